From an optimization exercise on the open Yosys and OpenROAD flow, aimed at small area; shortcuts taken in it are not production practice. Where RTL was checked, it was by simulation tests only, not by an equivalence proof against the original. Runs are listed by start time; runs that overlapped did not see each other's results, and the first one shown may already differ from the original design. Not every run is shown, and edits may drop behaviour that the tests do not exercise. Only the layout flow was run in runs 2, 3, 7 to 9, 12 to 23, 27, 31, 33 to 35, 39 and 41 to 50; the RTL was not checked for function there.

===== config.mk =====
export PLATFORM = sky130hd
export DESIGN_NAME = mulNbit
export DESIGN_NICKNAME = mulNbit
export VERILOG_FILES = /design/flow/design.v
export SDC_FILE = /design/flow/constraint.sdc
export NUM_CORES = 4
export LEC_CHECK = 0
export CAP_MARGIN = 20
export CORE_MARGIN = 2
export CORE_UTILIZATION = 40
export SLEW_MARGIN = 20

===== constraint.sdc =====
create_clock -name core_clock -period 8.5 [get_ports {clk}]
set_input_delay 1.7000 -clock core_clock [delete_from_list [all_inputs] [get_ports {clk}]]
set_output_delay 1.7000 -clock core_clock [all_outputs]
set_load 0.01 [all_outputs]

===== design.v =====
module mulNbit(a, b, clk, cin, rst, sum, cout);
	parameter N = 32;
	input [N-1:0] a, b;
	input cin, clk, rst;
	output reg [N-1:0] sum;
	output reg cout;
	always @ (posedge clk)
	begin
		if(~rst)
			begin
				sum <= 0;
				cout <= 0;
			end
		else 
			begin
				{cout, sum} = a * b;
			end
	end
endmodule

===== run.sh =====
#!/bin/bash
# synth_recipe.tcl (not shown) runs the flow's synth.tcl, then flattens the netlist and writes it again
# the make line also repeats each setting of config.mk as NAME=value (left out here)
make -C /OpenROAD-flow-scripts/flow DESIGN_CONFIG=/design/flow/config.mk WORK_HOME=/design/flow/orfs CLKGATE_MAP_FILE= SYNTH_SCRIPT=/design/flow/synth_recipe.tcl finish

==> results of run 1 <==
==> layout by cell type (no fill, tap or decap), types with 5 or more instances in the layout <==
cell,Yosys,routed
nor2_1,20,20
o21ai_0,19,17
nand2b_1,9,9
nand3_1,6,6
dfxtp_1,33,33
fa_1,438,436
ha_1,124,123
clkdlybuf4s50_1,0,82
and3_1,5,5
a21o_1,14,14
inv_1,429,428
clkbuf_16,0,5
and2_1,317,316
buf_12,0,33
xnor2_1,57,57
dlymetal6s2s_1,0,15
xor2_1,15,15
a21oi_1,31,27
nand2_1,276,276
buf_4,0,186
nand4_1,6,6
==> cells by family (layout without fill, tap and decap cells) <==
| group | after synthesis | in the layout | synth area share |
|---|---|---|---|
| simple gates | 655 | 655 | 0.191 |
| flops | 33 | 33 | 0.0375 |
| buf+inv | 527 | 758 | 0.113 |
| xor+xnor | 73 | 73 | 0.0370 |
| mux | 3 | 3 | 0.00170 |
| fa+ha+maj | 562 | 562 | 0.585 |
| compound gates | 94 | 94 | 0.0352 |
==> per-stage QoR <==
step	cell area, um^2	setup slack [ns]	utilization	hold slack [ns]
global placement	20900	-0.236	0.484	2.44
CTS	21100	0.0216	0.488	2.25
global route	21300	0.00305	0.493	2.28
floorplan	17600	0.503	-	1.85
finish	21300	0.204	0.493	2.24
detailed placement	20900	-0.313	0.484	2.44
==> cell type report <==
cell class / instances / area, um^2
Multi-Input combinational cell: 1387 / 15000
Timing Repair Buffer: 321 / 3120
Fill cell: 4128 / 21900
Clock inverter: 1 / 30.0
Inverter: 429 / 1610
Clock buffer: 7 / 143
Tap cell: 585 / 732
Sequential cell: 33 / 661
==> routing by layer <==
layer / wire length (um) / global-route usage / part of all wire / vias to the layer above
li1: - / - / - / 6077
met1: 20300 / 0.281 / 0.41 / 6845
met2: 24900 / 0.389 / 0.51 / 305
met3: 2260 / 0.0243 / 0.046 / 78
met4: 1620 / 0.0769 / 0.033 / 0
met5: 0 / 0 / 0 / -
==> final timing paths <==
| path | start | end | slack (ns) | cells past startpoint |
|---|---|---|---|---|
| worst max-delay path | a[11] | cout | 0.20 | 26 |
| worst min-delay path | rst | sum[27] | 2.24 | 4 |
==> registers in the layout (all words and copies together) (netlist names) <==
signal	flops
cout	1
sum	32
==> what timing repair did <==
| item | CTS | global route |
|---|---|---|
| gates resized for setup | 1 | 32 |
| setup endpoints to repair | 2 | 10 |
| setup buffers | 0 | 9 |
| cloned | 0 | 0 |
| pin swaps | 0 | 12 |
==> results.py, run 1 <==
metrics = {
    "synthesis": {
        "synth_top_flop_cell": "dfxtp_1",
        "synth_edf_count": 0,
        "yosysSeqAreaShare": 0.0375,
        "async_flop_share": 0,
        "synth_top_area_cell": "fa_1",
        "synthCells": 1947,
        "ys_types": 48,
        "synth-warning-count": 1,
        "synthesis.nets": 2576,
        "ys_top_cells_by_count": "fa_1 (438), inv_1 (429), and2_1 (317)",
        "synth_area_leaders": "fa_1 (50%), and2_1 (11%), inv_1 (9.1%), ha_1 (8.8%), nand2_1 (5.9%)",
        "syn_avg_cell_area_um2": 9.06,
        "synth_area_um2": 17600,
        "yosysMostFrequentCell": "fa_1",
        "synth_top_area_frac": 0.497,
        "ys_seq_elements": 33,
    },
    "floorplan": {
        "rows": 76,
        "core-area_um2": 43300,
        "start_util": 0.408,
        "boundaryPins": 100,
        "die_h_um": 214,
        "die_area_um2": 45800,
        "die_w_um": 214,
    },
    "placed_design": {
        "gp_congestion": 0.894,
        "dp_hpwl_um": 42800,
        "port_buffers": 98,
        "dp_cells": 2746,
    },
    "drt": {
        "wl_per_cell_um": 17.8,
        "drt_iter0_drc": 708,
        "ant_nets": 0,
        "drc_errors": 0,
        "routed_via_density": 4.82,
        "route.vias.total": 13300,
        "routed_wl_um": 49100,
        "first_pass_iters": 5,
    },
    "timing": {
        "relSlewSlack": 0.704,
        "period_share": 0.976,
        "slew_violations": 0,
        "setup_violations": 0,
        "final.setup.tns_ns": 0,
        "tightest_slew_ns": 0.440,
        "rsz0062_at_grt": "false",
        "period_needed_ns": 8.30,
        "fmax_mhz": 121,
        "finalHoldViolCount": 0,
    },
    "clock_network": {
        "clockBufferDepth": 2,
        "cts_inserted_buffers": 5,
        "hold_buffers": 0,
        "clk_pin_slew_ns": 0.05,
        "root_buffer": "clkbuf_16",
        "htreeDepth": 2,
        "cts.sinks": 33,
        "cts_tree": "yes",
    },
    "setup_path": {
        "crit_path_end_kind": "register",
        "path_buf_inv": 9,
        "path_class": "input port to register",
        "crit_fanout": 12,
        "cpMostUsedCell": "fa_1",
        "start_kind": "input port",
        "crit_arrival_ns": 8.48,
        "critPathSlowestCell": "fa_1",
        "cp.required_ns": 8.68,
        "critPathMaxStageDelay_ns": 0.55,
        "cp_top_family": "adder cells",
    },
    "global_routing": {
        "grt_usage": 0.220,
        "grt_pass1_wl_um": 78500,
        "grt_start_max_net_pins": 42,
        "antenna_found_initial": 0,
        "grt_pass1_vias": 14700,
        "gr-total-overflow": 0,
    },
    "layout": {
        "nets": 2806,
        "diodes": 0,
        "drive_gt1_frac": 0.113,
        "syn2layout_area_growth_pct": 21.0,
        "layout.cells.non_filler": 2763,
    },
    "flow_run": {
        "drv.max_cap_violation_count": 0,
    },
    "worst_hold_path": {
        "hold_class": "input port to register",
    },
    "status": {
        "outcome": "finished clean",
    },
}
Power of run 1 is not shown: default switching activity piles up to over one toggle a cycle in this logic, so the estimate is an artifact.
## Run 2: large edit since run 1, in outline
design.v: 19 -> 811 lines; modules unchanged: 0
  mulNbit: edited, 19 -> 805 lines, shown in part
  fa: new, 6 lines
==> module mulNbit as of run 2, first 6 of 805 lines <==
module mulNbit(a, b, clk, cin, rst, sum, cout);
	parameter N = 32;
	input [N-1:0] a, b;
	input cin, clk, rst;
	output reg [N-1:0] sum;
	output reg cout;
==> module fa as of run 2 <==
module fa(x, y, z, s, c);
	input x, y, z;
	output s, c;
	assign s = x ^ y ^ z;
	assign c = (x & y) | (x & z) | (y & z);
endmodule
--- a/config.mk
+++ b/config.mk
@@ -11 +11,3 @@
 export SLEW_MARGIN = 20
+export SYNTH_HIERARCHICAL = 1
+export SYNTH_MINIMUM_KEEP_SIZE = 0
==> run 2 against run 1 <==
Still clean. Worst hold slack worse by 0.032 ns. Wire length fell by 14%. Global-route usage rose by 4.3 points. Flip-flop and latch count unchanged. Synthesized cell count down 35%. Non-clock buffer count decreased by 100. Sequential share of layout area increased by 1.4 points. Utilization decreased by 2.3 points. Highest routed layer unchanged.
==> results.py, run 2 <==
metrics = {
    "drt": {
        "drt_iter0_drc": 939,
        "routed_wl_um": 42200,
        "drc_errors": 0,
        "ant_nets": 0,
        "first_pass_iters": 5,
        "route.vias.total": 10200,
        "routed_via_density": 5.85,
        "wl_per_cell_um": 24.2,
    },
    "status": {
        "outcome": "finished clean",
    },
    "timing": {
        "setup_ws_ns": 0.292,
        "finalHoldViolCount": 0,
        "setup_violations": 0,
        "rsz0062_at_grt": "false",
        "relSlewSlack": 0.472,
        "fmax_mhz": 122,
        "period_needed_ns": 8.21,
        "slew_violations": 0,
        "period_share": 0.966,
        "tightest_slew_ns": 0.792,
        "final.setup.tns_ns": 0,
    },
    "clock_network": {
        "root_buffer": "clkbuf_16",
        "cts.sinks": 33,
        "cts_tree": "yes",
        "cts_inserted_buffers": 5,
        "ctsResizeCount": 0,
        "clk_pin_slew_ns": 0.06,
        "hold_buffers": 0,
        "clockBufferDepth": 2,
        "htreeDepth": 2,
        "postCtsSetupBuffers": 0,
    },
    "floorplan": {
        "die_w_um": 182,
        "core-area_um2": 31300,
        "die_h_um": 182,
        "die_area_um2": 33000,
        "rows": 65,
        "boundaryPins": 100,
        "start_util": 0.403,
    },
    "synthesis": {
        "syn_avg_cell_area_um2": 9.94,
        "synth_top_area_frac": 0.381,
        "synth_top_area_cell": "fa_1",
        "ys_top_cells_by_count": "xnor2_1 (256), fa_1 (240), a22oi_1 (213)",
        "ys_seq_elements": 33,
        "synth_area_leaders": "fa_1 (38%), xnor2_1 (18%), a22oi_1 (13%), dfxtp_1 (5.2%), ha_1 (4.6%)",
        "ys_types": 40,
        "yosysMostFrequentCell": "xnor2_1",
        "synth_area_um2": 12600,
        "synth_top_flop_cell": "dfxtp_1",
        "synthesis.nets": 1622,
        "synth-warning-count": 7,
        "yosysSeqAreaShare": 0.0524,
        "async_flop_share": 0,
        "synth_edf_count": 0,
        "synthCells": 1269,
    },
    "setup_path": {
        "crit_path_end_kind": "register",
        "crit_chain": "clkdlybuf4s50_1 -> inv_1 -> ha_1 -> mux2_4 -> buf_4 -> a22oi_1 -> xnor2_1 -> fa_1 -> fa_1 -> fa_1 -> fa_1 -> fa_1 -> fa_1 -> fa_1 -> xor2_1 -> xnor2_1 -> xnor2_1 -> xnor2_1 -> xnor2_1 -> xnor3_2 -> xnor2_1 -> and2_1",
        "cpMostUsedCell": "fa_1",
        "path_class": "input port to register",
        "start_kind": "input port",
        "crit_arrival_ns": 8.40,
        "critPathMaxStageDelay_ns": 0.68,
        "crit_fanout": 8,
        "cp.required_ns": 8.69,
        "critPathSlowestCell": "clkdlybuf4s50_1",
    },
    "placed_design": {
        "dp_hpwl_um": 33500,
        "dp_cells": 1738,
        "place_ws_ns": -0.0595,
        "gp_congestion": 0.953,
        "port_buffers": 98,
    },
    "layout": {
        "diodes": 0,
        "fin_util": 0.470,
        "largest_reg_flops": 32,
        "final_cell_mix": "xnor2_1 (256), fa_1 (240), a22oi_1 (212)",
        "layout.cells.non_filler": 1746,
        "mostFrequentLayoutCell": "xnor2_1",
        "nets": 1696,
        "drive_gt1_frac": 0.117,
        "syn2layout_area_growth_pct": 16.6,
    },
    "global_routing": {
        "gr-total-overflow": 0,
        "antenna_found_initial": 0,
        "grt_pass1_wl_um": 65500,
        "grt_start_max_net_pins": 38,
        "grt_usage": 0.263,
        "grt_pass1_vias": 10700,
    },
    "flow_run": {
        "drv.max_cap_violation_count": 0,
    },
    "worst_hold_path": {
        "hold_class": "input port to register",
    },
}
==> run 2: cell types whose count changed after synthesis, sizes merged, moves of 24 or more <==
cell	before	now
buf	5	44
inv	429	44
xor2	15	39
xnor2	57	256
and2	317	44
ha	124	46
fa	438	240
a22oi	0	220
nand2	276	39
o31ai	1	27
==> run 2: modules after synthesis (local to each module, per instance) <==
module,flip-flops and latches,cells inside
mulNbit,33,1040
fa,0,1
==> run 2: cells by family (layout without fill, tap and decap cells) <==
| kind of cell | Yosys count | after routing | share of synthesized area |
|---|---|---|---|
| AND/OR/NAND/NOR | 117 | 117 | 0.0462 |
| buffers and inverters | 198 | 273 | 0.0612 |
| XOR/XNOR | 296 | 296 | 0.207 |
| adder cells (fa/ha/maj) | 286 | 286 | 0.426 |
| AO/OA/AOI/OAI | 324 | 324 | 0.192 |
| multiplexers | 15 | 15 | 0.0148 |
| flip-flops | 33 | 33 | 0.0524 |
==> run 2: area by class of cell <==
class	count	area, um^2
fillers	2973	16600
multi-input cells	1038	11200
repair buffers	221	2020
flip-flops and latches	33	661
well taps	402	503
inverters	44	165
clock buffers	7	143
clock inverters	1	30.0
==> run 2: worst paths after layout <==
| path | from | endpoint | slack (ns) | cells after the start |
|---|---|---|---|---|
| max | b[17] | cout | 0.29 | 22 |
| min | b[3] | sum[3] | 2.21 | 6 |
==> run 2: worst max-delay path, delay by kind of cell <==
family | cells | cell delay (ns)
simple gates | 1 | 0.15
buf+inv | 3 | 0.99
mux | 1 | 0.28
xor+xnor | 8 | 1.61
compound gates | 1 | 0.21
fa+ha+maj | 8 | 3.45
==> run 2: routing by layer <==
layer	share of wire	up-vias	GRT usage
li1	-	4460	-
met1	0.43	5203	0.357
met2	0.47	461	0.430
met3	0.062	82	0.0323
met4	0.042	0	0.104
met5	0	-	0
==> run 2: stage by stage <==
step | cell area (um^2) | hold slack (ns)
CTS | 14700 | 2.22
global placement | 14500 | 2.43
global route | 14700 | 2.28
floorplan | 12600 | 1.83
finish | 14700 | 2.21
detailed placement | 14500 | 2.43
Power of run 2 is left out for the same reason.
--- run 3: outline of the changes from run 2 ---
design.v: 811 -> 1034 lines; modules unchanged: 0
  mulNbit: edited, 805 -> 1034 lines, shown in part
  removed: fa
==> module mulNbit, changes in run 3, first 19 of 696 lines <==
@@ -363,237 +363,466 @@
   assign c355 = pc50 & pp51;
-  fa u_fa0 (.x(pp83), .y(pp52), .z(c355), .s(s356), .c(c357));
-  fa u_fa1 (.x(pp53), .y(pc84), .z(pp85), .s(s358), .c(c359));
+  assign s356 = pp83 ^ pp52 ^ c355;
+  assign c357 = (pp83 & pp52) | (pp83 & c355) | (pp52 & c355);
+  assign s358 = pp53 ^ pc84 ^ pp85;
+  assign c359 = (pp53 & pc84) | (pp53 & pp85) | (pc84 & pp85);
   assign s360 = s358 ^ c357;
   assign c361 = s358 & c357;
-  fa u_fa2 (.x(pp115), .y(pp54), .z(pp86), .s(s362), .c(c363));
-  fa u_fa3 (.x(c359), .y(s362), .z(c361), .s(s364), .c(c365));
-  fa u_fa4 (.x(pp55), .y(pp87), .z(pc116), .s(s366), .c(c367));
-  fa u_fa5 (.x(pp117), .y(c363), .z(s366), .s(s368), .c(c369));
+  assign s362 = pp115 ^ pp54 ^ pp86;
+  assign c363 = (pp115 & pp54) | (pp115 & pp86) | (pp54 & pp86);
+  assign s364 = c359 ^ s362 ^ c361;
+  assign c365 = (c359 & s362) | (c359 & c361) | (s362 & c361);
+  assign s366 = pp55 ^ pp87 ^ pc116;
--- a/config.mk
+++ b/config.mk
@@ -11,3 +11 @@
 export SLEW_MARGIN = 20
-export SYNTH_HIERARCHICAL = 1
-export SYNTH_MINIMUM_KEEP_SIZE = 0
==> run 3 against run 2 <==
Design area increased by 4.6%. Critical path depth increased by 1. Global-route usage decreased by 1.5 points. Sequential share of layout area decreased by 0.20 points. Largest cell class unchanged. Area after synthesis increased by 5.2%.
==> results.py, run 3 <==
metrics = {
    "status": {
        "outcome": "finished clean",
    },
    "drt": {
        "ant_nets": 0,
        "met2_length_um": 19700,
        "first_pass_iters": 7,
        "wl_per_cell_um": 21.0,
        "routed_wl_um": 41300,
        "top_layer_used": "met4",
        "route.vias.total": 10600,
        "drc_errors": 0,
        "drt_iter0_drc": 991,
        "wl_met1_um": 17700,
        "routed_via_density": 5.40,
        "met3_length_um": 2760,
    },
    "layout": {
        "drive_gt1_frac": 0.103,
        "syn2layout_area_growth_pct": 15.9,
        "final_cell_mix": "xnor2_1 (254), fa_1 (240), a22oi_1 (227)",
        "stdcell_area_um2": 15400,
        "diodes": 0,
        "nets": 1872,
        "mostFrequentLayoutCell": "xnor2_1",
        "largest_reg_flops": 32,
        "n_fill_cell": 3125,
    },
    "floorplan": {
        "rows": 66,
        "die_w_um": 186,
        "boundaryPins": 100,
        "die_h_um": 186,
        "core-area_um2": 32600,
        "die_area_um2": 34700,
        "start_util": 0.407,
    },
    "global_routing": {
        "antenna_found_initial": 0,
        "grt_pass1_vias": 10800,
        "gr-total-overflow": 0,
        "grt_usage": 0.249,
        "grt_start_max_net_pins": 42,
        "grt_pass1_wl_um": 64400,
    },
    "worst_hold_path": {
        "whs_path_depth": 2,
        "holdPathEnd": "sum[0]",
        "worstHoldStart": "b[0]",
        "hold_class": "input port to register",
    },
    "synthesis": {
        "ys_seq_elements": 33,
        "synth-warning-count": 1,
        "synthCells": 1444,
        "yosysMostFrequentCell": "xnor2_1",
        "synth_area_leaders": "fa_1 (36%), xnor2_1 (17%), a22oi_1 (13%), inv_1 (6.2%), dfxtp_1 (5.0%)",
        "syn_avg_cell_area_um2": 9.20,
        "synthesis.nets": 1797,
        "synth_edf_count": 0,
        "ys_types": 46,
        "synth_top_flop_cell": "dfxtp_1",
        "synth_top_area_frac": 0.362,
        "async_flop_share": 0,
        "yosysSeqAreaShare": 0.0498,
        "synth_area_um2": 13300,
        "synth_top_area_cell": "fa_1",
        "ys_top_cells_by_count": "xnor2_1 (254), fa_1 (240), a22oi_1 (227)",
    },
    "placed_design": {
        "placed_area_um2": 15200,
        "dp_hpwl_um": 33300,
        "gp_congestion": 0.902,
        "place_ws_ns": -0.162,
        "port_buffers": 98,
    },
    "clock_network": {
        "root_buffer": "clkbuf_16",
        "htreeDepth": 2,
        "clk_pin_slew_ns": 0.06,
        "clockBufferDepth": 2,
        "postCtsSetupBuffers": 0,
        "cts_inserted_buffers": 5,
        "cts.sinks": 33,
        "cts_tree": "yes",
    },
    "timing": {
        "period_needed_ns": 8.08,
        "relSlewSlack": 0.468,
        "hold_slack_ns": 2.04,
        "fmax_mhz": 124,
        "finalHoldViolCount": 0,
        "setup_violations": 0,
        "tightest_slew_ns": 0.791,
        "setup_ws_ns": 0.418,
        "slew_violations": 0,
        "period_share": 0.951,
        "rsz0062_at_grt": "false",
    },
    "flow_run": {
        "drv.max_cap_violation_count": 0,
    },
    "setup_path": {
        "path_class": "input port to register",
        "start_kind": "input port",
        "crit_arrival_ns": 8.28,
        "cp.required_ns": 8.70,
        "crit_path_end_kind": "register",
        "crit_fanout": 8,
    },
}
## run 3: changes by cell type in the layout (fill, tap and decap cells not counted), moves of 6 or more
cell / delta
a22o_1: -11
a22oi_1: +15
inv_1: +176
and2_1: -11
nor3_1: +13
a221oi_1: -10
a21oi_1: +7
nand2_1: -12
nor2_1: -8
inv_2: +6
o21ai_0: +9
o31ai_1: -14
a221o_1: +10
## run 3: worst max path at each step
stage | startpoint | end | slack, ns | depth (start not counted)
after global routing | b[5] | sum[30] | 0.09 | 27
after global placement | b[11] | sum[30] | -0.13 | 26
after CTS | b[11] | sum[30] | 0.15 | 26
after floorplan | b[1] | sum[30] | 0.14 | 26
after detailed placement | b[11] | sum[30] | -0.16 | 26
final | b[5] | cout | 0.42 | 23
## run 3: what timing repair did
action / in CTS / in global routing
setup endpoints to repair: 0 / 4
hold buffers: 0 / 0
gates resized for setup: 0 / 3
## run 3: logic make-up after synthesis
family,Yosys count,share of synthesized area
XOR/XNOR,295,0.196
AND/OR/NAND/NOR,110,0.0440
adder cells (fa/ha/maj),286,0.405
flip-flops,33,0.0498
AO/OA/AOI/OAI,327,0.181
multiplexers,15,0.0137
buffers and inverters,378,0.110
## run 3: metrics by stage
step | util | cells | setup TNS (ns)
finish | 0.472 | 1962 | 0
global route | 0.472 | 1962 | 0
global placement | 0.467 | 1954 | -0.188
CTS | 0.472 | 1962 | 0
floorplan | - | 1444 | 0
detailed placement | 0.467 | 1954 | -0.266
## run 3: layout make-up
cell class / count / area (um^2) / area share
multi-input combinational: 1033 / 11200 / 0.725
timing repair buffer: 217 / 2000 / 0.130
inverter: 229 / 860 / 0.0558
sequential: 33 / 661 / 0.0429
tap: 442 / 553 / 0.0359
clock buffer: 7 / 153 / 0.00992
clock inverter: 1 / 5.00 / 0.000325
## run 3: per-layer routing
| metal | track usage | vias up |
|---|---|---|
| li1 | - | 4821 |
| met1 | 0.341 | 5296 |
| met2 | 0.414 | 433 |
| met3 | 0.0312 | 52 |
| met4 | 0.0724 | 0 |
| met5 | 0 | - |
## run 3: critical path: stages
cell and delay, ns:
clkdlybuf4s50_1 0.61, inv_2 0.06, ha_1 0.19, mux2_2 0.35
a22oi_1 0.19, xnor2_1 0.12, fa_1 0.58, inv_1 0.08
fa_1 0.45, fa_1 0.52, inv_1 0.05, fa_1 0.38
fa_1 0.46, fa_1 0.39, fa_1 0.40, xor2_1 0.17
xnor2_1 0.19, xnor2_1 0.16, xnor2_1 0.15, xnor2_1 0.15
xnor3_1 0.31, or4_1 0.42, and3_1 0.18
Power of run 3 is left out for the same reason.
==> run 4: too many edits to list; what changed since run 3 <==
design.v: 1034 -> 802 lines; modules unchanged: 0
  mulNbit: edited, 1034 -> 790 lines, not shown
  benc: new, 6 lines
  fa: new, 6 lines
==> module benc as of run 4 <==
module benc(b1, b0, bm, one, two);
	input b1, b0, bm;
	output one, two;
	assign one = b0 ^ bm;
	assign two = (b1 ^ b0) & ~(b0 ^ bm);
endmodule
==> module fa as of run 4 <==
module fa(x, y, z, s, c);
	input x, y, z;
	output s, c;
	assign s = x ^ y ^ z;
	assign c = (x & y) | (x & z) | (y & z);
endmodule
--- a/config.mk
+++ b/config.mk
@@ -7,5 +7,8 @@
 export LEC_CHECK = 0
-export CAP_MARGIN = 20
+export CAP_MARGIN = 0
 export CORE_MARGIN = 2
 export CORE_UTILIZATION = 40
-export SLEW_MARGIN = 20
+export GPL_TIMING_DRIVEN = 0
+export SLEW_MARGIN = 0
+export SYNTH_HIERARCHICAL = 1
+export SYNTH_MINIMUM_KEEP_SIZE = 0
==> run 4 against run 3 <==
Setup slack got worse by 0.24 ns. Critical path type unchanged. Global-route usage is 2.8 points higher. Die area down 6.9%. Wire length increased by 7.1%. Still clean on timing, DRC and antenna. Clock-buffer cell count shrank 1. Largest cell class unchanged. Design area decreased by 8.9%. Sequential share of layout area up 0.42 points.
==> results.py, run 4 <==
metrics = {
    "timing": {
        "rsz0062_at_grt": "false",
        "fmax_mhz": 120,
        "slew_violations": 0,
        "setup_violations": 0,
        "period_share": 0.979,
        "hold_slack_ns": 2.19,
        "tightest_slew_ns": 1.21,
        "relSlewSlack": 0.196,
        "period_needed_ns": 8.32,
        "finalHoldViolCount": 0,
    },
    "floorplan": {
        "core-area_um2": 30500,
        "boundaryPins": 100,
        "start_util": 0.405,
        "rows": 64,
        "die_area_um2": 32300,
        "die_h_um": 180,
        "die_w_um": 180,
    },
    "layout": {
        "nets": 1671,
        "largest_reg_flops": 32,
        "mostFrequentLayoutCell": "xnor2_1",
        "syn2layout_area_growth_pct": 13.6,
        "diodes": 0,
        "final_cell_mix": "xnor2_1 (292), a22oi_1 (240), fa_1 (239)",
        "drive_gt1_frac": 0.0771,
    },
    "placed_design": {
        "dp_hpwl_um": 35400,
        "gp_congestion": 0.945,
        "port_buffers": 85,
    },
    "synthesis": {
        "yosysSeqAreaShare": 0.0535,
        "synthCells": 1257,
        "synthesis.nets": 1580,
        "synth-warning-count": 7,
        "synth_area_um2": 12300,
        "synth_top_area_frac": 0.389,
        "ys_top_cells_by_count": "xnor2_1 (295), a22oi_1 (240), fa_1 (240)",
        "synth_edf_count": 0,
        "yosysMostFrequentCell": "xnor2_1",
        "synth_area_leaders": "fa_1 (39%), xnor2_1 (21%), a22oi_1 (15%), dfxtp_1 (5.4%), clkbuf_1 (2.9%)",
        "synth_top_area_cell": "fa_1",
        "synth_top_flop_cell": "dfxtp_1",
        "async_flop_share": 0,
        "syn_avg_cell_area_um2": 9.82,
        "ys_types": 34,
        "ys_seq_elements": 33,
    },
    "drt": {
        "ant_nets": 0,
        "routed_via_density": 5.90,
        "wl_per_cell_um": 25.3,
        "drt_iter0_drc": 816,
        "route.vias.total": 10300,
        "drc_errors": 0,
        "routed_wl_um": 44200,
        "first_pass_iters": 6,
    },
    "worst_hold_path": {
        "hold_class": "input port to register",
        "whs_path_depth": 5,
    },
    "setup_path": {
        "start_kind": "input port",
        "cp.required_ns": 8.69,
        "crit_arrival_ns": 8.52,
        "crit_fanout": 10,
        "crit_path_end_kind": "register",
        "path_class": "input port to register",
    },
    "global_routing": {
        "grt_usage": 0.277,
        "grt_pass1_wl_um": 67400,
        "antenna_found_initial": 0,
        "grt_start_max_net_pins": 11,
        "grt_pass1_vias": 10900,
        "gr-total-overflow": 0,
    },
    "flow_run": {
        "drv.max_cap_violation_count": 0,
    },
    "status": {
        "outcome": "finished clean",
    },
    "clock_network": {
        "clk_pin_slew_ns": 0.06,
        "cts.sinks": 33,
        "hold_buffers": 0,
        "cts_tree": "yes",
        "htreeDepth": 2,
        "cts_inserted_buffers": 5,
        "clockBufferDepth": 2,
        "root_buffer": "clkbuf_16",
    },
}
-- run 4: routing by layer --
metal	track usage	routed length, um	vias to the layer above
met5	0	0	-
met4	0.137	2390	0
met3	0.0577	3990	98
met2	0.441	20200	511
met1	0.360	17600	5268
li1	-	-	4414
-- run 4: cell families after synthesis --
family,Yosys count,synth area share
flops,33,0.0535
xor+xnor,326,0.232
fa+ha+maj,256,0.405
compound gates,334,0.191
buf+inv,189,0.0589
simple gates,119,0.0590
-- run 4: per-module statistics from Yosys, one instance, submodules excluded --
module | cells inside | cell area, um^2 | flops+latches
fa | 1 | 20.0 | 0
mulNbit | 968 | 7290 | 33
benc | 4 | 31.3 | 0
-- run 4: worst paths after layout --
kind | startpoint | endpoint
min | a[1] | sum[1]
max | a[2] | sum[31]
-- run 4: worst max-delay path: stages --
cell,delay (ns)
clkdlybuf4s50_1,0.62
clkbuf_1,0.93
a22oi_1,0.25
xnor2_1,0.21
fa_1,0.45
fa_1,0.48
fa_1,0.52
fa_1,0.46
fa_1,0.43
fa_1,0.46
fa_1,0.46
ha_1,0.33
a41oi_1,0.15
o21ai_0,0.17
and2_1,0.21
fa_1,0.37
xor2_1,0.17
and2_1,0.15
-- run 4: metrics by stage --
stage / utilization / setup slack (ns) / TNS [ns] / instance area (um^2) / std cells
after floorplan: - / 0.925 / 0 / 12300 / 1257
after global placement: 0.449 / -0.925 / -7.25 / 13700 / 1738
after detailed placement: 0.449 / -0.979 / -7.48 / 13700 / 1738
after CTS: 0.457 / 0.0000488 / 0 / 13900 / 1746
after global routing: 0.460 / 0.00103 / 0 / 14000 / 1745
final: 0.460 / 0.177 / 0 / 14000 / 1745
-- run 4: repair_timing --
item                                    in CTS  in global routing
pin swaps                                    2                  4
resized for setup                           31                 83
endpoints found under the setup margin      12                  9
setup buffers                                2                  1
-- run 4: layout make-up --
type                    count  area (um^2)
repair buffers             88          881
well taps                 396          495
flip-flops and latches     33          661
multi-input cells        1035        11000
inverters                  40          150
clock inverters             2         10.0
plain buffers             145          659
fillers                  2952        16500
clock buffers               6          129
Power of run 4 is left out for the same reason.
==> run 5, diff against run 4 <==
--- a/config.mk
+++ b/config.mk
@@ -7,7 +7,6 @@
 export LEC_CHECK = 0
-export CAP_MARGIN = 0
+export CAP_MARGIN = 20
 export CORE_MARGIN = 2
 export CORE_UTILIZATION = 40
-export GPL_TIMING_DRIVEN = 0
-export SLEW_MARGIN = 0
+export SLEW_MARGIN = 20
 export SYNTH_HIERARCHICAL = 1
==> run 5 against run 4 <==
Non-clock buffer count decreased by 48. Cell count decreased by 2.7%. Setup slack improved by 0.12 ns. Critical path type unchanged. Critical endpoint unchanged. Largest cell class unchanged.
==> results.py, run 5 <==
metrics = {
    "floorplan": {
        "die_w_um": 180,
        "start_util": 0.405,
        "die_area_um2": 32300,
        "rows": 64,
        "core-area_um2": 30500,
        "boundaryPins": 100,
        "die_h_um": 180,
    },
    "placed_design": {
        "port_buffers": 98,
        "gp_congestion": 0.900,
        "place_ws_ns": -0.206,
        "dp_hpwl_um": 28400,
        "placed_area_um2": 14100,
    },
    "drt": {
        "ant_nets": 0,
        "routed_via_density": 5.77,
        "routed_wl_um": 37500,
        "route.vias.total": 9805,
        "drc_errors": 0,
        "first_pass_iters": 6,
        "drt_iter0_drc": 812,
        "wl_per_cell_um": 22.1,
    },
    "layout": {
        "final_cell_mix": "xnor2_1 (295), a22oi_1 (240), fa_1 (240)",
        "syn2layout_area_growth_pct": 15.8,
        "mostFrequentLayoutCell": "xnor2_1",
        "largest_reg_flops": 32,
        "stdcell_area_um2": 14300,
        "drive_gt1_frac": 0.0922,
        "nets": 1623,
    },
    "global_routing": {
        "grt_pass1_wl_um": 59300,
        "grt_usage": 0.236,
        "gr-total-overflow": 0,
        "antenna_found_initial": 0,
        "grt_pass1_vias": 10200,
        "grt_start_max_net_pins": 45,
    },
    "worst_hold_path": {
        "hold_class": "input port to register",
        "whs_path_depth": 2,
    },
    "synthesis": {
        "async_flop_share": 0,
        "ys_types": 34,
        "synthCells": 1257,
        "synthAdderAreaFrac": 0.405,
        "synth_top_flop_cell": "dfxtp_1",
        "synth_edf_count": 0,
        "synth_top_area_cell": "fa_1",
        "yosysMostFrequentCell": "xnor2_1",
        "synth_compound_area_frac": 0.191,
        "synth_mux_area_frac": 0,
        "syn_avg_cell_area_um2": 9.82,
        "ys_top_cells_by_count": "xnor2_1 (295), a22oi_1 (240), fa_1 (240)",
        "synth_area_leaders": "fa_1 (39%), xnor2_1 (21%), a22oi_1 (15%), dfxtp_1 (5.4%), clkbuf_1 (2.9%)",
        "yosysSeqAreaShare": 0.0535,
        "synth_xor_area_frac": 0.232,
        "synth_top_family_by_area": "adder cells",
        "ys_seq_elements": 33,
        "synth_area_um2": 12300,
        "synth-simple-area-share": 0.0590,
        "synth_top_area_frac": 0.389,
        "synth-warning-count": 7,
        "synthesis.nets": 1580,
    },
    "timing": {
        "relSlewSlack": 0.350,
        "setup_violations": 0,
        "hold_slack_ns": 1.93,
        "slew_violations": 0,
        "rsz0062_at_grt": "false",
        "finalHoldViolCount": 0,
        "setup_ws_ns": 0.297,
        "period_share": 0.965,
        "tightest_slew_ns": 0.974,
        "final.setup.tns_ns": 0,
        "fmax_mhz": 122,
        "period_needed_ns": 8.20,
    },
    "clock_network": {
        "clk_pin_slew_ns": 0.06,
        "cts.sinks": 33,
        "hold_buffers": 0,
        "postCtsSetupBuffers": 0,
        "clockBufferDepth": 2,
        "ctsResizeCount": 0,
        "root_buffer": "clkbuf_16",
        "cts_tree": "yes",
        "htreeDepth": 2,
        "cts_inserted_buffers": 5,
    },
    "setup_path": {
        "cp.required_ns": 8.69,
        "crit_path_end_kind": "register",
        "start_kind": "input port",
        "path_class": "input port to register",
        "crit_fanout": 16,
        "crit_arrival_ns": 8.39,
    },
    "status": {
        "outcome": "finished clean",
    },
    "flow_run": {
        "drv.max_cap_violation_count": 0,
    },
}
==> run 5: cell counts after synthesis <==
No cell type changed its count.
==> run 5: worst max-delay path, cell delays in order <==
cell and delay (ns):
clkdlybuf4s50_1 0.44, o21ai_2 0.78, a22oi_1 0.18, xnor2_1 0.24, fa_1 0.50, fa_1 0.46
fa_1 0.46, fa_1 0.43, fa_1 0.43, fa_1 0.46, ha_1 0.31, nand2_1 0.09
nor2_1 0.05, a311oi_1 0.42, buf_4 0.20, or2_2 0.16, o21ai_0 0.14, and2_1 0.20
fa_1 0.38, xor2_1 0.17, and2_1 0.16
==> run 5: final timing paths <==
path	from	to	slack [ns]
worst max-delay path	b[6]	sum[31]	0.30
worst min-delay path	rst	sum[12]	1.93
==> run 5: layout make-up <==
| cell class | instances | area [um^2] |
|---|---|---|
| tap | 396 | 495 |
| multi-input combinational | 1035 | 11000 |
| timing repair buffer | 185 | 1830 |
| antenna | 1 | 2.50 |
| inverter | 40 | 150 |
| sequential | 33 | 661 |
| clock inverter | 1 | 5.00 |
| clock buffer | 7 | 153 |
| fill | 2881 | 16200 |
==> run 5: layer usage <==
layer	vias to the layer above	part of all wire	global-route usage
met5	-	0	0
met4	0	0.039	0.0878
met3	72	0.061	0.0276
met2	407	0.49	0.393
met1	5013	0.41	0.315
li1	4313	-	-
==> run 5: through the flow <==
step / cells / utilization
detailed placement: 1689 / 0.463
global placement: 1689 / 0.463
CTS: 1697 / 0.468
global route: 1697 / 0.468
finish: 1698 / 0.469
floorplan: 1257 / -
==> run 5: logic make-up (layout without fill, tap and decap cells) <==
logic type      after synthesis  after routing
compound gates              334            334
xor+xnor                    326            326
fa+ha+maj                   256            256
buf+inv                     189            233
flops                        33             33
other cells                   0              1
simple gates                119            119
==> run 5: per-module statistics from Yosys, one instance, submodules excluded <==
module / cells inside / flip-flops and latches / times used / cell area, um^2
benc: 4 / 0 / 15 / 31.3
fa: 1 / 0 / 229 / 20.0
mulNbit: 968 / 33 / 1 / 7290
Power of run 5 is left out for the same reason.
==> run 6, diff against run 5 <==
==> flow/run.sh (new file) <==
#!/bin/bash
# Standard layout (standard.sh), with the port buffers made of the
# smallest buffer cell instead of the resizer's default choice.
set -euo pipefail
bash standard.sh BUFFER_PORTS_ARGS="-buffer_cell sky130_fd_sc_hd__buf_1" finish > standard.log 2>&1
==> standard.sh (new file) <==
#!/bin/bash
# synth_recipe.tcl (not shown) runs the flow's synth.tcl, then flattens the netlist and writes it again
# the make line also repeats each setting of config.mk as NAME=value (left out here)
make -C /OpenROAD-flow-scripts/flow DESIGN_CONFIG=/design/flow/config.mk WORK_HOME=/design/flow/orfs CLKGATE_MAP_FILE= SYNTH_SCRIPT=/design/flow/synth_recipe.tcl "${@:-finish}"
--- a/config.mk
+++ b/config.mk
@@ -7,6 +7,7 @@
 export LEC_CHECK = 0
-export CAP_MARGIN = 20
+export CAP_MARGIN = 0
 export CORE_MARGIN = 2
 export CORE_UTILIZATION = 40
-export SLEW_MARGIN = 20
+export GPL_TIMING_DRIVEN = 0
+export SLEW_MARGIN = 0
 export SYNTH_HIERARCHICAL = 1
removed: run.sh
==> run 6 against run 5 <==
Synthesized cell count unchanged. Global-route usage rose by 3.5 points. Worst hold slack better by 0.028 ns. Critical endpoint is now cout.
==> results.py, run 6 <==
metrics = {
    "floorplan": {
        "die_area_um2": 32300,
        "start_util": 0.405,
        "boundaryPins": 100,
        "die_w_um": 180,
        "rows": 64,
        "core-area_um2": 30500,
        "die_h_um": 180,
    },
    "layout": {
        "largest_reg_flops": 32,
        "mostFrequentLayoutCell": "xnor2_1",
        "nets": 1669,
        "final_cell_mix": "xnor2_1 (295), a22oi_1 (240), fa_1 (240)",
        "stdcell_area_um2": 13400,
        "diodes": 0,
        "syn2layout_area_growth_pct": 8.26,
        "drive_gt1_frac": 0.0438,
    },
    "synthesis": {
        "ys_top_cells_by_count": "xnor2_1 (295), a22oi_1 (240), fa_1 (240)",
        "yosysSeqAreaShare": 0.0535,
        "synth_area_um2": 12300,
        "synth_mux_area_frac": 0,
        "synth_top_area_cell": "fa_1",
        "synth_area_leaders": "fa_1 (39%), xnor2_1 (21%), a22oi_1 (15%), dfxtp_1 (5.4%), clkbuf_1 (2.9%)",
        "ys_types": 34,
        "synth_compound_area_frac": 0.191,
        "syn_avg_cell_area_um2": 9.82,
        "ys_seq_elements": 33,
        "synth-simple-area-share": 0.0590,
        "synth_top_area_frac": 0.389,
        "synthAdderAreaFrac": 0.405,
        "synth_top_family_by_area": "adder cells",
        "synthesis.nets": 1580,
        "synth-warning-count": 7,
        "async_flop_share": 0,
        "synth_top_flop_cell": "dfxtp_1",
        "synth_edf_count": 0,
        "synth_xor_area_frac": 0.232,
        "synthCells": 1257,
        "yosysMostFrequentCell": "xnor2_1",
    },
    "setup_path": {
        "crit_chain": "buf_1 -> xor2_1 -> clkbuf_1 -> a22oi_1 -> xnor2_1 -> fa_1 -> fa_1 -> fa_1 -> fa_1 -> fa_1 -> fa_1 -> fa_1 -> xnor2_1 -> xnor2_1 -> xnor3_1 -> xnor2_1 -> xnor2_1 -> nand3_1 -> and3b_1",
        "crit_path_end_kind": "register",
        "cp_top_family": "adder cells",
        "critPathMaxStageDelay_ns": 0.61,
        "crit_arrival_ns": 8.49,
        "start_kind": "input port",
        "cp.required_ns": 8.69,
        "path_class": "input port to register",
        "path_buf_inv": 2,
        "crit_fanout": 10,
        "cpMostUsedCell": "fa_1",
        "critPathSlowestCell": "fa_1",
    },
    "timing": {
        "setup_violations": 0,
        "period_share": 0.977,
        "final.setup.tns_ns": 0,
        "slew_violations": 0,
        "period_needed_ns": 8.30,
        "setup_ws_ns": 0.199,
        "tightest_slew_ns": 1.11,
        "fmax_mhz": 120,
        "finalHoldViolCount": 0,
        "rsz0062_at_grt": "false",
        "relSlewSlack": 0.259,
    },
    "worst_hold_path": {
        "hold_class": "input port to register",
        "holdPathEnd": "sum[0]",
        "worstHoldStart": "b[0]",
        "whs_path_depth": 3,
    },
    "placed_design": {
        "port_buffers": 85,
        "dp_hpwl_um": 35000,
        "gp_congestion": 0.966,
        "place_ws_ns": -0.515,
        "placed_area_um2": 13200,
    },
    "global_routing": {
        "grt_usage": 0.270,
        "grtUsageMet1": 0.365,
        "grt_start_max_net_pins": 11,
        "antenna_found_initial": 1,
        "grtUsageMet2": 0.420,
        "grtUsageMet3": 0.0466,
        "top_usage_layer": "met2",
        "grt_pass1_vias": 10600,
        "gr-total-overflow": 0,
        "grt_pass1_wl_um": 65800,
    },
    "drt": {
        "first_pass_iters": 5,
        "ant_nets": 0,
        "routed_wl_um": 43400,
        "drt_iter0_drc": 1036,
        "wl_per_cell_um": 24.9,
        "drc_errors": 0,
        "route.vias.total": 10300,
        "routed_via_density": 5.94,
    },
    "clock_network": {
        "clockBufferDepth": 2,
        "htreeDepth": 2,
        "cts.sinks": 33,
        "cts_inserted_buffers": 5,
        "hold_buffers": 0,
        "cts_tree": "yes",
        "root_buffer": "clkbuf_16",
        "clk_pin_slew_ns": 0.06,
    },
    "flow_run": {
        "drv.max_cap_violation_count": 0,
    },
    "status": {
        "outcome": "finished clean",
    },
}
## run 6: area by class of cell
type	count	area [um^2]
fill	2998	17100
multi-input combinational	1035	11000
sequential	33	661
buffer	146	604
tap	396	495
timing repair buffer	85	319
clock buffer	7	153
inverter	40	150
clock inverter	1	5.00
## run 6: layer usage
layer / share of wire / vias to the layer above
met2: 0.45 / 588
met1: 0.40 / 5255
met5: 0.00018 / -
li1: - / 4403
met4: 0.056 / 2
met3: 0.093 / 101
## run 6: worst max-delay path by stage
stage / start / end / slack [ns] / cells past startpoint
after detailed placement: b[5] / sum[31] / -0.51 / 23
after CTS: b[5] / sum[31] / 0.007 / 22
after floorplan: b[11] / sum[31] / 0.92 / 22
after global placement: b[5] / cout / -0.45 / 21
final: b[9] / cout / 0.20 / 19
after global routing: b[3] / sum[31] / 0.02 / 22
## run 6: stage by stage
| stage | hold slack, ns | std cells | util |
|---|---|---|---|
| after global routing | 2.00 | 1743 | 0.438 |
| after detailed placement | 2.08 | 1738 | 0.431 |
| after CTS | 1.96 | 1745 | 0.437 |
| after global placement | 2.09 | 1738 | 0.431 |
| after floorplan | 1.83 | 1257 | - |
| final | 1.96 | 1743 | 0.438 |
## run 6: per-module statistics from Yosys (local to each module, per instance)
module,area (um^2),cells inside,copies in the design
benc,31.3,4,15
mulNbit,7290,968,1
fa,20.0,1,229
## run 6: kinds of logic after synthesis
| family | after synthesis |
|---|---|
| AO/OA/AOI/OAI | 334 |
| XOR/XNOR | 326 |
| adder cells (fa/ha/maj) | 256 |
| buffers and inverters | 189 |
| AND/OR/NAND/NOR | 119 |
| flip-flops | 33 |
## run 6: timing repair
action | 4_1_cts | 5_1_grt
gates cloned | 0 | 0
pin swaps | 0 | 0
resized for setup | 6 | 34
setup buffers | 0 | 0
setup endpoints to repair | 5 | 8
Power of run 6 is left out for the same reason.
--- run 7: outline of the changes from run 6 ---
design.v: 802 -> 839 lines; modules unchanged: 1
  mulNbit: edited, 790 -> 822 lines, shown in part
  ainv: new, 5 lines
  bencn: new, 6 lines
  removed: benc
==> module mulNbit as of run 7, first 6 of 822 lines <==
module mulNbit(a, b, clk, cin, rst, sum, cout);
	parameter N = 32;
	input [N-1:0] a, b;
	input cin, clk, rst;
	output reg [N-1:0] sum;
	output reg cout;
==> module ainv as of run 7 <==
module ainv(x, y);
	input x;
	output y;
	assign y = ~x;
endmodule
==> module bencn as of run 7 <==
module bencn(b1, b0, bm, onen, twon);
	input b1, b0, bm;
	output onen, twon;
	assign onen = ~(b0 ^ bm);
	assign twon = ~(b1 ^ b0) | (b0 ^ bm);
endmodule
==> run 7 against run 6 <==
Flip-flop and latch count is the same. Global-route usage shrank 0.66 points. Non-clock buffer count grew 13. First-iteration DRC count grew 4.3%. Cell count shrank 1.1%. Critical path type unchanged.
==> results.py, run 7 <==
metrics = {
    "layout": {
        "nets": 1655,
        "drive_gt1_frac": 0.0690,
        "largest_reg_flops": 32,
        "diodes": 0,
        "multi_input_area_um2": 10600,
        "final_cell_mix": "fa_1 (240), o22ai_1 (238), xor2_1 (235)",
        "regArea_um2": 661,
        "mostFrequentLayoutCell": "fa_1",
        "stdcell_area_um2": 13200,
        "syn2layout_area_growth_pct": 9.02,
        "layout.cells.non_filler": 1723,
        "n_fill_cell": 2963,
    },
    "floorplan": {
        "die_area_um2": 31600,
        "rows": 63,
        "die_w_um": 178,
        "core-area_um2": 29700,
        "boundaryPins": 100,
        "die_h_um": 178,
        "start_util": 0.406,
    },
    "clock_network": {
        "cts_inserted_buffers": 5,
        "cts.sinks": 33,
        "clockBufferDepth": 2,
        "clk_pin_slew_ns": 0.05,
        "cts_tree": "yes",
        "postCtsSetupBuffers": 0,
        "root_buffer": "clkbuf_16",
        "htreeDepth": 2,
    },
    "synthesis": {
        "synth_top_area_cell": "fa_1",
        "synthesis.nets": 1552,
        "synth_top_flop_cell": "dfxtp_1",
        "synth_area_leaders": "fa_1 (40%), xor2_1 (17%), o22ai_1 (12%), xnor2_1 (6.6%), dfxtp_1 (5.5%)",
        "async_flop_share": 0,
        "synth_area_um2": 12100,
        "yosysSeqAreaShare": 0.0547,
        "ys_types": 36,
        "synthCells": 1229,
        "synth-warning-count": 7,
        "synth_edf_count": 0,
        "syn_avg_cell_area_um2": 9.83,
        "yosysMostFrequentCell": "fa_1",
        "ys_top_cells_by_count": "fa_1 (240), o22ai_1 (238), xor2_1 (235)",
        "synth_top_area_frac": 0.398,
        "ys_seq_elements": 33,
    },
    "drt": {
        "routed_wl_um": 40700,
        "drt_iter0_drc": 1081,
        "route.vias.total": 9994,
        "routed_via_density": 5.80,
        "drc_errors": 0,
        "wl_per_cell_um": 23.6,
        "first_pass_iters": 8,
        "ant_nets": 0,
    },
    "global_routing": {
        "grt_start_max_net_pins": 11,
        "grt_usage": 0.264,
        "gr-total-overflow": 0,
        "grt_pass1_wl_um": 61600,
        "grt_pass1_vias": 10400,
        "antenna_found_initial": 0,
    },
    "setup_path": {
        "cp.required_ns": 8.67,
        "path_class": "input port to register",
        "crit_path_end_kind": "register",
        "start_kind": "input port",
        "crit_arrival_ns": 8.38,
        "crit_fanout": 10,
    },
    "timing": {
        "hold_slack_ns": 1.81,
        "slew_violations": 0,
        "tightest_slew_ns": 0.896,
        "period_share": 0.966,
        "setup_violations": 0,
        "finalHoldViolCount": 0,
        "period_needed_ns": 8.21,
        "setup_ws_ns": 0.288,
        "fmax_mhz": 122,
        "rsz0062_at_grt": "true",
        "relSlewSlack": 0.403,
    },
    "flow_run": {
        "drv.max_cap_violation_count": 0,
    },
    "placed_design": {
        "place_ws_ns": -0.666,
        "dp_hpwl_um": 34000,
        "placed_area_um2": 12900,
        "dp_cells": 1716,
        "port_buffers": 97,
        "gp_congestion": 0.999,
    },
    "status": {
        "outcome": "finished clean",
    },
    "worst_hold_path": {
        "hold_class": "input port to register",
    },
}
run 7: cell types whose count changed after synthesis, moves of 16 or more:
cell / previous run / this run
o22ai_1: 0 / 238
xor2_1: 30 / 235
nor2_1: 5 / 34
a22oi_1: 240 / 0
clkbuf_1: 96 / 70
xnor2_1: 295 / 91
a22o_1: 2 / 31
and2_1: 44 / 28
a21oi_1: 64 / 3
run 7: metal layers:
layer | vias up | global-route usage | share of wire
met1 | 4977 | 0.358 | 0.41
met5 | - | 0 | 0
met2 | 564 | 0.407 | 0.44
met3 | 93 | 0.0698 | 0.11
li1 | 4360 | - | -
met4 | 0 | 0.0919 | 0.034
run 7: area by class of cell:
type	instances	area share
clock inverters	1	0.00228
inverters	44	0.0125
multi-input cells	1004	0.807
plain buffers	147	0.0521
repair buffers	97	0.0278
well taps	390	0.0371
clock buffers	7	0.0108
flip-flops and latches	33	0.0502
run 7: metrics by stage:
stage | TNS, ns | utilization
floorplan | 0 | -
global placement | -2.04 | 0.435
detailed placement | -2.18 | 0.435
CTS | 0 | 0.442
global route | -0.000713 | 0.443
finish | 0 | 0.443
run 7: modules after synthesis (local to each module, per instance):
module | copies in the design | flops+latches | cell area [um^2] | cells inside
ainv | 32 | 0 | 3.75 | 1
bencn | 15 | 0 | 30.0 | 4
mulNbit | 1 | 33 | 6920 | 908
fa | 229 | 0 | 20.0 | 1
run 7: worst max-delay path, cell delays in order:
cell and delay [ns]:
buf_1 0.36, and3b_1 0.24, a21oi_2 0.34, clkbuf_2 0.32, o22ai_1 0.14, xor2_1 0.20, fa_1 0.63, fa_1 0.46
fa_1 0.53, fa_1 0.48, fa_1 0.45, fa_1 0.46, fa_1 0.70, o2111ai_1 0.26, o21ai_1 0.27, a21oi_1 0.11
nor2b_1 0.14, fa_1 0.41, and2_1 0.16
run 7: final timing paths:
check,from,endpoint,slack [ns],cells past startpoint
max,b[19],sum[30],0.29,19
min,rst,sum[10],1.81,2
run 7: cell families after synthesis:
family,share of synthesized area
buffers and inverters,0.0678
adder cells (fa/ha/maj),0.414
flip-flops,0.0547
XOR/XNOR,0.239
AND/OR/NAND/NOR,0.0534
AO/OA/AOI/OAI,0.171
run 7: what timing repair did:
item	in CTS	in global routing
pin swaps	0	0
resized for setup	11	30
hold buffers	0	0
endpoints found under the setup margin	3	4
Power of run 7 is left out for the same reason.
==> run 8, diff against run 7 <==
--- a/config.mk
+++ b/config.mk
@@ -9,3 +9,4 @@
 export CORE_MARGIN = 2
-export CORE_UTILIZATION = 40
+export CORE_UTILIZATION = 60
+export CTS_BUF_LIST = sky130_fd_sc_hd__clkbuf_4 sky130_fd_sc_hd__clkbuf_8
 export GPL_TIMING_DRIVEN = 0
==> run 8 against run 7 <==
Still clean on timing, DRC and antenna. Cell count fell by 7.4%. Synthesized cell count did not move. Area after synthesis did not move. Critical path depth rose by 4. Die area fell by 33%. Global-route usage rose by 11 points. Utilization rose by 22 points. Clock-buffer cell count did not move. First-iteration DRC count rose by 1.4%. Fmax did not move. Critical endpoint is now sum[31].
==> results.py, run 8 <==
metrics = {
    "placed_design": {
        "place_ws_ns": -0.767,
        "port_buffers": 97,
        "gp_congestion": 0.982,
        "placed_area_um2": 12800,
        "dp_hpwl_um": 32100,
    },
    "global_routing": {
        "gr-total-overflow": 0,
        "grt_start_max_net_pins": 20,
        "antenna_found_initial": 0,
        "grt_usage": 0.372,
        "grt_pass1_vias": 10300,
        "grt_pass1_wl_um": 60200,
    },
    "floorplan": {
        "rows": 51,
        "boundaryPins": 100,
        "start_util": 0.616,
        "die_w_um": 146,
        "core-area_um2": 19600,
        "die_area_um2": 21300,
        "die_h_um": 146,
    },
    "synthesis": {
        "ys_seq_elements": 33,
        "syn_avg_cell_area_um2": 9.83,
        "synth_xor_area_frac": 0.239,
        "synth_mux_area_frac": 0,
        "synthAdderAreaFrac": 0.414,
        "yosysMostFrequentCell": "fa_1",
        "synth_top_flop_cell": "dfxtp_1",
        "ys_types": 36,
        "ys_top_cells_by_count": "fa_1 (240), o22ai_1 (238), xor2_1 (235)",
        "synth_top_family_by_area": "adder cells",
        "synth-simple-area-share": 0.0534,
        "synth_edf_count": 0,
        "synth_top_area_frac": 0.398,
        "async_flop_share": 0,
        "synth_area_um2": 12100,
        "synthesis.nets": 1552,
        "synth-warning-count": 7,
        "synthCells": 1229,
        "yosysSeqAreaShare": 0.0547,
        "synth_area_leaders": "fa_1 (40%), xor2_1 (17%), o22ai_1 (12%), xnor2_1 (6.6%), dfxtp_1 (5.5%)",
        "synth_compound_area_frac": 0.171,
        "synth_top_area_cell": "fa_1",
    },
    "layout": {
        "mostFrequentLayoutCell": "fa_1",
        "stdcell_area_um2": 12900,
        "nets": 1653,
        "syn2layout_area_growth_pct": 7.09,
        "n_fill_cell": 1718,
        "final_cell_mix": "fa_1 (240), o22ai_1 (238), xor2_1 (235)",
        "diodes": 0,
        "drive_gt1_frac": 0.0639,
        "largest_reg_flops": 32,
    },
    "timing": {
        "fmax_mhz": 122,
        "setup_violations": 0,
        "finalHoldViolCount": 0,
        "period_needed_ns": 8.21,
        "period_share": 0.966,
        "setup_ws_ns": 0.288,
        "relSlewSlack": 0.355,
        "hold_slack_ns": 1.78,
        "slew_violations": 0,
        "tightest_slew_ns": 0.968,
        "rsz0062_at_grt": "false",
    },
    "drt": {
        "drt_iter0_drc": 1096,
        "route.vias.total": 10200,
        "routed_via_density": 6.37,
        "drc_errors": 0,
        "wl_per_cell_um": 24.6,
        "first_pass_iters": 7,
        "ant_nets": 0,
        "routed_wl_um": 39300,
    },
    "flow_run": {
        "drv.max_cap_violation_count": 0,
    },
    "setup_path": {
        "cp-startpoint": "b[7]",
        "path_class": "input port to register",
        "crit_arrival_ns": 8.40,
        "start_kind": "input port",
        "crit_path_end_kind": "register",
        "cp.required_ns": 8.69,
        "crit_fanout": 10,
    },
    "worst_hold_path": {
        "whs_path_depth": 2,
        "holdPathEnd": "sum[12]",
        "hold_class": "input port to register",
        "worstHoldStart": "rst",
    },
    "clock_network": {
        "root_buffer": "clkbuf_8",
        "cts.sinks": 33,
        "postCtsSetupBuffers": 0,
        "htreeDepth": 2,
        "clockBufferDepth": 2,
        "clk_pin_slew_ns": 0.07,
        "hold_buffers": 0,
        "cts_tree": "yes",
        "cts_inserted_buffers": 5,
    },
    "status": {
        "outcome": "finished clean",
    },
}
-- run 8: cell families (layout without fill, tap and decap cells) --
logic type	Yosys count	count (layout)
AOI/OAI and AO/OA	307	307
xor gates and xnor gates	328	328
adders and majority gates	256	256
buffers and inverters	192	294
DFF	33	33
and+or+nand+nor	113	113
-- run 8: routing by layer --
| layer | vias to the layer above | wire, um | track usage |
|---|---|---|---|
| li1 | 4352 | - | - |
| met2 | 719 | 17700 | 0.585 |
| met5 | - | 0 | 0 |
| met4 | 0 | 1670 | 0.137 |
| met3 | 137 | 4880 | 0.0934 |
| met1 | 4965 | 15100 | 0.501 |
-- run 8: repair_timing --
| action | 4_1_cts | 5_1_grt |
|---|---|---|
| setup endpoints to repair | 5 | 3 |
| gates cloned | 0 | 0 |
| gates resized for setup | 11 | 17 |
| hold endpoints to repair | 0 | 0 |
-- run 8: Yosys stat by module (local to each module, per instance) --
module   cell area [um^2]  copies in the design  flip-flops and latches
bencn                30.0                    15                       0
mulNbit              6920                     1                      33
ainv                 3.75                    32                       0
fa                   20.0                   229                       0
-- run 8: layout make-up --
cell class / instances / area [um^2] / area share
repair buffers: 97 / 365 / 0.0283
multi-input cells: 1004 / 10600 / 0.821
well taps: 265 / 332 / 0.0256
plain buffers: 145 / 677 / 0.0523
clock inverters: 1 / 30.0 / 0.00232
clock buffers: 7 / 90.1 / 0.00697
inverters: 44 / 165 / 0.0128
flip-flops and latches: 33 / 661 / 0.0511
-- run 8: stage by stage --
step | utilization | cells | setup TNS (ns)
2_1_floorplan | - | 1229 | 0
3_3_place_gp | 0.652 | 1591 | -2.25
4_1_cts | 0.659 | 1598 | 0
6_report | 0.660 | 1596 | 0
3_5_place_dp | 0.652 | 1591 | -2.86
5_1_grt | 0.660 | 1596 | 0
-- run 8: worst max-delay path: stages --
cell      delay (ns)
buf_1           0.23
and3b_1         0.22
a21oi_2         0.10
buf_2           0.25
clkbuf_2        0.34
o22ai_1         0.15
xor2_1          0.18
fa_1            0.47
fa_1            0.49
fa_1            0.44
fa_1            0.51
fa_1            0.46
fa_1            0.43
fa_1            0.54
ha_1            0.36
and3_1          0.15
o21ai_1         0.24
o21ai_1         0.16
a21oi_1         0.19
nor2b_1         0.07
fa_1            0.37
xor2_1          0.17
and2_1          0.16
-- run 8: worst max path at each step --
stage | end
final | sum[31]
after global routing | sum[30]
after CTS | sum[31]
after detailed placement | sum[31]
after global placement | sum[31]
after floorplan | sum[31]
Power of run 8 is left out for the same reason.
==> run 9, diff against run 8 <==
==> flow/run.sh (replaced) <==
#!/bin/bash
# The standard layout (standard.sh) with two changes:
#  - after the standard synthesis, every combinational cell is set to the
#    smallest drive strength of its family (flow/downsize.py); the resizer
#    in placement, CTS and routing upsizes what timing needs;
#  - the port buffers are the smallest buffer cell.
set -euo pipefail
ARGS=(BUFFER_PORTS_ARGS="-buffer_cell sky130_fd_sc_hd__buf_1")
R=orfs/results/sky130hd/mulNbit/base
bash standard.sh "${ARGS[@]}" synth > synth.log 2>&1
cp $R/1_2_yosys.v 1_2_yosys.standard.v
python3 flow/downsize.py "$FLOW_HOME/platforms/sky130hd/lib/sky130_fd_sc_hd__tt_025C_1v80.lib" $R/1_2_yosys.v > downsize.log 2>&1
rm -f $R/1_synth.odb $R/1_synth.sdc
bash standard.sh "${ARGS[@]}" finish > standard.log 2>&1
==> flow/downsize.py (new file) <==
#!/usr/bin/env python3
"""Set every combinational cell of the synthesized netlist to the smallest
drive strength of its family (same function, same pins); the placement and
routing steps' resizer then upsizes whatever timing needs.
usage: downsize.py LIB NETLIST  (rewrites NETLIST in place)"""
import re
import sys
import collections

lib = open(sys.argv[1]).read()
cells = {}
for m in re.finditer(r'\n\s*cell\s*\(\s*"?(\w+)"?\s*\)\s*\{', lib):
    name = m.group(1)
    start = m.end()
    nxt = lib.find('\n    cell (', start)
    body = lib[start:nxt if nxt > 0 else len(lib)]
    am = re.search(r'area\s*:\s*([\d.]+)', body)
    pins = tuple(sorted(re.findall(r'pin\s*\(\s*"?(\w+)"?\s*\)', body)))
    ff = 'ff (' in body or 'ff(' in body or 'latch' in body
    cells[name] = (float(am.group(1)) if am else 0.0, pins, ff)
fam = collections.defaultdict(list)
for name, (area, pins, ff) in cells.items():
    m = re.match(r'(sky130_fd_sc_hd__\w+?)_(\d+)$', name)
    if m:
        fam[(m.group(1), pins)].append((area, int(m.group(2)), name))
best = {}
for (base, pins), lst in fam.items():
    lst.sort()
    for area, n, name in lst:
        best[name] = lst[0][2]
net = open(sys.argv[2]).read()
count = collections.Counter()


def rep(m):
    name = m.group(1)
    if name not in cells or cells[name][2]:
        return m.group(0)
    if name.startswith(('sky130_fd_sc_hd__clkbuf', 'sky130_fd_sc_hd__conb')):
        return m.group(0)
    b = best.get(name, name)
    if cells[b][0] >= cells[name][0]:
        b = name
    if b != name:
        count[(name, b)] += 1
    return m.group(0).replace(name, b, 1)


net = re.sub(r'^\s*(sky130_fd_sc_hd__\w+)\s', rep, net, flags=re.M)
open(sys.argv[2], 'w').write(net)
for (a, b), n in sorted(count.items()):
    print('%4d %s -> %s' % (n, a, b))
==> run 9 against run 8 <==
First-iteration DRC count down 2.0%. Die area down 1.5%. Area after synthesis fell by 1.5%. Critical endpoint unchanged. Clock-buffer cell count shrank 1. Cell count rose by 0.19%. Largest cell class unchanged. Utilization down 0.49 points. Design area decreased by 1.4%. Flip-flop and latch count did not move. Setup slack lost 0.033 ns. Synthesized cell count stayed put.
==> results.py, run 9 <==
metrics = {
    "worst_hold_path": {
        "holdPathEnd": "sum[10]",
        "hold_class": "input port to register",
        "whs_path_depth": 2,
        "worstHoldStart": "rst",
    },
    "global_routing": {
        "grt_pass1_wl_um": 59200,
        "grt_usage": 0.386,
        "antenna_found_initial": 0,
        "gr-total-overflow": 0,
        "grt_pass1_vias": 9948,
        "grt_start_max_net_pins": 11,
    },
    "floorplan": {
        "start_util": 0.611,
        "die_area_um2": 21000,
        "die_h_um": 145,
        "boundaryPins": 100,
        "rows": 51,
        "die_w_um": 145,
        "core-area_um2": 19500,
    },
    "drt": {
        "drc_errors": 0,
        "wl_met1_um": 15600,
        "drt_iter0_drc": 1074,
        "route.vias.total": 10100,
        "met2_length_um": 17600,
        "routed_via_density": 6.34,
        "routed_wl_um": 39100,
        "top_layer_used": "met4",
        "met3_length_um": 4360,
        "ant_nets": 0,
        "wl_per_cell_um": 24.5,
        "first_pass_iters": 6,
    },
    "placed_design": {
        "dp_hpwl_um": 32100,
        "gp_congestion": 0.994,
        "dp_cells": 1591,
        "port_buffers": 97,
    },
    "timing": {
        "hold_slack_ns": 1.77,
        "fmax_mhz": 121,
        "period_needed_ns": 8.25,
        "finalHoldViolCount": 0,
        "tightest_slew_ns": 0.990,
        "slew_violations": 0,
        "relSlewSlack": 0.340,
        "rsz0062_at_grt": "false",
        "period_share": 0.970,
        "setup_violations": 0,
    },
    "layout": {
        "layout.cells.non_filler": 1599,
        "nets": 1656,
        "final_cell_mix": "o22ai_1 (240), fa_1 (240), xor2_1 (237)",
        "fin_util": 0.655,
        "drive_gt1_frac": 0.0337,
        "diodes": 0,
        "syn2layout_area_growth_pct": 7.26,
        "largest_reg_flops": 32,
    },
    "setup_path": {
        "path_class": "input port to register",
        "crit_fanout": 10,
        "cp.required_ns": 8.68,
        "crit_arrival_ns": 8.43,
        "crit_path_end_kind": "register",
        "start_kind": "input port",
    },
    "clock_network": {
        "clk_pin_slew_ns": 0.06,
        "root_buffer": "clkbuf_8",
        "cts_inserted_buffers": 5,
        "htreeDepth": 2,
        "hold_buffers": 0,
        "cts_tree": "yes",
        "postCtsSetupBuffers": 0,
        "clockBufferDepth": 2,
        "cts.sinks": 33,
    },
    "synthesis": {
        "synth_area_um2": 11900,
        "synthesis.nets": 1552,
        "synthCells": 1229,
        "synth-warning-count": 7,
        "syn_avg_cell_area_um2": 9.67,
    },
    "status": {
        "outcome": "finished clean",
    },
    "flow_run": {
        "drv.max_cap_violation_count": 0,
    },
}
-- run 9: cell types whose count changed in the layout (fill, tap and decap cells not counted), sizes merged --
cell | before | now
clkinv | 0 | 2
buf | 164 | 161
bufinv | 1 | 0
clkbuf | 83 | 86
clkdlybuf4s15 | 2 | 4
-- run 9: through the flow --
step	cell area (um^2)	setup TNS, ns	worst slack (ns)
after CTS	12700	0	0.0297
after detailed placement	12600	-2.86	-0.751
after global routing	12800	0	0.00693
after global placement	12600	-2.33	-0.660
after floorplan	11900	0	0.774
final	12800	0	0.255
-- run 9: how the worst max path moves through the flow --
stage,start,to,slack (ns),cells past startpoint
finish,b[1],sum[31],0.25,21
global route,b[5],sum[30],0.007,24
CTS,b[13],sum[31],0.03,23
detailed placement,b[5],sum[31],-0.75,23
global placement,b[5],sum[31],-0.66,23
floorplan,b[11],sum[31],0.77,22
-- run 9: final cells by class --
type / count / area (um^2)
Clock inverter: 2 / 10.0
Fill cell: 1737 / 6710
Buffer: 148 / 627
Inverter: 44 / 165
Sequential cell: 33 / 661
Tap cell: 265 / 332
Multi-Input combinational cell: 1004 / 10500
Clock buffer: 6 / 76.3
Timing Repair Buffer: 97 / 365
-- run 9: metal layers --
layer	global-route usage	vias up
met5	0	-
met4	0.129	0
met3	0.0750	118
met2	0.605	717
met1	0.542	4938
li1	-	4366
-- run 9: worst max-delay path: stages --
cell,delay (ns)
buf_1,0.11
xnor2_1,0.55
buf_1,0.60
o22ai_1,0.16
xor2_1,0.21
fa_1,0.46
fa_1,0.41
fa_1,0.43
fa_1,0.49
fa_1,0.43
fa_1,0.46
fa_1,0.54
ha_1,0.36
and3_1,0.15
o21ai_1,0.25
o21ai_1,0.16
a21oi_1,0.18
nor2b_1,0.07
fa_1,0.37
xor2_1,0.16
and2_1,0.16
-- run 9: repair_timing --
item	CTS	global route
gates resized for setup	22	29
endpoints found under the setup margin	5	4
gates cloned	0	0
Power of run 9 is left out for the same reason.
## Run 10: large edit since run 9, in outline
design.v: 839 -> 844 lines; modules unchanged: 3
  mulNbit: edited, 822 -> 822 lines, shown in part
  bseln: new, 5 lines
==> module mulNbit as of run 10, first 6 of 822 lines <==
module mulNbit(a, b, clk, cin, rst, sum, cout);
	parameter N = 32;
	input [N-1:0] a, b;
	input cin, clk, rst;
	output reg [N-1:0] sum;
	output reg cout;
==> module bseln as of run 10 <==
module bseln(onen, twon, neg, xn1, xn0, p);
	input onen, twon, neg, xn1, xn0;
	output p;
	assign p = ~((onen | xn1) & (twon | xn0)) ^ neg;
endmodule
--- a/config.mk
+++ b/config.mk
@@ -7,3 +7,3 @@
 export LEC_CHECK = 0
-export CAP_MARGIN = 0
+export CAP_MARGIN = 20
 export CORE_MARGIN = 2
@@ -12,3 +12,3 @@
 export GPL_TIMING_DRIVEN = 0
-export SLEW_MARGIN = 0
+export SLEW_MARGIN = 20
 export SYNTH_HIERARCHICAL = 1
==> run 10 against run 9 <==
Still clean on timing, DRC and antenna. Synthesized cell count shrank 12%. Setup slack got worse by 0.047 ns. Wire length is 8.0% lower. Cell count decreased by 9.1%. First-iteration DRC count grew 15%. Sequential share of layout area about the same. Flip-flop and latch count did not move. Area after synthesis shrank 5.1%. Non-clock buffer count shrank 116. Design area decreased by 0.76%. Critical path type unchanged. Critical endpoint is now sum[30].
==> results.py, run 10 <==
metrics = {
    "synthesis": {
        "synth-warning-count": 7,
        "synthesis.nets": 1409,
        "synth_area_um2": 11300,
        "syn_avg_cell_area_um2": 10.4,
        "synthCells": 1086,
    },
    "clock_network": {
        "clk_pin_slew_ns": 0.07,
        "clockBufferDepth": 2,
        "htreeDepth": 2,
        "root_buffer": "clkbuf_8",
        "cts_inserted_buffers": 5,
        "cts_tree": "yes",
        "cts.sinks": 33,
        "postCtsSetupBuffers": 0,
    },
    "floorplan": {
        "die_area_um2": 19900,
        "die_w_um": 141,
        "start_util": 0.607,
        "boundaryPins": 100,
        "rows": 50,
        "core-area_um2": 18600,
        "die_h_um": 141,
    },
    "setup_path": {
        "critPathMaxStageDelay_ns": 0.68,
        "crit_arrival_ns": 8.50,
        "critPathSlowestCell": "a21oi_2",
        "start_kind": "input port",
        "cp.required_ns": 8.71,
        "path_class": "input port to register",
        "path_buf_inv": 1,
        "cp_top_family": "adder cells",
        "cp-startpoint": "b[19]",
        "cpMostUsedCell": "fa_1",
        "crit_chain": "buf_2 -> and3b_1 -> a21oi_2 -> o22ai_1 -> xor2_1 -> fa_1 -> fa_1 -> fa_1 -> fa_1 -> fa_1 -> fa_1 -> fa_1 -> o21ai_0 -> a41oi_2 -> a21oi_1 -> nor2b_1 -> fa_1 -> and2_1",
        "crit_path_end_kind": "register",
        "crit_fanout": 20,
    },
    "layout": {
        "syn2layout_area_growth_pct": 12.2,
        "nets": 1541,
        "n_fill_cell": 1540,
        "drive_gt1_frac": 0.0640,
        "final_cell_mix": "xor2_1 (282), o22ai_1 (271), fa_1 (240)",
        "multi_input_area_um2": 10600,
        "mostFrequentLayoutCell": "xor2_1",
        "largest_reg_flops": 32,
        "layout.cells.non_filler": 1453,
        "fin_util": 0.681,
        "diodes": 0,
        "regArea_um2": 661,
    },
    "timing": {
        "period_needed_ns": 8.29,
        "finalHoldViolCount": 0,
        "relSlewSlack": 0.234,
        "hold_slack_ns": 1.83,
        "tightest_slew_ns": 1.15,
        "rsz0062_at_grt": "false",
        "fmax_mhz": 121,
        "period_share": 0.976,
        "slew_violations": 0,
        "setup_violations": 0,
    },
    "global_routing": {
        "grt_pass1_vias": 9862,
        "grt_start_max_net_pins": 33,
        "grt_usage": 0.373,
        "grt_pass1_wl_um": 56800,
        "antenna_found_initial": 1,
        "gr-total-overflow": 0,
    },
    "placed_design": {
        "port_buffers": 98,
        "dp_hpwl_um": 26300,
        "gp_congestion": 0.880,
        "dp_cells": 1444,
    },
    "worst_hold_path": {
        "worstHoldStart": "rst",
        "hold_class": "input port to register",
    },
    "drt": {
        "routed_wl_um": 36000,
        "route.vias.total": 9740,
        "wl_per_cell_um": 24.8,
        "drc_errors": 0,
        "drt_iter0_drc": 1240,
        "ant_nets": 0,
        "routed_via_density": 6.70,
        "first_pass_iters": 5,
    },
    "status": {
        "outcome": "finished clean",
    },
    "flow_run": {
        "drv.max_cap_violation_count": 0,
    },
}
==> run 10: per-layer routing <==
layer	global-route usage	share of wire	vias to the layer above
li1	-	-	4143
met3	0.0645	0.094	105
met1	0.526	0.41	4861
met2	0.588	0.46	631
met4	0.129	0.034	0
met5	0	0	-
==> run 10: path summary, 6_finish.rpt <==
kind / end / slack, ns / cells after the start
worst min-delay path: sum[12] / 1.83 / 2
worst max-delay path: sum[30] / 0.21 / 18
==> run 10: final cells by class <==
class | count | share of cell area
Buffer | 5 | 0.00158
Clock buffer | 5 | 0.00544
Clock inverter | 3 | 0.00138
Inverter | 44 | 0.0136
Multi-Input combinational cell | 1004 | 0.839
Sequential cell | 33 | 0.0522
Tap cell | 234 | 0.0231
Timing Repair Buffer | 124 | 0.0631
Timing Repair inverter | 1 | 0.000395
==> run 10: what timing repair did <==
item / CTS / global route
hold buffers: 0 / 0
resized for setup: 7 / 6
setup endpoints to repair: 5 / 4
cloned: 0 / 1
==> run 10: stage by stage <==
stage / instance area [um^2] / TNS, ns / setup WS [ns]
after floorplan: 11300 / 0 / 0.423
after global placement: 11900 / -53.78 / -3.28
after detailed placement: 12500 / -3.77 / -0.790
after CTS: 12600 / 0 / 0.0323
after global routing: 12700 / 0 / 0.00786
final: 12700 / 0 / 0.208
Power of run 10 is left out for the same reason.
==> run 11, diff against run 10 <==
--- a/config.mk
+++ b/config.mk
@@ -7,3 +7,3 @@
 export LEC_CHECK = 0
-export CAP_MARGIN = 20
+export CAP_MARGIN = 10
 export CORE_MARGIN = 2
@@ -12,3 +12,3 @@
 export GPL_TIMING_DRIVEN = 0
-export SLEW_MARGIN = 20
+export SLEW_MARGIN = 10
 export SYNTH_HIERARCHICAL = 1
==> run 11 against run 10 <==
Fmax fell by 0.32%. Critical path depth rose by 2. First-iteration DRC count rose by 0.97%. Still clean. Worst hold slack better by 0.0031 ns. Flip-flop and latch count did not move. Largest cell class unchanged. Die area did not move. Setup slack got worse by 0.026 ns.
==> results.py, run 11 <==
metrics = {
    "floorplan": {
        "die_h_um": 141,
        "die_area_um2": 19900,
        "rows": 50,
        "die_w_um": 141,
        "core-area_um2": 18600,
        "start_util": 0.607,
        "boundaryPins": 100,
    },
    "global_routing": {
        "grt_pass1_vias": 9738,
        "grt_usage": 0.373,
        "grt_pass1_wl_um": 56800,
        "top_usage_layer": "met2",
        "grtUsageMet1": 0.547,
        "grt_start_max_net_pins": 33,
        "gr-total-overflow": 0,
        "grtUsageMet3": 0.0496,
        "antenna_found_initial": 0,
        "grtUsageMet2": 0.579,
    },
    "layout": {
        "drive_gt1_frac": 0.0592,
        "mostFrequentLayoutCell": "xor2_1",
        "nets": 1538,
        "syn2layout_area_growth_pct": 12.0,
        "final_cell_mix": "xor2_1 (282), o22ai_1 (271), fa_1 (240)",
        "largest_reg_flops": 32,
        "stdcell_area_um2": 12600,
    },
    "drt": {
        "routed_via_density": 6.75,
        "routed_wl_um": 36100,
        "wl_per_cell_um": 24.9,
        "drc_errors": 0,
        "route.vias.total": 9795,
        "first_pass_iters": 5,
        "drt_iter0_drc": 1252,
        "ant_nets": 0,
    },
    "clock_network": {
        "root_buffer": "clkbuf_8",
        "clockBufferDepth": 2,
        "cts_inserted_buffers": 5,
        "postCtsSetupBuffers": 0,
        "hold_buffers": 0,
        "clk_pin_slew_ns": 0.08,
        "cts_tree": "yes",
        "htreeDepth": 2,
        "cts.sinks": 33,
    },
    "setup_path": {
        "cp_top_family": "adder cells",
        "critPathMaxStageDelay_ns": 0.97,
        "cp.required_ns": 8.71,
        "path_buf_inv": 2,
        "crit_chain": "buf_1 -> clkinv_1 -> o22ai_1 -> xor2_1 -> fa_1 -> fa_1 -> fa_1 -> fa_1 -> fa_1 -> fa_1 -> ha_1 -> nand2_1 -> nor2_1 -> o21bai_1 -> a41oi_2 -> a21oi_1 -> nor2b_1 -> fa_1 -> xor2_1 -> and2_1",
        "critPathSlowestCell": "clkinv_1",
        "crit_fanout": 30,
        "path_class": "input port to register",
        "crit_path_end_kind": "register",
        "cpMostUsedCell": "fa_1",
        "start_kind": "input port",
        "crit_arrival_ns": 8.53,
    },
    "placed_design": {
        "dp_hpwl_um": 26100,
        "port_buffers": 98,
        "gp_congestion": 0.880,
        "placed_area_um2": 12400,
    },
    "synthesis": {
        "synthCells": 1086,
        "synthesis.nets": 1409,
        "syn_avg_cell_area_um2": 10.4,
        "synth_area_um2": 11300,
        "synth-warning-count": 7,
    },
    "timing": {
        "setup_violations": 0,
        "finalHoldViolCount": 0,
        "period_needed_ns": 8.32,
        "slew_violations": 0,
        "relSlewSlack": 0.145,
        "tightest_slew_ns": 1.28,
        "period_share": 0.979,
        "fmax_mhz": 120,
        "rsz0062_at_grt": "false",
    },
    "worst_hold_path": {
        "hold_class": "input port to register",
    },
    "flow_run": {
        "drv.max_cap_violation_count": 0,
    },
    "status": {
        "outcome": "finished clean",
    },
}
[run 11: cell types whose count changed in the layout (fill, tap and decap cells not counted), moves of 2 or more]
cell / change
a21oi_2: +2
buf_12: -2
buf_2: -2
buf_4: +2
buf_6: -5
buf_8: +2
diode_2: +2
inv_1: +3
inv_2: -2
xnor2_2: -2
[run 11: area by class of cell]
cell class,count,area (um^2)
repair buffers,120,764
plain buffers,5,20.0
inverters,44,173
clock inverters,3,17.5
clock buffers,5,68.8
repair inverters,1,5.00
diodes,2,5.00
well taps,234,293
flip-flops and latches,33,661
multi-input cells,1005,10600
fillers,1545,5950
[run 11: final timing paths]
| check | start | end | cells past startpoint |
|---|---|---|---|
| hold / removal | rst | sum[12] | 2 |
| setup / recovery | a[3] | sum[31] | 20 |
[run 11: what timing repair did]
action                                  4_1_cts  5_1_grt
gates resized for setup                      11        7
pin swaps                                     0        0
endpoints found under the setup margin       12        3
cloned                                        1        1
[run 11: through the flow]
stage	TNS (ns)	utilization	setup slack, ns	hold WS, ns	instances
6_report	0	0.680	0.181	1.83	1452
5_1_grt	0	0.680	0.00558	1.86	1450
4_1_cts	0	0.676	0.120	1.78	1448
3_5_place_dp	-8.98	0.668	-1.17	2.07	1439
3_3_place_gp	-53.78	0.643	-3.28	2.06	1418
2_1_floorplan	0	-	0.423	1.83	1086
[run 11: layer usage]
metal	part of all wire	routed length [um]	vias to the layer above
li1	-	-	4136
met1	0.42	15000	4947
met2	0.46	16700	618
met3	0.089	3210	94
met4	0.032	1140	0
met5	0	0	-
Power of run 11 is left out for the same reason.
==> run 12, diff against run 11 <==
--- a/design.v
+++ b/design.v
@@ -24,34 +24,34 @@
   assign neg16 = b[31];
-  ainv u_ai0 (.x(a[0]), .y(an17));
-  ainv u_ai1 (.x(a[1]), .y(an18));
-  ainv u_ai2 (.x(a[2]), .y(an19));
-  ainv u_ai3 (.x(a[3]), .y(an20));
-  ainv u_ai4 (.x(a[4]), .y(an21));
-  ainv u_ai5 (.x(a[5]), .y(an22));
-  ainv u_ai6 (.x(a[6]), .y(an23));
-  ainv u_ai7 (.x(a[7]), .y(an24));
-  ainv u_ai8 (.x(a[8]), .y(an25));
-  ainv u_ai9 (.x(a[9]), .y(an26));
-  ainv u_ai10 (.x(a[10]), .y(an27));
-  ainv u_ai11 (.x(a[11]), .y(an28));
-  ainv u_ai12 (.x(a[12]), .y(an29));
-  ainv u_ai13 (.x(a[13]), .y(an30));
-  ainv u_ai14 (.x(a[14]), .y(an31));
-  ainv u_ai15 (.x(a[15]), .y(an32));
-  ainv u_ai16 (.x(a[16]), .y(an33));
-  ainv u_ai17 (.x(a[17]), .y(an34));
-  ainv u_ai18 (.x(a[18]), .y(an35));
-  ainv u_ai19 (.x(a[19]), .y(an36));
-  ainv u_ai20 (.x(a[20]), .y(an37));
-  ainv u_ai21 (.x(a[21]), .y(an38));
-  ainv u_ai22 (.x(a[22]), .y(an39));
-  ainv u_ai23 (.x(a[23]), .y(an40));
-  ainv u_ai24 (.x(a[24]), .y(an41));
-  ainv u_ai25 (.x(a[25]), .y(an42));
-  ainv u_ai26 (.x(a[26]), .y(an43));
-  ainv u_ai27 (.x(a[27]), .y(an44));
-  ainv u_ai28 (.x(a[28]), .y(an45));
-  ainv u_ai29 (.x(a[29]), .y(an46));
-  ainv u_ai30 (.x(a[30]), .y(an47));
-  ainv u_ai31 (.x(a[31]), .y(an48));
+  ainvr u_ai0 (.x(a[0]), .r(rst), .y(an17));
+  ainvr u_ai1 (.x(a[1]), .r(rst), .y(an18));
+  ainvr u_ai2 (.x(a[2]), .r(rst), .y(an19));
+  ainvr u_ai3 (.x(a[3]), .r(rst), .y(an20));
+  ainvr u_ai4 (.x(a[4]), .r(rst), .y(an21));
+  ainvr u_ai5 (.x(a[5]), .r(rst), .y(an22));
+  ainvr u_ai6 (.x(a[6]), .r(rst), .y(an23));
+  ainvr u_ai7 (.x(a[7]), .r(rst), .y(an24));
+  ainvr u_ai8 (.x(a[8]), .r(rst), .y(an25));
+  ainvr u_ai9 (.x(a[9]), .r(rst), .y(an26));
+  ainvr u_ai10 (.x(a[10]), .r(rst), .y(an27));
+  ainvr u_ai11 (.x(a[11]), .r(rst), .y(an28));
+  ainvr u_ai12 (.x(a[12]), .r(rst), .y(an29));
+  ainvr u_ai13 (.x(a[13]), .r(rst), .y(an30));
+  ainvr u_ai14 (.x(a[14]), .r(rst), .y(an31));
+  ainvr u_ai15 (.x(a[15]), .r(rst), .y(an32));
+  ainvr u_ai16 (.x(a[16]), .r(rst), .y(an33));
+  ainvr u_ai17 (.x(a[17]), .r(rst), .y(an34));
+  ainvr u_ai18 (.x(a[18]), .r(rst), .y(an35));
+  ainvr u_ai19 (.x(a[19]), .r(rst), .y(an36));
+  ainvr u_ai20 (.x(a[20]), .r(rst), .y(an37));
+  ainvr u_ai21 (.x(a[21]), .r(rst), .y(an38));
+  ainvr u_ai22 (.x(a[22]), .r(rst), .y(an39));
+  ainvr u_ai23 (.x(a[23]), .r(rst), .y(an40));
+  ainvr u_ai24 (.x(a[24]), .r(rst), .y(an41));
+  ainvr u_ai25 (.x(a[25]), .r(rst), .y(an42));
+  ainvr u_ai26 (.x(a[26]), .r(rst), .y(an43));
+  ainvr u_ai27 (.x(a[27]), .r(rst), .y(an44));
+  ainvr u_ai28 (.x(a[28]), .r(rst), .y(an45));
+  ainvr u_ai29 (.x(a[29]), .r(rst), .y(an46));
+  ainvr u_ai30 (.x(a[30]), .r(rst), .y(an47));
+  ainvr u_ai31 (.x(a[31]), .r(rst), .y(an48));
   assign onen49 = ~b[0];
@@ -377,3 +377,3 @@
   bseln u_sel15_2 (.onen(onen79), .twon(twon80), .neg(neg16), .xn1(an19), .xn0(an18), .p(pp384));
-  assign pp385 = a[0] & b[31];
+  assign pp385 = ~an17 & b[31];
   assign s386 = pc82 ^ pp83;
@@ -811,11 +811,3 @@
 	begin
-		if(~rst)
-			begin
-				sum <= 0;
-				cout <= 0;
-			end
-		else
-			begin
-				{cout, sum} <= prod;
-			end
+		{cout, sum} <= prod;
 	end
@@ -827,2 +819,7 @@
 endmodule
+module ainvr(x, r, y);
+	input x, r;
+	output y;
+	assign y = ~(x & r);
+endmodule
 module bencn(b1, b0, bm, onen, twon);
==> run 12 against run 11 <==
Non-clock buffer count rose by 4. Clock-buffer cell count did not move. Sequential share of layout area barely moved. Global-route usage rose by 1.7 points. Cell count fell by 2.2%. Utilization rose by 1.5 points. First-iteration DRC count fell by 4.0%. Via count rose by 2.0%. Flip-flop and latch count did not move. Design area fell by 0.47%. Fmax rose by 0.49%. Critical path depth rose by 1.
==> results.py, run 12 <==
metrics = {
    "global_routing": {
        "grt_pass1_vias": 10300,
        "gr-total-overflow": 0,
        "grt_usage": 0.391,
        "grtUsageMet2": 0.573,
        "grt_start_max_net_pins": 34,
        "grtUsageMet3": 0.111,
        "antenna_found_initial": 0,
        "top_usage_layer": "met2",
        "grtUsageMet1": 0.554,
        "grt_pass1_wl_um": 58800,
    },
    "layout": {
        "nets": 1513,
        "stdcell_area_um2": 12600,
        "final_cell_mix": "xor2_1 (283), o22ai_1 (271), fa_1 (240)",
        "largest_reg_flops": 32,
        "fin_util": 0.695,
        "drive_gt1_frac": 0.0772,
        "mostFrequentLayoutCell": "xor2_1",
        "syn2layout_area_growth_pct": 13.2,
        "n_fill_cell": 1472,
        "diodes": 0,
    },
    "setup_path": {
        "path_class": "input port to register",
        "start_kind": "input port",
        "cp-startpoint": "b[13]",
        "crit_fanout": 26,
        "crit_end": "sum[31]",
        "crit_arrival_ns": 8.52,
        "cp.required_ns": 8.74,
        "crit_path_end_kind": "register",
    },
    "clock_network": {
        "cts_inserted_buffers": 5,
        "cts_tree": "yes",
        "cts.sinks": 33,
        "htreeDepth": 2,
        "root_buffer": "clkbuf_8",
        "hold_buffers": 0,
        "clockBufferDepth": 2,
        "clk_pin_slew_ns": 0.11,
    },
    "flow_run": {
        "drv.max_cap_violation_count": 0,
    },
    "timing": {
        "period_needed_ns": 8.28,
        "slew_violations": 0,
        "setup_ws_ns": 0.222,
        "fmax_mhz": 121,
        "rsz0062_at_grt": "false",
        "period_share": 0.974,
        "final.setup.tns_ns": 0,
        "relSlewSlack": 0.239,
        "tightest_slew_ns": 1.14,
        "setup_violations": 0,
        "finalHoldViolCount": 0,
    },
    "drt": {
        "wl_per_cell_um": 26.6,
        "drc_errors": 0,
        "ant_nets": 0,
        "drt_iter0_drc": 1202,
        "routed_via_density": 7.03,
        "first_pass_iters": 19,
        "routed_wl_um": 37800,
        "route.vias.total": 9988,
    },
    "synthesis": {
        "synthCells": 1054,
        "syn_avg_cell_area_um2": 10.5,
        "synthesis.nets": 1377,
        "synth-warning-count": 7,
        "synth_area_um2": 11100,
    },
    "floorplan": {
        "die_w_um": 140,
        "die_area_um2": 19600,
        "die_h_um": 140,
        "start_util": 0.614,
        "core-area_um2": 18100,
        "boundaryPins": 100,
        "rows": 49,
    },
    "placed_design": {
        "dp_hpwl_um": 26200,
        "gp_congestion": 0.922,
        "place_ws_ns": -1.77,
        "port_buffers": 98,
        "placed_area_um2": 12300,
    },
    "status": {
        "outcome": "finished clean",
    },
    "worst_hold_path": {
        "hold_class": "input port to register",
    },
}
## run 12: worst min path at each step
stage	cells past startpoint	slack [ns]	start	to
3_3_place_gp	1	2.09	sum[25]	sum[25]
6_report	4	2.12	b[2]	sum[2]
4_1_cts	4	2.11	b[2]	sum[2]
5_1_grt	4	2.26	b[2]	sum[2]
2_1_floorplan	2	1.95	b[1]	sum[1]
3_5_place_dp	1	2.09	sum[11]	sum[11]
## run 12: through the flow
stage / cells / hold slack, ns
CTS: 1414 / 2.11
floorplan: 1054 / 1.95
global placement: 1381 / 2.09
finish: 1420 / 2.12
global route: 1420 / 2.26
detailed placement: 1406 / 2.09
## run 12: routing by layer
metal / vias up / wire length, um
li1: 4097 / -
met1: 4919 / 14700
met2: 846 / 16500
met3: 126 / 5080
met4: 0 / 1530
met5: - / 0
## run 12: cell type report
class | instances | area (um^2) | share of cell area
Sequential cell | 33 | 661 | 0.0525
Buffer | 2 | 10.0 | 0.000796
Multi-Input combinational cell | 1007 | 10600 | 0.844
Clock buffer | 5 | 68.8 | 0.00547
Clock inverter | 3 | 46.3 | 0.00368
Timing Repair Buffer | 127 | 827 | 0.0658
Inverter | 14 | 56.3 | 0.00448
Tap cell | 229 | 287 | 0.0228
## run 12: critical path: stages
cell	delay [ns]
clkbuf_4	0.45
and3b_1	0.25
a21oi_2	0.53
buf_6	0.25
o22ai_1	0.09
xor2_1	0.20
fa_1	0.56
fa_1	0.59
fa_1	0.44
fa_1	0.43
fa_1	0.43
fa_1	0.45
fa_1	0.46
ha_1	0.34
nand3_1	0.09
nor2_1	0.05
o2bb2ai_1	0.11
a211o_1	0.33
and2_1	0.19
fa_1	0.37
xor2_1	0.17
## run 12: timing repair
action,CTS,global route
cloned,0,2
setup buffers,0,4
endpoints found under the setup margin,18,8
resized for setup,16,15
pin swaps,0,2
Power of run 12 is not shown: the default activity estimate is doubtful for this run.
## Run 13: large edit since run 12, in outline
design.v: 841 -> 881 lines; modules unchanged: 5
  mulNbit: edited, 814 -> 844 lines, shown in part
  bxor: new, 5 lines
  bxnor: new, 5 lines
==> module mulNbit as of run 13, first 6 of 844 lines <==
module mulNbit(a, b, clk, cin, rst, sum, cout);
	parameter N = 32;
	input [N-1:0] a, b;
	input cin, clk, rst;
	output reg [N-1:0] sum;
	output reg cout;
==> module bxor as of run 13 <==
module bxor(a, b, y);
	input a, b;
	output y;
	assign y = a ^ b;
endmodule
==> module bxnor as of run 13 <==
module bxnor(a, b, y);
	input a, b;
	output y;
	assign y = ~(a ^ b);
endmodule
==> run 13 against run 12 <==
Area after synthesis decreased by 0.61%. Cell count shrank 2.0%. Design area is 1.4% lower. Fmax is 0.58% higher. Wire length fell by 4.6%. Via count fell by 4.1%.
==> results.py, run 13 <==
metrics = {
    "status": {
        "outcome": "finished clean",
    },
    "layout": {
        "drive_gt1_frac": 0.0645,
        "mostFrequentLayoutCell": "xor2_1",
        "largest_reg_flops": 32,
        "layout.cells.non_filler": 1392,
        "syn2layout_area_growth_pct": 12.4,
        "diodes": 0,
        "final_cell_mix": "xor2_1 (297), o22ai_1 (271), fa_1 (240)",
        "nets": 1485,
    },
    "floorplan": {
        "start_util": 0.612,
        "die_w_um": 140,
        "die_area_um2": 19500,
        "boundaryPins": 100,
        "die_h_um": 140,
        "core-area_um2": 18000,
        "rows": 49,
    },
    "timing": {
        "finalHoldViolCount": 0,
        "setup_violations": 0,
        "fmax_mhz": 121,
        "relSlewSlack": 0.335,
        "period_share": 0.968,
        "period_needed_ns": 8.23,
        "tightest_slew_ns": 0.995,
        "rsz0062_at_grt": "false",
        "slew_violations": 0,
        "hold_slack_ns": 2.17,
    },
    "global_routing": {
        "grt_usage": 0.373,
        "gr-total-overflow": 0,
        "antenna_found_initial": 0,
        "grt_pass1_vias": 9814,
        "grt_pass1_wl_um": 56100,
        "grt_start_max_net_pins": 34,
    },
    "placed_design": {
        "dp_hpwl_um": 24600,
        "port_buffers": 98,
        "gp_congestion": 0.888,
        "dp_cells": 1378,
    },
    "worst_hold_path": {
        "worstHoldStart": "a[31]",
        "whs_path_depth": 7,
        "hold_class": "input port to register",
        "holdPathEnd": "cout",
    },
    "drt": {
        "first_pass_iters": 5,
        "ant_nets": 0,
        "routed_wl_um": 36000,
        "drc_errors": 0,
        "routed_via_density": 6.88,
        "drt_iter0_drc": 1138,
        "route.vias.total": 9581,
        "wl_per_cell_um": 25.9,
    },
    "clock_network": {
        "root_buffer": "clkbuf_8",
        "htreeDepth": 2,
        "clockBufferDepth": 2,
        "cts_inserted_buffers": 5,
        "clk_pin_slew_ns": 0.12,
        "cts_tree": "yes",
        "hold_buffers": 0,
        "cts.sinks": 33,
    },
    "setup_path": {
        "crit_fanout": 27,
        "cp_top_family": "adder cells",
        "cpMostUsedCell": "fa_1",
        "critPathSlowestCell": "fa_1",
        "crit_path_end_kind": "register",
        "critPathMaxStageDelay_ns": 0.61,
        "path_class": "input port to register",
        "cp.required_ns": 8.75,
        "crit_arrival_ns": 8.48,
        "start_kind": "input port",
        "crit_chain": "buf_4 -> xnor2_4 -> nand2_2 -> o22ai_1 -> xor2_1 -> fa_1 -> fa_1 -> fa_1 -> fa_1 -> fa_1 -> fa_1 -> ha_1 -> a31oi_1 -> nor2_1 -> a311oi_1 -> a2bb2oi_1 -> o31ai_1 -> fa_1 -> xor2_1",
        "path_buf_inv": 1,
    },
    "flow_run": {
        "drv.max_cap_violation_count": 0,
    },
    "synthesis": {
        "syn_avg_cell_area_um2": 10.6,
        "synth_area_um2": 11000,
        "synthesis.nets": 1363,
        "synth-warning-count": 7,
        "synthCells": 1040,
    },
}
==> run 13: area by class of cell <==
cell class,count,area (um^2)
Multi-Input combinational cell,992,10700
Sequential cell,33,661
Timing Repair Buffer,112,644
Fill cell,1472,5620
Timing Repair inverter,1,5.00
Clock inverter,3,17.5
Buffer,2,8.76
Tap cell,229,287
Inverter,15,60.1
Clock buffer,5,68.8
==> run 13: timing repair <==
item,4_1_cts,5_1_grt
gates resized for setup,30,21
endpoints found under the setup margin,14,7
gates cloned,2,1
setup buffers,0,3
pin swaps,2,4
==> run 13: per-layer routing <==
layer | share of wire | GRT usage
met1 | 0.39 | 0.524
met2 | 0.47 | 0.591
met3 | 0.10 | 0.0664
met4 | 0.033 | 0.131
met5 | 0 | 0
==> run 13: per-stage QoR <==
| step | worst slack (ns) | utilization | cell area, um^2 | setup TNS, ns |
|---|---|---|---|---|
| 2_1_floorplan | 0.0808 | - | 11100 | 0 |
| 3_3_place_gp | -3.64 | 0.650 | 11700 | -53.93 |
| 3_5_place_dp | -1.81 | 0.668 | 12000 | -17.21 |
| 4_1_cts | 0.0830 | 0.682 | 12300 | 0 |
| 5_1_grt | 0.00678 | 0.688 | 12400 | 0 |
| 6_report | 0.269 | 0.688 | 12400 | 0 |
==> run 13: worst max path at each step <==
| stage | startpoint | to | depth (start not counted) |
|---|---|---|---|
| final | b[9] | sum[31] | 19 |
| after detailed placement | b[7] | sum[28] | 20 |
| after CTS | rst | sum[29] | 22 |
| after global routing | b[9] | sum[28] | 19 |
| after floorplan | b[9] | sum[31] | 19 |
| after global placement | b[9] | sum[28] | 19 |
Power of run 13 is not shown: default switching activity piles up to over one toggle a cycle in this logic, so the estimate is an artifact.
==> run 14: too many edits to list; what changed since run 13 <==
design.v: 881 -> 863 lines; modules unchanged: 7
  mulNbit: edited, 844 -> 826 lines, shown in part
==> module mulNbit as of run 14, first 6 of 826 lines <==
module mulNbit(a, b, clk, cin, rst, sum, cout);
	parameter N = 32;
	input [N-1:0] a, b;
	input cin, clk, rst;
	output reg [N-1:0] sum;
	output reg cout;
==> run 14 against run 13 <==
Flip-flop and latch count did not move. Die area is 0.88% lower. Via count decreased by 2.6%. Clock-buffer cell count did not move. Non-clock buffer count stayed put. Wire length fell by 2.5%. Cell count fell by 0.86%. Area after synthesis shrank 0.91%. Utilization up 0.29 points. Sequential share of layout area about the same. Critical path type unchanged. Fmax about the same. Synthesized cell count decreased by 1.3%.
==> results.py, run 14 <==
metrics = {
    "drt": {
        "wl_per_cell_um": 25.4,
        "first_pass_iters": 5,
        "drt_iter0_drc": 1016,
        "drc_errors": 0,
        "route.vias.total": 9336,
        "routed_via_density": 6.77,
        "routed_wl_um": 35100,
        "ant_nets": 0,
    },
    "placed_design": {
        "dp_cells": 1364,
        "dp_hpwl_um": 23700,
        "port_buffers": 98,
        "gp_congestion": 0.896,
    },
    "global_routing": {
        "grt_pass1_wl_um": 55600,
        "grt_start_max_net_pins": 33,
        "gr-total-overflow": 0,
        "antenna_found_initial": 0,
        "grt_usage": 0.372,
        "grt_pass1_vias": 9775,
    },
    "synthesis": {
        "synth_area_um2": 10900,
        "synthCells": 1027,
        "synth-warning-count": 7,
        "synthesis.nets": 1350,
        "syn_avg_cell_area_um2": 10.6,
    },
    "clock_network": {
        "cts.sinks": 33,
        "clk_pin_slew_ns": 0.11,
        "cts_inserted_buffers": 5,
        "clockBufferDepth": 2,
        "cts_tree": "yes",
        "root_buffer": "clkbuf_8",
        "htreeDepth": 2,
    },
    "timing": {
        "tightest_slew_ns": 1.25,
        "rsz0062_at_grt": "false",
        "period_share": 0.969,
        "relSlewSlack": 0.168,
        "fmax_mhz": 121,
        "setup_violations": 0,
        "period_needed_ns": 8.23,
        "slew_violations": 0,
        "finalHoldViolCount": 0,
    },
    "layout": {
        "nets": 1473,
        "syn2layout_area_growth_pct": 13.1,
        "fin_util": 0.691,
        "final_cell_mix": "xor2_1 (295), o22ai_1 (271), fa_1 (240)",
        "drive_gt1_frac": 0.0652,
        "layout.cells.non_filler": 1380,
        "largest_reg_flops": 32,
        "diodes": 0,
        "mostFrequentLayoutCell": "xor2_1",
    },
    "worst_hold_path": {
        "hold_class": "input port to register",
        "holdPathEnd": "sum[1]",
        "worstHoldStart": "b[1]",
        "whs_path_depth": 3,
    },
    "floorplan": {
        "rows": 49,
        "start_util": 0.611,
        "die_w_um": 139,
        "die_h_um": 139,
        "die_area_um2": 19300,
        "core-area_um2": 17900,
        "boundaryPins": 100,
    },
    "setup_path": {
        "path_class": "input port to register",
        "crit_arrival_ns": 8.46,
        "crit_fanout": 21,
        "crit_path_end_kind": "register",
        "start_kind": "input port",
        "cp.required_ns": 8.72,
    },
    "status": {
        "outcome": "finished clean",
    },
    "flow_run": {
        "drv.max_cap_violation_count": 0,
    },
}
==> run 14: critical path: stages <==
cell and delay, ns:
buf_2 0.55, xnor2_2 0.29, nand2_1 0.59, o22ai_1 0.34
xor2_1 0.22, fa_1 0.47, fa_1 0.46, fa_1 0.51
fa_1 0.46, fa_1 0.43, fa_1 0.45, fa_1 0.44
ha_1 0.29, and3_1 0.16, nand4b_1 0.11, o21ai_1 0.45
fa_1 0.50
==> run 14: final cells by class <==
class                      instances  area [um^2]
buffer                             2         15.0
clock buffer                       5         68.8
clock inverter                     3         46.3
fill                            1454         5530
inverter                          14         56.3
multi-input combinational        981        10600
sequential                        33          661
tap                              229          287
timing repair buffer             112          628
timing repair inverter             1         5.00
==> run 14: stage by stage <==
stage / cell area, um^2 / setup WS (ns) / hold WS, ns / setup TNS [ns]
floorplan: 11000 / -0.0183 / 1.95 / -0.0183
detailed placement: 11900 / -1.72 / 2.09 / -21.07
CTS: 12200 / 0.0146 / 2.01 / 0
global route: 12400 / 0.00835 / 2.00 / 0
finish: 12400 / 0.267 / 1.98 / 0
global placement: 11600 / -2.97 / 2.09 / -47.78
==> run 14: how the worst max path moves through the flow <==
stage / to / startpoint
floorplan: sum[28] / b[0]
global placement: sum[31] / b[1]
detailed placement: sum[31] / rst
CTS: sum[28] / rst
global route: sum[28] / rst
finish: sum[30] / b[15]
==> run 14: what timing repair did <==
action,4_1_cts,5_1_grt
hold endpoints to repair,0,0
pin swaps,2,2
endpoints found under the setup margin,18,10
buffers inserted,3,1
gates cloned,3,1
hold buffers,0,0
gates resized for setup,25,35
==> run 14: layer usage <==
metal	up-vias	global-route usage	routed length (um)
li1	3950	-	-
met1	4636	0.510	13600
met2	638	0.587	16500
met3	112	0.0739	3600
met4	0	0.149	1340
met5	-	0	0
Power of run 14 is not shown: the default activity estimate is doubtful for this run.
==> run 15: too many edits to list; what changed since run 14 <==
design.v: 863 -> 847 lines; modules unchanged: 7
  mulNbit: edited, 826 -> 810 lines, shown in part
==> module mulNbit as of run 15, first 6 of 810 lines <==
module mulNbit(a, b, clk, cin, rst, sum, cout);
	parameter N = 32;
	input [N-1:0] a, b;
	input cin, clk, rst;
	output reg [N-1:0] sum;
	output reg cout;
==> run 15 against run 14 <==
Global-route usage about the same. Fmax decreased by 1.6%. Critical endpoint is now sum[31]. Sequential share of layout area decreased by 0.23 points. Critical path type unchanged. Via count increased by 2.6%. Critical path depth increased by 7.
==> results.py, run 15 <==
metrics = {
    "flow_run": {
        "drv.max_cap_violation_count": 0,
    },
    "layout": {
        "multi_input_area_um2": 10800,
        "largest_reg_flops": 32,
        "n_fill_cell": 1337,
        "diodes": 0,
        "regArea_um2": 661,
        "mostFrequentLayoutCell": "xor2_1",
        "drive_gt1_frac": 0.118,
        "syn2layout_area_growth_pct": 18.9,
        "nets": 1504,
        "final_cell_mix": "xor2_1 (292), o22ai_1 (269), fa_1 (232)",
    },
    "drt": {
        "wl_per_cell_um": 25.7,
        "route.vias.total": 9580,
        "first_pass_iters": 5,
        "drt_iter0_drc": 1258,
        "drc_errors": 0,
        "ant_nets": 0,
        "routed_wl_um": 36300,
        "routed_via_density": 6.79,
    },
    "placed_design": {
        "dp_hpwl_um": 23800,
        "port_buffers": 98,
        "gp_congestion": 0.911,
    },
    "clock_network": {
        "clk_pin_slew_ns": 0.09,
        "cts_tree": "yes",
        "cts.sinks": 33,
        "clockBufferDepth": 2,
        "cts_inserted_buffers": 5,
        "root_buffer": "clkbuf_8",
        "hold_buffers": 0,
        "htreeDepth": 2,
    },
    "synthesis": {
        "synthesis.nets": 1341,
        "synth_area_um2": 10900,
        "synthCells": 1018,
        "synth-warning-count": 7,
        "syn_avg_cell_area_um2": 10.7,
    },
    "worst_hold_path": {
        "whs_path_depth": 4,
        "hold_class": "input port to register",
        "worstHoldStart": "a[0]",
        "holdPathEnd": "sum[0]",
    },
    "floorplan": {
        "die_h_um": 139,
        "boundaryPins": 100,
        "die_w_um": 139,
        "die_area_um2": 19200,
        "start_util": 0.607,
        "core-area_um2": 17900,
        "rows": 49,
    },
    "setup_path": {
        "start_kind": "input port",
        "crit_path_end_kind": "register",
        "cp.required_ns": 8.72,
        "crit_arrival_ns": 8.59,
        "crit_fanout": 25,
        "path_class": "input port to register",
    },
    "timing": {
        "finalHoldViolCount": 0,
        "period_share": 0.985,
        "period_needed_ns": 8.37,
        "relSlewSlack": 0.153,
        "final.setup.tns_ns": 0,
        "slew_violations": 0,
        "tightest_slew_ns": 1.27,
        "setup_violations": 0,
        "fmax_mhz": 119,
    },
    "global_routing": {
        "grt_pass1_vias": 9776,
        "antenna_found_initial": 0,
        "grt_usage": 0.372,
        "grt_start_max_net_pins": 33,
        "grt_pass1_wl_um": 55500,
        "gr-total-overflow": 0,
    },
    "status": {
        "outcome": "finished clean",
    },
}
## run 15: timing repair
action                     in CTS  in global routing
resized for setup              53                 35
cloned                          7                  4
setup buffers                   9                 29
pin swaps                       7                 12
setup endpoints to repair      19                  5
## run 15: how the worst max path moves through the flow
stage | from | end | slack, ns | cells past startpoint
floorplan | b[5] | sum[31] | 0.007 | 24
global placement | b[1] | sum[31] | -2.77 | 29
detailed placement | rst | sum[31] | -2.54 | 30
CTS | b[1] | sum[31] | 0.006 | 30
global route | rst | sum[31] | -0.05 | 24
finish | rst | sum[31] | 0.13 | 24
## run 15: critical path: stages
cell and delay (ns):
buf_16 0.17, nand2_1 0.77, o22ai_1 0.53, xor2_1 0.16
fa_1 0.49, fa_1 0.50, fa_1 0.54, ha_4 0.19
fa_2 0.36, ha_2 0.19, fa_2 0.37, ha_4 0.17
fa_2 0.34, ha_2 0.18, fa_2 0.35, ha_4 0.19
a21oi_4 0.21, o311ai_4 0.12, a211oi_2 0.24, nor2_4 0.09
a21oi_2 0.14, nor2b_1 0.07, fa_2 0.33, xor2_1 0.16
## run 15: final cells by class
class / instances / share of cell area
buffer: 2 / 0.00145
clock buffer: 7 / 0.00697
clock inverter: 1 / 0.00232
inverter: 13 / 0.00406
multi-input combinational: 977 / 0.833
sequential: 33 / 0.0511
tap: 229 / 0.0222
timing repair buffer: 148 / 0.0790
timing repair inverter: 1 / 0.000387
## run 15: per-layer routing
metal,global-route usage,part of all wire,wire [um],up-vias
li1,-,-,-,3999
met1,0.494,0.37,13300,4799
met2,0.611,0.49,17700,640
met3,0.0760,0.10,3710,142
met4,0.141,0.043,1570,0
met5,0,0,0,-
## run 15: metrics by stage
step	utilization	instance area (um^2)	hold WS (ns)	std cells	worst slack, ns
CTS	0.695	12400	1.89	1378	0.00638
global placement	0.653	11700	2.09	1345	-2.77
detailed placement	0.667	11900	2.09	1354	-2.54
floorplan	-	11000	1.95	1018	0.00659
global route	0.722	12900	1.94	1411	-0.0530
finish	0.722	12900	1.94	1411	0.129
Power of run 15 is not shown: the default activity estimate is doubtful for this run.
--- run 16: outline of the changes from run 15 ---
design.v: 847 -> 878 lines; modules unchanged: 7
  mulNbit: edited, 810 -> 841 lines, shown in part
==> module mulNbit as of run 16, first 6 of 841 lines <==
module mulNbit(a, b, clk, cin, rst, sum, cout);
	parameter N = 32;
	input [N-1:0] a, b;
	input cin, clk, rst;
	output reg [N-1:0] sum;
	output reg cout;
==> run 16 against run 15 <==
Cell count fell by 0.21%. Design area fell by 3.8%. Setup slack improved by 0.096 ns. Die area rose by 1.1%. Wire length rose by 7.4%. Area after synthesis rose by 1.1%. Worst hold slack improved by 0.0090 ns. Highest routed layer unchanged.
==> results.py, run 16 <==
metrics = {
    "drt": {
        "first_pass_iters": 5,
        "wl_per_cell_um": 27.7,
        "ant_nets": 0,
        "routed_wl_um": 38900,
        "routed_via_density": 6.96,
        "route.vias.total": 9802,
        "drc_errors": 0,
        "drt_iter0_drc": 1152,
    },
    "setup_path": {
        "cp.required_ns": 8.75,
        "cp_top_family": "adder cells",
        "crit_path_end_kind": "register",
        "cpMostUsedCell": "fa_1",
        "crit_fanout": 15,
        "critPathMaxStageDelay_ns": 0.46,
        "start_kind": "input port",
        "critPathSlowestCell": "fa_1",
        "crit_arrival_ns": 8.52,
        "path_buf_inv": 4,
        "path_class": "input port to register",
    },
    "layout": {
        "diodes": 0,
        "n_fill_cell": 1451,
        "drive_gt1_frac": 0.0797,
        "regArea_um2": 661,
        "largest_reg_flops": 32,
        "syn2layout_area_growth_pct": 13.2,
        "final_cell_mix": "xor2_1 (303), o22ai_1 (271), fa_1 (240)",
        "nets": 1501,
        "fin_util": 0.693,
        "mostFrequentLayoutCell": "xor2_1",
        "multi_input_area_um2": 10500,
    },
    "clock_network": {
        "clockBufferDepth": 2,
        "cts_tree": "yes",
        "cts.sinks": 33,
        "hold_buffers": 0,
        "htreeDepth": 2,
        "clk_pin_slew_ns": 0.07,
        "root_buffer": "clkbuf_8",
        "cts_inserted_buffers": 5,
    },
    "global_routing": {
        "grt_pass1_vias": 9968,
        "grt_pass1_wl_um": 58900,
        "grt_start_max_net_pins": 33,
        "gr-total-overflow": 0,
        "antenna_found_initial": 0,
        "grt_usage": 0.397,
    },
    "placed_design": {
        "place_ws_ns": -1.83,
        "gp_congestion": 0.912,
        "dp_hpwl_um": 23800,
        "port_buffers": 98,
    },
    "floorplan": {
        "die_w_um": 139,
        "core-area_um2": 18000,
        "boundaryPins": 100,
        "rows": 49,
        "die_area_um2": 19400,
        "start_util": 0.612,
        "die_h_um": 139,
    },
    "timing": {
        "relSlewSlack": 0.186,
        "period_needed_ns": 8.28,
        "finalHoldViolCount": 0,
        "fmax_mhz": 121,
        "setup_violations": 0,
        "rsz0062_at_grt": "true",
        "tightest_slew_ns": 1.22,
        "final.setup.tns_ns": 0,
        "period_share": 0.974,
        "slew_violations": 0,
        "setup_ws_ns": 0.225,
    },
    "flow_run": {
        "drv.max_cap_violation_count": 0,
    },
    "worst_hold_path": {
        "hold_class": "input port to register",
        "whs_path_depth": 3,
        "worstHoldStart": "b[1]",
        "holdPathEnd": "sum[1]",
    },
    "synthesis": {
        "synthCells": 1042,
        "synth_area_um2": 11000,
        "synth-warning-count": 7,
        "synthesis.nets": 1365,
        "syn_avg_cell_area_um2": 10.5,
    },
    "status": {
        "outcome": "finished clean",
    },
}
## run 16: worst max-delay path by stage
stage               cells after the start  slack [ns]      end  start
floorplan                              25        0.16  sum[28]   b[1]
global placement                       26       -3.24  sum[28]   b[1]
detailed placement                     26       -1.83  sum[28]    rst
CTS                                    24       -0.07  sum[28]    rst
global route                           26       -0.09  sum[28]   b[2]
finish                                 26        0.22  sum[28]   b[1]
## run 16: worst min-delay path, cell delays in order
cell,delay [ns]
buf_8,0.16
xor2_1,0.21
ha_1,0.15
## run 16: routing by layer
metal  global-route usage  wire, um
met5                    0         0
met4                0.161      1860
met3               0.0970      5140
met2                0.612     17500
met1                0.545     14500
## run 16: timing repair
action / CTS / global route
resized for setup: 48 / 33
cloned: 7 / 3
endpoints found under the setup margin: 18 / 11
pin swaps: 0 / 2
setup buffers: 11 / 4
## run 16: through the flow
stage	hold WS, ns	cell area (um^2)	instances
after detailed placement	2.08	11800	1374
after global routing	1.97	12400	1408
after floorplan	1.95	11000	1042
after global placement	2.09	11700	1369
after CTS	1.95	12200	1400
final	1.95	12400	1408
## run 16: layout make-up
class / count / area share
Multi-Input combinational cell: 980 / 0.844
Tap cell: 229 / 0.0230
Inverter: 29 / 0.0115
Sequential cell: 33 / 0.0531
Clock buffer: 7 / 0.00724
Buffer: 2 / 0.00121
Clock inverter: 1 / 0.00241
Timing Repair Buffer: 119 / 0.0532
Timing Repair inverter: 8 / 0.00422
Power of run 16 is not shown: default switching activity piles up to over one toggle a cycle in this logic, so the estimate is an artifact.
--- run 17: outline of the changes from run 16 ---
design.v: 878 -> 896 lines; modules unchanged: 7
  mulNbit: edited, 841 -> 859 lines, shown in part
==> module mulNbit as of run 17, first 6 of 859 lines <==
module mulNbit(a, b, clk, cin, rst, sum, cout);
	parameter N = 32;
	input [N-1:0] a, b;
	input cin, clk, rst;
	output reg [N-1:0] sum;
	output reg cout;
==> run 17 against run 16 <==
Critical path depth shrank 6. Wire length is 6.2% lower. Sequential share of layout area about the same. First-iteration DRC count up 1.8%. Worst hold slack gained 0.17 ns. Utilization fell by 0.62 points. Critical endpoint is now sum[27].
==> results.py, run 17 <==
metrics = {
    "drt": {
        "routed_via_density": 6.83,
        "route.vias.total": 9645,
        "drc_errors": 0,
        "first_pass_iters": 6,
        "drt_iter0_drc": 1173,
        "wl_per_cell_um": 25.8,
        "routed_wl_um": 36500,
        "ant_nets": 0,
    },
    "layout": {
        "fin_util": 0.687,
        "n_fill_cell": 1471,
        "drive_gt1_frac": 0.0693,
        "regArea_um2": 661,
        "diodes": 0,
        "mostFrequentLayoutCell": "xor2_1",
        "multi_input_area_um2": 10500,
        "final_cell_mix": "xor2_1 (305), o22ai_1 (271), fa_1 (240)",
        "syn2layout_area_growth_pct": 11.6,
        "largest_reg_flops": 32,
        "nets": 1506,
    },
    "setup_path": {
        "crit_fanout": 17,
        "crit_arrival_ns": 8.53,
        "cp.required_ns": 8.71,
        "start_kind": "input port",
        "crit_path_end_kind": "register",
        "path_class": "input port to register",
        "cp-startpoint": "b[3]",
    },
    "floorplan": {
        "start_util": 0.615,
        "rows": 49,
        "die_h_um": 140,
        "die_w_um": 140,
        "core-area_um2": 18000,
        "boundaryPins": 100,
        "die_area_um2": 19600,
    },
    "timing": {
        "rsz0062_at_grt": "false",
        "fmax_mhz": 120,
        "relSlewSlack": 0.280,
        "finalHoldViolCount": 0,
        "tightest_slew_ns": 1.08,
        "slew_violations": 0,
        "period_needed_ns": 8.32,
        "setup_violations": 0,
        "final.setup.tns_ns": 0,
        "period_share": 0.979,
    },
    "global_routing": {
        "grt_usage": 0.379,
        "gr-total-overflow": 0,
        "antenna_found_initial": 0,
        "grt_pass1_wl_um": 57400,
        "grt_start_max_net_pins": 34,
        "grt_pass1_vias": 10100,
    },
    "worst_hold_path": {
        "worstHoldStart": "b[5]",
        "hold_class": "input port to register",
    },
    "placed_design": {
        "dp_hpwl_um": 24000,
        "port_buffers": 98,
        "gp_congestion": 0.915,
    },
    "clock_network": {
        "clockBufferDepth": 2,
        "cts.sinks": 33,
        "htreeDepth": 2,
        "root_buffer": "clkbuf_8",
        "cts_tree": "yes",
        "clk_pin_slew_ns": 0.08,
        "hold_buffers": 0,
        "cts_inserted_buffers": 5,
    },
    "synthesis": {
        "synth_area_um2": 11100,
        "synthCells": 1055,
        "syn_avg_cell_area_um2": 10.5,
        "synthesis.nets": 1378,
        "synth-warning-count": 7,
    },
    "flow_run": {
        "drv.max_cap_violation_count": 0,
    },
    "status": {
        "outcome": "finished clean",
    },
}
[run 17: path summary, 6_finish.rpt]
path,depth (start not counted),end
setup / recovery,20,sum[27]
hold / removal,4,sum[5]
[run 17: what timing repair did]
item                                   4_1_cts  5_1_grt
resized for setup                           36       27
cloned                                       5        2
setup endpoints to repair                   17        7
endpoints found under the hold margin        0        0
buffers inserted                             8        2
[run 17: cell type report]
class / count / share of cell area
multi-input combinational: 990 / 0.849
sequential: 33 / 0.0534
timing repair buffer: 114 / 0.0486
tap: 229 / 0.0232
inverter: 30 / 0.0121
clock buffer: 7 / 0.00728
timing repair inverter: 7 / 0.00344
clock inverter: 1 / 0.00243
buffer: 2 / 0.000708
[run 17: layer usage]
| layer | up-vias | part of all wire | global-route usage | routed length (um) |
|---|---|---|---|---|
| met4 | 0 | 0.041 | 0.135 | 1510 |
| met2 | 674 | 0.46 | 0.593 | 16800 |
| li1 | 4028 | - | - | - |
| met3 | 134 | 0.11 | 0.0906 | 3940 |
| met1 | 4809 | 0.39 | 0.523 | 14200 |
| met5 | - | 0 | 0 | 0 |
[run 17: worst max-delay path: stages]
cell and delay [ns]:
buf_4 0.30, buf_16 0.23, xor2_2 0.32, clkinvlp_4 0.24, buf_4 0.25, o22ai_1 0.22, xor2_1 0.24, fa_1 0.48
fa_1 0.50, fa_1 0.47, fa_1 0.47, fa_1 0.44, fa_1 0.47, ha_1 0.27, a21o_1 0.18, o311ai_1 0.67
a21oi_1 0.20, or2_2 0.34, fa_1 0.37, xor2_1 0.16
[run 17: metrics by stage]
stage | std cells | setup slack, ns | area (um^2) | hold slack (ns)
2_1_floorplan | 1055 | 0.495 | 11100 | 1.95
3_3_place_gp | 1382 | -3.14 | 11700 | 2.09
3_5_place_dp | 1387 | -1.97 | 11900 | 2.08
4_1_cts | 1408 | 0.000415 | 12200 | 2.08
5_1_grt | 1413 | 0.00405 | 12400 | 2.18
6_report | 1413 | 0.177 | 12400 | 2.13
Power of run 17 is left out for the same reason.
==> run 18, diff against run 17 <==
==> design.v: back to that of run 13 <==
--- a/flow/run.sh
+++ b/flow/run.sh
@@ -5,5 +5,6 @@
 #    in placement, CTS and routing upsizes what timing needs;
-#  - the port buffers are the smallest buffer cell.
+#  - the port buffers are the smallest buffer cell;
+#  - after global routing, non-critical cells are downsized (RECOVER_POWER).
 set -euo pipefail
-ARGS=(BUFFER_PORTS_ARGS="-buffer_cell sky130_fd_sc_hd__buf_1")
+ARGS=(BUFFER_PORTS_ARGS="-buffer_cell sky130_fd_sc_hd__buf_1" RECOVER_POWER=100)
 R=orfs/results/sky130hd/mulNbit/base
==> run 18 against run 17 <==
Cell count shrank 1.5%. Design area rose by 0.22%. Area after synthesis fell by 0.51%. Critical path depth is 1 lower. Highest routed layer unchanged. Global-route usage down 0.62 points. Still clean on timing, DRC and antenna. Utilization grew 0.15 points. Non-clock buffer count decreased by 2. Flip-flop and latch count stayed put.
==> results.py, run 18 <==
metrics = {
    "status": {
        "outcome": "finished clean",
    },
    "global_routing": {
        "grt_start_max_net_pins": 34,
        "grt_usage": 0.373,
        "antenna_found_initial": 0,
        "grt_pass1_vias": 9814,
        "gr-total-overflow": 0,
        "grt_pass1_wl_um": 56100,
    },
    "layout": {
        "nets": 1485,
        "diodes": 0,
        "drive_gt1_frac": 0.0645,
        "fin_util": 0.688,
        "final_cell_mix": "xor2_1 (297), o22ai_1 (271), fa_1 (240)",
        "syn2layout_area_growth_pct": 12.4,
        "largest_reg_flops": 32,
        "mostFrequentLayoutCell": "xor2_1",
    },
    "floorplan": {
        "die_h_um": 140,
        "rows": 49,
        "boundaryPins": 100,
        "die_w_um": 140,
        "start_util": 0.612,
        "core-area_um2": 18000,
        "die_area_um2": 19500,
    },
    "setup_path": {
        "crit_arrival_ns": 8.47,
        "critPathSlowestCell": "fa_1",
        "start_kind": "input port",
        "crit_path_end_kind": "register",
        "critPathMaxStageDelay_ns": 0.61,
        "cpMostUsedCell": "fa_1",
        "crit_chain": "buf_4 -> xnor2_4 -> nand2_2 -> o22ai_1 -> xor2_1 -> fa_1 -> fa_1 -> fa_1 -> fa_1 -> fa_1 -> fa_1 -> ha_1 -> a31oi_1 -> nor2_1 -> a311oi_1 -> a2bb2oi_1 -> o31ai_1 -> fa_1 -> xor2_1",
        "crit_fanout": 27,
        "cp.required_ns": 8.75,
        "path_class": "input port to register",
    },
    "clock_network": {
        "cts_tree": "yes",
        "clk_pin_slew_ns": 0.12,
        "clockBufferDepth": 2,
        "root_buffer": "clkbuf_8",
        "htreeDepth": 2,
        "cts.sinks": 33,
        "cts_inserted_buffers": 5,
        "hold_buffers": 0,
    },
    "synthesis": {
        "synthesis.nets": 1363,
        "syn_avg_cell_area_um2": 10.6,
        "synth-warning-count": 7,
        "synth_area_um2": 11000,
        "synthCells": 1040,
    },
    "timing": {
        "tightest_slew_ns": 0.981,
        "finalHoldViolCount": 0,
        "period_share": 0.967,
        "slew_violations": 0,
        "period_needed_ns": 8.22,
        "setup_violations": 0,
        "rsz0062_at_grt": "false",
        "fmax_mhz": 122,
        "relSlewSlack": 0.345,
        "setup_ws_ns": 0.280,
    },
    "drt": {
        "drt_iter0_drc": 1144,
        "drc_errors": 0,
        "first_pass_iters": 6,
        "routed_via_density": 6.88,
        "ant_nets": 0,
        "routed_wl_um": 35900,
        "wl_per_cell_um": 25.8,
        "route.vias.total": 9580,
    },
    "placed_design": {
        "place_ws_ns": -1.81,
        "port_buffers": 98,
        "gp_congestion": 0.888,
        "dp_hpwl_um": 24600,
    },
    "worst_hold_path": {
        "worstHoldStart": "a[31]",
        "whs_path_depth": 7,
        "holdPathEnd": "cout",
        "hold_class": "input port to register",
    },
    "flow_run": {
        "drv.max_cap_violation_count": 0,
    },
}
==> run 18: final cells by class <==
cell class	count	area, um^2
buffer	2	8.76
clock buffer	5	68.8
clock inverter	3	17.5
fill	1472	5620
inverter	15	60.1
multi-input combinational	992	10700
sequential	33	661
tap	229	287
timing repair buffer	112	644
timing repair inverter	1	5.00
==> run 18: routing by layer <==
metal  routed length [um]  track usage  vias up
li1                     -            -     3991
met1                14100        0.524     4806
met2                16700        0.591      662
met3                 3700       0.0664      121
met4                 1350        0.131        0
met5                    0            0        -
==> run 18: worst max path at each step <==
stage / from / end / slack (ns)
after floorplan: b[9] / sum[31] / 0.08
after global placement: b[9] / sum[28] / -3.64
after detailed placement: b[7] / sum[28] / -1.81
after CTS: rst / sum[29] / 0.08
after global routing: b[9] / sum[28] / 0.007
final: b[9] / sum[31] / 0.28
==> run 18: critical path, delay by kind of cell <==
family	cells	cell delay (ns)
adder cells (fa/ha/maj)	8	3.67
AO/OA/AOI/OAI	5	1.42
XOR/XNOR	3	0.77
AND/OR/NAND/NOR	2	0.59
buffers and inverters	1	0.26
==> run 18: repair_timing <==
action | CTS | global route
pin swaps | 2 | 4
endpoints found under the setup margin | 14 | 7
cloned | 2 | 1
hold endpoints to repair | 0 | 0
setup buffers | 0 | 3
gates resized for setup | 30 | 21
==> run 18: per-stage QoR <==
step / hold slack (ns) / cells / area (um^2) / TNS [ns]
after floorplan: 1.95 / 1040 / 11100 / 0
after global placement: 2.09 / 1367 / 11700 / -53.93
after detailed placement: 2.08 / 1378 / 12000 / -17.21
after CTS: 2.07 / 1388 / 12300 / 0
after global routing: 2.24 / 1392 / 12400 / 0
final: 2.18 / 1392 / 12400 / 0
Power of run 18 is left out for the same reason.
==> run 19, diff against run 18 <==
--- a/flow/run.sh
+++ b/flow/run.sh
@@ -5,6 +5,5 @@
 #    in placement, CTS and routing upsizes what timing needs;
-#  - the port buffers are the smallest buffer cell;
-#  - after global routing, non-critical cells are downsized (RECOVER_POWER).
+#  - the port buffers are the smallest buffer cell.
 set -euo pipefail
-ARGS=(BUFFER_PORTS_ARGS="-buffer_cell sky130_fd_sc_hd__buf_1" RECOVER_POWER=100)
+ARGS=(BUFFER_PORTS_ARGS="-buffer_cell sky130_fd_sc_hd__buf_1")
 R=orfs/results/sky130hd/mulNbit/base
--- a/config.mk
+++ b/config.mk
@@ -11,3 +11,3 @@
 export CTS_BUF_LIST = sky130_fd_sc_hd__clkbuf_4 sky130_fd_sc_hd__clkbuf_8
-export GPL_TIMING_DRIVEN = 0
+export GPL_TIMING_DRIVEN = 1
 export SLEW_MARGIN = 10
==> run 19 against run 18 <==
Still clean on timing, DRC and antenna. Synthesized cell count did not move. Via count fell by 1.4%. First-iteration DRC count fell by 19%. Critical path type unchanged.
==> results.py, run 19 <==
metrics = {
    "drt": {
        "drc_errors": 0,
        "met3_length_um": 3440,
        "routed_via_density": 6.52,
        "route.vias.total": 9444,
        "met2_length_um": 15600,
        "wl_met1_um": 14200,
        "first_pass_iters": 5,
        "wl_per_cell_um": 23.7,
        "ant_nets": 0,
        "drt_iter0_drc": 929,
        "top_layer_used": "met4",
        "routed_wl_um": 34400,
    },
    "global_routing": {
        "grt_pass1_vias": 9644,
        "antenna_found_initial": 0,
        "grt_pass1_wl_um": 54200,
        "grt_start_max_net_pins": 33,
        "gr-total-overflow": 0,
        "grt_usage": 0.361,
    },
    "floorplan": {
        "die_w_um": 140,
        "die_area_um2": 19500,
        "die_h_um": 140,
        "start_util": 0.612,
        "boundaryPins": 100,
        "rows": 49,
        "core-area_um2": 18000,
    },
    "clock_network": {
        "cts.sinks": 33,
        "postCtsSetupBuffers": 0,
        "clk_pin_slew_ns": 0.11,
        "root_buffer": "clkbuf_8",
        "cts_tree": "yes",
        "ctsResizeCount": 0,
        "clockBufferDepth": 2,
        "htreeDepth": 2,
        "cts_inserted_buffers": 5,
        "hold_buffers": 0,
    },
    "setup_path": {
        "crit_fanout": 18,
        "cpMostUsedCell": "fa_1",
        "crit_end": "sum[31]",
        "crit_chain": "clkbuf_2 -> xnor2_2 -> nand2_1 -> o22ai_1 -> xor2_1 -> fa_1 -> fa_1 -> fa_1 -> fa_1 -> fa_1 -> fa_1 -> fa_1 -> ha_1 -> nand4_1 -> nor2_1 -> a311oi_1 -> a2bb2oi_1 -> o31ai_1 -> fa_1 -> xor2_1",
        "crit_arrival_ns": 8.13,
        "cp.required_ns": 8.74,
        "path_class": "input port to register",
        "cp-startpoint": "b[7]",
        "critPathSlowestCell": "fa_1",
        "start_kind": "input port",
        "crit_path_end_kind": "register",
        "critPathMaxStageDelay_ns": 0.49,
    },
    "timing": {
        "period_needed_ns": 7.89,
        "period_share": 0.928,
        "hold_slack_ns": 1.89,
        "rsz0062_at_grt": "false",
        "final.setup.tns_ns": 0,
        "tightest_slew_ns": 0.742,
        "setup_ws_ns": 0.612,
        "setup_violations": 0,
        "relSlewSlack": 0.504,
        "slew_violations": 0,
        "fmax_mhz": 127,
        "finalHoldViolCount": 0,
    },
    "synthesis": {
        "synthesis.nets": 1363,
        "syn_avg_cell_area_um2": 10.6,
        "synth_area_um2": 11000,
        "synth-warning-count": 7,
        "synthCells": 1040,
    },
    "placed_design": {
        "dp_hpwl_um": 26000,
        "gp_congestion": 0.942,
        "port_buffers": 98,
        "place_ws_ns": 0.312,
    },
    "status": {
        "outcome": "finished clean",
    },
    "layout": {
        "n_fill_cell": 1508,
        "nets": 1541,
        "drive_gt1_frac": 0.0779,
        "syn2layout_area_growth_pct": 12.7,
        "largest_reg_flops": 32,
        "final_cell_mix": "xor2_1 (297), o22ai_1 (271), fa_1 (240)",
        "diodes": 0,
        "mostFrequentLayoutCell": "xor2_1",
    },
    "flow_run": {
        "drv.max_cap_violation_count": 0,
    },
    "worst_hold_path": {
        "hold_class": "input port to register",
    },
}
[run 19: worst min-delay path by stage]
| stage | startpoint | endpoint | slack [ns] | depth (start not counted) |
|---|---|---|---|---|
| after floorplan | b[1] | sum[1] | 1.95 | 2 |
| after global placement | sum[27] | sum[27] | 2.08 | 1 |
| after detailed placement | sum[1] | sum[1] | 2.08 | 1 |
| after CTS | b[0] | sum[0] | 1.86 | 4 |
| after global routing | b[0] | sum[0] | 1.91 | 4 |
| final | b[0] | sum[0] | 1.89 | 4 |
[run 19: worst max-delay path, delay by kind of cell]
| family | cells | cell delay (ns) |
|---|---|---|
| buf+inv | 1 | 0.28 |
| simple gates | 3 | 0.63 |
| xor+xnor | 3 | 0.54 |
| fa+ha+maj | 9 | 3.97 |
| compound gates | 4 | 0.97 |
[run 19: metal layers]
layer | vias up | GRT usage
li1 | 4103 | -
met1 | 4701 | 0.534
met2 | 573 | 0.551
met3 | 67 | 0.0557
met4 | 0 | 0.121
met5 | - | 0
[run 19: stage by stage]
| step | cells | instance area (um^2) | util |
|---|---|---|---|
| 2_1_floorplan | 1040 | 11100 | - |
| 3_3_place_gp | 1440 | 12400 | 0.685 |
| 3_5_place_dp | 1440 | 12400 | 0.685 |
| 4_1_cts | 1448 | 12400 | 0.690 |
| 5_1_grt | 1448 | 12400 | 0.690 |
| 6_report | 1448 | 12400 | 0.690 |
[run 19: final cells by class]
cell class	instances	area [um^2]	share of cell area
repair buffers	173	1000	0.0805
clock inverters	3	17.5	0.00141
flip-flops and latches	33	661	0.0531
inverters	15	56.3	0.00453
multi-input cells	990	10300	0.832
clock buffers	5	68.8	0.00553
well taps	229	287	0.0230
Power of run 19 is left out for the same reason.
==> run 20, diff against run 19 <==
--- a/flow/run.sh
+++ b/flow/run.sh
@@ -5,5 +5,6 @@
 #    in placement, CTS and routing upsizes what timing needs;
-#  - the port buffers are the smallest buffer cell.
+#  - the port buffers are the smallest buffer cell;
+#  - after global routing, non-critical cells are downsized (RECOVER_POWER).
 set -euo pipefail
-ARGS=(BUFFER_PORTS_ARGS="-buffer_cell sky130_fd_sc_hd__buf_1")
+ARGS=(BUFFER_PORTS_ARGS="-buffer_cell sky130_fd_sc_hd__buf_1" RECOVER_POWER=100)
 R=orfs/results/sky130hd/mulNbit/base
==> run 20 against run 19 <==
Global-route usage did not move. Utilization fell by 0.10 points. Non-clock buffer count did not move. First-iteration DRC count rose by 3.8%. Critical path depth did not move. Area after synthesis did not move. Fmax barely moved. Worst hold slack got worse by 0.0024 ns. Critical path type unchanged. Critical endpoint unchanged. Largest cell class unchanged. Highest routed layer unchanged.
==> results.py, run 20 <==
metrics = {
    "status": {
        "outcome": "finished clean",
    },
    "drt": {
        "route.vias.total": 9477,
        "ant_nets": 0,
        "drt_iter0_drc": 964,
        "routed_wl_um": 34300,
        "first_pass_iters": 5,
        "wl_per_cell_um": 23.7,
        "routed_via_density": 6.54,
        "drc_errors": 0,
    },
    "setup_path": {
        "crit_fanout": 18,
        "cp.required_ns": 8.75,
        "crit_end": "sum[31]",
        "crit_path_end_kind": "register",
        "start_kind": "input port",
        "cp-startpoint": "b[7]",
        "crit_arrival_ns": 8.14,
        "path_class": "input port to register",
    },
    "placed_design": {
        "placed_area_um2": 12400,
        "port_buffers": 98,
        "dp_hpwl_um": 26000,
        "gp_congestion": 0.942,
    },
    "synthesis": {
        "synthesis.nets": 1363,
        "synth_area_um2": 11000,
        "syn_avg_cell_area_um2": 10.6,
        "synthCells": 1040,
        "synth-warning-count": 7,
    },
    "layout": {
        "nets": 1541,
        "drive_gt1_frac": 0.0747,
        "largest_reg_flops": 32,
        "syn2layout_area_growth_pct": 12.5,
        "diodes": 0,
        "mostFrequentLayoutCell": "xor2_1",
        "final_cell_mix": "xor2_1 (297), o22ai_1 (271), fa_1 (240)",
        "stdcell_area_um2": 12400,
    },
    "timing": {
        "setup_violations": 0,
        "slew_violations": 0,
        "tightest_slew_ns": 0.744,
        "period_share": 0.928,
        "fmax_mhz": 127,
        "period_needed_ns": 7.89,
        "rsz0062_at_grt": "false",
        "relSlewSlack": 0.503,
        "final.setup.tns_ns": 0,
        "finalHoldViolCount": 0,
    },
    "floorplan": {
        "rows": 49,
        "core-area_um2": 18000,
        "boundaryPins": 100,
        "die_w_um": 140,
        "die_area_um2": 19500,
        "die_h_um": 140,
        "start_util": 0.612,
    },
    "clock_network": {
        "clockBufferDepth": 2,
        "hold_buffers": 0,
        "clk_pin_slew_ns": 0.12,
        "ctsResizeCount": 0,
        "cts_tree": "yes",
        "htreeDepth": 2,
        "cts.sinks": 33,
        "cts_inserted_buffers": 5,
        "root_buffer": "clkbuf_8",
        "postCtsSetupBuffers": 0,
    },
    "worst_hold_path": {
        "worstHoldStart": "b[0]",
        "hold_class": "input port to register",
    },
    "global_routing": {
        "grt_start_max_net_pins": 33,
        "antenna_found_initial": 0,
        "grt_pass1_wl_um": 54200,
        "gr-total-overflow": 0,
        "grt_pass1_vias": 9644,
        "grt_usage": 0.361,
    },
    "flow_run": {
        "drv.max_cap_violation_count": 0,
    },
}
-- run 20: cell types whose count changed in the layout (fill, tap and decap cells not counted), sizes merged --
cell	change
buf	-3
clkbuf	+3
-- run 20: per-layer routing --
layer	track usage	up-vias	wire (um)
met4	0.121	0	1170
met2	0.551	557	15600
li1	-	4111	-
met3	0.0557	79	3300
met5	0	-	0
met1	0.534	4730	14300
-- run 20: worst min-delay path by stage --
| stage | to | slack (ns) | cells after the start |
|---|---|---|---|
| floorplan | sum[1] | 1.95 | 2 |
| global placement | sum[27] | 2.08 | 1 |
| detailed placement | sum[1] | 2.08 | 1 |
| CTS | sum[0] | 1.86 | 4 |
| global route | sum[0] | 1.91 | 4 |
| finish | sum[0] | 1.88 | 4 |
-- run 20: per-stage QoR --
step           hold WS [ns]  worst slack [ns]  std cells  utilization
2_1_floorplan          1.95            0.0808       1040            -
3_3_place_gp           2.08             0.341       1440        0.685
3_5_place_dp           2.08             0.312       1440        0.685
4_1_cts                1.86             0.669       1448        0.690
5_1_grt                1.91             0.297       1448        0.689
6_report               1.88             0.610       1448        0.689
-- run 20: area by class of cell --
cell class	instances	area (um^2)
Multi-Input combinational cell	990	10300
Clock inverter	3	17.5
Timing Repair Buffer	173	990
Tap cell	229	287
Sequential cell	33	661
Fill cell	1512	5600
Clock buffer	5	68.8
Inverter	15	56.3
-- run 20: worst max-delay path: stages --
cell,delay [ns]
clkbuf_2,0.26
xnor2_1,0.29
nand2_1,0.45
o22ai_1,0.34
xor2_1,0.13
fa_1,0.48
fa_1,0.48
fa_1,0.45
fa_1,0.49
fa_1,0.43
fa_1,0.44
fa_1,0.47
ha_1,0.35
nand4_1,0.12
nor2_1,0.06
a311oi_1,0.29
a2bb2oi_1,0.22
o31ai_1,0.12
fa_1,0.38
xor2_1,0.16
Power of run 20 is left out for the same reason.
==> run 21, diff against run 20 <==
--- a/flow/run.sh
+++ b/flow/run.sh
@@ -5,6 +5,5 @@
 #    in placement, CTS and routing upsizes what timing needs;
-#  - the port buffers are the smallest buffer cell;
-#  - after global routing, non-critical cells are downsized (RECOVER_POWER).
+#  - the port buffers are the smallest buffer cell.
 set -euo pipefail
-ARGS=(BUFFER_PORTS_ARGS="-buffer_cell sky130_fd_sc_hd__buf_1" RECOVER_POWER=100)
+ARGS=(BUFFER_PORTS_ARGS="-buffer_cell sky130_fd_sc_hd__buf_1")
 R=orfs/results/sky130hd/mulNbit/base
--- a/config.mk
+++ b/config.mk
@@ -10,4 +10,4 @@
 export CORE_UTILIZATION = 60
-export CTS_BUF_LIST = sky130_fd_sc_hd__clkbuf_4 sky130_fd_sc_hd__clkbuf_8
-export GPL_TIMING_DRIVEN = 1
+export CTS_BUF_LIST = sky130_fd_sc_hd__clkbuf_8 sky130_fd_sc_hd__clkbuf_16
+export GPL_TIMING_DRIVEN = 0
 export SLEW_MARGIN = 10
==> run 21 against run 20 <==
Global-route usage grew 1.4 points. Critical endpoint unchanged. Fmax fell by 3.0%. Critical path type unchanged. Via count grew 1.8%. Die area did not move.
==> results.py, run 21 <==
metrics = {
    "drt": {
        "route.vias.total": 9644,
        "wl_per_cell_um": 25.9,
        "routed_via_density": 6.92,
        "routed_wl_um": 36100,
        "first_pass_iters": 6,
        "drc_errors": 0,
        "ant_nets": 0,
        "drt_iter0_drc": 1082,
    },
    "floorplan": {
        "start_util": 0.612,
        "die_w_um": 140,
        "rows": 49,
        "boundaryPins": 100,
        "die_area_um2": 19500,
        "die_h_um": 140,
        "core-area_um2": 18000,
    },
    "layout": {
        "final_cell_mix": "xor2_1 (297), o22ai_1 (271), fa_1 (240)",
        "mostFrequentLayoutCell": "xor2_1",
        "n_fill_cell": 1457,
        "nets": 1486,
        "largest_reg_flops": 32,
        "drive_gt1_frac": 0.0679,
        "syn2layout_area_growth_pct": 13.1,
        "diodes": 0,
    },
    "flow_run": {
        "drv.max_cap_violation_count": 0,
    },
    "global_routing": {
        "grt_usage": 0.376,
        "grt_pass1_vias": 9829,
        "grtUsageMet2": 0.593,
        "grt_pass1_wl_um": 56400,
        "grtUsageMet1": 0.527,
        "grt_start_max_net_pins": 34,
        "gr-total-overflow": 0,
        "grtUsageMet3": 0.0743,
        "top_usage_layer": "met2",
        "antenna_found_initial": 0,
    },
    "worst_hold_path": {
        "worstHoldStart": "a[31]",
        "hold_class": "input port to register",
    },
    "clock_network": {
        "cts_tree": "yes",
        "clk_pin_slew_ns": 0.08,
        "hold_buffers": 0,
        "root_buffer": "clkbuf_16",
        "clockBufferDepth": 2,
        "cts.sinks": 33,
        "cts_inserted_buffers": 5,
        "htreeDepth": 2,
    },
    "synthesis": {
        "synth-warning-count": 7,
        "syn_avg_cell_area_um2": 10.6,
        "synthCells": 1040,
        "synthesis.nets": 1363,
        "synth_area_um2": 11000,
    },
    "timing": {
        "period_needed_ns": 8.13,
        "period_share": 0.957,
        "tightest_slew_ns": 0.972,
        "setup_violations": 0,
        "slew_violations": 0,
        "finalHoldViolCount": 0,
        "final.setup.tns_ns": 0,
        "relSlewSlack": 0.352,
        "fmax_mhz": 123,
        "rsz0062_at_grt": "false",
    },
    "status": {
        "outcome": "finished clean",
    },
    "setup_path": {
        "cp.required_ns": 8.70,
        "crit_path_end_kind": "register",
        "cp-startpoint": "b[1]",
        "crit_arrival_ns": 8.34,
        "start_kind": "input port",
        "crit_fanout": 30,
        "crit_end": "sum[31]",
        "path_class": "input port to register",
    },
    "placed_design": {
        "dp_hpwl_um": 24600,
        "gp_congestion": 0.888,
        "port_buffers": 98,
    },
}
==> run 21: cell types whose count changed in the layout (fill, tap and decap cells not counted), sizes merged <==
cell           change
xnor2              +2
inv                -1
buf               -57
clkdlybuf4s15      +1
clkbuf             -2
clkinvlp           +2
==> run 21: critical path: stages <==
cell       delay [ns]
clkbuf_4         0.27
buf_16           0.25
xnor2_4          0.30
nand2_4          0.30
o22ai_1          0.24
xor2_1           0.23
fa_1             0.47
fa_1             0.59
fa_1             0.45
fa_1             0.44
fa_1             0.47
fa_1             0.46
ha_1             0.43
a31oi_2          0.33
nor2_1           0.09
a311oi_1         0.34
a2bb2oi_1        0.26
o31ai_1          0.12
fa_1             0.40
xor2_1           0.16
==> run 21: metrics by stage <==
stage	area (um^2)	setup WS [ns]	hold slack, ns	util	std cells
2_1_floorplan	11100	0.0808	1.95	-	1040
3_3_place_gp	11700	-3.64	2.09	0.650	1367
3_5_place_dp	12000	-1.81	2.08	0.668	1378
4_1_cts	12400	0.0314	2.12	0.685	1388
5_1_grt	12500	0.0181	2.29	0.693	1393
6_report	12500	0.366	2.24	0.693	1393
==> run 21: routing by layer <==
layer | wire length (um) | part of all wire
met1 | 14000 | 0.39
met2 | 16800 | 0.47
met3 | 3890 | 0.11
met4 | 1380 | 0.038
met5 | 0 | 0
==> run 21: area by class of cell <==
cell class	count	area (um^2)	area share
plain buffers	2	8.76	0.000701
clock buffers	5	125	0.0100
clock inverters	3	17.5	0.00140
inverters	15	60.1	0.00481
multi-input cells	992	10700	0.854
flip-flops and latches	33	661	0.0529
well taps	229	287	0.0229
repair buffers	113	656	0.0525
repair inverters	1	5.00	0.000401
==> run 21: how the worst min path moves through the flow <==
stage,endpoint,slack (ns),cells past startpoint
2_1_floorplan,sum[1],1.95,2
4_1_cts,sum[0],2.12,3
5_1_grt,sum[5],2.29,4
6_report,cout,2.24,7
3_3_place_gp,sum[28],2.09,1
3_5_place_dp,sum[19],2.08,1
==> run 21: repair_timing <==
action / 4_1_cts / 5_1_grt
cloned: 2 / 1
gates resized for setup: 30 / 26
endpoints found under the setup margin: 15 / 7
pin swaps: 2 / 4
buffers inserted: 0 / 4
Power of run 21 is left out for the same reason.
==> run 22, diff against run 21 <==
--- a/config.mk
+++ b/config.mk
@@ -9,4 +9,4 @@
 export CORE_MARGIN = 2
-export CORE_UTILIZATION = 60
-export CTS_BUF_LIST = sky130_fd_sc_hd__clkbuf_8 sky130_fd_sc_hd__clkbuf_16
+export CORE_UTILIZATION = 70
+export CTS_BUF_LIST = sky130_fd_sc_hd__clkbuf_4 sky130_fd_sc_hd__clkbuf_8
 export GPL_TIMING_DRIVEN = 0
==> run 22 against run 21 <==
Global-route usage is 6.8 points higher. Sequential share of layout area hardly changed. Wire length is 2.2% higher. Flip-flop and latch count stayed put. Worst hold slack worse by 0.046 ns. Critical path type unchanged. Critical endpoint is now sum[29].
==> results.py, run 22 <==
metrics = {
    "synthesis": {
        "synth-warning-count": 7,
        "syn_avg_cell_area_um2": 10.6,
        "synthCells": 1040,
        "synth_area_um2": 11000,
        "synthesis.nets": 1363,
    },
    "timing": {
        "fmax_mhz": 120,
        "final.setup.tns_ns": 0,
        "hold_slack_ns": 2.19,
        "tightest_slew_ns": 1.03,
        "period_needed_ns": 8.32,
        "relSlewSlack": 0.307,
        "finalHoldViolCount": 0,
        "period_share": 0.979,
        "rsz0062_at_grt": "false",
        "setup_violations": 0,
        "slew_violations": 0,
    },
    "floorplan": {
        "start_util": 0.721,
        "boundaryPins": 100,
        "die_area_um2": 16800,
        "core-area_um2": 15300,
        "die_w_um": 130,
        "rows": 45,
        "die_h_um": 130,
    },
    "setup_path": {
        "start_kind": "input port",
        "crit_fanout": 28,
        "crit_arrival_ns": 8.53,
        "cp.required_ns": 8.70,
        "path_class": "input port to register",
        "crit_path_end_kind": "register",
    },
    "clock_network": {
        "cts_inserted_buffers": 5,
        "root_buffer": "clkbuf_8",
        "cts_tree": "yes",
        "htreeDepth": 2,
        "cts.sinks": 33,
        "clk_pin_slew_ns": 0.08,
        "clockBufferDepth": 2,
    },
    "drt": {
        "drc_errors": 0,
        "route.vias.total": 10100,
        "routed_wl_um": 36900,
        "met2_length_um": 16700,
        "ant_nets": 0,
        "wl_met1_um": 12900,
        "top_layer_used": "met4",
        "wl_per_cell_um": 26.7,
        "first_pass_iters": 8,
        "routed_via_density": 7.32,
        "drt_iter0_drc": 1557,
        "met3_length_um": 4790,
    },
    "global_routing": {
        "grt_usage": 0.443,
        "grt_pass1_wl_um": 55800,
        "antenna_found_initial": 0,
        "grt_pass1_vias": 10300,
        "gr-total-overflow": 0,
        "grt_start_max_net_pins": 34,
    },
    "layout": {
        "final_cell_mix": "xor2_1 (297), o22ai_1 (271), fa_1 (240)",
        "regArea_um2": 661,
        "diodes": 0,
        "multi_input_area_um2": 10700,
        "n_fill_cell": 970,
        "mostFrequentLayoutCell": "xor2_1",
        "drive_gt1_frac": 0.0676,
        "nets": 1491,
        "syn2layout_area_growth_pct": 13.1,
        "largest_reg_flops": 32,
    },
    "placed_design": {
        "gp_congestion": 0.971,
        "port_buffers": 98,
        "dp_hpwl_um": 25000,
    },
    "status": {
        "outcome": "finished clean",
    },
    "worst_hold_path": {
        "hold_class": "input port to register",
    },
    "flow_run": {
        "drv.max_cap_violation_count": 0,
    },
}
-- run 22: critical path, cell delays in order --
cell	delay [ns]
buf_2	0.32
xnor2_4	0.59
nand2_4	0.38
o22ai_1	0.25
xor2_1	0.23
fa_1	0.49
fa_1	0.48
fa_1	0.47
fa_1	0.46
fa_1	0.43
fa_1	0.47
ha_1	0.27
a21o_1	0.18
o311ai_1	0.63
a21oi_1	0.21
o21ai_0	0.21
a21boi_0	0.13
fa_1	0.41
xor2_1	0.19
-- run 22: layer usage --
layer / vias to the layer above / track usage
li1: 4022 / -
met1: 4854 / 0.577
met2: 962 / 0.690
met3: 263 / 0.109
met4: 0 / 0.239
met5: - / 0
-- run 22: worst paths after layout --
| path | start | to | slack, ns | cells after the start |
|---|---|---|---|---|
| setup / recovery | b[3] | sum[29] | 0.18 | 19 |
| hold / removal | a[31] | cout | 2.19 | 7 |
-- run 22: final cells by class --
cell class / count / area share
multi-input cells: 993 / 0.854
inverters: 15 / 0.00481
flip-flops and latches: 33 / 0.0529
repair buffers: 118 / 0.0571
clock inverters: 1 / 0.00241
well taps: 211 / 0.0212
clock buffers: 7 / 0.00722
plain buffers: 2 / 0.000802
-- run 22: repair_timing --
action | in CTS | in global routing
pin swaps | 3 | 5
setup buffers | 0 | 8
endpoints found under the setup margin | 16 | 7
gates cloned | 3 | 0
hold buffers | 0 | 0
gates resized for setup | 31 | 18
-- run 22: metrics by stage --
step / worst slack, ns / util / area (um^2) / std cells
after floorplan: 0.0808 / - / 11100 / 1040
final: 0.178 / 0.815 / 12500 / 1380
after global routing: 0.0233 / 0.815 / 12500 / 1380
after global placement: -3.21 / 0.764 / 11700 / 1349
after CTS: 0.0199 / 0.806 / 12300 / 1372
after detailed placement: -1.77 / 0.788 / 12100 / 1361
Power of run 22 is left out for the same reason.
--- run 23: outline of the changes from run 22 ---
design.v: 881 -> 870 lines; modules unchanged: 7
  mulNbit: edited, 844 -> 833 lines, shown in part
==> module mulNbit as of run 23, first 6 of 833 lines <==
module mulNbit(a, b, clk, cin, rst, sum, cout);
	parameter N = 32;
	input [N-1:0] a, b;
	input cin, clk, rst;
	output reg [N-1:0] sum;
	output reg cout;
--- a/config.mk
+++ b/config.mk
@@ -9,3 +9,3 @@
 export CORE_MARGIN = 2
-export CORE_UTILIZATION = 70
+export CORE_UTILIZATION = 60
 export CTS_BUF_LIST = sky130_fd_sc_hd__clkbuf_4 sky130_fd_sc_hd__clkbuf_8
==> run 23 against run 22 <==
Still clean. Sequential share of layout area increased by 0.056 points. Setup slack better by 0.0035 ns. Fmax is essentially flat. Non-clock buffer count is 2 lower. Wire length decreased by 5.2%. Cell count up 0.29%. Design area is 1.0% lower. Area after synthesis shrank 0.69%. Worst hold slack worse by 0.22 ns. Via count is 7.3% lower. Clock-buffer cell count unchanged. Synthesized cell count is 1.2% lower. Largest cell class unchanged. Highest routed layer unchanged.
==> results.py, run 23 <==
metrics = {
    "synthesis": {
        "synth_area_um2": 11000,
        "syn_avg_cell_area_um2": 10.7,
        "synth-warning-count": 7,
        "synthCells": 1028,
        "synthesis.nets": 1351,
    },
    "timing": {
        "period_share": 0.979,
        "setup_ws_ns": 0.182,
        "tightest_slew_ns": 1.22,
        "fmax_mhz": 120,
        "period_needed_ns": 8.32,
        "slew_violations": 0,
        "relSlewSlack": 0.185,
        "rsz0062_at_grt": "false",
        "setup_violations": 0,
        "finalHoldViolCount": 0,
    },
    "layout": {
        "diodes": 0,
        "final_cell_mix": "xor2_1 (297), o22ai_1 (271), fa_1 (240)",
        "largest_reg_flops": 32,
        "n_fill_cell": 1476,
        "syn2layout_area_growth_pct": 12.7,
        "layout.cells.non_filler": 1384,
        "nets": 1477,
        "mostFrequentLayoutCell": "xor2_1",
        "drive_gt1_frac": 0.0623,
    },
    "setup_path": {
        "cp.required_ns": 8.76,
        "crit_chain": "buf_4 -> xnor2_4 -> buf_8 -> nand2_1 -> o22ai_1 -> xor2_1 -> fa_1 -> fa_1 -> fa_1 -> fa_1 -> fa_1 -> fa_1 -> fa_1 -> ha_1 -> a31oi_1 -> nor2b_1 -> a31o_1 -> fa_1 -> xor2_1",
        "crit_path_end_kind": "register",
        "critPathSlowestCell": "fa_1",
        "path_buf_inv": 2,
        "cp_top_family": "adder cells",
        "start_kind": "input port",
        "crit_arrival_ns": 8.57,
        "crit_fanout": 23,
        "cp.depth": 19,
        "cpMostUsedCell": "fa_1",
        "critPathMaxStageDelay_ns": 0.59,
        "path_class": "input port to register",
    },
    "worst_hold_path": {
        "whs_path_depth": 4,
        "hold_class": "input port to register",
    },
    "drt": {
        "first_pass_iters": 7,
        "ant_nets": 0,
        "wl_per_cell_um": 25.3,
        "route.vias.total": 9359,
        "drc_errors": 0,
        "routed_via_density": 6.76,
        "routed_wl_um": 35000,
        "drt_iter0_drc": 1003,
    },
    "global_routing": {
        "gr-total-overflow": 0,
        "grt_usage": 0.369,
        "grt_pass1_wl_um": 55400,
        "grt_start_max_net_pins": 34,
        "antenna_found_initial": 0,
        "grt_pass1_vias": 9722,
    },
    "status": {
        "outcome": "finished clean",
    },
    "placed_design": {
        "place_ws_ns": -1.99,
        "gp_congestion": 0.893,
        "dp_cells": 1368,
        "port_buffers": 98,
        "dp_hpwl_um": 24400,
    },
    "floorplan": {
        "die_h_um": 139,
        "die_w_um": 139,
        "rows": 49,
        "die_area_um2": 19400,
        "start_util": 0.610,
        "core-area_um2": 18000,
        "boundaryPins": 100,
    },
    "clock_network": {
        "hold_buffers": 0,
        "clockBufferDepth": 2,
        "htreeDepth": 2,
        "cts_tree": "yes",
        "root_buffer": "clkbuf_8",
        "clk_pin_slew_ns": 0.12,
        "cts_inserted_buffers": 5,
        "cts.sinks": 33,
    },
    "flow_run": {
        "drv.max_cap_violation_count": 0,
    },
}
[run 23: per-stage QoR]
stage               hold WS, ns  utilization  TNS, ns  cell area, um^2
finish                     1.97        0.687        0            12300
global route               1.96        0.687        0            12300
CTS                        2.06        0.683        0            12300
detailed placement         2.09        0.667   -27.77            12000
global placement           2.09        0.648   -56.58            11600
floorplan                  1.95            -        0            11000
[run 23: worst paths after layout]
check                 start      end  slack [ns]
worst max-delay path  b[13]  sum[31]        0.18
worst min-delay path   b[0]   sum[0]        1.97
[run 23: repair_timing]
item / in CTS / in global routing
endpoints found under the hold margin: 0 / 0
setup buffers: 1 / 4
pin swaps: 3 / 0
cloned: 2 / 1
gates resized for setup: 34 / 7
setup endpoints to repair: 20 / 8
[run 23: area by class of cell]
class                           instances  area [um^2]  share of cell area
Buffer                                  2         10.0            0.000811
Sequential cell                        33          661              0.0535
Tap cell                              229          287              0.0232
Clock inverter                          1         30.0             0.00243
Timing Repair Buffer                  116          668              0.0541
Inverter                               15         60.1             0.00486
Timing Repair inverter                  1         5.00            0.000405
Clock buffer                            7         90.1             0.00730
Multi-Input combinational cell        980        10500               0.853
[run 23: per-layer routing]
metal,vias to the layer above,GRT usage,share of wire
li1,3957,-,-
met5,-,0,0
met3,122,0.0936,0.11
met4,0,0.140,0.042
met1,4669,0.506,0.39
met2,611,0.571,0.46
Power of run 23 is not shown: the default activity estimate is doubtful for this run.
==> run 24: too many edits to list; what changed since run 23 <==
design.v: 870 -> 903 lines; modules unchanged: 7
  mulNbit: edited, 833 -> 866 lines, shown in part
==> module mulNbit as of run 24, first 6 of 866 lines <==
module mulNbit(a, b, clk, cin, rst, sum, cout);
	parameter N = 32;
	input [N-1:0] a, b;
	input cin, clk, rst;
	output reg [N-1:0] sum;
	output reg cout;
==> run 24 against run 23 <==
Area after synthesis barely moved. Critical path depth fell by 1. Flip-flop and latch count unchanged. Critical path type unchanged. Critical endpoint unchanged. Largest cell class unchanged.
==> results.py, run 24 <==
metrics = {
    "status": {
        "outcome": "finished clean",
    },
    "layout": {
        "largest_reg_flops": 32,
        "nets": 1483,
        "mostFrequentLayoutCell": "xor2_1",
        "final_cell_mix": "xor2_1 (293), o22ai_1 (271), fa_1 (233)",
        "fin_util": 0.685,
        "diodes": 0,
        "regArea_um2": 661,
        "drive_gt1_frac": 0.0651,
        "n_fill_cell": 1461,
        "syn2layout_area_growth_pct": 12.4,
        "multi_input_area_um2": 10500,
    },
    "floorplan": {
        "die_h_um": 139,
        "die_area_um2": 19400,
        "core-area_um2": 18000,
        "rows": 49,
        "start_util": 0.610,
        "boundaryPins": 100,
        "die_w_um": 139,
    },
    "clock_network": {
        "cts_inserted_buffers": 5,
        "cts.sinks": 33,
        "root_buffer": "clkbuf_8",
        "htreeDepth": 2,
        "hold_buffers": 0,
        "cts_tree": "yes",
        "clk_pin_slew_ns": 0.08,
        "clockBufferDepth": 2,
    },
    "drt": {
        "routed_via_density": 6.95,
        "route.vias.total": 9710,
        "ant_nets": 0,
        "drc_errors": 0,
        "wl_per_cell_um": 26.2,
        "first_pass_iters": 5,
        "routed_wl_um": 36500,
        "drt_iter0_drc": 1236,
    },
    "setup_path": {
        "path_buf_inv": 1,
        "crit_arrival_ns": 8.53,
        "crit_fanout": 23,
        "cp.required_ns": 8.74,
        "critPathMaxStageDelay_ns": 0.67,
        "cp-startpoint": "b[13]",
        "start_kind": "input port",
        "cp_top_family": "adder cells",
        "cpMostUsedCell": "fa_1",
        "critPathSlowestCell": "xnor2_2",
        "crit_end": "sum[31]",
        "crit_chain": "buf_2 -> xnor2_2 -> nand2_2 -> o22ai_1 -> xor2_1 -> fa_1 -> fa_1 -> fa_1 -> fa_1 -> fa_1 -> fa_1 -> ha_1 -> and3_1 -> and3_1 -> o311a_1 -> a311o_1 -> a31oi_1 -> xnor2_1",
        "path_class": "input port to register",
        "cp.depth": 18,
        "crit_path_end_kind": "register",
    },
    "timing": {
        "slew_violations": 0,
        "period_share": 0.975,
        "relSlewSlack": 0.264,
        "rsz0062_at_grt": "false",
        "hold_slack_ns": 2.26,
        "tightest_slew_ns": 1.10,
        "period_needed_ns": 8.29,
        "setup_violations": 0,
        "fmax_mhz": 121,
        "finalHoldViolCount": 0,
    },
    "synthesis": {
        "synthesis.nets": 1361,
        "synth_area_um2": 11000,
        "syn_avg_cell_area_um2": 10.5,
        "synth-warning-count": 7,
        "synthCells": 1045,
    },
    "global_routing": {
        "gr-total-overflow": 0,
        "antenna_found_initial": 0,
        "grt_usage": 0.390,
        "grt_pass1_wl_um": 57900,
        "grt_start_max_net_pins": 34,
        "grt_pass1_vias": 10200,
    },
    "worst_hold_path": {
        "hold_class": "input port to register",
    },
    "placed_design": {
        "port_buffers": 98,
        "gp_congestion": 0.927,
        "dp_hpwl_um": 25000,
    },
    "flow_run": {
        "drv.max_cap_violation_count": 0,
    },
}
==> run 24: worst min path at each step <==
stage                     startpoint  endpoint  slack (ns)  cells after the start
after floorplan                 b[1]    sum[1]        1.95                      2
after CTS                       b[0]    sum[0]        2.19                      3
after global placement       sum[26]   sum[26]        2.09                      1
after global routing            b[0]    sum[0]        2.24                      3
after detailed placement     sum[30]   sum[30]        2.08                      1
final                           b[0]    sum[0]        2.26                      3
==> run 24: stage by stage <==
| stage | TNS [ns] | setup slack [ns] | instances | instance area [um^2] |
|---|---|---|---|---|
| 2_1_floorplan | 0 | 0.0660 | 1045 | 11000 |
| 3_3_place_gp | -62.43 | -3.50 | 1372 | 11600 |
| 3_5_place_dp | -11.92 | -1.15 | 1386 | 12000 |
| 4_1_cts | -0.0355 | -0.0355 | 1394 | 12200 |
| 5_1_grt | 0 | 0.0251 | 1397 | 12300 |
| 6_report | 0 | 0.210 | 1397 | 12300 |
==> run 24: cell type report <==
class,instances,area share
Clock buffer,5,0.00559
Multi-Input combinational cell,996,0.855
Buffer,2,0.000813
Sequential cell,33,0.0537
Clock inverter,3,0.00142
Tap cell,229,0.0233
Timing Repair Buffer,115,0.0560
Inverter,14,0.00457
==> run 24: timing repair <==
| action | in CTS | in global routing |
|---|---|---|
| cloned | 0 | 0 |
| endpoints found under the setup margin | 13 | 8 |
| resized for setup | 16 | 26 |
| endpoints found under the hold margin | 0 | 0 |
| pin swaps | 0 | 2 |
| setup buffers | 0 | 3 |
==> run 24: per-layer routing <==
layer | wire length [um] | global-route usage
met1 | 14100 | 0.546
met2 | 16300 | 0.590
met3 | 4770 | 0.100
met4 | 1350 | 0.149
met5 | 0 | 0
Power of run 24 is not shown: default switching activity piles up to over one toggle a cycle in this logic, so the estimate is an artifact.
==> run 25, diff against run 24 <==
--- a/config.mk
+++ b/config.mk
@@ -12,2 +12,3 @@
 export GPL_TIMING_DRIVEN = 0
+export PLACE_DENSITY = 0.75
 export SLEW_MARGIN = 10
==> run 25 against run 24 <==
Still clean. First-iteration DRC count up 11%. Non-clock buffer count fell by 5. Area after synthesis stayed put. Cell count shrank 0.29%. Critical path type unchanged.
==> results.py, run 25 <==
metrics = {
    "layout": {
        "nets": 1479,
        "layout.cells.non_filler": 1393,
        "regArea_um2": 661,
        "multi_input_area_um2": 10500,
        "largest_reg_flops": 32,
        "diodes": 0,
        "final_cell_mix": "xor2_1 (293), o22ai_1 (271), fa_1 (233)",
        "n_fill_cell": 1414,
        "fin_util": 0.681,
        "mostFrequentLayoutCell": "xor2_1",
        "drive_gt1_frac": 0.0584,
        "stdcell_area_um2": 12200,
        "syn2layout_area_growth_pct": 11.6,
    },
    "drt": {
        "wl_per_cell_um": 25.5,
        "first_pass_iters": 6,
        "drt_iter0_drc": 1366,
        "drc_errors": 0,
        "routed_via_density": 7.17,
        "route.vias.total": 9991,
        "ant_nets": 0,
        "routed_wl_um": 35500,
    },
    "synthesis": {
        "synthCells": 1045,
        "syn_avg_cell_area_um2": 10.5,
        "synth-warning-count": 7,
        "synthesis.nets": 1361,
        "synth_area_um2": 11000,
    },
    "setup_path": {
        "path_class": "input port to register",
        "cp.required_ns": 8.73,
        "crit_path_end_kind": "register",
        "crit_fanout": 21,
        "start_kind": "input port",
        "crit_arrival_ns": 8.52,
    },
    "clock_network": {
        "clk_pin_slew_ns": 0.07,
        "cts_tree": "yes",
        "htreeDepth": 2,
        "root_buffer": "clkbuf_8",
        "clockBufferDepth": 2,
        "hold_buffers": 0,
        "cts_inserted_buffers": 5,
        "postCtsSetupBuffers": 0,
        "cts.sinks": 33,
    },
    "floorplan": {
        "die_h_um": 139,
        "boundaryPins": 100,
        "die_area_um2": 19400,
        "core-area_um2": 18000,
        "start_util": 0.610,
        "rows": 49,
        "die_w_um": 139,
    },
    "global_routing": {
        "top_usage_layer": "met2",
        "grtUsageMet2": 0.559,
        "antenna_found_initial": 0,
        "grt_usage": 0.367,
        "grt_start_max_net_pins": 34,
        "grt_pass1_vias": 10200,
        "gr-total-overflow": 0,
        "grt_pass1_wl_um": 55400,
        "grtUsageMet3": 0.103,
        "grtUsageMet1": 0.493,
    },
    "placed_design": {
        "dp_cells": 1384,
        "gp_congestion": 0.922,
        "placed_area_um2": 12000,
        "dp_hpwl_um": 24000,
        "port_buffers": 98,
    },
    "timing": {
        "setup_violations": 0,
        "slew_violations": 0,
        "hold_slack_ns": 2.25,
        "tightest_slew_ns": 1.06,
        "finalHoldViolCount": 0,
        "fmax_mhz": 121,
        "period_share": 0.976,
        "period_needed_ns": 8.29,
        "relSlewSlack": 0.289,
        "rsz0062_at_grt": "false",
    },
    "status": {
        "outcome": "finished clean",
    },
    "worst_hold_path": {
        "hold_class": "input port to register",
    },
    "flow_run": {
        "drv.max_cap_violation_count": 0,
    },
}
[run 25: repair_timing]
action                     CTS  global route
resized for setup           23            14
setup endpoints to repair   13             8
cloned                       0             1
pin swaps                    0             1
[run 25: path summary, 6_finish.rpt]
kind,start,endpoint,depth (start not counted)
worst max-delay path,b[15],sum[31],19
worst min-delay path,a[31],cout,7
[run 25: layout make-up]
class | count | share of cell area
inverters | 14 | 0.00461
repair buffers | 110 | 0.0498
plain buffers | 2 | 0.000716
well taps | 229 | 0.0234
clock buffers | 8 | 0.00747
multi-input cells | 997 | 0.860
flip-flops and latches | 33 | 0.0540
[run 25: metrics by stage]
step / TNS (ns) / setup slack [ns]
2_1_floorplan: 0 / 0.0660
3_3_place_gp: -56.33 / -3.33
3_5_place_dp: -10.76 / -1.09
4_1_cts: 0 / 0.0622
5_1_grt: 0 / 0.00343
6_report: 0 / 0.207
[run 25: per-layer routing]
layer / part of all wire / routed length (um) / vias to the layer above
met3: 0.15 / 5350 / 212
met1: 0.35 / 12400 / 4789
li1: - / - / 4003
met2: 0.43 / 15400 / 987
met4: 0.066 / 2360 / 0
met5: 0 / 0 / -
[run 25: critical path: stages]
cell and delay, ns:
buf_2 0.56, xnor2_2 0.30, buf_8 0.23, nand2_1 0.50
o22ai_1 0.34, xor2_1 0.25, fa_1 0.48, fa_1 0.45
fa_1 0.51, fa_1 0.48, fa_1 0.44, fa_1 0.45
fa_1 0.40, ha_1 0.34, and2_1 0.18, and2b_1 0.17
a311o_1 0.37, a31oi_1 0.21, xnor2_1 0.13
Power of run 25 is left out for the same reason.
==> run 26, diff against run 25 <==
--- a/config.mk
+++ b/config.mk
@@ -12,3 +12,3 @@
 export GPL_TIMING_DRIVEN = 0
-export PLACE_DENSITY = 0.75
+export PLACE_DENSITY = 0.9
 export SLEW_MARGIN = 10
==> run 26 against run 25 <==
Still clean. Design area increased by 0.22%. Worst hold slack lost 0.14 ns. Sequential share of layout area about the same. Setup slack lost 0.0056 ns. Non-clock buffer count up 5.
==> results.py, run 26 <==
metrics = {
    "status": {
        "outcome": "finished clean",
    },
    "placed_design": {
        "dp_hpwl_um": 24900,
        "place_ws_ns": -1.12,
        "port_buffers": 98,
        "gp_congestion": 0.969,
        "dp_cells": 1386,
    },
    "setup_path": {
        "critPathSlowestCell": "nand2_2",
        "critPathMaxStageDelay_ns": 0.86,
        "start_kind": "input port",
        "path_class": "input port to register",
        "crit_arrival_ns": 8.57,
        "crit_fanout": 33,
        "crit_chain": "buf_1 -> clkinvlp_4 -> nand2_2 -> o22ai_1 -> xor2_1 -> fa_1 -> fa_1 -> fa_1 -> fa_1 -> fa_1 -> fa_1 -> ha_1 -> a31oi_1 -> o21bai_1 -> and3_1 -> o311a_1 -> a311o_1 -> a31oi_1 -> xnor2_1",
        "cp_top_family": "adder cells",
        "path_buf_inv": 2,
        "crit_path_end_kind": "register",
        "cpMostUsedCell": "fa_1",
        "cp.required_ns": 8.78,
    },
    "flow_run": {
        "drv.max_cap_violation_count": 0,
    },
    "floorplan": {
        "rows": 49,
        "core-area_um2": 18000,
        "die_w_um": 139,
        "die_h_um": 139,
        "start_util": 0.610,
        "boundaryPins": 100,
        "die_area_um2": 19400,
    },
    "clock_network": {
        "root_buffer": "clkbuf_8",
        "clockBufferDepth": 2,
        "cts.sinks": 33,
        "cts_inserted_buffers": 5,
        "clk_pin_slew_ns": 0.08,
        "cts_tree": "yes",
        "htreeDepth": 2,
    },
    "timing": {
        "rsz0062_at_grt": "false",
        "setup_violations": 0,
        "slew_violations": 0,
        "tightest_slew_ns": 1.21,
        "setup_ws_ns": 0.201,
        "finalHoldViolCount": 0,
        "period_share": 0.976,
        "fmax_mhz": 120,
        "period_needed_ns": 8.30,
        "hold_slack_ns": 2.11,
        "relSlewSlack": 0.192,
    },
    "global_routing": {
        "antenna_found_initial": 0,
        "grt_start_max_net_pins": 34,
        "gr-total-overflow": 0,
        "grt_usage": 0.373,
        "grt_pass1_vias": 10600,
        "grt_pass1_wl_um": 56400,
    },
    "synthesis": {
        "syn_avg_cell_area_um2": 10.5,
        "synthCells": 1045,
        "synthesis.nets": 1361,
        "synth-warning-count": 7,
        "synth_area_um2": 11000,
    },
    "layout": {
        "nets": 1484,
        "syn2layout_area_growth_pct": 11.8,
        "diodes": 0,
        "mostFrequentLayoutCell": "xor2_1",
        "drive_gt1_frac": 0.0539,
        "fin_util": 0.682,
        "final_cell_mix": "xor2_1 (293), o22ai_1 (271), fa_1 (233)",
        "layout.cells.non_filler": 1398,
        "largest_reg_flops": 32,
    },
    "drt": {
        "routed_wl_um": 35900,
        "route.vias.total": 10200,
        "routed_via_density": 7.32,
        "drc_errors": 0,
        "drt_iter0_drc": 1772,
        "ant_nets": 0,
        "first_pass_iters": 7,
        "wl_per_cell_um": 25.7,
    },
    "worst_hold_path": {
        "hold_class": "input port to register",
    },
}
-- run 26: final timing paths --
kind,start,endpoint,slack (ns),cells past startpoint
worst max-delay path,b[0],sum[31],0.20,19
worst min-delay path,b[3],sum[3],2.11,4
-- run 26: timing repair --
action | in CTS | in global routing
gates cloned | 1 | 0
hold buffers | 0 | 0
pin swaps | 1 | 1
setup buffers | 0 | 2
resized for setup | 15 | 19
setup endpoints to repair | 12 | 8
-- run 26: final cells by class --
cell class,instances,area (um^2)
inverter,14,56.3
sequential,33,661
buffer,2,8.76
clock buffer,5,68.8
timing repair buffer,115,687
clock inverter,3,17.5
multi-input combinational,997,10500
fill,1253,5710
tap,229,287
-- run 26: metrics by stage --
step | setup TNS, ns | area, um^2
after floorplan | 0 | 11000
after global placement | -45.66 | 11600
after detailed placement | -11.41 | 12000
after CTS | 0 | 12200
after global routing | 0 | 12300
final | 0 | 12300
-- run 26: metal layers --
metal | part of all wire | wire length (um) | track usage
met5 | 0 | 0 | 0
met4 | 0.078 | 2800 | 0.203
met3 | 0.14 | 5020 | 0.113
met2 | 0.45 | 16200 | 0.590
met1 | 0.33 | 11900 | 0.462
Power of run 26 is not shown: the default activity estimate is doubtful for this run.
--- run 27: outline of the changes from run 26 ---
design.v: 903 -> 877 lines; modules unchanged: 7
  mulNbit: edited, 866 -> 840 lines, shown in part
==> module mulNbit as of run 27, first 6 of 840 lines <==
module mulNbit(a, b, clk, cin, rst, sum, cout);
	parameter N = 32;
	input [N-1:0] a, b;
	input cin, clk, rst;
	output reg [N-1:0] sum;
	output reg cout;
--- a/config.mk
+++ b/config.mk
@@ -12,3 +12,3 @@
 export GPL_TIMING_DRIVEN = 0
-export PLACE_DENSITY = 0.9
+export PLACE_DENSITY = 0.75
 export SLEW_MARGIN = 10
==> run 27 against run 26 <==
Flip-flop and latch count stayed put. Wire length fell by 0.58%. Setup slack worse by 0.033 ns. Critical path depth decreased by 1. Worst hold slack lost 0.093 ns. Non-clock buffer count increased by 7. Die area down 0.43%. Highest routed layer unchanged.
==> results.py, run 27 <==
metrics = {
    "status": {
        "outcome": "finished clean",
    },
    "drt": {
        "routed_via_density": 7.14,
        "wl_per_cell_um": 25.6,
        "drt_iter0_drc": 1531,
        "routed_wl_um": 35700,
        "first_pass_iters": 8,
        "drc_errors": 0,
        "route.vias.total": 9969,
        "ant_nets": 0,
    },
    "global_routing": {
        "gr-total-overflow": 0,
        "antenna_found_initial": 0,
        "grt_pass1_wl_um": 53900,
        "grt_pass1_vias": 9939,
        "grt_start_max_net_pins": 33,
        "grt_usage": 0.354,
    },
    "floorplan": {
        "core-area_um2": 17900,
        "die_area_um2": 19300,
        "rows": 49,
        "start_util": 0.609,
        "die_h_um": 139,
        "boundaryPins": 100,
        "die_w_um": 139,
    },
    "clock_network": {
        "root_buffer": "clkbuf_8",
        "clk_pin_slew_ns": 0.08,
        "htreeDepth": 2,
        "hold_buffers": 0,
        "cts_inserted_buffers": 5,
        "cts_tree": "yes",
        "clockBufferDepth": 2,
        "cts.sinks": 33,
    },
    "timing": {
        "relSlewSlack": 0.219,
        "final.setup.tns_ns": 0,
        "period_needed_ns": 8.33,
        "period_share": 0.980,
        "fmax_mhz": 120,
        "setup_violations": 0,
        "tightest_slew_ns": 1.17,
        "slew_violations": 0,
        "finalHoldViolCount": 0,
    },
    "layout": {
        "layout.cells.non_filler": 1396,
        "drive_gt1_frac": 0.0677,
        "syn2layout_area_growth_pct": 13.6,
        "nets": 1484,
        "fin_util": 0.692,
        "largest_reg_flops": 32,
        "final_cell_mix": "xor2_1 (292), o22ai_1 (270), fa_1 (235)",
        "stdcell_area_um2": 12400,
        "diodes": 0,
        "mostFrequentLayoutCell": "xor2_1",
    },
    "synthesis": {
        "synth_area_um2": 10900,
        "syn_avg_cell_area_um2": 10.5,
        "synthCells": 1035,
        "synth-warning-count": 7,
        "synthesis.nets": 1353,
    },
    "placed_design": {
        "dp_cells": 1374,
        "port_buffers": 98,
        "gp_congestion": 0.924,
        "placed_area_um2": 11900,
        "dp_hpwl_um": 23700,
    },
    "setup_path": {
        "cpMostUsedCell": "fa_1",
        "crit_arrival_ns": 8.57,
        "critPathSlowestCell": "xnor2_2",
        "cp_top_family": "adder cells",
        "crit_chain": "buf_2 -> xnor2_2 -> nand2_2 -> o22ai_1 -> xor2_1 -> fa_1 -> fa_1 -> fa_1 -> fa_1 -> fa_1 -> fa_1 -> fa_1 -> xnor2_1 -> xnor2_1 -> xnor2_1 -> xnor3_1 -> xnor2_1 -> xnor2_1",
        "start_kind": "input port",
        "cp.required_ns": 8.73,
        "path_buf_inv": 1,
        "crit_fanout": 21,
        "path_class": "input port to register",
        "critPathMaxStageDelay_ns": 0.67,
        "crit_path_end_kind": "register",
    },
    "flow_run": {
        "drv.max_cap_violation_count": 0,
    },
    "worst_hold_path": {
        "hold_class": "input port to register",
    },
}
-- run 27: timing repair --
item                                    in CTS  in global routing
buffers inserted                             1                  9
cloned                                       1                  2
pin swaps                                    1                  5
resized for setup                           31                 22
endpoints found under the setup margin      20                 10
endpoints found under the hold margin        0                  0
-- run 27: path summary, 6_finish.rpt --
path,startpoint,end,cells after the start
setup / recovery,b[15],cout,18
hold / removal,b[1],sum[1],3
-- run 27: worst min-delay path: stages --
cell    delay (ns)
buf_4         0.23
xor2_1        0.21
ha_1          0.15
-- run 27: layer usage --
metal | track usage | vias up | part of all wire
met1 | 0.466 | 4839 | 0.35
met4 | 0.175 | 0 | 0.064
met5 | 0 | - | 0
met2 | 0.562 | 909 | 0.47
met3 | 0.0763 | 237 | 0.13
li1 | - | 3984 | -
-- run 27: final cells by class --
cell class                 instances  area, um^2
timing repair buffer             122         768
fill                            1351        5510
timing repair inverter             1        5.00
clock inverter                     1        5.00
clock buffer                       7        96.3
tap                              229         287
sequential                        33         661
inverter                          14        56.3
multi-input combinational        987       10500
buffer                             2        10.0
-- run 27: stage by stage --
step                setup slack, ns  hold WS (ns)
floorplan                   0.00833          1.95
finish                        0.168          2.02
global placement              -3.46          2.09
global route                -0.0868          2.03
detailed placement            -1.67          2.08
CTS                        0.000597          2.06
Power of run 27 is not shown: the default activity estimate is doubtful for this run.
==> run 28, diff against run 27 <==
==> design.v: back to that of run 24 <==
--- a/config.mk
+++ b/config.mk
@@ -13,2 +13,3 @@
 export PLACE_DENSITY = 0.75
+export SETUP_SLACK_MARGIN = 0.05
 export SLEW_MARGIN = 10
==> run 28 against run 27 <==
Still clean on timing, DRC and antenna. Setup slack gained 0.090 ns. Die area is 0.43% higher. Cell count about the same. Utilization decreased by 0.99 points. Critical path type unchanged. Highest routed layer unchanged.
==> results.py, run 28 <==
metrics = {
    "clock_network": {
        "htreeDepth": 2,
        "clockBufferDepth": 2,
        "cts_tree": "yes",
        "cts.sinks": 33,
        "clk_pin_slew_ns": 0.07,
        "cts_inserted_buffers": 5,
        "root_buffer": "clkbuf_8",
        "hold_buffers": 0,
    },
    "timing": {
        "period_share": 0.970,
        "relSlewSlack": 0.289,
        "final.setup.tns_ns": 0,
        "setup_violations": 0,
        "period_needed_ns": 8.24,
        "fmax_mhz": 121,
        "tightest_slew_ns": 1.06,
        "slew_violations": 0,
        "finalHoldViolCount": 0,
        "rsz0062_at_grt": "true",
        "hold_slack_ns": 2.26,
    },
    "setup_path": {
        "cp_top_family": "adder cells",
        "crit_path_end_kind": "register",
        "cpMostUsedCell": "fa_1",
        "crit_fanout": 21,
        "crit_arrival_ns": 8.48,
        "path_buf_inv": 2,
        "critPathMaxStageDelay_ns": 0.51,
        "crit_chain": "clkbuf_4 -> xnor2_2 -> buf_8 -> nand2_1 -> o22ai_1 -> xor2_1 -> fa_1 -> fa_1 -> fa_1 -> fa_1 -> fa_1 -> fa_1 -> fa_1 -> ha_1 -> and2_1 -> and2b_1 -> a311o_1 -> a31oi_1 -> xnor2_1",
        "critPathSlowestCell": "nand2_1",
        "cp.required_ns": 8.74,
        "start_kind": "input port",
        "path_class": "input port to register",
    },
    "global_routing": {
        "grtUsageMet2": 0.559,
        "grt_pass1_vias": 10200,
        "grt_pass1_wl_um": 55400,
        "gr-total-overflow": 0,
        "top_usage_layer": "met2",
        "grt_usage": 0.367,
        "grtUsageMet1": 0.493,
        "antenna_found_initial": 0,
        "grtUsageMet3": 0.103,
        "grt_start_max_net_pins": 34,
    },
    "floorplan": {
        "die_area_um2": 19400,
        "rows": 49,
        "die_w_um": 139,
        "boundaryPins": 100,
        "core-area_um2": 18000,
        "die_h_um": 139,
        "start_util": 0.610,
    },
    "worst_hold_path": {
        "hold_class": "input port to register",
    },
    "layout": {
        "stdcell_area_um2": 12300,
        "mostFrequentLayoutCell": "xor2_1",
        "fin_util": 0.682,
        "nets": 1481,
        "n_fill_cell": 1406,
        "diodes": 0,
        "syn2layout_area_growth_pct": 11.8,
        "largest_reg_flops": 32,
        "drive_gt1_frac": 0.0609,
        "final_cell_mix": "xor2_1 (293), o22ai_1 (271), fa_1 (233)",
    },
    "synthesis": {
        "syn_avg_cell_area_um2": 10.5,
        "synthesis.nets": 1361,
        "synth_area_um2": 11000,
        "synthCells": 1045,
        "synth-warning-count": 7,
    },
    "status": {
        "outcome": "finished clean",
    },
    "drt": {
        "drt_iter0_drc": 1437,
        "routed_wl_um": 35600,
        "drc_errors": 0,
        "route.vias.total": 9924,
        "first_pass_iters": 8,
        "ant_nets": 0,
        "wl_per_cell_um": 25.5,
        "routed_via_density": 7.11,
    },
    "placed_design": {
        "placed_area_um2": 12000,
        "dp_hpwl_um": 24000,
        "port_buffers": 98,
        "gp_congestion": 0.922,
    },
    "flow_run": {
        "drv.max_cap_violation_count": 0,
    },
}
[run 28: cell types whose count changed in the layout (fill, tap and decap cells not counted), moves of 3 or more]
| cell | previous run | this run |
|---|---|---|
| xnor2_1 | 41 | 45 |
| and3_1 | 2 | 5 |
| clkbuf_4 | 1 | 6 |
| nor2_1 | 22 | 19 |
| nand2_1 | 40 | 34 |
| nand2_2 | 10 | 18 |
| buf_4 | 13 | 2 |
| buf_8 | 5 | 2 |
| a31oi_1 | 1 | 4 |
[run 28: layout make-up]
type                       instances  area, um^2  share of cell area
multi-input combinational        997       10500               0.858
buffer                             2        8.76            0.000715
inverter                          14        56.3             0.00459
sequential                        33         661              0.0539
tap                              229         287              0.0234
timing repair buffer             112         632              0.0516
clock buffer                       8        91.3             0.00745
[run 28: through the flow]
stage               setup WS [ns]  std cells
floorplan                  0.0660       1045
global placement            -3.33       1372
detailed placement          -1.09       1384
CTS                        0.0622       1392
global route               0.0404       1395
finish                      0.257       1395
[run 28: repair_timing]
item	in CTS	in global routing
hold endpoints to repair	0	0
pin swaps	0	2
setup buffers	0	2
setup endpoints to repair	13	8
cloned	0	1
gates resized for setup	23	18
[run 28: routing by layer]
layer  share of wire  vias up
li1                -     4006
met1            0.36     4740
met2            0.44      973
met3            0.14      205
met4           0.061        0
met5               0        -
[run 28: path summary, 6_finish.rpt]
path / slack (ns) / cells after the start / to / startpoint
min: 2.26 / 3 / sum[0] / b[0]
max: 0.26 / 19 / sum[31] / b[15]
Power of run 28 is left out: the tool's default activity adds up to more than one toggle a clock period on the data nets, which glitch-free logic cannot reach.
==> run 29, diff against run 28 <==
--- a/config.mk
+++ b/config.mk
@@ -9,3 +9,3 @@
 export CORE_MARGIN = 2
-export CORE_UTILIZATION = 60
+export CORE_UTILIZATION = 50
 export CTS_BUF_LIST = sky130_fd_sc_hd__clkbuf_4 sky130_fd_sc_hd__clkbuf_8
==> run 29 against run 28 <==
Utilization fell by 11 points. Non-clock buffer count is 2 lower. Area after synthesis stayed put. Die area rose by 19%. Global-route usage down 6.0 points. Via count shrank 2.3%. Flip-flop and latch count stayed put. Sequential share of layout area hardly changed. Design area increased by 0.49%. Synthesized cell count unchanged.
==> results.py, run 29 <==
metrics = {
    "drt": {
        "first_pass_iters": 5,
        "route.vias.total": 9699,
        "drc_errors": 0,
        "wl_per_cell_um": 24.7,
        "routed_wl_um": 35800,
        "routed_via_density": 6.71,
        "drt_iter0_drc": 1347,
        "ant_nets": 0,
    },
    "floorplan": {
        "die_h_um": 152,
        "die_w_um": 152,
        "rows": 54,
        "boundaryPins": 100,
        "die_area_um2": 23100,
        "core-area_um2": 21700,
        "start_util": 0.505,
    },
    "timing": {
        "slew_violations": 0,
        "hold_slack_ns": 2.11,
        "rsz0062_at_grt": "true",
        "relSlewSlack": 0.304,
        "period_share": 0.974,
        "finalHoldViolCount": 0,
        "tightest_slew_ns": 1.04,
        "period_needed_ns": 8.28,
        "fmax_mhz": 121,
        "setup_violations": 0,
    },
    "flow_run": {
        "drv.max_cap_violation_count": 0,
    },
    "setup_path": {
        "cp-startpoint": "b[0]",
        "cp.required_ns": 8.75,
        "path_class": "input port to register",
        "crit_fanout": 33,
        "start_kind": "input port",
        "crit_path_end_kind": "register",
        "crit_arrival_ns": 8.52,
    },
    "status": {
        "outcome": "finished clean",
    },
    "synthesis": {
        "synth_area_um2": 11000,
        "syn_avg_cell_area_um2": 10.5,
        "synthCells": 1045,
        "synthesis.nets": 1361,
        "synth-warning-count": 7,
    },
    "layout": {
        "fin_util": 0.568,
        "syn2layout_area_growth_pct": 12.4,
        "mostFrequentLayoutCell": "xor2_1",
        "stdcell_area_um2": 12300,
        "largest_reg_flops": 32,
        "layout.cells.non_filler": 1445,
        "multi_input_area_um2": 10500,
        "final_cell_mix": "xor2_1 (293), o22ai_1 (271), fa_1 (233)",
        "regArea_um2": 661,
        "nets": 1480,
        "n_fill_cell": 1884,
        "drive_gt1_frac": 0.0601,
        "diodes": 0,
    },
    "clock_network": {
        "clk_pin_slew_ns": 0.08,
        "htreeDepth": 2,
        "root_buffer": "clkbuf_8",
        "hold_buffers": 0,
        "cts.sinks": 33,
        "cts_tree": "yes",
        "clockBufferDepth": 2,
        "cts_inserted_buffers": 5,
    },
    "placed_design": {
        "dp_hpwl_um": 24500,
        "dp_cells": 1433,
        "port_buffers": 98,
        "gp_congestion": 0.928,
        "placed_area_um2": 12000,
    },
    "worst_hold_path": {
        "worstHoldStart": "b[5]",
        "hold_class": "input port to register",
    },
    "global_routing": {
        "grt_start_max_net_pins": 34,
        "grt_pass1_wl_um": 56200,
        "gr-total-overflow": 0,
        "grt_pass1_vias": 10200,
        "antenna_found_initial": 0,
        "grt_usage": 0.307,
    },
}
## run 29: changes by cell type in the layout (fill, tap and decap cells not counted), sizes merged
cell / previous run / this run
clkinv: 0 / 1
clkbuf: 15 / 8
bufinv: 0 / 2
buf: 107 / 109
xnor2: 58 / 59
## run 29: cell type report
type	count	share of cell area
multi-input combinational	998	0.855
inverter	14	0.00457
timing repair buffer	110	0.0466
clock inverter	3	0.00528
tap	280	0.0284
sequential	33	0.0536
buffer	2	0.000813
clock buffer	5	0.00559
## run 29: through the flow
step | setup TNS (ns) | setup WS (ns)
detailed placement | -12.29 | -1.16
global placement | -46.62 | -2.83
global route | 0 | 0.0421
floorplan | 0 | 0.0660
finish | 0 | 0.224
CTS | 0 | 0.0677
## run 29: per-layer routing
| metal | global-route usage | wire length (um) | share of wire | up-vias |
|---|---|---|---|---|
| met4 | 0.140 | 1760 | 0.049 | 0 |
| met3 | 0.0645 | 4060 | 0.11 | 177 |
| met5 | 0 | 0 | 0 | - |
| met2 | 0.491 | 16700 | 0.47 | 779 |
| li1 | - | - | - | 3995 |
| met1 | 0.404 | 13200 | 0.37 | 4748 |
## run 29: timing repair
action / in CTS / in global routing
pin swaps: 3 / 1
endpoints found under the hold margin: 0 / 0
cloned: 1 / 1
gates resized for setup: 22 / 21
buffers inserted: 1 / 0
endpoints found under the setup margin: 15 / 9
## run 29: worst max-delay path, stage by stage
cell	delay (ns)
buf_1	0.14
clkinvlp_4	0.60
nand2_2	0.86
o22ai_1	0.17
xor2_1	0.23
fa_1	0.49
fa_1	0.47
fa_1	0.49
fa_1	0.47
fa_1	0.45
fa_1	0.42
ha_1	0.36
a31oi_1	0.20
o21bai_1	0.10
and3_1	0.22
o311a_1	0.42
a311o_1	0.35
a31oi_1	0.22
xnor2_1	0.13
## run 29: final timing paths
path,to,cells after the start
max,sum[31],19
min,sum[5],4
Power of run 29 is not shown: the default activity estimate is doubtful for this run.
==> run 30, diff against run 29 <==
--- a/config.mk
+++ b/config.mk
@@ -7,5 +7,5 @@
 export LEC_CHECK = 0
-export CAP_MARGIN = 10
+export CAP_MARGIN = 5
 export CORE_MARGIN = 2
-export CORE_UTILIZATION = 50
+export CORE_UTILIZATION = 60
 export CTS_BUF_LIST = sky130_fd_sc_hd__clkbuf_4 sky130_fd_sc_hd__clkbuf_8
@@ -14,3 +14,3 @@
 export SETUP_SLACK_MARGIN = 0.05
-export SLEW_MARGIN = 10
+export SLEW_MARGIN = 5
 export SYNTH_HIERARCHICAL = 1
==> run 30 against run 29 <==
Still clean on timing, DRC and antenna. Design area fell by 0.40%. Via count increased by 2.5%. Utilization grew 12 points. Clock-buffer cell count is 3 higher. Flip-flop and latch count unchanged. Setup slack better by 0.043 ns. Sequential share of layout area about the same. Area after synthesis stayed put. Global-route usage increased by 6.2 points. Wire length is 0.51% higher. Critical path depth stayed put. Critical path type unchanged. Largest cell class unchanged.
==> results.py, run 30 <==
metrics = {
    "status": {
        "outcome": "finished clean",
    },
    "flow_run": {
        "drv.max_cap_violation_count": 0,
    },
    "setup_path": {
        "critPathSlowestCell": "nand2_1",
        "cpMostUsedCell": "fa_1",
        "critPathMaxStageDelay_ns": 0.53,
        "start_kind": "input port",
        "cp.required_ns": 8.73,
        "path_buf_inv": 2,
        "path_class": "input port to register",
        "crit_path_end_kind": "register",
        "crit_arrival_ns": 8.46,
        "crit_chain": "clkbuf_4 -> xnor2_2 -> buf_8 -> nand2_1 -> o22ai_1 -> xor2_1 -> fa_1 -> fa_1 -> fa_1 -> fa_1 -> fa_1 -> fa_1 -> fa_1 -> ha_1 -> and2_1 -> and2b_1 -> a311o_1 -> a31oi_1 -> xnor2_1",
        "cp_top_family": "adder cells",
        "crit_fanout": 21,
    },
    "clock_network": {
        "clockBufferDepth": 2,
        "hold_buffers": 0,
        "clk_pin_slew_ns": 0.07,
        "cts_inserted_buffers": 5,
        "htreeDepth": 2,
        "cts.sinks": 33,
        "cts_tree": "yes",
        "root_buffer": "clkbuf_8",
    },
    "timing": {
        "period_needed_ns": 8.23,
        "tightest_slew_ns": 1.08,
        "fmax_mhz": 121,
        "slew_violations": 0,
        "rsz0062_at_grt": "false",
        "period_share": 0.969,
        "finalHoldViolCount": 0,
        "setup_ws_ns": 0.267,
        "final.setup.tns_ns": 0,
        "setup_violations": 0,
        "relSlewSlack": 0.282,
    },
    "drt": {
        "routed_via_density": 7.14,
        "drc_errors": 0,
        "drt_iter0_drc": 1362,
        "routed_wl_um": 35900,
        "ant_nets": 0,
        "wl_per_cell_um": 25.8,
        "route.vias.total": 9942,
        "first_pass_iters": 6,
    },
    "placed_design": {
        "placed_area_um2": 11900,
        "dp_hpwl_um": 24100,
        "port_buffers": 98,
        "gp_congestion": 0.922,
        "place_ws_ns": -1.01,
    },
    "layout": {
        "final_cell_mix": "xor2_1 (293), o22ai_1 (271), fa_1 (233)",
        "drive_gt1_frac": 0.0610,
        "largest_reg_flops": 32,
        "stdcell_area_um2": 12300,
        "nets": 1479,
        "mostFrequentLayoutCell": "xor2_1",
        "n_fill_cell": 1424,
        "diodes": 0,
        "syn2layout_area_growth_pct": 11.9,
    },
    "floorplan": {
        "start_util": 0.610,
        "die_w_um": 139,
        "die_area_um2": 19400,
        "die_h_um": 139,
        "rows": 49,
        "boundaryPins": 100,
        "core-area_um2": 18000,
    },
    "global_routing": {
        "gr-total-overflow": 0,
        "grt_pass1_vias": 10300,
        "grt_usage": 0.369,
        "antenna_found_initial": 0,
        "grt_pass1_wl_um": 55700,
        "grt_start_max_net_pins": 34,
    },
    "synthesis": {
        "synthesis.nets": 1361,
        "synth_area_um2": 11000,
        "synth-warning-count": 7,
        "syn_avg_cell_area_um2": 10.5,
        "synthCells": 1045,
    },
    "worst_hold_path": {
        "hold_class": "input port to register",
    },
}
## run 30: worst paths after layout
| kind | start | endpoint | slack [ns] | cells after the start |
|---|---|---|---|---|
| worst min-delay path | a[31] | cout | 2.27 | 7 |
| worst max-delay path | b[15] | sum[31] | 0.27 | 19 |
## run 30: area by class of cell
class / instances / area [um^2] / area share
tap: 229 / 287 / 0.0234
sequential: 33 / 661 / 0.0539
buffer: 2 / 8.76 / 0.000714
timing repair buffer: 110 / 617 / 0.0503
clock buffer: 8 / 91.3 / 0.00745
multi-input combinational: 997 / 10500 / 0.860
inverter: 14 / 56.3 / 0.00459
## run 30: timing repair
action | in CTS | in global routing
cloned | 0 | 1
gates resized for setup | 31 | 22
pin swaps | 0 | 3
endpoints found under the setup margin | 13 | 9
hold endpoints to repair | 0 | 0
buffers inserted | 0 | 1
## run 30: metrics by stage
| step | cells | utilization | hold slack (ns) |
|---|---|---|---|
| after floorplan | 1045 | - | 1.95 |
| after global placement | 1372 | 0.648 | 2.09 |
| after detailed placement | 1383 | 0.665 | 2.09 |
| after CTS | 1391 | 0.676 | 2.21 |
| after global routing | 1393 | 0.683 | 2.32 |
| final | 1393 | 0.683 | 2.27 |
## run 30: worst min-delay path, cell delays in order
cell and delay (ns):
buf_1 0.07, nand2_1 0.08, o21ai_0 0.10, xnor2_1 0.17, xnor2_1 0.08, xnor2_1 0.19
xnor2_1 0.16
## run 30: per-layer routing
layer	up-vias	track usage	wire, um
li1	4010	-	-
met1	4700	0.480	12200
met2	993	0.563	15800
met3	239	0.123	5440
met4	0	0.175	2490
met5	-	0	0
Power of run 30 is left out: the tool's default activity adds up to more than one toggle a clock period on the data nets, which glitch-free logic cannot reach.
==> run 31: too many edits to list; what changed since run 30 <==
design.v: 903 -> 901 lines; modules unchanged: 7
  mulNbit: edited, 866 -> 859 lines, shown in part
  btwon: new, 5 lines
==> module mulNbit as of run 31, first 6 of 859 lines <==
module mulNbit(a, b, clk, cin, rst, sum, cout);
	parameter N = 32;
	input [N-1:0] a, b;
	input cin, clk, rst;
	output reg [N-1:0] sum;
	output reg cout;
==> module btwon as of run 31 <==
module btwon(one, t, twon);
	input one, t;
	output twon;
	assign twon = one | ~t;
endmodule
--- a/config.mk
+++ b/config.mk
@@ -7,3 +7,3 @@
 export LEC_CHECK = 0
-export CAP_MARGIN = 5
+export CAP_MARGIN = 10
 export CORE_MARGIN = 2
@@ -14,3 +14,3 @@
 export SETUP_SLACK_MARGIN = 0.05
-export SLEW_MARGIN = 5
+export SLEW_MARGIN = 10
 export SYNTH_HIERARCHICAL = 1
==> run 31 against run 30 <==
Wire length shrank 0.80%. Highest routed layer unchanged. Sequential share of layout area about the same. Clock-buffer cell count decreased by 3. First-iteration DRC count fell by 9.5%. Non-clock buffer count is the same. Setup slack got worse by 0.039 ns. Critical path depth is 1 higher. Flip-flop and latch count stayed put. Fmax shrank 0.47%. Synthesized cell count increased by 0.86%. Still clean on timing, DRC and antenna.
==> results.py, run 31 <==
metrics = {
    "clock_network": {
        "cts.sinks": 33,
        "root_buffer": "clkbuf_8",
        "clk_pin_slew_ns": 0.10,
        "clockBufferDepth": 2,
        "cts_inserted_buffers": 5,
        "htreeDepth": 2,
        "cts_tree": "yes",
    },
    "worst_hold_path": {
        "hold_class": "input port to register",
        "whs_path_depth": 3,
    },
    "global_routing": {
        "antenna_found_initial": 0,
        "grt_start_max_net_pins": 34,
        "gr-total-overflow": 0,
        "grt_pass1_wl_um": 55700,
        "grt_usage": 0.366,
        "grt_pass1_vias": 10100,
    },
    "synthesis": {
        "syn_avg_cell_area_um2": 10.6,
        "synth_area_um2": 11100,
        "synthesis.nets": 1377,
        "synthCells": 1054,
        "synth-warning-count": 7,
    },
    "floorplan": {
        "start_util": 0.615,
        "core-area_um2": 18100,
        "boundaryPins": 100,
        "die_w_um": 140,
        "rows": 49,
        "die_area_um2": 19600,
        "die_h_um": 140,
    },
    "drt": {
        "drt_iter0_drc": 1232,
        "drc_errors": 0,
        "routed_wl_um": 35700,
        "route.vias.total": 9786,
        "routed_via_density": 6.97,
        "first_pass_iters": 18,
        "wl_per_cell_um": 25.4,
        "ant_nets": 0,
    },
    "placed_design": {
        "gp_congestion": 0.880,
        "dp_hpwl_um": 23500,
        "port_buffers": 98,
    },
    "timing": {
        "fmax_mhz": 121,
        "slew_violations": 0,
        "relSlewSlack": 0.310,
        "period_needed_ns": 8.27,
        "period_share": 0.973,
        "finalHoldViolCount": 0,
        "rsz0062_at_grt": "false",
        "tightest_slew_ns": 1.03,
        "setup_violations": 0,
    },
    "setup_path": {
        "path_class": "input port to register",
        "crit_arrival_ns": 8.50,
        "crit_path_end_kind": "register",
        "crit_fanout": 27,
        "cp.required_ns": 8.73,
        "start_kind": "input port",
    },
    "layout": {
        "largest_reg_flops": 32,
        "drive_gt1_frac": 0.0604,
        "diodes": 0,
        "fin_util": 0.677,
        "n_fill_cell": 1437,
        "final_cell_mix": "xor2_1 (310), o22ai_1 (271), fa_1 (240)",
        "nets": 1499,
        "mostFrequentLayoutCell": "xor2_1",
        "syn2layout_area_growth_pct": 10.1,
        "regArea_um2": 661,
        "multi_input_area_um2": 10500,
    },
    "flow_run": {
        "drv.max_cap_violation_count": 0,
    },
    "status": {
        "outcome": "finished clean",
    },
}
run 31: layout make-up:
class	instances	area share
multi-input cells	991	0.856
flip-flops and latches	33	0.0539
repair buffers	110	0.0444
well taps	229	0.0234
inverters	29	0.0110
clock buffers	5	0.00562
clock inverters	2	0.00286
repair inverters	4	0.00245
plain buffers	2	0.000715
run 31: critical path: stages:
cell,delay [ns]
clkbuf_4,0.46
xor2_1,0.58
nand2b_4,0.46
o22ai_1,0.13
xor2_1,0.20
fa_1,0.49
fa_1,0.59
fa_1,0.45
fa_1,0.44
fa_1,0.43
fa_1,0.45
fa_1,0.45
ha_1,0.34
nand3_1,0.09
nor2_1,0.05
o2bb2ai_1,0.11
a211o_1,0.33
and2_1,0.19
fa_1,0.37
xor2_1,0.17
run 31: repair_timing:
action / CTS / global route
cloned: 1 / 4
hold buffers: 0 / 0
gates resized for setup: 17 / 36
setup buffers: 3 / 5
setup endpoints to repair: 9 / 9
run 31: per-layer routing:
| layer | up-vias | share of wire | wire [um] | track usage |
|---|---|---|---|---|
| met2 | 796 | 0.46 | 16400 | 0.584 |
| met5 | - | 0 | 0 | 0 |
| met3 | 180 | 0.12 | 4120 | 0.0660 |
| met1 | 4808 | 0.38 | 13400 | 0.505 |
| met4 | 0 | 0.049 | 1750 | 0.135 |
| li1 | 4002 | - | - | - |
run 31: through the flow:
| stage | instances | TNS, ns | hold slack [ns] | cell area, um^2 | setup WS [ns] |
|---|---|---|---|---|---|
| 6_report | 1405 | 0 | 2.16 | 12200 | 0.228 |
| 5_1_grt | 1405 | 0 | 2.19 | 12200 | 0.0412 |
| 4_1_cts | 1396 | 0 | 2.10 | 12100 | 0.0848 |
| 3_5_place_dp | 1385 | -5.67 | 2.09 | 11900 | -0.829 |
| 3_3_place_gp | 1381 | -27.19 | 2.09 | 11800 | -2.06 |
| 2_1_floorplan | 1054 | 0 | 1.95 | 11100 | 0.393 |
run 31: final timing paths:
check	startpoint	slack, ns	to
setup / recovery	b[9]	0.23	sum[31]
hold / removal	b[0]	2.16	sum[0]
Power of run 31 is not shown: the default activity estimate is doubtful for this run.
==> run 32, diff against run 31 <==
--- a/design.v
+++ b/design.v
@@ -6,3 +6,3 @@
 	output reg cout;
-  wire neg1, neg2, neg3, neg4, neg5, neg6, neg7, neg8, neg9, neg10, neg11, neg12, neg13, neg14, neg15, neg16, an17, an18, an19, an20, an21, an22, an23, an24, an25, an26, an27, an28, an29, an30, an31, an32, an33, an34, an35, an36, an37, an38, an39, an40, an41, an42, an43, an44, an45, an46, an47, an48, onen49, twon50, onen51, twon52, t53, one54, onen55, twon56, t57, one58, onen59, twon60, t61, one62, onen63, twon64, t65, one66, onen67, twon68, t69, one70, onen71, twon72, t73, one74, onen75, twon76, t77, one78, onen79, twon80, t81, one82, onen83, twon84, t85, one86, onen87, twon88, t89, one90, onen91, twon92, t93, one94, onen95, twon96, t97, one98, onen99, twon100, t101, one102, onen103, twon104, t105, one106, onen107, twon108, t109, one110, pp111, pc112, pp113, pp114, pp115, pp116, pp117, pp118, pp119, pp120, pp121, pp122, pp123, pp124, pp125, pp126, pp127, pp128, pp129, pp130, pp131, pp132, pp133, pp134, pp135, pp136, pp137, pp138, pp139, pp140, pp141, pp142, pp143, pp144, pp145, pc146, pp147, pp148, pp149, pp150, pp151, pp152, pp153, pp154, pp155, pp156, pp157, pp158, pp159, pp160, pp161, pp162, pp163, pp164, pp165, pp166, pp167, pp168, pp169, pp170, pp171, pp172, pp173, pp174, pp175, pp176, pp177, pc178, pp179, pp180, pp181, pp182, pp183, pp184, pp185, pp186, pp187, pp188, pp189, pp190, pp191, pp192, pp193, pp194, pp195, pp196, pp197, pp198, pp199, pp200, pp201, pp202, pp203, pp204, pp205, pp206, pp207, pc208, pp209, pp210, pp211, pp212, pp213, pp214, pp215, pp216, pp217, pp218, pp219, pp220, pp221, pp222, pp223, pp224, pp225, pp226, pp227, pp228, pp229, pp230, pp231, pp232, pp233, pp234, pp235, pc236, pp237, pp238, pp239, pp240, pp241, pp242, pp243, pp244, pp245, pp246, pp247, pp248, pp249, pp250, pp251, pp252, pp253, pp254, pp255, pp256, pp257, pp258, pp259, pp260, pp261, pc262, pp263, pp264, pp265, pp266, pp267, pp268, pp269, pp270, pp271, pp272, pp273, pp274, pp275, pp276, pp277, pp278, pp279, pp280, pp281, pp282, pp283, pp284, pp285, pc286, pp287, pp288, pp289, pp290, pp291, pp292, pp293, pp294, pp295, pp296, pp297, pp298, pp299, pp300, pp301, pp302, pp303, pp304, pp305, pp306, pp307, pc308, pp309, pp310, pp311, pp312, pp313, pp314, pp315, pp316, pp317, pp318, pp319, pp320, pp321, pp322, pp323, pp324, pp325, pp326, pp327, pc328, pp329, pp330, pp331, pp332, pp333, pp334, pp335, pp336, pp337, pp338, pp339, pp340, pp341, pp342, pp343, pp344, pp345, pc346, pp347, pp348, pp349, pp350, pp351, pp352, pp353, pp354, pp355, pp356, pp357, pp358, pp359, pp360, pp361, pc362, pp363, pp364, pp365, pp366, pp367, pp368, pp369, pp370, pp371, pp372, pp373, pp374, pp375, pc376, pp377, pp378, pp379, pp380, pp381, pp382, pp383, pp384, pp385, pp386, pp387, pc388, pp389, pp390, pp391, pp392, pp393, pp394, pp395, pp396, pp397, pc398, pp399, pp400, pp401, pp402, pp403, pp404, pp405, pc406, pp407, pp408, pp409, pp410, pp411, pc412, pp413, pp414, pp415, s416, c417, s418, c419, s420, c421, s422, c423, s424, c425, s426, c427, s428, c429, s430, c431, s432, c433, s434, c435, s436, c437, s438, c439, s440, c441, s442, c443, s444, c445, s446, c447, s448, c449, s450, c451, s452, c453, s454, c455, s456, c457, s458, c459, s460, c461, s462, c463, s464, c465, s466, c467, s468, c469, s470, c471, s472, c473, s474, c475, s476, c477, s478, c479, s480, c481, s482, c483, s484, c485, s486, c487, s488, c489, s490, c491, s492, c493, s494, c495, s496, c497, s498, c499, s500, c501, s502, c503, s504, c505, s506, c507, s508, c509, s510, c511, s512, c513, s514, c515, s516, c517, s518, c519, s520, c521, s522, c523, s524, c525, s526, c527, s528, c529, s530, c531, s532, c533, s534, c535, s536, c537, s538, c539, s540, c541, s542, c543, s544, c545, s546, c547, s548, c549, s550, c551, s552, c553, s554, c555, s556, c557, s558, c559, s560, c561, s562, c563, s564, c565, s566, c567, s568, c569, s570, c571, s572, c573, s574, c575, s576, c577, s578, c579, s580, c581, s582, c583, s584, c585, s586, c587, s588, c589, s590, c591, s592, c593, s594, c595, s596, c597, s598, c599, s600, c601, s602, c603, s604, c605, s606, c607, s608, c609, s610, c611, s612, c613, s614, c615, s616, c617, s618, c619, s620, c621, s622, c623, s624, c625, s626, c627, s628, c629, s630, c631, s632, c633, s634, c635, s636, c637, s638, c639, s640, c641, s642, c643, s644, c645, s646, c647, s648, c649, s650, c651, s652, c653, s654, c655, s656, c657, s658, c659, s660, c661, s662, c663, s664, c665, s666, c667, s668, c669, s670, c671, s672, c673, s674, c675, s676, c677, s678, c679, s680, c681, s682, c683, s684, c685, s686, c687, s688, c689, s690, c691, s692, c693, s694, c695, s696, c697, s698, c699, s700, c701, s702, c703, s704, c705, s706, c707, s708, c709, s710, c711, s712, c713, s714, c715, s716, c717, s718, c719, s720, c721, s722, c723, s724, c725, s726, c727, s728, c729, s730, c731, s732, c733, s734, c735, s736, c737, s738, c739, s740, c741, s742, c743, s744, c745, s746, c747, s748, c749, s750, c751, s752, c753, s754, c755, s756, c757, s758, c759, s760, c761, s762, c763, s764, c765, s766, c767, s768, c769, s770, c771, s772, c773, s774, c775, s776, c777, s778, c779, s780, c781, s782, c783, s784, c785, s786, c787, s788, c789, s790, c791, s792, c793, s794, c795, s796, c797, s798, c799, s800, c801, s802, c803, s804, c805, s806, c807, s808, c809, s810, c811, s812, c813, s814, c815, s816, c817, s818, c819, s820, c821, s822, c823, s824, c825, s826, c827, s828, c829, s830, c831, s832, c833, s834, c835, s836, c837, s838, c839, s840, c841, s842, c843, s844, c845, s846, c847, s848, c849, s850, c851, s852, c853, s854, c855, s856, c857, s858, c859, s860, c861, s862, c863, s864, c865, s866, c867, s868, c869, s870, c871, s872, c873, s874, c875, s876, c877, s878, c879, s880, c881, x882, x883, x884, x885, x886, x887, x888, x889, x890, x891, x892, x893, x894, x895, x896, x897, x898, x899, x900, x901, x902, x903, x904, x905, x906, x907, x908, x909, x910, x911, x912, g913, p914, g915, p916, g917, p918, g919, p920, g921, p922, g923, p924, g925, p926, g927, p928, g929, p930, g931, p932, g933, p934, g935, p936, G937, P938, G939, P940, G941, P942, G943, P944, G945, P946, G947, P948, G949, P950, G951, P952, G953, P954, G955, P956, G957, P958, G959, P960, G961, P962, G963, P964, G965, P966, G967, P968, G969, P970, G971, P972, G973, P974, G975, P976, G977, P978, G979, P980, G981, P982, G983, P984, G985, P986, G987, P988, G989, P990, G991, P992, G993, P994, G995, P996, G997, P998, G999, P1000, G1001, P1002, G1003, P1004, G1005, P1006, G1007, P1008, G1009, P1010, G1011, P1012, G1013, P1014, G1015, P1016, G1017, P1018, sum1019, sum1020, sum1021, sum1022, sum1023, sum1024, sum1025, sum1026, sum1027, sum1028, sum1029, sum1030, sum1031, sum1032, sum1033, sum1034, sum1035, sum1036, sum1037, sum1038, sum1039, sum1040, sum1041, sum1042;
+  wire neg1, neg2, neg3, neg4, neg5, neg6, neg7, neg8, neg9, neg10, neg11, neg12, neg13, neg14, neg15, neg16, an17, an18, an19, an20, an21, an22, an23, an24, an25, an26, an27, an28, an29, an30, an31, an32, an33, an34, an35, an36, an37, an38, an39, an40, an41, an42, an43, an44, an45, an46, an47, an48, onen49, twon50, onen51, twon52, t53, one54, onen55, twon56, t57, one58, onen59, twon60, t61, one62, onen63, twon64, t65, one66, onen67, twon68, t69, one70, onen71, twon72, t73, one74, onen75, twon76, t77, one78, onen79, twon80, t81, one82, onen83, twon84, t85, one86, onen87, twon88, t89, one90, onen91, twon92, t93, one94, onen95, twon96, t97, one98, onen99, twon100, t101, one102, onen103, twon104, t105, one106, onen107, twon108, t109, one110, pp111, pc112, pp113, pp114, pp115, pp116, pp117, pp118, pp119, pp120, pp121, pp122, pp123, pp124, pp125, pp126, pp127, pp128, pp129, pp130, pp131, pp132, pp133, pp134, pp135, pp136, pp137, pp138, pp139, pp140, pp141, pp142, pp143, pp144, pp145, pc146, pp147, pp148, pp149, pp150, pp151, pp152, pp153, pp154, pp155, pp156, pp157, pp158, pp159, pp160, pp161, pp162, pp163, pp164, pp165, pp166, pp167, pp168, pp169, pp170, pp171, pp172, pp173, pp174, pp175, pp176, pp177, pc178, pp179, pp180, pp181, pp182, pp183, pp184, pp185, pp186, pp187, pp188, pp189, pp190, pp191, pp192, pp193, pp194, pp195, pp196, pp197, pp198, pp199, pp200, pp201, pp202, pp203, pp204, pp205, pp206, pp207, pc208, pp209, pp210, pp211, pp212, pp213, pp214, pp215, pp216, pp217, pp218, pp219, pp220, pp221, pp222, pp223, pp224, pp225, pp226, pp227, pp228, pp229, pp230, pp231, pp232, pp233, pp234, pp235, pc236, pp237, pp238, pp239, pp240, pp241, pp242, pp243, pp244, pp245, pp246, pp247, pp248, pp249, pp250, pp251, pp252, pp253, pp254, pp255, pp256, pp257, pp258, pp259, pp260, pp261, pc262, pp263, pp264, pp265, pp266, pp267, pp268, pp269, pp270, pp271, pp272, pp273, pp274, pp275, pp276, pp277, pp278, pp279, pp280, pp281, pp282, pp283, pp284, pp285, pc286, pp287, pp288, pp289, pp290, pp291, pp292, pp293, pp294, pp295, pp296, pp297, pp298, pp299, pp300, pp301, pp302, pp303, pp304, pp305, pp306, pp307, pc308, pp309, pp310, pp311, pp312, pp313, pp314, pp315, pp316, pp317, pp318, pp319, pp320, pp321, pp322, pp323, pp324, pp325, pp326, pp327, pc328, pp329, pp330, pp331, pp332, pp333, pp334, pp335, pp336, pp337, pp338, pp339, pp340, pp341, pp342, pp343, pp344, pp345, pc346, pp347, pp348, pp349, pp350, pp351, pp352, pp353, pp354, pp355, pp356, pp357, pp358, pp359, pp360, pp361, pc362, pp363, pp364, pp365, pp366, pp367, pp368, pp369, pp370, pp371, pp372, pp373, pp374, pp375, pc376, pp377, pp378, pp379, pp380, pp381, pp382, pp383, pp384, pp385, pp386, pp387, pc388, pp389, pp390, pp391, pp392, pp393, pp394, pp395, pp396, pp397, pc398, pp399, pp400, pp401, pp402, pp403, pp404, pp405, pc406, pp407, pp408, pp409, pp410, pp411, pc412, pp413, pp414, pp415, s416, c417, s418, c419, s420, c421, s422, c423, s424, c425, s426, c427, s428, c429, s430, c431, s432, c433, s434, c435, s436, c437, s438, c439, s440, c441, s442, c443, s444, c445, s446, c447, s448, c449, s450, c451, s452, c453, s454, c455, s456, c457, s458, c459, s460, c461, s462, c463, s464, c465, s466, c467, s468, c469, s470, c471, s472, c473, s474, c475, s476, c477, s478, c479, s480, c481, s482, c483, s484, c485, s486, c487, s488, c489, s490, c491, s492, c493, s494, c495, s496, c497, s498, c499, s500, c501, s502, c503, s504, c505, s506, c507, s508, c509, s510, c511, s512, c513, s514, c515, s516, c517, s518, c519, s520, c521, s522, c523, s524, c525, s526, c527, s528, c529, s530, c531, s532, c533, s534, c535, s536, c537, s538, c539, s540, c541, s542, c543, s544, c545, s546, c547, s548, c549, s550, c551, s552, c553, s554, c555, s556, c557, s558, c559, s560, c561, s562, c563, s564, c565, s566, c567, s568, c569, s570, c571, s572, c573, s574, c575, s576, c577, s578, c579, s580, c581, s582, c583, s584, c585, s586, c587, s588, c589, s590, c591, s592, c593, s594, c595, s596, c597, s598, c599, s600, c601, s602, c603, s604, c605, s606, c607, s608, c609, s610, c611, s612, c613, s614, c615, s616, c617, s618, c619, s620, c621, s622, c623, s624, c625, s626, c627, s628, c629, s630, c631, s632, c633, s634, c635, s636, c637, s638, c639, s640, c641, s642, c643, s644, c645, s646, c647, s648, c649, s650, c651, s652, c653, s654, c655, s656, c657, s658, c659, s660, c661, s662, c663, s664, c665, s666, c667, s668, c669, s670, c671, s672, c673, s674, c675, s676, c677, s678, c679, s680, c681, s682, c683, s684, c685, s686, c687, s688, c689, s690, c691, s692, c693, s694, c695, s696, c697, s698, c699, s700, c701, s702, c703, s704, c705, s706, c707, s708, c709, s710, c711, s712, c713, s714, c715, s716, c717, s718, c719, s720, c721, s722, c723, s724, c725, s726, c727, s728, c729, s730, c731, s732, c733, s734, c735, s736, c737, s738, c739, s740, c741, s742, c743, s744, c745, s746, c747, s748, c749, s750, c751, s752, c753, s754, c755, s756, c757, s758, c759, s760, c761, s762, c763, s764, c765, s766, c767, s768, c769, s770, c771, s772, c773, s774, c775, s776, c777, s778, c779, s780, c781, s782, c783, s784, c785, s786, c787, s788, c789, s790, c791, s792, c793, s794, c795, s796, c797, s798, c799, s800, c801, s802, c803, s804, c805, s806, c807, s808, c809, s810, c811, s812, c813, s814, c815, s816, c817, s818, c819, s820, c821, s822, c823, s824, c825, s826, c827, s828, c829, s830, c831, s832, c833, s834, c835, s836, c837, s838, c839, s840, c841, s842, c843, s844, c845, s846, c847, s848, c849, s850, c851, s852, c853, s854, c855, s856, c857, s858, c859, s860, c861, s862, c863, s864, c865, s866, c867, s868, c869, s870, c871, s872, c873, s874, c875, s876, c877, s878, c879, s880, c881, x882, x883, x884, x885, x886, x887, x888, x889, x890, x891, x892, x893, x894, x895, x896, x897, x898, x899, x900, x901, x902, x903, x904, x905, x906, x907, x908, x909, x910, x911, x912, g913, p914, g915, p916, g917, p918, g919, p920, g921, p922, g923, p924, g925, p926, g927, p928, g929, p930, g931, p932, g933, p934, g935, p936, G937, P938, G939, P940, G941, P942, G943, P944, G945, P946, G947, P948, G949, P950, G951, P952, G953, P954, G955, P956, G957, P958, G959, P960, G961, P962, G963, P964, G965, P966, G967, P968, G969, P970, G971, P972, G973, P974, G975, P976, G977, P978, G979, P980, G981, P982, G983, P984, G985, P986, G987, P988, G989, P990, G991, P992, G993, P994, G995, P996, G997, P998, G999, P1000, G1001, P1002, G1003, P1004, G1005, P1006, G1007, P1008, G1009, P1010, G1011, P1012, G1013, P1014, G1015, P1016, G1017, P1018, G1019, P1020, G1021, P1022, G1023, P1024, G1025, P1026, G1027, P1028, G1029, P1030, G1031, P1032, G1033, P1034, G1035, P1036, G1037, P1038, G1039, P1040, sum1041, sum1042, sum1043, sum1044, sum1045, sum1046, sum1047, sum1048, sum1049, sum1050, sum1051, sum1052, sum1053, sum1054, sum1055, sum1056, sum1057, sum1058, sum1059, sum1060, sum1061, sum1062, sum1063, sum1064;
   wire [32:0] prod;
@@ -739,84 +739,106 @@
   assign P960 = s880 & p936;
-  assign G961 = G939 | (P940 & G937);
-  assign P962 = P940 & P938;
-  assign G963 = G943 | (P944 & G941);
-  assign P964 = P944 & P942;
-  assign G965 = G947 | (P948 & G945);
-  assign P966 = P948 & P946;
-  assign G967 = G951 | (P952 & G949);
-  assign P968 = P952 & P950;
-  assign G969 = G955 | (P956 & G953);
-  assign P970 = P956 & P954;
-  assign G971 = G959 | (P960 & G957);
-  assign P972 = P960 & P958;
-  assign G973 = G963 | (P964 & G961);
-  assign P974 = P964 & P962;
-  assign G975 = G967 | (P968 & G965);
-  assign P976 = P968 & P966;
-  assign G977 = G971 | (P972 & G969);
-  assign P978 = P972 & P970;
-  assign G979 = G975 | (P976 & G973);
-  assign P980 = P976 & P974;
-  assign G981 = G977 | (P978 & G979);
-  assign P982 = P978 & P980;
-  assign G983 = G965 | (P966 & G973);
-  assign P984 = P966 & P974;
-  assign G985 = G969 | (P970 & G979);
-  assign P986 = P970 & P980;
-  assign G987 = G941 | (P942 & G961);
-  assign P988 = P942 & P962;
-  assign G989 = G945 | (P946 & G973);
-  assign P990 = P946 & P974;
-  assign G991 = G949 | (P950 & G983);
-  assign P992 = P950 & P984;
-  assign G993 = G953 | (P954 & G979);
-  assign P994 = P954 & P980;
-  assign G995 = G957 | (P958 & G985);
-  assign P996 = P958 & P986;
-  assign G997 = g915 | (p916 & G937);
-  assign P998 = p916 & P938;
-  assign G999 = g917 | (p918 & G961);
-  assign P1000 = p918 & P962;
-  assign G1001 = g919 | (p920 & G987);
-  assign P1002 = p920 & P988;
-  assign G1003 = g921 | (p922 & G973);
-  assign P1004 = p922 & P974;
-  assign G1005 = g923 | (p924 & G989);
-  assign P1006 = p924 & P990;
-  assign G1007 = g925 | (p926 & G983);
-  assign P1008 = p926 & P984;
-  assign G1009 = g927 | (p928 & G991);
-  assign P1010 = p928 & P992;
-  assign G1011 = g929 | (p930 & G979);
-  assign P1012 = p930 & P980;
-  assign G1013 = g931 | (p932 & G993);
-  assign P1014 = p932 & P994;
-  assign G1015 = g933 | (p934 & G985);
-  assign P1016 = p934 & P986;
-  assign G1017 = g935 | (p936 & G995);
-  assign P1018 = p936 & P996;
-  assign sum1019 = p914 ^ 1'b0;
-  assign sum1020 = p916 ^ G937;
-  assign sum1021 = s480 ^ G997;
-  assign sum1022 = p918 ^ G961;
-  assign sum1023 = s502 ^ G999;
-  assign sum1024 = p920 ^ G987;
-  assign sum1025 = s528 ^ G1001;
-  assign sum1026 = p922 ^ G973;
-  assign sum1027 = s558 ^ G1003;
-  assign sum1028 = p924 ^ G989;
-  assign sum1029 = s592 ^ G1005;
-  assign sum1030 = p926 ^ G983;
-  assign sum1031 = s630 ^ G1007;
-  assign sum1032 = p928 ^ G991;
-  assign sum1033 = s672 ^ G1009;
-  assign sum1034 = p930 ^ G979;
-  assign sum1035 = s718 ^ G1011;
-  assign sum1036 = p932 ^ G993;
-  assign sum1037 = s768 ^ G1013;
-  assign sum1038 = p934 ^ G985;
-  assign sum1039 = s822 ^ G1015;
-  assign sum1040 = p936 ^ G995;
-  assign sum1041 = s880 ^ G1017;
-  assign sum1042 = x912 ^ G981;
+  assign G961 = g915 | (p916 & G937);
+  assign P962 = p916 & P938;
+  assign G963 = G939 | (P940 & G937);
+  assign P964 = P940 & P938;
+  assign G965 = g919 | (p920 & G941);
+  assign P966 = p920 & P942;
+  assign G967 = G943 | (P944 & G941);
+  assign P968 = P944 & P942;
+  assign G969 = g923 | (p924 & G945);
+  assign P970 = p924 & P946;
+  assign G971 = G947 | (P948 & G945);
+  assign P972 = P948 & P946;
+  assign G973 = g927 | (p928 & G949);
+  assign P974 = p928 & P950;
+  assign G975 = G951 | (P952 & G949);
+  assign P976 = P952 & P950;
+  assign G977 = g931 | (p932 & G953);
+  assign P978 = p932 & P954;
+  assign G979 = G955 | (P956 & G953);
+  assign P980 = P956 & P954;
+  assign G981 = g935 | (p936 & G957);
+  assign P982 = p936 & P958;
+  assign G983 = G959 | (P960 & G957);
+  assign P984 = P960 & P958;
+  assign G985 = g917 | (p918 & G963);
+  assign P986 = p918 & P964;
+  assign G987 = G941 | (P942 & G963);
+  assign P988 = P942 & P964;
+  assign G989 = G965 | (P966 & G963);
+  assign P990 = P966 & P964;
+  assign G991 = G967 | (P968 & G963);
+  assign P992 = P968 & P964;
+  assign G993 = g925 | (p926 & G971);
+  assign P994 = p926 & P972;
+  assign G995 = G949 | (P950 & G971);
+  assign P996 = P950 & P972;
+  assign G997 = G973 | (P974 & G971);
+  assign P998 = P974 & P972;
+  assign G999 = G975 | (P976 & G971);
+  assign P1000 = P976 & P972;
+  assign G1001 = g933 | (p934 & G979);
+  assign P1002 = p934 & P980;
+  assign G1003 = G957 | (P958 & G979);
+  assign P1004 = P958 & P980;
+  assign G1005 = G981 | (P982 & G979);
+  assign P1006 = P982 & P980;
+  assign G1007 = G983 | (P984 & G979);
+  assign P1008 = P984 & P980;
+  assign G1009 = g921 | (p922 & G991);
+  assign P1010 = p922 & P992;
+  assign G1011 = G945 | (P946 & G991);
+  assign P1012 = P946 & P992;
+  assign G1013 = G969 | (P970 & G991);
+  assign P1014 = P970 & P992;
+  assign G1015 = G971 | (P972 & G991);
+  assign P1016 = P972 & P992;
+  assign G1017 = G993 | (P994 & G991);
+  assign P1018 = P994 & P992;
+  assign G1019 = G995 | (P996 & G991);
+  assign P1020 = P996 & P992;
+  assign G1021 = G997 | (P998 & G991);
+  assign P1022 = P998 & P992;
+  assign G1023 = G999 | (P1000 & G991);
+  assign P1024 = P1000 & P992;
+  assign G1025 = g929 | (p930 & G1023);
+  assign P1026 = p930 & P1024;
+  assign G1027 = G953 | (P954 & G1023);
+  assign P1028 = P954 & P1024;
+  assign G1029 = G977 | (P978 & G1023);
+  assign P1030 = P978 & P1024;
+  assign G1031 = G979 | (P980 & G1023);
+  assign P1032 = P980 & P1024;
+  assign G1033 = G1001 | (P1002 & G1023);
+  assign P1034 = P1002 & P1024;
+  assign G1035 = G1003 | (P1004 & G1023);
+  assign P1036 = P1004 & P1024;
+  assign G1037 = G1005 | (P1006 & G1023);
+  assign P1038 = P1006 & P1024;
+  assign G1039 = G1007 | (P1008 & G1023);
+  assign P1040 = P1008 & P1024;
+  assign sum1041 = p914 ^ 1'b0;
+  assign sum1042 = p916 ^ G937;
+  assign sum1043 = s480 ^ G961;
+  assign sum1044 = p918 ^ G963;
+  assign sum1045 = s502 ^ G985;
+  assign sum1046 = p920 ^ G987;
+  assign sum1047 = s528 ^ G989;
+  assign sum1048 = p922 ^ G991;
+  assign sum1049 = s558 ^ G1009;
+  assign sum1050 = p924 ^ G1011;
+  assign sum1051 = s592 ^ G1013;
+  assign sum1052 = p926 ^ G1015;
+  assign sum1053 = s630 ^ G1017;
+  assign sum1054 = p928 ^ G1019;
+  assign sum1055 = s672 ^ G1021;
+  assign sum1056 = p930 ^ G1023;
+  assign sum1057 = s718 ^ G1025;
+  assign sum1058 = p932 ^ G1027;
+  assign sum1059 = s768 ^ G1029;
+  assign sum1060 = p934 ^ G1031;
+  assign sum1061 = s822 ^ G1033;
+  assign sum1062 = p936 ^ G1035;
+  assign sum1063 = s880 ^ G1037;
+  assign sum1064 = x912 ^ G1039;
   assign prod[0] = pp111;
@@ -830,26 +852,26 @@
   assign prod[8] = s454;
-  assign prod[9] = sum1019;
-  assign prod[10] = sum1020;
-  assign prod[11] = sum1021;
-  assign prod[12] = sum1022;
-  assign prod[13] = sum1023;
-  assign prod[14] = sum1024;
-  assign prod[15] = sum1025;
-  assign prod[16] = sum1026;
-  assign prod[17] = sum1027;
-  assign prod[18] = sum1028;
-  assign prod[19] = sum1029;
-  assign prod[20] = sum1030;
-  assign prod[21] = sum1031;
-  assign prod[22] = sum1032;
-  assign prod[23] = sum1033;
-  assign prod[24] = sum1034;
-  assign prod[25] = sum1035;
-  assign prod[26] = sum1036;
-  assign prod[27] = sum1037;
-  assign prod[28] = sum1038;
-  assign prod[29] = sum1039;
-  assign prod[30] = sum1040;
-  assign prod[31] = sum1041;
-  assign prod[32] = sum1042;
+  assign prod[9] = sum1041;
+  assign prod[10] = sum1042;
+  assign prod[11] = sum1043;
+  assign prod[12] = sum1044;
+  assign prod[13] = sum1045;
+  assign prod[14] = sum1046;
+  assign prod[15] = sum1047;
+  assign prod[16] = sum1048;
+  assign prod[17] = sum1049;
+  assign prod[18] = sum1050;
+  assign prod[19] = sum1051;
+  assign prod[20] = sum1052;
+  assign prod[21] = sum1053;
+  assign prod[22] = sum1054;
+  assign prod[23] = sum1055;
+  assign prod[24] = sum1056;
+  assign prod[25] = sum1057;
+  assign prod[26] = sum1058;
+  assign prod[27] = sum1059;
+  assign prod[28] = sum1060;
+  assign prod[29] = sum1061;
+  assign prod[30] = sum1062;
+  assign prod[31] = sum1063;
+  assign prod[32] = sum1064;
 	always @ (posedge clk)
==> run 32 against run 31 <==
Highest routed layer unchanged. Still clean. Synthesized cell count rose by 0.76%. Clock-buffer cell count is 2 higher. Critical path type unchanged. Worst hold slack worse by 0.14 ns. Largest cell class unchanged. Wire length down 6.8%. Flip-flop and latch count stayed put. Setup slack improved by 0.10 ns. Utilization decreased by 1.1 points. Design area fell by 2.0%.
==> results.py, run 32 <==
metrics = {
    "drt": {
        "routed_wl_um": 33200,
        "routed_via_density": 6.82,
        "ant_nets": 0,
        "wl_per_cell_um": 23.7,
        "route.vias.total": 9558,
        "drc_errors": 0,
        "first_pass_iters": 6,
        "drt_iter0_drc": 1259,
    },
    "setup_path": {
        "start_kind": "input port",
        "crit_fanout": 32,
        "crit_arrival_ns": 8.42,
        "path_class": "input port to register",
        "cp.required_ns": 8.75,
        "crit_path_end_kind": "register",
    },
    "global_routing": {
        "grt_pass1_wl_um": 52900,
        "antenna_found_initial": 0,
        "grt_usage": 0.345,
        "gr-total-overflow": 0,
        "grt_pass1_vias": 9699,
        "grt_start_max_net_pins": 34,
    },
    "timing": {
        "slew_violations": 0,
        "finalHoldViolCount": 0,
        "setup_violations": 0,
        "period_needed_ns": 8.17,
        "tightest_slew_ns": 1.29,
        "rsz0062_at_grt": "false",
        "relSlewSlack": 0.141,
        "period_share": 0.961,
        "fmax_mhz": 122,
    },
    "layout": {
        "diodes": 0,
        "syn2layout_area_growth_pct": 8.81,
        "drive_gt1_frac": 0.0444,
        "largest_reg_flops": 32,
        "final_cell_mix": "xor2_1 (309), o22ai_1 (271), fa_1 (233)",
        "mostFrequentLayoutCell": "xor2_1",
        "fin_util": 0.666,
        "nets": 1488,
    },
    "clock_network": {
        "cts.sinks": 33,
        "cts_tree": "yes",
        "cts_inserted_buffers": 5,
        "clockBufferDepth": 2,
        "htreeDepth": 2,
        "clk_pin_slew_ns": 0.08,
        "root_buffer": "clkbuf_8",
        "hold_buffers": 0,
    },
    "floorplan": {
        "rows": 49,
        "die_h_um": 140,
        "boundaryPins": 100,
        "start_util": 0.612,
        "die_w_um": 140,
        "die_area_um2": 19500,
        "core-area_um2": 18000,
    },
    "placed_design": {
        "port_buffers": 98,
        "gp_congestion": 0.936,
        "dp_hpwl_um": 23500,
    },
    "synthesis": {
        "synthCells": 1062,
        "synth_area_um2": 11000,
        "syn_avg_cell_area_um2": 10.4,
        "synth-warning-count": 7,
        "synthesis.nets": 1378,
    },
    "flow_run": {
        "drv.max_cap_violation_count": 0,
    },
    "worst_hold_path": {
        "hold_class": "input port to register",
    },
    "status": {
        "outcome": "finished clean",
    },
}
==> run 32: cell type report <==
class,count,area (um^2)
fillers,1474,6020
flip-flops and latches,33,661
repair buffers,103,512
clock buffers,7,90.1
multi-input cells,998,10300
inverters,29,116
plain buffers,2,8.76
well taps,229,287
==> run 32: worst paths after layout <==
check	end	cells past startpoint	startpoint
worst min-delay path	sum[1]	3	b[1]
worst max-delay path	cout	18	rst
==> run 32: repair_timing <==
item / in CTS / in global routing
resized for setup: 14 / 21
setup endpoints to repair: 15 / 2
setup buffers: 0 / 0
==> run 32: through the flow <==
step	cells	hold slack, ns	setup WS [ns]	setup TNS (ns)	cell area (um^2)
after CTS	1401	2.01	0.175	0	11900
after global routing	1401	2.04	0.0552	0	12000
after global placement	1389	2.09	-1.49	-19.40	11700
final	1401	2.02	0.328	0	12000
after detailed placement	1394	2.08	-0.685	-7.59	11800
after floorplan	1062	1.95	0.954	0	11000
==> run 32: metal layers <==
layer  global-route usage  part of all wire  vias to the layer above
li1                     -                 -                     4004
met1                0.456              0.36                     4690
met2                0.567              0.49                      723
met3               0.0674              0.10                      141
met4                0.136             0.042                        0
met5              0.00501                 0                        -
==> run 32: worst max-delay path, cell delays in order <==
cell             delay [ns]
clkdlybuf4s15_2        0.75
nand2_2                0.73
o22ai_1                0.41
xor2_1                 0.23
fa_1                   0.48
fa_1                   0.43
fa_1                   0.43
fa_1                   0.53
fa_1                   0.43
fa_1                   0.45
fa_1                   0.43
xnor2_1                0.15
xnor2_1                0.23
xnor2_1                0.16
xnor2_1                0.16
xnor2_1                0.13
xnor2_1                0.39
xnor2_1                0.17
Power of run 32 is not shown: the default activity estimate is doubtful for this run.
--- run 33: outline of the changes from run 32 ---
design.v: 923 -> 908 lines; modules unchanged: 8
  mulNbit: edited, 881 -> 866 lines, shown in part
==> module mulNbit as of run 33, first 6 of 866 lines <==
module mulNbit(a, b, clk, cin, rst, sum, cout);
	parameter N = 32;
	input [N-1:0] a, b;
	input cin, clk, rst;
	output reg [N-1:0] sum;
	output reg cout;
==> run 33 against run 32 <==
Still clean. Global-route usage grew 0.74 points. Cell count is 0.64% higher. Flip-flop and latch count unchanged. First-iteration DRC count rose by 2.2%. Design area is 1.3% higher. Non-clock buffer count up 12. Highest routed layer unchanged.
==> results.py, run 33 <==
metrics = {
    "status": {
        "outcome": "finished clean",
    },
    "timing": {
        "period_share": 0.963,
        "period_needed_ns": 8.18,
        "relSlewSlack": 0.154,
        "rsz0062_at_grt": "false",
        "finalHoldViolCount": 0,
        "tightest_slew_ns": 1.27,
        "slew_violations": 0,
        "setup_ws_ns": 0.315,
        "final.setup.tns_ns": 0,
        "setup_violations": 0,
        "fmax_mhz": 122,
    },
    "floorplan": {
        "core-area_um2": 18000,
        "rows": 49,
        "boundaryPins": 100,
        "die_h_um": 140,
        "die_area_um2": 19500,
        "die_w_um": 140,
        "start_util": 0.613,
    },
    "layout": {
        "stdcell_area_um2": 12200,
        "final_cell_mix": "xor2_1 (306), o22ai_1 (271), fa_1 (234)",
        "mostFrequentLayoutCell": "xor2_1",
        "nets": 1497,
        "drive_gt1_frac": 0.0525,
        "largest_reg_flops": 32,
        "diodes": 0,
        "syn2layout_area_growth_pct": 10.4,
        "fin_util": 0.677,
    },
    "clock_network": {
        "cts_tree": "yes",
        "htreeDepth": 2,
        "clockBufferDepth": 2,
        "root_buffer": "clkbuf_8",
        "cts_inserted_buffers": 5,
        "clk_pin_slew_ns": 0.12,
        "hold_buffers": 0,
        "cts.sinks": 33,
    },
    "drt": {
        "drc_errors": 0,
        "routed_via_density": 6.86,
        "ant_nets": 0,
        "route.vias.total": 9674,
        "drt_iter0_drc": 1287,
        "wl_per_cell_um": 24.4,
        "first_pass_iters": 6,
        "routed_wl_um": 34400,
    },
    "worst_hold_path": {
        "worstHoldStart": "b[0]",
        "whs_path_depth": 4,
        "hold_class": "input port to register",
    },
    "setup_path": {
        "cp.required_ns": 8.79,
        "cp-startpoint": "b[19]",
        "crit_path_end_kind": "register",
        "crit_fanout": 17,
        "start_kind": "input port",
        "crit_arrival_ns": 8.48,
        "path_class": "input port to register",
    },
    "synthesis": {
        "synth-warning-count": 7,
        "synth_area_um2": 11000,
        "synthCells": 1054,
        "synthesis.nets": 1371,
        "syn_avg_cell_area_um2": 10.5,
    },
    "global_routing": {
        "grt_pass1_vias": 9913,
        "grt_pass1_wl_um": 53800,
        "antenna_found_initial": 0,
        "grt_start_max_net_pins": 34,
        "gr-total-overflow": 0,
        "grt_usage": 0.353,
    },
    "placed_design": {
        "port_buffers": 98,
        "gp_congestion": 0.948,
        "place_ws_ns": -1.89,
        "dp_hpwl_um": 23100,
        "placed_area_um2": 11800,
    },
    "flow_run": {
        "drv.max_cap_violation_count": 0,
    },
}
-- run 33: critical path, stage by stage --
cell      delay (ns)
buf_1           0.91
xor2_1          0.23
nand2b_1        0.55
o22ai_1         0.17
xor2_1          0.24
fa_1            0.55
fa_1            0.45
fa_1            0.58
fa_1            0.45
fa_1            0.43
fa_1            0.45
fa_1            0.43
xnor2_1         0.23
xnor2_1         0.18
xnor2_1         0.16
xnor2_1         0.16
xnor2_1         0.11
xnor2_1         0.32
xnor2_1         0.15
-- run 33: routing by layer --
metal	track usage	up-vias	wire length [um]
li1	-	4011	-
met1	0.474	4788	12800
met2	0.567	735	16200
met3	0.0681	140	3730
met4	0.145	0	1630
met5	0	-	0
-- run 33: through the flow --
stage | std cells | hold WS (ns)
floorplan | 1054 | 1.95
global placement | 1381 | 2.09
detailed placement | 1385 | 2.08
CTS | 1398 | 2.08
global route | 1410 | 1.98
finish | 1410 | 1.95
-- run 33: path summary, 6_finish.rpt --
path / end / slack [ns]
worst max-delay path: cout / 0.32
worst min-delay path: sum[0] / 1.95
-- run 33: timing repair --
item                                    CTS  global route
endpoints found under the setup margin   19             7
gates resized for setup                  26            14
buffers inserted                          4             9
gates cloned                              1             3
-- run 33: final cells by class --
class | count | area (um^2)
Sequential cell | 33 | 661
Tap cell | 229 | 287
Timing Repair Buffer | 115 | 591
Clock buffer | 7 | 90.1
Timing Repair inverter | 4 | 22.5
Clock inverter | 1 | 30.0
Fill cell | 1431 | 5800
Buffer | 2 | 10.0
Inverter | 31 | 131
Multi-Input combinational cell | 988 | 10300
Power of run 33 is not shown: the default activity estimate is doubtful for this run.
## Run 34: large edit since run 33, in outline
design.v: 908 -> 934 lines; modules unchanged: 8
  mulNbit: edited, 866 -> 892 lines, shown in part
==> module mulNbit as of run 34, first 6 of 892 lines <==
module mulNbit(a, b, clk, cin, rst, sum, cout);
	parameter N = 32;
	input [N-1:0] a, b;
	input cin, clk, rst;
	output reg [N-1:0] sum;
	output reg cout;
==> run 34 against run 33 <==
Clock-buffer cell count stayed put. Via count is 2.1% higher. Die area is 0.34% higher. Synthesized cell count is 1.2% higher. Fmax is 0.71% lower. Non-clock buffer count is 5 lower. First-iteration DRC count is 9.3% higher. Critical path depth stayed put. Cell count is 0.43% higher.
==> results.py, run 34 <==
metrics = {
    "floorplan": {
        "core-area_um2": 18000,
        "boundaryPins": 100,
        "rows": 49,
        "start_util": 0.613,
        "die_h_um": 140,
        "die_w_um": 140,
        "die_area_um2": 19500,
    },
    "placed_design": {
        "port_buffers": 98,
        "gp_congestion": 0.910,
        "placed_area_um2": 11800,
        "dp_hpwl_um": 23700,
    },
    "clock_network": {
        "hold_buffers": 0,
        "root_buffer": "clkbuf_8",
        "clockBufferDepth": 2,
        "cts_tree": "yes",
        "cts_inserted_buffers": 5,
        "htreeDepth": 2,
        "cts.sinks": 33,
        "clk_pin_slew_ns": 0.08,
    },
    "global_routing": {
        "gr-total-overflow": 0,
        "grt_pass1_wl_um": 53900,
        "grtUsageMet3": 0.0657,
        "top_usage_layer": "met2",
        "grt_usage": 0.355,
        "antenna_found_initial": 0,
        "grtUsageMet1": 0.475,
        "grtUsageMet2": 0.550,
        "grt_start_max_net_pins": 34,
        "grt_pass1_vias": 9921,
    },
    "timing": {
        "setup_violations": 0,
        "slew_violations": 0,
        "finalHoldViolCount": 0,
        "relSlewSlack": 0.210,
        "period_share": 0.970,
        "period_needed_ns": 8.24,
        "final.setup.tns_ns": 0,
        "rsz0062_at_grt": "false",
        "tightest_slew_ns": 1.18,
        "fmax_mhz": 121,
    },
    "layout": {
        "final_cell_mix": "xor2_1 (310), o22ai_1 (271), fa_1 (232)",
        "nets": 1502,
        "syn2layout_area_growth_pct": 9.66,
        "largest_reg_flops": 32,
        "mostFrequentLayoutCell": "xor2_1",
        "diodes": 0,
        "drive_gt1_frac": 0.0539,
        "stdcell_area_um2": 12100,
    },
    "setup_path": {
        "path_class": "input port to register",
        "critPathMaxStageDelay_ns": 0.85,
        "critPathSlowestCell": "inv_1",
        "crit_arrival_ns": 8.42,
        "path_buf_inv": 2,
        "cp.required_ns": 8.68,
        "cp_top_family": "adder cells",
        "start_kind": "input port",
        "cpMostUsedCell": "fa_1",
        "crit_fanout": 29,
        "crit_chain": "buf_2 -> xor2_1 -> inv_1 -> o22ai_1 -> xor2_1 -> fa_1 -> fa_1 -> fa_1 -> fa_1 -> fa_1 -> fa_1 -> ha_1 -> nand2_1 -> or3_1 -> o31ai_2 -> o2111ai_1 -> a21oi_1 -> a41o_1 -> xnor2_1",
        "crit_path_end_kind": "register",
    },
    "flow_run": {
        "drv.max_cap_violation_count": 0,
    },
    "synthesis": {
        "synthesis.nets": 1382,
        "synthCells": 1067,
        "synth_area_um2": 11100,
        "syn_avg_cell_area_um2": 10.4,
        "synth-warning-count": 7,
    },
    "drt": {
        "routed_via_density": 6.98,
        "routed_wl_um": 35100,
        "first_pass_iters": 6,
        "drc_errors": 0,
        "route.vias.total": 9878,
        "drt_iter0_drc": 1407,
        "ant_nets": 0,
        "wl_per_cell_um": 24.8,
    },
    "worst_hold_path": {
        "hold_class": "input port to register",
    },
    "status": {
        "outcome": "finished clean",
    },
}
-- run 34: changes by cell type in the layout (fill, tap and decap cells not counted), moves of 4 or more --
cell,previous run,this run
nand2_1,32,28
nand2_4,1,6
xor2_1,306,310
nand2_2,5,9
nor2_1,18,25
buf_4,14,7
-- run 34: final timing paths --
path              startpoint  endpoint  slack (ns)  cells past startpoint
hold / removal          a[0]    sum[1]        2.18                      5
setup / recovery        b[3]      cout        0.26                     19
-- run 34: layer usage --
metal	vias up	part of all wire
li1	4045	-
met2	825	0.47
met1	4813	0.36
met5	-	0
met4	0	0.058
met3	195	0.11
-- run 34: final cells by class --
cell class	instances	area, um^2
Inverter	31	128
Clock buffer	7	90.1
Timing Repair inverter	2	12.5
Tap cell	229	287
Buffer	2	8.76
Multi-Input combinational cell	1002	10400
Fill cell	1452	5900
Sequential cell	33	661
Timing Repair Buffer	110	534
-- run 34: what timing repair did --
item	4_1_cts	5_1_grt
gates resized for setup	23	21
setup endpoints to repair	12	6
endpoints found under the hold margin	0	0
gates cloned	0	3
buffers inserted	0	7
-- run 34: tightest hold or removal path: cells and delay by family --
| family | cells | cell delay, ns |
|---|---|---|
| AOI/OAI and AO/OA | 1 | 0.13 |
| xor gates and xnor gates | 1 | 0.15 |
| adders and majority gates | 1 | 0.14 |
| buffers and inverters | 1 | 0.13 |
| and+or+nand+nor | 1 | 0.21 |
-- run 34: metrics by stage --
step | util | std cells | hold WS (ns) | worst slack (ns)
3_3_place_gp | 0.650 | 1394 | 2.09 | -1.97
4_1_cts | 0.665 | 1406 | 2.12 | 0.146
3_5_place_dp | 0.656 | 1399 | 2.08 | -1.34
5_1_grt | 0.673 | 1416 | 2.20 | 0.0686
6_report | 0.673 | 1416 | 2.18 | 0.257
2_1_floorplan | - | 1067 | 1.95 | 0.696
Power of run 34 is not shown: the default activity estimate is doubtful for this run.
==> run 35: too many edits to list; what changed since run 34 <==
design.v: 934 -> 997 lines; modules unchanged: 8
  mulNbit: edited, 892 -> 955 lines, shown in part
==> module mulNbit as of run 35, first 6 of 955 lines <==
module mulNbit(a, b, clk, cin, rst, sum, cout);
	parameter N = 32;
	input [N-1:0] a, b;
	input cin, clk, rst;
	output reg [N-1:0] sum;
	output reg cout;
==> run 35 against run 34 <==
Non-clock buffer count down 4. Global-route usage down 0.47 points. Fmax down 1.1%. First-iteration DRC count down 8.0%. Worst hold slack worse by 0.11 ns. Largest cell class unchanged. Critical endpoint unchanged. Critical path depth down 1.
==> results.py, run 35 <==
metrics = {
    "setup_path": {
        "path_class": "input port to register",
        "crit_arrival_ns": 8.58,
        "start_kind": "input port",
        "crit_path_end_kind": "register",
        "cp.required_ns": 8.74,
        "cp-startpoint": "b[9]",
        "crit_end": "cout",
        "crit_fanout": 27,
    },
    "synthesis": {
        "synthCells": 1068,
        "synth_area_um2": 11100,
        "synthesis.nets": 1381,
        "synth-warning-count": 7,
        "syn_avg_cell_area_um2": 10.4,
    },
    "global_routing": {
        "grt_pass1_wl_um": 53800,
        "grt_start_max_net_pins": 34,
        "grt_pass1_vias": 9685,
        "antenna_found_initial": 0,
        "gr-total-overflow": 0,
        "grt_usage": 0.350,
    },
    "placed_design": {
        "gp_congestion": 0.947,
        "port_buffers": 98,
        "dp_hpwl_um": 23500,
        "dp_cells": 1399,
    },
    "layout": {
        "mostFrequentLayoutCell": "xor2_1",
        "fin_util": 0.674,
        "largest_reg_flops": 32,
        "syn2layout_area_growth_pct": 9.58,
        "diodes": 0,
        "layout.cells.non_filler": 1414,
        "drive_gt1_frac": 0.0489,
        "final_cell_mix": "xor2_1 (310), o22ai_1 (271), fa_1 (230)",
        "nets": 1497,
    },
    "floorplan": {
        "rows": 49,
        "start_util": 0.615,
        "die_area_um2": 19600,
        "core-area_um2": 18000,
        "die_w_um": 140,
        "die_h_um": 140,
        "boundaryPins": 100,
    },
    "drt": {
        "drt_iter0_drc": 1295,
        "ant_nets": 0,
        "first_pass_iters": 5,
        "routed_wl_um": 34400,
        "routed_via_density": 6.91,
        "route.vias.total": 9769,
        "drc_errors": 0,
        "wl_per_cell_um": 24.3,
    },
    "timing": {
        "relSlewSlack": 0.289,
        "rsz0062_at_grt": "false",
        "fmax_mhz": 120,
        "period_share": 0.981,
        "finalHoldViolCount": 0,
        "tightest_slew_ns": 1.07,
        "hold_slack_ns": 2.07,
        "period_needed_ns": 8.34,
        "setup_violations": 0,
        "slew_violations": 0,
    },
    "worst_hold_path": {
        "hold_class": "input port to register",
        "whs_path_depth": 3,
    },
    "clock_network": {
        "cts.sinks": 33,
        "root_buffer": "clkbuf_8",
        "clk_pin_slew_ns": 0.07,
        "clockBufferDepth": 2,
        "htreeDepth": 2,
        "cts_tree": "yes",
        "cts_inserted_buffers": 5,
    },
    "flow_run": {
        "drv.max_cap_violation_count": 0,
    },
    "status": {
        "outcome": "finished clean",
    },
}
run 35: worst min path at each step:
stage | startpoint | endpoint | slack [ns]
floorplan | b[1] | sum[1] | 1.95
global placement | sum[17] | sum[17] | 2.09
detailed placement | sum[17] | sum[17] | 2.08
CTS | b[1] | sum[1] | 2.08
global route | b[1] | sum[1] | 2.11
finish | b[1] | sum[1] | 2.07
run 35: repair_timing:
item	in CTS	in global routing
gates cloned	0	3
setup endpoints to repair	11	8
hold buffers	0	0
setup buffers	0	4
gates resized for setup	15	25
run 35: area by class of cell:
class | count | area [um^2]
Timing Repair inverter | 3 | 17.5
Clock inverter | 1 | 30.0
Tap cell | 229 | 287
Multi-Input combinational cell | 1013 | 10500
Timing Repair Buffer | 106 | 518
Inverter | 20 | 90.1
Sequential cell | 33 | 661
Clock buffer | 7 | 90.1
Buffer | 2 | 8.76
Fill cell | 1470 | 5870
run 35: critical path, stage by stage:
cell	delay (ns)
clkbuf_4	0.45
xor2_1	0.45
clkinvlp_2	0.71
o22ai_1	0.43
xor2_1	0.13
fa_1	0.46
fa_1	0.41
fa_1	0.48
fa_1	0.46
fa_1	0.41
fa_1	0.45
fa_1	0.42
xnor2_1	0.20
xnor2_1	0.17
xnor2_1	0.14
xnor3_1	0.42
xnor2_1	0.46
xnor2_1	0.18
run 35: per-stage QoR:
stage	setup TNS, ns	instance area [um^2]	setup slack [ns]
global placement	-30.13	11700	-2.19
detailed placement	-6.22	11900	-0.898
floorplan	0	11100	0.691
global route	0	12200	0.0544
finish	0	12200	0.164
CTS	0	12000	0.0611
run 35: layer usage:
metal / share of wire / track usage / vias to the layer above / wire length [um]
li1: - / - / 4086 / -
met1: 0.38 / 0.487 / 4837 / 13100
met2: 0.46 / 0.534 / 692 / 15800
met3: 0.10 / 0.0667 / 154 / 3610
met4: 0.055 / 0.165 / 0 / 1900
met5: 0 / 0 / - / 0
Power of run 35 is left out: the tool's default activity adds up to more than one toggle a clock period on the data nets, which glitch-free logic cannot reach.
==> run 36, diff against run 35 <==
==> design.v: back to that of run 32 <==
--- a/config.mk
+++ b/config.mk
@@ -12,3 +12,3 @@
 export GPL_TIMING_DRIVEN = 0
-export PLACE_DENSITY = 0.75
+export PLACE_DENSITY = 0.7
 export SETUP_SLACK_MARGIN = 0.05
==> run 36 against run 35 <==
Largest cell class unchanged. Clock-buffer cell count stayed put. Design area shrank 1.4%. Fmax grew 1.5%. Setup slack improved by 0.12 ns. Sequential share of layout area rose by 0.077 points. Flip-flop and latch count stayed put. Wire length shrank 3.1%. Highest routed layer unchanged. First-iteration DRC count down 18%. Non-clock buffer count fell by 3. Cell count shrank 0.92%. Global-route usage about the same.
==> results.py, run 36 <==
metrics = {
    "drt": {
        "drt_iter0_drc": 1062,
        "drc_errors": 0,
        "routed_wl_um": 33300,
        "ant_nets": 0,
        "routed_via_density": 6.69,
        "wl_per_cell_um": 23.8,
        "route.vias.total": 9378,
        "first_pass_iters": 5,
    },
    "setup_path": {
        "start_kind": "input port",
        "crit_path_end_kind": "register",
        "cp.required_ns": 8.75,
        "crit_arrival_ns": 8.46,
        "cp-startpoint": "b[11]",
        "path_class": "input port to register",
        "crit_end": "cout",
        "crit_fanout": 25,
    },
    "placed_design": {
        "dp_hpwl_um": 23600,
        "port_buffers": 98,
        "gp_congestion": 0.905,
        "place_ws_ns": -0.756,
    },
    "synthesis": {
        "synthesis.nets": 1378,
        "synth_area_um2": 11000,
        "synth-warning-count": 7,
        "synthCells": 1062,
        "syn_avg_cell_area_um2": 10.4,
    },
    "timing": {
        "setup_violations": 0,
        "setup_ws_ns": 0.285,
        "period_needed_ns": 8.22,
        "rsz0062_at_grt": "true",
        "fmax_mhz": 122,
        "slew_violations": 0,
        "relSlewSlack": 0.156,
        "tightest_slew_ns": 1.27,
        "finalHoldViolCount": 0,
        "period_share": 0.967,
    },
    "floorplan": {
        "rows": 49,
        "boundaryPins": 100,
        "die_h_um": 140,
        "die_w_um": 140,
        "start_util": 0.612,
        "core-area_um2": 18000,
        "die_area_um2": 19500,
    },
    "global_routing": {
        "grt_pass1_wl_um": 53200,
        "grt_start_max_net_pins": 34,
        "grt_usage": 0.350,
        "gr-total-overflow": 0,
        "antenna_found_initial": 0,
        "grt_pass1_vias": 9723,
    },
    "clock_network": {
        "clockBufferDepth": 2,
        "cts.sinks": 33,
        "root_buffer": "clkbuf_8",
        "cts_tree": "yes",
        "cts_inserted_buffers": 5,
        "htreeDepth": 2,
        "clk_pin_slew_ns": 0.08,
    },
    "layout": {
        "drive_gt1_frac": 0.0358,
        "n_fill_cell": 1494,
        "nets": 1488,
        "mostFrequentLayoutCell": "xor2_1",
        "diodes": 0,
        "largest_reg_flops": 32,
        "final_cell_mix": "xor2_1 (309), o22ai_1 (271), fa_1 (233)",
        "syn2layout_area_growth_pct": 8.57,
    },
    "status": {
        "outcome": "finished clean",
    },
    "flow_run": {
        "drv.max_cap_violation_count": 0,
    },
    "worst_hold_path": {
        "hold_class": "input port to register",
    },
}
## run 36: critical path, cell delays in order
cell	delay, ns
buf_2	0.61
xor2_1	0.22
nand2b_1	0.78
o22ai_1	0.17
xor2_1	0.21
fa_1	0.55
fa_1	0.46
fa_1	0.58
fa_1	0.45
fa_1	0.44
fa_1	0.45
fa_1	0.42
xnor2_1	0.15
xnor2_1	0.24
xnor2_1	0.17
xnor2_1	0.16
xnor2_1	0.11
xnor2_1	0.41
xnor2_1	0.17
## run 36: worst min path at each step
stage	from	to	slack (ns)	depth (start not counted)
after global routing	b[0]	sum[0]	2.17	3
after CTS	b[1]	sum[1]	2.19	4
final	b[0]	sum[0]	2.14	3
after global placement	sum[30]	sum[30]	2.09	1
after detailed placement	sum[22]	sum[22]	2.09	1
after floorplan	b[1]	sum[1]	1.95	2
## run 36: final cells by class
| class | count | area, um^2 | share of cell area |
|---|---|---|---|
| Timing Repair Buffer | 103 | 519 | 0.0433 |
| Sequential cell | 33 | 661 | 0.0551 |
| Buffer | 2 | 8.76 | 0.000731 |
| Tap cell | 229 | 287 | 0.0239 |
| Clock buffer | 7 | 90.1 | 0.00752 |
| Inverter | 29 | 113 | 0.00940 |
| Multi-Input combinational cell | 998 | 10300 | 0.860 |
## run 36: timing repair
action                     CTS  global route
setup endpoints to repair   17             3
setup buffers                0             0
hold buffers                 0             0
gates resized for setup     16             5
## run 36: per-stage QoR
stage                     TNS (ns)   util  hold WS (ns)  cell area [um^2]  cells
final                            0  0.665          2.14             12000   1401
after global routing             0  0.665          2.17             12000   1401
after CTS                        0  0.664          2.19             12000   1401
after detailed placement     -8.92  0.657          2.09             11800   1394
after global placement      -21.96  0.649          2.09             11700   1389
after floorplan                  0      -          1.95             11000   1062
## run 36: metal layers
metal  routed length (um)  GRT usage  vias to the layer above
li1                     -          -                     4005
met1                12500      0.470                     4672
met2                16200      0.560                      594
met4                 1380      0.144                        0
met3                 3260     0.0695                      107
met5                    0          0                        -
Power of run 36 is not shown: the default activity estimate is doubtful for this run.
==> run 37, diff against run 36 <==
--- a/config.mk
+++ b/config.mk
@@ -12,4 +12,3 @@
 export GPL_TIMING_DRIVEN = 0
-export PLACE_DENSITY = 0.7
-export SETUP_SLACK_MARGIN = 0.05
+export PLACE_DENSITY = 0.8
 export SLEW_MARGIN = 10
==> run 37 against run 36 <==
First-iteration DRC count increased by 18%. Via count is 3.2% higher. Flip-flop and latch count unchanged. Cell count hardly changed. Setup slack got worse by 0.056 ns. Clock-buffer cell count is the same.
==> results.py, run 37 <==
metrics = {
    "status": {
        "outcome": "finished clean",
    },
    "timing": {
        "period_share": 0.973,
        "finalHoldViolCount": 0,
        "final.setup.tns_ns": 0,
        "slew_violations": 0,
        "period_needed_ns": 8.27,
        "relSlewSlack": 0.0857,
        "rsz0062_at_grt": "false",
        "setup_violations": 0,
        "tightest_slew_ns": 1.37,
        "fmax_mhz": 121,
    },
    "placed_design": {
        "port_buffers": 98,
        "placed_area_um2": 11800,
        "gp_congestion": 0.970,
        "dp_hpwl_um": 23100,
    },
    "flow_run": {
        "drv.max_cap_violation_count": 0,
    },
    "floorplan": {
        "start_util": 0.612,
        "die_w_um": 140,
        "boundaryPins": 100,
        "rows": 49,
        "die_area_um2": 19500,
        "core-area_um2": 18000,
        "die_h_um": 140,
    },
    "drt": {
        "route.vias.total": 9677,
        "wl_per_cell_um": 24.0,
        "first_pass_iters": 6,
        "routed_via_density": 6.91,
        "ant_nets": 0,
        "drc_errors": 0,
        "drt_iter0_drc": 1250,
        "routed_wl_um": 33600,
    },
    "worst_hold_path": {
        "worstHoldStart": "b[3]",
        "hold_class": "input port to register",
        "whs_path_depth": 4,
        "holdPathEnd": "sum[3]",
    },
    "synthesis": {
        "syn_avg_cell_area_um2": 10.4,
        "synthCells": 1062,
        "synth_area_um2": 11000,
        "synth-warning-count": 7,
        "synthesis.nets": 1378,
    },
    "setup_path": {
        "crit_arrival_ns": 8.52,
        "crit_path_end_kind": "register",
        "start_kind": "input port",
        "path_class": "input port to register",
        "cp.required_ns": 8.75,
        "crit_fanout": 33,
    },
    "layout": {
        "final_cell_mix": "xor2_1 (309), o22ai_1 (271), fa_1 (233)",
        "nets": 1486,
        "mostFrequentLayoutCell": "xor2_1",
        "largest_reg_flops": 32,
        "diodes": 0,
        "stdcell_area_um2": 11900,
        "syn2layout_area_growth_pct": 8.24,
        "drive_gt1_frac": 0.0350,
    },
    "clock_network": {
        "cts_inserted_buffers": 5,
        "clockBufferDepth": 2,
        "clk_pin_slew_ns": 0.08,
        "cts_tree": "yes",
        "hold_buffers": 0,
        "htreeDepth": 2,
        "root_buffer": "clkbuf_8",
        "cts.sinks": 33,
    },
    "global_routing": {
        "grt_start_max_net_pins": 34,
        "grt_pass1_wl_um": 52600,
        "gr-total-overflow": 0,
        "grt_usage": 0.344,
        "antenna_found_initial": 0,
        "grt_pass1_vias": 10000,
    },
}
## run 37: cell types whose count changed in the layout (fill, tap and decap cells not counted), sizes merged
| cell | delta |
|---|---|
| buf | -1 |
| bufinv | +1 |
| clkbuf | -1 |
| clkinvlp | -1 |
| inv | +1 |
## run 37: per-layer routing
layer,vias up,part of all wire,global-route usage
met5,-,0,0
met4,0,0.055,0.180
met3,178,0.12,0.0905
met2,805,0.48,0.551
met1,4688,0.35,0.432
li1,4006,-,-
## run 37: worst max-delay path: stages
cell,delay (ns)
buf_1,0.08
inv_1,0.80
nand2_2,0.68
o22ai_1,0.33
xor2_1,0.28
fa_1,0.48
fa_1,0.49
fa_1,0.45
fa_1,0.53
fa_1,0.44
fa_1,0.46
fa_1,0.42
xnor2_1,0.15
xnor2_1,0.25
xnor2_1,0.12
xnor2_1,0.23
xnor2_1,0.11
xnor2_1,0.33
xnor2_1,0.16
## run 37: per-stage QoR
stage	utilization	std cells	setup WS, ns	hold WS, ns
2_1_floorplan	-	1062	0.954	1.95
3_3_place_gp	0.649	1389	-1.39	2.09
3_5_place_dp	0.653	1392	-0.750	2.08
4_1_cts	0.662	1400	0.0785	2.06
5_1_grt	0.663	1400	0.00846	2.14
6_report	0.663	1400	0.228	2.06
## run 37: final cells by class
class | count | area (um^2)
repair buffers | 101 | 454
clock inverters | 1 | 30.0
inverters | 29 | 109
plain buffers | 2 | 8.76
clock buffers | 7 | 90.1
fillers | 1473 | 6080
well taps | 229 | 287
flip-flops and latches | 33 | 661
multi-input cells | 998 | 10300
## run 37: worst max-delay path by stage
stage | from | cells after the start | to | slack, ns
global route | b[0] | 19 | cout | 0.008
CTS | b[1] | 20 | cout | 0.08
floorplan | b[0] | 17 | sum[24] | 0.95
detailed placement | rst | 19 | sum[25] | -0.75
global placement | b[1] | 18 | cout | -1.39
finish | b[0] | 19 | cout | 0.23
## run 37: repair_timing
action / CTS / global route
pin swaps: 0 / 0
resized for setup: 14 / 7
setup endpoints to repair: 15 / 7
setup buffers: 0 / 0
Power of run 37 is not shown: the default activity estimate is doubtful for this run.
==> run 38, diff against run 37 <==
--- a/config.mk
+++ b/config.mk
@@ -12,3 +12,4 @@
 export GPL_TIMING_DRIVEN = 0
-export PLACE_DENSITY = 0.8
+export PLACE_DENSITY = 0.85
+export SETUP_SLACK_MARGIN = 0.05
 export SLEW_MARGIN = 10
==> run 38 against run 37 <==
First-iteration DRC count is 19% higher. Cell count is the same. Synthesized cell count stayed put. Critical path type unchanged.
==> results.py, run 38 <==
metrics = {
    "status": {
        "outcome": "finished clean",
    },
    "placed_design": {
        "dp_cells": 1392,
        "port_buffers": 98,
        "place_ws_ns": -0.715,
        "gp_congestion": 0.956,
        "dp_hpwl_um": 23400,
    },
    "floorplan": {
        "die_w_um": 140,
        "die_area_um2": 19500,
        "core-area_um2": 18000,
        "rows": 49,
        "boundaryPins": 100,
        "die_h_um": 140,
        "start_util": 0.612,
    },
    "global_routing": {
        "antenna_found_initial": 0,
        "grt_pass1_wl_um": 53200,
        "grt_usage": 0.346,
        "gr-total-overflow": 0,
        "grt_start_max_net_pins": 34,
        "grt_pass1_vias": 10100,
    },
    "layout": {
        "layout.cells.non_filler": 1400,
        "multi_input_area_um2": 10300,
        "nets": 1486,
        "drive_gt1_frac": 0.0359,
        "regArea_um2": 661,
        "final_cell_mix": "xor2_1 (309), o22ai_1 (271), fa_1 (233)",
        "largest_reg_flops": 32,
        "n_fill_cell": 1385,
        "mostFrequentLayoutCell": "xor2_1",
        "diodes": 0,
        "syn2layout_area_growth_pct": 8.46,
    },
    "clock_network": {
        "hold_buffers": 0,
        "postCtsSetupBuffers": 0,
        "root_buffer": "clkbuf_8",
        "cts_tree": "yes",
        "clockBufferDepth": 2,
        "htreeDepth": 2,
        "cts_inserted_buffers": 5,
        "clk_pin_slew_ns": 0.08,
        "cts.sinks": 33,
    },
    "drt": {
        "drc_errors": 0,
        "ant_nets": 0,
        "wl_per_cell_um": 24.0,
        "drt_iter0_drc": 1483,
        "route.vias.total": 9852,
        "first_pass_iters": 8,
        "routed_via_density": 7.04,
        "routed_wl_um": 33700,
    },
    "setup_path": {
        "critPathMaxStageDelay_ns": 0.82,
        "critPathSlowestCell": "nand2b_1",
        "start_kind": "input port",
        "cp.required_ns": 8.75,
        "cp-startpoint": "b[11]",
        "crit_path_end_kind": "register",
        "crit_end": "cout",
        "path_class": "input port to register",
        "crit_fanout": 25,
        "crit_arrival_ns": 8.46,
        "crit_chain": "buf_2 -> xor2_1 -> nand2b_1 -> o22ai_1 -> xor2_1 -> fa_1 -> fa_1 -> fa_1 -> fa_1 -> fa_1 -> fa_1 -> fa_1 -> xnor2_1 -> xnor2_1 -> xnor2_1 -> xnor2_1 -> xnor2_1 -> xnor2_1 -> xnor2_1",
    },
    "timing": {
        "tightest_slew_ns": 1.34,
        "finalHoldViolCount": 0,
        "fmax_mhz": 122,
        "setup_ws_ns": 0.291,
        "slew_violations": 0,
        "period_needed_ns": 8.21,
        "rsz0062_at_grt": "false",
        "setup_violations": 0,
        "relSlewSlack": 0.106,
        "period_share": 0.966,
    },
    "synthesis": {
        "synth_area_um2": 11000,
        "syn_avg_cell_area_um2": 10.4,
        "synthesis.nets": 1378,
        "synth-warning-count": 7,
        "synthCells": 1062,
    },
    "flow_run": {
        "drv.max_cap_violation_count": 0,
    },
    "worst_hold_path": {
        "hold_class": "input port to register",
    },
}
==> run 38: worst max-delay path, delay by kind of cell <==
family,cells,cell delay [ns]
adder cells (fa/ha/maj),7,3.40
XOR/XNOR,9,1.73
AND/OR/NAND/NOR,1,0.82
buffers and inverters,1,0.61
AO/OA/AOI/OAI,1,0.18
==> run 38: timing repair <==
action,4_1_cts,5_1_grt
endpoints found under the setup margin,14,5
cloned,0,0
resized for setup,15,6
==> run 38: final cells by class <==
cell class                 instances  area share
buffer                             2    0.000732
clock buffer                       5     0.00575
clock inverter                     3     0.00544
inverter                          29     0.00941
multi-input combinational        998       0.861
sequential                        33      0.0552
tap                              229      0.0239
timing repair buffer             101      0.0387
==> run 38: layer usage <==
metal | track usage | share of wire | vias up | wire [um]
met5 | 0.0150 | 0.0010 | - | 34
met4 | 0.156 | 0.055 | 2 | 1850
met3 | 0.0702 | 0.12 | 181 | 3910
met2 | 0.564 | 0.48 | 886 | 16100
met1 | 0.449 | 0.35 | 4776 | 11700
li1 | - | - | 4007 | -
==> run 38: per-stage QoR <==
stage / setup TNS [ns] / instance area (um^2) / utilization / hold WS, ns
6_report: 0 / 12000 / 0.664 / 2.06
5_1_grt: 0 / 12000 / 0.664 / 2.05
4_1_cts: 0 / 12000 / 0.663 / 2.02
3_5_place_dp: -7.52 / 11800 / 0.653 / 2.09
3_3_place_gp: -18.09 / 11700 / 0.649 / 2.09
2_1_floorplan: 0 / 11000 / - / 1.95
==> run 38: how the worst min path moves through the flow <==
stage	startpoint	cells past startpoint	endpoint
final	b[1]	3	sum[1]
after global routing	b[1]	3	sum[1]
after CTS	b[1]	3	sum[1]
after detailed placement	sum[25]	1	sum[25]
after global placement	sum[17]	1	sum[17]
after floorplan	b[1]	2	sum[1]
Power of run 38 is not shown: the default activity estimate is doubtful for this run.
==> run 39, diff against run 38 <==
--- a/design.v
+++ b/design.v
@@ -660,33 +660,33 @@
   fa u_fa228 (.x(c849), .y(s878), .z(c851), .s(s880), .c(c881));
-  assign x882 = pp415 ^ pp144;
-  assign x883 = pp176 ^ pp206;
-  assign x884 = pp234 ^ pp260;
-  assign x885 = pp284 ^ pp306;
-  assign x886 = pp326 ^ pp344;
-  assign x887 = pp360 ^ pp374;
-  assign x888 = pp386 ^ pp396;
-  assign x889 = pp404 ^ pp410;
-  assign x890 = pp414 ^ x882;
-  assign x891 = x883 ^ x884;
-  assign x892 = x885 ^ x886;
-  assign x893 = x887 ^ x888;
-  assign x894 = x889 ^ c853;
-  assign x895 = c855 ^ c857;
-  assign x896 = c859 ^ c861;
-  assign x897 = x890 ^ x891;
-  assign x898 = x892 ^ x893;
-  assign x899 = x894 ^ x895;
-  assign x900 = x896 ^ x897;
-  assign x901 = x898 ^ c863;
-  assign x902 = c865 ^ x899;
-  assign x903 = c867 ^ c869;
-  assign x904 = x900 ^ x901;
-  assign x905 = x902 ^ x903;
-  assign x906 = x904 ^ c871;
-  assign x907 = x905 ^ c873;
-  assign x908 = x906 ^ x907;
-  assign x909 = c875 ^ x908;
-  assign x910 = x909 ^ c877;
-  assign x911 = x910 ^ c879;
-  assign x912 = x911 ^ c881;
+  bxor u_x32_x882 (.a(pp415), .b(pp144), .y(x882));
+  bxor u_x32_x883 (.a(pp176), .b(pp206), .y(x883));
+  bxor u_x32_x884 (.a(pp234), .b(pp260), .y(x884));
+  bxor u_x32_x885 (.a(pp284), .b(pp306), .y(x885));
+  bxor u_x32_x886 (.a(pp326), .b(pp344), .y(x886));
+  bxor u_x32_x887 (.a(pp360), .b(pp374), .y(x887));
+  bxor u_x32_x888 (.a(pp386), .b(pp396), .y(x888));
+  bxor u_x32_x889 (.a(pp404), .b(pp410), .y(x889));
+  bxor u_x32_x890 (.a(pp414), .b(x882), .y(x890));
+  bxor u_x32_x891 (.a(x883), .b(x884), .y(x891));
+  bxor u_x32_x892 (.a(x885), .b(x886), .y(x892));
+  bxor u_x32_x893 (.a(x887), .b(x888), .y(x893));
+  bxor u_x32_x894 (.a(x889), .b(c853), .y(x894));
+  bxor u_x32_x895 (.a(c855), .b(c857), .y(x895));
+  bxor u_x32_x896 (.a(c859), .b(c861), .y(x896));
+  bxor u_x32_x897 (.a(x890), .b(x891), .y(x897));
+  bxor u_x32_x898 (.a(x892), .b(x893), .y(x898));
+  bxor u_x32_x899 (.a(x894), .b(x895), .y(x899));
+  bxor u_x32_x900 (.a(x896), .b(x897), .y(x900));
+  bxor u_x32_x901 (.a(x898), .b(c863), .y(x901));
+  bxor u_x32_x902 (.a(c865), .b(x899), .y(x902));
+  bxor u_x32_x903 (.a(c867), .b(c869), .y(x903));
+  bxor u_x32_x904 (.a(x900), .b(x901), .y(x904));
+  bxor u_x32_x905 (.a(x902), .b(x903), .y(x905));
+  bxor u_x32_x906 (.a(x904), .b(c871), .y(x906));
+  bxor u_x32_x907 (.a(x905), .b(c873), .y(x907));
+  bxor u_x32_x908 (.a(x906), .b(x907), .y(x908));
+  bxor u_x32_x909 (.a(c875), .b(x908), .y(x909));
+  bxor u_x32_x910 (.a(x909), .b(c877), .y(x910));
+  bxor u_x32_x911 (.a(x910), .b(c879), .y(x911));
+  bxor u_x32_x912 (.a(x911), .b(c881), .y(x912));
   assign g913 = s462 & c455;
@@ -891,3 +891,3 @@
 endmodule
-module bxor(a, b, y);
+module bxor(a, b, y);   
 	input a, b;
--- a/config.mk
+++ b/config.mk
@@ -12,3 +12,3 @@
 export GPL_TIMING_DRIVEN = 0
-export PLACE_DENSITY = 0.85
+export PLACE_DENSITY = 0.8
 export SETUP_SLACK_MARGIN = 0.05
==> run 39 against run 38 <==
Cell count grew 1.2%. Critical path depth down 1. Critical endpoint is now sum[25]. Global-route usage decreased by 0.30 points. Setup slack lost 0.076 ns. Clock-buffer cell count increased by 2. Design area rose by 1.7%. Worst hold slack gained 0.098 ns. Die area increased by 0.47%. Flip-flop and latch count unchanged. Utilization increased by 1.1 points. Still clean on timing, DRC and antenna. Sequential share of layout area down 0.092 points. First-iteration DRC count increased by 0.54%.
==> results.py, run 39 <==
metrics = {
    "status": {
        "outcome": "finished clean",
    },
    "timing": {
        "setup_ws_ns": 0.215,
        "period_needed_ns": 8.29,
        "tightest_slew_ns": 1.29,
        "final.setup.tns_ns": 0,
        "setup_violations": 0,
        "slew_violations": 0,
        "relSlewSlack": 0.142,
        "period_share": 0.975,
        "finalHoldViolCount": 0,
        "fmax_mhz": 121,
        "rsz0062_at_grt": "false",
    },
    "setup_path": {
        "path_buf_inv": 2,
        "cpMostUsedCell": "fa_1",
        "crit_fanout": 30,
        "critPathMaxStageDelay_ns": 0.65,
        "crit_chain": "buf_2 -> buf_16 -> xor2_2 -> nand2b_4 -> o22ai_1 -> xor2_1 -> fa_1 -> fa_1 -> fa_1 -> fa_1 -> fa_1 -> fa_1 -> nand2_1 -> nor3_1 -> o2111ai_1 -> and2_0 -> fa_1 -> xnor2_1",
        "path_class": "input port to register",
        "critPathSlowestCell": "fa_1",
        "cp_top_family": "adder cells",
        "cp.required_ns": 8.71,
        "start_kind": "input port",
        "crit_arrival_ns": 8.49,
        "crit_path_end_kind": "register",
    },
    "placed_design": {
        "place_ws_ns": -1.02,
        "dp_hpwl_um": 23200,
        "port_buffers": 98,
        "gp_congestion": 0.937,
    },
    "layout": {
        "largest_reg_flops": 32,
        "syn2layout_area_growth_pct": 9.76,
        "mostFrequentLayoutCell": "xor2_1",
        "nets": 1504,
        "drive_gt1_frac": 0.0522,
        "diodes": 0,
        "final_cell_mix": "xor2_1 (333), o22ai_1 (271), fa_1 (233)",
    },
    "synthesis": {
        "syn_avg_cell_area_um2": 10.4,
        "synthesis.nets": 1385,
        "synth_area_um2": 11100,
        "synth-warning-count": 7,
        "synthCells": 1069,
    },
    "worst_hold_path": {
        "hold_class": "input port to register",
        "whs_path_depth": 3,
        "worstHoldStart": "b[0]",
        "holdPathEnd": "sum[0]",
    },
    "drt": {
        "drc_errors": 0,
        "routed_via_density": 7.14,
        "route.vias.total": 10100,
        "drt_iter0_drc": 1491,
        "first_pass_iters": 6,
        "ant_nets": 0,
        "wl_per_cell_um": 24.4,
        "routed_wl_um": 34600,
    },
    "clock_network": {
        "root_buffer": "clkbuf_8",
        "clk_pin_slew_ns": 0.08,
        "htreeDepth": 2,
        "hold_buffers": 0,
        "cts.sinks": 33,
        "clockBufferDepth": 2,
        "cts_tree": "yes",
        "cts_inserted_buffers": 5,
    },
    "floorplan": {
        "die_w_um": 140,
        "rows": 49,
        "core-area_um2": 18000,
        "die_area_um2": 19600,
        "start_util": 0.615,
        "die_h_um": 140,
        "boundaryPins": 100,
    },
    "flow_run": {
        "drv.max_cap_violation_count": 0,
    },
    "global_routing": {
        "grt_start_max_net_pins": 34,
        "gr-total-overflow": 0,
        "antenna_found_initial": 0,
        "grt_pass1_vias": 9922,
        "grt_usage": 0.343,
        "grt_pass1_wl_um": 52800,
    },
}
## run 39: how the worst max path moves through the flow
stage / start / end / slack [ns] / cells after the start
2_1_floorplan: b[0] / sum[25] / 0.90 / 16
3_3_place_gp: b[1] / sum[25] / -1.80 / 16
3_5_place_dp: rst / sum[25] / -1.02 / 18
4_1_cts: b[1] / sum[24] / 0.14 / 19
5_1_grt: b[5] / sum[25] / 0.05 / 18
6_report: b[1] / sum[25] / 0.21 / 18
## run 39: final cells by class
cell class / count / area (um^2)
Multi-Input combinational cell: 1002 / 10400
Fill cell: 1398 / 5850
Sequential cell: 33 / 661
Timing Repair Buffer: 109 / 531
Tap cell: 229 / 287
Inverter: 32 / 139
Clock buffer: 7 / 90.1
Timing Repair inverter: 3 / 22.5
Buffer: 2 / 8.76
## run 39: through the flow
stage          std cells  cell area (um^2)   util  hold WS [ns]
4_1_cts             1410             12000  0.668          2.11
3_5_place_dp        1399             11800  0.657          2.08
6_report            1417             12200  0.675          2.16
5_1_grt             1417             12200  0.675          2.17
3_3_place_gp        1396             11700  0.652          2.09
2_1_floorplan       1069             11100      -          1.95
## run 39: what timing repair did
action | 4_1_cts | 5_1_grt
resized for setup | 26 | 25
cloned | 1 | 2
endpoints found under the hold margin | 0 | 0
setup endpoints to repair | 10 | 7
buffers inserted | 3 | 5
## run 39: routing by layer
metal	wire length (um)	global-route usage	share of wire
met4	1970	0.170	0.057
met5	0	0	0
met3	4780	0.101	0.14
met1	11800	0.436	0.34
met2	16000	0.540	0.46
Power of run 39 is not shown: the default activity estimate is doubtful for this run.
==> run 40, diff against run 39 <==
==> design.v: back to that of run 32 <==
==> run 40 against run 39 <==
Fmax up 1.2%. Non-clock buffer count fell by 8. Global-route usage rose by 0.080 points. Setup slack improved by 0.097 ns. Synthesized cell count fell by 0.65%. Still clean. Critical path type unchanged. Largest cell class unchanged. Flip-flop and latch count did not move.
==> results.py, run 40 <==
metrics = {
    "timing": {
        "tightest_slew_ns": 1.39,
        "rsz0062_at_grt": "false",
        "finalHoldViolCount": 0,
        "fmax_mhz": 122,
        "period_share": 0.963,
        "setup_violations": 0,
        "slew_violations": 0,
        "relSlewSlack": 0.0755,
        "period_needed_ns": 8.19,
    },
    "layout": {
        "syn2layout_area_growth_pct": 8.29,
        "drive_gt1_frac": 0.0367,
        "layout.cells.non_filler": 1400,
        "nets": 1486,
        "largest_reg_flops": 32,
        "mostFrequentLayoutCell": "xor2_1",
        "diodes": 0,
        "final_cell_mix": "xor2_1 (309), o22ai_1 (271), fa_1 (233)",
    },
    "drt": {
        "drt_iter0_drc": 1269,
        "route.vias.total": 9680,
        "routed_via_density": 6.91,
        "wl_per_cell_um": 24.1,
        "routed_wl_um": 33700,
        "drc_errors": 0,
        "ant_nets": 0,
        "first_pass_iters": 7,
    },
    "setup_path": {
        "cp.required_ns": 8.75,
        "crit_path_end_kind": "register",
        "crit_chain": "buf_2 -> buf_12 -> xor2_1 -> nand2b_1 -> o22ai_1 -> xor2_1 -> fa_1 -> fa_1 -> fa_1 -> fa_1 -> fa_1 -> fa_1 -> fa_1 -> xnor2_1 -> xnor2_1 -> xnor2_1 -> xnor2_1 -> xnor2_1 -> xnor2_1 -> xnor2_1",
        "start_kind": "input port",
        "critPathMaxStageDelay_ns": 1.07,
        "path_class": "input port to register",
        "crit_fanout": 30,
        "crit_arrival_ns": 8.44,
        "critPathSlowestCell": "nand2b_1",
    },
    "global_routing": {
        "grt_pass1_wl_um": 52600,
        "antenna_found_initial": 0,
        "grt_pass1_vias": 10000,
        "grt_usage": 0.344,
        "grt_start_max_net_pins": 34,
        "gr-total-overflow": 0,
    },
    "clock_network": {
        "clockBufferDepth": 2,
        "clk_pin_slew_ns": 0.08,
        "htreeDepth": 2,
        "hold_buffers": 0,
        "cts_tree": "yes",
        "cts.sinks": 33,
        "root_buffer": "clkbuf_8",
        "cts_inserted_buffers": 5,
    },
    "status": {
        "outcome": "finished clean",
    },
    "placed_design": {
        "dp_cells": 1392,
        "gp_congestion": 0.970,
        "dp_hpwl_um": 23100,
        "port_buffers": 98,
    },
    "worst_hold_path": {
        "hold_class": "input port to register",
        "whs_path_depth": 4,
    },
    "synthesis": {
        "synthesis.nets": 1378,
        "synth-warning-count": 7,
        "synthCells": 1062,
        "synth_area_um2": 11000,
        "syn_avg_cell_area_um2": 10.4,
    },
    "floorplan": {
        "core-area_um2": 18000,
        "die_h_um": 140,
        "die_area_um2": 19500,
        "boundaryPins": 100,
        "rows": 49,
        "start_util": 0.612,
        "die_w_um": 140,
    },
    "flow_run": {
        "drv.max_cap_violation_count": 0,
    },
}
[run 40: critical path, delay by kind of cell]
| kind | cells | cell delay, ns |
|---|---|---|
| xor+xnor | 9 | 1.77 |
| buf+inv | 2 | 0.39 |
| fa+ha+maj | 7 | 3.33 |
| simple gates | 1 | 1.07 |
| compound gates | 1 | 0.18 |
[run 40: metrics by stage]
| step | cell area, um^2 | TNS (ns) | utilization | hold WS [ns] | worst slack (ns) |
|---|---|---|---|---|---|
| floorplan | 11000 | 0 | - | 1.95 | 0.954 |
| global placement | 11700 | -17.91 | 0.649 | 2.09 | -1.39 |
| detailed placement | 11800 | -8.41 | 0.653 | 2.08 | -0.750 |
| CTS | 11900 | 0 | 0.662 | 2.06 | 0.0785 |
| global route | 12000 | 0 | 0.663 | 2.14 | 0.0910 |
| finish | 12000 | 0 | 0.663 | 2.06 | 0.312 |
[run 40: what timing repair did]
item / in CTS / in global routing
buffers inserted: 0 / 0
resized for setup: 14 / 10
endpoints found under the setup margin: 16 / 9
hold endpoints to repair: 0 / 0
[run 40: cell type report]
class,instances,area [um^2]
Fill cell,1471,6070
Timing Repair Buffer,101,455
Multi-Input combinational cell,998,10300
Sequential cell,33,661
Inverter,29,113
Buffer,2,8.76
Clock inverter,1,30.0
Tap cell,229,287
Clock buffer,7,90.1
[run 40: final timing paths]
check	startpoint	endpoint
setup / recovery	b[3]	cout
hold / removal	b[3]	sum[3]
[run 40: routing by layer]
layer | routed length (um) | track usage
met5 | 0 | 0
met4 | 1810 | 0.180
met3 | 4040 | 0.0905
met2 | 16000 | 0.551
met1 | 11900 | 0.432
Power of run 40 is not shown: the default activity estimate is doubtful for this run.
==> run 41, diff against run 40 <==
--- a/design.v
+++ b/design.v
@@ -482,4 +482,4 @@
   fa u_fa50 (.x(s518), .y(s520), .z(c509), .s(s524), .c(c525));
-  fa u_fa51 (.x(c511), .y(s522), .z(c513), .s(s526), .c(c527));
-  fa u_fa52 (.x(s524), .y(c515), .z(s526), .s(s528), .c(c529));
+  fa u_fa51 (.x(c511), .y(s522), .z(s524), .s(s526), .c(c527));
+  fa u_fa52 (.x(c513), .y(s526), .z(c515), .s(s528), .c(c529));
   fa u_fa53 (.x(pp327), .y(pp128), .z(pp160), .s(s530), .c(c531));
@@ -588,4 +588,4 @@
   fa u_fa156 (.x(c709), .y(s728), .z(s730), .s(s736), .c(c737));
-  fa u_fa157 (.x(s732), .y(c711), .z(c713), .s(s738), .c(c739));
-  fa u_fa158 (.x(s734), .y(s736), .z(c715), .s(s740), .c(c741));
+  fa u_fa157 (.x(s732), .y(c711), .z(s734), .s(s738), .c(c739));
+  fa u_fa158 (.x(c713), .y(s736), .z(c715), .s(s740), .c(c741));
   fa u_fa159 (.x(s738), .y(c717), .z(s740), .s(s742), .c(c743));
@@ -642,3 +642,3 @@
   fa u_fa210 (.x(s836), .y(s838), .z(c813), .s(s844), .c(c845));
-  fa u_fa211 (.x(c815), .y(s840), .z(s842), .s(s846), .c(c847));
+  fa u_fa211 (.x(s840), .y(c815), .z(s842), .s(s846), .c(c847));
   fa u_fa212 (.x(c817), .y(s844), .z(c819), .s(s848), .c(c849));
@@ -672,16 +672,16 @@
   assign x893 = x887 ^ x888;
-  assign x894 = x889 ^ c853;
-  assign x895 = c855 ^ c857;
-  assign x896 = c859 ^ c861;
-  assign x897 = x890 ^ x891;
-  assign x898 = x892 ^ x893;
+  assign x894 = x889 ^ x890;
+  assign x895 = x891 ^ x892;
+  assign x896 = x893 ^ c853;
+  assign x897 = c855 ^ c857;
+  assign x898 = c859 ^ c861;
   assign x899 = x894 ^ x895;
   assign x900 = x896 ^ x897;
-  assign x901 = x898 ^ c863;
-  assign x902 = c865 ^ x899;
-  assign x903 = c867 ^ c869;
-  assign x904 = x900 ^ x901;
+  assign x901 = x898 ^ x899;
+  assign x902 = x900 ^ c863;
+  assign x903 = c865 ^ c867;
+  assign x904 = c869 ^ x901;
   assign x905 = x902 ^ x903;
-  assign x906 = x904 ^ c871;
-  assign x907 = x905 ^ c873;
+  assign x906 = x904 ^ x905;
+  assign x907 = c871 ^ c873;
   assign x908 = x906 ^ x907;
@@ -699,4 +699,4 @@
   assign p920 = s514 ^ c503;
-  assign g921 = c529 & s542;
-  assign p922 = c529 ^ s542;
+  assign g921 = s542 & c529;
+  assign p922 = s542 ^ c529;
   assign g923 = s574 & c559;
@@ -891,3 +891,3 @@
 endmodule
-module bxor(a, b, y);
+module bxor(a, b, y);   
 	input a, b;
==> run 41 against run 40 <==
Still clean on timing, DRC and antenna. Clock-buffer cell count decreased by 1. Via count barely moved. Flip-flop and latch count unchanged. First-iteration DRC count fell by 0.79%. Setup slack lost 0.067 ns. Critical path depth fell by 2. Utilization barely moved. Synthesized cell count down 0.56%. Area after synthesis barely moved. Cell count shrank 0.36%. Design area barely moved. Critical path type unchanged.
==> results.py, run 41 <==
metrics = {
    "drt": {
        "first_pass_iters": 6,
        "drt_iter0_drc": 1259,
        "ant_nets": 0,
        "routed_via_density": 6.94,
        "route.vias.total": 9679,
        "routed_wl_um": 33200,
        "wl_per_cell_um": 23.8,
        "drc_errors": 0,
    },
    "clock_network": {
        "root_buffer": "clkbuf_8",
        "clk_pin_slew_ns": 0.08,
        "cts_tree": "yes",
        "cts_inserted_buffers": 5,
        "clockBufferDepth": 2,
        "cts.sinks": 33,
        "htreeDepth": 2,
        "postCtsSetupBuffers": 0,
    },
    "layout": {
        "diodes": 0,
        "n_fill_cell": 1432,
        "layout.cells.non_filler": 1395,
        "drive_gt1_frac": 0.0472,
        "final_cell_mix": "xor2_1 (309), o22ai_1 (271), fa_1 (233)",
        "stdcell_area_um2": 12000,
        "largest_reg_flops": 32,
        "mostFrequentLayoutCell": "xor2_1",
        "syn2layout_area_growth_pct": 8.37,
        "nets": 1481,
    },
    "floorplan": {
        "die_w_um": 140,
        "die_h_um": 140,
        "die_area_um2": 19500,
        "rows": 49,
        "core-area_um2": 18000,
        "boundaryPins": 100,
        "start_util": 0.612,
    },
    "setup_path": {
        "path_class": "input port to register",
        "start_kind": "input port",
        "cp_top_family": "adder cells",
        "crit_fanout": 27,
        "critPathMaxStageDelay_ns": 0.72,
        "crit_path_end_kind": "register",
        "cpMostUsedCell": "fa_1",
        "critPathSlowestCell": "inv_1",
        "cp.required_ns": 8.74,
        "crit_arrival_ns": 8.50,
        "path_buf_inv": 2,
        "cp-startpoint": "b[9]",
        "crit_chain": "buf_2 -> xor2_1 -> inv_1 -> o22ai_1 -> xor2_1 -> fa_1 -> fa_1 -> fa_1 -> fa_1 -> fa_1 -> fa_1 -> fa_1 -> xnor2_1 -> xnor2_1 -> xnor2_1 -> xnor3_1 -> xnor2_1 -> xnor2_1",
    },
    "timing": {
        "slew_violations": 0,
        "relSlewSlack": 0.251,
        "finalHoldViolCount": 0,
        "period_share": 0.971,
        "setup_violations": 0,
        "setup_ws_ns": 0.245,
        "fmax_mhz": 121,
        "rsz0062_at_grt": "true",
        "tightest_slew_ns": 1.12,
        "hold_slack_ns": 1.88,
        "period_needed_ns": 8.26,
    },
    "placed_design": {
        "port_buffers": 98,
        "gp_congestion": 0.939,
        "dp_hpwl_um": 23100,
        "place_ws_ns": -0.893,
        "dp_cells": 1386,
        "placed_area_um2": 11800,
    },
    "flow_run": {
        "drv.max_cap_violation_count": 0,
    },
    "status": {
        "outcome": "finished clean",
    },
    "worst_hold_path": {
        "hold_class": "input port to register",
        "whs_path_depth": 3,
        "holdPathEnd": "sum[1]",
        "worstHoldStart": "b[1]",
    },
    "global_routing": {
        "grt_pass1_wl_um": 51700,
        "grt_pass1_vias": 9714,
        "gr-total-overflow": 0,
        "grt_usage": 0.337,
        "antenna_found_initial": 0,
        "grt_start_max_net_pins": 34,
    },
    "synthesis": {
        "synth_area_um2": 11000,
        "synth-warning-count": 7,
        "syn_avg_cell_area_um2": 10.4,
        "synthCells": 1056,
        "synthesis.nets": 1372,
    },
}
-- run 41: final cells by class --
type                            count  area [um^2]  area share
Buffer                              2         8.76    0.000732
Clock inverter                      2         10.0    0.000837
Inverter                           26          101     0.00848
Timing Repair Buffer              102          459      0.0384
Tap cell                          229          287      0.0240
Clock buffer                        6         76.3     0.00638
Multi-Input combinational cell    995        10400       0.866
Sequential cell                    33          661      0.0552
-- run 41: per-stage QoR --
| step | utilization | setup TNS [ns] |
|---|---|---|
| 6_report | 0.663 | 0 |
| 5_1_grt | 0.663 | -0.0319 |
| 4_1_cts | 0.660 | 0 |
| 3_5_place_dp | 0.653 | -7.01 |
| 3_3_place_gp | 0.648 | -18.41 |
| 2_1_floorplan | - | 0 |
-- run 41: how the worst max path moves through the flow --
stage	cells after the start	end
final	18	cout
after floorplan	19	sum[25]
after global routing	18	cout
after CTS	18	cout
after global placement	17	cout
after detailed placement	22	sum[24]
-- run 41: routing by layer --
metal | track usage | up-vias | wire [um]
li1 | - | 3999 | -
met4 | 0.157 | 0 | 1710
met5 | 0 | - | 0
met1 | 0.433 | 4689 | 11700
met2 | 0.539 | 832 | 15800
met3 | 0.0867 | 159 | 3960
-- run 41: timing repair --
item / in CTS / in global routing
endpoints found under the setup margin: 10 / 8
resized for setup: 13 / 23
hold buffers: 0 / 0
Power of run 41 is not shown: the default activity estimate is doubtful for this run.
==> run 42, diff against run 41 <==
--- a/design.v
+++ b/design.v
@@ -482,4 +482,4 @@
   fa u_fa50 (.x(s518), .y(s520), .z(c509), .s(s524), .c(c525));
-  fa u_fa51 (.x(c511), .y(s522), .z(s524), .s(s526), .c(c527));
-  fa u_fa52 (.x(c513), .y(s526), .z(c515), .s(s528), .c(c529));
+  fa u_fa51 (.x(c511), .y(s522), .z(c513), .s(s526), .c(c527));
+  fa u_fa52 (.x(s524), .y(c515), .z(s526), .s(s528), .c(c529));
   fa u_fa53 (.x(pp327), .y(pp128), .z(pp160), .s(s530), .c(c531));
@@ -588,4 +588,4 @@
   fa u_fa156 (.x(c709), .y(s728), .z(s730), .s(s736), .c(c737));
-  fa u_fa157 (.x(s732), .y(c711), .z(s734), .s(s738), .c(c739));
-  fa u_fa158 (.x(c713), .y(s736), .z(c715), .s(s740), .c(c741));
+  fa u_fa157 (.x(s732), .y(c711), .z(c713), .s(s738), .c(c739));
+  fa u_fa158 (.x(s734), .y(s736), .z(c715), .s(s740), .c(c741));
   fa u_fa159 (.x(s738), .y(c717), .z(s740), .s(s742), .c(c743));
@@ -642,3 +642,3 @@
   fa u_fa210 (.x(s836), .y(s838), .z(c813), .s(s844), .c(c845));
-  fa u_fa211 (.x(s840), .y(c815), .z(s842), .s(s846), .c(c847));
+  fa u_fa211 (.x(c815), .y(s840), .z(s842), .s(s846), .c(c847));
   fa u_fa212 (.x(c817), .y(s844), .z(c819), .s(s848), .c(c849));
@@ -672,16 +672,16 @@
   assign x893 = x887 ^ x888;
-  assign x894 = x889 ^ x890;
-  assign x895 = x891 ^ x892;
-  assign x896 = x893 ^ c853;
-  assign x897 = c855 ^ c857;
-  assign x898 = c859 ^ c861;
+  assign x894 = x889 ^ c853;
+  assign x895 = c855 ^ c857;
+  assign x896 = c859 ^ c861;
+  assign x897 = x890 ^ x891;
+  assign x898 = x892 ^ x893;
   assign x899 = x894 ^ x895;
   assign x900 = x896 ^ x897;
-  assign x901 = x898 ^ x899;
-  assign x902 = x900 ^ c863;
-  assign x903 = c865 ^ c867;
-  assign x904 = c869 ^ x901;
+  assign x901 = x898 ^ c863;
+  assign x902 = c865 ^ x899;
+  assign x903 = c867 ^ c869;
+  assign x904 = x900 ^ x901;
   assign x905 = x902 ^ x903;
-  assign x906 = x904 ^ x905;
-  assign x907 = c871 ^ c873;
+  assign x906 = x904 ^ c871;
+  assign x907 = x905 ^ c873;
   assign x908 = x906 ^ x907;
@@ -699,4 +699,4 @@
   assign p920 = s514 ^ c503;
-  assign g921 = s542 & c529;
-  assign p922 = s542 ^ c529;
+  assign g921 = c529 & s542;
+  assign p922 = c529 ^ s542;
   assign g923 = s574 & c559;
--- a/config.mk
+++ b/config.mk
@@ -11,2 +11,4 @@
 export CTS_BUF_LIST = sky130_fd_sc_hd__clkbuf_4 sky130_fd_sc_hd__clkbuf_8
+export CTS_CLUSTER_DIAMETER = 300
+export CTS_CLUSTER_SIZE = 40
 export GPL_TIMING_DRIVEN = 0
==> run 42 against run 41 <==
Still clean on timing, DRC and antenna. Utilization about the same. Setup slack improved by 0.067 ns. Flip-flop and latch count unchanged. Cell count increased by 0.36%. Via count about the same. Worst hold slack improved by 0.18 ns. First-iteration DRC count increased by 0.79%. Highest routed layer unchanged.
==> results.py, run 42 <==
metrics = {
    "timing": {
        "rsz0062_at_grt": "false",
        "setup_ws_ns": 0.312,
        "slew_violations": 0,
        "setup_violations": 0,
        "hold_slack_ns": 2.06,
        "relSlewSlack": 0.0755,
        "tightest_slew_ns": 1.39,
        "fmax_mhz": 122,
        "period_share": 0.963,
        "finalHoldViolCount": 0,
        "period_needed_ns": 8.19,
    },
    "floorplan": {
        "die_w_um": 140,
        "die_h_um": 140,
        "die_area_um2": 19500,
        "boundaryPins": 100,
        "rows": 49,
        "core-area_um2": 18000,
        "start_util": 0.612,
    },
    "layout": {
        "largest_reg_flops": 32,
        "mostFrequentLayoutCell": "xor2_1",
        "diodes": 0,
        "stdcell_area_um2": 12000,
        "drive_gt1_frac": 0.0367,
        "n_fill_cell": 1471,
        "final_cell_mix": "xor2_1 (309), o22ai_1 (271), fa_1 (233)",
        "syn2layout_area_growth_pct": 8.29,
        "nets": 1486,
    },
    "clock_network": {
        "hold_buffers": 0,
        "cts_tree": "yes",
        "cts.sinks": 33,
        "root_buffer": "clkbuf_8",
        "clk_pin_slew_ns": 0.08,
        "clockBufferDepth": 2,
        "htreeDepth": 2,
        "postCtsSetupBuffers": 0,
        "cts_inserted_buffers": 5,
    },
    "placed_design": {
        "dp_hpwl_um": 23100,
        "placed_area_um2": 11800,
        "gp_congestion": 0.970,
        "place_ws_ns": -0.750,
        "port_buffers": 98,
    },
    "setup_path": {
        "cp.required_ns": 8.75,
        "crit_path_end_kind": "register",
        "path_class": "input port to register",
        "crit_fanout": 30,
        "start_kind": "input port",
        "crit_arrival_ns": 8.44,
    },
    "global_routing": {
        "grt_pass1_vias": 10000,
        "gr-total-overflow": 0,
        "antenna_found_initial": 0,
        "grt_pass1_wl_um": 52600,
        "grt_start_max_net_pins": 34,
        "grt_usage": 0.344,
    },
    "drt": {
        "route.vias.total": 9680,
        "drt_iter0_drc": 1269,
        "wl_per_cell_um": 24.1,
        "ant_nets": 0,
        "routed_wl_um": 33700,
        "first_pass_iters": 7,
        "drc_errors": 0,
        "routed_via_density": 6.91,
    },
    "synthesis": {
        "synth_area_um2": 11000,
        "synthCells": 1062,
        "syn_avg_cell_area_um2": 10.4,
        "synth-warning-count": 7,
        "synthesis.nets": 1378,
    },
    "worst_hold_path": {
        "hold_class": "input port to register",
    },
    "flow_run": {
        "drv.max_cap_violation_count": 0,
    },
    "status": {
        "outcome": "finished clean",
    },
}
run 42: worst paths after layout:
check                 startpoint      to  slack [ns]  cells past startpoint
worst max-delay path        b[3]    cout        0.31                     20
worst min-delay path        b[3]  sum[3]        2.06                      4
run 42: stage by stage:
stage          setup TNS [ns]  instances  utilization
2_1_floorplan               0       1062            -
3_3_place_gp           -17.91       1389        0.649
3_5_place_dp            -8.41       1392        0.653
4_1_cts                     0       1400        0.662
5_1_grt                     0       1400        0.663
6_report                    0       1400        0.663
run 42: final cells by class:
| class | count | area [um^2] | area share |
|---|---|---|---|
| flip-flops and latches | 33 | 661 | 0.0553 |
| repair buffers | 101 | 455 | 0.0381 |
| plain buffers | 2 | 8.76 | 0.000733 |
| well taps | 229 | 287 | 0.0240 |
| inverters | 29 | 113 | 0.00942 |
| multi-input cells | 998 | 10300 | 0.862 |
| clock buffers | 7 | 90.1 | 0.00754 |
| clock inverters | 1 | 30.0 | 0.00251 |
run 42: critical path, stage by stage:
cell	delay (ns)
buf_2	0.14
buf_12	0.25
xor2_1	0.19
nand2b_1	1.07
o22ai_1	0.18
xor2_1	0.23
fa_1	0.49
fa_1	0.51
fa_1	0.48
fa_1	0.53
fa_1	0.44
fa_1	0.46
fa_1	0.42
xnor2_1	0.15
xnor2_1	0.25
xnor2_1	0.12
xnor2_1	0.23
xnor2_1	0.11
xnor2_1	0.33
xnor2_1	0.16
run 42: metal layers:
layer  up-vias  global-route usage  wire [um]
met5         -                   0          0
met1      4682               0.432      11900
met4         0               0.180       1810
met3       175              0.0905       4040
li1       4002                   -          -
met2       821               0.551      16000
run 42: repair_timing:
| item | CTS | global route |
|---|---|---|
| resized for setup | 14 | 10 |
| endpoints found under the hold margin | 0 | 0 |
| setup endpoints to repair | 16 | 9 |
Power of run 42 is not shown: the default activity estimate is doubtful for this run.
==> run 43, diff against run 42 <==
--- a/config.mk
+++ b/config.mk
@@ -9,6 +9,4 @@
 export CORE_MARGIN = 2
-export CORE_UTILIZATION = 60
+export CORE_UTILIZATION = 70
 export CTS_BUF_LIST = sky130_fd_sc_hd__clkbuf_4 sky130_fd_sc_hd__clkbuf_8
-export CTS_CLUSTER_DIAMETER = 300
-export CTS_CLUSTER_SIZE = 40
 export GPL_TIMING_DRIVEN = 0
==> run 43 against run 42 <==
Fmax shrank 0.53%. Still clean. Die area shrank 14%. Highest routed layer unchanged. Global-route usage up 8.0 points.
==> results.py, run 43 <==
metrics = {
    "setup_path": {
        "crit_path_end_kind": "register",
        "path_class": "input port to register",
        "crit_chain": "buf_2 -> xor2_1 -> nand2b_1 -> o22ai_1 -> xor2_1 -> fa_1 -> fa_1 -> fa_1 -> fa_1 -> fa_1 -> fa_1 -> fa_1 -> xnor2_1 -> xnor2_1 -> xnor2_1 -> xnor2_1 -> xnor2_1 -> xnor2_1 -> xnor2_1",
        "critPathSlowestCell": "nand2b_1",
        "critPathMaxStageDelay_ns": 0.81,
        "start_kind": "input port",
        "crit_fanout": 25,
        "cp_top_family": "adder cells",
        "cp.required_ns": 8.79,
        "crit_arrival_ns": 8.52,
        "path_buf_inv": 1,
    },
    "layout": {
        "largest_reg_flops": 32,
        "nets": 1489,
        "drive_gt1_frac": 0.0417,
        "mostFrequentLayoutCell": "xor2_1",
        "syn2layout_area_growth_pct": 8.79,
        "diodes": 0,
        "final_cell_mix": "xor2_1 (309), o22ai_1 (271), fa_1 (233)",
    },
    "drt": {
        "ant_nets": 0,
        "wl_per_cell_um": 24.6,
        "route.vias.total": 9835,
        "drc_errors": 0,
        "routed_wl_um": 34100,
        "first_pass_iters": 8,
        "drt_iter0_drc": 1334,
        "routed_via_density": 7.10,
    },
    "clock_network": {
        "cts_tree": "yes",
        "htreeDepth": 2,
        "clockBufferDepth": 2,
        "clk_pin_slew_ns": 0.11,
        "hold_buffers": 0,
        "cts.sinks": 33,
        "root_buffer": "clkbuf_8",
        "cts_inserted_buffers": 5,
    },
    "synthesis": {
        "synthCells": 1062,
        "syn_avg_cell_area_um2": 10.4,
        "synthesis.nets": 1378,
        "synth_area_um2": 11000,
        "synth-warning-count": 7,
    },
    "placed_design": {
        "dp_hpwl_um": 23000,
        "port_buffers": 98,
        "gp_congestion": 0.915,
    },
    "timing": {
        "relSlewSlack": 0.219,
        "fmax_mhz": 121,
        "final.setup.tns_ns": 0,
        "period_share": 0.968,
        "period_needed_ns": 8.23,
        "tightest_slew_ns": 1.17,
        "rsz0062_at_grt": "false",
        "slew_violations": 0,
        "finalHoldViolCount": 0,
        "setup_violations": 0,
    },
    "worst_hold_path": {
        "hold_class": "input port to register",
    },
    "global_routing": {
        "grt_usage": 0.424,
        "grt_pass1_vias": 10000,
        "antenna_found_initial": 0,
        "gr-total-overflow": 0,
        "grt_start_max_net_pins": 34,
        "grt_pass1_wl_um": 53800,
    },
    "floorplan": {
        "start_util": 0.721,
        "core-area_um2": 15300,
        "rows": 45,
        "die_area_um2": 16800,
        "die_w_um": 130,
        "boundaryPins": 100,
        "die_h_um": 130,
    },
    "status": {
        "outcome": "finished clean",
    },
    "flow_run": {
        "drv.max_cap_violation_count": 0,
    },
}
run 43: metal layers:
layer | GRT usage | wire [um] | vias to the layer above
met2 | 0.659 | 15600 | 888
met1 | 0.560 | 12100 | 4748
li1 | - | - | 4002
met3 | 0.122 | 4490 | 197
met5 | 0 | 0 | -
met4 | 0.187 | 1890 | 0
run 43: stage by stage:
stage	hold slack (ns)	cells	cell area (um^2)	setup slack, ns	util
2_1_floorplan	1.95	1062	11000	0.954	-
3_3_place_gp	2.08	1371	11700	-1.46	0.762
3_5_place_dp	2.08	1376	11800	-0.841	0.771
4_1_cts	1.96	1384	12000	0.184	0.781
5_1_grt	2.01	1385	12000	0.0546	0.784
6_report	1.97	1385	12000	0.268	0.784
run 43: cell type report:
cell class              count  area [um^2]
multi-input cells         998        10300
fillers                  1101         3310
flip-flops and latches     33          661
repair buffers            104          526
well taps                 211          264
inverters                  29          113
clock buffers               7         90.1
clock inverters             1         30.0
plain buffers               2         8.76
run 43: repair_timing:
action,CTS,global route
setup buffers,0,0
gates resized for setup,13,10
cloned,0,0
setup endpoints to repair,15,7
run 43: worst paths after layout:
path | start | end | cells after the start
max | b[11] | cout | 19
min | b[1] | sum[1] | 3
run 43: tightest hold or removal path, stage by stage:
cell and delay [ns]:
buf_2 0.21, xor2_1 0.21, ha_1 0.15
Power of run 43 is not shown: the default activity estimate is doubtful for this run.
==> run 44, diff against run 43 <==
--- a/config.mk
+++ b/config.mk
@@ -9,3 +9,3 @@
 export CORE_MARGIN = 2
-export CORE_UTILIZATION = 70
+export CORE_UTILIZATION = 50
 export CTS_BUF_LIST = sky130_fd_sc_hd__clkbuf_4 sky130_fd_sc_hd__clkbuf_8
==> run 44 against run 43 <==
Still clean on timing, DRC and antenna. First-iteration DRC count is 1.3% lower. Flip-flop and latch count unchanged. Die area rose by 39%. Non-clock buffer count is the same. Utilization down 23 points. Global-route usage down 12 points. Cell count rose by 5.1%. Critical endpoint unchanged. Highest routed layer unchanged.
==> results.py, run 44 <==
metrics = {
    "global_routing": {
        "grt_pass1_wl_um": 56100,
        "grt_start_max_net_pins": 34,
        "gr-total-overflow": 0,
        "antenna_found_initial": 0,
        "grt_pass1_vias": 10500,
        "grt_usage": 0.303,
    },
    "setup_path": {
        "crit_arrival_ns": 8.49,
        "cp.required_ns": 8.77,
        "crit_path_end_kind": "register",
        "crit_fanout": 27,
        "path_class": "input port to register",
        "start_kind": "input port",
    },
    "layout": {
        "final_cell_mix": "xor2_1 (309), o22ai_1 (271), fa_1 (233)",
        "syn2layout_area_growth_pct": 9.57,
        "mostFrequentLayoutCell": "xor2_1",
        "drive_gt1_frac": 0.0383,
        "largest_reg_flops": 32,
        "nets": 1489,
        "layout.cells.non_filler": 1455,
    },
    "synthesis": {
        "synth_area_um2": 11000,
        "syn_avg_cell_area_um2": 10.4,
        "synth-warning-count": 7,
        "synthCells": 1062,
        "synthesis.nets": 1378,
    },
    "timing": {
        "setup_violations": 0,
        "final.setup.tns_ns": 0,
        "fmax_mhz": 122,
        "relSlewSlack": 0.181,
        "tightest_slew_ns": 1.23,
        "rsz0062_at_grt": "false",
        "period_share": 0.966,
        "slew_violations": 0,
        "finalHoldViolCount": 0,
        "period_needed_ns": 8.22,
    },
    "flow_run": {
        "drv.max_cap_violation_count": 0,
    },
    "clock_network": {
        "cts_tree": "yes",
        "clockBufferDepth": 2,
        "cts.sinks": 33,
        "ctsResizeCount": 12,
        "cts_inserted_buffers": 5,
        "postCtsSetupBuffers": 0,
        "htreeDepth": 2,
        "clk_pin_slew_ns": 0.10,
        "root_buffer": "clkbuf_8",
        "hold_buffers": 0,
    },
    "worst_hold_path": {
        "worstHoldStart": "b[1]",
        "hold_class": "input port to register",
        "whs_path_depth": 3,
        "holdPathEnd": "sum[1]",
    },
    "placed_design": {
        "dp_hpwl_um": 24400,
        "port_buffers": 98,
        "gp_congestion": 0.919,
        "dp_cells": 1445,
    },
    "drt": {
        "routed_via_density": 6.85,
        "met3_length_um": 3890,
        "ant_nets": 0,
        "route.vias.total": 9974,
        "routed_wl_um": 35300,
        "wl_per_cell_um": 24.3,
        "drc_errors": 0,
        "first_pass_iters": 6,
        "met2_length_um": 16300,
        "drt_iter0_drc": 1316,
        "top_layer_used": "met4",
        "wl_met1_um": 12700,
    },
    "floorplan": {
        "rows": 54,
        "boundaryPins": 100,
        "start_util": 0.507,
        "die_area_um2": 23300,
        "die_h_um": 153,
        "core-area_um2": 21800,
        "die_w_um": 153,
    },
    "status": {
        "outcome": "finished clean",
    },
}
[run 44: cell count changes in the layout (fill, tap and decap cells not counted), sizes merged]
cell / delta
diode: +1
[run 44: worst max-delay path by stage]
| stage | startpoint | to | slack [ns] | cells after the start |
|---|---|---|---|---|
| floorplan | b[0] | sum[24] | 0.95 | 17 |
| global placement | b[1] | cout | -1.56 | 18 |
| detailed placement | rst | sum[25] | -0.81 | 19 |
| CTS | b[5] | cout | 0.11 | 20 |
| global route | b[5] | cout | 0.10 | 20 |
| finish | b[5] | cout | 0.28 | 20 |
[run 44: per-layer routing]
metal / track usage / vias up
met5: 0 / -
met4: 0.171 / 0
met3: 0.0708 / 240
met2: 0.475 / 889
met1: 0.387 / 4844
li1: - / 4001
[run 44: metrics by stage]
step / hold WS (ns) / setup WS, ns / utilization / area [um^2]
global placement: 2.08 / -1.56 / 0.540 / 11800
CTS: 2.04 / 0.112 / 0.554 / 12100
floorplan: 1.95 / 0.954 / - / 11000
detailed placement: 2.08 / -0.814 / 0.547 / 11900
finish: 2.07 / 0.285 / 0.556 / 12100
global route: 2.10 / 0.104 / 0.556 / 12100
[run 44: critical path, stage by stage]
cell,delay (ns)
buf_2,0.47
buf_16,0.24
xor2_1,0.09
inv_1,0.78
o22ai_1,0.23
xor2_1,0.22
fa_1,0.55
fa_1,0.58
fa_1,0.45
fa_1,0.51
fa_1,0.44
fa_1,0.45
fa_1,0.44
xnor2_1,0.16
xnor2_1,0.22
xnor2_1,0.16
xnor2_1,0.16
xnor2_1,0.11
xnor2_1,0.34
xnor2_1,0.16
[run 44: area by class of cell]
type | instances | area (um^2)
multi-input combinational | 998 | 10300
fill | 1868 | 9660
buffer | 2 | 8.76
clock inverter | 1 | 30.0
antenna | 1 | 2.50
tap | 280 | 350
clock buffer | 7 | 90.1
sequential | 33 | 661
timing repair buffer | 104 | 533
inverter | 29 | 113
Power of run 44 is not shown: the default activity estimate is doubtful for this run.
==> run 45, diff against run 44 <==
--- a/flow/run.sh
+++ b/flow/run.sh
@@ -5,5 +5,6 @@
 #    in placement, CTS and routing upsizes what timing needs;
-#  - the port buffers are the smallest buffer cell.
+#  - the port buffers are the smallest buffer cell;
+#  - after global routing, non-critical cells are downsized (RECOVER_POWER).
 set -euo pipefail
-ARGS=(BUFFER_PORTS_ARGS="-buffer_cell sky130_fd_sc_hd__buf_1")
+ARGS=(BUFFER_PORTS_ARGS="-buffer_cell sky130_fd_sc_hd__buf_1" RECOVER_POWER=100)
 R=orfs/results/sky130hd/mulNbit/base
--- a/config.mk
+++ b/config.mk
@@ -9,3 +9,3 @@
 export CORE_MARGIN = 2
-export CORE_UTILIZATION = 50
+export CORE_UTILIZATION = 60
 export CTS_BUF_LIST = sky130_fd_sc_hd__clkbuf_4 sky130_fd_sc_hd__clkbuf_8
==> run 45 against run 44 <==
Via count is 2.9% lower. Wire length is 4.6% lower. Still clean. Largest cell class unchanged. Global-route usage rose by 4.1 points.
==> results.py, run 45 <==
metrics = {
    "synthesis": {
        "synth_area_um2": 11000,
        "synthCells": 1062,
        "synthesis.nets": 1378,
        "synth-warning-count": 7,
        "syn_avg_cell_area_um2": 10.4,
    },
    "clock_network": {
        "root_buffer": "clkbuf_8",
        "cts_tree": "yes",
        "hold_buffers": 0,
        "htreeDepth": 2,
        "clockBufferDepth": 2,
        "clk_pin_slew_ns": 0.08,
        "cts.sinks": 33,
        "cts_inserted_buffers": 5,
    },
    "floorplan": {
        "boundaryPins": 100,
        "start_util": 0.612,
        "die_area_um2": 19500,
        "rows": 49,
        "core-area_um2": 18000,
        "die_h_um": 140,
        "die_w_um": 140,
    },
    "setup_path": {
        "cp.required_ns": 8.75,
        "crit_fanout": 30,
        "path_class": "input port to register",
        "crit_arrival_ns": 8.44,
        "crit_path_end_kind": "register",
        "start_kind": "input port",
    },
    "placed_design": {
        "gp_congestion": 0.970,
        "place_ws_ns": -0.750,
        "port_buffers": 98,
        "dp_cells": 1392,
        "dp_hpwl_um": 23100,
    },
    "timing": {
        "period_share": 0.963,
        "setup_ws_ns": 0.312,
        "period_needed_ns": 8.19,
        "finalHoldViolCount": 0,
        "rsz0062_at_grt": "false",
        "tightest_slew_ns": 1.39,
        "setup_violations": 0,
        "final.setup.tns_ns": 0,
        "relSlewSlack": 0.0755,
        "slew_violations": 0,
        "fmax_mhz": 122,
    },
    "layout": {
        "mostFrequentLayoutCell": "xor2_1",
        "drive_gt1_frac": 0.0367,
        "syn2layout_area_growth_pct": 8.29,
        "largest_reg_flops": 32,
        "nets": 1486,
        "layout.cells.non_filler": 1400,
        "final_cell_mix": "xor2_1 (309), o22ai_1 (271), fa_1 (233)",
        "diodes": 0,
    },
    "drt": {
        "routed_wl_um": 33700,
        "route.vias.total": 9680,
        "ant_nets": 0,
        "first_pass_iters": 7,
        "drc_errors": 0,
        "routed_via_density": 6.91,
        "drt_iter0_drc": 1269,
        "wl_per_cell_um": 24.1,
    },
    "global_routing": {
        "grt_pass1_wl_um": 52600,
        "grt_start_max_net_pins": 34,
        "grt_pass1_vias": 10000,
        "gr-total-overflow": 0,
        "antenna_found_initial": 0,
        "grt_usage": 0.344,
    },
    "worst_hold_path": {
        "whs_path_depth": 4,
        "hold_class": "input port to register",
    },
    "flow_run": {
        "drv.max_cap_violation_count": 0,
    },
    "status": {
        "outcome": "finished clean",
    },
}
==> run 45: metal layers <==
metal	routed length, um	global-route usage
met1	11900	0.432
met5	0	0
met4	1810	0.180
met2	16000	0.551
met3	4040	0.0905
==> run 45: per-stage QoR <==
stage          hold WS (ns)  cell area [um^2]   util
2_1_floorplan          1.95             11000      -
3_3_place_gp           2.09             11700  0.649
3_5_place_dp           2.08             11800  0.653
4_1_cts                2.06             11900  0.662
5_1_grt                2.14             12000  0.663
6_report               2.06             12000  0.663
==> run 45: worst paths after layout <==
path  startpoint  slack (ns)  endpoint
max         b[3]        0.31      cout
min         b[3]        2.06    sum[3]
==> run 45: final cells by class <==
type	instances	area, um^2
multi-input cells	998	10300
fillers	1471	6070
flip-flops and latches	33	661
repair buffers	101	455
well taps	229	287
inverters	29	113
clock buffers	7	90.1
clock inverters	1	30.0
plain buffers	2	8.76
==> run 45: worst max-delay path: stages <==
cell and delay (ns):
buf_2 0.14, buf_12 0.25, xor2_1 0.19, nand2b_1 1.07, o22ai_1 0.18, xor2_1 0.23
fa_1 0.49, fa_1 0.51, fa_1 0.48, fa_1 0.53, fa_1 0.44, fa_1 0.46
fa_1 0.42, xnor2_1 0.15, xnor2_1 0.25, xnor2_1 0.12, xnor2_1 0.23, xnor2_1 0.11
xnor2_1 0.33, xnor2_1 0.16
==> run 45: what timing repair did <==
action,CTS,global route
pin swaps,0,0
setup endpoints to repair,16,9
buffers inserted,0,0
gates resized for setup,14,10
Power of run 45 is not shown: the default activity estimate is doubtful for this run.
==> run 46, diff against run 45 <==
--- a/flow/run.sh
+++ b/flow/run.sh
@@ -5,6 +5,5 @@
 #    in placement, CTS and routing upsizes what timing needs;
-#  - the port buffers are the smallest buffer cell;
-#  - after global routing, non-critical cells are downsized (RECOVER_POWER).
+#  - the port buffers are the smallest buffer cell.
 set -euo pipefail
-ARGS=(BUFFER_PORTS_ARGS="-buffer_cell sky130_fd_sc_hd__buf_1" RECOVER_POWER=100)
+ARGS=(BUFFER_PORTS_ARGS="-buffer_cell sky130_fd_sc_hd__buf_1")
 R=orfs/results/sky130hd/mulNbit/base
--- a/config.mk
+++ b/config.mk
@@ -10,3 +10,4 @@
 export CORE_UTILIZATION = 60
-export CTS_BUF_LIST = sky130_fd_sc_hd__clkbuf_4 sky130_fd_sc_hd__clkbuf_8
+export CTS_BUF_LIST = sky130_fd_sc_hd__clkbuf_8
+export CTS_CLUSTER_SIZE = 20
 export GPL_TIMING_DRIVEN = 0
==> run 46 against run 45 <==
Still clean. Via count down 0.52%. Critical path depth down 1. Non-clock buffer count unchanged. Cell count unchanged. Die area unchanged. Synthesized cell count unchanged. Fmax down 0.16%. Flip-flop and latch count unchanged. Area after synthesis unchanged. Design area about the same. Clock-buffer cell count down 1. Critical path type unchanged.
==> results.py, run 46 <==
metrics = {
    "clock_network": {
        "cts_inserted_buffers": 5,
        "clk_pin_slew_ns": 0.08,
        "cts_tree": "yes",
        "root_buffer": "clkbuf_8",
        "htreeDepth": 2,
        "clockBufferDepth": 2,
        "cts.sinks": 33,
        "hold_buffers": 0,
    },
    "timing": {
        "setup_violations": 0,
        "slew_violations": 0,
        "finalHoldViolCount": 0,
        "tightest_slew_ns": 1.33,
        "period_needed_ns": 8.20,
        "period_share": 0.965,
        "hold_slack_ns": 2.07,
        "rsz0062_at_grt": "false",
        "relSlewSlack": 0.115,
        "fmax_mhz": 122,
        "final.setup.tns_ns": 0,
    },
    "global_routing": {
        "grtUsageMet3": 0.0908,
        "grt_start_max_net_pins": 34,
        "gr-total-overflow": 0,
        "antenna_found_initial": 0,
        "grt_pass1_vias": 9973,
        "grt_usage": 0.344,
        "top_usage_layer": "met2",
        "grt_pass1_wl_um": 52600,
        "grtUsageMet2": 0.558,
        "grtUsageMet1": 0.433,
    },
    "synthesis": {
        "synthesis.nets": 1378,
        "synth_area_um2": 11000,
        "synth-warning-count": 7,
        "synthCells": 1062,
        "syn_avg_cell_area_um2": 10.4,
    },
    "drt": {
        "ant_nets": 0,
        "wl_per_cell_um": 23.9,
        "routed_wl_um": 33500,
        "first_pass_iters": 8,
        "drc_errors": 0,
        "drt_iter0_drc": 1409,
        "routed_via_density": 6.88,
        "route.vias.total": 9630,
    },
    "placed_design": {
        "port_buffers": 98,
        "dp_hpwl_um": 23100,
        "gp_congestion": 0.970,
    },
    "worst_hold_path": {
        "hold_class": "input port to register",
        "whs_path_depth": 4,
        "holdPathEnd": "sum[3]",
        "worstHoldStart": "b[3]",
    },
    "floorplan": {
        "rows": 49,
        "die_w_um": 140,
        "die_area_um2": 19500,
        "start_util": 0.612,
        "boundaryPins": 100,
        "die_h_um": 140,
        "core-area_um2": 18000,
    },
    "flow_run": {
        "drv.max_cap_violation_count": 0,
    },
    "setup_path": {
        "path_class": "input port to register",
        "crit_fanout": 23,
        "crit_path_end_kind": "register",
        "crit_arrival_ns": 8.44,
        "cp.required_ns": 8.74,
        "start_kind": "input port",
    },
    "layout": {
        "syn2layout_area_growth_pct": 8.25,
        "drive_gt1_frac": 0.0359,
        "nets": 1486,
        "final_cell_mix": "xor2_1 (309), o22ai_1 (271), fa_1 (233)",
        "largest_reg_flops": 32,
        "diodes": 0,
        "mostFrequentLayoutCell": "xor2_1",
    },
    "status": {
        "outcome": "finished clean",
    },
}
==> run 46: repair_timing <==
item	CTS	global route
setup buffers	0	0
pin swaps	0	0
resized for setup	14	10
endpoints found under the setup margin	16	9
==> run 46: worst max-delay path by stage <==
stage / to / startpoint / slack [ns]
2_1_floorplan: sum[24] / b[0] / 0.95
3_3_place_gp: cout / b[1] / -1.39
3_5_place_dp: sum[25] / rst / -0.75
4_1_cts: cout / b[1] / 0.07
5_1_grt: cout / b[1] / 0.09
6_report: cout / b[13] / 0.30
==> run 46: final cells by class <==
type	instances	area, um^2
clock buffers	6	82.6
flip-flops and latches	33	661
repair buffers	101	455
fillers	1473	6080
clock inverters	2	33.8
inverters	29	113
plain buffers	2	8.76
multi-input cells	998	10300
well taps	229	287
==> run 46: metrics by stage <==
step           setup slack, ns  cell area, um^2  utilization  std cells
2_1_floorplan            0.954            11000            -       1062
3_3_place_gp             -1.39            11700        0.649       1389
3_5_place_dp            -0.750            11800        0.653       1392
4_1_cts                 0.0711            11900        0.662       1400
5_1_grt                 0.0913            11900        0.663       1400
6_report                 0.299            11900        0.663       1400
==> run 46: per-layer routing <==
metal / up-vias / part of all wire
li1: 4003 / -
met1: 4672 / 0.36
met2: 817 / 0.48
met3: 138 / 0.11
met4: 0 / 0.047
met5: - / 0
==> run 46: worst max-delay path, cell delays in order <==
cell	delay, ns
buf_2	0.59
xor2_1	0.24
nand2b_1	0.76
o22ai_1	0.19
xor2_1	0.21
fa_1	0.54
fa_1	0.49
fa_1	0.57
fa_1	0.46
fa_1	0.44
fa_1	0.46
fa_1	0.42
xnor2_1	0.15
xnor2_1	0.25
xnor2_1	0.12
xnor2_1	0.23
xnor2_1	0.11
xnor2_1	0.33
xnor2_1	0.16
Power of run 46 is not shown: the default activity estimate is doubtful for this run.
==> run 47, diff against run 46 <==
--- a/config.mk
+++ b/config.mk
@@ -10,5 +10,4 @@
 export CORE_UTILIZATION = 60
-export CTS_BUF_LIST = sky130_fd_sc_hd__clkbuf_8
-export CTS_CLUSTER_SIZE = 20
-export GPL_TIMING_DRIVEN = 0
+export CTS_BUF_LIST = sky130_fd_sc_hd__clkbuf_4 sky130_fd_sc_hd__clkbuf_8
+export GPL_TIMING_DRIVEN = 1
 export PLACE_DENSITY = 0.8
==> run 47 against run 46 <==
Non-clock buffer count grew 60. Worst hold slack lost 0.072 ns. Area after synthesis is the same. Critical endpoint unchanged. Flip-flop and latch count is the same. Global-route usage grew 0.56 points. Sequential share of layout area shrank 0.17 points. Cell count grew 4.3%. First-iteration DRC count shrank 21%.
==> results.py, run 47 <==
metrics = {
    "clock_network": {
        "ctsResizeCount": 0,
        "htreeDepth": 2,
        "root_buffer": "clkbuf_8",
        "clockBufferDepth": 2,
        "cts_tree": "yes",
        "cts_inserted_buffers": 5,
        "hold_buffers": 0,
        "postCtsSetupBuffers": 0,
        "clk_pin_slew_ns": 0.08,
        "cts.sinks": 33,
    },
    "drt": {
        "drc_errors": 0,
        "ant_nets": 0,
        "route.vias.total": 9846,
        "wl_per_cell_um": 23.3,
        "drt_iter0_drc": 1107,
        "routed_wl_um": 34000,
        "first_pass_iters": 6,
        "routed_via_density": 6.74,
    },
    "setup_path": {
        "start_kind": "input port",
        "crit_fanout": 32,
        "crit_chain": "buf_1 -> buf_4 -> nand2_1 -> buf_4 -> o22ai_1 -> xor2_1 -> fa_1 -> fa_1 -> fa_1 -> fa_1 -> fa_1 -> fa_1 -> fa_1 -> ha_1 -> nand2_1 -> nor2_1 -> o211ai_1 -> a21oi_1 -> o21ai_0 -> xnor2_1",
        "critPathSlowestCell": "nand2_1",
        "path_class": "input port to register",
        "crit_arrival_ns": 7.87,
        "crit_path_end_kind": "register",
        "cp.required_ns": 8.71,
        "critPathMaxStageDelay_ns": 0.59,
        "path_buf_inv": 3,
        "cpMostUsedCell": "fa_1",
        "cp_top_family": "adder cells",
    },
    "worst_hold_path": {
        "hold_class": "input port to register",
    },
    "floorplan": {
        "start_util": 0.612,
        "die_h_um": 140,
        "die_area_um2": 19500,
        "rows": 49,
        "boundaryPins": 100,
        "core-area_um2": 18000,
        "die_w_um": 140,
    },
    "layout": {
        "n_fill_cell": 1390,
        "syn2layout_area_growth_pct": 11.8,
        "largest_reg_flops": 32,
        "mostFrequentLayoutCell": "xor2_1",
        "final_cell_mix": "xor2_1 (309), o22ai_1 (271), fa_1 (233)",
        "diodes": 0,
        "fin_util": 0.684,
        "nets": 1546,
        "drive_gt1_frac": 0.0658,
    },
    "placed_design": {
        "port_buffers": 98,
        "gp_congestion": 0.973,
        "dp_hpwl_um": 25200,
        "place_ws_ns": 0.620,
    },
    "timing": {
        "setup_violations": 0,
        "hold_slack_ns": 2.00,
        "final.setup.tns_ns": 0,
        "rsz0062_at_grt": "false",
        "finalHoldViolCount": 0,
        "slew_violations": 0,
        "relSlewSlack": 0.434,
        "period_needed_ns": 7.67,
        "tightest_slew_ns": 0.847,
        "period_share": 0.902,
        "fmax_mhz": 130,
        "setup_ws_ns": 0.833,
    },
    "synthesis": {
        "syn_avg_cell_area_um2": 10.4,
        "synth-warning-count": 7,
        "synth_area_um2": 11000,
        "synthCells": 1062,
        "synthesis.nets": 1378,
    },
    "global_routing": {
        "grtUsageMet2": 0.559,
        "gr-total-overflow": 0,
        "grt_usage": 0.350,
        "grt_pass1_vias": 10200,
        "grtUsageMet3": 0.0847,
        "grtUsageMet1": 0.449,
        "top_usage_layer": "met2",
        "grt_pass1_wl_um": 53300,
        "grt_start_max_net_pins": 34,
        "antenna_found_initial": 0,
    },
    "flow_run": {
        "drv.max_cap_violation_count": 0,
    },
    "status": {
        "outcome": "finished clean",
    },
}
run 47: cell types whose count changed in the layout (fill, tap and decap cells not counted), sizes merged:
cell	change
buf	+58
clkbuf	+4
clkdlybuf4s15	-1
clkinvlp	-1
run 47: layout make-up:
class / instances / area [um^2] / share of cell area
Clock buffer: 7 / 90.1 / 0.00730
Clock inverter: 1 / 30.0 / 0.00243
Inverter: 29 / 109 / 0.00882
Multi-Input combinational cell: 998 / 10300 / 0.832
Sequential cell: 33 / 661 / 0.0536
Tap cell: 229 / 287 / 0.0232
Timing Repair Buffer: 163 / 901 / 0.0730
run 47: final timing paths:
check  start  endpoint  slack [ns]  cells past startpoint
max      rst      cout        0.83                     20
min     a[0]    sum[0]        2.00                      4
run 47: worst min-delay path: cells and delay by family:
| kind | cells | cell delay (ns) |
|---|---|---|
| buffers and inverters | 2 | 0.33 |
| and+or+nand+nor | 2 | 0.24 |
run 47: metrics by stage:
step	instances	instance area, um^2
final	1460	12300
after global routing	1460	12300
after CTS	1460	12300
after detailed placement	1452	12200
after global placement	1452	12200
after floorplan	1062	11000
run 47: routing by layer:
metal	routed length, um	part of all wire
met2	16000	0.47
met3	4010	0.12
met4	1840	0.054
met5	0	0
met1	12200	0.36
Power of run 47 is not shown: the default activity estimate is doubtful for this run.
==> run 48, diff against run 47 <==
--- a/config.mk
+++ b/config.mk
@@ -11,3 +11,4 @@
 export CTS_BUF_LIST = sky130_fd_sc_hd__clkbuf_4 sky130_fd_sc_hd__clkbuf_8
-export GPL_TIMING_DRIVEN = 1
+export GPL_ROUTABILITY_DRIVEN = 0
+export GPL_TIMING_DRIVEN = 0
 export PLACE_DENSITY = 0.8
==> run 48 against run 47 <==
Still clean. Area after synthesis is the same. Synthesized cell count is the same. Via count shrank 2.0%. Die area is the same. Setup slack lost 0.63 ns. Cell count shrank 4.0%. Design area shrank 3.0%. Clock-buffer cell count is the same. Fmax shrank 7.6%. First-iteration DRC count grew 18%. Sequential share of layout area grew 0.17 points. Critical path type unchanged.
==> results.py, run 48 <==
metrics = {
    "layout": {
        "n_fill_cell": 1449,
        "regArea_um2": 661,
        "multi_input_area_um2": 10300,
        "stdcell_area_um2": 12000,
        "nets": 1487,
        "final_cell_mix": "xor2_1 (309), o22ai_1 (271), fa_1 (233)",
        "mostFrequentLayoutCell": "xor2_1",
        "largest_reg_flops": 32,
        "diodes": 0,
        "layout.cells.non_filler": 1401,
        "drive_gt1_frac": 0.0358,
        "syn2layout_area_growth_pct": 8.42,
    },
    "floorplan": {
        "die_area_um2": 19500,
        "core-area_um2": 18000,
        "boundaryPins": 100,
        "start_util": 0.612,
        "die_w_um": 140,
        "rows": 49,
        "die_h_um": 140,
    },
    "drt": {
        "routed_wl_um": 33700,
        "ant_nets": 0,
        "wl_per_cell_um": 24.0,
        "top_layer_used": "met4",
        "route.vias.total": 9651,
        "first_pass_iters": 6,
        "met3_length_um": 3690,
        "drc_errors": 0,
        "wl_met1_um": 12100,
        "met2_length_um": 16100,
        "routed_via_density": 6.89,
        "drt_iter0_drc": 1305,
    },
    "clock_network": {
        "cts.sinks": 33,
        "clk_pin_slew_ns": 0.08,
        "clockBufferDepth": 2,
        "htreeDepth": 2,
        "cts_tree": "yes",
        "hold_buffers": 0,
        "cts_inserted_buffers": 5,
        "root_buffer": "clkbuf_8",
    },
    "timing": {
        "period_share": 0.976,
        "relSlewSlack": 0.137,
        "period_needed_ns": 8.30,
        "tightest_slew_ns": 1.29,
        "finalHoldViolCount": 0,
        "setup_violations": 0,
        "slew_violations": 0,
        "rsz0062_at_grt": "false",
        "fmax_mhz": 121,
    },
    "setup_path": {
        "crit_path_end_kind": "register",
        "start_kind": "input port",
        "critPathMaxStageDelay_ns": 0.88,
        "crit_arrival_ns": 8.54,
        "critPathSlowestCell": "nand2b_1",
        "path_class": "input port to register",
        "cp_top_family": "adder cells",
        "path_buf_inv": 1,
        "cp.required_ns": 8.74,
        "crit_chain": "buf_2 -> xor2_1 -> nand2b_1 -> o22ai_1 -> xor2_1 -> fa_1 -> fa_1 -> fa_1 -> fa_1 -> fa_1 -> fa_1 -> fa_1 -> xnor2_1 -> xnor2_1 -> xnor2_1 -> xnor2_1 -> xnor2_1 -> xnor2_1 -> xnor2_1",
        "crit_fanout": 27,
    },
    "flow_run": {
        "drv.max_cap_violation_count": 0,
    },
    "global_routing": {
        "grt_pass1_wl_um": 53500,
        "grt_start_max_net_pins": 34,
        "antenna_found_initial": 0,
        "gr-total-overflow": 0,
        "grt_pass1_vias": 9950,
        "grt_usage": 0.348,
    },
    "placed_design": {
        "dp_cells": 1393,
        "dp_hpwl_um": 23300,
        "placed_area_um2": 11800,
        "port_buffers": 98,
    },
    "synthesis": {
        "synthCells": 1062,
        "syn_avg_cell_area_um2": 10.4,
        "synth-warning-count": 7,
        "synth_area_um2": 11000,
        "synthesis.nets": 1378,
    },
    "worst_hold_path": {
        "hold_class": "input port to register",
    },
    "status": {
        "outcome": "finished clean",
    },
}
-- run 48: metrics by stage --
step	TNS [ns]	setup slack, ns	hold WS [ns]	util
floorplan	0	0.954	1.95	-
global placement	-17.75	-1.38	2.09	0.649
detailed placement	-8.46	-0.740	2.08	0.654
CTS	0	0.149	2.07	0.663
global route	0	0.0536	2.12	0.664
finish	0	0.201	2.07	0.664
-- run 48: final timing paths --
kind / startpoint / to / slack, ns / cells after the start
hold / removal: b[3] / sum[3] / 2.07 / 4
setup / recovery: b[9] / cout / 0.20 / 19
-- run 48: timing repair --
action / in CTS / in global routing
hold endpoints to repair: 0 / 0
gates cloned: 0 / 0
setup endpoints to repair: 16 / 6
gates resized for setup: 14 / 7
buffers inserted: 0 / 0
-- run 48: cell type report --
| class | instances | share of cell area |
|---|---|---|
| Tap cell | 229 | 0.0239 |
| Inverter | 29 | 0.00941 |
| Timing Repair Buffer | 102 | 0.0397 |
| Clock inverter | 1 | 0.00251 |
| Sequential cell | 33 | 0.0552 |
| Multi-Input combinational cell | 998 | 0.861 |
| Buffer | 2 | 0.000732 |
| Clock buffer | 7 | 0.00753 |
-- run 48: layer usage --
| layer | global-route usage | vias to the layer above |
|---|---|---|
| li1 | - | 4009 |
| met1 | 0.453 | 4719 |
| met2 | 0.554 | 762 |
| met3 | 0.0847 | 161 |
| met4 | 0.166 | 0 |
| met5 | 0 | - |
-- run 48: worst min-delay path, stage by stage --
cell	delay, ns
buf_2	0.15
nor2b_1	0.20
fa_1	0.20
ha_1	0.12
Power of run 48 is not shown: the default activity estimate is doubtful for this run.
==> run 49, diff against run 48 <==
--- a/design.v
+++ b/design.v
@@ -819,25 +819,25 @@
   assign P1040 = P1008 & P1024;
-  assign sum1041 = p914 ^ 1'b0;
-  assign sum1042 = p916 ^ G937;
-  assign sum1043 = s480 ^ G961;
-  assign sum1044 = p918 ^ G963;
-  assign sum1045 = s502 ^ G985;
-  assign sum1046 = p920 ^ G987;
-  assign sum1047 = s528 ^ G989;
-  assign sum1048 = p922 ^ G991;
-  assign sum1049 = s558 ^ G1009;
-  assign sum1050 = p924 ^ G1011;
-  assign sum1051 = s592 ^ G1013;
-  assign sum1052 = p926 ^ G1015;
-  assign sum1053 = s630 ^ G1017;
-  assign sum1054 = p928 ^ G1019;
-  assign sum1055 = s672 ^ G1021;
-  assign sum1056 = p930 ^ G1023;
-  assign sum1057 = s718 ^ G1025;
-  assign sum1058 = p932 ^ G1027;
-  assign sum1059 = s768 ^ G1029;
-  assign sum1060 = p934 ^ G1031;
-  assign sum1061 = s822 ^ G1033;
-  assign sum1062 = p936 ^ G1035;
-  assign sum1063 = s880 ^ G1037;
+  bxor u_sum9 (.a(p914), .b(1'b0), .y(sum1041));
+  bxor u_sum10 (.a(p916), .b(G937), .y(sum1042));
+  bxor u_sum11 (.a(s480), .b(G961), .y(sum1043));
+  bxor u_sum12 (.a(p918), .b(G963), .y(sum1044));
+  bxor u_sum13 (.a(s502), .b(G985), .y(sum1045));
+  bxor u_sum14 (.a(p920), .b(G987), .y(sum1046));
+  bxor u_sum15 (.a(s528), .b(G989), .y(sum1047));
+  bxor u_sum16 (.a(p922), .b(G991), .y(sum1048));
+  bxor u_sum17 (.a(s558), .b(G1009), .y(sum1049));
+  bxor u_sum18 (.a(p924), .b(G1011), .y(sum1050));
+  bxor u_sum19 (.a(s592), .b(G1013), .y(sum1051));
+  bxor u_sum20 (.a(p926), .b(G1015), .y(sum1052));
+  bxor u_sum21 (.a(s630), .b(G1017), .y(sum1053));
+  bxor u_sum22 (.a(p928), .b(G1019), .y(sum1054));
+  bxor u_sum23 (.a(s672), .b(G1021), .y(sum1055));
+  bxor u_sum24 (.a(p930), .b(G1023), .y(sum1056));
+  bxor u_sum25 (.a(s718), .b(G1025), .y(sum1057));
+  bxor u_sum26 (.a(p932), .b(G1027), .y(sum1058));
+  bxor u_sum27 (.a(s768), .b(G1029), .y(sum1059));
+  bxor u_sum28 (.a(p934), .b(G1031), .y(sum1060));
+  bxor u_sum29 (.a(s822), .b(G1033), .y(sum1061));
+  bxor u_sum30 (.a(p936), .b(G1035), .y(sum1062));
+  bxor u_sum31 (.a(s880), .b(G1037), .y(sum1063));
   assign sum1064 = x912 ^ G1039;
--- a/config.mk
+++ b/config.mk
@@ -11,5 +11,4 @@
 export CTS_BUF_LIST = sky130_fd_sc_hd__clkbuf_4 sky130_fd_sc_hd__clkbuf_8
-export GPL_ROUTABILITY_DRIVEN = 0
 export GPL_TIMING_DRIVEN = 0
-export PLACE_DENSITY = 0.8
+export PLACE_DENSITY = 0.75
 export SETUP_SLACK_MARGIN = 0.05
==> run 49 against run 48 <==
Synthesized cell count shrank 1.6%. Area after synthesis down 0.54%. Critical endpoint unchanged. Global-route usage up 0.72 points. Cell count fell by 0.29%. Non-clock buffer count is 8 higher. Largest cell class unchanged.
==> results.py, run 49 <==
metrics = {
    "status": {
        "outcome": "finished clean",
    },
    "clock_network": {
        "hold_buffers": 0,
        "cts_tree": "yes",
        "cts.sinks": 33,
        "htreeDepth": 2,
        "cts_inserted_buffers": 5,
        "root_buffer": "clkbuf_8",
        "clockBufferDepth": 2,
        "clk_pin_slew_ns": 0.09,
    },
    "drt": {
        "wl_per_cell_um": 25.1,
        "first_pass_iters": 5,
        "routed_wl_um": 35100,
        "ant_nets": 0,
        "routed_via_density": 6.95,
        "route.vias.total": 9712,
        "drt_iter0_drc": 1318,
        "drc_errors": 0,
    },
    "synthesis": {
        "synth_area_um2": 11000,
        "synth-warning-count": 7,
        "syn_avg_cell_area_um2": 10.5,
        "synthCells": 1045,
        "synthesis.nets": 1357,
    },
    "global_routing": {
        "gr-total-overflow": 0,
        "antenna_found_initial": 0,
        "grt_pass1_wl_um": 53800,
        "grt_usage": 0.355,
        "grt_start_max_net_pins": 34,
        "grt_pass1_vias": 9891,
    },
    "floorplan": {
        "die_area_um2": 19400,
        "die_w_um": 139,
        "rows": 49,
        "die_h_um": 139,
        "core-area_um2": 18000,
        "boundaryPins": 100,
        "start_util": 0.611,
    },
    "placed_design": {
        "gp_congestion": 0.941,
        "dp_hpwl_um": 23400,
        "port_buffers": 98,
    },
    "setup_path": {
        "critPathMaxStageDelay_ns": 0.60,
        "crit_path_end_kind": "register",
        "critPathSlowestCell": "xor2_1",
        "crit_chain": "clkbuf_4 -> xor2_1 -> nand2b_4 -> o22ai_1 -> xor2_1 -> fa_1 -> fa_1 -> fa_1 -> fa_1 -> fa_1 -> fa_1 -> fa_1 -> xnor2_1 -> xnor2_1 -> xnor2_1 -> xnor3_1 -> xnor2_1 -> xnor2_1",
        "crit_arrival_ns": 8.55,
        "start_kind": "input port",
        "cp.required_ns": 8.75,
        "cpMostUsedCell": "fa_1",
        "crit_fanout": 27,
        "path_class": "input port to register",
    },
    "layout": {
        "drive_gt1_frac": 0.0591,
        "regArea_um2": 661,
        "multi_input_area_um2": 10400,
        "diodes": 0,
        "n_fill_cell": 1433,
        "largest_reg_flops": 32,
        "nets": 1479,
        "syn2layout_area_growth_pct": 10.3,
        "final_cell_mix": "xor2_1 (325), o22ai_1 (271), fa_1 (229)",
        "mostFrequentLayoutCell": "xor2_1",
    },
    "timing": {
        "period_needed_ns": 8.30,
        "tightest_slew_ns": 1.07,
        "period_share": 0.977,
        "slew_violations": 0,
        "rsz0062_at_grt": "false",
        "fmax_mhz": 120,
        "finalHoldViolCount": 0,
        "final.setup.tns_ns": 0,
        "relSlewSlack": 0.284,
        "setup_violations": 0,
    },
    "worst_hold_path": {
        "holdPathEnd": "sum[1]",
        "whs_path_depth": 3,
        "hold_class": "input port to register",
        "worstHoldStart": "b[1]",
    },
    "flow_run": {
        "drv.max_cap_violation_count": 0,
    },
}
[run 49: area by class of cell]
type / instances / share of cell area
sequential: 33 / 0.0546
clock inverter: 2 / 0.000827
buffer: 1 / 0.000414
timing repair inverter: 5 / 0.00310
multi-input combinational: 992 / 0.855
timing repair buffer: 111 / 0.0482
tap: 229 / 0.0237
clock buffer: 6 / 0.00631
inverter: 18 / 0.00744
[run 49: routing by layer]
metal,up-vias,part of all wire,GRT usage
met5,-,0,0
li1,3995,-,-
met2,853,0.45,0.533
met3,139,0.13,0.0936
met4,0,0.044,0.171
met1,4725,0.37,0.485
[run 49: how the worst max path moves through the flow]
stage	startpoint	endpoint	slack (ns)	cells after the start
final	b[9]	cout	0.20	18
after global routing	b[21]	cout	0.05	18
after CTS	b[11]	sum[28]	0.08	19
after detailed placement	rst	cout	-1.44	19
after global placement	b[1]	sum[28]	-2.06	18
after floorplan	b[0]	cout	0.82	17
[run 49: through the flow]
stage | hold slack [ns] | cells | worst slack [ns] | instance area, um^2 | utilization
global route | 2.08 | 1397 | 0.0536 | 12100 | 0.674
detailed placement | 2.08 | 1377 | -1.44 | 11800 | 0.656
floorplan | 1.95 | 1045 | 0.824 | 11000 | -
CTS | 2.05 | 1385 | 0.0762 | 11900 | 0.663
finish | 2.08 | 1397 | 0.199 | 12100 | 0.674
global placement | 2.09 | 1372 | -2.06 | 11600 | 0.647
[run 49: critical path, delay by kind of cell]
kind,cells,cell delay [ns]
buf+inv,1,0.49
xor+xnor,8,2.40
compound gates,1,0.13
fa+ha+maj,7,3.30
simple gates,1,0.49
[run 49: what timing repair did]
| item | 4_1_cts | 5_1_grt |
|---|---|---|
| resized for setup | 19 | 28 |
| pin swaps | 0 | 0 |
| gates cloned | 0 | 5 |
| endpoints found under the setup margin | 16 | 6 |
| setup buffers | 0 | 8 |
Power of run 49 is not shown: the default activity estimate is doubtful for this run.
==> run 50, diff against run 49 <==
--- a/config.mk
+++ b/config.mk
@@ -12,3 +12,3 @@
 export GPL_TIMING_DRIVEN = 0
-export PLACE_DENSITY = 0.75
+export PLACE_DENSITY = 0.8
 export SETUP_SLACK_MARGIN = 0.05
==> run 50 against run 49 <==
Still clean. Global-route usage is 0.43 points higher. Die area did not move. Setup slack better by 0.096 ns. Flip-flop and latch count did not move. Non-clock buffer count increased by 5. Design area is 0.17% higher. Sequential share of layout area barely moved. Highest routed layer is now met5.
==> results.py, run 50 <==
metrics = {
    "floorplan": {
        "rows": 49,
        "die_w_um": 139,
        "core-area_um2": 18000,
        "start_util": 0.611,
        "die_h_um": 139,
        "boundaryPins": 100,
        "die_area_um2": 19400,
    },
    "drt": {
        "wl_per_cell_um": 25.4,
        "routed_wl_um": 35600,
        "drt_iter0_drc": 1485,
        "drc_errors": 0,
        "route.vias.total": 9969,
        "ant_nets": 0,
        "first_pass_iters": 8,
        "routed_via_density": 7.12,
    },
    "status": {
        "outcome": "finished clean",
    },
    "timing": {
        "slew_violations": 0,
        "hold_slack_ns": 1.93,
        "setup_violations": 0,
        "rsz0062_at_grt": "false",
        "period_needed_ns": 8.20,
        "period_share": 0.965,
        "finalHoldViolCount": 0,
        "relSlewSlack": 0.254,
        "fmax_mhz": 122,
        "tightest_slew_ns": 1.12,
    },
    "layout": {
        "mostFrequentLayoutCell": "xor2_1",
        "drive_gt1_frac": 0.0623,
        "diodes": 0,
        "final_cell_mix": "xor2_1 (326), o22ai_1 (271), fa_1 (229)",
        "largest_reg_flops": 32,
        "fin_util": 0.675,
        "n_fill_cell": 1409,
        "nets": 1483,
        "syn2layout_area_growth_pct": 10.5,
    },
    "setup_path": {
        "cp_top_family": "adder cells",
        "critPathMaxStageDelay_ns": 0.59,
        "crit_chain": "clkbuf_4 -> xor2_1 -> clkinvlp_4 -> o22ai_1 -> xor2_1 -> fa_1 -> fa_1 -> fa_1 -> fa_1 -> fa_1 -> fa_1 -> fa_1 -> xnor2_1 -> xnor2_1 -> xnor2_1 -> xnor3_1 -> xnor2_1 -> xnor2_1",
        "start_kind": "input port",
        "cp.required_ns": 8.73,
        "path_class": "input port to register",
        "path_buf_inv": 2,
        "cpMostUsedCell": "fa_1",
        "crit_path_end_kind": "register",
        "crit_arrival_ns": 8.44,
        "crit_fanout": 27,
        "critPathSlowestCell": "fa_1",
    },
    "synthesis": {
        "synthesis.nets": 1357,
        "synthCells": 1045,
        "syn_avg_cell_area_um2": 10.5,
        "synth_area_um2": 11000,
        "synth-warning-count": 7,
    },
    "clock_network": {
        "hold_buffers": 0,
        "cts.sinks": 33,
        "root_buffer": "clkbuf_8",
        "cts_tree": "yes",
        "clockBufferDepth": 2,
        "cts_inserted_buffers": 5,
        "clk_pin_slew_ns": 0.08,
        "htreeDepth": 2,
    },
    "placed_design": {
        "dp_hpwl_um": 23400,
        "gp_congestion": 0.936,
        "port_buffers": 98,
    },
    "global_routing": {
        "grt_usage": 0.360,
        "grt_pass1_vias": 10100,
        "grt_start_max_net_pins": 34,
        "grt_pass1_wl_um": 54400,
        "antenna_found_initial": 0,
        "gr-total-overflow": 0,
    },
    "worst_hold_path": {
        "hold_class": "input port to register",
    },
    "flow_run": {
        "drv.max_cap_violation_count": 0,
    },
}
## run 50: timing repair
| action | 4_1_cts | 5_1_grt |
|---|---|---|
| cloned | 0 | 4 |
| endpoints found under the setup margin | 19 | 3 |
| pin swaps | 0 | 0 |
| resized for setup | 18 | 28 |
| setup buffers | 0 | 11 |
## run 50: layout make-up
class,instances,area (um^2),share of cell area
sequential,33,661,0.0545
buffer,2,10.0,0.000826
clock buffer,5,68.8,0.00568
inverter,18,90.1,0.00743
tap,229,287,0.0236
timing repair buffer,115,618,0.0510
multi-input combinational,992,10300,0.853
timing repair inverter,4,27.5,0.00227
clock inverter,3,17.5,0.00144
## run 50: worst paths after layout
path,startpoint,to,slack [ns],cells after the start
worst min-delay path,b[1],sum[1],1.93,3
worst max-delay path,b[9],cout,0.30,18
## run 50: routing by layer
| layer | GRT usage | wire (um) |
|---|---|---|
| met1 | 0.474 | 12300 |
| met2 | 0.550 | 16000 |
| met3 | 0.107 | 5070 |
| met4 | 0.165 | 2180 |
| met5 | 0.0226 | 61 |
## run 50: stage by stage
step	worst slack (ns)	area, um^2	instances	TNS [ns]
final	0.296	12100	1401	0
after global placement	-2.22	11600	1372	-30.49
after CTS	0.0574	11900	1385	0
after floorplan	0.824	11000	1045	0
after global routing	0.0624	12100	1401	0
after detailed placement	-1.61	11800	1377	-19.30
## run 50: tightest hold or removal path, stage by stage
cell	delay, ns
buf_2	0.22
nor2b_1	0.16
ha_1	0.12
Power of run 50 is not shown: the default activity estimate is doubtful for this run.

## afterwards: timing with drivers on the ports
In the flow no input, the clock included, has a driving cell. The finished layouts below were timed again as built, in two steps.
Step 1 sets driving cells, clkbuf_16 on the clock port and buf_2 on the other inputs (assumed; they add their load-dependent delay and slew).
Step 2 also shifts input and output timing later by t, the mid clock arrival at the registers, as if the neighbouring blocks saw the same clock.
a / b / c = ideal ports / drivers / drivers and shift; a / b = the first two.
run | t (ns) | setup WS [ns] | worst slew at a driven data input, ns
run 1 | 0.334 | 0.204 / 0.220 / -0.114 | 0.06
run 2 | 0.347 | 0.292 / 0.316 / -0.032 | 0.04
run 3 | 0.346 | 0.418 / 0.439 / 0.094 | 0.05
run 4 | 0.347 | 0.177 / 0.189 / -0.158 | 0.05
run 5 | 0.342 | 0.297 / 0.324 / -0.017 | 0.06
run 6 | 0.339 | 0.199 / 0.220 / -0.119 | 0.08
run 7 | 0.320 | 0.288 / 0.303 / -0.017 | 0.03
run 8 | 0.314 | 0.288 / 0.297 / -0.017 | 0.04
run 9 | 0.320 | 0.255 / 0.271 / -0.048 | 0.03
run 10 | 0.362 | 0.208 / 0.229 / -0.133 | 0.05
run 11 | 0.362 | 0.181 / 0.188 / -0.174 | 0.05
run 12 | 0.370 | 0.222 / 0.235 / -0.135 | 0.04
run 13 | 0.387 | 0.269 / 0.290 / -0.097 | 0.06
run 14 | 0.373 | 0.267 / 0.282 / -0.091 | 0.06
run 15 | 0.364 | 0.129 / -0.003 / -0.368 | 0.17
run 16 | 0.341 | 0.225 / 0.211 / -0.130 | 0.06
run 17 | 0.378 | 0.177 / 0.195 / -0.183 | 0.06
run 18 | 0.386 | 0.280 / 0.301 / -0.085 | 0.06
run 19 | 0.371 | 0.612 / 0.632 / 0.260 | 0.05
run 20 | 0.376 | 0.610 / 0.631 / 0.255 | 0.05
run 21 | 0.351 | 0.366 / 0.392 / 0.041 | 0.06
run 22 | 0.371 | 0.178 / 0.197 / -0.174 | 0.06
run 23 | 0.384 | 0.182 / 0.202 / -0.182 | 0.06
run 24 | 0.355 | 0.210 / 0.234 / -0.122 | 0.04
run 25 | 0.331 | 0.207 / 0.222 / -0.109 | 0.04
run 26 | 0.373 | 0.201 / 0.211 / -0.162 | 0.05
run 27 | 0.345 | 0.168 / 0.181 / -0.164 | 0.07
run 28 | 0.334 | 0.257 / 0.274 / -0.059 | 0.04
run 29 | 0.363 | 0.224 / 0.241 / -0.122 | 0.04
run 30 | 0.331 | 0.267 / 0.283 / -0.048 | 0.04
run 31 | 0.367 | 0.228 / 0.245 / -0.122 | 0.05
run 32 | 0.360 | 0.328 / 0.346 / -0.014 | 0.04
run 33 | 0.377 | 0.315 / 0.325 / -0.052 | 0.05
run 34 | 0.348 | 0.257 / 0.271 / -0.077 | 0.05
run 35 | 0.354 | 0.164 / 0.170 / -0.184 | 0.05
run 36 | 0.351 | 0.285 / 0.294 / -0.057 | 0.04
run 37 | 0.357 | 0.228 / 0.246 / -0.111 | 0.04
run 38 | 0.366 | 0.291 / 0.307 / -0.059 | 0.05
run 39 | 0.356 | 0.215 / 0.235 / -0.122 | 0.04
run 40 | 0.361 | 0.312 / 0.319 / -0.042 | 0.04
run 41 | 0.352 | 0.245 / 0.254 / -0.099 | 0.04
run 42 | 0.361 | 0.312 / 0.319 / -0.042 | 0.04
run 43 | 0.374 | 0.268 / 0.283 / -0.091 | 0.04
run 44 | 0.372 | 0.285 / 0.304 / -0.068 | 0.04
run 45 | 0.361 | 0.312 / 0.319 / -0.042 | 0.04
run 46 | 0.353 | 0.299 / 0.305 / -0.048 | 0.04
run 47 | 0.362 | 0.833 / 0.849 / 0.486 | 0.06
run 48 | 0.358 | 0.201 / 0.220 / -0.138 | 0.04
run 49 | 0.350 | 0.199 / 0.202 / -0.148 | 0.04
run 50 | 0.354 | 0.296 / 0.305 / -0.049 | 0.04
Met with ideal ports but missed after step 2: setup timing in 45 of these runs. For run 15, which loses most, drivers alone change the setup slack by -0.132 ns; drivers and shift together by -0.497 ns.
